Background: an optimization exercise with open tools, aiming at small area. Do not read the settings as production practice.
RTL that was checked went through simulation tests only; none was proved equivalent to the original.
Order is by start time. A run may have started before the one above it ended, and the first run may already hold edits.
Not every run is shown, and edits may drop behaviour that the tests do not exercise.
Function not checked in runs 2 to 4 and 6 to 10: the RTL went through the layout flow alone.
No activity file was given, so power comes from the tool's default toggle rates.

===== flow/design.v =====
`timescale 1ns / 1ps
module xctrl (
	      input                    clk,
	      input                    rst,
	      output reg [10-2:0] pc,
	      input [32-1:0]     instruction,
	      output                   mem_sel,
	      output                   mem_we,
	      output reg [10-1:0] mem_addr,
	      input [32-1:0]      mem_data_from,
	      output [32-1:0]     mem_data_to
	      );
   wire [4-1 :0] 		  opcode;
   wire signed [32-1:0] 		  imm;
   wire [32-1:0] 			  operand;
   reg [32-1:0] 			  regA;
   reg [32-1:0] 			  regB;
   reg [32-1:0] 			  regC;
   reg [32:0]                        alu_result;
   reg                                    alu_carry;
   reg                                    alu_overflow;
   reg                                    alu_negative;
   wire                                   load_imm_ops = (opcode == 6 || opcode == 7);
   wire                                   load_mem_ops = (opcode == 8 || opcode == 10);
   wire                                   load_ops = load_imm_ops | load_mem_ops;
   wire                                   store_mem_ops = (opcode == 9 || opcode == 11);
   wire                                   alu_imm_ops = (opcode == 0 || opcode == 3);
   wire                                   alu_arith_ops  = (opcode == 0 || opcode == 1 || opcode == 2);
   wire                                   alu_logic_ops  = (opcode == 4 || opcode == 5);
   wire                                   alu_mem_ops  = (alu_arith_ops && opcode != 0) || alu_logic_ops;
   wire                                   alu_ops  = alu_imm_ops | alu_logic_ops | alu_arith_ops ;
   wire                                   imm_ops = load_imm_ops | alu_imm_ops;
   wire                                   branch_ops = (opcode == 12 || opcode == 14 || opcode == 13 || opcode == 15);
   assign opcode  = instruction[32-1 -: 4];
   assign imm  = (opcode == 7)?                 
                 {instruction[32/2-1:0], regA[32/2-1:0]} :
                 { { (32-28) {instruction[28-1]} }, instruction[28-1:0]};
   assign mem_sel = (store_mem_ops | load_mem_ops | alu_mem_ops) && mem_addr != (512+2**4) && mem_addr != (512+2**4+1);
   assign mem_we = store_mem_ops;
   assign mem_data_to = regA;
   always @ * begin
      if(opcode == 10 || opcode == 11)
        mem_addr = regB[10-1:0];
      else
        mem_addr = imm[10-1:0];
   end
   reg [32-1:0]                     operand_int;
   always @ * begin
      operand_int = 0;
      if(load_ops || alu_ops) begin
         if (mem_addr == ((512+2**4)))
           operand_int = regB;
         else if (mem_addr == ((512+2**4+1)))
	   operand_int = regC;
         else if (imm_ops)
           operand_int = imm;
         else if (mem_sel)
           operand_int = mem_data_from;
      end
   end
   assign operand = (opcode == 2)? -operand_int: operand_int;
   always @(posedge clk, posedge rst)
      if(rst)
        pc  <= 0;
      else begin
         pc <= pc + 1'b1;
         if (opcode == 12 && regA == 0) begin 
	    pc <= imm[10-1:0];
         end else if (opcode == 14 && regA != 0) begin
	    pc <= imm[10-1:0];
         end else if (opcode == 13 && regA == 0) begin 
	    pc <= regB[10-1:0];
         end else if (opcode == 15 && regA != 0) begin
	    pc <= regB[10-1:0];
         end
      end
   always @(posedge clk, posedge rst)
      if(rst)
        regA <= 0;
      else if (load_ops)
	regA <= operand;
      else if(alu_ops)
	regA <= alu_result;
      else if(branch_ops)
        regA <= regA-1'b1;
   always @(posedge clk, posedge rst)
     if(rst)
       regB <= 0;
     else if (mem_addr == (512+2**4) && mem_we) 
       regB <= regA;
   always @(posedge clk, posedge rst)
      if(rst)
        regC <= 0;
      else if (alu_ops)
        regC <= {alu_negative, alu_overflow, alu_carry} | 0;
   wire [32-1:0] adder_res_1 = regA[32-2:0] + operand[32-2:0];
   wire [32:0]   adder_res_2 = regA + operand;
   wire carry_n_1 = adder_res_1[32-1];
   wire carry_n = adder_res_2[32];
   wire [32-1:0] and_res = regA & operand;
   wire [32-1:0] xor_res = regA ^ operand;
   always @* begin
      alu_result = 0;
      alu_carry = 0;
      alu_negative = 0;
      alu_overflow = 0;
      if(alu_arith_ops) begin
         alu_result = adder_res_2;
         alu_carry = carry_n;
         alu_overflow = carry_n ^ carry_n_1;
         alu_negative = adder_res_2[32-1];
      end else if(opcode == 3)
        if(operand[32-1]) begin  
           alu_result = regA << 1;
           alu_carry = regA[32-1];
           alu_overflow = regA[32-1] ^ regA[32-2];
           alu_negative = regA[32-2];
        end else begin  
           alu_result = {regA[32-1], regA[32-1:1]};
           alu_carry = 0;
           alu_overflow = 0;
           alu_negative = regA[32-1];
        end
      else if(opcode == 4) begin
         alu_result = and_res;
         alu_carry = 0;
         alu_negative = and_res[32-1];
         alu_overflow = 0;
      end
      else if(opcode == 5) begin
         alu_result = xor_res;
         alu_carry = 0;
         alu_negative = xor_res[32-1];
         alu_overflow = 0;
      end   
   end
endmodule
`timescale 1ns / 1ps
module xregf (
	      input                    clk,
	      input                    sel,
	      input                    we,
	      input [4-1:0] addr,
	      input [32-1:0]      data_in,
	      output [32-1:0]     data_out
	      );
   reg [32-1:0]                   regf [2**4-1:0];
   assign data_out = sel? regf[addr] : 32'h0;
   always @ (posedge clk)
      if (sel && we)
	 regf[addr] <= data_in;
endmodule
`timescale 1ns / 1ps
module xled (
		input   	    sel,
		input 		data_in,
		output  reg	data_out,		
		input 		clk,
		input 		rst
	);
always @ (posedge clk , posedge rst)
       if(rst)
	      data_out<=0;
      else if(sel)
	      data_out<=data_in;
endmodule
`timescale 1ns / 1ps
module xaddr_decoder (
	              input [10-1:0] addr,
                      input               sel,
	              output reg          mem_sel,
                      input [31:0]        mem_data_to_rd,
	              output reg          regf_sel,
                      input [31:0]        regf_data_to_rd,
                      output reg          ext_sel,
                      input [31:0]        ext_data_to_rd,
                      output reg          trap_sel,
                      output reg          led_sel,
                      output reg [31:0]   data_to_rd
                     );
   always @ * begin
      mem_sel = 1'b0;
      regf_sel = 1'b0;
      ext_sel = 1'b0;
      trap_sel = 1'b0;
      led_sel = 1'b0;
      if ( (addr & {  {10-9{1'b1}}, {9{1'b0}}  }) == 0)
        mem_sel = sel;
      else if ( (addr & {  {10-4{1'b1}}, {4{1'b0}}  }) == 512)
        regf_sel = sel;
	  else if ( (addr & {  {10-0{1'b1}}, {0{1'b0}}  }) == 602)
        led_sel = sel;
      else
          trap_sel = sel;
   end
   always @ * begin
      data_to_rd = 32'd0;
      if(mem_sel)
        data_to_rd = mem_data_to_rd;
      else if(regf_sel)
        data_to_rd = regf_data_to_rd;
      else if(ext_sel)
        data_to_rd = ext_data_to_rd;
   end
endmodule
`timescale 1ns / 1ps
module picoversat (
             input                 clk,
             input                 rst,
             output                trap,
             output                led,
             output [10-2:0]  imem_addr,
             input [32-1:0]  imem_rdata,
             output                dmem_en,
             output                dmem_we,
             output [10-2:0]  dmem_addr,
             output [32-1:0]  dmem_wdata,
             input [32-1:0]   dmem_rdata
             );
   wire [10-2:0]             pc;
   wire                           data_sel;
   wire                           data_we;
   wire [10-1:0]             data_addr;
   wire [32-1:0]             data_to_rd;
   wire [32-1:0]             data_to_wr;
   wire                           led_sel;
   wire                           mem_sel;
   wire                           regf_sel;
   wire [32-1:0]             regf_data_to_rd;
   wire                           ext_sel;
   assign imem_addr = pc;
   assign dmem_en = mem_sel;
   assign dmem_we = data_we;
   assign dmem_addr = data_addr[10-2:0];
   assign dmem_wdata = data_to_wr;
   xled ledcontroller (
            .clk(clk),
            .sel(led_sel),
            .data_in(data_to_wr[0]),
            .data_out(led),
            .rst(rst)
            );
   xctrl controller (
                     .clk(clk),
                     .rst(rst),
                     .pc(pc),
                     .instruction(imem_rdata),
                     .mem_sel(data_sel),
                     .mem_we (data_we),
                     .mem_addr(data_addr),
                     .mem_data_from(data_to_rd),
                     .mem_data_to(data_to_wr)
                     );
   xregf regf (
               .clk(clk),
               .sel(regf_sel),
               .we(data_we),
               .addr(data_addr[4-1:0]),
               .data_in(data_to_wr),
               .data_out(regf_data_to_rd)
               );
   xaddr_decoder addr_decoder (
                               .led_sel(led_sel),
                               .sel(data_sel),
                               .addr(data_addr),
                               .mem_sel(mem_sel),
                               .mem_data_to_rd(dmem_rdata),
                               .regf_sel(regf_sel),
                               .regf_data_to_rd(regf_data_to_rd),
                               .ext_sel(ext_sel),
                               .ext_data_to_rd(32'd0),
                               .trap_sel(trap),
                               .data_to_rd(data_to_rd)
                               );
endmodule

===== flow/run.sh =====
#!/bin/bash
# synth_recipe.tcl (not shown) runs the flow's synth.tcl, then flattens the netlist and writes it again
# the make line also repeats each setting of config.mk as NAME=value (left out here)
make -C /OpenROAD-flow-scripts/flow DESIGN_CONFIG=/design/flow/config.mk WORK_HOME=/design/flow/orfs CLKGATE_MAP_FILE= SYNTH_SCRIPT=/design/flow/synth_recipe.tcl finish

===== flow/config.mk =====
export PLATFORM = sky130hd
export DESIGN_NAME = picoversat
export DESIGN_NICKNAME = picoversat
export VERILOG_FILES = /design/flow/design.v
export SDC_FILE = /design/flow/constraint.sdc
export NUM_CORES = 4
export LEC_CHECK = 0
export CAP_MARGIN = 20
export CORE_MARGIN = 2
export CORE_UTILIZATION = 40
export PLACE_DENSITY = 0.6
export SLEW_MARGIN = 20

===== flow/constraint.sdc =====
create_clock -name core_clock -period 7.5 [get_ports {clk}]
set_input_delay 1.5000 -clock core_clock [delete_from_list [all_inputs] [get_ports {clk}]]
set_output_delay 1.5000 -clock core_clock [all_outputs]
set_load 0.01 [all_outputs]

==> metrics.yaml, run 1 <==
fmax_mhz: 139
hold_ws_ns: 0.488
seqPwrFrac_pct: 40.7
slew_headroom_pct: 21.4
clock-sinks: 589
yosysTopAreaCell: "edfxtp_1"
p_int_uw: 6650
status: "finished clean"
pwr-share-clk_pct: 34.9
ys_ff_latch: 589
drc_errors: 0
seq_area_frac_synth_pct: 52.2
regToRegSetupSlack_ns: 0.84
cts_tree: "built"
cp.required_ns: 8.00
yosys_warnings: 4
dominantRegCellSynth: "edfxtp_1"
synth_fa_ha_area_share_pct: 1.42
min_from: "controller.regB[31]"
syn-cell-area_um2: 33200
wl_per_cell_um: 30.3
place_ws_ns: -0.825
slowest_delay_ns: 0.58
start_kind: "primary input"
drt_iter0_markers: 3866
synth.top_cell.area_share_pct: 46.4
hpwl_mm: 97.0
power_leakage_uw: 0.0151
cts-root-buf: "clkbuf_16"
ir_drop_mv: 0.151
ios: 120
ys_types: 96
crit_top_cell: "buf_4"
arrival_ns: 7.70
r2r_start: "controller.regB[0]"
antenna_found_initial: 3
ant_nets: 0
vias: 30111
finalHoldViolCount: 0
first_global_vias: 29551
finalCriticalPeriod_ns: 7.20
rr_endpoint: "controller.regA[25]"
period_share_pct: 96.0
fin_ws_ns: 0.299
endpoint_kind: "flop"
sw_frac_of_total_pct: 30.5
fin_util_pct: 50.8
grt_max_degree: 64
start_util_pct: 40.4
finClkSkew_ns: 0.0342
synth_mux_area_share_pct: 10.2
crit_slowest_cell: "or4b_2"
maxCapViolations: 0
fin_setup_tns_ns: 0
drive_gt1_share_pct: 25.6
synth-async-reset-ratio_pct: 13.1
rsz0062_at_grt: "no"
portBuffers: 119
drt-total-wl_mm: 139
p_total_uw: 9570
syn_nets: 3067
yosys-top-cells-area: "edfxtp_1 (46%), dfrtp_1 (5.8%), mux4_2 (4.3%)"
pwr-share-comb_pct: 24.3
p_sw_uw: 2920
fp.dieW_um: 292
syn-instance-count: 2964
viasPerCell: 6.55
hold_end: "controller.regB[31]"
synth_top_family_by_area: "compound AO/OA/AOI/OAI gates"
critPathMaxFanout: 4
h-tree-depth: 3
tightestPinTransition_ns: 1.18
syn-mean-instance-area_um2: 11.2
clkLatencyLatePin_ns: 0.63
hp-class: "flop to flop"
grt_pass1_wl_mm: 200
final_nets: 3578
cellPowerDensity_nw_per_um2: 229
place_congestion: 1.03
area_growth_pct: 25.8
drtPass1Iterations: 6
slew_violations: 0
cts.path.max_buffers: 3
die_h_um: 292
path_class: "primary input to flop"
gr-total-overflow: 0
dieArea_um2: 85200
cts_buffers: 68
synth-simple-area-share_pct: 13.0
coreArea_um2: 82100
synth-compound-area-share_pct: 17.4
cts.clk_slew.worst_paths_ns: 0.07
setup_viol: 0
worstHoldPathCells: 2
synth_xor_area_share_pct: 1.88
track_usage_pct: 31.9
synth_edf_count: 512
fp-row-count: 105
worstSetupStartpoint: "imem_rdata[9]"
ff2ff_path_depth: 27
==> worst max path at each step <==
stage	endpoint	slack (ns)	depth (start not counted)
6_report	controller.regA[25]	0.30	30
5_1_grt	controller.regA[25]	0.07	31
4_1_cts	controller.regC[1]	0.009	31
2_1_floorplan	controller.regA[30]	0.33	27
3_3_place_gp	controller.regA[30]	-0.77	29
3_5_place_dp	controller.regA[30]	-0.82	30
==> Yosys cell counts, types with 28 or more instances <==
cell       instances
or3_1             92
nor2_1           322
edfxtp_1         512
buf_2             77
xnor2_1           46
mux2i_1          139
mux4_2            63
dfrtp_1           77
o31ai_1           29
a21oi_1          198
a22oi_1           39
nand3_1           28
mux2_2            37
clkbuf_1         111
a31oi_1           32
o21ai_0          146
o22ai_1           96
nor3_1           156
o2111ai_1         29
ha_1              36
nand2_1          154
==> what timing repair did <==
action                                  CTS  global route
endpoints found under the setup margin   10            17
buffers inserted                          0            11
gates resized for setup                  10            61
gates cloned                              0             1
pin swaps                                 0            26
hold buffers                              0             0
==> cells by family (layout without fill, tap and decap cells) <==
kind of cell,Yosys count,count (layout)
compound gates,857,857
xor+xnor,71,71
fa+ha+maj,37,37
buf+inv,270,834
flops,589,589
mux,248,248
other cells,0,1
simple gates,892,892
==> area by class of cell <==
type,instances,area (um2)
Clock buffer,81,1770
Timing Repair Buffer,683,5720
Clock inverter,42,425
Fill cell,7057,40400
Multi-Input combinational cell,2105,15000
Sequential cell,589,17300
Antenna cell,1,2.50
Inverter,28,106
Tap cell,1070,1340
==> metrics by stage <==
stage	std cells	cell area [um2]
6_report	4599	41700
5_1_grt	4598	41700
4_1_cts	4586	41300
3_5_place_dp	4463	39100
3_3_place_gp	4463	39100
2_1_floorplan	2964	33200
==> critical path, delay by kind of cell <==
family          cells  cell delay, ns
mux                 1            0.09
compound gates     10            2.17
fa+ha+maj           1            0.31
simple gates       11            2.06
xor+xnor            1            0.16
buf+inv             6            1.40
==> layer usage <==
layer | up-vias | track usage, % | share of wire [%]
li1 | 12615 | - | -
met1 | 14955 | 41.1 | 38
met2 | 2095 | 50.6 | 45
met3 | 446 | 6.42 | 10
met4 | 0 | 17.2 | 5.9
met5 | - | 0 | 0
==> placed cells by master (no fill, tap or decap), drive strengths merged, types with 13 or more instances in the layout <==
master	n
a31oi	33
buf	564
nand3	31
o221ai	23
a211oi	15
o21ai	153
nand4	13
nor4	27
a22oi	39
clkinv	30
xnor2	46
mux4	63
o211ai	27
clkdlybuf4s50	115
ha	36
nor3	161
o2111ai	29
dfrtp	77
nand2b	19
or3	93
edfxtp	512
inv	31
a21oi	200
a221oi	24
nor2	322
a2bb2oi	18
clkbuf	82
mux2	43
a21o	27
o41ai	19
nand2	156
o22a	13
o31ai	30
o2bb2ai	26
xor2	25
mux2i	142
or4	13
o22ai	96
==> power by group through the flow <==
stage / logic (uW) / clock network [uW] / registers [uW]
2_1_floorplan: 973 / 0 / 4030
3_3_place_gp: 2200 / 0 / 3960
3_5_place_dp: 2230 / 0 / 3960
4_1_cts: 2240 / 3370 / 3890
5_1_grt: 2450 / 3510 / 3900
6_report: 2330 / 3340 / 3900
==> flip-flops by register name, indices dropped and copies added, names as in the netlist <==
register,cells
controller.pc,9
controller.regA,32
controller.regB,32
controller.regC,3
ledcontroller.data_out,1
regf.regf,512
==> inputs of run 2 (changes only) <==
==> flow/design.v (replaced) <==
`timescale 1ns / 1ps
module picoversat (
             input                 clk,
             input                 rst,
             output                trap,
             output                led,
             output [10-2:0]  imem_addr,
             input [32-1:0]  imem_rdata,
             output                dmem_en,
             output                dmem_we,
             output [10-2:0]  dmem_addr,
             output [32-1:0]  dmem_wdata,
             input [32-1:0]   dmem_rdata
             );
   reg [8:0]   pc;
   reg [31:0]  ra;
   reg [31:0]  rb_q;       
   reg         rb_v;       
   reg [2:0]   rc;         
   reg         led_q;
   reg [31:0]  rf [0:15];
   wire [31:0] rb = rb_q & {32{rb_v}};
   wire [31:0] instr = imem_rdata;
   wire [3:0]  op = instr[31:28];
   wire [15:0] opd;
   genvar gi;
   generate
      for (gi = 0; gi < 16; gi = gi + 1) begin : g_opd
         assign opd[gi] = (op == gi);
      end
   endgenerate
   wire op_sub    = opd[2];
   wire op_shft   = opd[3];
   wire op_and    = opd[4];
   wire op_xor    = opd[5];
   wire op_ldih   = opd[7];
   wire arith_ops = opd[0] | opd[1] | opd[2];
   wire alu_ops   = arith_ops | opd[3] | opd[4] | opd[5];
   wire load_ops  = opd[6] | opd[7] | opd[8] | opd[10];
   wire imm_ops   = opd[0] | opd[3] | opd[6] | opd[7];
   wire store_ops = opd[9] | opd[11];
   wire mem_ops   = opd[1] | opd[2] | opd[4] | opd[5] | opd[8] | opd[10];
   wire branch_ops = op[3] & op[2];
   wire use_opnd  = alu_ops | load_ops;
   wire [9:0]  addr = (opd[10] | opd[11]) ? rb[9:0] :
                      op_ldih ? ra[9:0] : instr[9:0];
   wire        is_rb  = (addr == 10'd528);
   wire        is_rc  = (addr == 10'd529);
   wire        not_bc = ~is_rb & ~is_rc;
   wire        in_ram = ~addr[9];
   wire        in_rf  = (addr[9:4] == 6'b100000);
   wire        in_led = (addr == 10'd602);
   wire        data_sel = (store_ops | mem_ops) & not_bc;
   assign dmem_en   = data_sel & in_ram;
   assign dmem_we   = store_ops;
   assign dmem_addr = addr[8:0];
   assign dmem_wdata = ra;
   assign trap = data_sel & ~in_ram & ~in_rf & ~in_led;
   wire        led_sel = data_sel & in_led;
   wire        rf_we = store_ops & not_bc & in_rf;
   wire        rb_we = store_ops & is_rb;
   wire        rf_rd = mem_ops & not_bc & in_rf;
   reg [31:0]  rf_out;
   integer     i;
   always @* begin
      rf_out = 32'd0;
      for (i = 0; i < 16; i = i + 1)
        rf_out = rf_out | (rf[i] & {32{rf_rd && addr[3:0] == i}});
   end
   wire [31:0] imm = op_ldih ? {instr[15:0], ra[15:0]} : {{4{instr[27]}}, instr[27:0]};
   wire        sel_rb  = use_opnd & is_rb;
   wire        sel_rc  = use_opnd & is_rc;
   wire        sel_imm = imm_ops & not_bc;
   wire        sel_mem = mem_ops & not_bc & in_ram;
   wire [31:0] opnd = (rb & {32{sel_rb}}) |
                      ({29'd0, rc} & {32{sel_rc}}) |
                      (imm & {32{sel_imm}}) |
                      (dmem_rdata & {32{sel_mem}}) |
                      rf_out;
   wire        inv = op_sub | branch_ops;
   wire [31:0] b = opnd ^ {32{inv}};
   wire [31:0] p = ra ^ b;
   wire [31:0] g = ra & b;
   wire [32:0] c;
   assign c[0] = op_sub;
   generate
      for (gi = 0; gi < 32; gi = gi + 1) begin : g_add
         assign c[gi+1] = g[gi] | (p[gi] & c[gi]);
      end
   endgenerate
   wire [31:0] sum = p ^ c[31:0];
   wire        nz31 = |opnd[30:0];
   wire        nz32 = nz31 | opnd[31];
   wire        cf   = c[32] & ~(op_sub & ~nz32);
   wire        c31  = c[31] & ~(op_sub & ~nz31);
   wire        shl = opnd[31];
   wire [31:0] shres = shl ? {ra[30:0], 1'b0} : {ra[31], ra[31:1]};
   reg [31:0]  ra_nx;
   always @* begin
      if (load_ops)
        ra_nx = opnd;
      else if (op_and)
        ra_nx = g;
      else if (op_xor)
        ra_nx = p;
      else if (op_shft)
        ra_nx = shres;
      else
        ra_nx = sum;
   end
   reg [2:0]   rc_nx;
   always @* begin
      if (arith_ops)
        rc_nx = {sum[31], cf ^ c31, cf};
      else if (op_shft)
        rc_nx = shl ? {ra[30], ra[31] ^ ra[30], ra[31]} : {ra[31], 2'b00};
      else if (op_and)
        rc_nx = {g[31], 2'b00};
      else
        rc_nx = {p[31], 2'b00};
   end
   wire        ra_z = (ra == 32'd0);
   wire        taken = branch_ops & (op[1] ^ ra_z);
   wire [8:0]  target = op[0] ? rb[8:0] : instr[8:0];
   always @(posedge clk, posedge rst)
     if (rst) begin
        pc <= 9'd0;
        ra <= 32'd0;
        rc <= 3'd0;
        rb_v <= 1'b0;
        led_q <= 1'b0;
     end else begin
        pc <= taken ? target : pc + 9'd1;
        ra <= ra_nx;
        if (alu_ops)
          rc <= rc_nx;
        if (rb_we)
          rb_v <= 1'b1;
        if (led_sel)
          led_q <= ra[0];
     end
   always @(posedge clk)
     if (rb_we)
       rb_q <= ra;
   generate
      for (gi = 0; gi < 16; gi = gi + 1) begin : g_rf
         always @(posedge clk)
           if (rf_we && addr[3:0] == gi)
             rf[gi] <= ra;
      end
   endgenerate
   assign imem_addr = pc;
   assign led = led_q;
endmodule
==> metrics.yaml, run 2 <==
status: "finished with violations"
so_faults: "setup timing"
hpwl_mm: 86.8
ir_drop_mv: 0.196
dpl_cell_area_um2: 32900
clkLatencyLatePin_ns: 0.62
fp.dieW_um: 264
place_congestion: 1.01
gr-total-overflow: 0
fin_ws_ns: -7.76
synthTopCellsByCount: "edfxtp_1 (544), nand2_1 (174), nor2_1 (148)"
syn_nets: 2164
largest_reg_flops: 512
cts.clk_slew.worst_paths_ns: 0.06
vias: 22112
wl_per_cell_um: 35.4
synth-async-reset-ratio_pct: 7.80
syn-instance-count: 2032
ys_ff_latch: 590
finalCriticalPeriod_ns: 15.26
ys_types: 88
cts_buffers: 67
crit_slowest_cell: "fa_2"
slew_headroom_pct: 28.6
tightestPinTransition_ns: 1.07
ios: 120
maxCapViolations: 0
ant_nets: 0
cts.path.max_buffers: 3
period_share_pct: 203
drive_gt1_share_pct: 28.5
seq_area_frac_synth_pct: 64.9
final_nets: 2734
drc_errors: 0
track_usage_pct: 35.6
die_h_um: 264
yosys-top-cells-area: "edfxtp_1 (61%), dfrtp_1 (4.3%), a22oi_1 (3.2%)"
yosysMostFrequentCell: "edfxtp_1"
start_util_pct: 40.3
start_kind: "primary input"
nFillCells: 5693
syn-mean-instance-area_um2: 13.3
dieArea_um2: 69500
grt_pass1_wl_mm: 171
coreArea_um2: 66900
crit_top_cell: "fa_2"
postLayoutCellArea_um2: 35500
arrival_ns: 15.74
rsz0062_at_grt: "yes"
grt_max_degree: 65
setup_viol: 25
slew_violations: 0
hp-class: "flop to flop"
finalHoldViolCount: 0
syn-cell-area_um2: 27000
area_growth_pct: 31.7
drt-total-wl_mm: 125
antenna_cells: 0
finClkSkew_ns: 0.0225
synth_edf_count: 544
p_total_uw: 10800
drt_iter0_markers: 3177
power_leakage_uw: 0.0130
fp-row-count: 95
layout_common_cells: "edfxtp_1 (544), buf_4 (478), nand2_1 (170)"
top_register: "rf"
cellPowerDensity_nw_per_um2: 305
hold_ws_ns: 0.511
portBuffers: 119
yosys_warnings: 2
seq_area_um2: 17500
fin_setup_tns_ns: -109.34
drtPass1Iterations: 9
slowest_delay_ns: 0.45
cts_tree: "built"
path_class: "primary input to flop"
multiInputGateArea_um2: 9210
fmax_mhz: 65.5
cts-root-buf: "clkbuf_16"
critPathMaxFanout: 11
h-tree-depth: 3
cp.required_ns: 7.98
cts_hold_buf: 0
antenna_found_initial: 7
first_global_vias: 21454
clock-sinks: 590
viasPerCell: 6.28
synth.top_cell.area_share_pct: 60.6
yosysTopAreaCell: "edfxtp_1"
reg_top3: "rf: 512 flops, ra: 32 flops, rb_q: 32 flops"
endpoint_kind: "flop"
dominantRegCellSynth: "edfxtp_1"
final_common_cell: "edfxtp_1"
[run 2: power breakdown]
group / switching, uW / internal, uW / leakage, uW
combinational: 1990 / 1260 / 0.00646
clock: 1380 / 1810 / 0.00104
sequential: 227 / 4160 / 0.00546
[run 2: logic make-up after synthesis]
kind of cell | after synthesis | share of synthesized area, %
xor gates and xnor gates | 43 | 1.40
adders and majority gates | 66 | 3.96
and+or+nand+nor | 520 | 9.13
muxes | 62 | 2.35
buffers and inverters | 198 | 3.05
DFF | 590 | 64.9
AOI/OAI and AO/OA | 553 | 15.2
[run 2: cell type report]
cell class / count / share of cell area, %
sequential: 590 / 49.3
multi-input combinational: 1244 / 26.0
timing repair buffer: 629 / 15.0
clock buffer: 84 / 5.01
tap: 873 / 3.08
clock inverter: 33 / 0.923
inverter: 70 / 0.740
[run 2: final timing paths]
path	startpoint	end	slack, ns	cells past startpoint
worst min-delay path	led_q	led_q	0.51	1
worst min register to register	led_q	led_q	0.51	1
worst max-delay path	imem_rdata[29]	ra[31]	-7.76	52
max in group asynchronous	rst	ra[13]	5.56	3
min in group asynchronous	rst	ra[9]	1.43	3
worst max register to register	ra[6]	ra[31]	-7.23	47
[run 2: what timing repair did]
item                       4_1_cts  5_1_grt
setup endpoints to repair       27       26
cloned                           2        0
setup buffers                   21        9
resized for setup               73       20
pin swaps                       24       20
[run 2: worst max-delay path: cells and delay by family]
| family | cells | cell delay, ns |
|---|---|---|
| compound gates | 6 | 1.11 |
| xor+xnor | 1 | 0.22 |
| fa+ha+maj | 29 | 10.39 |
| buf+inv | 9 | 1.32 |
| simple gates | 7 | 1.13 |
[run 2: stage by stage]
step | util (%) | worst slack [ns] | instances
finish | 53.1 | -7.76 | 3523
global route | 53.1 | -8.06 | 3523
floorplan | - | -7.70 | 2032
CTS | 52.8 | -7.72 | 3514
global placement | 49.1 | -9.05 | 3375
detailed placement | 49.1 | -8.97 | 3375
[run 2: per-layer routing]
layer	global-route usage [%]	vias up	part of all wire [%]
li1	-	9135	-
met1	47.4	11077	38
met2	55.3	1606	45
met3	7.91	292	11
met4	17.1	2	5.8
met5	0	-	0.013
==> inputs of run 3 (changes only) <==
--- a/flow/config.mk
+++ b/flow/config.mk
@@ -6,7 +6,9 @@
 export NUM_CORES = 4
 export LEC_CHECK = 0
-export CAP_MARGIN = 20
+export ABC_AREA = 1
+export CAP_MARGIN = 0
 export CORE_MARGIN = 2
-export CORE_UTILIZATION = 40
-export PLACE_DENSITY = 0.6
-export SLEW_MARGIN = 20
+export CORE_UTILIZATION = 60
+export GPL_TIMING_DRIVEN = 0
+export PLACE_DENSITY = 0.7
+export SLEW_MARGIN = 0
==> metrics.yaml, run 3 <==
status: "finished with violations"
so_faults: "capacitance limit, slew limit, setup timing"
seq_area_frac_synth_pct: 60.2
arrival_ns: 16.32
antenna_found_initial: 8
slew_violations: 24
h-tree-depth: 2
coreArea_um2: 47700
finClkSkew_ns: 0.0196
pwr-share-comb_pct: 20.2
ys_ff_latch: 590
top_register: "rf"
yosys-top-cells-area: "edfxtp_1 (56%), nand2_1 (6.3%), nand4_1 (6.1%)"
p_int_uw: 6700
cellPowerDensity_nw_per_um2: 294
final_common_cell: "edfxtp_1"
setup_viol: 26
cts.path.max_buffers: 3
syn-cell-area_um2: 29100
fin_cells: 3840
start_util_pct: 60.8
seqPwrFrac_pct: 50.8
slowest_delay_ns: 0.45
synthTopCellsByCount: "edfxtp_1 (544), nand2_1 (489), nor2_1 (463)"
min_from: "led_q"
fp.dieW_um: 224
crit_slowest_cell: "fa_2"
dp.cells: 3673
fmax_mhz: 63.4
cts_tree: "built"
cts-root-buf: "clkbuf_16"
die_h_um: 224
ant_nets: 0
period_share_pct: 210
path_class: "primary input to flop"
fin_util_pct: 73.3
clock-sinks: 590
final_nets: 3304
largest_reg_flops: 512
syn_nets: 3019
hp-class: "flop to flop"
cts_buffers: 59
rr_endpoint: "ra[31]"
postLayoutCellArea_um2: 35000
wl_per_cell_um: 31.4
finalHoldViolCount: 0
r2r_start: "ra[2]"
yosysMostFrequentCell: "edfxtp_1"
drc_errors: 0
p_sw_uw: 3570
place_congestion: 0.994
finalCriticalPeriod_ns: 15.78
layout_common_cells: "edfxtp_1 (544), nand2_1 (458), nor2_1 (437)"
ys_types: 46
rsz0062_at_grt: "yes"
synth_edf_count: 544
place_ws_ns: -10.62
fp-row-count: 80
maxCapViolations: 1
drive_gt1_share_pct: 16.4
cts_hold_buf: 0
first_global_vias: 24358
ios: 120
hpwl_mm: 82.3
crit_top_cell: "fa_2"
critPathMaxFanout: 10
grt_max_degree: 31
reg_top3: "rf: 512 flops, ra: 32 flops, rb_q: 32 flops"
dieArea_um2: 50200
cp.required_ns: 8.04
endpoint_kind: "flop"
syn-mean-instance-area_um2: 10.1
area_growth_pct: 20.4
ir_drop_mv: 0.196
track_usage_pct: 47.8
sw_frac_of_total_pct: 34.7
cts.clk_slew.worst_paths_ns: 0.07
fin_ws_ns: -8.28
synth-async-reset-ratio_pct: 7.80
drtPass1Iterations: 10
slew_headroom_pct: -2.46
hold_end: "led_q"
gr-total-overflow: 0
regToRegSetupSlack_ns: -8.26
dominantRegCellSynth: "edfxtp_1"
drt-total-wl_mm: 121
tightestPinTransition_ns: 1.54
synth.top_cell.area_share_pct: 56.2
yosys_warnings: 2
start_kind: "primary input"
power_leakage_uw: 0.0143
ff2ff_path_depth: 55
syn-instance-count: 2887
yosysTopAreaCell: "edfxtp_1"
dpl_cell_area_um2: 31900
vias: 25979
portBuffers: 118
viasPerCell: 6.77
worstHoldPathCells: 2
drt_iter0_markers: 5085
grt_pass1_wl_mm: 168
clkLatencyLatePin_ns: 0.65
pwr-share-clk_pct: 29.0
p_total_uw: 10300
==> run 3: how the worst max path moves through the flow <==
| stage | start | slack [ns] | endpoint | cells after the start |
|---|---|---|---|---|
| 2_1_floorplan | imem_rdata[29] | -7.49 | ra[31] | 59 |
| 3_3_place_gp | imem_rdata[28] | -10.51 | ra[31] | 55 |
| 4_1_cts | imem_rdata[30] | -8.11 | ra[31] | 63 |
| 5_1_grt | imem_rdata[30] | -8.42 | ra[31] | 63 |
| 3_5_place_dp | imem_rdata[28] | -10.62 | ra[31] | 55 |
| 6_report | imem_rdata[28] | -8.28 | ra[31] | 60 |
==> run 3: kinds of logic after synthesis <==
group           synth area share, %
compound gates                 3.19
xor+xnor                       1.15
fa+ha+maj                      3.67
buf+inv                        7.05
flops                          60.2
mux                           0.194
simple gates                   24.6
==> run 3: layout make-up <==
| type | count | area, um2 |
|---|---|---|
| antenna | 3 | 7.51 |
| buffer | 151 | 1070 |
| clock buffer | 79 | 1570 |
| clock inverter | 32 | 320 |
| fill | 3346 | 12800 |
| inverter | 321 | 1220 |
| multi-input combinational | 1825 | 10200 |
| sequential | 590 | 17500 |
| tap | 615 | 769 |
| timing repair buffer | 224 | 2310 |
==> run 3: layer usage <==
| metal | global-route usage [%] | vias to the layer above | routed length [um] |
|---|---|---|---|
| li1 | - | 10493 | - |
| met1 | 63.7 | 12278 | 40800 |
| met2 | 66.2 | 2658 | 49000 |
| met3 | 18.9 | 542 | 21600 |
| met4 | 27.6 | 8 | 8910 |
| met5 | 2.44 | - | 190 |
==> run 3: per-stage QoR <==
stage	setup TNS (ns)	hold WS, ns
after floorplan	-107.82	0.459
after global placement	-1254.55	0.501
after detailed placement	-193.17	0.506
after CTS	-118.79	0.530
after global routing	-125.80	0.588
final	-123.22	0.528
==> run 3: power groups by stage <==
stage | Sequential, uW | Clock (uW) | Combinational (uW)
after global routing | 5170 | 3050 | 2230
after detailed placement | 5180 | 0 | 1890
after CTS | 5120 | 2940 | 1990
final | 5220 | 2980 | 2070
after global placement | 5160 | 0 | 1850
after floorplan | 4630 | 0 | 1140
==> run 3: what timing repair did <==
action,in CTS,in global routing
endpoints found under the setup margin,32,27
pin swaps,25,17
setup buffers,46,6
resized for setup,193,32
cloned,0,1
==> run 3: worst max-delay path, delay by kind of cell <==
family	cells	cell delay, ns
AOI/OAI and AO/OA	2	0.31
xor gates and xnor gates	1	0.16
adders and majority gates	32	11.53
and+or+nand+nor	18	1.91
buffers and inverters	7	0.88
==> inputs of run 4 (changes only) <==
==> flow/design.v (replaced) <==
`timescale 1ns / 1ps
module xctrl (
              input [31:0]  ra,
              input [31:0]  opnd,
              input         inv,
              input         cin,
              input         ld,
              input         op_and,
              input         op_xor,
              input         op_shft,
              input         arith,
              output [31:0] ra_nx,
              output [2:0]  rc_nx
              );
   wire c32, c31, sum31;
   wire shl = op_shft & opnd[31];
   wire shr = op_shft & ~opnd[31];
   wire sum_sel = ~(ld | op_and | op_xor | op_shft);
   wire b0;
   wire b1;
   wire b2;
   wire b3;
   wire b4;
   wire b5;
   wire b6;
   wire b7;
   wire b8;
   wire b9;
   wire b10;
   wire b11;
   wire b12;
   wire b13;
   wire b14;
   wire b15;
   wire b16;
   wire b17;
   wire b18;
   wire b19;
   wire b20;
   wire b21;
   wire b22;
   wire b23;
   wire b24;
   wire b25;
   wire b26;
   wire b27;
   wire b28;
   wire b29;
   wire b30;
   wire b31;
   wire p0;
   wire g0;
   wire p1;
   wire g1;
   wire p2;
   wire g2;
   wire p3;
   wire g3;
   wire p4;
   wire g4;
   wire p5;
   wire g5;
   wire p6;
   wire g6;
   wire p7;
   wire g7;
   wire p8;
   wire g8;
   wire p9;
   wire g9;
   wire p10;
   wire g10;
   wire p11;
   wire g11;
   wire p12;
   wire g12;
   wire p13;
   wire g13;
   wire p14;
   wire g14;
   wire p15;
   wire g15;
   wire p16;
   wire g16;
   wire p17;
   wire g17;
   wire p18;
   wire g18;
   wire p19;
   wire g19;
   wire p20;
   wire g20;
   wire p21;
   wire g21;
   wire p22;
   wire g22;
   wire p23;
   wire g23;
   wire p24;
   wire g24;
   wire p25;
   wire g25;
   wire p26;
   wire g26;
   wire p27;
   wire g27;
   wire p28;
   wire g28;
   wire p29;
   wire g29;
   wire p30;
   wire g30;
   wire p31;
   wire g31;
   wire n64;
   wire n66;
   wire n68;
   wire n70;
   wire n72;
   wire n74;
   wire n76;
   wire n78;
   wire n80;
   wire n82;
   wire n84;
   wire n86;
   wire n88;
   wire n90;
   wire n92;
   wire n94;
   wire n96;
   wire n98;
   wire n100;
   wire n102;
   wire n104;
   wire n106;
   wire n108;
   wire n110;
   wire n112;
   wire n114;
   wire n116;
   wire n118;
   wire n120;
   wire n122;
   wire n124;
   wire n126;
   wire n128;
   wire n130;
   wire n132;
   wire n134;
   wire n136;
   wire n138;
   wire n140;
   wire n142;
   wire n144;
   wire n146;
   wire n148;
   wire n150;
   wire n152;
   wire n154;
   wire n156;
   wire n158;
   wire n160;
   wire n162;
   wire n164;
   wire n166;
   wire n168;
   wire n170;
   wire n172;
   wire n174;
   wire n176;
   wire n178;
   wire n180;
   wire n182;
   wire n184;
   wire n186;
   wire n188;
   wire n190;
   wire n192;
   wire n194;
   wire n196;
   wire n198;
   wire n200;
   wire n202;
   wire n204;
   wire n206;
   wire n208;
   wire n210;
   wire n212;
   wire n214;
   wire n216;
   wire n218;
   wire n220;
   wire n222;
   wire n224;
   wire n226;
   wire n228;
   wire n230;
   wire n232;
   wire n234;
   wire n236;
   wire n238;
   wire n240;
   wire n242;
   wire n244;
   wire n246;
   wire n248;
   wire n250;
   wire n252;
   wire n254;
   wire n256;
   wire n258;
   wire n260;
   wire n262;
   wire n264;
   wire n266;
   wire n268;
   wire n270;
   wire n272;
   wire n274;
   wire n276;
   wire n278;
   wire n280;
   wire n282;
   wire n284;
   wire n286;
   wire s0;
   wire s1;
   wire s2;
   wire s3;
   wire s4;
   wire s5;
   wire s6;
   wire s7;
   wire s8;
   wire s9;
   wire s10;
   wire s11;
   wire s12;
   wire s13;
   wire s14;
   wire s15;
   wire s16;
   wire s17;
   wire s18;
   wire s19;
   wire s20;
   wire s21;
   wire s22;
   wire s23;
   wire s24;
   wire s25;
   wire s26;
   wire s27;
   wire s28;
   wire s29;
   wire s30;
   wire s31;
   wire n320;
   wire n322;
   wire n325;
   wire n327;
   wire n330;
   wire n332;
   wire n335;
   wire n337;
   wire n340;
   wire n342;
   wire n345;
   wire n347;
   wire n350;
   wire n352;
   wire n355;
   wire n357;
   wire n360;
   wire n362;
   wire n365;
   wire n367;
   wire n370;
   wire n372;
   wire n375;
   wire n377;
   wire n380;
   wire n382;
   wire n385;
   wire n387;
   wire n390;
   wire n392;
   wire n395;
   wire n397;
   wire n400;
   wire n402;
   wire n405;
   wire n407;
   wire n410;
   wire n412;
   wire n415;
   wire n417;
   wire n420;
   wire n422;
   wire n425;
   wire n427;
   wire n430;
   wire n432;
   wire n435;
   wire n437;
   wire n440;
   wire n442;
   wire n445;
   wire n447;
   wire n450;
   wire n452;
   wire n455;
   wire n457;
   wire n460;
   wire n462;
   wire n465;
   wire n467;
   wire n470;
   wire n472;
   wire n475;
   wire n477;
   c_xor2 u0 (.a(opnd[0]), .b(inv), .y(b0));
   c_xor2 u1 (.a(opnd[1]), .b(inv), .y(b1));
   c_xor2 u2 (.a(opnd[2]), .b(inv), .y(b2));
   c_xor2 u3 (.a(opnd[3]), .b(inv), .y(b3));
   c_xor2 u4 (.a(opnd[4]), .b(inv), .y(b4));
   c_xor2 u5 (.a(opnd[5]), .b(inv), .y(b5));
   c_xor2 u6 (.a(opnd[6]), .b(inv), .y(b6));
   c_xor2 u7 (.a(opnd[7]), .b(inv), .y(b7));
   c_xor2 u8 (.a(opnd[8]), .b(inv), .y(b8));
   c_xor2 u9 (.a(opnd[9]), .b(inv), .y(b9));
   c_xor2 u10 (.a(opnd[10]), .b(inv), .y(b10));
   c_xor2 u11 (.a(opnd[11]), .b(inv), .y(b11));
   c_xor2 u12 (.a(opnd[12]), .b(inv), .y(b12));
   c_xor2 u13 (.a(opnd[13]), .b(inv), .y(b13));
   c_xor2 u14 (.a(opnd[14]), .b(inv), .y(b14));
   c_xor2 u15 (.a(opnd[15]), .b(inv), .y(b15));
   c_xor2 u16 (.a(opnd[16]), .b(inv), .y(b16));
   c_xor2 u17 (.a(opnd[17]), .b(inv), .y(b17));
   c_xor2 u18 (.a(opnd[18]), .b(inv), .y(b18));
   c_xor2 u19 (.a(opnd[19]), .b(inv), .y(b19));
   c_xor2 u20 (.a(opnd[20]), .b(inv), .y(b20));
   c_xor2 u21 (.a(opnd[21]), .b(inv), .y(b21));
   c_xor2 u22 (.a(opnd[22]), .b(inv), .y(b22));
   c_xor2 u23 (.a(opnd[23]), .b(inv), .y(b23));
   c_xor2 u24 (.a(opnd[24]), .b(inv), .y(b24));
   c_xor2 u25 (.a(opnd[25]), .b(inv), .y(b25));
   c_xor2 u26 (.a(opnd[26]), .b(inv), .y(b26));
   c_xor2 u27 (.a(opnd[27]), .b(inv), .y(b27));
   c_xor2 u28 (.a(opnd[28]), .b(inv), .y(b28));
   c_xor2 u29 (.a(opnd[29]), .b(inv), .y(b29));
   c_xor2 u30 (.a(opnd[30]), .b(inv), .y(b30));
   c_xor2 u31 (.a(opnd[31]), .b(inv), .y(b31));
   c_ha u32 (.a(ra[0]), .b(b0), .s(p0), .co(g0));
   c_ha u33 (.a(ra[1]), .b(b1), .s(p1), .co(g1));
   c_ha u34 (.a(ra[2]), .b(b2), .s(p2), .co(g2));
   c_ha u35 (.a(ra[3]), .b(b3), .s(p3), .co(g3));
   c_ha u36 (.a(ra[4]), .b(b4), .s(p4), .co(g4));
   c_ha u37 (.a(ra[5]), .b(b5), .s(p5), .co(g5));
   c_ha u38 (.a(ra[6]), .b(b6), .s(p6), .co(g6));
   c_ha u39 (.a(ra[7]), .b(b7), .s(p7), .co(g7));
   c_ha u40 (.a(ra[8]), .b(b8), .s(p8), .co(g8));
   c_ha u41 (.a(ra[9]), .b(b9), .s(p9), .co(g9));
   c_ha u42 (.a(ra[10]), .b(b10), .s(p10), .co(g10));
   c_ha u43 (.a(ra[11]), .b(b11), .s(p11), .co(g11));
   c_ha u44 (.a(ra[12]), .b(b12), .s(p12), .co(g12));
   c_ha u45 (.a(ra[13]), .b(b13), .s(p13), .co(g13));
   c_ha u46 (.a(ra[14]), .b(b14), .s(p14), .co(g14));
   c_ha u47 (.a(ra[15]), .b(b15), .s(p15), .co(g15));
   c_ha u48 (.a(ra[16]), .b(b16), .s(p16), .co(g16));
   c_ha u49 (.a(ra[17]), .b(b17), .s(p17), .co(g17));
   c_ha u50 (.a(ra[18]), .b(b18), .s(p18), .co(g18));
   c_ha u51 (.a(ra[19]), .b(b19), .s(p19), .co(g19));
   c_ha u52 (.a(ra[20]), .b(b20), .s(p20), .co(g20));
   c_ha u53 (.a(ra[21]), .b(b21), .s(p21), .co(g21));
   c_ha u54 (.a(ra[22]), .b(b22), .s(p22), .co(g22));
   c_ha u55 (.a(ra[23]), .b(b23), .s(p23), .co(g23));
   c_ha u56 (.a(ra[24]), .b(b24), .s(p24), .co(g24));
   c_ha u57 (.a(ra[25]), .b(b25), .s(p25), .co(g25));
   c_ha u58 (.a(ra[26]), .b(b26), .s(p26), .co(g26));
   c_ha u59 (.a(ra[27]), .b(b27), .s(p27), .co(g27));
   c_ha u60 (.a(ra[28]), .b(b28), .s(p28), .co(g28));
   c_ha u61 (.a(ra[29]), .b(b29), .s(p29), .co(g29));
   c_ha u62 (.a(ra[30]), .b(b30), .s(p30), .co(g30));
   c_ha u63 (.a(ra[31]), .b(b31), .s(p31), .co(g31));
   c_ao21 u65 (.a1(p1), .a2(g0), .b(g1), .y(n64));
   c_and2 u67 (.a(p1), .b(p0), .y(n66));
   c_ao21 u69 (.a1(p2), .a2(n64), .b(g2), .y(n68));
   c_and3 u71 (.a(p2), .b(p1), .c(p0), .y(n70));
   c_ao21 u73 (.a1(p3), .a2(g2), .b(g3), .y(n72));
   c_and2 u75 (.a(p3), .b(p2), .y(n74));
   c_ao21 u77 (.a1(n74), .a2(n64), .b(n72), .y(n76));
   c_and2 u79 (.a(n74), .b(n66), .y(n78));
   c_ao21 u81 (.a1(p5), .a2(g4), .b(g5), .y(n80));
   c_and2 u83 (.a(p5), .b(p4), .y(n82));
   c_ao21 u85 (.a1(p6), .a2(n80), .b(g6), .y(n84));
   c_and3 u87 (.a(p6), .b(p5), .c(p4), .y(n86));
   c_ao21 u89 (.a1(p7), .a2(g6), .b(g7), .y(n88));
   c_and2 u91 (.a(p7), .b(p6), .y(n90));
   c_ao21 u93 (.a1(n90), .a2(n80), .b(n88), .y(n92));
   c_and2 u95 (.a(n90), .b(n82), .y(n94));
   c_ao21 u97 (.a1(p9), .a2(g8), .b(g9), .y(n96));
   c_and2 u99 (.a(p9), .b(p8), .y(n98));
   c_ao21 u101 (.a1(p10), .a2(n96), .b(g10), .y(n100));
   c_and3 u103 (.a(p10), .b(p9), .c(p8), .y(n102));
   c_ao21 u105 (.a1(p11), .a2(g10), .b(g11), .y(n104));
   c_and2 u107 (.a(p11), .b(p10), .y(n106));
   c_ao21 u109 (.a1(n106), .a2(n96), .b(n104), .y(n108));
   c_and2 u111 (.a(n106), .b(n98), .y(n110));
   c_ao21 u113 (.a1(p13), .a2(g12), .b(g13), .y(n112));
   c_and2 u115 (.a(p13), .b(p12), .y(n114));
   c_ao21 u117 (.a1(p14), .a2(n112), .b(g14), .y(n116));
   c_and3 u119 (.a(p14), .b(p13), .c(p12), .y(n118));
   c_ao21 u121 (.a1(p15), .a2(g14), .b(g15), .y(n120));
   c_and2 u123 (.a(p15), .b(p14), .y(n122));
   c_ao21 u125 (.a1(n122), .a2(n112), .b(n120), .y(n124));
   c_and2 u127 (.a(n122), .b(n114), .y(n126));
   c_ao21 u129 (.a1(p17), .a2(g16), .b(g17), .y(n128));
   c_and2 u131 (.a(p17), .b(p16), .y(n130));
   c_ao21 u133 (.a1(p18), .a2(n128), .b(g18), .y(n132));
   c_and3 u135 (.a(p18), .b(p17), .c(p16), .y(n134));
   c_ao21 u137 (.a1(p19), .a2(g18), .b(g19), .y(n136));
   c_and2 u139 (.a(p19), .b(p18), .y(n138));
   c_ao21 u141 (.a1(n138), .a2(n128), .b(n136), .y(n140));
   c_and2 u143 (.a(n138), .b(n130), .y(n142));
   c_ao21 u145 (.a1(p21), .a2(g20), .b(g21), .y(n144));
   c_and2 u147 (.a(p21), .b(p20), .y(n146));
   c_ao21 u149 (.a1(p22), .a2(n144), .b(g22), .y(n148));
   c_and3 u151 (.a(p22), .b(p21), .c(p20), .y(n150));
   c_ao21 u153 (.a1(p23), .a2(g22), .b(g23), .y(n152));
   c_and2 u155 (.a(p23), .b(p22), .y(n154));
   c_ao21 u157 (.a1(n154), .a2(n144), .b(n152), .y(n156));
   c_and2 u159 (.a(n154), .b(n146), .y(n158));
   c_ao21 u161 (.a1(p25), .a2(g24), .b(g25), .y(n160));
   c_and2 u163 (.a(p25), .b(p24), .y(n162));
   c_ao21 u165 (.a1(p26), .a2(n160), .b(g26), .y(n164));
   c_and3 u167 (.a(p26), .b(p25), .c(p24), .y(n166));
   c_ao21 u169 (.a1(p27), .a2(g26), .b(g27), .y(n168));
   c_and2 u171 (.a(p27), .b(p26), .y(n170));
   c_ao21 u173 (.a1(n170), .a2(n160), .b(n168), .y(n172));
   c_and2 u175 (.a(n170), .b(n162), .y(n174));
   c_ao21 u177 (.a1(p29), .a2(g28), .b(g29), .y(n176));
   c_and2 u179 (.a(p29), .b(p28), .y(n178));
   c_ao21 u181 (.a1(p30), .a2(n176), .b(g30), .y(n180));
   c_and3 u183 (.a(p30), .b(p29), .c(p28), .y(n182));
   c_ao21 u185 (.a1(p31), .a2(g30), .b(g31), .y(n184));
   c_and2 u187 (.a(p31), .b(p30), .y(n186));
   c_ao21 u189 (.a1(n186), .a2(n176), .b(n184), .y(n188));
   c_and2 u191 (.a(n186), .b(n178), .y(n190));
   c_ao21 u193 (.a1(n94), .a2(n76), .b(n92), .y(n192));
   c_and2 u195 (.a(n94), .b(n78), .y(n194));
   c_ao21 u197 (.a1(n110), .a2(n192), .b(n108), .y(n196));
   c_and3 u199 (.a(n110), .b(n94), .c(n78), .y(n198));
   c_ao21 u201 (.a1(n126), .a2(n108), .b(n124), .y(n200));
   c_and2 u203 (.a(n126), .b(n110), .y(n202));
   c_ao21 u205 (.a1(n202), .a2(n192), .b(n200), .y(n204));
   c_and2 u207 (.a(n202), .b(n194), .y(n206));
   c_ao21 u209 (.a1(n78), .a2(cin), .b(n76), .y(n208));
   c_ao21 u211 (.a1(n194), .a2(cin), .b(n192), .y(n210));
   c_ao21 u213 (.a1(n198), .a2(cin), .b(n196), .y(n212));
   c_ao21 u215 (.a1(n206), .a2(cin), .b(n204), .y(n214));
   c_ao21 u217 (.a1(n158), .a2(n140), .b(n156), .y(n216));
   c_and2 u219 (.a(n158), .b(n142), .y(n218));
   c_ao21 u221 (.a1(n174), .a2(n216), .b(n172), .y(n220));
   c_and3 u223 (.a(n174), .b(n158), .c(n142), .y(n222));
   c_ao21 u225 (.a1(n190), .a2(n172), .b(n188), .y(n224));
   c_and2 u227 (.a(n190), .b(n174), .y(n226));
   c_ao21 u229 (.a1(n226), .a2(n216), .b(n224), .y(n228));
   c_and2 u231 (.a(n226), .b(n218), .y(n230));
   c_ao21 u233 (.a1(n142), .a2(n214), .b(n140), .y(n232));
   c_ao21 u235 (.a1(n218), .a2(n214), .b(n216), .y(n234));
   c_ao21 u237 (.a1(n222), .a2(n214), .b(n220), .y(n236));
   c_ao21 u239 (.a1(n230), .a2(n214), .b(n228), .y(n238));
   assign c32 = n238;
   c_ao21 u241 (.a1(p0), .a2(cin), .b(g0), .y(n240));
   c_ao21 u243 (.a1(n66), .a2(cin), .b(n64), .y(n242));
   c_ao21 u245 (.a1(n70), .a2(cin), .b(n68), .y(n244));
   c_ao21 u247 (.a1(p4), .a2(n208), .b(g4), .y(n246));
   c_ao21 u249 (.a1(n82), .a2(n208), .b(n80), .y(n248));
   c_ao21 u251 (.a1(n86), .a2(n208), .b(n84), .y(n250));
   c_ao21 u253 (.a1(p8), .a2(n210), .b(g8), .y(n252));
   c_ao21 u255 (.a1(n98), .a2(n210), .b(n96), .y(n254));
   c_ao21 u257 (.a1(n102), .a2(n210), .b(n100), .y(n256));
   c_ao21 u259 (.a1(p12), .a2(n212), .b(g12), .y(n258));
   c_ao21 u261 (.a1(n114), .a2(n212), .b(n112), .y(n260));
   c_ao21 u263 (.a1(n118), .a2(n212), .b(n116), .y(n262));
   c_ao21 u265 (.a1(p16), .a2(n214), .b(g16), .y(n264));
   c_ao21 u267 (.a1(n130), .a2(n214), .b(n128), .y(n266));
   c_ao21 u269 (.a1(n134), .a2(n214), .b(n132), .y(n268));
   c_ao21 u271 (.a1(p20), .a2(n232), .b(g20), .y(n270));
   c_ao21 u273 (.a1(n146), .a2(n232), .b(n144), .y(n272));
   c_ao21 u275 (.a1(n150), .a2(n232), .b(n148), .y(n274));
   c_ao21 u277 (.a1(p24), .a2(n234), .b(g24), .y(n276));
   c_ao21 u279 (.a1(n162), .a2(n234), .b(n160), .y(n278));
   c_ao21 u281 (.a1(n166), .a2(n234), .b(n164), .y(n280));
   c_ao21 u283 (.a1(p28), .a2(n236), .b(g28), .y(n282));
   c_ao21 u285 (.a1(n178), .a2(n236), .b(n176), .y(n284));
   c_ao21 u287 (.a1(n182), .a2(n236), .b(n180), .y(n286));
   assign c31 = n286;
   c_xor2 u288 (.a(p0), .b(cin), .y(s0));
   c_xor2 u289 (.a(p1), .b(n240), .y(s1));
   c_xor2 u290 (.a(p2), .b(n242), .y(s2));
   c_xor2 u291 (.a(p3), .b(n244), .y(s3));
   c_xor2 u292 (.a(p4), .b(n208), .y(s4));
   c_xor2 u293 (.a(p5), .b(n246), .y(s5));
   c_xor2 u294 (.a(p6), .b(n248), .y(s6));
   c_xor2 u295 (.a(p7), .b(n250), .y(s7));
   c_xor2 u296 (.a(p8), .b(n210), .y(s8));
   c_xor2 u297 (.a(p9), .b(n252), .y(s9));
   c_xor2 u298 (.a(p10), .b(n254), .y(s10));
   c_xor2 u299 (.a(p11), .b(n256), .y(s11));
   c_xor2 u300 (.a(p12), .b(n212), .y(s12));
   c_xor2 u301 (.a(p13), .b(n258), .y(s13));
   c_xor2 u302 (.a(p14), .b(n260), .y(s14));
   c_xor2 u303 (.a(p15), .b(n262), .y(s15));
   c_xor2 u304 (.a(p16), .b(n214), .y(s16));
   c_xor2 u305 (.a(p17), .b(n264), .y(s17));
   c_xor2 u306 (.a(p18), .b(n266), .y(s18));
   c_xor2 u307 (.a(p19), .b(n268), .y(s19));
   c_xor2 u308 (.a(p20), .b(n232), .y(s20));
   c_xor2 u309 (.a(p21), .b(n270), .y(s21));
   c_xor2 u310 (.a(p22), .b(n272), .y(s22));
   c_xor2 u311 (.a(p23), .b(n274), .y(s23));
   c_xor2 u312 (.a(p24), .b(n234), .y(s24));
   c_xor2 u313 (.a(p25), .b(n276), .y(s25));
   c_xor2 u314 (.a(p26), .b(n278), .y(s26));
   c_xor2 u315 (.a(p27), .b(n280), .y(s27));
   c_xor2 u316 (.a(p28), .b(n236), .y(s28));
   c_xor2 u317 (.a(p29), .b(n282), .y(s29));
   c_xor2 u318 (.a(p30), .b(n284), .y(s30));
   c_xor2 u319 (.a(p31), .b(n286), .y(s31));
   c_aoi222 u321 (.a1(opnd[0]), .a2(ld), .b1(g0), .b2(op_and), .c1(p0), .c2(op_xor), .y(n320));
   c_aoi222 u323 (.a1(ra[1]), .a2(shr), .b1(s0), .b2(sum_sel), .c1(ra[0]), .c2(1'b0), .y(n322));
   c_nand2 u324 (.a(n320), .b(n322), .y(ra_nx[0]));
   c_aoi222 u326 (.a1(opnd[1]), .a2(ld), .b1(g1), .b2(op_and), .c1(p1), .c2(op_xor), .y(n325));
   c_aoi222 u328 (.a1(ra[0]), .a2(shl), .b1(ra[2]), .b2(shr), .c1(s1), .c2(sum_sel), .y(n327));
   c_nand2 u329 (.a(n325), .b(n327), .y(ra_nx[1]));
   c_aoi222 u331 (.a1(opnd[2]), .a2(ld), .b1(g2), .b2(op_and), .c1(p2), .c2(op_xor), .y(n330));
   c_aoi222 u333 (.a1(ra[1]), .a2(shl), .b1(ra[3]), .b2(shr), .c1(s2), .c2(sum_sel), .y(n332));
   c_nand2 u334 (.a(n330), .b(n332), .y(ra_nx[2]));
   c_aoi222 u336 (.a1(opnd[3]), .a2(ld), .b1(g3), .b2(op_and), .c1(p3), .c2(op_xor), .y(n335));
   c_aoi222 u338 (.a1(ra[2]), .a2(shl), .b1(ra[4]), .b2(shr), .c1(s3), .c2(sum_sel), .y(n337));
   c_nand2 u339 (.a(n335), .b(n337), .y(ra_nx[3]));
   c_aoi222 u341 (.a1(opnd[4]), .a2(ld), .b1(g4), .b2(op_and), .c1(p4), .c2(op_xor), .y(n340));
   c_aoi222 u343 (.a1(ra[3]), .a2(shl), .b1(ra[5]), .b2(shr), .c1(s4), .c2(sum_sel), .y(n342));
   c_nand2 u344 (.a(n340), .b(n342), .y(ra_nx[4]));
   c_aoi222 u346 (.a1(opnd[5]), .a2(ld), .b1(g5), .b2(op_and), .c1(p5), .c2(op_xor), .y(n345));
   c_aoi222 u348 (.a1(ra[4]), .a2(shl), .b1(ra[6]), .b2(shr), .c1(s5), .c2(sum_sel), .y(n347));
   c_nand2 u349 (.a(n345), .b(n347), .y(ra_nx[5]));
   c_aoi222 u351 (.a1(opnd[6]), .a2(ld), .b1(g6), .b2(op_and), .c1(p6), .c2(op_xor), .y(n350));
   c_aoi222 u353 (.a1(ra[5]), .a2(shl), .b1(ra[7]), .b2(shr), .c1(s6), .c2(sum_sel), .y(n352));
   c_nand2 u354 (.a(n350), .b(n352), .y(ra_nx[6]));
   c_aoi222 u356 (.a1(opnd[7]), .a2(ld), .b1(g7), .b2(op_and), .c1(p7), .c2(op_xor), .y(n355));
   c_aoi222 u358 (.a1(ra[6]), .a2(shl), .b1(ra[8]), .b2(shr), .c1(s7), .c2(sum_sel), .y(n357));
   c_nand2 u359 (.a(n355), .b(n357), .y(ra_nx[7]));
   c_aoi222 u361 (.a1(opnd[8]), .a2(ld), .b1(g8), .b2(op_and), .c1(p8), .c2(op_xor), .y(n360));
   c_aoi222 u363 (.a1(ra[7]), .a2(shl), .b1(ra[9]), .b2(shr), .c1(s8), .c2(sum_sel), .y(n362));
   c_nand2 u364 (.a(n360), .b(n362), .y(ra_nx[8]));
   c_aoi222 u366 (.a1(opnd[9]), .a2(ld), .b1(g9), .b2(op_and), .c1(p9), .c2(op_xor), .y(n365));
   c_aoi222 u368 (.a1(ra[8]), .a2(shl), .b1(ra[10]), .b2(shr), .c1(s9), .c2(sum_sel), .y(n367));
   c_nand2 u369 (.a(n365), .b(n367), .y(ra_nx[9]));
   c_aoi222 u371 (.a1(opnd[10]), .a2(ld), .b1(g10), .b2(op_and), .c1(p10), .c2(op_xor), .y(n370));
   c_aoi222 u373 (.a1(ra[9]), .a2(shl), .b1(ra[11]), .b2(shr), .c1(s10), .c2(sum_sel), .y(n372));
   c_nand2 u374 (.a(n370), .b(n372), .y(ra_nx[10]));
   c_aoi222 u376 (.a1(opnd[11]), .a2(ld), .b1(g11), .b2(op_and), .c1(p11), .c2(op_xor), .y(n375));
   c_aoi222 u378 (.a1(ra[10]), .a2(shl), .b1(ra[12]), .b2(shr), .c1(s11), .c2(sum_sel), .y(n377));
   c_nand2 u379 (.a(n375), .b(n377), .y(ra_nx[11]));
   c_aoi222 u381 (.a1(opnd[12]), .a2(ld), .b1(g12), .b2(op_and), .c1(p12), .c2(op_xor), .y(n380));
   c_aoi222 u383 (.a1(ra[11]), .a2(shl), .b1(ra[13]), .b2(shr), .c1(s12), .c2(sum_sel), .y(n382));
   c_nand2 u384 (.a(n380), .b(n382), .y(ra_nx[12]));
   c_aoi222 u386 (.a1(opnd[13]), .a2(ld), .b1(g13), .b2(op_and), .c1(p13), .c2(op_xor), .y(n385));
   c_aoi222 u388 (.a1(ra[12]), .a2(shl), .b1(ra[14]), .b2(shr), .c1(s13), .c2(sum_sel), .y(n387));
   c_nand2 u389 (.a(n385), .b(n387), .y(ra_nx[13]));
   c_aoi222 u391 (.a1(opnd[14]), .a2(ld), .b1(g14), .b2(op_and), .c1(p14), .c2(op_xor), .y(n390));
   c_aoi222 u393 (.a1(ra[13]), .a2(shl), .b1(ra[15]), .b2(shr), .c1(s14), .c2(sum_sel), .y(n392));
   c_nand2 u394 (.a(n390), .b(n392), .y(ra_nx[14]));
   c_aoi222 u396 (.a1(opnd[15]), .a2(ld), .b1(g15), .b2(op_and), .c1(p15), .c2(op_xor), .y(n395));
   c_aoi222 u398 (.a1(ra[14]), .a2(shl), .b1(ra[16]), .b2(shr), .c1(s15), .c2(sum_sel), .y(n397));
   c_nand2 u399 (.a(n395), .b(n397), .y(ra_nx[15]));
   c_aoi222 u401 (.a1(opnd[16]), .a2(ld), .b1(g16), .b2(op_and), .c1(p16), .c2(op_xor), .y(n400));
   c_aoi222 u403 (.a1(ra[15]), .a2(shl), .b1(ra[17]), .b2(shr), .c1(s16), .c2(sum_sel), .y(n402));
   c_nand2 u404 (.a(n400), .b(n402), .y(ra_nx[16]));
   c_aoi222 u406 (.a1(opnd[17]), .a2(ld), .b1(g17), .b2(op_and), .c1(p17), .c2(op_xor), .y(n405));
   c_aoi222 u408 (.a1(ra[16]), .a2(shl), .b1(ra[18]), .b2(shr), .c1(s17), .c2(sum_sel), .y(n407));
   c_nand2 u409 (.a(n405), .b(n407), .y(ra_nx[17]));
   c_aoi222 u411 (.a1(opnd[18]), .a2(ld), .b1(g18), .b2(op_and), .c1(p18), .c2(op_xor), .y(n410));
   c_aoi222 u413 (.a1(ra[17]), .a2(shl), .b1(ra[19]), .b2(shr), .c1(s18), .c2(sum_sel), .y(n412));
   c_nand2 u414 (.a(n410), .b(n412), .y(ra_nx[18]));
   c_aoi222 u416 (.a1(opnd[19]), .a2(ld), .b1(g19), .b2(op_and), .c1(p19), .c2(op_xor), .y(n415));
   c_aoi222 u418 (.a1(ra[18]), .a2(shl), .b1(ra[20]), .b2(shr), .c1(s19), .c2(sum_sel), .y(n417));
   c_nand2 u419 (.a(n415), .b(n417), .y(ra_nx[19]));
   c_aoi222 u421 (.a1(opnd[20]), .a2(ld), .b1(g20), .b2(op_and), .c1(p20), .c2(op_xor), .y(n420));
   c_aoi222 u423 (.a1(ra[19]), .a2(shl), .b1(ra[21]), .b2(shr), .c1(s20), .c2(sum_sel), .y(n422));
   c_nand2 u424 (.a(n420), .b(n422), .y(ra_nx[20]));
   c_aoi222 u426 (.a1(opnd[21]), .a2(ld), .b1(g21), .b2(op_and), .c1(p21), .c2(op_xor), .y(n425));
   c_aoi222 u428 (.a1(ra[20]), .a2(shl), .b1(ra[22]), .b2(shr), .c1(s21), .c2(sum_sel), .y(n427));
   c_nand2 u429 (.a(n425), .b(n427), .y(ra_nx[21]));
   c_aoi222 u431 (.a1(opnd[22]), .a2(ld), .b1(g22), .b2(op_and), .c1(p22), .c2(op_xor), .y(n430));
   c_aoi222 u433 (.a1(ra[21]), .a2(shl), .b1(ra[23]), .b2(shr), .c1(s22), .c2(sum_sel), .y(n432));
   c_nand2 u434 (.a(n430), .b(n432), .y(ra_nx[22]));
   c_aoi222 u436 (.a1(opnd[23]), .a2(ld), .b1(g23), .b2(op_and), .c1(p23), .c2(op_xor), .y(n435));
   c_aoi222 u438 (.a1(ra[22]), .a2(shl), .b1(ra[24]), .b2(shr), .c1(s23), .c2(sum_sel), .y(n437));
   c_nand2 u439 (.a(n435), .b(n437), .y(ra_nx[23]));
   c_aoi222 u441 (.a1(opnd[24]), .a2(ld), .b1(g24), .b2(op_and), .c1(p24), .c2(op_xor), .y(n440));
   c_aoi222 u443 (.a1(ra[23]), .a2(shl), .b1(ra[25]), .b2(shr), .c1(s24), .c2(sum_sel), .y(n442));
   c_nand2 u444 (.a(n440), .b(n442), .y(ra_nx[24]));
   c_aoi222 u446 (.a1(opnd[25]), .a2(ld), .b1(g25), .b2(op_and), .c1(p25), .c2(op_xor), .y(n445));
   c_aoi222 u448 (.a1(ra[24]), .a2(shl), .b1(ra[26]), .b2(shr), .c1(s25), .c2(sum_sel), .y(n447));
   c_nand2 u449 (.a(n445), .b(n447), .y(ra_nx[25]));
   c_aoi222 u451 (.a1(opnd[26]), .a2(ld), .b1(g26), .b2(op_and), .c1(p26), .c2(op_xor), .y(n450));
   c_aoi222 u453 (.a1(ra[25]), .a2(shl), .b1(ra[27]), .b2(shr), .c1(s26), .c2(sum_sel), .y(n452));
   c_nand2 u454 (.a(n450), .b(n452), .y(ra_nx[26]));
   c_aoi222 u456 (.a1(opnd[27]), .a2(ld), .b1(g27), .b2(op_and), .c1(p27), .c2(op_xor), .y(n455));
   c_aoi222 u458 (.a1(ra[26]), .a2(shl), .b1(ra[28]), .b2(shr), .c1(s27), .c2(sum_sel), .y(n457));
   c_nand2 u459 (.a(n455), .b(n457), .y(ra_nx[27]));
   c_aoi222 u461 (.a1(opnd[28]), .a2(ld), .b1(g28), .b2(op_and), .c1(p28), .c2(op_xor), .y(n460));
   c_aoi222 u463 (.a1(ra[27]), .a2(shl), .b1(ra[29]), .b2(shr), .c1(s28), .c2(sum_sel), .y(n462));
   c_nand2 u464 (.a(n460), .b(n462), .y(ra_nx[28]));
   c_aoi222 u466 (.a1(opnd[29]), .a2(ld), .b1(g29), .b2(op_and), .c1(p29), .c2(op_xor), .y(n465));
   c_aoi222 u468 (.a1(ra[28]), .a2(shl), .b1(ra[30]), .b2(shr), .c1(s29), .c2(sum_sel), .y(n467));
   c_nand2 u469 (.a(n465), .b(n467), .y(ra_nx[29]));
   c_aoi222 u471 (.a1(opnd[30]), .a2(ld), .b1(g30), .b2(op_and), .c1(p30), .c2(op_xor), .y(n470));
   c_aoi222 u473 (.a1(ra[29]), .a2(shl), .b1(ra[31]), .b2(shr), .c1(s30), .c2(sum_sel), .y(n472));
   c_nand2 u474 (.a(n470), .b(n472), .y(ra_nx[30]));
   c_aoi222 u476 (.a1(opnd[31]), .a2(ld), .b1(g31), .b2(op_and), .c1(p31), .c2(op_xor), .y(n475));
   c_aoi222 u478 (.a1(ra[30]), .a2(shl), .b1(ra[31]), .b2(shr), .c1(s31), .c2(sum_sel), .y(n477));
   c_nand2 u479 (.a(n475), .b(n477), .y(ra_nx[31]));
   assign sum31 = s31;
   xflags flags (.ra31(ra[31]), .ra30(ra[30]), .opnd(opnd), .cin(cin),
                 .c32(c32), .c31(c31), .sum31(sum31), .p31(p31), .g31(g31),
                 .arith(arith), .shl(shl), .shr(shr), .op_and(op_and),
                 .rc_nx(rc_nx));
endmodule
module xflags (
               input        ra31,
               input        ra30,
               input [31:0] opnd,
               input        cin,
               input        c32,
               input        c31,
               input        sum31,
               input        p31,
               input        g31,
               input        arith,
               input        shl,
               input        shr,
               input        op_and,
               output [2:0] rc_nx
               );
   wire nz31 = |opnd[30:0];
   wire nz32 = nz31 | opnd[31];
   wire cf   = c32 & ~(cin & ~nz32);
   wire cv   = c31 & ~(cin & ~nz31);
   assign rc_nx = arith ? {sum31, cf ^ cv, cf} :
                  shl ? {ra30, ra31 ^ ra30, ra31} :
                  shr ? {ra31, 2'b00} :
                  op_and ? {g31, 2'b00} :
                  {p31, 2'b00};
endmodule
`timescale 1ns / 1ps
module xregf (
              input [20:0]  sel,   
              input [511:0] rf,
              input [31:0]  rb,
              input [2:0]   rc,
              input [31:0]  dmem,
              input [27:0]  instr,
              input [15:0]  ra,
              output [31:0] q
              );
   wire n0;
   wire n2;
   wire n4;
   wire n6;
   wire n8;
   wire n10;
   wire n12;
   wire n14;
   wire n16;
   wire n19;
   wire n21;
   wire n23;
   wire n25;
   wire n27;
   wire n29;
   wire n31;
   wire n33;
   wire n35;
   wire n38;
   wire n40;
   wire n42;
   wire n44;
   wire n46;
   wire n48;
   wire n50;
   wire n52;
   wire n54;
   wire n57;
   wire n59;
   wire n61;
   wire n63;
   wire n65;
   wire n67;
   wire n69;
   wire n71;
   wire n73;
   wire n76;
   wire n78;
   wire n80;
   wire n82;
   wire n84;
   wire n86;
   wire n88;
   wire n90;
   wire n92;
   wire n95;
   wire n97;
   wire n99;
   wire n101;
   wire n103;
   wire n105;
   wire n107;
   wire n109;
   wire n111;
   wire n114;
   wire n116;
   wire n118;
   wire n120;
   wire n122;
   wire n124;
   wire n126;
   wire n128;
   wire n130;
   wire n133;
   wire n135;
   wire n137;
   wire n139;
   wire n141;
   wire n143;
   wire n145;
   wire n147;
   wire n149;
   wire n152;
   wire n154;
   wire n156;
   wire n158;
   wire n160;
   wire n162;
   wire n164;
   wire n166;
   wire n168;
   wire n171;
   wire n173;
   wire n175;
   wire n177;
   wire n179;
   wire n181;
   wire n183;
   wire n185;
   wire n187;
   wire n190;
   wire n192;
   wire n194;
   wire n196;
   wire n198;
   wire n200;
   wire n202;
   wire n204;
   wire n206;
   wire n209;
   wire n211;
   wire n213;
   wire n215;
   wire n217;
   wire n219;
   wire n221;
   wire n223;
   wire n225;
   wire n228;
   wire n230;
   wire n232;
   wire n234;
   wire n236;
   wire n238;
   wire n240;
   wire n242;
   wire n244;
   wire n247;
   wire n249;
   wire n251;
   wire n253;
   wire n255;
   wire n257;
   wire n259;
   wire n261;
   wire n263;
   wire n266;
   wire n268;
   wire n270;
   wire n272;
   wire n274;
   wire n276;
   wire n278;
   wire n280;
   wire n282;
   wire n285;
   wire n287;
   wire n289;
   wire n291;
   wire n293;
   wire n295;
   wire n297;
   wire n299;
   wire n301;
   wire n304;
   wire n306;
   wire n308;
   wire n310;
   wire n312;
   wire n314;
   wire n316;
   wire n318;
   wire n320;
   wire n323;
   wire n325;
   wire n327;
   wire n329;
   wire n331;
   wire n333;
   wire n335;
   wire n337;
   wire n339;
   wire n342;
   wire n344;
   wire n346;
   wire n348;
   wire n350;
   wire n352;
   wire n354;
   wire n356;
   wire n358;
   wire n361;
   wire n363;
   wire n365;
   wire n367;
   wire n369;
   wire n371;
   wire n373;
   wire n375;
   wire n377;
   wire n380;
   wire n382;
   wire n384;
   wire n386;
   wire n388;
   wire n390;
   wire n392;
   wire n394;
   wire n396;
   wire n399;
   wire n401;
   wire n403;
   wire n405;
   wire n407;
   wire n409;
   wire n411;
   wire n413;
   wire n415;
   wire n418;
   wire n420;
   wire n422;
   wire n424;
   wire n426;
   wire n428;
   wire n430;
   wire n432;
   wire n434;
   wire n437;
   wire n439;
   wire n441;
   wire n443;
   wire n445;
   wire n447;
   wire n449;
   wire n451;
   wire n453;
   wire n456;
   wire n458;
   wire n460;
   wire n462;
   wire n464;
   wire n466;
   wire n468;
   wire n470;
   wire n472;
   wire n475;
   wire n477;
   wire n479;
   wire n481;
   wire n483;
   wire n485;
   wire n487;
   wire n489;
   wire n491;
   wire n494;
   wire n496;
   wire n498;
   wire n500;
   wire n502;
   wire n504;
   wire n506;
   wire n508;
   wire n510;
   wire n513;
   wire n515;
   wire n517;
   wire n519;
   wire n521;
   wire n523;
   wire n525;
   wire n527;
   wire n529;
   wire n532;
   wire n534;
   wire n536;
   wire n538;
   wire n540;
   wire n542;
   wire n544;
   wire n546;
   wire n548;
   wire n551;
   wire n553;
   wire n555;
   wire n557;
   wire n559;
   wire n561;
   wire n563;
   wire n565;
   wire n567;
   wire n570;
   wire n572;
   wire n574;
   wire n576;
   wire n578;
   wire n580;
   wire n582;
   wire n584;
   wire n586;
   wire n589;
   wire n591;
   wire n593;
   wire n595;
   wire n597;
   wire n599;
   wire n601;
   wire n603;
   wire n605;
   c_aoi222 u1 (.a1(rf[0]), .a2(sel[0]), .b1(rf[32]), .b2(sel[1]), .c1(rf[64]), .c2(sel[2]), .y(n0));
   c_aoi222 u3 (.a1(rf[96]), .a2(sel[3]), .b1(rf[128]), .b2(sel[4]), .c1(rf[160]), .c2(sel[5]), .y(n2));
   c_aoi222 u5 (.a1(rf[192]), .a2(sel[6]), .b1(rf[224]), .b2(sel[7]), .c1(rf[256]), .c2(sel[8]), .y(n4));
   c_aoi222 u7 (.a1(rf[288]), .a2(sel[9]), .b1(rf[320]), .b2(sel[10]), .c1(rf[352]), .c2(sel[11]), .y(n6));
   c_aoi222 u9 (.a1(rf[384]), .a2(sel[12]), .b1(rf[416]), .b2(sel[13]), .c1(rf[448]), .c2(sel[14]), .y(n8));
   c_aoi222 u11 (.a1(rf[480]), .a2(sel[15]), .b1(rb[0]), .b2(sel[16]), .c1(dmem[0]), .c2(sel[18]), .y(n10));
   c_aoi222 u13 (.a1(instr[0]), .a2(sel[19]), .b1(ra[0]), .b2(sel[20]), .c1(rc[0]), .c2(sel[17]), .y(n12));
   c_nand4 u15 (.a(n0), .b(n2), .c(n4), .d(n6), .y(n14));
   c_nand3 u17 (.a(n8), .b(n10), .c(n12), .y(n16));
   c_or2 u18 (.a(n14), .b(n16), .y(q[0]));
   c_aoi222 u20 (.a1(rf[1]), .a2(sel[0]), .b1(rf[33]), .b2(sel[1]), .c1(rf[65]), .c2(sel[2]), .y(n19));
   c_aoi222 u22 (.a1(rf[97]), .a2(sel[3]), .b1(rf[129]), .b2(sel[4]), .c1(rf[161]), .c2(sel[5]), .y(n21));
   c_aoi222 u24 (.a1(rf[193]), .a2(sel[6]), .b1(rf[225]), .b2(sel[7]), .c1(rf[257]), .c2(sel[8]), .y(n23));
   c_aoi222 u26 (.a1(rf[289]), .a2(sel[9]), .b1(rf[321]), .b2(sel[10]), .c1(rf[353]), .c2(sel[11]), .y(n25));
   c_aoi222 u28 (.a1(rf[385]), .a2(sel[12]), .b1(rf[417]), .b2(sel[13]), .c1(rf[449]), .c2(sel[14]), .y(n27));
   c_aoi222 u30 (.a1(rf[481]), .a2(sel[15]), .b1(rb[1]), .b2(sel[16]), .c1(dmem[1]), .c2(sel[18]), .y(n29));
   c_aoi222 u32 (.a1(instr[1]), .a2(sel[19]), .b1(ra[1]), .b2(sel[20]), .c1(rc[1]), .c2(sel[17]), .y(n31));
   c_nand4 u34 (.a(n19), .b(n21), .c(n23), .d(n25), .y(n33));
   c_nand3 u36 (.a(n27), .b(n29), .c(n31), .y(n35));
   c_or2 u37 (.a(n33), .b(n35), .y(q[1]));
   c_aoi222 u39 (.a1(rf[2]), .a2(sel[0]), .b1(rf[34]), .b2(sel[1]), .c1(rf[66]), .c2(sel[2]), .y(n38));
   c_aoi222 u41 (.a1(rf[98]), .a2(sel[3]), .b1(rf[130]), .b2(sel[4]), .c1(rf[162]), .c2(sel[5]), .y(n40));
   c_aoi222 u43 (.a1(rf[194]), .a2(sel[6]), .b1(rf[226]), .b2(sel[7]), .c1(rf[258]), .c2(sel[8]), .y(n42));
   c_aoi222 u45 (.a1(rf[290]), .a2(sel[9]), .b1(rf[322]), .b2(sel[10]), .c1(rf[354]), .c2(sel[11]), .y(n44));
   c_aoi222 u47 (.a1(rf[386]), .a2(sel[12]), .b1(rf[418]), .b2(sel[13]), .c1(rf[450]), .c2(sel[14]), .y(n46));
   c_aoi222 u49 (.a1(rf[482]), .a2(sel[15]), .b1(rb[2]), .b2(sel[16]), .c1(dmem[2]), .c2(sel[18]), .y(n48));
   c_aoi222 u51 (.a1(instr[2]), .a2(sel[19]), .b1(ra[2]), .b2(sel[20]), .c1(rc[2]), .c2(sel[17]), .y(n50));
   c_nand4 u53 (.a(n38), .b(n40), .c(n42), .d(n44), .y(n52));
   c_nand3 u55 (.a(n46), .b(n48), .c(n50), .y(n54));
   c_or2 u56 (.a(n52), .b(n54), .y(q[2]));
   c_aoi222 u58 (.a1(rf[3]), .a2(sel[0]), .b1(rf[35]), .b2(sel[1]), .c1(rf[67]), .c2(sel[2]), .y(n57));
   c_aoi222 u60 (.a1(rf[99]), .a2(sel[3]), .b1(rf[131]), .b2(sel[4]), .c1(rf[163]), .c2(sel[5]), .y(n59));
   c_aoi222 u62 (.a1(rf[195]), .a2(sel[6]), .b1(rf[227]), .b2(sel[7]), .c1(rf[259]), .c2(sel[8]), .y(n61));
   c_aoi222 u64 (.a1(rf[291]), .a2(sel[9]), .b1(rf[323]), .b2(sel[10]), .c1(rf[355]), .c2(sel[11]), .y(n63));
   c_aoi222 u66 (.a1(rf[387]), .a2(sel[12]), .b1(rf[419]), .b2(sel[13]), .c1(rf[451]), .c2(sel[14]), .y(n65));
   c_aoi222 u68 (.a1(rf[483]), .a2(sel[15]), .b1(rb[3]), .b2(sel[16]), .c1(dmem[3]), .c2(sel[18]), .y(n67));
   c_ao22 u70 (.a1(instr[3]), .a2(sel[19]), .b1(ra[3]), .b2(sel[20]), .y(n69));
   c_nand4 u72 (.a(n57), .b(n59), .c(n61), .d(n63), .y(n71));
   c_nand2 u74 (.a(n65), .b(n67), .y(n73));
   c_or3 u75 (.a(n71), .b(n73), .c(n69), .y(q[3]));
   c_aoi222 u77 (.a1(rf[4]), .a2(sel[0]), .b1(rf[36]), .b2(sel[1]), .c1(rf[68]), .c2(sel[2]), .y(n76));
   c_aoi222 u79 (.a1(rf[100]), .a2(sel[3]), .b1(rf[132]), .b2(sel[4]), .c1(rf[164]), .c2(sel[5]), .y(n78));
   c_aoi222 u81 (.a1(rf[196]), .a2(sel[6]), .b1(rf[228]), .b2(sel[7]), .c1(rf[260]), .c2(sel[8]), .y(n80));
   c_aoi222 u83 (.a1(rf[292]), .a2(sel[9]), .b1(rf[324]), .b2(sel[10]), .c1(rf[356]), .c2(sel[11]), .y(n82));
   c_aoi222 u85 (.a1(rf[388]), .a2(sel[12]), .b1(rf[420]), .b2(sel[13]), .c1(rf[452]), .c2(sel[14]), .y(n84));
   c_aoi222 u87 (.a1(rf[484]), .a2(sel[15]), .b1(rb[4]), .b2(sel[16]), .c1(dmem[4]), .c2(sel[18]), .y(n86));
   c_ao22 u89 (.a1(instr[4]), .a2(sel[19]), .b1(ra[4]), .b2(sel[20]), .y(n88));
   c_nand4 u91 (.a(n76), .b(n78), .c(n80), .d(n82), .y(n90));
   c_nand2 u93 (.a(n84), .b(n86), .y(n92));
   c_or3 u94 (.a(n90), .b(n92), .c(n88), .y(q[4]));
   c_aoi222 u96 (.a1(rf[5]), .a2(sel[0]), .b1(rf[37]), .b2(sel[1]), .c1(rf[69]), .c2(sel[2]), .y(n95));
   c_aoi222 u98 (.a1(rf[101]), .a2(sel[3]), .b1(rf[133]), .b2(sel[4]), .c1(rf[165]), .c2(sel[5]), .y(n97));
   c_aoi222 u100 (.a1(rf[197]), .a2(sel[6]), .b1(rf[229]), .b2(sel[7]), .c1(rf[261]), .c2(sel[8]), .y(n99));
   c_aoi222 u102 (.a1(rf[293]), .a2(sel[9]), .b1(rf[325]), .b2(sel[10]), .c1(rf[357]), .c2(sel[11]), .y(n101));
   c_aoi222 u104 (.a1(rf[389]), .a2(sel[12]), .b1(rf[421]), .b2(sel[13]), .c1(rf[453]), .c2(sel[14]), .y(n103));
   c_aoi222 u106 (.a1(rf[485]), .a2(sel[15]), .b1(rb[5]), .b2(sel[16]), .c1(dmem[5]), .c2(sel[18]), .y(n105));
   c_ao22 u108 (.a1(instr[5]), .a2(sel[19]), .b1(ra[5]), .b2(sel[20]), .y(n107));
   c_nand4 u110 (.a(n95), .b(n97), .c(n99), .d(n101), .y(n109));
   c_nand2 u112 (.a(n103), .b(n105), .y(n111));
   c_or3 u113 (.a(n109), .b(n111), .c(n107), .y(q[5]));
   c_aoi222 u115 (.a1(rf[6]), .a2(sel[0]), .b1(rf[38]), .b2(sel[1]), .c1(rf[70]), .c2(sel[2]), .y(n114));
   c_aoi222 u117 (.a1(rf[102]), .a2(sel[3]), .b1(rf[134]), .b2(sel[4]), .c1(rf[166]), .c2(sel[5]), .y(n116));
   c_aoi222 u119 (.a1(rf[198]), .a2(sel[6]), .b1(rf[230]), .b2(sel[7]), .c1(rf[262]), .c2(sel[8]), .y(n118));
   c_aoi222 u121 (.a1(rf[294]), .a2(sel[9]), .b1(rf[326]), .b2(sel[10]), .c1(rf[358]), .c2(sel[11]), .y(n120));
   c_aoi222 u123 (.a1(rf[390]), .a2(sel[12]), .b1(rf[422]), .b2(sel[13]), .c1(rf[454]), .c2(sel[14]), .y(n122));
   c_aoi222 u125 (.a1(rf[486]), .a2(sel[15]), .b1(rb[6]), .b2(sel[16]), .c1(dmem[6]), .c2(sel[18]), .y(n124));
   c_ao22 u127 (.a1(instr[6]), .a2(sel[19]), .b1(ra[6]), .b2(sel[20]), .y(n126));
   c_nand4 u129 (.a(n114), .b(n116), .c(n118), .d(n120), .y(n128));
   c_nand2 u131 (.a(n122), .b(n124), .y(n130));
   c_or3 u132 (.a(n128), .b(n130), .c(n126), .y(q[6]));
   c_aoi222 u134 (.a1(rf[7]), .a2(sel[0]), .b1(rf[39]), .b2(sel[1]), .c1(rf[71]), .c2(sel[2]), .y(n133));
   c_aoi222 u136 (.a1(rf[103]), .a2(sel[3]), .b1(rf[135]), .b2(sel[4]), .c1(rf[167]), .c2(sel[5]), .y(n135));
   c_aoi222 u138 (.a1(rf[199]), .a2(sel[6]), .b1(rf[231]), .b2(sel[7]), .c1(rf[263]), .c2(sel[8]), .y(n137));
   c_aoi222 u140 (.a1(rf[295]), .a2(sel[9]), .b1(rf[327]), .b2(sel[10]), .c1(rf[359]), .c2(sel[11]), .y(n139));
   c_aoi222 u142 (.a1(rf[391]), .a2(sel[12]), .b1(rf[423]), .b2(sel[13]), .c1(rf[455]), .c2(sel[14]), .y(n141));
   c_aoi222 u144 (.a1(rf[487]), .a2(sel[15]), .b1(rb[7]), .b2(sel[16]), .c1(dmem[7]), .c2(sel[18]), .y(n143));
   c_ao22 u146 (.a1(instr[7]), .a2(sel[19]), .b1(ra[7]), .b2(sel[20]), .y(n145));
   c_nand4 u148 (.a(n133), .b(n135), .c(n137), .d(n139), .y(n147));
   c_nand2 u150 (.a(n141), .b(n143), .y(n149));
   c_or3 u151 (.a(n147), .b(n149), .c(n145), .y(q[7]));
   c_aoi222 u153 (.a1(rf[8]), .a2(sel[0]), .b1(rf[40]), .b2(sel[1]), .c1(rf[72]), .c2(sel[2]), .y(n152));
   c_aoi222 u155 (.a1(rf[104]), .a2(sel[3]), .b1(rf[136]), .b2(sel[4]), .c1(rf[168]), .c2(sel[5]), .y(n154));
   c_aoi222 u157 (.a1(rf[200]), .a2(sel[6]), .b1(rf[232]), .b2(sel[7]), .c1(rf[264]), .c2(sel[8]), .y(n156));
   c_aoi222 u159 (.a1(rf[296]), .a2(sel[9]), .b1(rf[328]), .b2(sel[10]), .c1(rf[360]), .c2(sel[11]), .y(n158));
   c_aoi222 u161 (.a1(rf[392]), .a2(sel[12]), .b1(rf[424]), .b2(sel[13]), .c1(rf[456]), .c2(sel[14]), .y(n160));
   c_aoi222 u163 (.a1(rf[488]), .a2(sel[15]), .b1(rb[8]), .b2(sel[16]), .c1(dmem[8]), .c2(sel[18]), .y(n162));
   c_ao22 u165 (.a1(instr[8]), .a2(sel[19]), .b1(ra[8]), .b2(sel[20]), .y(n164));
   c_nand4 u167 (.a(n152), .b(n154), .c(n156), .d(n158), .y(n166));
   c_nand2 u169 (.a(n160), .b(n162), .y(n168));
   c_or3 u170 (.a(n166), .b(n168), .c(n164), .y(q[8]));
   c_aoi222 u172 (.a1(rf[9]), .a2(sel[0]), .b1(rf[41]), .b2(sel[1]), .c1(rf[73]), .c2(sel[2]), .y(n171));
   c_aoi222 u174 (.a1(rf[105]), .a2(sel[3]), .b1(rf[137]), .b2(sel[4]), .c1(rf[169]), .c2(sel[5]), .y(n173));
   c_aoi222 u176 (.a1(rf[201]), .a2(sel[6]), .b1(rf[233]), .b2(sel[7]), .c1(rf[265]), .c2(sel[8]), .y(n175));
   c_aoi222 u178 (.a1(rf[297]), .a2(sel[9]), .b1(rf[329]), .b2(sel[10]), .c1(rf[361]), .c2(sel[11]), .y(n177));
   c_aoi222 u180 (.a1(rf[393]), .a2(sel[12]), .b1(rf[425]), .b2(sel[13]), .c1(rf[457]), .c2(sel[14]), .y(n179));
   c_aoi222 u182 (.a1(rf[489]), .a2(sel[15]), .b1(rb[9]), .b2(sel[16]), .c1(dmem[9]), .c2(sel[18]), .y(n181));
   c_ao22 u184 (.a1(instr[9]), .a2(sel[19]), .b1(ra[9]), .b2(sel[20]), .y(n183));
   c_nand4 u186 (.a(n171), .b(n173), .c(n175), .d(n177), .y(n185));
   c_nand2 u188 (.a(n179), .b(n181), .y(n187));
   c_or3 u189 (.a(n185), .b(n187), .c(n183), .y(q[9]));
   c_aoi222 u191 (.a1(rf[10]), .a2(sel[0]), .b1(rf[42]), .b2(sel[1]), .c1(rf[74]), .c2(sel[2]), .y(n190));
   c_aoi222 u193 (.a1(rf[106]), .a2(sel[3]), .b1(rf[138]), .b2(sel[4]), .c1(rf[170]), .c2(sel[5]), .y(n192));
   c_aoi222 u195 (.a1(rf[202]), .a2(sel[6]), .b1(rf[234]), .b2(sel[7]), .c1(rf[266]), .c2(sel[8]), .y(n194));
   c_aoi222 u197 (.a1(rf[298]), .a2(sel[9]), .b1(rf[330]), .b2(sel[10]), .c1(rf[362]), .c2(sel[11]), .y(n196));
   c_aoi222 u199 (.a1(rf[394]), .a2(sel[12]), .b1(rf[426]), .b2(sel[13]), .c1(rf[458]), .c2(sel[14]), .y(n198));
   c_aoi222 u201 (.a1(rf[490]), .a2(sel[15]), .b1(rb[10]), .b2(sel[16]), .c1(dmem[10]), .c2(sel[18]), .y(n200));
   c_ao22 u203 (.a1(instr[10]), .a2(sel[19]), .b1(ra[10]), .b2(sel[20]), .y(n202));
   c_nand4 u205 (.a(n190), .b(n192), .c(n194), .d(n196), .y(n204));
   c_nand2 u207 (.a(n198), .b(n200), .y(n206));
   c_or3 u208 (.a(n204), .b(n206), .c(n202), .y(q[10]));
   c_aoi222 u210 (.a1(rf[11]), .a2(sel[0]), .b1(rf[43]), .b2(sel[1]), .c1(rf[75]), .c2(sel[2]), .y(n209));
   c_aoi222 u212 (.a1(rf[107]), .a2(sel[3]), .b1(rf[139]), .b2(sel[4]), .c1(rf[171]), .c2(sel[5]), .y(n211));
   c_aoi222 u214 (.a1(rf[203]), .a2(sel[6]), .b1(rf[235]), .b2(sel[7]), .c1(rf[267]), .c2(sel[8]), .y(n213));
   c_aoi222 u216 (.a1(rf[299]), .a2(sel[9]), .b1(rf[331]), .b2(sel[10]), .c1(rf[363]), .c2(sel[11]), .y(n215));
   c_aoi222 u218 (.a1(rf[395]), .a2(sel[12]), .b1(rf[427]), .b2(sel[13]), .c1(rf[459]), .c2(sel[14]), .y(n217));
   c_aoi222 u220 (.a1(rf[491]), .a2(sel[15]), .b1(rb[11]), .b2(sel[16]), .c1(dmem[11]), .c2(sel[18]), .y(n219));
   c_ao22 u222 (.a1(instr[11]), .a2(sel[19]), .b1(ra[11]), .b2(sel[20]), .y(n221));
   c_nand4 u224 (.a(n209), .b(n211), .c(n213), .d(n215), .y(n223));
   c_nand2 u226 (.a(n217), .b(n219), .y(n225));
   c_or3 u227 (.a(n223), .b(n225), .c(n221), .y(q[11]));
   c_aoi222 u229 (.a1(rf[12]), .a2(sel[0]), .b1(rf[44]), .b2(sel[1]), .c1(rf[76]), .c2(sel[2]), .y(n228));
   c_aoi222 u231 (.a1(rf[108]), .a2(sel[3]), .b1(rf[140]), .b2(sel[4]), .c1(rf[172]), .c2(sel[5]), .y(n230));
   c_aoi222 u233 (.a1(rf[204]), .a2(sel[6]), .b1(rf[236]), .b2(sel[7]), .c1(rf[268]), .c2(sel[8]), .y(n232));
   c_aoi222 u235 (.a1(rf[300]), .a2(sel[9]), .b1(rf[332]), .b2(sel[10]), .c1(rf[364]), .c2(sel[11]), .y(n234));
   c_aoi222 u237 (.a1(rf[396]), .a2(sel[12]), .b1(rf[428]), .b2(sel[13]), .c1(rf[460]), .c2(sel[14]), .y(n236));
   c_aoi222 u239 (.a1(rf[492]), .a2(sel[15]), .b1(rb[12]), .b2(sel[16]), .c1(dmem[12]), .c2(sel[18]), .y(n238));
   c_ao22 u241 (.a1(instr[12]), .a2(sel[19]), .b1(ra[12]), .b2(sel[20]), .y(n240));
   c_nand4 u243 (.a(n228), .b(n230), .c(n232), .d(n234), .y(n242));
   c_nand2 u245 (.a(n236), .b(n238), .y(n244));
   c_or3 u246 (.a(n242), .b(n244), .c(n240), .y(q[12]));
   c_aoi222 u248 (.a1(rf[13]), .a2(sel[0]), .b1(rf[45]), .b2(sel[1]), .c1(rf[77]), .c2(sel[2]), .y(n247));
   c_aoi222 u250 (.a1(rf[109]), .a2(sel[3]), .b1(rf[141]), .b2(sel[4]), .c1(rf[173]), .c2(sel[5]), .y(n249));
   c_aoi222 u252 (.a1(rf[205]), .a2(sel[6]), .b1(rf[237]), .b2(sel[7]), .c1(rf[269]), .c2(sel[8]), .y(n251));
   c_aoi222 u254 (.a1(rf[301]), .a2(sel[9]), .b1(rf[333]), .b2(sel[10]), .c1(rf[365]), .c2(sel[11]), .y(n253));
   c_aoi222 u256 (.a1(rf[397]), .a2(sel[12]), .b1(rf[429]), .b2(sel[13]), .c1(rf[461]), .c2(sel[14]), .y(n255));
   c_aoi222 u258 (.a1(rf[493]), .a2(sel[15]), .b1(rb[13]), .b2(sel[16]), .c1(dmem[13]), .c2(sel[18]), .y(n257));
   c_ao22 u260 (.a1(instr[13]), .a2(sel[19]), .b1(ra[13]), .b2(sel[20]), .y(n259));
   c_nand4 u262 (.a(n247), .b(n249), .c(n251), .d(n253), .y(n261));
   c_nand2 u264 (.a(n255), .b(n257), .y(n263));
   c_or3 u265 (.a(n261), .b(n263), .c(n259), .y(q[13]));
   c_aoi222 u267 (.a1(rf[14]), .a2(sel[0]), .b1(rf[46]), .b2(sel[1]), .c1(rf[78]), .c2(sel[2]), .y(n266));
   c_aoi222 u269 (.a1(rf[110]), .a2(sel[3]), .b1(rf[142]), .b2(sel[4]), .c1(rf[174]), .c2(sel[5]), .y(n268));
   c_aoi222 u271 (.a1(rf[206]), .a2(sel[6]), .b1(rf[238]), .b2(sel[7]), .c1(rf[270]), .c2(sel[8]), .y(n270));
   c_aoi222 u273 (.a1(rf[302]), .a2(sel[9]), .b1(rf[334]), .b2(sel[10]), .c1(rf[366]), .c2(sel[11]), .y(n272));
   c_aoi222 u275 (.a1(rf[398]), .a2(sel[12]), .b1(rf[430]), .b2(sel[13]), .c1(rf[462]), .c2(sel[14]), .y(n274));
   c_aoi222 u277 (.a1(rf[494]), .a2(sel[15]), .b1(rb[14]), .b2(sel[16]), .c1(dmem[14]), .c2(sel[18]), .y(n276));
   c_ao22 u279 (.a1(instr[14]), .a2(sel[19]), .b1(ra[14]), .b2(sel[20]), .y(n278));
   c_nand4 u281 (.a(n266), .b(n268), .c(n270), .d(n272), .y(n280));
   c_nand2 u283 (.a(n274), .b(n276), .y(n282));
   c_or3 u284 (.a(n280), .b(n282), .c(n278), .y(q[14]));
   c_aoi222 u286 (.a1(rf[15]), .a2(sel[0]), .b1(rf[47]), .b2(sel[1]), .c1(rf[79]), .c2(sel[2]), .y(n285));
   c_aoi222 u288 (.a1(rf[111]), .a2(sel[3]), .b1(rf[143]), .b2(sel[4]), .c1(rf[175]), .c2(sel[5]), .y(n287));
   c_aoi222 u290 (.a1(rf[207]), .a2(sel[6]), .b1(rf[239]), .b2(sel[7]), .c1(rf[271]), .c2(sel[8]), .y(n289));
   c_aoi222 u292 (.a1(rf[303]), .a2(sel[9]), .b1(rf[335]), .b2(sel[10]), .c1(rf[367]), .c2(sel[11]), .y(n291));
   c_aoi222 u294 (.a1(rf[399]), .a2(sel[12]), .b1(rf[431]), .b2(sel[13]), .c1(rf[463]), .c2(sel[14]), .y(n293));
   c_aoi222 u296 (.a1(rf[495]), .a2(sel[15]), .b1(rb[15]), .b2(sel[16]), .c1(dmem[15]), .c2(sel[18]), .y(n295));
   c_ao22 u298 (.a1(instr[15]), .a2(sel[19]), .b1(ra[15]), .b2(sel[20]), .y(n297));
   c_nand4 u300 (.a(n285), .b(n287), .c(n289), .d(n291), .y(n299));
   c_nand2 u302 (.a(n293), .b(n295), .y(n301));
   c_or3 u303 (.a(n299), .b(n301), .c(n297), .y(q[15]));
   c_aoi222 u305 (.a1(rf[16]), .a2(sel[0]), .b1(rf[48]), .b2(sel[1]), .c1(rf[80]), .c2(sel[2]), .y(n304));
   c_aoi222 u307 (.a1(rf[112]), .a2(sel[3]), .b1(rf[144]), .b2(sel[4]), .c1(rf[176]), .c2(sel[5]), .y(n306));
   c_aoi222 u309 (.a1(rf[208]), .a2(sel[6]), .b1(rf[240]), .b2(sel[7]), .c1(rf[272]), .c2(sel[8]), .y(n308));
   c_aoi222 u311 (.a1(rf[304]), .a2(sel[9]), .b1(rf[336]), .b2(sel[10]), .c1(rf[368]), .c2(sel[11]), .y(n310));
   c_aoi222 u313 (.a1(rf[400]), .a2(sel[12]), .b1(rf[432]), .b2(sel[13]), .c1(rf[464]), .c2(sel[14]), .y(n312));
   c_aoi222 u315 (.a1(rf[496]), .a2(sel[15]), .b1(rb[16]), .b2(sel[16]), .c1(dmem[16]), .c2(sel[18]), .y(n314));
   c_ao22 u317 (.a1(instr[16]), .a2(sel[19]), .b1(instr[0]), .b2(sel[20]), .y(n316));
   c_nand4 u319 (.a(n304), .b(n306), .c(n308), .d(n310), .y(n318));
   c_nand2 u321 (.a(n312), .b(n314), .y(n320));
   c_or3 u322 (.a(n318), .b(n320), .c(n316), .y(q[16]));
   c_aoi222 u324 (.a1(rf[17]), .a2(sel[0]), .b1(rf[49]), .b2(sel[1]), .c1(rf[81]), .c2(sel[2]), .y(n323));
   c_aoi222 u326 (.a1(rf[113]), .a2(sel[3]), .b1(rf[145]), .b2(sel[4]), .c1(rf[177]), .c2(sel[5]), .y(n325));
   c_aoi222 u328 (.a1(rf[209]), .a2(sel[6]), .b1(rf[241]), .b2(sel[7]), .c1(rf[273]), .c2(sel[8]), .y(n327));
   c_aoi222 u330 (.a1(rf[305]), .a2(sel[9]), .b1(rf[337]), .b2(sel[10]), .c1(rf[369]), .c2(sel[11]), .y(n329));
   c_aoi222 u332 (.a1(rf[401]), .a2(sel[12]), .b1(rf[433]), .b2(sel[13]), .c1(rf[465]), .c2(sel[14]), .y(n331));
   c_aoi222 u334 (.a1(rf[497]), .a2(sel[15]), .b1(rb[17]), .b2(sel[16]), .c1(dmem[17]), .c2(sel[18]), .y(n333));
   c_ao22 u336 (.a1(instr[17]), .a2(sel[19]), .b1(instr[1]), .b2(sel[20]), .y(n335));
   c_nand4 u338 (.a(n323), .b(n325), .c(n327), .d(n329), .y(n337));
   c_nand2 u340 (.a(n331), .b(n333), .y(n339));
   c_or3 u341 (.a(n337), .b(n339), .c(n335), .y(q[17]));
   c_aoi222 u343 (.a1(rf[18]), .a2(sel[0]), .b1(rf[50]), .b2(sel[1]), .c1(rf[82]), .c2(sel[2]), .y(n342));
   c_aoi222 u345 (.a1(rf[114]), .a2(sel[3]), .b1(rf[146]), .b2(sel[4]), .c1(rf[178]), .c2(sel[5]), .y(n344));
   c_aoi222 u347 (.a1(rf[210]), .a2(sel[6]), .b1(rf[242]), .b2(sel[7]), .c1(rf[274]), .c2(sel[8]), .y(n346));
   c_aoi222 u349 (.a1(rf[306]), .a2(sel[9]), .b1(rf[338]), .b2(sel[10]), .c1(rf[370]), .c2(sel[11]), .y(n348));
   c_aoi222 u351 (.a1(rf[402]), .a2(sel[12]), .b1(rf[434]), .b2(sel[13]), .c1(rf[466]), .c2(sel[14]), .y(n350));
   c_aoi222 u353 (.a1(rf[498]), .a2(sel[15]), .b1(rb[18]), .b2(sel[16]), .c1(dmem[18]), .c2(sel[18]), .y(n352));
   c_ao22 u355 (.a1(instr[18]), .a2(sel[19]), .b1(instr[2]), .b2(sel[20]), .y(n354));
   c_nand4 u357 (.a(n342), .b(n344), .c(n346), .d(n348), .y(n356));
   c_nand2 u359 (.a(n350), .b(n352), .y(n358));
   c_or3 u360 (.a(n356), .b(n358), .c(n354), .y(q[18]));
   c_aoi222 u362 (.a1(rf[19]), .a2(sel[0]), .b1(rf[51]), .b2(sel[1]), .c1(rf[83]), .c2(sel[2]), .y(n361));
   c_aoi222 u364 (.a1(rf[115]), .a2(sel[3]), .b1(rf[147]), .b2(sel[4]), .c1(rf[179]), .c2(sel[5]), .y(n363));
   c_aoi222 u366 (.a1(rf[211]), .a2(sel[6]), .b1(rf[243]), .b2(sel[7]), .c1(rf[275]), .c2(sel[8]), .y(n365));
   c_aoi222 u368 (.a1(rf[307]), .a2(sel[9]), .b1(rf[339]), .b2(sel[10]), .c1(rf[371]), .c2(sel[11]), .y(n367));
   c_aoi222 u370 (.a1(rf[403]), .a2(sel[12]), .b1(rf[435]), .b2(sel[13]), .c1(rf[467]), .c2(sel[14]), .y(n369));
   c_aoi222 u372 (.a1(rf[499]), .a2(sel[15]), .b1(rb[19]), .b2(sel[16]), .c1(dmem[19]), .c2(sel[18]), .y(n371));
   c_ao22 u374 (.a1(instr[19]), .a2(sel[19]), .b1(instr[3]), .b2(sel[20]), .y(n373));
   c_nand4 u376 (.a(n361), .b(n363), .c(n365), .d(n367), .y(n375));
   c_nand2 u378 (.a(n369), .b(n371), .y(n377));
   c_or3 u379 (.a(n375), .b(n377), .c(n373), .y(q[19]));
   c_aoi222 u381 (.a1(rf[20]), .a2(sel[0]), .b1(rf[52]), .b2(sel[1]), .c1(rf[84]), .c2(sel[2]), .y(n380));
   c_aoi222 u383 (.a1(rf[116]), .a2(sel[3]), .b1(rf[148]), .b2(sel[4]), .c1(rf[180]), .c2(sel[5]), .y(n382));
   c_aoi222 u385 (.a1(rf[212]), .a2(sel[6]), .b1(rf[244]), .b2(sel[7]), .c1(rf[276]), .c2(sel[8]), .y(n384));
   c_aoi222 u387 (.a1(rf[308]), .a2(sel[9]), .b1(rf[340]), .b2(sel[10]), .c1(rf[372]), .c2(sel[11]), .y(n386));
   c_aoi222 u389 (.a1(rf[404]), .a2(sel[12]), .b1(rf[436]), .b2(sel[13]), .c1(rf[468]), .c2(sel[14]), .y(n388));
   c_aoi222 u391 (.a1(rf[500]), .a2(sel[15]), .b1(rb[20]), .b2(sel[16]), .c1(dmem[20]), .c2(sel[18]), .y(n390));
   c_ao22 u393 (.a1(instr[20]), .a2(sel[19]), .b1(instr[4]), .b2(sel[20]), .y(n392));
   c_nand4 u395 (.a(n380), .b(n382), .c(n384), .d(n386), .y(n394));
   c_nand2 u397 (.a(n388), .b(n390), .y(n396));
   c_or3 u398 (.a(n394), .b(n396), .c(n392), .y(q[20]));
   c_aoi222 u400 (.a1(rf[21]), .a2(sel[0]), .b1(rf[53]), .b2(sel[1]), .c1(rf[85]), .c2(sel[2]), .y(n399));
   c_aoi222 u402 (.a1(rf[117]), .a2(sel[3]), .b1(rf[149]), .b2(sel[4]), .c1(rf[181]), .c2(sel[5]), .y(n401));
   c_aoi222 u404 (.a1(rf[213]), .a2(sel[6]), .b1(rf[245]), .b2(sel[7]), .c1(rf[277]), .c2(sel[8]), .y(n403));
   c_aoi222 u406 (.a1(rf[309]), .a2(sel[9]), .b1(rf[341]), .b2(sel[10]), .c1(rf[373]), .c2(sel[11]), .y(n405));
   c_aoi222 u408 (.a1(rf[405]), .a2(sel[12]), .b1(rf[437]), .b2(sel[13]), .c1(rf[469]), .c2(sel[14]), .y(n407));
   c_aoi222 u410 (.a1(rf[501]), .a2(sel[15]), .b1(rb[21]), .b2(sel[16]), .c1(dmem[21]), .c2(sel[18]), .y(n409));
   c_ao22 u412 (.a1(instr[21]), .a2(sel[19]), .b1(instr[5]), .b2(sel[20]), .y(n411));
   c_nand4 u414 (.a(n399), .b(n401), .c(n403), .d(n405), .y(n413));
   c_nand2 u416 (.a(n407), .b(n409), .y(n415));
   c_or3 u417 (.a(n413), .b(n415), .c(n411), .y(q[21]));
   c_aoi222 u419 (.a1(rf[22]), .a2(sel[0]), .b1(rf[54]), .b2(sel[1]), .c1(rf[86]), .c2(sel[2]), .y(n418));
   c_aoi222 u421 (.a1(rf[118]), .a2(sel[3]), .b1(rf[150]), .b2(sel[4]), .c1(rf[182]), .c2(sel[5]), .y(n420));
   c_aoi222 u423 (.a1(rf[214]), .a2(sel[6]), .b1(rf[246]), .b2(sel[7]), .c1(rf[278]), .c2(sel[8]), .y(n422));
   c_aoi222 u425 (.a1(rf[310]), .a2(sel[9]), .b1(rf[342]), .b2(sel[10]), .c1(rf[374]), .c2(sel[11]), .y(n424));
   c_aoi222 u427 (.a1(rf[406]), .a2(sel[12]), .b1(rf[438]), .b2(sel[13]), .c1(rf[470]), .c2(sel[14]), .y(n426));
   c_aoi222 u429 (.a1(rf[502]), .a2(sel[15]), .b1(rb[22]), .b2(sel[16]), .c1(dmem[22]), .c2(sel[18]), .y(n428));
   c_ao22 u431 (.a1(instr[22]), .a2(sel[19]), .b1(instr[6]), .b2(sel[20]), .y(n430));
   c_nand4 u433 (.a(n418), .b(n420), .c(n422), .d(n424), .y(n432));
   c_nand2 u435 (.a(n426), .b(n428), .y(n434));
   c_or3 u436 (.a(n432), .b(n434), .c(n430), .y(q[22]));
   c_aoi222 u438 (.a1(rf[23]), .a2(sel[0]), .b1(rf[55]), .b2(sel[1]), .c1(rf[87]), .c2(sel[2]), .y(n437));
   c_aoi222 u440 (.a1(rf[119]), .a2(sel[3]), .b1(rf[151]), .b2(sel[4]), .c1(rf[183]), .c2(sel[5]), .y(n439));
   c_aoi222 u442 (.a1(rf[215]), .a2(sel[6]), .b1(rf[247]), .b2(sel[7]), .c1(rf[279]), .c2(sel[8]), .y(n441));
   c_aoi222 u444 (.a1(rf[311]), .a2(sel[9]), .b1(rf[343]), .b2(sel[10]), .c1(rf[375]), .c2(sel[11]), .y(n443));
   c_aoi222 u446 (.a1(rf[407]), .a2(sel[12]), .b1(rf[439]), .b2(sel[13]), .c1(rf[471]), .c2(sel[14]), .y(n445));
   c_aoi222 u448 (.a1(rf[503]), .a2(sel[15]), .b1(rb[23]), .b2(sel[16]), .c1(dmem[23]), .c2(sel[18]), .y(n447));
   c_ao22 u450 (.a1(instr[23]), .a2(sel[19]), .b1(instr[7]), .b2(sel[20]), .y(n449));
   c_nand4 u452 (.a(n437), .b(n439), .c(n441), .d(n443), .y(n451));
   c_nand2 u454 (.a(n445), .b(n447), .y(n453));
   c_or3 u455 (.a(n451), .b(n453), .c(n449), .y(q[23]));
   c_aoi222 u457 (.a1(rf[24]), .a2(sel[0]), .b1(rf[56]), .b2(sel[1]), .c1(rf[88]), .c2(sel[2]), .y(n456));
   c_aoi222 u459 (.a1(rf[120]), .a2(sel[3]), .b1(rf[152]), .b2(sel[4]), .c1(rf[184]), .c2(sel[5]), .y(n458));
   c_aoi222 u461 (.a1(rf[216]), .a2(sel[6]), .b1(rf[248]), .b2(sel[7]), .c1(rf[280]), .c2(sel[8]), .y(n460));
   c_aoi222 u463 (.a1(rf[312]), .a2(sel[9]), .b1(rf[344]), .b2(sel[10]), .c1(rf[376]), .c2(sel[11]), .y(n462));
   c_aoi222 u465 (.a1(rf[408]), .a2(sel[12]), .b1(rf[440]), .b2(sel[13]), .c1(rf[472]), .c2(sel[14]), .y(n464));
   c_aoi222 u467 (.a1(rf[504]), .a2(sel[15]), .b1(rb[24]), .b2(sel[16]), .c1(dmem[24]), .c2(sel[18]), .y(n466));
   c_ao22 u469 (.a1(instr[24]), .a2(sel[19]), .b1(instr[8]), .b2(sel[20]), .y(n468));
   c_nand4 u471 (.a(n456), .b(n458), .c(n460), .d(n462), .y(n470));
   c_nand2 u473 (.a(n464), .b(n466), .y(n472));
   c_or3 u474 (.a(n470), .b(n472), .c(n468), .y(q[24]));
   c_aoi222 u476 (.a1(rf[25]), .a2(sel[0]), .b1(rf[57]), .b2(sel[1]), .c1(rf[89]), .c2(sel[2]), .y(n475));
   c_aoi222 u478 (.a1(rf[121]), .a2(sel[3]), .b1(rf[153]), .b2(sel[4]), .c1(rf[185]), .c2(sel[5]), .y(n477));
   c_aoi222 u480 (.a1(rf[217]), .a2(sel[6]), .b1(rf[249]), .b2(sel[7]), .c1(rf[281]), .c2(sel[8]), .y(n479));
   c_aoi222 u482 (.a1(rf[313]), .a2(sel[9]), .b1(rf[345]), .b2(sel[10]), .c1(rf[377]), .c2(sel[11]), .y(n481));
   c_aoi222 u484 (.a1(rf[409]), .a2(sel[12]), .b1(rf[441]), .b2(sel[13]), .c1(rf[473]), .c2(sel[14]), .y(n483));
   c_aoi222 u486 (.a1(rf[505]), .a2(sel[15]), .b1(rb[25]), .b2(sel[16]), .c1(dmem[25]), .c2(sel[18]), .y(n485));
   c_ao22 u488 (.a1(instr[25]), .a2(sel[19]), .b1(instr[9]), .b2(sel[20]), .y(n487));
   c_nand4 u490 (.a(n475), .b(n477), .c(n479), .d(n481), .y(n489));
   c_nand2 u492 (.a(n483), .b(n485), .y(n491));
   c_or3 u493 (.a(n489), .b(n491), .c(n487), .y(q[25]));
   c_aoi222 u495 (.a1(rf[26]), .a2(sel[0]), .b1(rf[58]), .b2(sel[1]), .c1(rf[90]), .c2(sel[2]), .y(n494));
   c_aoi222 u497 (.a1(rf[122]), .a2(sel[3]), .b1(rf[154]), .b2(sel[4]), .c1(rf[186]), .c2(sel[5]), .y(n496));
   c_aoi222 u499 (.a1(rf[218]), .a2(sel[6]), .b1(rf[250]), .b2(sel[7]), .c1(rf[282]), .c2(sel[8]), .y(n498));
   c_aoi222 u501 (.a1(rf[314]), .a2(sel[9]), .b1(rf[346]), .b2(sel[10]), .c1(rf[378]), .c2(sel[11]), .y(n500));
   c_aoi222 u503 (.a1(rf[410]), .a2(sel[12]), .b1(rf[442]), .b2(sel[13]), .c1(rf[474]), .c2(sel[14]), .y(n502));
   c_aoi222 u505 (.a1(rf[506]), .a2(sel[15]), .b1(rb[26]), .b2(sel[16]), .c1(dmem[26]), .c2(sel[18]), .y(n504));
   c_ao22 u507 (.a1(instr[26]), .a2(sel[19]), .b1(instr[10]), .b2(sel[20]), .y(n506));
   c_nand4 u509 (.a(n494), .b(n496), .c(n498), .d(n500), .y(n508));
   c_nand2 u511 (.a(n502), .b(n504), .y(n510));
   c_or3 u512 (.a(n508), .b(n510), .c(n506), .y(q[26]));
   c_aoi222 u514 (.a1(rf[27]), .a2(sel[0]), .b1(rf[59]), .b2(sel[1]), .c1(rf[91]), .c2(sel[2]), .y(n513));
   c_aoi222 u516 (.a1(rf[123]), .a2(sel[3]), .b1(rf[155]), .b2(sel[4]), .c1(rf[187]), .c2(sel[5]), .y(n515));
   c_aoi222 u518 (.a1(rf[219]), .a2(sel[6]), .b1(rf[251]), .b2(sel[7]), .c1(rf[283]), .c2(sel[8]), .y(n517));
   c_aoi222 u520 (.a1(rf[315]), .a2(sel[9]), .b1(rf[347]), .b2(sel[10]), .c1(rf[379]), .c2(sel[11]), .y(n519));
   c_aoi222 u522 (.a1(rf[411]), .a2(sel[12]), .b1(rf[443]), .b2(sel[13]), .c1(rf[475]), .c2(sel[14]), .y(n521));
   c_aoi222 u524 (.a1(rf[507]), .a2(sel[15]), .b1(rb[27]), .b2(sel[16]), .c1(dmem[27]), .c2(sel[18]), .y(n523));
   c_ao22 u526 (.a1(instr[27]), .a2(sel[19]), .b1(instr[11]), .b2(sel[20]), .y(n525));
   c_nand4 u528 (.a(n513), .b(n515), .c(n517), .d(n519), .y(n527));
   c_nand2 u530 (.a(n521), .b(n523), .y(n529));
   c_or3 u531 (.a(n527), .b(n529), .c(n525), .y(q[27]));
   c_aoi222 u533 (.a1(rf[28]), .a2(sel[0]), .b1(rf[60]), .b2(sel[1]), .c1(rf[92]), .c2(sel[2]), .y(n532));
   c_aoi222 u535 (.a1(rf[124]), .a2(sel[3]), .b1(rf[156]), .b2(sel[4]), .c1(rf[188]), .c2(sel[5]), .y(n534));
   c_aoi222 u537 (.a1(rf[220]), .a2(sel[6]), .b1(rf[252]), .b2(sel[7]), .c1(rf[284]), .c2(sel[8]), .y(n536));
   c_aoi222 u539 (.a1(rf[316]), .a2(sel[9]), .b1(rf[348]), .b2(sel[10]), .c1(rf[380]), .c2(sel[11]), .y(n538));
   c_aoi222 u541 (.a1(rf[412]), .a2(sel[12]), .b1(rf[444]), .b2(sel[13]), .c1(rf[476]), .c2(sel[14]), .y(n540));
   c_aoi222 u543 (.a1(rf[508]), .a2(sel[15]), .b1(rb[28]), .b2(sel[16]), .c1(dmem[28]), .c2(sel[18]), .y(n542));
   c_ao22 u545 (.a1(instr[27]), .a2(sel[19]), .b1(instr[12]), .b2(sel[20]), .y(n544));
   c_nand4 u547 (.a(n532), .b(n534), .c(n536), .d(n538), .y(n546));
   c_nand2 u549 (.a(n540), .b(n542), .y(n548));
   c_or3 u550 (.a(n546), .b(n548), .c(n544), .y(q[28]));
   c_aoi222 u552 (.a1(rf[29]), .a2(sel[0]), .b1(rf[61]), .b2(sel[1]), .c1(rf[93]), .c2(sel[2]), .y(n551));
   c_aoi222 u554 (.a1(rf[125]), .a2(sel[3]), .b1(rf[157]), .b2(sel[4]), .c1(rf[189]), .c2(sel[5]), .y(n553));
   c_aoi222 u556 (.a1(rf[221]), .a2(sel[6]), .b1(rf[253]), .b2(sel[7]), .c1(rf[285]), .c2(sel[8]), .y(n555));
   c_aoi222 u558 (.a1(rf[317]), .a2(sel[9]), .b1(rf[349]), .b2(sel[10]), .c1(rf[381]), .c2(sel[11]), .y(n557));
   c_aoi222 u560 (.a1(rf[413]), .a2(sel[12]), .b1(rf[445]), .b2(sel[13]), .c1(rf[477]), .c2(sel[14]), .y(n559));
   c_aoi222 u562 (.a1(rf[509]), .a2(sel[15]), .b1(rb[29]), .b2(sel[16]), .c1(dmem[29]), .c2(sel[18]), .y(n561));
   c_ao22 u564 (.a1(instr[27]), .a2(sel[19]), .b1(instr[13]), .b2(sel[20]), .y(n563));
   c_nand4 u566 (.a(n551), .b(n553), .c(n555), .d(n557), .y(n565));
   c_nand2 u568 (.a(n559), .b(n561), .y(n567));
   c_or3 u569 (.a(n565), .b(n567), .c(n563), .y(q[29]));
   c_aoi222 u571 (.a1(rf[30]), .a2(sel[0]), .b1(rf[62]), .b2(sel[1]), .c1(rf[94]), .c2(sel[2]), .y(n570));
   c_aoi222 u573 (.a1(rf[126]), .a2(sel[3]), .b1(rf[158]), .b2(sel[4]), .c1(rf[190]), .c2(sel[5]), .y(n572));
   c_aoi222 u575 (.a1(rf[222]), .a2(sel[6]), .b1(rf[254]), .b2(sel[7]), .c1(rf[286]), .c2(sel[8]), .y(n574));
   c_aoi222 u577 (.a1(rf[318]), .a2(sel[9]), .b1(rf[350]), .b2(sel[10]), .c1(rf[382]), .c2(sel[11]), .y(n576));
   c_aoi222 u579 (.a1(rf[414]), .a2(sel[12]), .b1(rf[446]), .b2(sel[13]), .c1(rf[478]), .c2(sel[14]), .y(n578));
   c_aoi222 u581 (.a1(rf[510]), .a2(sel[15]), .b1(rb[30]), .b2(sel[16]), .c1(dmem[30]), .c2(sel[18]), .y(n580));
   c_ao22 u583 (.a1(instr[27]), .a2(sel[19]), .b1(instr[14]), .b2(sel[20]), .y(n582));
   c_nand4 u585 (.a(n570), .b(n572), .c(n574), .d(n576), .y(n584));
   c_nand2 u587 (.a(n578), .b(n580), .y(n586));
   c_or3 u588 (.a(n584), .b(n586), .c(n582), .y(q[30]));
   c_aoi222 u590 (.a1(rf[31]), .a2(sel[0]), .b1(rf[63]), .b2(sel[1]), .c1(rf[95]), .c2(sel[2]), .y(n589));
   c_aoi222 u592 (.a1(rf[127]), .a2(sel[3]), .b1(rf[159]), .b2(sel[4]), .c1(rf[191]), .c2(sel[5]), .y(n591));
   c_aoi222 u594 (.a1(rf[223]), .a2(sel[6]), .b1(rf[255]), .b2(sel[7]), .c1(rf[287]), .c2(sel[8]), .y(n593));
   c_aoi222 u596 (.a1(rf[319]), .a2(sel[9]), .b1(rf[351]), .b2(sel[10]), .c1(rf[383]), .c2(sel[11]), .y(n595));
   c_aoi222 u598 (.a1(rf[415]), .a2(sel[12]), .b1(rf[447]), .b2(sel[13]), .c1(rf[479]), .c2(sel[14]), .y(n597));
   c_aoi222 u600 (.a1(rf[511]), .a2(sel[15]), .b1(rb[31]), .b2(sel[16]), .c1(dmem[31]), .c2(sel[18]), .y(n599));
   c_ao22 u602 (.a1(instr[27]), .a2(sel[19]), .b1(instr[15]), .b2(sel[20]), .y(n601));
   c_nand4 u604 (.a(n589), .b(n591), .c(n593), .d(n595), .y(n603));
   c_nand2 u606 (.a(n597), .b(n599), .y(n605));
   c_or3 u607 (.a(n603), .b(n605), .c(n601), .y(q[31]));
endmodule
`timescale 1ns / 1ps
module c_aoi222 (input a1, a2, b1, b2, c1, c2, output y);
   assign y = ~((a1 & a2) | (b1 & b2) | (c1 & c2));
endmodule
module c_ao22 (input a1, a2, b1, b2, output y);
   assign y = (a1 & a2) | (b1 & b2);
endmodule
module c_ao21 (input a1, a2, b, output y);
   assign y = (a1 & a2) | b;
endmodule
module c_nand2 (input a, b, output y);
   assign y = ~(a & b);
endmodule
module c_nand3 (input a, b, c, output y);
   assign y = ~(a & b & c);
endmodule
module c_nand4 (input a, b, c, d, output y);
   assign y = ~(a & b & c & d);
endmodule
module c_and2 (input a, b, output y);
   assign y = a & b;
endmodule
module c_and3 (input a, b, c, output y);
   assign y = a & b & c;
endmodule
module c_or2 (input a, b, output y);
   assign y = a | b;
endmodule
module c_or3 (input a, b, c, output y);
   assign y = a | b | c;
endmodule
module c_xor2 (input a, b, output y);
   assign y = a ^ b;
endmodule
module c_ha (input a, input b, output s, output co);
   assign s = a ^ b;
   assign co = a & b;
endmodule
`timescale 1ns / 1ps
module xaddr_decoder (
                      input [31:0]  instr,
                      input [9:0]   ra,
                      input [9:0]   rb,
                      output [20:0] opnd_sel,   
                      output [15:0] rf_wsel,
                      output [15:0] rf_wseln,
                      output        rb_we,
                      output        led_sel,
                      output        dmem_en,
                      output        dmem_we,
                      output        trap,
                      output [8:0]  daddr,
                      output        alu_inv,    
                      output        alu_cin,    
                      output        alu_ld,     
                      output        alu_and,
                      output        alu_xor,
                      output        alu_shft,
                      output        alu_arith,
                      output        alu_ops     
                      );
   wire [3:0]  op = instr[31:28];
   wire [15:0] opd;
   genvar      k;
   generate
      for (k = 0; k < 16; k = k + 1) begin : g_opd
         assign opd[k] = (op == k);
      end
   endgenerate
   wire arith_ops = opd[0] | opd[1] | opd[2];
   wire alu_all   = arith_ops | opd[3] | opd[4] | opd[5];
   wire load_ops  = opd[6] | opd[7] | opd[8] | opd[10];
   wire store_ops = opd[9] | opd[11];
   wire mem_ops   = opd[1] | opd[2] | opd[4] | opd[5] | opd[8] | opd[10];
   wire acc_ops   = store_ops | mem_ops;
   wire use_opnd  = alu_all | load_ops;
   wire branch_ops = op[3] & op[2];
   wire src_b = opd[10] | opd[11];
   wire src_a = opd[7];
   wire src_i = ~src_b & ~src_a;
   wire [9:0] ai = instr[9:0];
   wire i_rb = (ai == 10'd528);
   wire i_rc = (ai == 10'd529);
   wire b_rb = (rb == 10'd528);
   wire b_rc = (rb == 10'd529);
   wire a_rb = (ra == 10'd528);
   wire a_rc = (ra == 10'd529);
   wire is_rb = (src_i & i_rb) | (src_b & b_rb) | (src_a & a_rb);
   wire is_rc = (src_i & i_rc) | (src_b & b_rc) | (src_a & a_rc);
   wire in_ram = src_b ? ~rb[9] : ~ai[9];
   wire in_rf  = src_b ? (rb[9:4] == 6'b100000) : (ai[9:4] == 6'b100000);
   wire in_led = src_b ? (rb == 10'd602) : (ai == 10'd602);
   assign daddr = src_b ? rb[8:0] : ai[8:0];
   wire [15:0] rf_dec;
   generate
      for (k = 0; k < 16; k = k + 1) begin : g_dec
         assign rf_dec[k] = (daddr[3:0] == k);
      end
   endgenerate
   wire rf_rd = mem_ops & in_rf;
   wire rf_wr = store_ops & in_rf;
   assign rf_wsel = rf_dec & {16{rf_wr}};
   assign rf_wseln = ~rf_wsel;
   assign opnd_sel[15:0] = rf_dec & {16{rf_rd}};
   assign opnd_sel[16] = use_opnd & is_rb;
   assign opnd_sel[17] = use_opnd & is_rc;
   assign opnd_sel[18] = mem_ops & in_ram;
   assign opnd_sel[19] = (opd[0] | opd[3] | opd[6]) & ~i_rb & ~i_rc;
   assign opnd_sel[20] = opd[7] & ~a_rb & ~a_rc;
   assign rb_we   = store_ops & is_rb;
   assign led_sel = acc_ops & in_led;
   assign dmem_en = acc_ops & in_ram;
   assign dmem_we = store_ops;
   assign trap    = acc_ops & ~in_ram & ~in_rf & ~in_led & ~is_rb & ~is_rc;
   assign alu_inv   = opd[2] | branch_ops;
   assign alu_cin   = opd[2];
   assign alu_ld    = load_ops;
   assign alu_and   = opd[4];
   assign alu_xor   = opd[5];
   assign alu_shft  = opd[3];
   assign alu_arith = arith_ops;
   assign alu_ops   = alu_all;
endmodule
`timescale 1ns / 1ps
module picoversat (
             input                 clk,
             input                 rst,
             output                trap,
             output                led,
             output [10-2:0]  imem_addr,
             input [32-1:0]  imem_rdata,
             output                dmem_en,
             output                dmem_we,
             output [10-2:0]  dmem_addr,
             output [32-1:0]  dmem_wdata,
             input [32-1:0]   dmem_rdata
             );
   reg [8:0]   pc;
   reg [31:0]  ra;
   reg [31:0]  rb;
   reg [2:0]   rc;         
   reg         led_q;
   reg [511:0] rf;         
   wire [31:0] instr = imem_rdata;
   wire [3:0]  op = instr[31:28];
   wire [20:0] opnd_sel;
   wire [15:0] rf_wsel, rf_wseln;
   wire        rb_we, led_sel;
   wire        alu_inv, alu_cin, alu_ld, alu_and, alu_xor, alu_shft, alu_arith, alu_ops;
   xaddr_decoder dec (
                      .instr(instr),
                      .ra(ra[9:0]),
                      .rb(rb[9:0]),
                      .opnd_sel(opnd_sel),
                      .rf_wsel(rf_wsel),
                      .rf_wseln(rf_wseln),
                      .rb_we(rb_we),
                      .led_sel(led_sel),
                      .dmem_en(dmem_en),
                      .dmem_we(dmem_we),
                      .trap(trap),
                      .daddr(dmem_addr),
                      .alu_inv(alu_inv),
                      .alu_cin(alu_cin),
                      .alu_ld(alu_ld),
                      .alu_and(alu_and),
                      .alu_xor(alu_xor),
                      .alu_shft(alu_shft),
                      .alu_arith(alu_arith),
                      .alu_ops(alu_ops)
                      );
   genvar       gi, gj;
   wire [31:0] opnd;
   xregf opmux (
                .sel(opnd_sel),
                .rf(rf),
                .rb(rb),
                .rc(rc),
                .dmem(dmem_rdata),
                .instr(instr[27:0]),
                .ra(ra[15:0]),
                .q(opnd)
                );
   wire [31:0] ra_nx;
   wire [2:0]  rc_nx;
   xctrl alu (
              .ra(ra),
              .opnd(opnd),
              .inv(alu_inv),
              .cin(alu_cin),
              .ld(alu_ld),
              .op_and(alu_and),
              .op_xor(alu_xor),
              .op_shft(alu_shft),
              .arith(alu_arith),
              .ra_nx(ra_nx),
              .rc_nx(rc_nx)
              );
   wire        ra_z = ~|ra;
   wire        taken = op[3] & op[2] & (op[1] ^ ra_z);
   wire [8:0]  target = op[0] ? rb[8:0] : instr[8:0];
   wire [511:0] rf_d;
   wire [31:0]  rb_d;
   wire [2:0]   rc_d;
   wire         led_d;
   generate
      for (gj = 0; gj < 16; gj = gj + 1) begin : g_rfw
         for (gi = 0; gi < 32; gi = gi + 1) begin : g_b
            c_ao22 u (.a1(ra[gi]), .a2(rf_wsel[gj]), .b1(rf[32*gj+gi]), .b2(rf_wseln[gj]),
                      .y(rf_d[32*gj+gi]));
         end
      end
      for (gi = 0; gi < 32; gi = gi + 1) begin : g_rbw
         c_ao22 u (.a1(ra[gi]), .a2(rb_we), .b1(rb[gi]), .b2(~rb_we), .y(rb_d[gi]));
      end
      for (gi = 0; gi < 3; gi = gi + 1) begin : g_rcw
         c_ao22 u (.a1(rc_nx[gi]), .a2(alu_ops), .b1(rc[gi]), .b2(~alu_ops), .y(rc_d[gi]));
      end
   endgenerate
   c_ao22 u_ledw (.a1(ra[0]), .a2(led_sel), .b1(led_q), .b2(~led_sel), .y(led_d));
   always @(posedge clk, posedge rst)
     if (rst) begin
        pc <= 9'd0;
        ra <= 32'd0;
        rb <= 32'd0;
        rc <= 3'd0;
        led_q <= 1'b0;
     end else begin
        pc <= taken ? target : pc + 9'd1;
        ra <= ra_nx;
        rb <= rb_d;
        rc <= rc_d;
        led_q <= led_d;
     end
   always @(posedge clk)
     rf <= rf_d;
   assign imem_addr = pc;
   assign dmem_wdata = ra;
   assign led = led_q;
endmodule
==> flow/config.mk (replaced) <==
export PLATFORM = sky130hd
export DESIGN_NAME = picoversat
export DESIGN_NICKNAME = picoversat
export VERILOG_FILES = /design/flow/design.v
export SDC_FILE = /design/flow/constraint.sdc
export NUM_CORES = 4
export LEC_CHECK = 0
export CAP_MARGIN = 20
export CORE_MARGIN = 2
export CORE_UTILIZATION = 55
export CTS_CLUSTER_DIAMETER = 150
export CTS_CLUSTER_SIZE = 30
export GPL_TIMING_DRIVEN = 0
export PLACE_DENSITY = 0.65
export SETUP_SLACK_MARGIN = 0.15
export SLEW_MARGIN = 20
export SYNTH_HIERARCHICAL = 1
==> metrics.yaml, run 4 <==
nFillCells: 3384
period_share_pct: 95.1
synthTopCellsByCount: "a22o_1 (577), dfxtp_1 (512), a222oi_1 (259)"
dieArea_um2: 45200
endpoint_kind: "flop"
layout_common_cells: "a22o_1 (577), dfxtp_1 (512), a222oi_1 (259)"
yosys-top-cells-area: "dfxtp_1 (43%), a22o_1 (21%), a222oi_1 (11%)"
critPathMaxFanout: 28
clock-sinks: 589
r2r_start: "rb[9]"
fp-row-count: 76
drive_gt1_share_pct: 8.35
regToRegSetupSlack_ns: 1.43
finClkSkew_ns: 0.0243
fmax_mhz: 140
seqPwrFrac_pct: 55.9
largest_reg_flops: 512
first_global_vias: 21042
status: "finished clean"
dominantRegCellSynth: "dfxtp_1"
wl_per_cell_um: 31.4
yosysTopAreaCell: "dfxtp_1"
synth_edf_count: 0
finalHoldViolCount: 0
slew_violations: 0
coreArea_um2: 43000
cts_buffers: 23
cts.clk_slew.worst_paths_ns: 0.12
syn-instance-count: 2031
power_leakage_uw: 0.0114
cts_hold_buf: 0
hp-class: "flop to flop"
pwr-share-clk_pct: 21.4
yosys_warnings: 7
slew_headroom_pct: 24.6
ios: 120
ant_nets: 0
reg_top3: "rf: 512 flops, ra: 32 flops, rb: 32 flops"
final_nets: 2342
seq_area_frac_synth_pct: 50.9
cp.required_ns: 7.99
clkLatencyLatePin_ns: 0.60
path_class: "primary input to flop"
syn_nets: 2130
setup_viol: 0
fp.dieW_um: 213
grt_pass1_wl_mm: 133
start_util_pct: 55.7
dpl_cell_area_um2: 27300
gr-total-overflow: 0
h-tree-depth: 1
final_common_cell: "a22o_1"
grt_max_degree: 42
hold_ws_ns: 0.488
top_register: "rf"
syn-cell-area_um2: 23900
synth-async-reset-ratio_pct: 13.1
area_growth_pct: 17.3
finalCriticalPeriod_ns: 7.13
vias: 21731
track_usage_pct: 38.4
drc_errors: 0
p_sw_uw: 2610
min_from: "rf[252]"
cts_tree: "built"
viasPerCell: 7.66
cellPowerDensity_nw_per_um2: 259
place_congestion: 0.945
die_h_um: 213
start_kind: "primary input"
ys_ff_latch: 589
antenna_found_initial: 2
worstSetupStartpoint: "imem_rdata[30]"
pwr-share-comb_pct: 22.7
cts.path.max_buffers: 3
arrival_ns: 7.63
drt-total-wl_mm: 89.0
ys_types: 61
postLayoutCellArea_um2: 28100
p_int_uw: 4650
hpwl_mm: 55.6
yosysMostFrequentCell: "a22o_1"
syn-mean-instance-area_um2: 11.8
portBuffers: 119
synth.top_cell.area_share_pct: 42.8
drtPass1Iterations: 13
drt_iter0_markers: 4037
cts-root-buf: "clkbuf_16"
sw_frac_of_total_pct: 35.9
tightestPinTransition_ns: 1.13
maxCapViolations: 0
ir_drop_mv: 0.202
rsz0062_at_grt: "no"
-- run 4: area by class of cell --
class                   count  area [um2]  area share, %
diodes                      1        2.50        0.00891
plain buffers              18         105          0.374
clock buffers              32         609           2.17
clock inverters             1        16.3         0.0579
inverters                  10        40.0          0.143
multi-input cells        1414       12000           42.7
flip-flops and latches    589       12200           43.4
well taps                 585         732           2.61
repair buffers            187        2400           8.54
-- run 4: metrics by stage --
stage          utilization, %  setup TNS [ns]  total power (uW)  setup WS, ns  cells
2_1_floorplan               -               0              4840         0.675   2031
3_3_place_gp             60.2         -176.90              5610         -3.44   2735
3_5_place_dp             63.5           -9.86              5690        -0.736   2794
4_1_cts                  65.1               0              7200         0.305   2833
5_1_grt                  65.3               0              7550         0.193   2836
6_report                 65.3               0              7260         0.368   2837
-- run 4: path summary, 6_finish.rpt --
| kind | end | depth (start not counted) |
|---|---|---|
| min | rf[252] | 1 |
| max | rc[2] | 27 |
| min reg2reg | rf[252] | 1 |
| max in group asynchronous | pc[0] | 3 |
| max reg2reg | rc[2] | 24 |
| min in group asynchronous | rb[25] | 2 |
-- run 4: critical path, cell delays in order --
cell             delay, ns
clkdlybuf4s50_1       0.54
clkbuf_4              0.22
and3b_1               0.18
buf_2                 0.18
and3_1                0.15
buf_2                 0.17
o211ai_1              0.19
buf_4                 0.21
buf_4                 0.14
nor2_4                0.06
buf_12                0.18
a222oi_1              0.39
nand2_1               0.21
or3_1                 0.51
xor2_1                0.18
ha_1                  0.37
and2_1                0.18
and2_1                0.19
a21o_1                0.22
a21o_1                0.16
a21o_2                0.28
a21o_1                0.25
a21o_1                0.21
xor2_1                0.19
nand2_1               0.08
o21ai_0               0.15
a22o_1                0.30
-- run 4: per-layer routing --
layer	part of all wire, %	routed length, um	track usage [%]	vias up
met1	40	35700	53.5	10834
met3	11	9650	6.45	214
met4	4.6	4110	16.4	0
met5	0	0	0	-
li1	-	-	-	9165
met2	44	39500	59.0	1518
-- run 4: power groups by stage --
| stage | sequential [uW] | combinational, uW | clock (uW) |
|---|---|---|---|
| global route | 4090 | 1790 | 1670 |
| CTS | 4030 | 1610 | 1560 |
| finish | 4060 | 1650 | 1560 |
| floorplan | 3800 | 1040 | 0 |
| global placement | 4070 | 1540 | 0 |
| detailed placement | 4100 | 1600 | 0 |
-- run 4: timing repair --
action,CTS,global route
buffers inserted,6,3
resized for setup,4,17
pin swaps,3,2
gates cloned,0,0
setup endpoints to repair,11,11
-- run 4: kinds of logic (layout without fill, tap and decap cells) --
group,after synthesis,after routing,share of synthesized area [%]
AO/OA/AOI/OAI,952,952,35.6
flip-flops,589,589,50.9
other,1,2,0.0157
multiplexers,22,22,0.951
buffers and inverters,28,248,0.512
adder cells (fa/ha/maj),33,33,1.73
AND/OR/NAND/NOR,331,331,7.58
XOR/XNOR,75,75,2.74
-- run 4: per-module statistics from Yosys (local to each module, per instance), a selection --
module | cells inside | times used
c_and2 | 1 | 30
picoversat | 643 | 1
c_nand2 | 1 | 61
xaddr_decoder | 187 | 1
c_ao22 | 1 | 577
c_aoi222 | 1 | 259
c_nand3 | 1 | 3
==> inputs of run 5 (changes only) <==
--- a/flow/design.v
+++ b/flow/design.v
@@ -1324,5 +1324,4 @@
                       output [20:0] opnd_sel,   
                       output [15:0] rf_wsel,
-                      output [15:0] rf_wseln,
                       output        rb_we,
                       output        led_sel,
@@ -1381,5 +1380,4 @@
    wire rf_wr = store_ops & in_rf;
    assign rf_wsel = rf_dec & {16{rf_wr}};
-   assign rf_wseln = ~rf_wsel;
    assign opnd_sel[15:0] = rf_dec & {16{rf_rd}};
    assign opnd_sel[16] = use_opnd & is_rb;
@@ -1421,9 +1419,9 @@
    reg [2:0]   rc;         
    reg         led_q;
-   reg [511:0] rf;         
+   reg [31:0]  rf [0:15];
    wire [31:0] instr = imem_rdata;
    wire [3:0]  op = instr[31:28];
    wire [20:0] opnd_sel;
-   wire [15:0] rf_wsel, rf_wseln;
+   wire [15:0] rf_wsel;
    wire        rb_we, led_sel;
    wire        alu_inv, alu_cin, alu_ld, alu_and, alu_xor, alu_shft, alu_arith, alu_ops;
@@ -1434,5 +1432,4 @@
                       .opnd_sel(opnd_sel),
                       .rf_wsel(rf_wsel),
-                      .rf_wseln(rf_wseln),
                       .rb_we(rb_we),
                       .led_sel(led_sel),
@@ -1450,9 +1447,15 @@
                       .alu_ops(alu_ops)
                       );
-   genvar       gi, gj;
+   wire [511:0] rf_all;
+   genvar       gi;
+   generate
+      for (gi = 0; gi < 16; gi = gi + 1) begin : g_rfall
+         assign rf_all[32*gi +: 32] = rf[gi];
+      end
+   endgenerate
    wire [31:0] opnd;
    xregf opmux (
                 .sel(opnd_sel),
-                .rf(rf),
+                .rf(rf_all),
                 .rb(rb),
                 .rc(rc),
@@ -1480,23 +1483,4 @@
    wire        taken = op[3] & op[2] & (op[1] ^ ra_z);
    wire [8:0]  target = op[0] ? rb[8:0] : instr[8:0];
-   wire [511:0] rf_d;
-   wire [31:0]  rb_d;
-   wire [2:0]   rc_d;
-   wire         led_d;
-   generate
-      for (gj = 0; gj < 16; gj = gj + 1) begin : g_rfw
-         for (gi = 0; gi < 32; gi = gi + 1) begin : g_b
-            c_ao22 u (.a1(ra[gi]), .a2(rf_wsel[gj]), .b1(rf[32*gj+gi]), .b2(rf_wseln[gj]),
-                      .y(rf_d[32*gj+gi]));
-         end
-      end
-      for (gi = 0; gi < 32; gi = gi + 1) begin : g_rbw
-         c_ao22 u (.a1(ra[gi]), .a2(rb_we), .b1(rb[gi]), .b2(~rb_we), .y(rb_d[gi]));
-      end
-      for (gi = 0; gi < 3; gi = gi + 1) begin : g_rcw
-         c_ao22 u (.a1(rc_nx[gi]), .a2(alu_ops), .b1(rc[gi]), .b2(~alu_ops), .y(rc_d[gi]));
-      end
-   endgenerate
-   c_ao22 u_ledw (.a1(ra[0]), .a2(led_sel), .b1(led_q), .b2(~led_sel), .y(led_d));
    always @(posedge clk, posedge rst)
      if (rst) begin
@@ -1509,10 +1493,18 @@
         pc <= taken ? target : pc + 9'd1;
         ra <= ra_nx;
-        rb <= rb_d;
-        rc <= rc_d;
-        led_q <= led_d;
+        if (rb_we)
+          rb <= ra;
+        if (alu_ops)
+          rc <= rc_nx;
+        if (led_sel)
+          led_q <= ra[0];
      end
-   always @(posedge clk)
-     rf <= rf_d;
+   generate
+      for (gi = 0; gi < 16; gi = gi + 1) begin : g_rf
+         always @(posedge clk)
+           if (rf_wsel[gi])
+             rf[gi] <= ra;
+      end
+   endgenerate
    assign imem_addr = pc;
    assign dmem_wdata = ra;
--- a/flow/config.mk
+++ b/flow/config.mk
@@ -9,6 +9,6 @@
 export CORE_MARGIN = 2
 export CORE_UTILIZATION = 55
-export CTS_CLUSTER_DIAMETER = 150
-export CTS_CLUSTER_SIZE = 30
+export CTS_CLUSTER_DIAMETER = 100
+export CTS_CLUSTER_SIZE = 20
 export GPL_TIMING_DRIVEN = 0
 export PLACE_DENSITY = 0.65
==> metrics.yaml, run 5 <==
status: "finished clean"
fin_setup_tns_ns: 0
endpoint_kind: "flop"
period_share_pct: 95.6
grt_util_met3_pct: 5.09
synth_edf_count: 512
gr-total-overflow: 0
cts-root-buf: "clkbuf_16"
finClkSkew_ns: 0.0216
synth-async-reset-ratio_pct: 13.1
grt_pass1_wl_mm: 107
grt_max_degree: 64
fmax_mhz: 139
wl_per_cell_um: 31.1
gr-max-usage-layer: "met2"
yosys-top-cells-area: "edfxtp_1 (62%), a222oi_1 (11%), dfrtp_1 (7.8%)"
setup_viol: 0
antenna_found_initial: 4
coreArea_um2: 44200
synthTopCellsByCount: "edfxtp_1 (512), a222oi_1 (259), nand2_1 (94)"
drtPass1Iterations: 11
seq_area_frac_synth_pct: 70.1
arrival_ns: 7.64
multiInputGateArea_um2: 7690
finalCriticalPeriod_ns: 7.17
crit_slowest_cell: "nor2_4"
ff2ff_path_depth: 22
clock-sinks: 589
yosysTopAreaCell: "edfxtp_1"
syn-mean-instance-area_um2: 16.4
met2_usage_pct: 49.7
fp.dieW_um: 216
drt_iter0_markers: 3055
largest_reg_flops: 512
antenna_cells: 0
finalHoldViolCount: 0
slew_violations: 0
area_growth_pct: 19.2
drive_gt1_share_pct: 13.5
cellPowerDensity_nw_per_um2: 285
rsz0062_at_grt: "no"
crit_path_cell_trace: "clkdlybuf4s50_1 -> clkbuf_1 -> or2_2 -> xnor2_2 -> o21ai_4 -> nor2_4 -> a222oi_1 -> nand4_1 -> or2_1 -> xor2_1 -> ha_1 -> and2_1 -> a21o_1 -> a21o_1 -> a21o_1 -> a21o_1 -> a21o_1 -> a21o_1 -> xor2_1 -> a2bb2oi_1 -> o22ai_1 -> mux2_2"
h-tree-depth: 2
hp-class: "flop to flop"
nFillCells: 3094
yosysMostFrequentCell: "edfxtp_1"
path_class: "primary input to flop"
die_h_um: 216
syn-cell-area_um2: 24700
top_register: "rf"
cts.path.max_buffers: 3
final_nets: 1832
syn_nets: 1599
ios: 120
vias: 16695
power_leakage_uw: 0.0107
cts_tree: "built"
seq_area_um2: 17300
tightestPinTransition_ns: 1.07
hold_ws_ns: 0.500
crit_top_cell: "a21o_1"
layout_common_cells: "edfxtp_1 (512), a222oi_1 (259), clkdlybuf4s50_1 (118)"
final_common_cell: "edfxtp_1"
drc_errors: 0
cts.clk_slew.worst_paths_ns: 0.08
drt-total-wl_mm: 72.7
fp-row-count: 77
synth.top_cell.area_share_pct: 62.3
start_util_pct: 55.8
track_usage_pct: 31.1
ant_nets: 0
critPathMaxFanout: 21
cp.required_ns: 7.97
grt_util_met1_pct: 43.7
slowest_delay_ns: 0.66
ys_types: 68
dieArea_um2: 46600
slew_headroom_pct: 28.9
reg_top3: "rf: 512 flops, ra: 32 flops, rb: 32 flops"
syn-instance-count: 1500
first_global_vias: 16399
viasPerCell: 7.13
yosys_warnings: 8
place_congestion: 0.898
portBuffers: 119
maxCapViolations: 0
ir_drop_mv: 0.206
hpwl_mm: 49.0
worstHoldPathCells: 1
cts_hold_buf: 0
dominantRegCellSynth: "edfxtp_1"
clkLatencyLatePin_ns: 0.59
start_kind: "primary input"
cts_buffers: 35
ys_ff_latch: 589
[run 5: cell types whose count changed after synthesis, sizes merged, moves of 4 or more]
| cell | delta |
|---|---|
| nor2b | -4 |
| edfxtp | +512 |
| o211ai | -7 |
| nand2 | +4 |
| dfxtp | -512 |
| a32oi | +5 |
| a22o | -548 |
| or2 | -17 |
| nor4 | +5 |
| mux2 | +36 |
[run 5: per-module statistics from Yosys, one instance, submodules excluded, excerpt]
module | area (um2) | copies in the design | cells inside | flops+latches
c_xor2 | 8.76 | 64 | 1 | 0
xctrl | 28.8 | 1 | 4 | 0
c_or3 | 6.26 | 29 | 1 | 0
c_and2 | 6.26 | 30 | 1 | 0
xaddr_decoder | 1060 | 1 | 167 | 0
c_ao22 | 8.76 | 29 | 1 | 0
c_nand4 | 6.26 | 32 | 1 | 0
c_ha | 12.5 | 32 | 1 | 0
c_or2 | 6.26 | 3 | 1 | 0
picoversat | 18200 | 1 | 680 | 589
c_and3 | 6.26 | 10 | 1 | 0
c_ao21 | 7.51 | 72 | 1 | 0
c_nand2 | 3.75 | 61 | 1 | 0
c_nand3 | 5.00 | 3 | 1 | 0
xflags | 174 | 1 | 25 | 0
c_aoi222 | 10.0 | 259 | 1 | 0
[run 5: timing repair]
action | in CTS | in global routing
resized for setup | 7 | 12
pin swaps | 3 | 14
buffers inserted | 5 | 12
setup endpoints to repair | 16 | 12
gates cloned | 0 | 2
[run 5: worst paths after layout]
check	start	endpoint	slack, ns
max in group asynchronous	rst	rb[16]	5.65
worst min-delay path	rb[31]	rb[31]	0.50
worst max register to register	rb[8]	rc[1]	1.51
min in group asynchronous	rst	pc[8]	1.21
worst max-delay path	imem_rdata[28]	rc[1]	0.33
worst min register to register	rb[31]	rb[31]	0.50
[run 5: cell families (layout without fill, tap and decap cells)]
| family | count (synthesis) | count (layout) | synth area share [%] |
|---|---|---|---|
| and+or+nand+nor | 317 | 319 | 7.32 |
| buffers and inverters | 25 | 272 | 0.497 |
| AOI/OAI and AO/OA | 402 | 402 | 15.1 |
| muxes | 58 | 58 | 2.57 |
| xor gates and xnor gates | 75 | 75 | 2.69 |
| DFF | 589 | 589 | 70.1 |
| other | 1 | 1 | 0.0152 |
| adders and majority gates | 33 | 33 | 1.67 |
[run 5: final cells by class]
| cell class | instances | area share (%) |
|---|---|---|
| Clock inverter | 4 | 0.243 |
| Multi-Input combinational cell | 888 | 26.2 |
| Inverter | 7 | 0.106 |
| Timing Repair Buffer | 194 | 8.61 |
| Buffer | 18 | 0.357 |
| Tap cell | 592 | 2.52 |
| Clock buffer | 49 | 3.16 |
| Sequential cell | 589 | 58.9 |
[run 5: metrics by stage]
step                      cell area (um2)  util (%)  power, uW  cells  worst slack, ns
after global routing                29400      66.5       8730   2341            0.147
after CTS                           29200      66.1       8360   2327            0.172
after floorplan                     24700         -       5590   1500            0.905
after detailed placement            28100      63.7       6460   2269           -0.858
after global placement              26600      60.2       6370   2211            -3.64
final                               29400      66.5       8370   2341            0.329
[run 5: metal layers]
layer	up-vias	wire, um
li1	7086	-
met1	8532	29000
met2	937	34600
met3	140	6820
met4	0	2360
met5	-	0
[run 5: worst max-delay path, delay by kind of cell]
kind | cells | cell delay (ns)
and+or+nand+nor | 5 | 1.85
AOI/OAI and AO/OA | 10 | 2.02
xor gates and xnor gates | 3 | 0.86
adders and majority gates | 1 | 0.30
buffers and inverters | 2 | 0.77
muxes | 1 | 0.29
[run 5: power breakdown]
part           switching [uW]  total, uW  internal, uW  leakage [uW]
combinational             821       1650           829       0.00453
clock                    1040       1950           909      0.000480
sequential                695       4780          4080       0.00566
total                    2560       8370          5820        0.0107
==> inputs of run 6 (changes only) <==
==> flow/design.v: back to that of run 4 <==
==> flow/flow/run.sh (new file) <==
#!/bin/bash
set -euo pipefail
export BUFFER_PORTS_ARGS="-buffer_cell sky130_fd_sc_hd__buf_1"
export RECOVER_POWER=100
bash standard.sh > standard.log 2>&1
==> flow/standard.sh (new file) <==
#!/bin/bash
# synth_recipe.tcl (not shown) runs the flow's synth.tcl, then flattens the netlist and writes it again
# the make line also repeats each setting of config.mk as NAME=value (left out here)
make -C /OpenROAD-flow-scripts/flow DESIGN_CONFIG=/design/flow/config.mk WORK_HOME=/design/flow/orfs CLKGATE_MAP_FILE= SYNTH_SCRIPT=/design/flow/synth_recipe.tcl "${@:-finish}"
removed: flow/run.sh
==> metrics.yaml, run 6 <==
status: "finished with violations"
so_faults: "capacitance limit, slew limit"
worstHoldPathCells: 1
crit_top_cell: "a21o_1"
die_h_um: 213
coreArea_um2: 43000
fin_cells: 2851
drt-total-wl_mm: 89.5
synth_edf_count: 0
drtPass1Iterations: 11
area_growth_pct: 14.6
rsz0062_at_grt: "no"
grt_pass1_wl_mm: 134
dp.cells: 2794
hp-class: "flop to flop"
fin_ws_ns: 0.272
grt_util_met1_pct: 54.4
grt_util_met3_pct: 7.58
final_common_cell: "a22o_1"
cts_hold_buf: 0
path_class: "primary input to flop"
dieArea_um2: 45200
crit_slowest_cell: "or3_1"
largest_reg_flops: 512
top_register: "rf"
drc_errors: 0
cts-root-buf: "clkbuf_16"
synthTopCellsByCount: "a22o_1 (577), dfxtp_1 (512), a222oi_1 (259)"
grt_max_degree: 41
rr_endpoint: "rc[2]"
cp.required_ns: 7.97
cts.path.max_buffers: 3
p_int_uw: 4800
endpoint_kind: "flop"
gr-max-usage-layer: "met2"
cts_buffers: 35
cellPowerDensity_nw_per_um2: 273
finClkSkew_ns: 0.0187
reg_top3: "rf: 512 flops, ra: 32 flops, rb: 32 flops"
yosysTopAreaCell: "dfxtp_1"
gr-total-overflow: 0
drt_iter0_markers: 3952
pwr-share-clk_pct: 26.2
syn-cell-area_um2: 23900
seqPwrFrac_pct: 54.1
wl_per_cell_um: 31.4
start_util_pct: 55.7
h-tree-depth: 2
cts_tree: "built"
ios: 120
hpwl_mm: 55.7
sw_frac_of_total_pct: 36.0
fp-row-count: 76
viasPerCell: 7.70
power_leakage_uw: 0.0111
min_from: "rf[118]"
ir_drop_mv: 0.203
ff2ff_path_depth: 23
fp.dieW_um: 213
cts.clk_slew.worst_paths_ns: 0.09
r2r_start: "rb[8]"
antenna_found_initial: 1
setup_viol: 0
layout_common_cells: "a22o_1 (577), dfxtp_1 (512), a222oi_1 (259)"
start_kind: "primary input"
syn-instance-count: 2031
regToRegSetupSlack_ns: 1.13
clkLatencyLatePin_ns: 0.58
finalCriticalPeriod_ns: 7.23
pwr-share-comb_pct: 19.6
period_share_pct: 96.4
synth-async-reset-ratio_pct: 13.1
path_buf_inv: 6
syn_nets: 2130
ys_types: 61
met2_usage_pct: 58.4
portBuffers: 119
first_global_vias: 20814
arrival_ns: 7.70
ys_ff_latch: 589
slowest_delay_ns: 0.53
dominantRegCellSynth: "dfxtp_1"
place_ws_ns: -0.457
tightestPinTransition_ns: 3.14
vias: 21961
fmax_mhz: 138
yosys_warnings: 7
p_sw_uw: 2700
critPathMaxFanout: 19
seq_area_frac_synth_pct: 50.9
synth.top_cell.area_share_pct: 42.8
ant_nets: 0
hold_ws_ns: 0.479
yosysMostFrequentCell: "a22o_1"
slew_headroom_pct: -109
place_congestion: 0.914
slew_violations: 497
maxCapViolations: 17
hold_end: "rf[118]"
final_nets: 2352
yosys-top-cells-area: "dfxtp_1 (43%), a22o_1 (21%), a222oi_1 (11%)"
syn-mean-instance-area_um2: 11.8
track_usage_pct: 39.0
drive_gt1_share_pct: 7.02
critical_path.top_delay_family: "simple AND/OR/NAND/NOR gates"
clock-sinks: 589
finalHoldViolCount: 0
==> run 6: worst max-delay path by stage <==
stage	start	endpoint	slack, ns	cells past startpoint
final	imem_rdata[30]	rc[2]	0.27	25
after detailed placement	imem_rdata[30]	rc[2]	-0.46	25
after CTS	imem_rdata[30]	rc[2]	0.15	25
after global placement	imem_rdata[30]	ra[26]	-3.36	7
after global routing	imem_rdata[30]	rc[2]	0.1	25
after floorplan	imem_rdata[30]	rc[1]	0.68	22
==> run 6: layout make-up <==
class | instances | area, um2
multi-input cells | 1414 | 11900
fillers | 3400 | 15600
plain buffers | 18 | 77.6
inverters | 10 | 38.8
flip-flops and latches | 589 | 12200
clock buffers | 46 | 938
repair buffers | 185 | 1510
clock inverters | 3 | 41.3
well taps | 585 | 732
diodes | 1 | 2.50
==> run 6: repair_timing <==
action,CTS,global route
endpoints found under the hold margin,0,0
resized for setup,0,11
pin swaps,1,3
setup buffers,0,7
setup endpoints to repair,1,14
==> run 6: logic make-up (layout without fill, tap and decap cells) <==
logic type,after synthesis,in the layout,share of synthesized area [%]
xor gates and xnor gates,75,75,2.74
DFF,589,589,50.9
muxes,22,22,0.951
and+or+nand+nor,331,331,7.58
AOI/OAI and AO/OA,952,952,35.6
other,1,2,0.0157
buffers and inverters,28,262,0.512
adders and majority gates,33,33,1.73
==> run 6: stage by stage <==
stage                     power [uW]  cell area, um2  TNS (ns)  util [%]
after floorplan                 4840           23900         0         -
after global placement          5460           25100   -159.54      58.4
after detailed placement        5540           26600     -3.61      61.9
final                           7490           27400         0      63.8
after global routing            7790           27400         0      63.8
after CTS                       7460           27600         0      64.2
==> run 6: worst register-to-register path, delay by kind of cell, from the launching register on <==
family,cells,cell delay [ns]
adder cells (fa/ha/maj),1,0.31
flip-flops,1,0.48
buffers and inverters,3,0.71
AO/OA/AOI/OAI,7,1.63
XOR/XNOR,2,0.36
AND/OR/NAND/NOR,10,2.77
==> run 6: per-module statistics from Yosys (local to each module, per instance), a selection <==
module	cells inside	cell area [um2]	flops+latches
xctrl	4	28.8	0
c_ao21	1	7.51	0
c_or2	1	6.26	0
c_nand4	1	6.26	0
c_and3	1	6.26	0
c_nand2	1	3.75	0
==> run 6: power by group through the flow <==
stage / clock (uW) / sequential [uW] / combinational (uW)
2_1_floorplan: 0 / 3800 / 1040
3_3_place_gp: 0 / 4070 / 1390
3_5_place_dp: 0 / 4100 / 1440
4_1_cts: 1980 / 4030 / 1450
5_1_grt: 2090 / 4080 / 1620
6_report: 1970 / 4060 / 1470
==> run 6: metal layers <==
layer  vias to the layer above  wire length, um
li1                       9209                -
met1                     10959            36000
met2                      1565            38900
met3                       228            10300
met4                         0             4190
met5                         -                0
==> inputs of run 7 (changes only) <==
==> flow/run.sh (new file) <==
#!/bin/bash
# synth_recipe.tcl (not shown) runs the flow's synth.tcl, then flattens the netlist and writes it again
# the make line also repeats each setting of config.mk as NAME=value (left out here)
make -C /OpenROAD-flow-scripts/flow DESIGN_CONFIG=/design/flow/config.mk WORK_HOME=/design/flow/orfs CLKGATE_MAP_FILE= SYNTH_SCRIPT=/design/flow/synth_recipe.tcl finish
--- a/flow/config.mk
+++ b/flow/config.mk
@@ -6,5 +6,5 @@
 export NUM_CORES = 4
 export LEC_CHECK = 0
-export CAP_MARGIN = 20
+export CAP_MARGIN = 5
 export CORE_MARGIN = 2
 export CORE_UTILIZATION = 55
@@ -14,4 +14,4 @@
 export PLACE_DENSITY = 0.65
 export SETUP_SLACK_MARGIN = 0.15
-export SLEW_MARGIN = 20
+export SLEW_MARGIN = 5
 export SYNTH_HIERARCHICAL = 1
removed: flow/flow/run.sh
removed: flow/standard.sh
==> metrics.yaml, run 7 <==
slew_violations: 0
synth.top_cell.area_share_pct: 42.8
wl_met2_mm: 39.9
synth-async-reset-ratio_pct: 13.1
maxCapViolations: 0
grt_pass1_wl_mm: 133
synth_edf_count: 0
arrival_ns: 7.71
cts.clk_slew.worst_paths_ns: 0.09
portBuffers: 119
dominantRegCellSynth: "dfxtp_1"
yosys-top-cells-area: "dfxtp_1 (43%), a22o_1 (21%), a222oi_1 (11%)"
cp.required_ns: 7.98
finClkSkew_ns: 0.0194
wl_met3_mm: 10.1
largest_reg_flops: 512
coreArea_um2: 43000
yosysMostFrequentCell: "a22o_1"
synth_xor_area_share_pct: 2.74
yosys_warnings: 7
top_layer: "met4"
cts.path.max_buffers: 3
start_util_pct: 55.7
syn-cell-area_um2: 23900
hp-class: "flop to flop"
final_common_cell: "a22o_1"
ant_nets: 0
synth-compound-area-share_pct: 35.6
cts_buffers: 35
fin_ws_ns: 0.262
hpwl_mm: 54.4
fmax_mhz: 138
dieArea_um2: 45200
finalHoldViolCount: 0
clkLatencyLatePin_ns: 0.58
fin_setup_tns_ns: 0
synth_top_family_by_area: "compound AO/OA/AOI/OAI gates"
drtPass1Iterations: 9
path_class: "primary input to flop"
synth_fa_ha_area_share_pct: 1.73
drt-total-wl_mm: 89.6
antenna_found_initial: 1
finalCriticalPeriod_ns: 7.24
start_kind: "primary input"
status: "finished clean"
ys_types: 61
endpoint_kind: "flop"
h-tree-depth: 2
yosysTopAreaCell: "dfxtp_1"
die_h_um: 213
area_growth_pct: 17.7
synth-simple-area-share_pct: 7.58
dp.cells: 2782
grt_max_degree: 42
clock-sinks: 589
cts-root-buf: "clkbuf_16"
syn_nets: 2130
fp-row-count: 76
drive_gt1_share_pct: 8.24
drt_iter0_markers: 3777
hold_ws_ns: 0.481
tightestPinTransition_ns: 1.32
critPathMaxFanout: 19
place_ws_ns: -0.758
drc_errors: 0
synth_mux_area_share_pct: 0.952
ys_ff_latch: 589
layout_common_cells: "a22o_1 (577), dfxtp_1 (512), a222oi_1 (259)"
period_share_pct: 96.5
gr-total-overflow: 0
fin_util_pct: 65.5
slew_headroom_pct: 11.9
reg_top3: "rf: 512 flops, ra: 32 flops, rb: 32 flops"
wl_met1_mm: 35.8
syn-instance-count: 2031
vias: 21793
setup_viol: 0
place_congestion: 0.945
wl_per_cell_um: 31.5
viasPerCell: 7.66
track_usage_pct: 38.7
rsz0062_at_grt: "no"
synthTopCellsByCount: "a22o_1 (577), dfxtp_1 (512), a222oi_1 (259)"
seq_area_frac_synth_pct: 50.9
ios: 120
ir_drop_mv: 0.218
first_global_vias: 20990
cellPowerDensity_nw_per_um2: 271
final_nets: 2345
syn-mean-instance-area_um2: 11.8
fin_cells: 2844
top_register: "rf"
cts_tree: "built"
power_leakage_uw: 0.0114
fp.dieW_um: 213
run 7: changes by cell type in the layout (fill, tap and decap cells not counted), sizes merged:
cell and change:
clkdlybuf4s50 +119, diode +1, clkbuf -13, buf -118, clkinv +1, nor2 +4, clkinvlp -1
run 7: final cells by class:
type	count	area [um2]
diodes	2	5.00
plain buffers	18	103
clock buffers	45	913
clock inverters	3	48.8
fillers	3349	14800
inverters	10	40.0
multi-input cells	1418	12000
flip-flops and latches	589	12200
well taps	585	732
repair buffers	174	2140
run 7: cells by family (layout without fill, tap and decap cells):
logic type	count (synthesis)	after routing
buffers and inverters	28	250
adder cells (fa/ha/maj)	33	33
multiplexers	22	22
flip-flops	589	589
AO/OA/AOI/OAI	952	952
XOR/XNOR	75	75
other	1	3
AND/OR/NAND/NOR	331	335
run 7: per-module statistics from Yosys, one instance, submodules excluded, excerpt:
module | flops+latches | area (um2) | cells
c_nand2 | 0 | 3.75 | 1
c_nand3 | 0 | 5.00 | 1
c_or2 | 0 | 6.26 | 1
xflags | 0 | 174 | 25
c_nand4 | 0 | 6.26 | 1
picoversat | 589 | 12600 | 643
c_or3 | 0 | 6.26 | 1
c_and2 | 0 | 6.26 | 1
c_and3 | 0 | 6.26 | 1
c_aoi222 | 0 | 10.0 | 1
xaddr_decoder | 0 | 1090 | 187
c_ao21 | 0 | 7.51 | 1
c_ha | 0 | 12.5 | 1
c_xor2 | 0 | 8.76 | 1
c_ao22 | 0 | 8.76 | 1
run 7: timing repair:
item	in CTS	in global routing
endpoints found under the hold margin	0	0
hold buffers	0	0
setup endpoints to repair	14	13
pin swaps	3	6
gates resized for setup	4	14
cloned	0	4
buffers inserted	6	2
run 7: per-stage QoR:
step	total power (uW)	instance area, um2
6_report	7620	28200
5_1_grt	7920	28200
4_1_cts	7580	28100
3_5_place_dp	5690	27000
3_3_place_gp	5610	25900
2_1_floorplan	4840	23900
run 7: power breakdown:
group / leakage [uW] / switching, uW / internal [uW] / total (uW)
clock: 0.000464 / 1070 / 868 / 1940
combinational: 0.00582 / 812 / 821 / 1630
sequential: 0.00513 / 804 / 3250 / 4050
total: 0.0114 / 2690 / 4940 / 7620
run 7: critical path: stages:
cell	delay [ns]
clkdlybuf4s50_1	0.59
buf_2	0.30
nand3b_1	0.26
a31oi_1	0.39
clkbuf_4	0.39
nor2_4	0.17
buf_16	0.21
a222oi_1	0.45
nand4_1	0.21
or3_1	0.48
xor2_1	0.18
ha_1	0.36
and2_1	0.20
and2_1	0.17
a21o_1	0.22
a21o_1	0.17
a21o_2	0.28
a21o_1	0.24
a21o_1	0.21
xor2_1	0.19
nand2_1	0.08
o21ai_0	0.14
a22o_1	0.29
run 7: worst paths after layout:
check / startpoint / end / slack, ns / depth (start not counted)
setup / recovery: imem_rdata[31] / rc[2] / 0.26 / 23
hold / removal: rf[221] / rf[221] / 0.48 / 1
setup reg to reg: rb[8] / rc[2] / 1.47 / 24
hold reg to reg: rf[221] / rf[221] / 0.48 / 1
max in group asynchronous: rst / rb[8] / 5.55 / 3
min in group asynchronous: rst / rb[25] / 1.32 / 2
run 7: per-layer routing:
metal,up-vias,GRT usage [%]
li1,9190,-
met1,10920,53.4
met2,1459,59.2
met3,224,7.34
met4,0,17.2
met5,-,0
==> inputs of run 8 (changes only) <==
==> flow/flow/run.sh (new file) <==
#!/bin/bash
# The standard layout (standard.sh: the standard flow's own ORFS run with the standard
# synthesis), with the port buffers made of the smallest buffer cell
# (sky130_fd_sc_hd__buf_1) instead of ORFS's default choice. Every input and
# output port still gets its own buffer. ORFS writes each step's log under
# orfs/logs; standard.log holds make's own output.
set -euo pipefail
export BUFFER_PORTS_ARGS="-buffer_cell sky130_fd_sc_hd__buf_1"
bash standard.sh > standard.log 2>&1
==> flow/standard.sh (new file) <==
#!/bin/bash
# synth_recipe.tcl (not shown) runs the flow's synth.tcl, then flattens the netlist and writes it again
# the make line also repeats each setting of config.mk as NAME=value (left out here)
make -C /OpenROAD-flow-scripts/flow DESIGN_CONFIG=/design/flow/config.mk WORK_HOME=/design/flow/orfs CLKGATE_MAP_FILE= SYNTH_SCRIPT=/design/flow/synth_recipe.tcl "${@:-finish}"
--- a/flow/config.mk
+++ b/flow/config.mk
@@ -9,6 +9,6 @@
 export CORE_MARGIN = 2
 export CORE_UTILIZATION = 55
-export CTS_CLUSTER_DIAMETER = 100
-export CTS_CLUSTER_SIZE = 20
+export CTS_CLUSTER_DIAMETER = 150
+export CTS_CLUSTER_SIZE = 30
 export GPL_TIMING_DRIVEN = 0
 export PLACE_DENSITY = 0.65
removed: flow/run.sh
==> metrics.yaml, run 8 <==
status: "finished clean"
ff2ff_path_depth: 23
path_class: "primary input to flop"
period_share_pct: 96.4
setup_viol: 0
final_nets: 2329
ys_ff_latch: 589
die_h_um: 213
rsz0062_at_grt: "no"
synth_edf_count: 0
portBuffers: 119
fin_setup_tns_ns: 0
cts_tree: "built"
viasPerCell: 7.72
start_kind: "primary input"
cts.path.max_buffers: 3
synth-async-reset-ratio_pct: 13.1
drt-total-wl_mm: 89.6
place_congestion: 0.914
finClkSkew_ns: 0.0268
fin_ws_ns: 0.273
grt_max_degree: 41
critPathMaxFanout: 20
coreArea_um2: 43000
seq_area_frac_synth_pct: 50.9
grt_pass1_wl_mm: 133
crit_path_cell_trace: "buf_1 -> clkbuf_1 -> or2_2 -> xnor2_1 -> o21ai_1 -> nor2_4 -> buf_16 -> a222oi_1 -> nand4_1 -> or3_1 -> xor2_1 -> ha_1 -> a21o_1 -> a21o_1 -> a21o_1 -> a21o_1 -> a21o_1 -> a21o_1 -> a21o_1 -> xor2_1 -> nand2_1 -> o21ai_0 -> a22o_1"
endpoint_kind: "flop"
slowest_delay_ns: 0.62
syn_nets: 2130
pwr-share-clk_pct: 22.1
first_global_vias: 20690
antenna_found_initial: 1
fin_util_pct: 62.9
top_layer: "met4"
wl_met2_mm: 38.9
h-tree-depth: 1
ir_drop_mv: 0.183
fp-row-count: 76
p_total_uw: 7100
synth.top_cell.area_share_pct: 42.8
cellPowerDensity_nw_per_um2: 263
fmax_mhz: 138
cts.clk_slew.worst_paths_ns: 0.12
r2r_start: "rb[8]"
drive_gt1_share_pct: 7.42
power_leakage_uw: 0.0109
regToRegSetupSlack_ns: 0.99
nFillCells: 3467
wl_met1_mm: 36.3
top_register: "rf"
rr_endpoint: "rc[2]"
syn-mean-instance-area_um2: 11.8
pwr-share-comb_pct: 20.9
finalCriticalPeriod_ns: 7.23
syn-instance-count: 2031
vias: 21797
finalHoldViolCount: 0
ant_nets: 0
gr-total-overflow: 0
layout_common_cells: "a22o_1 (577), dfxtp_1 (512), a222oi_1 (259)"
hpwl_mm: 54.5
ios: 120
reg_top3: "rf: 512 flops, ra: 32 flops, rb: 32 flops"
slew_violations: 0
path_buf_inv: 3
start_util_pct: 55.7
yosys_warnings: 7
syn-cell-area_um2: 23900
crit_cells: 23
dominantRegCellSynth: "dfxtp_1"
yosys-top-cells-area: "dfxtp_1 (43%), a22o_1 (21%), a222oi_1 (11%)"
cts_buffers: 23
drc_errors: 0
tightestPinTransition_ns: 1.39
worstHoldPathCells: 1
crit_top_cell: "a21o_1"
clkLatencyLatePin_ns: 0.61
drtPass1Iterations: 10
hp-class: "flop to flop"
ys_types: 61
place_ws_ns: -0.493
yosysMostFrequentCell: "a22o_1"
synthTopCellsByCount: "a22o_1 (577), dfxtp_1 (512), a222oi_1 (259)"
critical_path.top_delay_family: "compound AO/OA/AOI/OAI gates"
yosysTopAreaCell: "dfxtp_1"
fp.dieW_um: 213
cp.required_ns: 8.00
p_sw_uw: 2610
wl_per_cell_um: 31.8
wl_met3_mm: 10.4
clock-sinks: 589
p_int_uw: 4500
cts-root-buf: "clkbuf_16"
hold_ws_ns: 0.484
dieArea_um2: 45200
sw_frac_of_total_pct: 36.7
drt_iter0_markers: 4036
worstSetupStartpoint: "imem_rdata[28]"
slew_headroom_pct: 7.47
track_usage_pct: 38.7
antenna_cells: 0
area_growth_pct: 13.0
final_common_cell: "a22o_1"
largest_reg_flops: 512
arrival_ns: 7.73
endpoint: "rc[2]"
maxCapViolations: 0
crit_slowest_cell: "o21ai_1"
seqPwrFrac_pct: 57.0
## run 8: worst min-delay path by stage
| stage | startpoint | endpoint | slack [ns] |
|---|---|---|---|
| CTS | rf[106] | rf[106] | 0.49 |
| global placement | rf[510] | rf[510] | 0.46 |
| global route | rf[220] | rf[220] | 0.50 |
| floorplan | rf[0] | rf[0] | 0.44 |
| finish | rf[485] | rf[485] | 0.48 |
| detailed placement | rf[399] | rf[399] | 0.45 |
## run 8: per-stage QoR
step,std cells,cell area (um2)
2_1_floorplan,2031,23900
3_3_place_gp,2735,25100
3_5_place_dp,2782,26300
4_1_cts,2814,26900
5_1_grt,2822,27000
6_report,2822,27000
## run 8: area by class of cell
cell class,count,area [um2],area share [%]
clock inverters,2,36.3,0.134
multi-input cells,1414,12000,44.2
plain buffers,18,88.8,0.329
repair buffers,174,1410,5.22
clock buffers,30,602,2.23
well taps,585,732,2.71
inverters,10,40.0,0.148
flip-flops and latches,589,12200,45.0
## run 8: worst reg2reg max path: stages (launching register included)
cell      delay, ns
dfrtp_1        0.49
nor4b_1        0.70
and3_1         0.27
buf_2          0.21
o211ai_1       0.10
buf_4          0.20
buf_12         0.13
nor2_4         0.74
a222oi_1       0.27
nand2_1        0.22
or3_1          0.23
xor2_1         0.18
ha_1           0.32
and2_1         0.19
and2_1         0.20
a21o_1         0.24
a21o_1         0.17
a21o_1         0.30
a21o_1         0.29
a21o_1         0.21
xor2_1         0.19
nand2_1        0.07
o21ai_0        0.19
a22o_1         0.31
## run 8: modules after synthesis, one instance, submodules excluded, excerpt
module         flip-flops and latches  times used
picoversat                        589           1
xaddr_decoder                       0           1
xflags                              0           1
xctrl                               0           1
c_ha                                0          32
c_xor2                              0          64
c_ao21                              0          72
c_or2                               0           3
c_and3                              0          10
c_nand4                             0          32
c_or3                               0          29
c_nand3                             0           3
c_nand2                             0          61
## run 8: power groups by stage
stage | Combinational [uW] | Sequential (uW) | Clock [uW]
after floorplan | 1040 | 3800 | 0
after global placement | 1390 | 4070 | 0
after detailed placement | 1440 | 4100 | 0
after CTS | 1450 | 4030 | 1580
after global routing | 1620 | 4090 | 1680
final | 1480 | 4050 | 1570
## run 8: metal layers
layer / GRT usage [%] / vias to the layer above
met5: 0 / -
met4: 17.2 / 0
met3: 5.85 / 224
met2: 57.9 / 1584
met1: 55.3 / 10849
li1: - / 9140
## run 8: logic make-up after synthesis
logic type / count (synthesis) / synth area share (%)
AO/OA/AOI/OAI: 952 / 35.6
flip-flops: 589 / 50.9
AND/OR/NAND/NOR: 331 / 7.58
XOR/XNOR: 75 / 2.74
adder cells (fa/ha/maj): 33 / 1.73
buffers and inverters: 28 / 0.512
multiplexers: 22 / 0.951
other: 1 / 0.0157
## run 8: repair_timing
| item | 4_1_cts | 5_1_grt |
|---|---|---|
| endpoints found under the setup margin | 2 | 13 |
| hold buffers | 0 | 0 |
| setup buffers | 0 | 8 |
| resized for setup | 0 | 10 |
| pin swaps | 1 | 3 |
==> inputs of run 9 (changes only) <==
--- a/flow/config.mk
+++ b/flow/config.mk
@@ -9,5 +9,5 @@
 export CORE_MARGIN = 2
 export CORE_UTILIZATION = 55
-export CTS_CLUSTER_DIAMETER = 150
+export CTS_CLUSTER_DIAMETER = 100
 export CTS_CLUSTER_SIZE = 30
 export GPL_TIMING_DRIVEN = 0
==> metrics.yaml, run 9 <==
fp.dieW_um: 213
ff2ff_path_depth: 22
nFillCells: 3465
syn-cell-area_um2: 23900
multiInputGateArea_um2: 12000
yosys-top-cells-area: "dfxtp_1 (43%), a22o_1 (21%), a222oi_1 (11%)"
antenna_found_initial: 2
ys_ff_latch: 589
endpoint_kind: "flop"
yosys_warnings: 7
cts_tree: "built"
syn-mean-instance-area_um2: 11.8
vias: 21783
portBuffers: 119
ir_drop_mv: 0.212
finalHoldViolCount: 0
die_h_um: 213
final_nets: 2328
maxCapViolations: 0
period_share_pct: 96.0
grt_pass1_wl_mm: 133
worstSetupStartpoint: "imem_rdata[30]"
postLayoutCellArea_um2: 27100
slew_violations: 0
dpl_cell_area_um2: 26300
cts.path.max_buffers: 3
clock-sinks: 589
grt_max_degree: 41
regToRegSetupSlack_ns: 1.05
dieArea_um2: 45200
arrival_ns: 7.71
start_util_pct: 55.7
seq_area_frac_synth_pct: 50.9
wl_per_cell_um: 31.7
syn_nets: 2130
yosysMostFrequentCell: "a22o_1"
synth.top_cell.area_share_pct: 42.8
yosysTopAreaCell: "dfxtp_1"
slew_headroom_pct: 6.90
final_common_cell: "a22o_1"
p_total_uw: 7170
drc_errors: 0
coreArea_um2: 43000
top_register: "rf"
drive_gt1_share_pct: 7.41
place_congestion: 0.914
synthTopCellsByCount: "a22o_1 (577), dfxtp_1 (512), a222oi_1 (259)"
fmax_mhz: 139
clkLatencyLatePin_ns: 0.61
track_usage_pct: 38.7
cts-root-buf: "clkbuf_16"
fp-row-count: 76
critPathMaxFanout: 20
hpwl_mm: 54.5
synth-async-reset-ratio_pct: 13.1
cp.required_ns: 8.01
setup_viol: 0
r2r_start: "rb[8]"
cts_buffers: 24
path_class: "primary input to flop"
endpoint: "rc[2]"
ios: 120
drt_iter0_markers: 3971
rr_endpoint: "rc[2]"
cts_hold_buf: 0
finClkSkew_ns: 0.0437
reg_top3: "rf: 512 flops, ra: 32 flops, rb: 32 flops"
dominantRegCellSynth: "dfxtp_1"
area_growth_pct: 13.2
tightestPinTransition_ns: 1.40
finalCriticalPeriod_ns: 7.20
h-tree-depth: 1
seq_area_um2: 12200
status: "finished clean"
viasPerCell: 7.71
synth_edf_count: 0
syn-instance-count: 2031
ant_nets: 0
power_leakage_uw: 0.0109
cellPowerDensity_nw_per_um2: 265
first_global_vias: 20710
ys_types: 61
drt-total-wl_mm: 89.6
start_kind: "primary input"
largest_reg_flops: 512
layout_common_cells: "a22o_1 (577), dfxtp_1 (512), a222oi_1 (259)"
rsz0062_at_grt: "no"
drtPass1Iterations: 9
fin_setup_tns_ns: 0
cts.clk_slew.worst_paths_ns: 0.12
hp-class: "flop to flop"
gr-total-overflow: 0
run 9: cell types whose count changed in the layout (fill, tap and decap cells not counted):
cell	change
clkinv_16	+1
buf_12	-1
clkbuf_16	+2
clkinv_8	-1
inv_16	-1
clkbuf_1	+2
buf_4	-1
inv_12	+1
diode_2	+1
run 9: cells by family (layout without fill, tap and decap cells):
| family | Yosys count | after routing | synth area share (%) |
|---|---|---|---|
| simple gates | 331 | 331 | 7.58 |
| fa+ha+maj | 33 | 33 | 1.73 |
| mux | 22 | 22 | 0.951 |
| buf+inv | 28 | 236 | 0.512 |
| compound gates | 952 | 952 | 35.6 |
| flops | 589 | 589 | 50.9 |
| xor+xnor | 75 | 75 | 2.74 |
| other cells | 1 | 2 | 0.0157 |
run 9: cell type report:
cell class,count,share of cell area (%)
repair buffers,172,5.11
flip-flops and latches,589,45.0
inverters,10,0.148
well taps,585,2.70
clock buffers,34,2.43
clock inverters,2,0.171
diodes,1,0.00924
multi-input cells,1414,44.1
plain buffers,18,0.328
run 9: modules after synthesis (local to each module, per instance), excerpt:
| module | cell area (um2) | copies in the design |
|---|---|---|
| c_and2 | 6.26 | 30 |
| c_and3 | 6.26 | 10 |
| c_ao21 | 7.51 | 72 |
| c_ao22 | 8.76 | 577 |
| c_aoi222 | 10.0 | 259 |
| c_ha | 12.5 | 32 |
| c_nand2 | 3.75 | 61 |
| c_nand3 | 5.00 | 3 |
| c_nand4 | 6.26 | 32 |
| c_or2 | 6.26 | 3 |
| c_or3 | 6.26 | 29 |
| c_xor2 | 8.76 | 64 |
| picoversat | 12600 | 1 |
| xaddr_decoder | 1090 | 1 |
| xctrl | 28.8 | 1 |
| xflags | 174 | 1 |
run 9: per-stage QoR:
stage	cells	worst slack [ns]	hold slack, ns	utilization [%]
floorplan	2031	0.675	0.442	-
global placement	2735	-3.36	0.455	58.4
detailed placement	2782	-0.493	0.454	61.2
CTS	2818	0.161	0.480	62.9
global route	2824	0.133	0.496	63.0
finish	2825	0.301	0.480	63.0
run 9: where the power goes:
part	switching [uW]	total [uW]	leakage, uW	internal, uW
logic	814	1480	0.00547	666
registers	805	4050	0.00513	3250
clock network	1000	1640	0.000337	633
run 9: worst min path at each step:
stage                       start       to  slack, ns  cells past startpoint
after floorplan             rf[0]    rf[0]       0.44                      1
after global routing      rf[260]  rf[260]       0.50                      1
after CTS                 rf[260]  rf[260]       0.48                      1
after global placement    rf[510]  rf[510]       0.46                      1
final                     rf[260]  rf[260]       0.48                      1
after detailed placement  rf[399]  rf[399]       0.45                      1
run 9: critical path, cell delays in order:
cell and delay (ns):
buf_1 0.15, buf_2 0.22, and4b_1 0.27, and4_1 0.23
o21ai_1 0.79, nor2_4 0.27, buf_16 0.27, a222oi_1 0.43
nand4_1 0.24, or3_1 0.47, xor2_1 0.18, ha_1 0.35
a21o_1 0.24, a21o_1 0.18, a21o_1 0.21, a21o_1 0.17
a21o_1 0.29, a21o_1 0.27, a21o_1 0.21, xor2_1 0.18
nand2_1 0.07, o21ai_0 0.18, a22o_1 0.31
run 9: what timing repair did:
| item | in CTS | in global routing |
|---|---|---|
| buffers inserted | 0 | 6 |
| pin swaps | 1 | 3 |
| setup endpoints to repair | 1 | 13 |
| resized for setup | 0 | 10 |
run 9: metal layers:
metal / vias up / global-route usage [%] / part of all wire (%)
met5: - / 0 / 0
met4: 0 / 17.3 / 4.8
met3: 234 / 6.38 / 11
met2: 1517 / 57.8 / 43
met1: 10874 / 55.2 / 41
li1: 9158 / - / -
==> inputs of run 10 (changes only) <==
==> flow/flow/run.sh (replaced) <==
#!/bin/bash
# The standard layout (standard.sh: the standard flow's own ORFS run with the standard
# synthesis), with the port buffers made of the smallest buffer cell
# (sky130_fd_sc_hd__buf_1) instead of ORFS's default choice, and the largest
# plain buffers (buf_12, buf_16) kept out of buffer insertion and sizing, so
# long nets are repaired with smaller buffers. Every input and output port
# still gets its own buffer. ORFS writes each step's log under orfs/logs;
# standard.log holds make's own output.
set -euo pipefail
export BUFFER_PORTS_ARGS="-buffer_cell sky130_fd_sc_hd__buf_1"
export DONT_USE_CELLS="sky130_fd_sc_hd__buf_12 sky130_fd_sc_hd__buf_16"
bash standard.sh > standard.log 2>&1
==> metrics.yaml, run 10 <==
status: "finished clean"
ys_ff_latch: 589
sw_frac_of_total_pct: 36.6
pwr-share-comb_pct: 20.6
synth-simple-area-share_pct: 7.58
wl_per_cell_um: 31.7
ys_types: 61
synth_mux_area_share_pct: 0.952
reg_top3: "rf: 512 flops, ra: 32 flops, rb: 32 flops"
largest_reg_flops: 512
p_total_uw: 7170
synth_xor_area_share_pct: 2.74
ir_drop_mv: 0.212
synth.top_cell.area_share_pct: 42.8
seqPwrFrac_pct: 56.5
finalCriticalPeriod_ns: 7.20
fp.dieW_um: 213
fp-row-count: 76
antenna_found_initial: 2
drive_gt1_share_pct: 7.41
drc_errors: 0
path_class: "primary input to flop"
rsz0062_at_grt: "no"
dp.cells: 2782
finClkSkew_ns: 0.0437
cts.clk_slew.worst_paths_ns: 0.12
cts_hold_buf: 0
seq_area_frac_synth_pct: 50.9
hpwl_mm: 54.5
drt-total-wl_mm: 89.6
start_util_pct: 55.7
clock-sinks: 589
layout_common_cells: "a22o_1 (577), dfxtp_1 (512), a222oi_1 (259)"
first_global_vias: 20710
viasPerCell: 7.71
die_h_um: 213
dieArea_um2: 45200
drt_iter0_markers: 3971
cts.path.max_buffers: 3
vias: 21783
finalHoldViolCount: 0
dpl_cell_area_um2: 26300
period_share_pct: 96.0
cts-root-buf: "clkbuf_16"
top_register: "rf"
synth_edf_count: 0
yosysTopAreaCell: "dfxtp_1"
ios: 120
grt_pass1_wl_mm: 133
slew_violations: 0
tightestPinTransition_ns: 1.40
synth_top_family_by_area: "compound AO/OA/AOI/OAI gates"
place_congestion: 0.914
portBuffers: 119
hp-class: "flop to flop"
gr-total-overflow: 0
p_int_uw: 4550
ant_nets: 0
cp.required_ns: 8.01
clkLatencyLatePin_ns: 0.61
yosysMostFrequentCell: "a22o_1"
syn_nets: 2130
coreArea_um2: 43000
syn-instance-count: 2031
fin_setup_tns_ns: 0
p_sw_uw: 2620
yosys-top-cells-area: "dfxtp_1 (43%), a22o_1 (21%), a222oi_1 (11%)"
fmax_mhz: 139
grt_max_degree: 41
synth-compound-area-share_pct: 35.6
area_growth_pct: 13.2
cts_buffers: 24
cts_tree: "built"
fin_cells: 2825
worstHoldPathCells: 1
dominantRegCellSynth: "dfxtp_1"
fin_util_pct: 63.0
h-tree-depth: 1
final_common_cell: "a22o_1"
endpoint_kind: "flop"
synth_fa_ha_area_share_pct: 1.73
syn-mean-instance-area_um2: 11.8
final_nets: 2328
track_usage_pct: 38.7
power_leakage_uw: 0.0109
syn-cell-area_um2: 23900
synth-async-reset-ratio_pct: 13.1
setup_viol: 0
postLayoutCellArea_um2: 27100
synthTopCellsByCount: "a22o_1 (577), dfxtp_1 (512), a222oi_1 (259)"
start_kind: "primary input"
drtPass1Iterations: 9
slew_headroom_pct: 6.90
cellPowerDensity_nw_per_um2: 265
pwr-share-clk_pct: 22.8
maxCapViolations: 0
ff2ff_path_depth: 22
yosys_warnings: 7
arrival_ns: 7.71
critPathMaxFanout: 20
==> run 10: cell counts after synthesis <==
No cell type changed its count.
==> run 10: path summary, 6_finish.rpt <==
path / from / to / slack [ns]
hold reg to reg: rf[260] / rf[260] / 0.48
max in group asynchronous: rst / led_q / 5.87
setup reg to reg: rb[8] / rc[2] / 1.05
setup / recovery: imem_rdata[30] / rc[2] / 0.30
min in group asynchronous: rst / rb[25] / 0.95
hold / removal: rf[260] / rf[260] / 0.48
==> run 10: cell families (layout without fill, tap and decap cells) <==
group           Yosys count  after routing
compound gates          952            952
flops                   589            589
simple gates            331            331
xor+xnor                 75             75
fa+ha+maj                33             33
buf+inv                  28            236
mux                      22             22
other cells               1              2
==> run 10: what timing repair did <==
action	CTS	global route
endpoints found under the setup margin	1	13
gates resized for setup	0	10
pin swaps	1	3
buffers inserted	0	6
==> run 10: layer usage <==
| metal | wire [um] | GRT usage [%] | up-vias |
|---|---|---|---|
| met4 | 4310 | 17.3 | 0 |
| met2 | 38700 | 57.8 | 1517 |
| met5 | 0 | 0 | - |
| met1 | 36300 | 55.2 | 10874 |
| met3 | 10200 | 6.38 | 234 |
| li1 | - | - | 9158 |
==> run 10: power groups by stage <==
stage / clock network [uW] / registers (uW) / logic (uW)
finish: 1640 / 4050 / 1480
global route: 1750 / 4090 / 1620
CTS: 1650 / 4030 / 1450
detailed placement: 0 / 4100 / 1440
global placement: 0 / 4070 / 1390
floorplan: 0 / 3800 / 1040
==> run 10: Yosys stat by module, one instance, submodules excluded, a selection <==
module	flip-flops and latches	times used
picoversat	589	1
xaddr_decoder	0	1
xflags	0	1
xctrl	0	1
c_ha	0	32
c_aoi222	0	259
c_ao22	0	577
c_ao21	0	72
c_or2	0	3
c_and3	0	10
c_and2	0	30
c_or3	0	29
c_nand4	0	32
c_nand3	0	3
c_nand2	0	61
==> run 10: critical path, stage by stage <==
cell	delay, ns
buf_1	0.15
buf_2	0.22
and4b_1	0.27
and4_1	0.23
o21ai_1	0.79
nor2_4	0.27
buf_16	0.27
a222oi_1	0.43
nand4_1	0.24
or3_1	0.47
xor2_1	0.18
ha_1	0.35
a21o_1	0.24
a21o_1	0.18
a21o_1	0.21
a21o_1	0.17
a21o_1	0.29
a21o_1	0.27
a21o_1	0.21
xor2_1	0.18
nand2_1	0.07
o21ai_0	0.18
a22o_1	0.31
==> run 10: stage by stage <==
stage	hold WS [ns]	worst slack [ns]
final	0.480	0.301
after detailed placement	0.454	-0.493
after CTS	0.480	0.161
after global routing	0.496	0.133
after floorplan	0.442	0.675
after global placement	0.455	-3.36
==> run 10: layout make-up <==
class	count	area, um2
inverters	10	40.0
plain buffers	18	88.8
diodes	1	2.50
fillers	3465	15900
multi-input cells	1414	12000
clock inverters	2	46.3
flip-flops and latches	589	12200
well taps	585	732
clock buffers	34	659
repair buffers	172	1380
==> inputs of run 11 (changes only) <==
--- a/flow/design.v
+++ b/flow/design.v
@@ -3,10 +3,12 @@
               input [31:0]  ra,
               input [31:0]  opnd,
-              input         inv,
+              input [1:0]   inv,       
               input         cin,
-              input         ld,
-              input         op_and,
-              input         op_xor,
-              input         op_shft,
+              input [1:0]   ld,
+              input [1:0]   op_and,
+              input [1:0]   op_xor,
+              input [1:0]   sum_sel,
+              input [1:0]   op_shft,
+              input         op_shftn,
               input         arith,
               output [31:0] ra_nx,
@@ -14,7 +16,9 @@
               );
    wire c32, c31, sum31;
-   wire shl = op_shft & opnd[31];
-   wire shr = op_shft & ~opnd[31];
-   wire sum_sel = ~(ld | op_and | op_xor | op_shft);
+   wire [1:0] shl, shr;
+   c_and2 u_shl0 (.a(op_shft[0]), .b(opnd[31]), .y(shl[0]));
+   c_and2 u_shl1 (.a(op_shft[1]), .b(opnd[31]), .y(shl[1]));
+   c_nor2 u_shr0 (.a(op_shftn), .b(opnd[31]), .y(shr[0]));
+   c_nor2 u_shr1 (.a(op_shftn), .b(opnd[31]), .y(shr[1]));
    wire b0;
    wire b1;
@@ -321,36 +325,36 @@
    wire n475;
    wire n477;
-   c_xor2 u0 (.a(opnd[0]), .b(inv), .y(b0));
-   c_xor2 u1 (.a(opnd[1]), .b(inv), .y(b1));
-   c_xor2 u2 (.a(opnd[2]), .b(inv), .y(b2));
-   c_xor2 u3 (.a(opnd[3]), .b(inv), .y(b3));
-   c_xor2 u4 (.a(opnd[4]), .b(inv), .y(b4));
-   c_xor2 u5 (.a(opnd[5]), .b(inv), .y(b5));
-   c_xor2 u6 (.a(opnd[6]), .b(inv), .y(b6));
-   c_xor2 u7 (.a(opnd[7]), .b(inv), .y(b7));
-   c_xor2 u8 (.a(opnd[8]), .b(inv), .y(b8));
-   c_xor2 u9 (.a(opnd[9]), .b(inv), .y(b9));
-   c_xor2 u10 (.a(opnd[10]), .b(inv), .y(b10));
-   c_xor2 u11 (.a(opnd[11]), .b(inv), .y(b11));
-   c_xor2 u12 (.a(opnd[12]), .b(inv), .y(b12));
-   c_xor2 u13 (.a(opnd[13]), .b(inv), .y(b13));
-   c_xor2 u14 (.a(opnd[14]), .b(inv), .y(b14));
-   c_xor2 u15 (.a(opnd[15]), .b(inv), .y(b15));
-   c_xor2 u16 (.a(opnd[16]), .b(inv), .y(b16));
-   c_xor2 u17 (.a(opnd[17]), .b(inv), .y(b17));
-   c_xor2 u18 (.a(opnd[18]), .b(inv), .y(b18));
-   c_xor2 u19 (.a(opnd[19]), .b(inv), .y(b19));
-   c_xor2 u20 (.a(opnd[20]), .b(inv), .y(b20));
-   c_xor2 u21 (.a(opnd[21]), .b(inv), .y(b21));
-   c_xor2 u22 (.a(opnd[22]), .b(inv), .y(b22));
-   c_xor2 u23 (.a(opnd[23]), .b(inv), .y(b23));
-   c_xor2 u24 (.a(opnd[24]), .b(inv), .y(b24));
-   c_xor2 u25 (.a(opnd[25]), .b(inv), .y(b25));
-   c_xor2 u26 (.a(opnd[26]), .b(inv), .y(b26));
-   c_xor2 u27 (.a(opnd[27]), .b(inv), .y(b27));
-   c_xor2 u28 (.a(opnd[28]), .b(inv), .y(b28));
-   c_xor2 u29 (.a(opnd[29]), .b(inv), .y(b29));
-   c_xor2 u30 (.a(opnd[30]), .b(inv), .y(b30));
-   c_xor2 u31 (.a(opnd[31]), .b(inv), .y(b31));
+   c_xor2 u0 (.a(opnd[0]), .b(inv[0]), .y(b0));
+   c_xor2 u1 (.a(opnd[1]), .b(inv[0]), .y(b1));
+   c_xor2 u2 (.a(opnd[2]), .b(inv[0]), .y(b2));
+   c_xor2 u3 (.a(opnd[3]), .b(inv[0]), .y(b3));
+   c_xor2 u4 (.a(opnd[4]), .b(inv[0]), .y(b4));
+   c_xor2 u5 (.a(opnd[5]), .b(inv[0]), .y(b5));
+   c_xor2 u6 (.a(opnd[6]), .b(inv[0]), .y(b6));
+   c_xor2 u7 (.a(opnd[7]), .b(inv[0]), .y(b7));
+   c_xor2 u8 (.a(opnd[8]), .b(inv[0]), .y(b8));
+   c_xor2 u9 (.a(opnd[9]), .b(inv[0]), .y(b9));
+   c_xor2 u10 (.a(opnd[10]), .b(inv[0]), .y(b10));
+   c_xor2 u11 (.a(opnd[11]), .b(inv[0]), .y(b11));
+   c_xor2 u12 (.a(opnd[12]), .b(inv[0]), .y(b12));
+   c_xor2 u13 (.a(opnd[13]), .b(inv[0]), .y(b13));
+   c_xor2 u14 (.a(opnd[14]), .b(inv[0]), .y(b14));
+   c_xor2 u15 (.a(opnd[15]), .b(inv[0]), .y(b15));
+   c_xor2 u16 (.a(opnd[16]), .b(inv[1]), .y(b16));
+   c_xor2 u17 (.a(opnd[17]), .b(inv[1]), .y(b17));
+   c_xor2 u18 (.a(opnd[18]), .b(inv[1]), .y(b18));
+   c_xor2 u19 (.a(opnd[19]), .b(inv[1]), .y(b19));
+   c_xor2 u20 (.a(opnd[20]), .b(inv[1]), .y(b20));
+   c_xor2 u21 (.a(opnd[21]), .b(inv[1]), .y(b21));
+   c_xor2 u22 (.a(opnd[22]), .b(inv[1]), .y(b22));
+   c_xor2 u23 (.a(opnd[23]), .b(inv[1]), .y(b23));
+   c_xor2 u24 (.a(opnd[24]), .b(inv[1]), .y(b24));
+   c_xor2 u25 (.a(opnd[25]), .b(inv[1]), .y(b25));
+   c_xor2 u26 (.a(opnd[26]), .b(inv[1]), .y(b26));
+   c_xor2 u27 (.a(opnd[27]), .b(inv[1]), .y(b27));
+   c_xor2 u28 (.a(opnd[28]), .b(inv[1]), .y(b28));
+   c_xor2 u29 (.a(opnd[29]), .b(inv[1]), .y(b29));
+   c_xor2 u30 (.a(opnd[30]), .b(inv[1]), .y(b30));
+   c_xor2 u31 (.a(opnd[31]), .b(inv[1]), .y(b31));
    c_ha u32 (.a(ra[0]), .b(b0), .s(p0), .co(g0));
    c_ha u33 (.a(ra[1]), .b(b1), .s(p1), .co(g1));
@@ -531,104 +535,104 @@
    c_xor2 u318 (.a(p30), .b(n284), .y(s30));
    c_xor2 u319 (.a(p31), .b(n286), .y(s31));
-   c_aoi222 u321 (.a1(opnd[0]), .a2(ld), .b1(g0), .b2(op_and), .c1(p0), .c2(op_xor), .y(n320));
-   c_aoi222 u323 (.a1(ra[1]), .a2(shr), .b1(s0), .b2(sum_sel), .c1(ra[0]), .c2(1'b0), .y(n322));
+   c_aoi222 u321 (.a1(opnd[0]), .a2(ld[0]), .b1(g0), .b2(op_and[0]), .c1(p0), .c2(op_xor[0]), .y(n320));
+   c_aoi222 u323 (.a1(ra[1]), .a2(shr[0]), .b1(s0), .b2(sum_sel[0]), .c1(ra[0]), .c2(1'b0), .y(n322));
    c_nand2 u324 (.a(n320), .b(n322), .y(ra_nx[0]));
-   c_aoi222 u326 (.a1(opnd[1]), .a2(ld), .b1(g1), .b2(op_and), .c1(p1), .c2(op_xor), .y(n325));
-   c_aoi222 u328 (.a1(ra[0]), .a2(shl), .b1(ra[2]), .b2(shr), .c1(s1), .c2(sum_sel), .y(n327));
+   c_aoi222 u326 (.a1(opnd[1]), .a2(ld[0]), .b1(g1), .b2(op_and[0]), .c1(p1), .c2(op_xor[0]), .y(n325));
+   c_aoi222 u328 (.a1(ra[0]), .a2(shl[0]), .b1(ra[2]), .b2(shr[0]), .c1(s1), .c2(sum_sel[0]), .y(n327));
    c_nand2 u329 (.a(n325), .b(n327), .y(ra_nx[1]));
-   c_aoi222 u331 (.a1(opnd[2]), .a2(ld), .b1(g2), .b2(op_and), .c1(p2), .c2(op_xor), .y(n330));
-   c_aoi222 u333 (.a1(ra[1]), .a2(shl), .b1(ra[3]), .b2(shr), .c1(s2), .c2(sum_sel), .y(n332));
+   c_aoi222 u331 (.a1(opnd[2]), .a2(ld[0]), .b1(g2), .b2(op_and[0]), .c1(p2), .c2(op_xor[0]), .y(n330));
+   c_aoi222 u333 (.a1(ra[1]), .a2(shl[0]), .b1(ra[3]), .b2(shr[0]), .c1(s2), .c2(sum_sel[0]), .y(n332));
    c_nand2 u334 (.a(n330), .b(n332), .y(ra_nx[2]));
-   c_aoi222 u336 (.a1(opnd[3]), .a2(ld), .b1(g3), .b2(op_and), .c1(p3), .c2(op_xor), .y(n335));
-   c_aoi222 u338 (.a1(ra[2]), .a2(shl), .b1(ra[4]), .b2(shr), .c1(s3), .c2(sum_sel), .y(n337));
+   c_aoi222 u336 (.a1(opnd[3]), .a2(ld[0]), .b1(g3), .b2(op_and[0]), .c1(p3), .c2(op_xor[0]), .y(n335));
+   c_aoi222 u338 (.a1(ra[2]), .a2(shl[0]), .b1(ra[4]), .b2(shr[0]), .c1(s3), .c2(sum_sel[0]), .y(n337));
    c_nand2 u339 (.a(n335), .b(n337), .y(ra_nx[3]));
-   c_aoi222 u341 (.a1(opnd[4]), .a2(ld), .b1(g4), .b2(op_and), .c1(p4), .c2(op_xor), .y(n340));
-   c_aoi222 u343 (.a1(ra[3]), .a2(shl), .b1(ra[5]), .b2(shr), .c1(s4), .c2(sum_sel), .y(n342));
+   c_aoi222 u341 (.a1(opnd[4]), .a2(ld[0]), .b1(g4), .b2(op_and[0]), .c1(p4), .c2(op_xor[0]), .y(n340));
+   c_aoi222 u343 (.a1(ra[3]), .a2(shl[0]), .b1(ra[5]), .b2(shr[0]), .c1(s4), .c2(sum_sel[0]), .y(n342));
    c_nand2 u344 (.a(n340), .b(n342), .y(ra_nx[4]));
-   c_aoi222 u346 (.a1(opnd[5]), .a2(ld), .b1(g5), .b2(op_and), .c1(p5), .c2(op_xor), .y(n345));
-   c_aoi222 u348 (.a1(ra[4]), .a2(shl), .b1(ra[6]), .b2(shr), .c1(s5), .c2(sum_sel), .y(n347));
+   c_aoi222 u346 (.a1(opnd[5]), .a2(ld[0]), .b1(g5), .b2(op_and[0]), .c1(p5), .c2(op_xor[0]), .y(n345));
+   c_aoi222 u348 (.a1(ra[4]), .a2(shl[0]), .b1(ra[6]), .b2(shr[0]), .c1(s5), .c2(sum_sel[0]), .y(n347));
    c_nand2 u349 (.a(n345), .b(n347), .y(ra_nx[5]));
-   c_aoi222 u351 (.a1(opnd[6]), .a2(ld), .b1(g6), .b2(op_and), .c1(p6), .c2(op_xor), .y(n350));
-   c_aoi222 u353 (.a1(ra[5]), .a2(shl), .b1(ra[7]), .b2(shr), .c1(s6), .c2(sum_sel), .y(n352));
+   c_aoi222 u351 (.a1(opnd[6]), .a2(ld[0]), .b1(g6), .b2(op_and[0]), .c1(p6), .c2(op_xor[0]), .y(n350));
+   c_aoi222 u353 (.a1(ra[5]), .a2(shl[0]), .b1(ra[7]), .b2(shr[0]), .c1(s6), .c2(sum_sel[0]), .y(n352));
    c_nand2 u354 (.a(n350), .b(n352), .y(ra_nx[6]));
-   c_aoi222 u356 (.a1(opnd[7]), .a2(ld), .b1(g7), .b2(op_and), .c1(p7), .c2(op_xor), .y(n355));
-   c_aoi222 u358 (.a1(ra[6]), .a2(shl), .b1(ra[8]), .b2(shr), .c1(s7), .c2(sum_sel), .y(n357));
+   c_aoi222 u356 (.a1(opnd[7]), .a2(ld[0]), .b1(g7), .b2(op_and[0]), .c1(p7), .c2(op_xor[0]), .y(n355));
+   c_aoi222 u358 (.a1(ra[6]), .a2(shl[0]), .b1(ra[8]), .b2(shr[0]), .c1(s7), .c2(sum_sel[0]), .y(n357));
    c_nand2 u359 (.a(n355), .b(n357), .y(ra_nx[7]));
-   c_aoi222 u361 (.a1(opnd[8]), .a2(ld), .b1(g8), .b2(op_and), .c1(p8), .c2(op_xor), .y(n360));
-   c_aoi222 u363 (.a1(ra[7]), .a2(shl), .b1(ra[9]), .b2(shr), .c1(s8), .c2(sum_sel), .y(n362));
+   c_aoi222 u361 (.a1(opnd[8]), .a2(ld[0]), .b1(g8), .b2(op_and[0]), .c1(p8), .c2(op_xor[0]), .y(n360));
+   c_aoi222 u363 (.a1(ra[7]), .a2(shl[0]), .b1(ra[9]), .b2(shr[0]), .c1(s8), .c2(sum_sel[0]), .y(n362));
    c_nand2 u364 (.a(n360), .b(n362), .y(ra_nx[8]));
-   c_aoi222 u366 (.a1(opnd[9]), .a2(ld), .b1(g9), .b2(op_and), .c1(p9), .c2(op_xor), .y(n365));
-   c_aoi222 u368 (.a1(ra[8]), .a2(shl), .b1(ra[10]), .b2(shr), .c1(s9), .c2(sum_sel), .y(n367));
+   c_aoi222 u366 (.a1(opnd[9]), .a2(ld[0]), .b1(g9), .b2(op_and[0]), .c1(p9), .c2(op_xor[0]), .y(n365));
+   c_aoi222 u368 (.a1(ra[8]), .a2(shl[0]), .b1(ra[10]), .b2(shr[0]), .c1(s9), .c2(sum_sel[0]), .y(n367));
    c_nand2 u369 (.a(n365), .b(n367), .y(ra_nx[9]));
-   c_aoi222 u371 (.a1(opnd[10]), .a2(ld), .b1(g10), .b2(op_and), .c1(p10), .c2(op_xor), .y(n370));
-   c_aoi222 u373 (.a1(ra[9]), .a2(shl), .b1(ra[11]), .b2(shr), .c1(s10), .c2(sum_sel), .y(n372));
+   c_aoi222 u371 (.a1(opnd[10]), .a2(ld[0]), .b1(g10), .b2(op_and[0]), .c1(p10), .c2(op_xor[0]), .y(n370));
+   c_aoi222 u373 (.a1(ra[9]), .a2(shl[0]), .b1(ra[11]), .b2(shr[0]), .c1(s10), .c2(sum_sel[0]), .y(n372));
    c_nand2 u374 (.a(n370), .b(n372), .y(ra_nx[10]));
-   c_aoi222 u376 (.a1(opnd[11]), .a2(ld), .b1(g11), .b2(op_and), .c1(p11), .c2(op_xor), .y(n375));
-   c_aoi222 u378 (.a1(ra[10]), .a2(shl), .b1(ra[12]), .b2(shr), .c1(s11), .c2(sum_sel), .y(n377));
+   c_aoi222 u376 (.a1(opnd[11]), .a2(ld[0]), .b1(g11), .b2(op_and[0]), .c1(p11), .c2(op_xor[0]), .y(n375));
+   c_aoi222 u378 (.a1(ra[10]), .a2(shl[0]), .b1(ra[12]), .b2(shr[0]), .c1(s11), .c2(sum_sel[0]), .y(n377));
    c_nand2 u379 (.a(n375), .b(n377), .y(ra_nx[11]));
-   c_aoi222 u381 (.a1(opnd[12]), .a2(ld), .b1(g12), .b2(op_and), .c1(p12), .c2(op_xor), .y(n380));
-   c_aoi222 u383 (.a1(ra[11]), .a2(shl), .b1(ra[13]), .b2(shr), .c1(s12), .c2(sum_sel), .y(n382));
+   c_aoi222 u381 (.a1(opnd[12]), .a2(ld[0]), .b1(g12), .b2(op_and[0]), .c1(p12), .c2(op_xor[0]), .y(n380));
+   c_aoi222 u383 (.a1(ra[11]), .a2(shl[0]), .b1(ra[13]), .b2(shr[0]), .c1(s12), .c2(sum_sel[0]), .y(n382));
    c_nand2 u384 (.a(n380), .b(n382), .y(ra_nx[12]));
-   c_aoi222 u386 (.a1(opnd[13]), .a2(ld), .b1(g13), .b2(op_and), .c1(p13), .c2(op_xor), .y(n385));
-   c_aoi222 u388 (.a1(ra[12]), .a2(shl), .b1(ra[14]), .b2(shr), .c1(s13), .c2(sum_sel), .y(n387));
+   c_aoi222 u386 (.a1(opnd[13]), .a2(ld[0]), .b1(g13), .b2(op_and[0]), .c1(p13), .c2(op_xor[0]), .y(n385));
+   c_aoi222 u388 (.a1(ra[12]), .a2(shl[0]), .b1(ra[14]), .b2(shr[0]), .c1(s13), .c2(sum_sel[0]), .y(n387));
    c_nand2 u389 (.a(n385), .b(n387), .y(ra_nx[13]));
-   c_aoi222 u391 (.a1(opnd[14]), .a2(ld), .b1(g14), .b2(op_and), .c1(p14), .c2(op_xor), .y(n390));
-   c_aoi222 u393 (.a1(ra[13]), .a2(shl), .b1(ra[15]), .b2(shr), .c1(s14), .c2(sum_sel), .y(n392));
+   c_aoi222 u391 (.a1(opnd[14]), .a2(ld[0]), .b1(g14), .b2(op_and[0]), .c1(p14), .c2(op_xor[0]), .y(n390));
+   c_aoi222 u393 (.a1(ra[13]), .a2(shl[0]), .b1(ra[15]), .b2(shr[0]), .c1(s14), .c2(sum_sel[0]), .y(n392));
    c_nand2 u394 (.a(n390), .b(n392), .y(ra_nx[14]));
-   c_aoi222 u396 (.a1(opnd[15]), .a2(ld), .b1(g15), .b2(op_and), .c1(p15), .c2(op_xor), .y(n395));
-   c_aoi222 u398 (.a1(ra[14]), .a2(shl), .b1(ra[16]), .b2(shr), .c1(s15), .c2(sum_sel), .y(n397));
+   c_aoi222 u396 (.a1(opnd[15]), .a2(ld[0]), .b1(g15), .b2(op_and[0]), .c1(p15), .c2(op_xor[0]), .y(n395));
+   c_aoi222 u398 (.a1(ra[14]), .a2(shl[0]), .b1(ra[16]), .b2(shr[0]), .c1(s15), .c2(sum_sel[0]), .y(n397));
    c_nand2 u399 (.a(n395), .b(n397), .y(ra_nx[15]));
-   c_aoi222 u401 (.a1(opnd[16]), .a2(ld), .b1(g16), .b2(op_and), .c1(p16), .c2(op_xor), .y(n400));
-   c_aoi222 u403 (.a1(ra[15]), .a2(shl), .b1(ra[17]), .b2(shr), .c1(s16), .c2(sum_sel), .y(n402));
+   c_aoi222 u401 (.a1(opnd[16]), .a2(ld[1]), .b1(g16), .b2(op_and[1]), .c1(p16), .c2(op_xor[1]), .y(n400));
+   c_aoi222 u403 (.a1(ra[15]), .a2(shl[1]), .b1(ra[17]), .b2(shr[1]), .c1(s16), .c2(sum_sel[1]), .y(n402));
    c_nand2 u404 (.a(n400), .b(n402), .y(ra_nx[16]));
-   c_aoi222 u406 (.a1(opnd[17]), .a2(ld), .b1(g17), .b2(op_and), .c1(p17), .c2(op_xor), .y(n405));
-   c_aoi222 u408 (.a1(ra[16]), .a2(shl), .b1(ra[18]), .b2(shr), .c1(s17), .c2(sum_sel), .y(n407));
+   c_aoi222 u406 (.a1(opnd[17]), .a2(ld[1]), .b1(g17), .b2(op_and[1]), .c1(p17), .c2(op_xor[1]), .y(n405));
+   c_aoi222 u408 (.a1(ra[16]), .a2(shl[1]), .b1(ra[18]), .b2(shr[1]), .c1(s17), .c2(sum_sel[1]), .y(n407));
    c_nand2 u409 (.a(n405), .b(n407), .y(ra_nx[17]));
-   c_aoi222 u411 (.a1(opnd[18]), .a2(ld), .b1(g18), .b2(op_and), .c1(p18), .c2(op_xor), .y(n410));
-   c_aoi222 u413 (.a1(ra[17]), .a2(shl), .b1(ra[19]), .b2(shr), .c1(s18), .c2(sum_sel), .y(n412));
+   c_aoi222 u411 (.a1(opnd[18]), .a2(ld[1]), .b1(g18), .b2(op_and[1]), .c1(p18), .c2(op_xor[1]), .y(n410));
+   c_aoi222 u413 (.a1(ra[17]), .a2(shl[1]), .b1(ra[19]), .b2(shr[1]), .c1(s18), .c2(sum_sel[1]), .y(n412));
    c_nand2 u414 (.a(n410), .b(n412), .y(ra_nx[18]));
-   c_aoi222 u416 (.a1(opnd[19]), .a2(ld), .b1(g19), .b2(op_and), .c1(p19), .c2(op_xor), .y(n415));
-   c_aoi222 u418 (.a1(ra[18]), .a2(shl), .b1(ra[20]), .b2(shr), .c1(s19), .c2(sum_sel), .y(n417));
+   c_aoi222 u416 (.a1(opnd[19]), .a2(ld[1]), .b1(g19), .b2(op_and[1]), .c1(p19), .c2(op_xor[1]), .y(n415));
+   c_aoi222 u418 (.a1(ra[18]), .a2(shl[1]), .b1(ra[20]), .b2(shr[1]), .c1(s19), .c2(sum_sel[1]), .y(n417));
    c_nand2 u419 (.a(n415), .b(n417), .y(ra_nx[19]));
-   c_aoi222 u421 (.a1(opnd[20]), .a2(ld), .b1(g20), .b2(op_and), .c1(p20), .c2(op_xor), .y(n420));
-   c_aoi222 u423 (.a1(ra[19]), .a2(shl), .b1(ra[21]), .b2(shr), .c1(s20), .c2(sum_sel), .y(n422));
+   c_aoi222 u421 (.a1(opnd[20]), .a2(ld[1]), .b1(g20), .b2(op_and[1]), .c1(p20), .c2(op_xor[1]), .y(n420));
+   c_aoi222 u423 (.a1(ra[19]), .a2(shl[1]), .b1(ra[21]), .b2(shr[1]), .c1(s20), .c2(sum_sel[1]), .y(n422));
    c_nand2 u424 (.a(n420), .b(n422), .y(ra_nx[20]));
-   c_aoi222 u426 (.a1(opnd[21]), .a2(ld), .b1(g21), .b2(op_and), .c1(p21), .c2(op_xor), .y(n425));
-   c_aoi222 u428 (.a1(ra[20]), .a2(shl), .b1(ra[22]), .b2(shr), .c1(s21), .c2(sum_sel), .y(n427));
+   c_aoi222 u426 (.a1(opnd[21]), .a2(ld[1]), .b1(g21), .b2(op_and[1]), .c1(p21), .c2(op_xor[1]), .y(n425));
+   c_aoi222 u428 (.a1(ra[20]), .a2(shl[1]), .b1(ra[22]), .b2(shr[1]), .c1(s21), .c2(sum_sel[1]), .y(n427));
    c_nand2 u429 (.a(n425), .b(n427), .y(ra_nx[21]));
-   c_aoi222 u431 (.a1(opnd[22]), .a2(ld), .b1(g22), .b2(op_and), .c1(p22), .c2(op_xor), .y(n430));
-   c_aoi222 u433 (.a1(ra[21]), .a2(shl), .b1(ra[23]), .b2(shr), .c1(s22), .c2(sum_sel), .y(n432));
+   c_aoi222 u431 (.a1(opnd[22]), .a2(ld[1]), .b1(g22), .b2(op_and[1]), .c1(p22), .c2(op_xor[1]), .y(n430));
+   c_aoi222 u433 (.a1(ra[21]), .a2(shl[1]), .b1(ra[23]), .b2(shr[1]), .c1(s22), .c2(sum_sel[1]), .y(n432));
    c_nand2 u434 (.a(n430), .b(n432), .y(ra_nx[22]));
-   c_aoi222 u436 (.a1(opnd[23]), .a2(ld), .b1(g23), .b2(op_and), .c1(p23), .c2(op_xor), .y(n435));
-   c_aoi222 u438 (.a1(ra[22]), .a2(shl), .b1(ra[24]), .b2(shr), .c1(s23), .c2(sum_sel), .y(n437));
+   c_aoi222 u436 (.a1(opnd[23]), .a2(ld[1]), .b1(g23), .b2(op_and[1]), .c1(p23), .c2(op_xor[1]), .y(n435));
+   c_aoi222 u438 (.a1(ra[22]), .a2(shl[1]), .b1(ra[24]), .b2(shr[1]), .c1(s23), .c2(sum_sel[1]), .y(n437));
    c_nand2 u439 (.a(n435), .b(n437), .y(ra_nx[23]));
-   c_aoi222 u441 (.a1(opnd[24]), .a2(ld), .b1(g24), .b2(op_and), .c1(p24), .c2(op_xor), .y(n440));
-   c_aoi222 u443 (.a1(ra[23]), .a2(shl), .b1(ra[25]), .b2(shr), .c1(s24), .c2(sum_sel), .y(n442));
+   c_aoi222 u441 (.a1(opnd[24]), .a2(ld[1]), .b1(g24), .b2(op_and[1]), .c1(p24), .c2(op_xor[1]), .y(n440));
+   c_aoi222 u443 (.a1(ra[23]), .a2(shl[1]), .b1(ra[25]), .b2(shr[1]), .c1(s24), .c2(sum_sel[1]), .y(n442));
    c_nand2 u444 (.a(n440), .b(n442), .y(ra_nx[24]));
-   c_aoi222 u446 (.a1(opnd[25]), .a2(ld), .b1(g25), .b2(op_and), .c1(p25), .c2(op_xor), .y(n445));
-   c_aoi222 u448 (.a1(ra[24]), .a2(shl), .b1(ra[26]), .b2(shr), .c1(s25), .c2(sum_sel), .y(n447));
+   c_aoi222 u446 (.a1(opnd[25]), .a2(ld[1]), .b1(g25), .b2(op_and[1]), .c1(p25), .c2(op_xor[1]), .y(n445));
+   c_aoi222 u448 (.a1(ra[24]), .a2(shl[1]), .b1(ra[26]), .b2(shr[1]), .c1(s25), .c2(sum_sel[1]), .y(n447));
    c_nand2 u449 (.a(n445), .b(n447), .y(ra_nx[25]));
-   c_aoi222 u451 (.a1(opnd[26]), .a2(ld), .b1(g26), .b2(op_and), .c1(p26), .c2(op_xor), .y(n450));
-   c_aoi222 u453 (.a1(ra[25]), .a2(shl), .b1(ra[27]), .b2(shr), .c1(s26), .c2(sum_sel), .y(n452));
+   c_aoi222 u451 (.a1(opnd[26]), .a2(ld[1]), .b1(g26), .b2(op_and[1]), .c1(p26), .c2(op_xor[1]), .y(n450));
+   c_aoi222 u453 (.a1(ra[25]), .a2(shl[1]), .b1(ra[27]), .b2(shr[1]), .c1(s26), .c2(sum_sel[1]), .y(n452));
    c_nand2 u454 (.a(n450), .b(n452), .y(ra_nx[26]));
-   c_aoi222 u456 (.a1(opnd[27]), .a2(ld), .b1(g27), .b2(op_and), .c1(p27), .c2(op_xor), .y(n455));
-   c_aoi222 u458 (.a1(ra[26]), .a2(shl), .b1(ra[28]), .b2(shr), .c1(s27), .c2(sum_sel), .y(n457));
+   c_aoi222 u456 (.a1(opnd[27]), .a2(ld[1]), .b1(g27), .b2(op_and[1]), .c1(p27), .c2(op_xor[1]), .y(n455));
+   c_aoi222 u458 (.a1(ra[26]), .a2(shl[1]), .b1(ra[28]), .b2(shr[1]), .c1(s27), .c2(sum_sel[1]), .y(n457));
    c_nand2 u459 (.a(n455), .b(n457), .y(ra_nx[27]));
-   c_aoi222 u461 (.a1(opnd[28]), .a2(ld), .b1(g28), .b2(op_and), .c1(p28), .c2(op_xor), .y(n460));
-   c_aoi222 u463 (.a1(ra[27]), .a2(shl), .b1(ra[29]), .b2(shr), .c1(s28), .c2(sum_sel), .y(n462));
+   c_aoi222 u461 (.a1(opnd[28]), .a2(ld[1]), .b1(g28), .b2(op_and[1]), .c1(p28), .c2(op_xor[1]), .y(n460));
+   c_aoi222 u463 (.a1(ra[27]), .a2(shl[1]), .b1(ra[29]), .b2(shr[1]), .c1(s28), .c2(sum_sel[1]), .y(n462));
    c_nand2 u464 (.a(n460), .b(n462), .y(ra_nx[28]));
-   c_aoi222 u466 (.a1(opnd[29]), .a2(ld), .b1(g29), .b2(op_and), .c1(p29), .c2(op_xor), .y(n465));
-   c_aoi222 u468 (.a1(ra[28]), .a2(shl), .b1(ra[30]), .b2(shr), .c1(s29), .c2(sum_sel), .y(n467));
+   c_aoi222 u466 (.a1(opnd[29]), .a2(ld[1]), .b1(g29), .b2(op_and[1]), .c1(p29), .c2(op_xor[1]), .y(n465));
+   c_aoi222 u468 (.a1(ra[28]), .a2(shl[1]), .b1(ra[30]), .b2(shr[1]), .c1(s29), .c2(sum_sel[1]), .y(n467));
    c_nand2 u469 (.a(n465), .b(n467), .y(ra_nx[29]));
-   c_aoi222 u471 (.a1(opnd[30]), .a2(ld), .b1(g30), .b2(op_and), .c1(p30), .c2(op_xor), .y(n470));
-   c_aoi222 u473 (.a1(ra[29]), .a2(shl), .b1(ra[31]), .b2(shr), .c1(s30), .c2(sum_sel), .y(n472));
+   c_aoi222 u471 (.a1(opnd[30]), .a2(ld[1]), .b1(g30), .b2(op_and[1]), .c1(p30), .c2(op_xor[1]), .y(n470));
+   c_aoi222 u473 (.a1(ra[29]), .a2(shl[1]), .b1(ra[31]), .b2(shr[1]), .c1(s30), .c2(sum_sel[1]), .y(n472));
    c_nand2 u474 (.a(n470), .b(n472), .y(ra_nx[30]));
-   c_aoi222 u476 (.a1(opnd[31]), .a2(ld), .b1(g31), .b2(op_and), .c1(p31), .c2(op_xor), .y(n475));
-   c_aoi222 u478 (.a1(ra[30]), .a2(shl), .b1(ra[31]), .b2(shr), .c1(s31), .c2(sum_sel), .y(n477));
+   c_aoi222 u476 (.a1(opnd[31]), .a2(ld[1]), .b1(g31), .b2(op_and[1]), .c1(p31), .c2(op_xor[1]), .y(n475));
+   c_aoi222 u478 (.a1(ra[30]), .a2(shl[1]), .b1(ra[31]), .b2(shr[1]), .c1(s31), .c2(sum_sel[1]), .y(n477));
    c_nand2 u479 (.a(n475), .b(n477), .y(ra_nx[31]));
    assign sum31 = s31;
    xflags flags (.ra31(ra[31]), .ra30(ra[30]), .opnd(opnd), .cin(cin),
                  .c32(c32), .c31(c31), .sum31(sum31), .p31(p31), .g31(g31),
-                 .arith(arith), .shl(shl), .shr(shr), .op_and(op_and),
+                 .arith(arith), .shl(shl[1]), .shr(shr[1]), .op_and(op_and[1]),
                  .rc_nx(rc_nx));
 endmodule
@@ -661,5 +665,5 @@
 `timescale 1ns / 1ps
 module xregf (
-              input [20:0]  sel,   
+              input [41:0]  sel,   
               input [511:0] rf,
               input [31:0]  rb,
@@ -1118,161 +1122,161 @@
    c_nand2 u302 (.a(n293), .b(n295), .y(n301));
    c_or3 u303 (.a(n299), .b(n301), .c(n297), .y(q[15]));
-   c_aoi222 u305 (.a1(rf[16]), .a2(sel[0]), .b1(rf[48]), .b2(sel[1]), .c1(rf[80]), .c2(sel[2]), .y(n304));
-   c_aoi222 u307 (.a1(rf[112]), .a2(sel[3]), .b1(rf[144]), .b2(sel[4]), .c1(rf[176]), .c2(sel[5]), .y(n306));
-   c_aoi222 u309 (.a1(rf[208]), .a2(sel[6]), .b1(rf[240]), .b2(sel[7]), .c1(rf[272]), .c2(sel[8]), .y(n308));
-   c_aoi222 u311 (.a1(rf[304]), .a2(sel[9]), .b1(rf[336]), .b2(sel[10]), .c1(rf[368]), .c2(sel[11]), .y(n310));
-   c_aoi222 u313 (.a1(rf[400]), .a2(sel[12]), .b1(rf[432]), .b2(sel[13]), .c1(rf[464]), .c2(sel[14]), .y(n312));
-   c_aoi222 u315 (.a1(rf[496]), .a2(sel[15]), .b1(rb[16]), .b2(sel[16]), .c1(dmem[16]), .c2(sel[18]), .y(n314));
-   c_ao22 u317 (.a1(instr[16]), .a2(sel[19]), .b1(instr[0]), .b2(sel[20]), .y(n316));
+   c_aoi222 u305 (.a1(rf[16]), .a2(sel[21]), .b1(rf[48]), .b2(sel[22]), .c1(rf[80]), .c2(sel[23]), .y(n304));
+   c_aoi222 u307 (.a1(rf[112]), .a2(sel[24]), .b1(rf[144]), .b2(sel[25]), .c1(rf[176]), .c2(sel[26]), .y(n306));
+   c_aoi222 u309 (.a1(rf[208]), .a2(sel[27]), .b1(rf[240]), .b2(sel[28]), .c1(rf[272]), .c2(sel[29]), .y(n308));
+   c_aoi222 u311 (.a1(rf[304]), .a2(sel[30]), .b1(rf[336]), .b2(sel[31]), .c1(rf[368]), .c2(sel[32]), .y(n310));
+   c_aoi222 u313 (.a1(rf[400]), .a2(sel[33]), .b1(rf[432]), .b2(sel[34]), .c1(rf[464]), .c2(sel[35]), .y(n312));
+   c_aoi222 u315 (.a1(rf[496]), .a2(sel[36]), .b1(rb[16]), .b2(sel[37]), .c1(dmem[16]), .c2(sel[39]), .y(n314));
+   c_ao22 u317 (.a1(instr[16]), .a2(sel[40]), .b1(instr[0]), .b2(sel[41]), .y(n316));
    c_nand4 u319 (.a(n304), .b(n306), .c(n308), .d(n310), .y(n318));
    c_nand2 u321 (.a(n312), .b(n314), .y(n320));
    c_or3 u322 (.a(n318), .b(n320), .c(n316), .y(q[16]));
-   c_aoi222 u324 (.a1(rf[17]), .a2(sel[0]), .b1(rf[49]), .b2(sel[1]), .c1(rf[81]), .c2(sel[2]), .y(n323));
-   c_aoi222 u326 (.a1(rf[113]), .a2(sel[3]), .b1(rf[145]), .b2(sel[4]), .c1(rf[177]), .c2(sel[5]), .y(n325));
-   c_aoi222 u328 (.a1(rf[209]), .a2(sel[6]), .b1(rf[241]), .b2(sel[7]), .c1(rf[273]), .c2(sel[8]), .y(n327));
-   c_aoi222 u330 (.a1(rf[305]), .a2(sel[9]), .b1(rf[337]), .b2(sel[10]), .c1(rf[369]), .c2(sel[11]), .y(n329));
-   c_aoi222 u332 (.a1(rf[401]), .a2(sel[12]), .b1(rf[433]), .b2(sel[13]), .c1(rf[465]), .c2(sel[14]), .y(n331));
-   c_aoi222 u334 (.a1(rf[497]), .a2(sel[15]), .b1(rb[17]), .b2(sel[16]), .c1(dmem[17]), .c2(sel[18]), .y(n333));
-   c_ao22 u336 (.a1(instr[17]), .a2(sel[19]), .b1(instr[1]), .b2(sel[20]), .y(n335));
+   c_aoi222 u324 (.a1(rf[17]), .a2(sel[21]), .b1(rf[49]), .b2(sel[22]), .c1(rf[81]), .c2(sel[23]), .y(n323));
+   c_aoi222 u326 (.a1(rf[113]), .a2(sel[24]), .b1(rf[145]), .b2(sel[25]), .c1(rf[177]), .c2(sel[26]), .y(n325));
+   c_aoi222 u328 (.a1(rf[209]), .a2(sel[27]), .b1(rf[241]), .b2(sel[28]), .c1(rf[273]), .c2(sel[29]), .y(n327));
+   c_aoi222 u330 (.a1(rf[305]), .a2(sel[30]), .b1(rf[337]), .b2(sel[31]), .c1(rf[369]), .c2(sel[32]), .y(n329));
+   c_aoi222 u332 (.a1(rf[401]), .a2(sel[33]), .b1(rf[433]), .b2(sel[34]), .c1(rf[465]), .c2(sel[35]), .y(n331));
+   c_aoi222 u334 (.a1(rf[497]), .a2(sel[36]), .b1(rb[17]), .b2(sel[37]), .c1(dmem[17]), .c2(sel[39]), .y(n333));
+   c_ao22 u336 (.a1(instr[17]), .a2(sel[40]), .b1(instr[1]), .b2(sel[41]), .y(n335));
    c_nand4 u338 (.a(n323), .b(n325), .c(n327), .d(n329), .y(n337));
    c_nand2 u340 (.a(n331), .b(n333), .y(n339));
    c_or3 u341 (.a(n337), .b(n339), .c(n335), .y(q[17]));
-   c_aoi222 u343 (.a1(rf[18]), .a2(sel[0]), .b1(rf[50]), .b2(sel[1]), .c1(rf[82]), .c2(sel[2]), .y(n342));
-   c_aoi222 u345 (.a1(rf[114]), .a2(sel[3]), .b1(rf[146]), .b2(sel[4]), .c1(rf[178]), .c2(sel[5]), .y(n344));
-   c_aoi222 u347 (.a1(rf[210]), .a2(sel[6]), .b1(rf[242]), .b2(sel[7]), .c1(rf[274]), .c2(sel[8]), .y(n346));
-   c_aoi222 u349 (.a1(rf[306]), .a2(sel[9]), .b1(rf[338]), .b2(sel[10]), .c1(rf[370]), .c2(sel[11]), .y(n348));
-   c_aoi222 u351 (.a1(rf[402]), .a2(sel[12]), .b1(rf[434]), .b2(sel[13]), .c1(rf[466]), .c2(sel[14]), .y(n350));
-   c_aoi222 u353 (.a1(rf[498]), .a2(sel[15]), .b1(rb[18]), .b2(sel[16]), .c1(dmem[18]), .c2(sel[18]), .y(n352));
-   c_ao22 u355 (.a1(instr[18]), .a2(sel[19]), .b1(instr[2]), .b2(sel[20]), .y(n354));
+   c_aoi222 u343 (.a1(rf[18]), .a2(sel[21]), .b1(rf[50]), .b2(sel[22]), .c1(rf[82]), .c2(sel[23]), .y(n342));
+   c_aoi222 u345 (.a1(rf[114]), .a2(sel[24]), .b1(rf[146]), .b2(sel[25]), .c1(rf[178]), .c2(sel[26]), .y(n344));
+   c_aoi222 u347 (.a1(rf[210]), .a2(sel[27]), .b1(rf[242]), .b2(sel[28]), .c1(rf[274]), .c2(sel[29]), .y(n346));
+   c_aoi222 u349 (.a1(rf[306]), .a2(sel[30]), .b1(rf[338]), .b2(sel[31]), .c1(rf[370]), .c2(sel[32]), .y(n348));
+   c_aoi222 u351 (.a1(rf[402]), .a2(sel[33]), .b1(rf[434]), .b2(sel[34]), .c1(rf[466]), .c2(sel[35]), .y(n350));
+   c_aoi222 u353 (.a1(rf[498]), .a2(sel[36]), .b1(rb[18]), .b2(sel[37]), .c1(dmem[18]), .c2(sel[39]), .y(n352));
+   c_ao22 u355 (.a1(instr[18]), .a2(sel[40]), .b1(instr[2]), .b2(sel[41]), .y(n354));
    c_nand4 u357 (.a(n342), .b(n344), .c(n346), .d(n348), .y(n356));
    c_nand2 u359 (.a(n350), .b(n352), .y(n358));
    c_or3 u360 (.a(n356), .b(n358), .c(n354), .y(q[18]));
-   c_aoi222 u362 (.a1(rf[19]), .a2(sel[0]), .b1(rf[51]), .b2(sel[1]), .c1(rf[83]), .c2(sel[2]), .y(n361));
-   c_aoi222 u364 (.a1(rf[115]), .a2(sel[3]), .b1(rf[147]), .b2(sel[4]), .c1(rf[179]), .c2(sel[5]), .y(n363));
-   c_aoi222 u366 (.a1(rf[211]), .a2(sel[6]), .b1(rf[243]), .b2(sel[7]), .c1(rf[275]), .c2(sel[8]), .y(n365));
-   c_aoi222 u368 (.a1(rf[307]), .a2(sel[9]), .b1(rf[339]), .b2(sel[10]), .c1(rf[371]), .c2(sel[11]), .y(n367));
-   c_aoi222 u370 (.a1(rf[403]), .a2(sel[12]), .b1(rf[435]), .b2(sel[13]), .c1(rf[467]), .c2(sel[14]), .y(n369));
-   c_aoi222 u372 (.a1(rf[499]), .a2(sel[15]), .b1(rb[19]), .b2(sel[16]), .c1(dmem[19]), .c2(sel[18]), .y(n371));
-   c_ao22 u374 (.a1(instr[19]), .a2(sel[19]), .b1(instr[3]), .b2(sel[20]), .y(n373));
+   c_aoi222 u362 (.a1(rf[19]), .a2(sel[21]), .b1(rf[51]), .b2(sel[22]), .c1(rf[83]), .c2(sel[23]), .y(n361));
+   c_aoi222 u364 (.a1(rf[115]), .a2(sel[24]), .b1(rf[147]), .b2(sel[25]), .c1(rf[179]), .c2(sel[26]), .y(n363));
+   c_aoi222 u366 (.a1(rf[211]), .a2(sel[27]), .b1(rf[243]), .b2(sel[28]), .c1(rf[275]), .c2(sel[29]), .y(n365));
+   c_aoi222 u368 (.a1(rf[307]), .a2(sel[30]), .b1(rf[339]), .b2(sel[31]), .c1(rf[371]), .c2(sel[32]), .y(n367));
+   c_aoi222 u370 (.a1(rf[403]), .a2(sel[33]), .b1(rf[435]), .b2(sel[34]), .c1(rf[467]), .c2(sel[35]), .y(n369));
+   c_aoi222 u372 (.a1(rf[499]), .a2(sel[36]), .b1(rb[19]), .b2(sel[37]), .c1(dmem[19]), .c2(sel[39]), .y(n371));
+   c_ao22 u374 (.a1(instr[19]), .a2(sel[40]), .b1(instr[3]), .b2(sel[41]), .y(n373));
    c_nand4 u376 (.a(n361), .b(n363), .c(n365), .d(n367), .y(n375));
    c_nand2 u378 (.a(n369), .b(n371), .y(n377));
    c_or3 u379 (.a(n375), .b(n377), .c(n373), .y(q[19]));
-   c_aoi222 u381 (.a1(rf[20]), .a2(sel[0]), .b1(rf[52]), .b2(sel[1]), .c1(rf[84]), .c2(sel[2]), .y(n380));
-   c_aoi222 u383 (.a1(rf[116]), .a2(sel[3]), .b1(rf[148]), .b2(sel[4]), .c1(rf[180]), .c2(sel[5]), .y(n382));
-   c_aoi222 u385 (.a1(rf[212]), .a2(sel[6]), .b1(rf[244]), .b2(sel[7]), .c1(rf[276]), .c2(sel[8]), .y(n384));
-   c_aoi222 u387 (.a1(rf[308]), .a2(sel[9]), .b1(rf[340]), .b2(sel[10]), .c1(rf[372]), .c2(sel[11]), .y(n386));
-   c_aoi222 u389 (.a1(rf[404]), .a2(sel[12]), .b1(rf[436]), .b2(sel[13]), .c1(rf[468]), .c2(sel[14]), .y(n388));
-   c_aoi222 u391 (.a1(rf[500]), .a2(sel[15]), .b1(rb[20]), .b2(sel[16]), .c1(dmem[20]), .c2(sel[18]), .y(n390));
-   c_ao22 u393 (.a1(instr[20]), .a2(sel[19]), .b1(instr[4]), .b2(sel[20]), .y(n392));
+   c_aoi222 u381 (.a1(rf[20]), .a2(sel[21]), .b1(rf[52]), .b2(sel[22]), .c1(rf[84]), .c2(sel[23]), .y(n380));
+   c_aoi222 u383 (.a1(rf[116]), .a2(sel[24]), .b1(rf[148]), .b2(sel[25]), .c1(rf[180]), .c2(sel[26]), .y(n382));
+   c_aoi222 u385 (.a1(rf[212]), .a2(sel[27]), .b1(rf[244]), .b2(sel[28]), .c1(rf[276]), .c2(sel[29]), .y(n384));
+   c_aoi222 u387 (.a1(rf[308]), .a2(sel[30]), .b1(rf[340]), .b2(sel[31]), .c1(rf[372]), .c2(sel[32]), .y(n386));
+   c_aoi222 u389 (.a1(rf[404]), .a2(sel[33]), .b1(rf[436]), .b2(sel[34]), .c1(rf[468]), .c2(sel[35]), .y(n388));
+   c_aoi222 u391 (.a1(rf[500]), .a2(sel[36]), .b1(rb[20]), .b2(sel[37]), .c1(dmem[20]), .c2(sel[39]), .y(n390));
+   c_ao22 u393 (.a1(instr[20]), .a2(sel[40]), .b1(instr[4]), .b2(sel[41]), .y(n392));
    c_nand4 u395 (.a(n380), .b(n382), .c(n384), .d(n386), .y(n394));
    c_nand2 u397 (.a(n388), .b(n390), .y(n396));
    c_or3 u398 (.a(n394), .b(n396), .c(n392), .y(q[20]));
-   c_aoi222 u400 (.a1(rf[21]), .a2(sel[0]), .b1(rf[53]), .b2(sel[1]), .c1(rf[85]), .c2(sel[2]), .y(n399));
-   c_aoi222 u402 (.a1(rf[117]), .a2(sel[3]), .b1(rf[149]), .b2(sel[4]), .c1(rf[181]), .c2(sel[5]), .y(n401));
-   c_aoi222 u404 (.a1(rf[213]), .a2(sel[6]), .b1(rf[245]), .b2(sel[7]), .c1(rf[277]), .c2(sel[8]), .y(n403));
-   c_aoi222 u406 (.a1(rf[309]), .a2(sel[9]), .b1(rf[341]), .b2(sel[10]), .c1(rf[373]), .c2(sel[11]), .y(n405));
-   c_aoi222 u408 (.a1(rf[405]), .a2(sel[12]), .b1(rf[437]), .b2(sel[13]), .c1(rf[469]), .c2(sel[14]), .y(n407));
-   c_aoi222 u410 (.a1(rf[501]), .a2(sel[15]), .b1(rb[21]), .b2(sel[16]), .c1(dmem[21]), .c2(sel[18]), .y(n409));
-   c_ao22 u412 (.a1(instr[21]), .a2(sel[19]), .b1(instr[5]), .b2(sel[20]), .y(n411));
+   c_aoi222 u400 (.a1(rf[21]), .a2(sel[21]), .b1(rf[53]), .b2(sel[22]), .c1(rf[85]), .c2(sel[23]), .y(n399));
+   c_aoi222 u402 (.a1(rf[117]), .a2(sel[24]), .b1(rf[149]), .b2(sel[25]), .c1(rf[181]), .c2(sel[26]), .y(n401));
+   c_aoi222 u404 (.a1(rf[213]), .a2(sel[27]), .b1(rf[245]), .b2(sel[28]), .c1(rf[277]), .c2(sel[29]), .y(n403));
+   c_aoi222 u406 (.a1(rf[309]), .a2(sel[30]), .b1(rf[341]), .b2(sel[31]), .c1(rf[373]), .c2(sel[32]), .y(n405));
+   c_aoi222 u408 (.a1(rf[405]), .a2(sel[33]), .b1(rf[437]), .b2(sel[34]), .c1(rf[469]), .c2(sel[35]), .y(n407));
+   c_aoi222 u410 (.a1(rf[501]), .a2(sel[36]), .b1(rb[21]), .b2(sel[37]), .c1(dmem[21]), .c2(sel[39]), .y(n409));
+   c_ao22 u412 (.a1(instr[21]), .a2(sel[40]), .b1(instr[5]), .b2(sel[41]), .y(n411));
    c_nand4 u414 (.a(n399), .b(n401), .c(n403), .d(n405), .y(n413));
    c_nand2 u416 (.a(n407), .b(n409), .y(n415));
    c_or3 u417 (.a(n413), .b(n415), .c(n411), .y(q[21]));
-   c_aoi222 u419 (.a1(rf[22]), .a2(sel[0]), .b1(rf[54]), .b2(sel[1]), .c1(rf[86]), .c2(sel[2]), .y(n418));
-   c_aoi222 u421 (.a1(rf[118]), .a2(sel[3]), .b1(rf[150]), .b2(sel[4]), .c1(rf[182]), .c2(sel[5]), .y(n420));
-   c_aoi222 u423 (.a1(rf[214]), .a2(sel[6]), .b1(rf[246]), .b2(sel[7]), .c1(rf[278]), .c2(sel[8]), .y(n422));
-   c_aoi222 u425 (.a1(rf[310]), .a2(sel[9]), .b1(rf[342]), .b2(sel[10]), .c1(rf[374]), .c2(sel[11]), .y(n424));
-   c_aoi222 u427 (.a1(rf[406]), .a2(sel[12]), .b1(rf[438]), .b2(sel[13]), .c1(rf[470]), .c2(sel[14]), .y(n426));
-   c_aoi222 u429 (.a1(rf[502]), .a2(sel[15]), .b1(rb[22]), .b2(sel[16]), .c1(dmem[22]), .c2(sel[18]), .y(n428));
-   c_ao22 u431 (.a1(instr[22]), .a2(sel[19]), .b1(instr[6]), .b2(sel[20]), .y(n430));
+   c_aoi222 u419 (.a1(rf[22]), .a2(sel[21]), .b1(rf[54]), .b2(sel[22]), .c1(rf[86]), .c2(sel[23]), .y(n418));
+   c_aoi222 u421 (.a1(rf[118]), .a2(sel[24]), .b1(rf[150]), .b2(sel[25]), .c1(rf[182]), .c2(sel[26]), .y(n420));
+   c_aoi222 u423 (.a1(rf[214]), .a2(sel[27]), .b1(rf[246]), .b2(sel[28]), .c1(rf[278]), .c2(sel[29]), .y(n422));
+   c_aoi222 u425 (.a1(rf[310]), .a2(sel[30]), .b1(rf[342]), .b2(sel[31]), .c1(rf[374]), .c2(sel[32]), .y(n424));
+   c_aoi222 u427 (.a1(rf[406]), .a2(sel[33]), .b1(rf[438]), .b2(sel[34]), .c1(rf[470]), .c2(sel[35]), .y(n426));
+   c_aoi222 u429 (.a1(rf[502]), .a2(sel[36]), .b1(rb[22]), .b2(sel[37]), .c1(dmem[22]), .c2(sel[39]), .y(n428));
+   c_ao22 u431 (.a1(instr[22]), .a2(sel[40]), .b1(instr[6]), .b2(sel[41]), .y(n430));
    c_nand4 u433 (.a(n418), .b(n420), .c(n422), .d(n424), .y(n432));
    c_nand2 u435 (.a(n426), .b(n428), .y(n434));
    c_or3 u436 (.a(n432), .b(n434), .c(n430), .y(q[22]));
-   c_aoi222 u438 (.a1(rf[23]), .a2(sel[0]), .b1(rf[55]), .b2(sel[1]), .c1(rf[87]), .c2(sel[2]), .y(n437));
-   c_aoi222 u440 (.a1(rf[119]), .a2(sel[3]), .b1(rf[151]), .b2(sel[4]), .c1(rf[183]), .c2(sel[5]), .y(n439));
-   c_aoi222 u442 (.a1(rf[215]), .a2(sel[6]), .b1(rf[247]), .b2(sel[7]), .c1(rf[279]), .c2(sel[8]), .y(n441));
-   c_aoi222 u444 (.a1(rf[311]), .a2(sel[9]), .b1(rf[343]), .b2(sel[10]), .c1(rf[375]), .c2(sel[11]), .y(n443));
-   c_aoi222 u446 (.a1(rf[407]), .a2(sel[12]), .b1(rf[439]), .b2(sel[13]), .c1(rf[471]), .c2(sel[14]), .y(n445));
-   c_aoi222 u448 (.a1(rf[503]), .a2(sel[15]), .b1(rb[23]), .b2(sel[16]), .c1(dmem[23]), .c2(sel[18]), .y(n447));
-   c_ao22 u450 (.a1(instr[23]), .a2(sel[19]), .b1(instr[7]), .b2(sel[20]), .y(n449));
+   c_aoi222 u438 (.a1(rf[23]), .a2(sel[21]), .b1(rf[55]), .b2(sel[22]), .c1(rf[87]), .c2(sel[23]), .y(n437));
+   c_aoi222 u440 (.a1(rf[119]), .a2(sel[24]), .b1(rf[151]), .b2(sel[25]), .c1(rf[183]), .c2(sel[26]), .y(n439));
+   c_aoi222 u442 (.a1(rf[215]), .a2(sel[27]), .b1(rf[247]), .b2(sel[28]), .c1(rf[279]), .c2(sel[29]), .y(n441));
+   c_aoi222 u444 (.a1(rf[311]), .a2(sel[30]), .b1(rf[343]), .b2(sel[31]), .c1(rf[375]), .c2(sel[32]), .y(n443));
+   c_aoi222 u446 (.a1(rf[407]), .a2(sel[33]), .b1(rf[439]), .b2(sel[34]), .c1(rf[471]), .c2(sel[35]), .y(n445));
+   c_aoi222 u448 (.a1(rf[503]), .a2(sel[36]), .b1(rb[23]), .b2(sel[37]), .c1(dmem[23]), .c2(sel[39]), .y(n447));
+   c_ao22 u450 (.a1(instr[23]), .a2(sel[40]), .b1(instr[7]), .b2(sel[41]), .y(n449));
    c_nand4 u452 (.a(n437), .b(n439), .c(n441), .d(n443), .y(n451));
    c_nand2 u454 (.a(n445), .b(n447), .y(n453));
    c_or3 u455 (.a(n451), .b(n453), .c(n449), .y(q[23]));
-   c_aoi222 u457 (.a1(rf[24]), .a2(sel[0]), .b1(rf[56]), .b2(sel[1]), .c1(rf[88]), .c2(sel[2]), .y(n456));
-   c_aoi222 u459 (.a1(rf[120]), .a2(sel[3]), .b1(rf[152]), .b2(sel[4]), .c1(rf[184]), .c2(sel[5]), .y(n458));
-   c_aoi222 u461 (.a1(rf[216]), .a2(sel[6]), .b1(rf[248]), .b2(sel[7]), .c1(rf[280]), .c2(sel[8]), .y(n460));
-   c_aoi222 u463 (.a1(rf[312]), .a2(sel[9]), .b1(rf[344]), .b2(sel[10]), .c1(rf[376]), .c2(sel[11]), .y(n462));
-   c_aoi222 u465 (.a1(rf[408]), .a2(sel[12]), .b1(rf[440]), .b2(sel[13]), .c1(rf[472]), .c2(sel[14]), .y(n464));
-   c_aoi222 u467 (.a1(rf[504]), .a2(sel[15]), .b1(rb[24]), .b2(sel[16]), .c1(dmem[24]), .c2(sel[18]), .y(n466));
-   c_ao22 u469 (.a1(instr[24]), .a2(sel[19]), .b1(instr[8]), .b2(sel[20]), .y(n468));
+   c_aoi222 u457 (.a1(rf[24]), .a2(sel[21]), .b1(rf[56]), .b2(sel[22]), .c1(rf[88]), .c2(sel[23]), .y(n456));
+   c_aoi222 u459 (.a1(rf[120]), .a2(sel[24]), .b1(rf[152]), .b2(sel[25]), .c1(rf[184]), .c2(sel[26]), .y(n458));
+   c_aoi222 u461 (.a1(rf[216]), .a2(sel[27]), .b1(rf[248]), .b2(sel[28]), .c1(rf[280]), .c2(sel[29]), .y(n460));
+   c_aoi222 u463 (.a1(rf[312]), .a2(sel[30]), .b1(rf[344]), .b2(sel[31]), .c1(rf[376]), .c2(sel[32]), .y(n462));
+   c_aoi222 u465 (.a1(rf[408]), .a2(sel[33]), .b1(rf[440]), .b2(sel[34]), .c1(rf[472]), .c2(sel[35]), .y(n464));
+   c_aoi222 u467 (.a1(rf[504]), .a2(sel[36]), .b1(rb[24]), .b2(sel[37]), .c1(dmem[24]), .c2(sel[39]), .y(n466));
+   c_ao22 u469 (.a1(instr[24]), .a2(sel[40]), .b1(instr[8]), .b2(sel[41]), .y(n468));
    c_nand4 u471 (.a(n456), .b(n458), .c(n460), .d(n462), .y(n470));
    c_nand2 u473 (.a(n464), .b(n466), .y(n472));
    c_or3 u474 (.a(n470), .b(n472), .c(n468), .y(q[24]));
-   c_aoi222 u476 (.a1(rf[25]), .a2(sel[0]), .b1(rf[57]), .b2(sel[1]), .c1(rf[89]), .c2(sel[2]), .y(n475));
-   c_aoi222 u478 (.a1(rf[121]), .a2(sel[3]), .b1(rf[153]), .b2(sel[4]), .c1(rf[185]), .c2(sel[5]), .y(n477));
-   c_aoi222 u480 (.a1(rf[217]), .a2(sel[6]), .b1(rf[249]), .b2(sel[7]), .c1(rf[281]), .c2(sel[8]), .y(n479));
-   c_aoi222 u482 (.a1(rf[313]), .a2(sel[9]), .b1(rf[345]), .b2(sel[10]), .c1(rf[377]), .c2(sel[11]), .y(n481));
-   c_aoi222 u484 (.a1(rf[409]), .a2(sel[12]), .b1(rf[441]), .b2(sel[13]), .c1(rf[473]), .c2(sel[14]), .y(n483));
-   c_aoi222 u486 (.a1(rf[505]), .a2(sel[15]), .b1(rb[25]), .b2(sel[16]), .c1(dmem[25]), .c2(sel[18]), .y(n485));
-   c_ao22 u488 (.a1(instr[25]), .a2(sel[19]), .b1(instr[9]), .b2(sel[20]), .y(n487));
+   c_aoi222 u476 (.a1(rf[25]), .a2(sel[21]), .b1(rf[57]), .b2(sel[22]), .c1(rf[89]), .c2(sel[23]), .y(n475));
+   c_aoi222 u478 (.a1(rf[121]), .a2(sel[24]), .b1(rf[153]), .b2(sel[25]), .c1(rf[185]), .c2(sel[26]), .y(n477));
+   c_aoi222 u480 (.a1(rf[217]), .a2(sel[27]), .b1(rf[249]), .b2(sel[28]), .c1(rf[281]), .c2(sel[29]), .y(n479));
+   c_aoi222 u482 (.a1(rf[313]), .a2(sel[30]), .b1(rf[345]), .b2(sel[31]), .c1(rf[377]), .c2(sel[32]), .y(n481));
+   c_aoi222 u484 (.a1(rf[409]), .a2(sel[33]), .b1(rf[441]), .b2(sel[34]), .c1(rf[473]), .c2(sel[35]), .y(n483));
+   c_aoi222 u486 (.a1(rf[505]), .a2(sel[36]), .b1(rb[25]), .b2(sel[37]), .c1(dmem[25]), .c2(sel[39]), .y(n485));
+   c_ao22 u488 (.a1(instr[25]), .a2(sel[40]), .b1(instr[9]), .b2(sel[41]), .y(n487));
    c_nand4 u490 (.a(n475), .b(n477), .c(n479), .d(n481), .y(n489));
    c_nand2 u492 (.a(n483), .b(n485), .y(n491));
    c_or3 u493 (.a(n489), .b(n491), .c(n487), .y(q[25]));
-   c_aoi222 u495 (.a1(rf[26]), .a2(sel[0]), .b1(rf[58]), .b2(sel[1]), .c1(rf[90]), .c2(sel[2]), .y(n494));
-   c_aoi222 u497 (.a1(rf[122]), .a2(sel[3]), .b1(rf[154]), .b2(sel[4]), .c1(rf[186]), .c2(sel[5]), .y(n496));
-   c_aoi222 u499 (.a1(rf[218]), .a2(sel[6]), .b1(rf[250]), .b2(sel[7]), .c1(rf[282]), .c2(sel[8]), .y(n498));
-   c_aoi222 u501 (.a1(rf[314]), .a2(sel[9]), .b1(rf[346]), .b2(sel[10]), .c1(rf[378]), .c2(sel[11]), .y(n500));
-   c_aoi222 u503 (.a1(rf[410]), .a2(sel[12]), .b1(rf[442]), .b2(sel[13]), .c1(rf[474]), .c2(sel[14]), .y(n502));
-   c_aoi222 u505 (.a1(rf[506]), .a2(sel[15]), .b1(rb[26]), .b2(sel[16]), .c1(dmem[26]), .c2(sel[18]), .y(n504));
-   c_ao22 u507 (.a1(instr[26]), .a2(sel[19]), .b1(instr[10]), .b2(sel[20]), .y(n506));
+   c_aoi222 u495 (.a1(rf[26]), .a2(sel[21]), .b1(rf[58]), .b2(sel[22]), .c1(rf[90]), .c2(sel[23]), .y(n494));
+   c_aoi222 u497 (.a1(rf[122]), .a2(sel[24]), .b1(rf[154]), .b2(sel[25]), .c1(rf[186]), .c2(sel[26]), .y(n496));
+   c_aoi222 u499 (.a1(rf[218]), .a2(sel[27]), .b1(rf[250]), .b2(sel[28]), .c1(rf[282]), .c2(sel[29]), .y(n498));
+   c_aoi222 u501 (.a1(rf[314]), .a2(sel[30]), .b1(rf[346]), .b2(sel[31]), .c1(rf[378]), .c2(sel[32]), .y(n500));
+   c_aoi222 u503 (.a1(rf[410]), .a2(sel[33]), .b1(rf[442]), .b2(sel[34]), .c1(rf[474]), .c2(sel[35]), .y(n502));
+   c_aoi222 u505 (.a1(rf[506]), .a2(sel[36]), .b1(rb[26]), .b2(sel[37]), .c1(dmem[26]), .c2(sel[39]), .y(n504));
+   c_ao22 u507 (.a1(instr[26]), .a2(sel[40]), .b1(instr[10]), .b2(sel[41]), .y(n506));
    c_nand4 u509 (.a(n494), .b(n496), .c(n498), .d(n500), .y(n508));
    c_nand2 u511 (.a(n502), .b(n504), .y(n510));
    c_or3 u512 (.a(n508), .b(n510), .c(n506), .y(q[26]));
-   c_aoi222 u514 (.a1(rf[27]), .a2(sel[0]), .b1(rf[59]), .b2(sel[1]), .c1(rf[91]), .c2(sel[2]), .y(n513));
-   c_aoi222 u516 (.a1(rf[123]), .a2(sel[3]), .b1(rf[155]), .b2(sel[4]), .c1(rf[187]), .c2(sel[5]), .y(n515));
-   c_aoi222 u518 (.a1(rf[219]), .a2(sel[6]), .b1(rf[251]), .b2(sel[7]), .c1(rf[283]), .c2(sel[8]), .y(n517));
-   c_aoi222 u520 (.a1(rf[315]), .a2(sel[9]), .b1(rf[347]), .b2(sel[10]), .c1(rf[379]), .c2(sel[11]), .y(n519));
-   c_aoi222 u522 (.a1(rf[411]), .a2(sel[12]), .b1(rf[443]), .b2(sel[13]), .c1(rf[475]), .c2(sel[14]), .y(n521));
-   c_aoi222 u524 (.a1(rf[507]), .a2(sel[15]), .b1(rb[27]), .b2(sel[16]), .c1(dmem[27]), .c2(sel[18]), .y(n523));
-   c_ao22 u526 (.a1(instr[27]), .a2(sel[19]), .b1(instr[11]), .b2(sel[20]), .y(n525));
+   c_aoi222 u514 (.a1(rf[27]), .a2(sel[21]), .b1(rf[59]), .b2(sel[22]), .c1(rf[91]), .c2(sel[23]), .y(n513));
+   c_aoi222 u516 (.a1(rf[123]), .a2(sel[24]), .b1(rf[155]), .b2(sel[25]), .c1(rf[187]), .c2(sel[26]), .y(n515));
+   c_aoi222 u518 (.a1(rf[219]), .a2(sel[27]), .b1(rf[251]), .b2(sel[28]), .c1(rf[283]), .c2(sel[29]), .y(n517));
+   c_aoi222 u520 (.a1(rf[315]), .a2(sel[30]), .b1(rf[347]), .b2(sel[31]), .c1(rf[379]), .c2(sel[32]), .y(n519));
+   c_aoi222 u522 (.a1(rf[411]), .a2(sel[33]), .b1(rf[443]), .b2(sel[34]), .c1(rf[475]), .c2(sel[35]), .y(n521));
+   c_aoi222 u524 (.a1(rf[507]), .a2(sel[36]), .b1(rb[27]), .b2(sel[37]), .c1(dmem[27]), .c2(sel[39]), .y(n523));
+   c_ao22 u526 (.a1(instr[27]), .a2(sel[40]), .b1(instr[11]), .b2(sel[41]), .y(n525));
    c_nand4 u528 (.a(n513), .b(n515), .c(n517), .d(n519), .y(n527));
    c_nand2 u530 (.a(n521), .b(n523), .y(n529));
    c_or3 u531 (.a(n527), .b(n529), .c(n525), .y(q[27]));
-   c_aoi222 u533 (.a1(rf[28]), .a2(sel[0]), .b1(rf[60]), .b2(sel[1]), .c1(rf[92]), .c2(sel[2]), .y(n532));
-   c_aoi222 u535 (.a1(rf[124]), .a2(sel[3]), .b1(rf[156]), .b2(sel[4]), .c1(rf[188]), .c2(sel[5]), .y(n534));
-   c_aoi222 u537 (.a1(rf[220]), .a2(sel[6]), .b1(rf[252]), .b2(sel[7]), .c1(rf[284]), .c2(sel[8]), .y(n536));
-   c_aoi222 u539 (.a1(rf[316]), .a2(sel[9]), .b1(rf[348]), .b2(sel[10]), .c1(rf[380]), .c2(sel[11]), .y(n538));
-   c_aoi222 u541 (.a1(rf[412]), .a2(sel[12]), .b1(rf[444]), .b2(sel[13]), .c1(rf[476]), .c2(sel[14]), .y(n540));
-   c_aoi222 u543 (.a1(rf[508]), .a2(sel[15]), .b1(rb[28]), .b2(sel[16]), .c1(dmem[28]), .c2(sel[18]), .y(n542));
-   c_ao22 u545 (.a1(instr[27]), .a2(sel[19]), .b1(instr[12]), .b2(sel[20]), .y(n544));
+   c_aoi222 u533 (.a1(rf[28]), .a2(sel[21]), .b1(rf[60]), .b2(sel[22]), .c1(rf[92]), .c2(sel[23]), .y(n532));
+   c_aoi222 u535 (.a1(rf[124]), .a2(sel[24]), .b1(rf[156]), .b2(sel[25]), .c1(rf[188]), .c2(sel[26]), .y(n534));
+   c_aoi222 u537 (.a1(rf[220]), .a2(sel[27]), .b1(rf[252]), .b2(sel[28]), .c1(rf[284]), .c2(sel[29]), .y(n536));
+   c_aoi222 u539 (.a1(rf[316]), .a2(sel[30]), .b1(rf[348]), .b2(sel[31]), .c1(rf[380]), .c2(sel[32]), .y(n538));
+   c_aoi222 u541 (.a1(rf[412]), .a2(sel[33]), .b1(rf[444]), .b2(sel[34]), .c1(rf[476]), .c2(sel[35]), .y(n540));
+   c_aoi222 u543 (.a1(rf[508]), .a2(sel[36]), .b1(rb[28]), .b2(sel[37]), .c1(dmem[28]), .c2(sel[39]), .y(n542));
+   c_ao22 u545 (.a1(instr[27]), .a2(sel[40]), .b1(instr[12]), .b2(sel[41]), .y(n544));
    c_nand4 u547 (.a(n532), .b(n534), .c(n536), .d(n538), .y(n546));
    c_nand2 u549 (.a(n540), .b(n542), .y(n548));
    c_or3 u550 (.a(n546), .b(n548), .c(n544), .y(q[28]));
-   c_aoi222 u552 (.a1(rf[29]), .a2(sel[0]), .b1(rf[61]), .b2(sel[1]), .c1(rf[93]), .c2(sel[2]), .y(n551));
-   c_aoi222 u554 (.a1(rf[125]), .a2(sel[3]), .b1(rf[157]), .b2(sel[4]), .c1(rf[189]), .c2(sel[5]), .y(n553));
-   c_aoi222 u556 (.a1(rf[221]), .a2(sel[6]), .b1(rf[253]), .b2(sel[7]), .c1(rf[285]), .c2(sel[8]), .y(n555));
-   c_aoi222 u558 (.a1(rf[317]), .a2(sel[9]), .b1(rf[349]), .b2(sel[10]), .c1(rf[381]), .c2(sel[11]), .y(n557));
-   c_aoi222 u560 (.a1(rf[413]), .a2(sel[12]), .b1(rf[445]), .b2(sel[13]), .c1(rf[477]), .c2(sel[14]), .y(n559));
-   c_aoi222 u562 (.a1(rf[509]), .a2(sel[15]), .b1(rb[29]), .b2(sel[16]), .c1(dmem[29]), .c2(sel[18]), .y(n561));
-   c_ao22 u564 (.a1(instr[27]), .a2(sel[19]), .b1(instr[13]), .b2(sel[20]), .y(n563));
+   c_aoi222 u552 (.a1(rf[29]), .a2(sel[21]), .b1(rf[61]), .b2(sel[22]), .c1(rf[93]), .c2(sel[23]), .y(n551));
+   c_aoi222 u554 (.a1(rf[125]), .a2(sel[24]), .b1(rf[157]), .b2(sel[25]), .c1(rf[189]), .c2(sel[26]), .y(n553));
+   c_aoi222 u556 (.a1(rf[221]), .a2(sel[27]), .b1(rf[253]), .b2(sel[28]), .c1(rf[285]), .c2(sel[29]), .y(n555));
+   c_aoi222 u558 (.a1(rf[317]), .a2(sel[30]), .b1(rf[349]), .b2(sel[31]), .c1(rf[381]), .c2(sel[32]), .y(n557));
+   c_aoi222 u560 (.a1(rf[413]), .a2(sel[33]), .b1(rf[445]), .b2(sel[34]), .c1(rf[477]), .c2(sel[35]), .y(n559));
+   c_aoi222 u562 (.a1(rf[509]), .a2(sel[36]), .b1(rb[29]), .b2(sel[37]), .c1(dmem[29]), .c2(sel[39]), .y(n561));
+   c_ao22 u564 (.a1(instr[27]), .a2(sel[40]), .b1(instr[13]), .b2(sel[41]), .y(n563));
    c_nand4 u566 (.a(n551), .b(n553), .c(n555), .d(n557), .y(n565));
    c_nand2 u568 (.a(n559), .b(n561), .y(n567));
    c_or3 u569 (.a(n565), .b(n567), .c(n563), .y(q[29]));
-   c_aoi222 u571 (.a1(rf[30]), .a2(sel[0]), .b1(rf[62]), .b2(sel[1]), .c1(rf[94]), .c2(sel[2]), .y(n570));
-   c_aoi222 u573 (.a1(rf[126]), .a2(sel[3]), .b1(rf[158]), .b2(sel[4]), .c1(rf[190]), .c2(sel[5]), .y(n572));
-   c_aoi222 u575 (.a1(rf[222]), .a2(sel[6]), .b1(rf[254]), .b2(sel[7]), .c1(rf[286]), .c2(sel[8]), .y(n574));
-   c_aoi222 u577 (.a1(rf[318]), .a2(sel[9]), .b1(rf[350]), .b2(sel[10]), .c1(rf[382]), .c2(sel[11]), .y(n576));
-   c_aoi222 u579 (.a1(rf[414]), .a2(sel[12]), .b1(rf[446]), .b2(sel[13]), .c1(rf[478]), .c2(sel[14]), .y(n578));
-   c_aoi222 u581 (.a1(rf[510]), .a2(sel[15]), .b1(rb[30]), .b2(sel[16]), .c1(dmem[30]), .c2(sel[18]), .y(n580));
-   c_ao22 u583 (.a1(instr[27]), .a2(sel[19]), .b1(instr[14]), .b2(sel[20]), .y(n582));
+   c_aoi222 u571 (.a1(rf[30]), .a2(sel[21]), .b1(rf[62]), .b2(sel[22]), .c1(rf[94]), .c2(sel[23]), .y(n570));
+   c_aoi222 u573 (.a1(rf[126]), .a2(sel[24]), .b1(rf[158]), .b2(sel[25]), .c1(rf[190]), .c2(sel[26]), .y(n572));
+   c_aoi222 u575 (.a1(rf[222]), .a2(sel[27]), .b1(rf[254]), .b2(sel[28]), .c1(rf[286]), .c2(sel[29]), .y(n574));
+   c_aoi222 u577 (.a1(rf[318]), .a2(sel[30]), .b1(rf[350]), .b2(sel[31]), .c1(rf[382]), .c2(sel[32]), .y(n576));
+   c_aoi222 u579 (.a1(rf[414]), .a2(sel[33]), .b1(rf[446]), .b2(sel[34]), .c1(rf[478]), .c2(sel[35]), .y(n578));
+   c_aoi222 u581 (.a1(rf[510]), .a2(sel[36]), .b1(rb[30]), .b2(sel[37]), .c1(dmem[30]), .c2(sel[39]), .y(n580));
+   c_ao22 u583 (.a1(instr[27]), .a2(sel[40]), .b1(instr[14]), .b2(sel[41]), .y(n582));
    c_nand4 u585 (.a(n570), .b(n572), .c(n574), .d(n576), .y(n584));
    c_nand2 u587 (.a(n578), .b(n580), .y(n586));
    c_or3 u588 (.a(n584), .b(n586), .c(n582), .y(q[30]));
-   c_aoi222 u590 (.a1(rf[31]), .a2(sel[0]), .b1(rf[63]), .b2(sel[1]), .c1(rf[95]), .c2(sel[2]), .y(n589));
-   c_aoi222 u592 (.a1(rf[127]), .a2(sel[3]), .b1(rf[159]), .b2(sel[4]), .c1(rf[191]), .c2(sel[5]), .y(n591));
-   c_aoi222 u594 (.a1(rf[223]), .a2(sel[6]), .b1(rf[255]), .b2(sel[7]), .c1(rf[287]), .c2(sel[8]), .y(n593));
-   c_aoi222 u596 (.a1(rf[319]), .a2(sel[9]), .b1(rf[351]), .b2(sel[10]), .c1(rf[383]), .c2(sel[11]), .y(n595));
-   c_aoi222 u598 (.a1(rf[415]), .a2(sel[12]), .b1(rf[447]), .b2(sel[13]), .c1(rf[479]), .c2(sel[14]), .y(n597));
-   c_aoi222 u600 (.a1(rf[511]), .a2(sel[15]), .b1(rb[31]), .b2(sel[16]), .c1(dmem[31]), .c2(sel[18]), .y(n599));
-   c_ao22 u602 (.a1(instr[27]), .a2(sel[19]), .b1(instr[15]), .b2(sel[20]), .y(n601));
+   c_aoi222 u590 (.a1(rf[31]), .a2(sel[21]), .b1(rf[63]), .b2(sel[22]), .c1(rf[95]), .c2(sel[23]), .y(n589));
+   c_aoi222 u592 (.a1(rf[127]), .a2(sel[24]), .b1(rf[159]), .b2(sel[25]), .c1(rf[191]), .c2(sel[26]), .y(n591));
+   c_aoi222 u594 (.a1(rf[223]), .a2(sel[27]), .b1(rf[255]), .b2(sel[28]), .c1(rf[287]), .c2(sel[29]), .y(n593));
+   c_aoi222 u596 (.a1(rf[319]), .a2(sel[30]), .b1(rf[351]), .b2(sel[31]), .c1(rf[383]), .c2(sel[32]), .y(n595));
+   c_aoi222 u598 (.a1(rf[415]), .a2(sel[33]), .b1(rf[447]), .b2(sel[34]), .c1(rf[479]), .c2(sel[35]), .y(n597));
+   c_aoi222 u600 (.a1(rf[511]), .a2(sel[36]), .b1(rb[31]), .b2(sel[37]), .c1(dmem[31]), .c2(sel[39]), .y(n599));
+   c_ao22 u602 (.a1(instr[27]), .a2(sel[40]), .b1(instr[15]), .b2(sel[41]), .y(n601));
    c_nand4 u604 (.a(n589), .b(n591), .c(n593), .d(n595), .y(n603));
    c_nand2 u606 (.a(n597), .b(n599), .y(n605));
@@ -1307,4 +1311,7 @@
    assign y = a | b;
 endmodule
+module c_nor2 (input a, b, output y);
+   assign y = ~(a | b);
+endmodule
 module c_or3 (input a, b, c, output y);
    assign y = a | b | c;
@@ -1322,7 +1329,7 @@
                       input [9:0]   ra,
                       input [9:0]   rb,
-                      output [20:0] opnd_sel,   
-                      output [15:0] rf_wsel,
-                      output [15:0] rf_wseln,
+                      output [41:0] opnd_sel,   
+                      output [31:0] rf_wsel,    
+                      output [31:0] rf_wseln,
                       output        rb_we,
                       output        led_sel,
@@ -1331,10 +1338,12 @@
                       output        trap,
                       output [8:0]  daddr,
-                      output        alu_inv,    
+                      output [1:0]  alu_inv,    
                       output        alu_cin,    
-                      output        alu_ld,     
-                      output        alu_and,
-                      output        alu_xor,
-                      output        alu_shft,
+                      output [1:0]  alu_ld,     
+                      output [1:0]  alu_and,
+                      output [1:0]  alu_xor,
+                      output [1:0]  alu_sum,    
+                      output [1:0]  alu_shft,
+                      output        alu_shftn,
                       output        alu_arith,
                       output        alu_ops     
@@ -1342,5 +1351,5 @@
    wire [3:0]  op = instr[31:28];
    wire [15:0] opd;
-   genvar      k;
+   genvar      k, c;
    generate
       for (k = 0; k < 16; k = k + 1) begin : g_opd
@@ -1380,12 +1389,35 @@
    wire rf_rd = mem_ops & in_rf;
    wire rf_wr = store_ops & in_rf;
-   assign rf_wsel = rf_dec & {16{rf_wr}};
-   assign rf_wseln = ~rf_wsel;
-   assign opnd_sel[15:0] = rf_dec & {16{rf_rd}};
-   assign opnd_sel[16] = use_opnd & is_rb;
-   assign opnd_sel[17] = use_opnd & is_rc;
-   assign opnd_sel[18] = mem_ops & in_ram;
-   assign opnd_sel[19] = (opd[0] | opd[3] | opd[6]) & ~i_rb & ~i_rc;
-   assign opnd_sel[20] = opd[7] & ~a_rb & ~a_rc;
+   wire [20:0] sa, sb;
+   assign sa[15:0] = rf_dec;
+   assign sb[15:0] = {16{rf_rd}};
+   assign sa[16] = use_opnd;                      assign sb[16] = is_rb;
+   assign sa[17] = use_opnd;                      assign sb[17] = is_rc;
+   assign sa[18] = mem_ops;                       assign sb[18] = in_ram;
+   assign sa[19] = opd[0] | opd[3] | opd[6];      assign sb[19] = ~i_rb & ~i_rc;
+   assign sa[20] = opd[7];                        assign sb[20] = ~a_rb & ~a_rc;
+   wire ld_a  = opd[6] | opd[7];
+   wire ld_b  = opd[8] | opd[10];
+   wire lo3   = ~op[3] & op[2];                    
+   wire sum_a = load_ops;
+   wire sum_b = opd[3] | opd[4] | opd[5];
+   generate
+      for (c = 0; c < 2; c = c + 1) begin : g_copy
+         for (k = 0; k < 21; k = k + 1) begin : g_sel
+            c_and2 u_sel (.a(sa[k]), .b(sb[k]), .y(opnd_sel[21*c+k]));
+         end
+         for (k = 0; k < 16; k = k + 1) begin : g_w
+            c_and2 u_w (.a(rf_dec[k]), .b(rf_wr), .y(rf_wsel[16*c+k]));
+            c_nand2 u_wn (.a(rf_dec[k]), .b(rf_wr), .y(rf_wseln[16*c+k]));
+         end
+         c_or2 u_inv (.a(opd[2]), .b(branch_ops), .y(alu_inv[c]));
+         c_or2 u_ld (.a(ld_a), .b(ld_b), .y(alu_ld[c]));
+         c_and2 u_and (.a(lo3), .b(~op[1] & ~op[0]), .y(alu_and[c]));
+         c_and2 u_xor (.a(lo3), .b(~op[1] & op[0]), .y(alu_xor[c]));
+         c_nor2 u_sum (.a(sum_a), .b(sum_b), .y(alu_sum[c]));
+         c_and2 u_shft (.a(~op[3] & ~op[2]), .b(op[1] & op[0]), .y(alu_shft[c]));
+      end
+   endgenerate
+   assign alu_shftn = ~opd[3];
    assign rb_we   = store_ops & is_rb;
    assign led_sel = acc_ops & in_led;
@@ -1393,10 +1425,5 @@
    assign dmem_we = store_ops;
    assign trap    = acc_ops & ~in_ram & ~in_rf & ~in_led & ~is_rb & ~is_rc;
-   assign alu_inv   = opd[2] | branch_ops;
    assign alu_cin   = opd[2];
-   assign alu_ld    = load_ops;
-   assign alu_and   = opd[4];
-   assign alu_xor   = opd[5];
-   assign alu_shft  = opd[3];
    assign alu_arith = arith_ops;
    assign alu_ops   = alu_all;
@@ -1424,8 +1451,9 @@
    wire [31:0] instr = imem_rdata;
    wire [3:0]  op = instr[31:28];
-   wire [20:0] opnd_sel;
-   wire [15:0] rf_wsel, rf_wseln;
+   wire [41:0] opnd_sel;
+   wire [31:0] rf_wsel, rf_wseln;
    wire        rb_we, led_sel;
-   wire        alu_inv, alu_cin, alu_ld, alu_and, alu_xor, alu_shft, alu_arith, alu_ops;
+   wire [1:0]  alu_inv, alu_ld, alu_and, alu_xor, alu_sum, alu_shft;
+   wire        alu_cin, alu_shftn, alu_arith, alu_ops;
    xaddr_decoder dec (
                       .instr(instr),
@@ -1446,5 +1474,7 @@
                       .alu_and(alu_and),
                       .alu_xor(alu_xor),
+                      .alu_sum(alu_sum),
                       .alu_shft(alu_shft),
+                      .alu_shftn(alu_shftn),
                       .alu_arith(alu_arith),
                       .alu_ops(alu_ops)
@@ -1472,5 +1502,7 @@
               .op_and(alu_and),
               .op_xor(alu_xor),
+              .sum_sel(alu_sum),
               .op_shft(alu_shft),
+              .op_shftn(alu_shftn),
               .arith(alu_arith),
               .ra_nx(ra_nx),
@@ -1487,5 +1519,5 @@
       for (gj = 0; gj < 16; gj = gj + 1) begin : g_rfw
          for (gi = 0; gi < 32; gi = gi + 1) begin : g_b
-            c_ao22 u (.a1(ra[gi]), .a2(rf_wsel[gj]), .b1(rf[32*gj+gi]), .b2(rf_wseln[gj]),
+            c_ao22 u (.a1(ra[gi]), .a2(rf_wsel[16*(gi/16)+gj]), .b1(rf[32*gj+gi]), .b2(rf_wseln[16*(gi/16)+gj]),
                       .y(rf_d[32*gj+gi]));
          end
==> flow/flow/run.sh (replaced) <==
#!/bin/bash
# The standard layout (standard.sh: the standard flow's own ORFS run with the standard
# synthesis), with the port buffers made of the smallest buffer cell
# (sky130_fd_sc_hd__buf_1) instead of ORFS's default choice. Every input and
# output port still gets its own buffer. ORFS writes each step's log under
# orfs/logs; standard.log holds make's own output.
set -euo pipefail
export BUFFER_PORTS_ARGS="-buffer_cell sky130_fd_sc_hd__buf_1"
bash standard.sh > standard.log 2>&1
--- a/flow/config.mk
+++ b/flow/config.mk
@@ -10,5 +10,5 @@
 export CORE_UTILIZATION = 55
 export CTS_CLUSTER_DIAMETER = 100
-export CTS_CLUSTER_SIZE = 30
+export CTS_CLUSTER_SIZE = 20
 export GPL_TIMING_DRIVEN = 0
 export PLACE_DENSITY = 0.65
==> metrics.yaml, run 11 <==
status: "finished clean"
finalCriticalPeriod_ns: 7.12
final_nets: 2335
clock-sinks: 589
vias: 21341
hold_end: "rf[231]"
ir_drop_mv: 0.304
cellPowerDensity_nw_per_um2: 285
fin_setup_tns_ns: 0
start_kind: "primary input"
dieArea_um2: 45700
drt_iter0_markers: 3602
cts.clk_slew.worst_paths_ns: 0.11
grt_util_met1_pct: 52.5
drive_gt1_share_pct: 3.60
critPathMaxFanout: 16
path_class: "primary input to flop"
hp-class: "flop to flop"
gr-max-usage-layer: "met2"
syn_nets: 2174
start_util_pct: 55.9
min_from: "rf[231]"
maxCapViolations: 0
drc_errors: 0
syn-instance-count: 2075
wl_per_cell_um: 30.3
place_congestion: 0.948
slew_headroom_pct: 10.5
finalHoldViolCount: 0
rsz0062_at_grt: "no"
fin_util_pct: 61.2
cts_tree: "built"
largest_reg_flops: 512
setup_viol: 0
antenna_found_initial: 3
ff2ff_path_depth: 21
r2r_start: "ra[9]"
cts-root-buf: "clkbuf_16"
multiInputGateArea_um2: 12000
slew_violations: 0
fp-row-count: 76
drt-total-wl_mm: 85.9
clkLatencyLatePin_ns: 0.60
viasPerCell: 7.53
worstSetupStartpoint: "imem_rdata[30]"
arrival_ns: 7.61
reg_top3: "rf: 512 flops, ra: 32 flops, rb: 32 flops"
track_usage_pct: 36.6
grt_pass1_wl_mm: 126
seq_area_um2: 12200
nFillCells: 3595
finClkSkew_ns: 0.0392
die_h_um: 214
syn-mean-instance-area_um2: 11.7
tightestPinTransition_ns: 1.34
syn-cell-area_um2: 24200
fp.dieW_um: 214
regToRegSetupSlack_ns: 1.24
ant_nets: 0
area_growth_pct: 9.46
final_common_cell: "a22o_1"
endpoint_kind: "flop"
yosys_warnings: 7
coreArea_um2: 43300
top_register: "rf"
portBuffers: 119
hpwl_mm: 53.4
ios: 120
cp.required_ns: 8.00
power_leakage_uw: 0.0108
worstHoldPathCells: 1
met2_usage_pct: 56.3
grt_max_degree: 43
fmax_mhz: 141
cts.path.max_buffers: 3
gr-total-overflow: 0
cts_buffers: 35
grt_util_met3_pct: 4.99
drtPass1Iterations: 12
period_share_pct: 94.9
layout_common_cells: "a22o_1 (577), dfxtp_1 (512), a222oi_1 (259)"
h-tree-depth: 2
first_global_vias: 19492
rr_endpoint: "rc[1]"
run 11: how the worst max path moves through the flow:
stage	endpoint	slack (ns)
5_1_grt	rc[1]	0.19
2_1_floorplan	rc[1]	1.44
3_5_place_dp	rc[1]	-0.35
6_report	rc[1]	0.38
4_1_cts	rc[1]	0.28
3_3_place_gp	rc[1]	-1.10
run 11: where the power goes:
group,total (uW),switching (uW),internal (uW)
clock network,1960,1070,886
logic,1420,776,649
registers,4170,925,3250
run 11: critical path: stages:
cell and delay [ns]:
buf_1 0.25, nand3b_4 0.23, buf_2 0.27, nor3_1 0.13, o21bai_4 0.31, nor2_4 0.18, and2_1 0.44, a222oi_1 0.75
nand4_1 0.33, or3_1 0.49, xor2_1 0.17, ha_1 0.38, and2_1 0.17, and2_1 0.16, and2_1 0.16, a21o_1 0.18
a21o_1 0.31, a21o_1 0.29, a21o_1 0.21, xor2_1 0.14, a2bb2oi_1 0.15, o22ai_1 0.13, a22o_1 0.25
run 11: what timing repair did:
| item | CTS | global route |
|---|---|---|
| hold buffers | 0 | 0 |
| endpoints found under the setup margin | 0 | 12 |
| gates resized for setup | 0 | 9 |
| buffers inserted | 0 | 0 |
run 11: final cells by class:
type	count	area share [%]
Inverter	11	0.165
Tap cell	585	2.76
Sequential cell	589	46.0
Buffer	8	0.179
Clock inverter	3	0.156
Multi-Input combinational cell	1468	45.3
Antenna cell	2	0.0189
Clock buffer	45	3.53
Timing Repair Buffer	123	1.92
run 11: stage by stage:
stage          worst slack [ns]  cell area [um2]  hold slack [ns]  std cells  total power (uW)
2_1_floorplan              1.44            24200            0.442       2075              4820
3_3_place_gp              -1.10            25400            0.455       2779              5550
3_5_place_dp             -0.350            25500            0.454       2782              5600
4_1_cts                   0.281            26400            0.479       2830              7510
5_1_grt                   0.187            26500            0.489       2833              7840
6_report                  0.384            26500            0.478       2834              7550
run 11: routing by layer:
layer / vias up / wire [um]
met2: 1272 / 39200
met3: 179 / 7560
met5: - / 0
met1: 10724 / 35900
li1: 9166 / -
met4: 0 / 3230
==> inputs of run 12 (changes only) <==
--- a/flow/config.mk
+++ b/flow/config.mk
@@ -9,6 +9,6 @@
 export CORE_MARGIN = 2
 export CORE_UTILIZATION = 55
-export CTS_CLUSTER_DIAMETER = 100
-export CTS_CLUSTER_SIZE = 20
+export CTS_CLUSTER_DIAMETER = 80
+export CTS_CLUSTER_SIZE = 25
 export GPL_TIMING_DRIVEN = 0
 export PLACE_DENSITY = 0.65
==> metrics.yaml, run 12 <==
status: "finished clean"
cts.path.max_buffers: 3
hpwl_mm: 53.4
hold_end: "rf[331]"
vias: 21353
top_register: "rf"
cts_setup_buffers: 0
track_usage_pct: 36.5
fmax_mhz: 139
critical_path.top_delay_family: "compound AO/OA/AOI/OAI gates"
syn_nets: 2174
finClkSkew_ns: 0.0331
slew_headroom_pct: 7.04
fin_util_pct: 61.4
layout_common_cells: "a22o_1 (577), dfxtp_1 (512), a222oi_1 (259)"
sw_frac_of_total_pct: 37.1
p_total_uw: 7620
power_leakage_uw: 0.0109
area_growth_pct: 9.69
slew_violations: 0
fp-row-count: 76
endpoint_kind: "flop"
hold_ws_ns: 0.481
arrival_ns: 7.64
grt_pass1_wl_mm: 126
crit_cells: 22
path_class: "primary input to flop"
critPathMaxFanout: 16
cts_hold_buf: 0
fin_setup_tns_ns: 0
final_nets: 2333
start_kind: "primary input"
ios: 120
cp.required_ns: 7.95
yosys_warnings: 7
finalHoldViolCount: 0
syn-mean-instance-area_um2: 11.7
seq_area_um2: 12200
grt_util_met1_pct: 52.3
final_common_cell: "a22o_1"
clkLatencyLatePin_ns: 0.59
cts_tree: "built"
place_congestion: 0.948
multiInputGateArea_um2: 12000
crit_path_cell_trace: "buf_1 -> clkbuf_1 -> nor2_1 -> xnor2_2 -> nor2_4 -> and2_1 -> a222oi_1 -> nand4_1 -> or3_1 -> xor2_1 -> ha_1 -> and2_1 -> and2_1 -> and2_1 -> a21o_1 -> a21o_1 -> a21o_1 -> a21o_1 -> xor2_1 -> a2bb2oi_1 -> o22ai_1 -> a22o_1"
min_from: "rf[331]"
syn-instance-count: 2075
tightestPinTransition_ns: 1.39
maxCapViolations: 0
p_sw_uw: 2830
syn-cell-area_um2: 24200
drtPass1Iterations: 13
slowest_delay_ns: 0.72
drt-total-wl_mm: 85.7
finalCriticalPeriod_ns: 7.18
ant_nets: 0
pwr-share-clk_pct: 26.6
crit_slowest_cell: "a222oi_1"
grt_max_degree: 43
pwr-share-comb_pct: 18.7
ff2ff_path_depth: 21
antenna_found_initial: 2
setup_viol: 0
cellPowerDensity_nw_per_um2: 287
post_cts_resized: 0
rsz0062_at_grt: "no"
viasPerCell: 7.53
hp-class: "flop to flop"
ir_drop_mv: 0.303
seqPwrFrac_pct: 54.7
largest_reg_flops: 512
reg_top3: "rf: 512 flops, ra: 32 flops, rb: 32 flops"
grt_util_met3_pct: 5.24
dieArea_um2: 45700
p_int_uw: 4800
place_ws_ns: -0.350
die_h_um: 214
regToRegSetupSlack_ns: 1.18
cts-root-buf: "clkbuf_16"
gr-total-overflow: 0
first_global_vias: 19525
drive_gt1_share_pct: 3.87
wl_per_cell_um: 30.2
drt_iter0_markers: 3832
period_share_pct: 95.8
cts_buffers: 34
h-tree-depth: 2
clock-sinks: 589
gr-max-usage-layer: "met2"
drc_errors: 0
fp.dieW_um: 214
r2r_start: "rb[8]"
worstHoldPathCells: 1
cts.clk_slew.worst_paths_ns: 0.09
portBuffers: 119
coreArea_um2: 43300
fin_ws_ns: 0.319
path_buf_inv: 2
nFillCells: 3600
rr_endpoint: "rc[1]"
start_util_pct: 55.9
met2_usage_pct: 56.2
==> run 12: cell types whose count changed in the layout (fill, tap and decap cells not counted), sizes merged <==
cell	before	now
buf	127	126
clkbuf	49	43
clkinv	3	2
inv	11	19
==> run 12: power groups by stage <==
stage | Clock, uW | Combinational [uW] | Sequential [uW]
2_1_floorplan | 0 | 1010 | 3800
3_3_place_gp | 0 | 1360 | 4190
5_1_grt | 2150 | 1570 | 4190
4_1_cts | 2050 | 1400 | 4140
6_report | 2030 | 1430 | 4170
3_5_place_dp | 0 | 1380 | 4210
==> run 12: metal layers <==
layer,vias to the layer above,routed length (um)
li1,9145,-
met1,10747,35700
met2,1295,39100
met3,166,7930
met4,0,3050
met5,-,0
==> run 12: area by class of cell <==
| class | instances | share of cell area [%] |
|---|---|---|
| Clock buffer | 39 | 3.39 |
| Inverter | 11 | 0.165 |
| Antenna cell | 2 | 0.0189 |
| Tap cell | 585 | 2.76 |
| Multi-Input combinational cell | 1468 | 45.2 |
| Sequential cell | 589 | 45.9 |
| Clock inverter | 10 | 0.519 |
| Buffer | 8 | 0.174 |
| Timing Repair Buffer | 122 | 1.89 |
==> run 12: worst max-delay path by stage <==
| stage | start | to |
|---|---|---|
| 6_report | imem_rdata[31] | rc[1] |
| 4_1_cts | imem_rdata[31] | rc[1] |
| 3_5_place_dp | imem_rdata[31] | rc[1] |
| 2_1_floorplan | imem_rdata[30] | rc[1] |
| 5_1_grt | imem_rdata[31] | rc[1] |
| 3_3_place_gp | imem_rdata[30] | rc[1] |
==> run 12: stage by stage <==
step	instance area, um2	cells
4_1_cts	26500	2831
3_5_place_dp	25500	2782
3_3_place_gp	25400	2779
5_1_grt	26500	2833
6_report	26500	2834
2_1_floorplan	24200	2075
==> inputs of run 13 (changes only) <==
--- a/flow/config.mk
+++ b/flow/config.mk
@@ -6,12 +6,12 @@
 export NUM_CORES = 4
 export LEC_CHECK = 0
-export CAP_MARGIN = 5
+export CAP_MARGIN = 10
 export CORE_MARGIN = 2
-export CORE_UTILIZATION = 55
+export CORE_UTILIZATION = 65
 export CTS_CLUSTER_DIAMETER = 80
 export CTS_CLUSTER_SIZE = 25
 export GPL_TIMING_DRIVEN = 0
-export PLACE_DENSITY = 0.65
+export PLACE_DENSITY = 0.75
 export SETUP_SLACK_MARGIN = 0.15
-export SLEW_MARGIN = 5
+export SLEW_MARGIN = 10
 export SYNTH_HIERARCHICAL = 1
==> metrics.yaml, run 13 <==
start_kind: "primary input"
wl_per_cell_um: 30.6
cts_hold_buf: 0
area_growth_pct: 8.68
layout_common_cells: "a22o_1 (577), dfxtp_1 (512), a222oi_1 (259)"
setup_viol: 0
hpwl_mm: 51.9
slew_headroom_pct: 11.7
cts_tree: "built"
clkLatencyLatePin_ns: 0.64
coreArea_um2: 36600
rr_endpoint: "rc[1]"
ant_nets: 0
drt_iter0_markers: 3390
status: "finished clean"
ios: 120
dp.cells: 2665
p_total_uw: 7500
maxCapViolations: 0
die_h_um: 197
cts-root-buf: "clkbuf_16"
start_util_pct: 66.1
h-tree-depth: 1
arrival_ns: 7.71
slew_violations: 0
endpoint_kind: "flop"
multiInputGateArea_um2: 12000
gr-total-overflow: 0
ir_drop_mv: 0.408
ff2ff_path_depth: 21
path_class: "primary input to flop"
drc_errors: 0
period_share_pct: 95.8
portBuffers: 119
syn_nets: 2174
hp-class: "flop to flop"
rsz0062_at_grt: "no"
finalHoldViolCount: 0
r2r_start: "rb[7]"
largest_reg_flops: 512
drt-total-wl_mm: 83.0
antenna_found_initial: 2
reg_top3: "rf: 512 flops, ra: 32 flops, rb: 32 flops"
cts.path.max_buffers: 3
cts.clk_slew.worst_paths_ns: 0.09
syn-mean-instance-area_um2: 11.7
fin_cells: 2714
place_congestion: 0.987
hold_end: "rf[426]"
nFillCells: 2680
fp-row-count: 70
dieArea_um2: 38800
finClkSkew_ns: 0.0286
top_register: "rf"
final_common_cell: "a22o_1"
viasPerCell: 8.04
worstHoldPathCells: 1
grt_pass1_wl_mm: 125
regToRegSetupSlack_ns: 0.92
min_from: "rf[426]"
fp.dieW_um: 197
track_usage_pct: 41.5
hold_ws_ns: 0.485
cts_buffers: 30
final_nets: 2328
clock-sinks: 589
yosys_warnings: 7
power_leakage_uw: 0.0108
finalCriticalPeriod_ns: 7.19
drive_gt1_share_pct: 3.65
seq_area_um2: 12200
syn-instance-count: 2075
vias: 21811
fin_ws_ns: 0.312
syn-cell-area_um2: 24200
tightestPinTransition_ns: 1.32
fmax_mhz: 139
place_ws_ns: -0.286
critPathMaxFanout: 16
first_global_vias: 20306
grt_max_degree: 45
drtPass1Iterations: 14
cellPowerDensity_nw_per_um2: 285
cp.required_ns: 8.02
fin_setup_tns_ns: 0
run 13: worst max-delay path by stage:
| stage | depth (start not counted) | from | endpoint | slack [ns] |
|---|---|---|---|---|
| 6_report | 23 | imem_rdata[30] | rc[1] | 0.31 |
| 5_1_grt | 23 | imem_rdata[30] | rc[1] | 0.15 |
| 4_1_cts | 23 | imem_rdata[30] | rc[1] | 0.34 |
| 3_5_place_dp | 23 | imem_rdata[30] | rc[1] | -0.29 |
| 3_3_place_gp | 23 | imem_rdata[30] | rc[1] | -1.01 |
| 2_1_floorplan | 22 | imem_rdata[30] | rc[1] | 1.44 |
run 13: critical path, stage by stage:
cell and delay (ns):
buf_1 0.26, nand3b_4 0.24, buf_6 0.17, mux2_4 0.33, nand2_1 0.24, nor2_1 0.20
and2_1 0.43, a222oi_1 0.75, nand4_1 0.35, or3_1 0.50, xor2_1 0.17, ha_1 0.38
and2_1 0.18, and2_1 0.16, and2_1 0.16, and2_1 0.15, a21o_1 0.33, a21o_1 0.28
a21o_1 0.21, xor2_1 0.14, a2bb2oi_1 0.17, o22ai_1 0.11, a22o_1 0.25
run 13: where the power goes:
| part | internal [uW] | switching, uW | total (uW) |
|---|---|---|---|
| logic | 648 | 784 | 1430 |
| registers | 3250 | 908 | 4160 |
| clock network | 849 | 1070 | 1920 |
| total | 4740 | 2760 | 7500 |
run 13: per-stage QoR:
step	util, %	area (um2)
finish	71.8	26300
global route	71.8	26300
CTS	71.7	26300
detailed placement	69.1	25300
global placement	68.9	25200
floorplan	-	24200
run 13: layer usage:
layer,part of all wire (%),up-vias,global-route usage (%)
met5,0,-,0
met4,6.5,0,21.7
met3,11,282,7.10
met2,44,1619,62.6
met1,38,10758,57.4
li1,-,9152,-
run 13: repair_timing:
item,CTS,global route
endpoints found under the hold margin,0,0
endpoints found under the setup margin,0,12
resized for setup,0,6
buffers inserted,0,0
run 13: area by class of cell:
type	instances	area share, %
Inverter	11	0.167
Multi-Input combinational cell	1467	45.6
Timing Repair Buffer	122	1.88
Buffer	8	0.176
Clock buffer	37	3.03
Antenna cell	2	0.0190
Sequential cell	589	46.3
Tap cell	468	2.23
Clock inverter	10	0.628
==> inputs of run 14 (changes only) <==
--- a/flow/design.v
+++ b/flow/design.v
@@ -197,36 +197,4 @@
    wire n220;
    wire n222;
-   wire n224;
-   wire n226;
-   wire n228;
-   wire n230;
-   wire n232;
-   wire n234;
-   wire n236;
-   wire n238;
-   wire n240;
-   wire n242;
-   wire n244;
-   wire n246;
-   wire n248;
-   wire n250;
-   wire n252;
-   wire n254;
-   wire n256;
-   wire n258;
-   wire n260;
-   wire n262;
-   wire n264;
-   wire n266;
-   wire n268;
-   wire n270;
-   wire n272;
-   wire n274;
-   wire n276;
-   wire n278;
-   wire n280;
-   wire n282;
-   wire n284;
-   wire n286;
    wire s0;
    wire s1;
@@ -261,68 +229,68 @@
    wire s30;
    wire s31;
-   wire n320;
-   wire n322;
-   wire n325;
-   wire n327;
-   wire n330;
-   wire n332;
-   wire n335;
-   wire n337;
-   wire n340;
-   wire n342;
-   wire n345;
-   wire n347;
-   wire n350;
-   wire n352;
-   wire n355;
-   wire n357;
-   wire n360;
-   wire n362;
-   wire n365;
-   wire n367;
-   wire n370;
-   wire n372;
-   wire n375;
-   wire n377;
-   wire n380;
-   wire n382;
-   wire n385;
-   wire n387;
-   wire n390;
-   wire n392;
-   wire n395;
-   wire n397;
-   wire n400;
-   wire n402;
-   wire n405;
-   wire n407;
-   wire n410;
-   wire n412;
-   wire n415;
-   wire n417;
-   wire n420;
-   wire n422;
-   wire n425;
-   wire n427;
-   wire n430;
-   wire n432;
-   wire n435;
-   wire n437;
-   wire n440;
-   wire n442;
-   wire n445;
-   wire n447;
-   wire n450;
-   wire n452;
-   wire n455;
-   wire n457;
-   wire n460;
-   wire n462;
-   wire n465;
-   wire n467;
-   wire n470;
-   wire n472;
-   wire n475;
-   wire n477;
+   wire n256;
+   wire n258;
+   wire n261;
+   wire n263;
+   wire n266;
+   wire n268;
+   wire n271;
+   wire n273;
+   wire n276;
+   wire n278;
+   wire n281;
+   wire n283;
+   wire n286;
+   wire n288;
+   wire n291;
+   wire n293;
+   wire n296;
+   wire n298;
+   wire n301;
+   wire n303;
+   wire n306;
+   wire n308;
+   wire n311;
+   wire n313;
+   wire n316;
+   wire n318;
+   wire n321;
+   wire n323;
+   wire n326;
+   wire n328;
+   wire n331;
+   wire n333;
+   wire n336;
+   wire n338;
+   wire n341;
+   wire n343;
+   wire n346;
+   wire n348;
+   wire n351;
+   wire n353;
+   wire n356;
+   wire n358;
+   wire n361;
+   wire n363;
+   wire n366;
+   wire n368;
+   wire n371;
+   wire n373;
+   wire n376;
+   wire n378;
+   wire n381;
+   wire n383;
+   wire n386;
+   wire n388;
+   wire n391;
+   wire n393;
+   wire n396;
+   wire n398;
+   wire n401;
+   wire n403;
+   wire n406;
+   wire n408;
+   wire n411;
+   wire n413;
    c_xor2 u0 (.a(opnd[0]), .b(inv[0]), .y(b0));
    c_xor2 u1 (.a(opnd[1]), .b(inv[0]), .y(b1));
@@ -390,245 +358,213 @@
    c_ha u63 (.a(ra[31]), .b(b31), .s(p31), .co(g31));
    c_ao21 u65 (.a1(p1), .a2(g0), .b(g1), .y(n64));
-   c_and2 u67 (.a(p1), .b(p0), .y(n66));
-   c_ao21 u69 (.a1(p2), .a2(n64), .b(g2), .y(n68));
-   c_and3 u71 (.a(p2), .b(p1), .c(p0), .y(n70));
-   c_ao21 u73 (.a1(p3), .a2(g2), .b(g3), .y(n72));
-   c_and2 u75 (.a(p3), .b(p2), .y(n74));
-   c_ao21 u77 (.a1(n74), .a2(n64), .b(n72), .y(n76));
-   c_and2 u79 (.a(n74), .b(n66), .y(n78));
-   c_ao21 u81 (.a1(p5), .a2(g4), .b(g5), .y(n80));
-   c_and2 u83 (.a(p5), .b(p4), .y(n82));
-   c_ao21 u85 (.a1(p6), .a2(n80), .b(g6), .y(n84));
-   c_and3 u87 (.a(p6), .b(p5), .c(p4), .y(n86));
-   c_ao21 u89 (.a1(p7), .a2(g6), .b(g7), .y(n88));
-   c_and2 u91 (.a(p7), .b(p6), .y(n90));
-   c_ao21 u93 (.a1(n90), .a2(n80), .b(n88), .y(n92));
-   c_and2 u95 (.a(n90), .b(n82), .y(n94));
-   c_ao21 u97 (.a1(p9), .a2(g8), .b(g9), .y(n96));
-   c_and2 u99 (.a(p9), .b(p8), .y(n98));
-   c_ao21 u101 (.a1(p10), .a2(n96), .b(g10), .y(n100));
-   c_and3 u103 (.a(p10), .b(p9), .c(p8), .y(n102));
-   c_ao21 u105 (.a1(p11), .a2(g10), .b(g11), .y(n104));
-   c_and2 u107 (.a(p11), .b(p10), .y(n106));
-   c_ao21 u109 (.a1(n106), .a2(n96), .b(n104), .y(n108));
-   c_and2 u111 (.a(n106), .b(n98), .y(n110));
-   c_ao21 u113 (.a1(p13), .a2(g12), .b(g13), .y(n112));
-   c_and2 u115 (.a(p13), .b(p12), .y(n114));
-   c_ao21 u117 (.a1(p14), .a2(n112), .b(g14), .y(n116));
-   c_and3 u119 (.a(p14), .b(p13), .c(p12), .y(n118));
-   c_ao21 u121 (.a1(p15), .a2(g14), .b(g15), .y(n120));
-   c_and2 u123 (.a(p15), .b(p14), .y(n122));
-   c_ao21 u125 (.a1(n122), .a2(n112), .b(n120), .y(n124));
-   c_and2 u127 (.a(n122), .b(n114), .y(n126));
-   c_ao21 u129 (.a1(p17), .a2(g16), .b(g17), .y(n128));
-   c_and2 u131 (.a(p17), .b(p16), .y(n130));
-   c_ao21 u133 (.a1(p18), .a2(n128), .b(g18), .y(n132));
-   c_and3 u135 (.a(p18), .b(p17), .c(p16), .y(n134));
-   c_ao21 u137 (.a1(p19), .a2(g18), .b(g19), .y(n136));
-   c_and2 u139 (.a(p19), .b(p18), .y(n138));
+   c_ao21 u67 (.a1(p2), .a2(n64), .b(g2), .y(n66));
+   c_ao21 u69 (.a1(p3), .a2(n66), .b(g3), .y(n68));
+   c_and4 u71 (.a(p0), .b(p1), .c(p2), .d(p3), .y(n70));
+   c_ao21 u73 (.a1(p5), .a2(g4), .b(g5), .y(n72));
+   c_ao21 u75 (.a1(p6), .a2(n72), .b(g6), .y(n74));
+   c_ao21 u77 (.a1(p7), .a2(n74), .b(g7), .y(n76));
+   c_and4 u79 (.a(p4), .b(p5), .c(p6), .d(p7), .y(n78));
+   c_ao21 u81 (.a1(p9), .a2(g8), .b(g9), .y(n80));
+   c_ao21 u83 (.a1(p10), .a2(n80), .b(g10), .y(n82));
+   c_ao21 u85 (.a1(p11), .a2(n82), .b(g11), .y(n84));
+   c_and4 u87 (.a(p8), .b(p9), .c(p10), .d(p11), .y(n86));
+   c_ao21 u89 (.a1(p13), .a2(g12), .b(g13), .y(n88));
+   c_ao21 u91 (.a1(p14), .a2(n88), .b(g14), .y(n90));
+   c_ao21 u93 (.a1(p15), .a2(n90), .b(g15), .y(n92));
+   c_and4 u95 (.a(p12), .b(p13), .c(p14), .d(p15), .y(n94));
+   c_ao21 u97 (.a1(p17), .a2(g16), .b(g17), .y(n96));
+   c_ao21 u99 (.a1(p18), .a2(n96), .b(g18), .y(n98));
+   c_ao21 u101 (.a1(p19), .a2(n98), .b(g19), .y(n100));
+   c_and4 u103 (.a(p16), .b(p17), .c(p18), .d(p19), .y(n102));
+   c_ao21 u105 (.a1(p21), .a2(g20), .b(g21), .y(n104));
+   c_ao21 u107 (.a1(p22), .a2(n104), .b(g22), .y(n106));
+   c_ao21 u109 (.a1(p23), .a2(n106), .b(g23), .y(n108));
+   c_and4 u111 (.a(p20), .b(p21), .c(p22), .d(p23), .y(n110));
+   c_ao21 u113 (.a1(p25), .a2(g24), .b(g25), .y(n112));
+   c_ao21 u115 (.a1(p26), .a2(n112), .b(g26), .y(n114));
+   c_ao21 u117 (.a1(p27), .a2(n114), .b(g27), .y(n116));
+   c_and4 u119 (.a(p24), .b(p25), .c(p26), .d(p27), .y(n118));
+   c_ao21 u121 (.a1(p29), .a2(g28), .b(g29), .y(n120));
+   c_ao21 u123 (.a1(p30), .a2(n120), .b(g30), .y(n122));
+   c_ao21 u125 (.a1(p31), .a2(n122), .b(g31), .y(n124));
+   c_and4 u127 (.a(p28), .b(p29), .c(p30), .d(p31), .y(n126));
+   c_ao21 u129 (.a1(n78), .a2(n68), .b(n76), .y(n128));
+   c_and2 u131 (.a(n78), .b(n70), .y(n130));
+   c_ao21 u133 (.a1(n86), .a2(n128), .b(n84), .y(n132));
+   c_and3 u135 (.a(n86), .b(n78), .c(n70), .y(n134));
+   c_ao21 u137 (.a1(n94), .a2(n84), .b(n92), .y(n136));
+   c_and2 u139 (.a(n94), .b(n86), .y(n138));
    c_ao21 u141 (.a1(n138), .a2(n128), .b(n136), .y(n140));
    c_and2 u143 (.a(n138), .b(n130), .y(n142));
-   c_ao21 u145 (.a1(p21), .a2(g20), .b(g21), .y(n144));
-   c_and2 u147 (.a(p21), .b(p20), .y(n146));
-   c_ao21 u149 (.a1(p22), .a2(n144), .b(g22), .y(n148));
-   c_and3 u151 (.a(p22), .b(p21), .c(p20), .y(n150));
-   c_ao21 u153 (.a1(p23), .a2(g22), .b(g23), .y(n152));
-   c_and2 u155 (.a(p23), .b(p22), .y(n154));
-   c_ao21 u157 (.a1(n154), .a2(n144), .b(n152), .y(n156));
-   c_and2 u159 (.a(n154), .b(n146), .y(n158));
-   c_ao21 u161 (.a1(p25), .a2(g24), .b(g25), .y(n160));
-   c_and2 u163 (.a(p25), .b(p24), .y(n162));
-   c_ao21 u165 (.a1(p26), .a2(n160), .b(g26), .y(n164));
-   c_and3 u167 (.a(p26), .b(p25), .c(p24), .y(n166));
-   c_ao21 u169 (.a1(p27), .a2(g26), .b(g27), .y(n168));
-   c_and2 u171 (.a(p27), .b(p26), .y(n170));
-   c_ao21 u173 (.a1(n170), .a2(n160), .b(n168), .y(n172));
-   c_and2 u175 (.a(n170), .b(n162), .y(n174));
-   c_ao21 u177 (.a1(p29), .a2(g28), .b(g29), .y(n176));
-   c_and2 u179 (.a(p29), .b(p28), .y(n178));
-   c_ao21 u181 (.a1(p30), .a2(n176), .b(g30), .y(n180));
-   c_and3 u183 (.a(p30), .b(p29), .c(p28), .y(n182));
-   c_ao21 u185 (.a1(p31), .a2(g30), .b(g31), .y(n184));
-   c_and2 u187 (.a(p31), .b(p30), .y(n186));
-   c_ao21 u189 (.a1(n186), .a2(n176), .b(n184), .y(n188));
-   c_and2 u191 (.a(n186), .b(n178), .y(n190));
-   c_ao21 u193 (.a1(n94), .a2(n76), .b(n92), .y(n192));
-   c_and2 u195 (.a(n94), .b(n78), .y(n194));
-   c_ao21 u197 (.a1(n110), .a2(n192), .b(n108), .y(n196));
-   c_and3 u199 (.a(n110), .b(n94), .c(n78), .y(n198));
-   c_ao21 u201 (.a1(n126), .a2(n108), .b(n124), .y(n200));
-   c_and2 u203 (.a(n126), .b(n110), .y(n202));
-   c_ao21 u205 (.a1(n202), .a2(n192), .b(n200), .y(n204));
-   c_and2 u207 (.a(n202), .b(n194), .y(n206));
-   c_ao21 u209 (.a1(n78), .a2(cin), .b(n76), .y(n208));
-   c_ao21 u211 (.a1(n194), .a2(cin), .b(n192), .y(n210));
-   c_ao21 u213 (.a1(n198), .a2(cin), .b(n196), .y(n212));
-   c_ao21 u215 (.a1(n206), .a2(cin), .b(n204), .y(n214));
-   c_ao21 u217 (.a1(n158), .a2(n140), .b(n156), .y(n216));
-   c_and2 u219 (.a(n158), .b(n142), .y(n218));
-   c_ao21 u221 (.a1(n174), .a2(n216), .b(n172), .y(n220));
-   c_and3 u223 (.a(n174), .b(n158), .c(n142), .y(n222));
-   c_ao21 u225 (.a1(n190), .a2(n172), .b(n188), .y(n224));
-   c_and2 u227 (.a(n190), .b(n174), .y(n226));
-   c_ao21 u229 (.a1(n226), .a2(n216), .b(n224), .y(n228));
-   c_and2 u231 (.a(n226), .b(n218), .y(n230));
-   c_ao21 u233 (.a1(n142), .a2(n214), .b(n140), .y(n232));
-   c_ao21 u235 (.a1(n218), .a2(n214), .b(n216), .y(n234));
-   c_ao21 u237 (.a1(n222), .a2(n214), .b(n220), .y(n236));
-   c_ao21 u239 (.a1(n230), .a2(n214), .b(n228), .y(n238));
-   assign c32 = n238;
-   c_ao21 u241 (.a1(p0), .a2(cin), .b(g0), .y(n240));
-   c_ao21 u243 (.a1(n66), .a2(cin), .b(n64), .y(n242));
-   c_ao21 u245 (.a1(n70), .a2(cin), .b(n68), .y(n244));
-   c_ao21 u247 (.a1(p4), .a2(n208), .b(g4), .y(n246));
-   c_ao21 u249 (.a1(n82), .a2(n208), .b(n80), .y(n248));
-   c_ao21 u251 (.a1(n86), .a2(n208), .b(n84), .y(n250));
-   c_ao21 u253 (.a1(p8), .a2(n210), .b(g8), .y(n252));
-   c_ao21 u255 (.a1(n98), .a2(n210), .b(n96), .y(n254));
-   c_ao21 u257 (.a1(n102), .a2(n210), .b(n100), .y(n256));
-   c_ao21 u259 (.a1(p12), .a2(n212), .b(g12), .y(n258));
-   c_ao21 u261 (.a1(n114), .a2(n212), .b(n112), .y(n260));
-   c_ao21 u263 (.a1(n118), .a2(n212), .b(n116), .y(n262));
-   c_ao21 u265 (.a1(p16), .a2(n214), .b(g16), .y(n264));
-   c_ao21 u267 (.a1(n130), .a2(n214), .b(n128), .y(n266));
-   c_ao21 u269 (.a1(n134), .a2(n214), .b(n132), .y(n268));
-   c_ao21 u271 (.a1(p20), .a2(n232), .b(g20), .y(n270));
-   c_ao21 u273 (.a1(n146), .a2(n232), .b(n144), .y(n272));
-   c_ao21 u275 (.a1(n150), .a2(n232), .b(n148), .y(n274));
-   c_ao21 u277 (.a1(p24), .a2(n234), .b(g24), .y(n276));
-   c_ao21 u279 (.a1(n162), .a2(n234), .b(n160), .y(n278));
-   c_ao21 u281 (.a1(n166), .a2(n234), .b(n164), .y(n280));
-   c_ao21 u283 (.a1(p28), .a2(n236), .b(g28), .y(n282));
-   c_ao21 u285 (.a1(n178), .a2(n236), .b(n176), .y(n284));
-   c_ao21 u287 (.a1(n182), .a2(n236), .b(n180), .y(n286));
-   assign c31 = n286;
-   c_xor2 u288 (.a(p0), .b(cin), .y(s0));
-   c_xor2 u289 (.a(p1), .b(n240), .y(s1));
-   c_xor2 u290 (.a(p2), .b(n242), .y(s2));
-   c_xor2 u291 (.a(p3), .b(n244), .y(s3));
-   c_xor2 u292 (.a(p4), .b(n208), .y(s4));
-   c_xor2 u293 (.a(p5), .b(n246), .y(s5));
-   c_xor2 u294 (.a(p6), .b(n248), .y(s6));
-   c_xor2 u295 (.a(p7), .b(n250), .y(s7));
-   c_xor2 u296 (.a(p8), .b(n210), .y(s8));
-   c_xor2 u297 (.a(p9), .b(n252), .y(s9));
-   c_xor2 u298 (.a(p10), .b(n254), .y(s10));
-   c_xor2 u299 (.a(p11), .b(n256), .y(s11));
-   c_xor2 u300 (.a(p12), .b(n212), .y(s12));
-   c_xor2 u301 (.a(p13), .b(n258), .y(s13));
-   c_xor2 u302 (.a(p14), .b(n260), .y(s14));
-   c_xor2 u303 (.a(p15), .b(n262), .y(s15));
-   c_xor2 u304 (.a(p16), .b(n214), .y(s16));
-   c_xor2 u305 (.a(p17), .b(n264), .y(s17));
-   c_xor2 u306 (.a(p18), .b(n266), .y(s18));
-   c_xor2 u307 (.a(p19), .b(n268), .y(s19));
-   c_xor2 u308 (.a(p20), .b(n232), .y(s20));
-   c_xor2 u309 (.a(p21), .b(n270), .y(s21));
-   c_xor2 u310 (.a(p22), .b(n272), .y(s22));
-   c_xor2 u311 (.a(p23), .b(n274), .y(s23));
-   c_xor2 u312 (.a(p24), .b(n234), .y(s24));
-   c_xor2 u313 (.a(p25), .b(n276), .y(s25));
-   c_xor2 u314 (.a(p26), .b(n278), .y(s26));
-   c_xor2 u315 (.a(p27), .b(n280), .y(s27));
-   c_xor2 u316 (.a(p28), .b(n236), .y(s28));
-   c_xor2 u317 (.a(p29), .b(n282), .y(s29));
-   c_xor2 u318 (.a(p30), .b(n284), .y(s30));
-   c_xor2 u319 (.a(p31), .b(n286), .y(s31));
-   c_aoi222 u321 (.a1(opnd[0]), .a2(ld[0]), .b1(g0), .b2(op_and[0]), .c1(p0), .c2(op_xor[0]), .y(n320));
-   c_aoi222 u323 (.a1(ra[1]), .a2(shr[0]), .b1(s0), .b2(sum_sel[0]), .c1(ra[0]), .c2(1'b0), .y(n322));
-   c_nand2 u324 (.a(n320), .b(n322), .y(ra_nx[0]));
-   c_aoi222 u326 (.a1(opnd[1]), .a2(ld[0]), .b1(g1), .b2(op_and[0]), .c1(p1), .c2(op_xor[0]), .y(n325));
-   c_aoi222 u328 (.a1(ra[0]), .a2(shl[0]), .b1(ra[2]), .b2(shr[0]), .c1(s1), .c2(sum_sel[0]), .y(n327));
-   c_nand2 u329 (.a(n325), .b(n327), .y(ra_nx[1]));
-   c_aoi222 u331 (.a1(opnd[2]), .a2(ld[0]), .b1(g2), .b2(op_and[0]), .c1(p2), .c2(op_xor[0]), .y(n330));
-   c_aoi222 u333 (.a1(ra[1]), .a2(shl[0]), .b1(ra[3]), .b2(shr[0]), .c1(s2), .c2(sum_sel[0]), .y(n332));
-   c_nand2 u334 (.a(n330), .b(n332), .y(ra_nx[2]));
-   c_aoi222 u336 (.a1(opnd[3]), .a2(ld[0]), .b1(g3), .b2(op_and[0]), .c1(p3), .c2(op_xor[0]), .y(n335));
-   c_aoi222 u338 (.a1(ra[2]), .a2(shl[0]), .b1(ra[4]), .b2(shr[0]), .c1(s3), .c2(sum_sel[0]), .y(n337));
-   c_nand2 u339 (.a(n335), .b(n337), .y(ra_nx[3]));
-   c_aoi222 u341 (.a1(opnd[4]), .a2(ld[0]), .b1(g4), .b2(op_and[0]), .c1(p4), .c2(op_xor[0]), .y(n340));
-   c_aoi222 u343 (.a1(ra[3]), .a2(shl[0]), .b1(ra[5]), .b2(shr[0]), .c1(s4), .c2(sum_sel[0]), .y(n342));
-   c_nand2 u344 (.a(n340), .b(n342), .y(ra_nx[4]));
-   c_aoi222 u346 (.a1(opnd[5]), .a2(ld[0]), .b1(g5), .b2(op_and[0]), .c1(p5), .c2(op_xor[0]), .y(n345));
-   c_aoi222 u348 (.a1(ra[4]), .a2(shl[0]), .b1(ra[6]), .b2(shr[0]), .c1(s5), .c2(sum_sel[0]), .y(n347));
-   c_nand2 u349 (.a(n345), .b(n347), .y(ra_nx[5]));
-   c_aoi222 u351 (.a1(opnd[6]), .a2(ld[0]), .b1(g6), .b2(op_and[0]), .c1(p6), .c2(op_xor[0]), .y(n350));
-   c_aoi222 u353 (.a1(ra[5]), .a2(shl[0]), .b1(ra[7]), .b2(shr[0]), .c1(s6), .c2(sum_sel[0]), .y(n352));
-   c_nand2 u354 (.a(n350), .b(n352), .y(ra_nx[6]));
-   c_aoi222 u356 (.a1(opnd[7]), .a2(ld[0]), .b1(g7), .b2(op_and[0]), .c1(p7), .c2(op_xor[0]), .y(n355));
-   c_aoi222 u358 (.a1(ra[6]), .a2(shl[0]), .b1(ra[8]), .b2(shr[0]), .c1(s7), .c2(sum_sel[0]), .y(n357));
-   c_nand2 u359 (.a(n355), .b(n357), .y(ra_nx[7]));
-   c_aoi222 u361 (.a1(opnd[8]), .a2(ld[0]), .b1(g8), .b2(op_and[0]), .c1(p8), .c2(op_xor[0]), .y(n360));
-   c_aoi222 u363 (.a1(ra[7]), .a2(shl[0]), .b1(ra[9]), .b2(shr[0]), .c1(s8), .c2(sum_sel[0]), .y(n362));
-   c_nand2 u364 (.a(n360), .b(n362), .y(ra_nx[8]));
-   c_aoi222 u366 (.a1(opnd[9]), .a2(ld[0]), .b1(g9), .b2(op_and[0]), .c1(p9), .c2(op_xor[0]), .y(n365));
-   c_aoi222 u368 (.a1(ra[8]), .a2(shl[0]), .b1(ra[10]), .b2(shr[0]), .c1(s9), .c2(sum_sel[0]), .y(n367));
-   c_nand2 u369 (.a(n365), .b(n367), .y(ra_nx[9]));
-   c_aoi222 u371 (.a1(opnd[10]), .a2(ld[0]), .b1(g10), .b2(op_and[0]), .c1(p10), .c2(op_xor[0]), .y(n370));
-   c_aoi222 u373 (.a1(ra[9]), .a2(shl[0]), .b1(ra[11]), .b2(shr[0]), .c1(s10), .c2(sum_sel[0]), .y(n372));
-   c_nand2 u374 (.a(n370), .b(n372), .y(ra_nx[10]));
-   c_aoi222 u376 (.a1(opnd[11]), .a2(ld[0]), .b1(g11), .b2(op_and[0]), .c1(p11), .c2(op_xor[0]), .y(n375));
-   c_aoi222 u378 (.a1(ra[10]), .a2(shl[0]), .b1(ra[12]), .b2(shr[0]), .c1(s11), .c2(sum_sel[0]), .y(n377));
-   c_nand2 u379 (.a(n375), .b(n377), .y(ra_nx[11]));
-   c_aoi222 u381 (.a1(opnd[12]), .a2(ld[0]), .b1(g12), .b2(op_and[0]), .c1(p12), .c2(op_xor[0]), .y(n380));
-   c_aoi222 u383 (.a1(ra[11]), .a2(shl[0]), .b1(ra[13]), .b2(shr[0]), .c1(s12), .c2(sum_sel[0]), .y(n382));
-   c_nand2 u384 (.a(n380), .b(n382), .y(ra_nx[12]));
-   c_aoi222 u386 (.a1(opnd[13]), .a2(ld[0]), .b1(g13), .b2(op_and[0]), .c1(p13), .c2(op_xor[0]), .y(n385));
-   c_aoi222 u388 (.a1(ra[12]), .a2(shl[0]), .b1(ra[14]), .b2(shr[0]), .c1(s13), .c2(sum_sel[0]), .y(n387));
-   c_nand2 u389 (.a(n385), .b(n387), .y(ra_nx[13]));
-   c_aoi222 u391 (.a1(opnd[14]), .a2(ld[0]), .b1(g14), .b2(op_and[0]), .c1(p14), .c2(op_xor[0]), .y(n390));
-   c_aoi222 u393 (.a1(ra[13]), .a2(shl[0]), .b1(ra[15]), .b2(shr[0]), .c1(s14), .c2(sum_sel[0]), .y(n392));
-   c_nand2 u394 (.a(n390), .b(n392), .y(ra_nx[14]));
-   c_aoi222 u396 (.a1(opnd[15]), .a2(ld[0]), .b1(g15), .b2(op_and[0]), .c1(p15), .c2(op_xor[0]), .y(n395));
-   c_aoi222 u398 (.a1(ra[14]), .a2(shl[0]), .b1(ra[16]), .b2(shr[0]), .c1(s15), .c2(sum_sel[0]), .y(n397));
-   c_nand2 u399 (.a(n395), .b(n397), .y(ra_nx[15]));
-   c_aoi222 u401 (.a1(opnd[16]), .a2(ld[1]), .b1(g16), .b2(op_and[1]), .c1(p16), .c2(op_xor[1]), .y(n400));
-   c_aoi222 u403 (.a1(ra[15]), .a2(shl[1]), .b1(ra[17]), .b2(shr[1]), .c1(s16), .c2(sum_sel[1]), .y(n402));
-   c_nand2 u404 (.a(n400), .b(n402), .y(ra_nx[16]));
-   c_aoi222 u406 (.a1(opnd[17]), .a2(ld[1]), .b1(g17), .b2(op_and[1]), .c1(p17), .c2(op_xor[1]), .y(n405));
-   c_aoi222 u408 (.a1(ra[16]), .a2(shl[1]), .b1(ra[18]), .b2(shr[1]), .c1(s17), .c2(sum_sel[1]), .y(n407));
-   c_nand2 u409 (.a(n405), .b(n407), .y(ra_nx[17]));
-   c_aoi222 u411 (.a1(opnd[18]), .a2(ld[1]), .b1(g18), .b2(op_and[1]), .c1(p18), .c2(op_xor[1]), .y(n410));
-   c_aoi222 u413 (.a1(ra[17]), .a2(shl[1]), .b1(ra[19]), .b2(shr[1]), .c1(s18), .c2(sum_sel[1]), .y(n412));
-   c_nand2 u414 (.a(n410), .b(n412), .y(ra_nx[18]));
-   c_aoi222 u416 (.a1(opnd[19]), .a2(ld[1]), .b1(g19), .b2(op_and[1]), .c1(p19), .c2(op_xor[1]), .y(n415));
-   c_aoi222 u418 (.a1(ra[18]), .a2(shl[1]), .b1(ra[20]), .b2(shr[1]), .c1(s19), .c2(sum_sel[1]), .y(n417));
-   c_nand2 u419 (.a(n415), .b(n417), .y(ra_nx[19]));
-   c_aoi222 u421 (.a1(opnd[20]), .a2(ld[1]), .b1(g20), .b2(op_and[1]), .c1(p20), .c2(op_xor[1]), .y(n420));
-   c_aoi222 u423 (.a1(ra[19]), .a2(shl[1]), .b1(ra[21]), .b2(shr[1]), .c1(s20), .c2(sum_sel[1]), .y(n422));
-   c_nand2 u424 (.a(n420), .b(n422), .y(ra_nx[20]));
-   c_aoi222 u426 (.a1(opnd[21]), .a2(ld[1]), .b1(g21), .b2(op_and[1]), .c1(p21), .c2(op_xor[1]), .y(n425));
-   c_aoi222 u428 (.a1(ra[20]), .a2(shl[1]), .b1(ra[22]), .b2(shr[1]), .c1(s21), .c2(sum_sel[1]), .y(n427));
-   c_nand2 u429 (.a(n425), .b(n427), .y(ra_nx[21]));
-   c_aoi222 u431 (.a1(opnd[22]), .a2(ld[1]), .b1(g22), .b2(op_and[1]), .c1(p22), .c2(op_xor[1]), .y(n430));
-   c_aoi222 u433 (.a1(ra[21]), .a2(shl[1]), .b1(ra[23]), .b2(shr[1]), .c1(s22), .c2(sum_sel[1]), .y(n432));
-   c_nand2 u434 (.a(n430), .b(n432), .y(ra_nx[22]));
-   c_aoi222 u436 (.a1(opnd[23]), .a2(ld[1]), .b1(g23), .b2(op_and[1]), .c1(p23), .c2(op_xor[1]), .y(n435));
-   c_aoi222 u438 (.a1(ra[22]), .a2(shl[1]), .b1(ra[24]), .b2(shr[1]), .c1(s23), .c2(sum_sel[1]), .y(n437));
-   c_nand2 u439 (.a(n435), .b(n437), .y(ra_nx[23]));
-   c_aoi222 u441 (.a1(opnd[24]), .a2(ld[1]), .b1(g24), .b2(op_and[1]), .c1(p24), .c2(op_xor[1]), .y(n440));
-   c_aoi222 u443 (.a1(ra[23]), .a2(shl[1]), .b1(ra[25]), .b2(shr[1]), .c1(s24), .c2(sum_sel[1]), .y(n442));
-   c_nand2 u444 (.a(n440), .b(n442), .y(ra_nx[24]));
-   c_aoi222 u446 (.a1(opnd[25]), .a2(ld[1]), .b1(g25), .b2(op_and[1]), .c1(p25), .c2(op_xor[1]), .y(n445));
-   c_aoi222 u448 (.a1(ra[24]), .a2(shl[1]), .b1(ra[26]), .b2(shr[1]), .c1(s25), .c2(sum_sel[1]), .y(n447));
-   c_nand2 u449 (.a(n445), .b(n447), .y(ra_nx[25]));
-   c_aoi222 u451 (.a1(opnd[26]), .a2(ld[1]), .b1(g26), .b2(op_and[1]), .c1(p26), .c2(op_xor[1]), .y(n450));
-   c_aoi222 u453 (.a1(ra[25]), .a2(shl[1]), .b1(ra[27]), .b2(shr[1]), .c1(s26), .c2(sum_sel[1]), .y(n452));
-   c_nand2 u454 (.a(n450), .b(n452), .y(ra_nx[26]));
-   c_aoi222 u456 (.a1(opnd[27]), .a2(ld[1]), .b1(g27), .b2(op_and[1]), .c1(p27), .c2(op_xor[1]), .y(n455));
-   c_aoi222 u458 (.a1(ra[26]), .a2(shl[1]), .b1(ra[28]), .b2(shr[1]), .c1(s27), .c2(sum_sel[1]), .y(n457));
-   c_nand2 u459 (.a(n455), .b(n457), .y(ra_nx[27]));
-   c_aoi222 u461 (.a1(opnd[28]), .a2(ld[1]), .b1(g28), .b2(op_and[1]), .c1(p28), .c2(op_xor[1]), .y(n460));
-   c_aoi222 u463 (.a1(ra[27]), .a2(shl[1]), .b1(ra[29]), .b2(shr[1]), .c1(s28), .c2(sum_sel[1]), .y(n462));
-   c_nand2 u464 (.a(n460), .b(n462), .y(ra_nx[28]));
-   c_aoi222 u466 (.a1(opnd[29]), .a2(ld[1]), .b1(g29), .b2(op_and[1]), .c1(p29), .c2(op_xor[1]), .y(n465));
-   c_aoi222 u468 (.a1(ra[28]), .a2(shl[1]), .b1(ra[30]), .b2(shr[1]), .c1(s29), .c2(sum_sel[1]), .y(n467));
-   c_nand2 u469 (.a(n465), .b(n467), .y(ra_nx[29]));
-   c_aoi222 u471 (.a1(opnd[30]), .a2(ld[1]), .b1(g30), .b2(op_and[1]), .c1(p30), .c2(op_xor[1]), .y(n470));
-   c_aoi222 u473 (.a1(ra[29]), .a2(shl[1]), .b1(ra[31]), .b2(shr[1]), .c1(s30), .c2(sum_sel[1]), .y(n472));
-   c_nand2 u474 (.a(n470), .b(n472), .y(ra_nx[30]));
-   c_aoi222 u476 (.a1(opnd[31]), .a2(ld[1]), .b1(g31), .b2(op_and[1]), .c1(p31), .c2(op_xor[1]), .y(n475));
-   c_aoi222 u478 (.a1(ra[30]), .a2(shl[1]), .b1(ra[31]), .b2(shr[1]), .c1(s31), .c2(sum_sel[1]), .y(n477));
-   c_nand2 u479 (.a(n475), .b(n477), .y(ra_nx[31]));
+   c_ao21 u145 (.a1(n70), .a2(cin), .b(n68), .y(n144));
+   c_ao21 u147 (.a1(n130), .a2(cin), .b(n128), .y(n146));
+   c_ao21 u149 (.a1(n134), .a2(cin), .b(n132), .y(n148));
+   c_ao21 u151 (.a1(n142), .a2(cin), .b(n140), .y(n150));
+   c_ao21 u153 (.a1(n110), .a2(n100), .b(n108), .y(n152));
+   c_and2 u155 (.a(n110), .b(n102), .y(n154));
+   c_ao21 u157 (.a1(n118), .a2(n152), .b(n116), .y(n156));
+   c_and3 u159 (.a(n118), .b(n110), .c(n102), .y(n158));
+   c_ao21 u161 (.a1(n126), .a2(n116), .b(n124), .y(n160));
+   c_and2 u163 (.a(n126), .b(n118), .y(n162));
+   c_ao21 u165 (.a1(n162), .a2(n152), .b(n160), .y(n164));
+   c_and2 u167 (.a(n162), .b(n154), .y(n166));
+   c_ao21 u169 (.a1(n102), .a2(n150), .b(n100), .y(n168));
+   c_ao21 u171 (.a1(n154), .a2(n150), .b(n152), .y(n170));
+   c_ao21 u173 (.a1(n158), .a2(n150), .b(n156), .y(n172));
+   c_ao21 u175 (.a1(n166), .a2(n150), .b(n164), .y(n174));
+   assign c32 = n174;
+   c_ao21 u177 (.a1(p0), .a2(cin), .b(g0), .y(n176));
+   c_ao21 u179 (.a1(p1), .a2(n176), .b(g1), .y(n178));
+   c_ao21 u181 (.a1(p2), .a2(n178), .b(g2), .y(n180));
+   c_ao21 u183 (.a1(p4), .a2(n144), .b(g4), .y(n182));
+   c_ao21 u185 (.a1(p5), .a2(n182), .b(g5), .y(n184));
+   c_ao21 u187 (.a1(p6), .a2(n184), .b(g6), .y(n186));
+   c_ao21 u189 (.a1(p8), .a2(n146), .b(g8), .y(n188));
+   c_ao21 u191 (.a1(p9), .a2(n188), .b(g9), .y(n190));
+   c_ao21 u193 (.a1(p10), .a2(n190), .b(g10), .y(n192));
+   c_ao21 u195 (.a1(p12), .a2(n148), .b(g12), .y(n194));
+   c_ao21 u197 (.a1(p13), .a2(n194), .b(g13), .y(n196));
+   c_ao21 u199 (.a1(p14), .a2(n196), .b(g14), .y(n198));
+   c_ao21 u201 (.a1(p16), .a2(n150), .b(g16), .y(n200));
+   c_ao21 u203 (.a1(p17), .a2(n200), .b(g17), .y(n202));
+   c_ao21 u205 (.a1(p18), .a2(n202), .b(g18), .y(n204));
+   c_ao21 u207 (.a1(p20), .a2(n168), .b(g20), .y(n206));
+   c_ao21 u209 (.a1(p21), .a2(n206), .b(g21), .y(n208));
+   c_ao21 u211 (.a1(p22), .a2(n208), .b(g22), .y(n210));
+   c_ao21 u213 (.a1(p24), .a2(n170), .b(g24), .y(n212));
+   c_ao21 u215 (.a1(p25), .a2(n212), .b(g25), .y(n214));
+   c_ao21 u217 (.a1(p26), .a2(n214), .b(g26), .y(n216));
+   c_ao21 u219 (.a1(p28), .a2(n172), .b(g28), .y(n218));
+   c_ao21 u221 (.a1(p29), .a2(n218), .b(g29), .y(n220));
+   c_ao21 u223 (.a1(p30), .a2(n220), .b(g30), .y(n222));
+   assign c31 = n222;
+   c_xor2 u224 (.a(p0), .b(cin), .y(s0));
+   c_xor2 u225 (.a(p1), .b(n176), .y(s1));
+   c_xor2 u226 (.a(p2), .b(n178), .y(s2));
+   c_xor2 u227 (.a(p3), .b(n180), .y(s3));
+   c_xor2 u228 (.a(p4), .b(n144), .y(s4));
+   c_xor2 u229 (.a(p5), .b(n182), .y(s5));
+   c_xor2 u230 (.a(p6), .b(n184), .y(s6));
+   c_xor2 u231 (.a(p7), .b(n186), .y(s7));
+   c_xor2 u232 (.a(p8), .b(n146), .y(s8));
+   c_xor2 u233 (.a(p9), .b(n188), .y(s9));
+   c_xor2 u234 (.a(p10), .b(n190), .y(s10));
+   c_xor2 u235 (.a(p11), .b(n192), .y(s11));
+   c_xor2 u236 (.a(p12), .b(n148), .y(s12));
+   c_xor2 u237 (.a(p13), .b(n194), .y(s13));
+   c_xor2 u238 (.a(p14), .b(n196), .y(s14));
+   c_xor2 u239 (.a(p15), .b(n198), .y(s15));
+   c_xor2 u240 (.a(p16), .b(n150), .y(s16));
+   c_xor2 u241 (.a(p17), .b(n200), .y(s17));
+   c_xor2 u242 (.a(p18), .b(n202), .y(s18));
+   c_xor2 u243 (.a(p19), .b(n204), .y(s19));
+   c_xor2 u244 (.a(p20), .b(n168), .y(s20));
+   c_xor2 u245 (.a(p21), .b(n206), .y(s21));
+   c_xor2 u246 (.a(p22), .b(n208), .y(s22));
+   c_xor2 u247 (.a(p23), .b(n210), .y(s23));
+   c_xor2 u248 (.a(p24), .b(n170), .y(s24));
+   c_xor2 u249 (.a(p25), .b(n212), .y(s25));
+   c_xor2 u250 (.a(p26), .b(n214), .y(s26));
+   c_xor2 u251 (.a(p27), .b(n216), .y(s27));
+   c_xor2 u252 (.a(p28), .b(n172), .y(s28));
+   c_xor2 u253 (.a(p29), .b(n218), .y(s29));
+   c_xor2 u254 (.a(p30), .b(n220), .y(s30));
+   c_xor2 u255 (.a(p31), .b(n222), .y(s31));
+   c_aoi222 u257 (.a1(opnd[0]), .a2(ld[0]), .b1(g0), .b2(op_and[0]), .c1(p0), .c2(op_xor[0]), .y(n256));
+   c_aoi222 u259 (.a1(ra[1]), .a2(shr[0]), .b1(s0), .b2(sum_sel[0]), .c1(ra[0]), .c2(1'b0), .y(n258));
+   c_nand2 u260 (.a(n256), .b(n258), .y(ra_nx[0]));
+   c_aoi222 u262 (.a1(opnd[1]), .a2(ld[0]), .b1(g1), .b2(op_and[0]), .c1(p1), .c2(op_xor[0]), .y(n261));
+   c_aoi222 u264 (.a1(ra[0]), .a2(shl[0]), .b1(ra[2]), .b2(shr[0]), .c1(s1), .c2(sum_sel[0]), .y(n263));
+   c_nand2 u265 (.a(n261), .b(n263), .y(ra_nx[1]));
+   c_aoi222 u267 (.a1(opnd[2]), .a2(ld[0]), .b1(g2), .b2(op_and[0]), .c1(p2), .c2(op_xor[0]), .y(n266));
+   c_aoi222 u269 (.a1(ra[1]), .a2(shl[0]), .b1(ra[3]), .b2(shr[0]), .c1(s2), .c2(sum_sel[0]), .y(n268));
+   c_nand2 u270 (.a(n266), .b(n268), .y(ra_nx[2]));
+   c_aoi222 u272 (.a1(opnd[3]), .a2(ld[0]), .b1(g3), .b2(op_and[0]), .c1(p3), .c2(op_xor[0]), .y(n271));
+   c_aoi222 u274 (.a1(ra[2]), .a2(shl[0]), .b1(ra[4]), .b2(shr[0]), .c1(s3), .c2(sum_sel[0]), .y(n273));
+   c_nand2 u275 (.a(n271), .b(n273), .y(ra_nx[3]));
+   c_aoi222 u277 (.a1(opnd[4]), .a2(ld[0]), .b1(g4), .b2(op_and[0]), .c1(p4), .c2(op_xor[0]), .y(n276));
+   c_aoi222 u279 (.a1(ra[3]), .a2(shl[0]), .b1(ra[5]), .b2(shr[0]), .c1(s4), .c2(sum_sel[0]), .y(n278));
+   c_nand2 u280 (.a(n276), .b(n278), .y(ra_nx[4]));
+   c_aoi222 u282 (.a1(opnd[5]), .a2(ld[0]), .b1(g5), .b2(op_and[0]), .c1(p5), .c2(op_xor[0]), .y(n281));
+   c_aoi222 u284 (.a1(ra[4]), .a2(shl[0]), .b1(ra[6]), .b2(shr[0]), .c1(s5), .c2(sum_sel[0]), .y(n283));
+   c_nand2 u285 (.a(n281), .b(n283), .y(ra_nx[5]));
+   c_aoi222 u287 (.a1(opnd[6]), .a2(ld[0]), .b1(g6), .b2(op_and[0]), .c1(p6), .c2(op_xor[0]), .y(n286));
+   c_aoi222 u289 (.a1(ra[5]), .a2(shl[0]), .b1(ra[7]), .b2(shr[0]), .c1(s6), .c2(sum_sel[0]), .y(n288));
+   c_nand2 u290 (.a(n286), .b(n288), .y(ra_nx[6]));
+   c_aoi222 u292 (.a1(opnd[7]), .a2(ld[0]), .b1(g7), .b2(op_and[0]), .c1(p7), .c2(op_xor[0]), .y(n291));
+   c_aoi222 u294 (.a1(ra[6]), .a2(shl[0]), .b1(ra[8]), .b2(shr[0]), .c1(s7), .c2(sum_sel[0]), .y(n293));
+   c_nand2 u295 (.a(n291), .b(n293), .y(ra_nx[7]));
+   c_aoi222 u297 (.a1(opnd[8]), .a2(ld[0]), .b1(g8), .b2(op_and[0]), .c1(p8), .c2(op_xor[0]), .y(n296));
+   c_aoi222 u299 (.a1(ra[7]), .a2(shl[0]), .b1(ra[9]), .b2(shr[0]), .c1(s8), .c2(sum_sel[0]), .y(n298));
+   c_nand2 u300 (.a(n296), .b(n298), .y(ra_nx[8]));
+   c_aoi222 u302 (.a1(opnd[9]), .a2(ld[0]), .b1(g9), .b2(op_and[0]), .c1(p9), .c2(op_xor[0]), .y(n301));
+   c_aoi222 u304 (.a1(ra[8]), .a2(shl[0]), .b1(ra[10]), .b2(shr[0]), .c1(s9), .c2(sum_sel[0]), .y(n303));
+   c_nand2 u305 (.a(n301), .b(n303), .y(ra_nx[9]));
+   c_aoi222 u307 (.a1(opnd[10]), .a2(ld[0]), .b1(g10), .b2(op_and[0]), .c1(p10), .c2(op_xor[0]), .y(n306));
+   c_aoi222 u309 (.a1(ra[9]), .a2(shl[0]), .b1(ra[11]), .b2(shr[0]), .c1(s10), .c2(sum_sel[0]), .y(n308));
+   c_nand2 u310 (.a(n306), .b(n308), .y(ra_nx[10]));
+   c_aoi222 u312 (.a1(opnd[11]), .a2(ld[0]), .b1(g11), .b2(op_and[0]), .c1(p11), .c2(op_xor[0]), .y(n311));
+   c_aoi222 u314 (.a1(ra[10]), .a2(shl[0]), .b1(ra[12]), .b2(shr[0]), .c1(s11), .c2(sum_sel[0]), .y(n313));
+   c_nand2 u315 (.a(n311), .b(n313), .y(ra_nx[11]));
+   c_aoi222 u317 (.a1(opnd[12]), .a2(ld[0]), .b1(g12), .b2(op_and[0]), .c1(p12), .c2(op_xor[0]), .y(n316));
+   c_aoi222 u319 (.a1(ra[11]), .a2(shl[0]), .b1(ra[13]), .b2(shr[0]), .c1(s12), .c2(sum_sel[0]), .y(n318));
+   c_nand2 u320 (.a(n316), .b(n318), .y(ra_nx[12]));
+   c_aoi222 u322 (.a1(opnd[13]), .a2(ld[0]), .b1(g13), .b2(op_and[0]), .c1(p13), .c2(op_xor[0]), .y(n321));
+   c_aoi222 u324 (.a1(ra[12]), .a2(shl[0]), .b1(ra[14]), .b2(shr[0]), .c1(s13), .c2(sum_sel[0]), .y(n323));
+   c_nand2 u325 (.a(n321), .b(n323), .y(ra_nx[13]));
+   c_aoi222 u327 (.a1(opnd[14]), .a2(ld[0]), .b1(g14), .b2(op_and[0]), .c1(p14), .c2(op_xor[0]), .y(n326));
+   c_aoi222 u329 (.a1(ra[13]), .a2(shl[0]), .b1(ra[15]), .b2(shr[0]), .c1(s14), .c2(sum_sel[0]), .y(n328));
+   c_nand2 u330 (.a(n326), .b(n328), .y(ra_nx[14]));
+   c_aoi222 u332 (.a1(opnd[15]), .a2(ld[0]), .b1(g15), .b2(op_and[0]), .c1(p15), .c2(op_xor[0]), .y(n331));
+   c_aoi222 u334 (.a1(ra[14]), .a2(shl[0]), .b1(ra[16]), .b2(shr[0]), .c1(s15), .c2(sum_sel[0]), .y(n333));
+   c_nand2 u335 (.a(n331), .b(n333), .y(ra_nx[15]));
+   c_aoi222 u337 (.a1(opnd[16]), .a2(ld[1]), .b1(g16), .b2(op_and[1]), .c1(p16), .c2(op_xor[1]), .y(n336));
+   c_aoi222 u339 (.a1(ra[15]), .a2(shl[1]), .b1(ra[17]), .b2(shr[1]), .c1(s16), .c2(sum_sel[1]), .y(n338));
+   c_nand2 u340 (.a(n336), .b(n338), .y(ra_nx[16]));
+   c_aoi222 u342 (.a1(opnd[17]), .a2(ld[1]), .b1(g17), .b2(op_and[1]), .c1(p17), .c2(op_xor[1]), .y(n341));
+   c_aoi222 u344 (.a1(ra[16]), .a2(shl[1]), .b1(ra[18]), .b2(shr[1]), .c1(s17), .c2(sum_sel[1]), .y(n343));
+   c_nand2 u345 (.a(n341), .b(n343), .y(ra_nx[17]));
+   c_aoi222 u347 (.a1(opnd[18]), .a2(ld[1]), .b1(g18), .b2(op_and[1]), .c1(p18), .c2(op_xor[1]), .y(n346));
+   c_aoi222 u349 (.a1(ra[17]), .a2(shl[1]), .b1(ra[19]), .b2(shr[1]), .c1(s18), .c2(sum_sel[1]), .y(n348));
+   c_nand2 u350 (.a(n346), .b(n348), .y(ra_nx[18]));
+   c_aoi222 u352 (.a1(opnd[19]), .a2(ld[1]), .b1(g19), .b2(op_and[1]), .c1(p19), .c2(op_xor[1]), .y(n351));
+   c_aoi222 u354 (.a1(ra[18]), .a2(shl[1]), .b1(ra[20]), .b2(shr[1]), .c1(s19), .c2(sum_sel[1]), .y(n353));
+   c_nand2 u355 (.a(n351), .b(n353), .y(ra_nx[19]));
+   c_aoi222 u357 (.a1(opnd[20]), .a2(ld[1]), .b1(g20), .b2(op_and[1]), .c1(p20), .c2(op_xor[1]), .y(n356));
+   c_aoi222 u359 (.a1(ra[19]), .a2(shl[1]), .b1(ra[21]), .b2(shr[1]), .c1(s20), .c2(sum_sel[1]), .y(n358));
+   c_nand2 u360 (.a(n356), .b(n358), .y(ra_nx[20]));
+   c_aoi222 u362 (.a1(opnd[21]), .a2(ld[1]), .b1(g21), .b2(op_and[1]), .c1(p21), .c2(op_xor[1]), .y(n361));
+   c_aoi222 u364 (.a1(ra[20]), .a2(shl[1]), .b1(ra[22]), .b2(shr[1]), .c1(s21), .c2(sum_sel[1]), .y(n363));
+   c_nand2 u365 (.a(n361), .b(n363), .y(ra_nx[21]));
+   c_aoi222 u367 (.a1(opnd[22]), .a2(ld[1]), .b1(g22), .b2(op_and[1]), .c1(p22), .c2(op_xor[1]), .y(n366));
+   c_aoi222 u369 (.a1(ra[21]), .a2(shl[1]), .b1(ra[23]), .b2(shr[1]), .c1(s22), .c2(sum_sel[1]), .y(n368));
+   c_nand2 u370 (.a(n366), .b(n368), .y(ra_nx[22]));
+   c_aoi222 u372 (.a1(opnd[23]), .a2(ld[1]), .b1(g23), .b2(op_and[1]), .c1(p23), .c2(op_xor[1]), .y(n371));
+   c_aoi222 u374 (.a1(ra[22]), .a2(shl[1]), .b1(ra[24]), .b2(shr[1]), .c1(s23), .c2(sum_sel[1]), .y(n373));
+   c_nand2 u375 (.a(n371), .b(n373), .y(ra_nx[23]));
+   c_aoi222 u377 (.a1(opnd[24]), .a2(ld[1]), .b1(g24), .b2(op_and[1]), .c1(p24), .c2(op_xor[1]), .y(n376));
+   c_aoi222 u379 (.a1(ra[23]), .a2(shl[1]), .b1(ra[25]), .b2(shr[1]), .c1(s24), .c2(sum_sel[1]), .y(n378));
+   c_nand2 u380 (.a(n376), .b(n378), .y(ra_nx[24]));
+   c_aoi222 u382 (.a1(opnd[25]), .a2(ld[1]), .b1(g25), .b2(op_and[1]), .c1(p25), .c2(op_xor[1]), .y(n381));
+   c_aoi222 u384 (.a1(ra[24]), .a2(shl[1]), .b1(ra[26]), .b2(shr[1]), .c1(s25), .c2(sum_sel[1]), .y(n383));
+   c_nand2 u385 (.a(n381), .b(n383), .y(ra_nx[25]));
+   c_aoi222 u387 (.a1(opnd[26]), .a2(ld[1]), .b1(g26), .b2(op_and[1]), .c1(p26), .c2(op_xor[1]), .y(n386));
+   c_aoi222 u389 (.a1(ra[25]), .a2(shl[1]), .b1(ra[27]), .b2(shr[1]), .c1(s26), .c2(sum_sel[1]), .y(n388));
+   c_nand2 u390 (.a(n386), .b(n388), .y(ra_nx[26]));
+   c_aoi222 u392 (.a1(opnd[27]), .a2(ld[1]), .b1(g27), .b2(op_and[1]), .c1(p27), .c2(op_xor[1]), .y(n391));
+   c_aoi222 u394 (.a1(ra[26]), .a2(shl[1]), .b1(ra[28]), .b2(shr[1]), .c1(s27), .c2(sum_sel[1]), .y(n393));
+   c_nand2 u395 (.a(n391), .b(n393), .y(ra_nx[27]));
+   c_aoi222 u397 (.a1(opnd[28]), .a2(ld[1]), .b1(g28), .b2(op_and[1]), .c1(p28), .c2(op_xor[1]), .y(n396));
+   c_aoi222 u399 (.a1(ra[27]), .a2(shl[1]), .b1(ra[29]), .b2(shr[1]), .c1(s28), .c2(sum_sel[1]), .y(n398));
+   c_nand2 u400 (.a(n396), .b(n398), .y(ra_nx[28]));
+   c_aoi222 u402 (.a1(opnd[29]), .a2(ld[1]), .b1(g29), .b2(op_and[1]), .c1(p29), .c2(op_xor[1]), .y(n401));
+   c_aoi222 u404 (.a1(ra[28]), .a2(shl[1]), .b1(ra[30]), .b2(shr[1]), .c1(s29), .c2(sum_sel[1]), .y(n403));
+   c_nand2 u405 (.a(n401), .b(n403), .y(ra_nx[29]));
+   c_aoi222 u407 (.a1(opnd[30]), .a2(ld[1]), .b1(g30), .b2(op_and[1]), .c1(p30), .c2(op_xor[1]), .y(n406));
+   c_aoi222 u409 (.a1(ra[29]), .a2(shl[1]), .b1(ra[31]), .b2(shr[1]), .c1(s30), .c2(sum_sel[1]), .y(n408));
+   c_nand2 u410 (.a(n406), .b(n408), .y(ra_nx[30]));
+   c_aoi222 u412 (.a1(opnd[31]), .a2(ld[1]), .b1(g31), .b2(op_and[1]), .c1(p31), .c2(op_xor[1]), .y(n411));
+   c_aoi222 u414 (.a1(ra[30]), .a2(shl[1]), .b1(ra[31]), .b2(shr[1]), .c1(s31), .c2(sum_sel[1]), .y(n413));
+   c_nand2 u415 (.a(n411), .b(n413), .y(ra_nx[31]));
    assign sum31 = s31;
    xflags flags (.ra31(ra[31]), .ra30(ra[30]), .opnd(opnd), .cin(cin),
@@ -1308,4 +1244,7 @@
    assign y = a & b & c;
 endmodule
+module c_and4 (input a, b, c, d, output y);
+   assign y = a & b & c & d;
+endmodule
 module c_or2 (input a, b, output y);
    assign y = a | b;
==> flow/config.mk (replaced) <==
export PLATFORM = sky130hd
export DESIGN_NAME = picoversat
export DESIGN_NICKNAME = picoversat
export VERILOG_FILES = /design/flow/design.v
export SDC_FILE = /design/flow/constraint.sdc
export NUM_CORES = 4
export LEC_CHECK = 0
export CAP_MARGIN = 5
export CORE_MARGIN = 2
export CORE_UTILIZATION = 55
export CTS_CLUSTER_DIAMETER = 100
export CTS_CLUSTER_SIZE = 20
export GPL_TIMING_DRIVEN = 0
export PLACE_DENSITY = 0.65
export SETUP_SLACK_MARGIN = 0.15
export SLEW_MARGIN = 5
export SYNTH_HIERARCHICAL = 1
==> metrics.yaml, run 14 <==
wl_per_cell_um: 30.5
rr_endpoint: "rc[1]"
maxCapViolations: 0
ff2ff_path_depth: 24
critPathMaxFanout: 16
finalHoldViolCount: 0
cp.required_ns: 7.99
layout_common_cells: "a22o_1 (577), dfxtp_1 (512), a222oi_1 (259)"
fp-row-count: 76
nFillCells: 3596
final_common_cell: "a22o_1"
finClkSkew_ns: 0.0368
status: "finished clean"
area_growth_pct: 9.78
regToRegSetupSlack_ns: 0.77
slew_violations: 0
worstHoldPathCells: 1
drt-total-wl_mm: 85.6
slowest_delay_ns: 0.66
reg_top3: "rf: 512 flops, ra: 32 flops, rb: 32 flops"
drt_iter0_markers: 3517
ant_nets: 0
finalCriticalPeriod_ns: 7.29
power_leakage_uw: 0.0107
min_from: "rf[97]"
fin_setup_tns_ns: 0
cts.clk_slew.worst_paths_ns: 0.11
clock-sinks: 589
coreArea_um2: 43100
fp.dieW_um: 213
arrival_ns: 7.78
hold_end: "rf[97]"
antenna_found_initial: 4
grt_max_degree: 50
rsz0062_at_grt: "no"
r2r_start: "ra[9]"
gr-total-overflow: 0
vias: 21312
endpoint_kind: "flop"
hpwl_mm: 52.9
viasPerCell: 7.60
drc_errors: 0
top_register: "rf"
tightestPinTransition_ns: 1.39
first_global_vias: 19520
dieArea_um2: 45300
crit_top_cell: "a21o_1"
p_total_uw: 7460
ios: 120
ir_drop_mv: 0.317
cts_tree: "built"
syn-instance-count: 2043
place_congestion: 0.937
cts.path.max_buffers: 3
slew_headroom_pct: 7.16
drtPass1Iterations: 13
syn-cell-area_um2: 24000
cellPowerDensity_nw_per_um2: 283
hp-class: "flop to flop"
largest_reg_flops: 512
period_share_pct: 97.2
final_nets: 2305
die_h_um: 213
fmax_mhz: 137
drive_gt1_share_pct: 4.87
start_kind: "primary input"
clkLatencyLatePin_ns: 0.59
portBuffers: 119
crit_slowest_cell: "a222oi_1"
syn_nets: 2142
setup_viol: 0
cts-root-buf: "clkbuf_16"
h-tree-depth: 2
cts_buffers: 35
grt_pass1_wl_mm: 126
syn-mean-instance-area_um2: 11.8
yosys_warnings: 7
start_util_pct: 55.7
track_usage_pct: 36.6
cts_hold_buf: 0
path_class: "primary input to flop"
## run 14: layer usage
metal / wire, um / global-route usage, %
met5: 0 / 0
met4: 4040 / 16.4
met3: 7880 / 4.96
met2: 38500 / 56.0
met1: 35200 / 51.6
## run 14: final cells by class
type / count / area, um2 / share of cell area (%)
antenna: 4 / 10.0 / 0.0380
buffer: 8 / 47.5 / 0.180
clock buffer: 46 / 960 / 3.64
clock inverter: 1 / 16.3 / 0.0617
inverter: 11 / 43.8 / 0.166
multi-input combinational: 1436 / 11800 / 44.9
sequential: 589 / 12200 / 46.2
tap: 585 / 732 / 2.78
timing repair buffer: 125 / 528 / 2.00
## run 14: worst max path at each step
stage	start	end
final	imem_rdata[30]	rc[1]
after global routing	imem_rdata[30]	rc[1]
after CTS	imem_rdata[30]	rc[1]
after detailed placement	imem_rdata[30]	rc[1]
after global placement	imem_rdata[30]	rc[1]
after floorplan	imem_rdata[30]	rc[1]
## run 14: what timing repair did
action	4_1_cts	5_1_grt
pin swaps	5	4
gates cloned	1	0
gates resized for setup	10	27
endpoints found under the hold margin	0	0
setup endpoints to repair	8	8
buffers inserted	2	0
## run 14: critical path: cells and delay by family
family	cells	cell delay [ns]
xor+xnor	2	0.31
mux	1	0.22
compound gates	14	3.07
simple gates	6	1.94
fa+ha+maj	1	0.38
buf+inv	2	0.32
## run 14: where the power goes
| part | internal, uW | leakage (uW) | switching [uW] |
|---|---|---|---|
| Clock | 902 | 0.000474 | 1060 |
| Combinational | 601 | 0.00511 | 716 |
| Sequential | 3240 | 0.00513 | 937 |
## run 14: metrics by stage
stage	util [%]	area, um2	setup slack, ns	hold WS [ns]	instances
floorplan	-	24000	1.04	0.442	2043
global placement	58.5	25200	-1.57	0.455	2747
detailed placement	58.7	25300	-0.748	0.455	2750
CTS	61.0	26300	0.169	0.480	2800
global route	61.2	26400	0.147	0.486	2805
finish	61.2	26400	0.211	0.479	2805
==> inputs of run 15 (changes only) <==
==> flow/config.mk (replaced) <==
export PLATFORM = sky130hd
export DESIGN_NAME = picoversat
export DESIGN_NICKNAME = picoversat
export VERILOG_FILES = /design/flow/design.v
export SDC_FILE = /design/flow/constraint.sdc
export NUM_CORES = 4
export LEC_CHECK = 0
export CAP_MARGIN = 10
export CORE_MARGIN = 2
export CORE_UTILIZATION = 65
export CTS_CLUSTER_DIAMETER = 60
export CTS_CLUSTER_SIZE = 30
export GPL_TIMING_DRIVEN = 0
export PLACE_DENSITY = 0.75
export SETUP_SLACK_MARGIN = 0.15
export SLEW_MARGIN = 10
export SYNTH_HIERARCHICAL = 1
==> metrics.yaml, run 15 <==
cts_buffers: 38
h-tree-depth: 2
cts.path.max_buffers: 3
drt_iter0_markers: 3361
critPathMaxFanout: 16
slowest_delay_ns: 0.62
ff2ff_path_depth: 24
clock-sinks: 589
crit_top_cell: "a21o_1"
path_class: "primary input to flop"
syn-mean-instance-area_um2: 11.8
dpl_cell_area_um2: 25100
power_leakage_uw: 0.0109
drtPass1Iterations: 14
start_kind: "primary input"
clkLatencyLatePin_ns: 0.61
rr_endpoint: "rc[1]"
fp-row-count: 70
hpwl_mm: 51.1
r2r_start: "ra[9]"
met2_usage_pct: 64.0
gr-max-usage-layer: "met2"
finalCriticalPeriod_ns: 7.26
pwr-share-comb_pct: 16.9
finalHoldViolCount: 0
critical_path.top_delay_family: "compound AO/OA/AOI/OAI gates"
area_growth_pct: 11.1
drc_errors: 0
pwr-share-clk_pct: 30.4
nFillCells: 2631
ios: 120
place_congestion: 0.949
die_h_um: 196
setup_viol: 0
cts-root-buf: "clkbuf_16"
syn-cell-area_um2: 24000
slew_headroom_pct: 12.3
top_register: "rf"
hold_end: "rf[400]"
grt_pass1_wl_mm: 124
grt_util_met3_pct: 7.94
cts_tree: "built"
fmax_mhz: 138
vias: 21641
viasPerCell: 7.97
final_common_cell: "a22o_1"
yosys_warnings: 7
fin_setup_tns_ns: 0
postLayoutCellArea_um2: 26700
crit_slowest_cell: "a222oi_1"
slew_violations: 0
finClkSkew_ns: 0.0326
seqPwrFrac_pct: 52.7
status: "finished clean"
period_share_pct: 96.9
cellPowerDensity_nw_per_um2: 296
final_nets: 2311
ant_nets: 0
path_buf_inv: 2
fp.dieW_um: 196
regToRegSetupSlack_ns: 0.69
ir_drop_mv: 0.356
cts.clk_slew.worst_paths_ns: 0.09
start_util_pct: 65.7
drive_gt1_share_pct: 5.84
first_global_vias: 19964
worstSetupStartpoint: "imem_rdata[30]"
hp-class: "flop to flop"
tightestPinTransition_ns: 1.32
dieArea_um2: 38500
grt_max_degree: 47
worstHoldPathCells: 1
drt-total-wl_mm: 82.7
largest_reg_flops: 512
track_usage_pct: 41.7
p_sw_uw: 2910
p_int_uw: 4980
endpoint_kind: "flop"
layout_common_cells: "a22o_1 (577), dfxtp_1 (512), a222oi_1 (259)"
rsz0062_at_grt: "no"
portBuffers: 119
cp.required_ns: 7.97
syn_nets: 2142
min_from: "rf[400]"
gr-total-overflow: 0
reg_top3: "rf: 512 flops, ra: 32 flops, rb: 32 flops"
maxCapViolations: 0
hold_ws_ns: 0.481
arrival_ns: 7.74
sw_frac_of_total_pct: 36.9
wl_per_cell_um: 30.5
coreArea_um2: 36500
antenna_found_initial: 3
grt_util_met1_pct: 57.3
syn-instance-count: 2043
==> run 15: what timing repair did <==
| action | CTS | global route |
|---|---|---|
| buffers inserted | 0 | 6 |
| setup endpoints to repair | 5 | 9 |
| hold buffers | 0 | 0 |
| gates cloned | 0 | 1 |
| resized for setup | 7 | 22 |
| pin swaps | 2 | 8 |
==> run 15: power groups by stage <==
stage,Clock [uW],Sequential (uW),Combinational [uW]
after floorplan,0,3800,936
after global placement,0,4160,1260
after detailed placement,0,4190,1290
after CTS,2400,4120,1300
after global routing,2520,4170,1450
final,2400,4160,1330
==> run 15: how the worst max path moves through the flow <==
stage / slack (ns) / cells past startpoint / endpoint
detailed placement: -0.67 / 26 / rc[1]
global placement: -1.34 / 26 / rc[1]
floorplan: 1.04 / 25 / rc[1]
global route: 0.21 / 26 / rc[1]
CTS: 0.18 / 26 / rc[1]
finish: 0.24 / 26 / rc[1]
==> run 15: layout make-up <==
class,instances,area [um2],area share (%)
tap,468,586,2.20
inverter,11,43.8,0.164
clock buffer,45,1080,4.06
sequential,589,12200,45.7
multi-input combinational,1436,11800,44.4
timing repair buffer,128,551,2.06
clock inverter,25,327,1.22
buffer,8,48.8,0.183
antenna,5,12.5,0.0469
==> run 15: layer usage <==
layer  wire length (um)  share of wire [%]
met2              36900                 45
met1              31800                 38
met3               9240                 11
met5                  0                  0
met4               4760                5.8
==> run 15: per-stage QoR <==
step / cells / setup WS, ns / power [uW] / util (%)
floorplan: 2043 / 1.04 / 4740 / -
CTS: 2703 / 0.182 / 7820 / 72.7
global route: 2713 / 0.214 / 8140 / 73.0
global placement: 2630 / -1.34 / 5420 / 68.6
finish: 2715 / 0.235 / 7890 / 73.0
detailed placement: 2633 / -0.669 / 5480 / 68.8
==> inputs of run 16 (changes only) <==
--- a/flow/config.mk
+++ b/flow/config.mk
@@ -9,6 +9,6 @@
 export CORE_MARGIN = 2
 export CORE_UTILIZATION = 65
-export CTS_CLUSTER_DIAMETER = 60
-export CTS_CLUSTER_SIZE = 30
+export CTS_CLUSTER_DIAMETER = 80
+export CTS_CLUSTER_SIZE = 25
 export GPL_TIMING_DRIVEN = 0
 export PLACE_DENSITY = 0.75
==> metrics.yaml, run 16 <==
status: "finished clean"
hpwl_mm: 51.1
portBuffers: 119
cts.path.max_buffers: 3
final_common_cell: "a22o_1"
seqPwrFrac_pct: 56.5
ant_nets: 0
critical_path.top_delay_family: "compound AO/OA/AOI/OAI gates"
r2r_start: "ra[9]"
cts.clk_slew.worst_paths_ns: 0.10
p_total_uw: 7360
cts_hold_buf: 0
drive_gt1_share_pct: 4.55
cts_tree: "built"
vias: 21520
grt_max_degree: 47
syn_nets: 2142
reg_top3: "rf: 512 flops, ra: 32 flops, rb: 32 flops"
slowest_delay_ns: 0.60
layout_common_cells: "a22o_1 (577), dfxtp_1 (512), a222oi_1 (259)"
pwr-share-comb_pct: 18.1
finalCriticalPeriod_ns: 7.27
pwr-share-clk_pct: 25.4
first_global_vias: 19924
yosys_warnings: 7
path_class: "primary input to flop"
track_usage_pct: 41.1
largest_reg_flops: 512
slew_violations: 0
fp.dieW_um: 196
p_sw_uw: 2700
path_buf_inv: 2
setup_viol: 0
clkLatencyLatePin_ns: 0.62
crit_slowest_cell: "a222oi_1"
slew_headroom_pct: 14.5
syn-mean-instance-area_um2: 11.8
wl_per_cell_um: 30.5
critPathMaxFanout: 16
clock-sinks: 589
min_from: "rf[197]"
dp.cells: 2633
fmax_mhz: 137
viasPerCell: 8.00
drc_errors: 0
hold_ws_ns: 0.481
start_util_pct: 65.7
die_h_um: 196
maxCapViolations: 0
ir_drop_mv: 0.343
drtPass1Iterations: 12
fp-row-count: 70
nFillCells: 2692
h-tree-depth: 1
syn-instance-count: 2043
finalHoldViolCount: 0
ios: 120
grt_pass1_wl_mm: 123
coreArea_um2: 36500
start_kind: "primary input"
dieArea_um2: 38500
gr-total-overflow: 0
finClkSkew_ns: 0.0369
endpoint_kind: "flop"
hp-class: "flop to flop"
drt_iter0_markers: 3357
top_register: "rf"
sw_frac_of_total_pct: 36.7
place_congestion: 0.949
p_int_uw: 4660
final_nets: 2303
drt-total-wl_mm: 82.1
arrival_ns: 7.78
power_leakage_uw: 0.0107
antenna_found_initial: 3
fin_cells: 2690
tightestPinTransition_ns: 1.28
syn-cell-area_um2: 24000
rsz0062_at_grt: "no"
worstSetupStartpoint: "imem_rdata[31]"
cts_buffers: 30
cellPowerDensity_nw_per_um2: 281
crit_top_cell: "a21o_1"
period_share_pct: 97.0
area_growth_pct: 9.09
fin_util_pct: 71.7
cts-root-buf: "clkbuf_16"
cp.required_ns: 8.01
run 16: cell count changes in the layout (fill, tap and decap cells not counted), moves of 2 or more:
cell       change
inv_12         -5
buf_1          +2
inv_16         -3
inv_6          -5
and2_4         +2
clkbuf_1       +4
clkbuf_16     -10
clkbuf_2       -2
run 16: timing repair:
item,4_1_cts,5_1_grt
setup endpoints to repair,5,7
setup buffers,0,6
cloned,0,1
pin swaps,2,9
gates resized for setup,7,22
run 16: worst paths after layout:
| kind | endpoint | slack [ns] | depth (start not counted) |
|---|---|---|---|
| min in group asynchronous | pc[3] | 0.90 | 2 |
| worst max register to register | rc[1] | 0.74 | 24 |
| max in group asynchronous | ra[9] | 5.97 | 3 |
| worst min register to register | rf[197] | 0.48 | 1 |
| worst min-delay path | rf[197] | 0.48 | 1 |
| worst max-delay path | rc[1] | 0.23 | 26 |
run 16: worst reg2reg max path: stages, from the launching register on:
cell       delay (ns)
dfrtp_1          1.20
nor4b_2          0.37
nand3b_1         0.14
or3_4            0.44
o221ai_2         0.24
and2_1           0.61
a222oi_1         0.15
nand2_1          0.16
or3_1            0.23
xor2_1           0.17
ha_1             0.31
a21o_1           0.20
a21o_1           0.15
a21o_1           0.15
a21o_1           0.18
a21o_1           0.17
a21o_1           0.29
a21o_1           0.24
a21o_1           0.19
a21o_1           0.18
a21o_1           0.19
xor2_1           0.15
a2bb2oi_1        0.17
o22ai_1          0.11
a22o_1           0.24
run 16: per-stage QoR:
step	cell area (um2)	setup WS, ns	TNS [ns]
after detailed placement	25100	-0.669	-5.78
after CTS	26100	0.209	0
after global routing	26200	0.163	0
after global placement	25000	-1.34	-23.55
after floorplan	24000	1.04	0
final	26200	0.226	0
run 16: layout make-up:
| type | count | area (um2) | share of cell area, % |
|---|---|---|---|
| plain buffers | 8 | 48.8 | 0.186 |
| diodes | 4 | 10.0 | 0.0382 |
| flip-flops and latches | 589 | 12200 | 46.5 |
| inverters | 11 | 43.8 | 0.167 |
| well taps | 468 | 586 | 2.24 |
| multi-input cells | 1436 | 11800 | 45.2 |
| repair buffers | 128 | 548 | 2.09 |
| clock buffers | 38 | 833 | 3.18 |
| clock inverters | 8 | 101 | 0.387 |
run 16: power by group through the flow:
| stage | sequential [uW] | combinational, uW | clock (uW) |
|---|---|---|---|
| 2_1_floorplan | 3800 | 936 | 0 |
| 3_3_place_gp | 4160 | 1260 | 0 |
| 3_5_place_dp | 4190 | 1290 | 0 |
| 4_1_cts | 4120 | 1300 | 1870 |
| 5_1_grt | 4170 | 1450 | 1970 |
| 6_report | 4160 | 1330 | 1870 |
run 16: per-layer routing:
| layer | part of all wire (%) | wire, um | GRT usage (%) | up-vias |
|---|---|---|---|---|
| met4 | 6.1 | 4980 | 20.2 | 0 |
| met1 | 39 | 31800 | 57.3 | 10597 |
| met2 | 45 | 36600 | 63.0 | 1552 |
| met5 | 0 | 0 | 0 | - |
| met3 | 11 | 8780 | 6.10 | 297 |
| li1 | - | - | - | 9074 |
==> inputs of run 17 (changes only) <==
==> flow/config.mk (replaced) <==
export PLATFORM = sky130hd
export DESIGN_NAME = picoversat
export DESIGN_NICKNAME = picoversat
export VERILOG_FILES = /design/flow/design.v
export SDC_FILE = /design/flow/constraint.sdc
export NUM_CORES = 4
export LEC_CHECK = 0
export CAP_MARGIN = 5
export CORE_MARGIN = 2
export CORE_UTILIZATION = 55
export CTS_BUF_LIST = sky130_fd_sc_hd__clkbuf_8
export CTS_CLUSTER_DIAMETER = 80
export CTS_CLUSTER_SIZE = 16
export GPL_TIMING_DRIVEN = 0
export PLACE_DENSITY = 0.65
export SETUP_SLACK_MARGIN = 0.15
export SLEW_MARGIN = 5
export SYNTH_HIERARCHICAL = 1
==> metrics.yaml, run 17 <==
status: "finished clean"
cts_hold_buf: 0
endpoint_kind: "flop"
slew_headroom_pct: 6.79
start_kind: "primary input"
cts-root-buf: "clkbuf_8"
syn_nets: 2142
hold_ws_ns: 0.483
die_h_um: 213
rsz0062_at_grt: "no"
final_nets: 2312
clock-sinks: 589
critPathMaxFanout: 16
drt_iter0_markers: 3598
drt-total-wl_mm: 85.6
r2r_start: "ra[9]"
hp-class: "flop to flop"
nFillCells: 3653
wl_met3_mm: 8.27
fin_util_pct: 60.5
setup_viol: 0
clkLatencyLatePin_ns: 0.67
gr-total-overflow: 0
finalHoldViolCount: 0
hold_end: "rf[411]"
h-tree-depth: 2
p_int_uw: 4400
first_global_vias: 19507
min_from: "rf[411]"
wl_per_cell_um: 30.4
sw_frac_of_total_pct: 38.0
portBuffers: 119
drive_gt1_share_pct: 4.71
finalCriticalPeriod_ns: 7.25
wl_met2_mm: 38.6
fin_ws_ns: 0.251
slew_violations: 0
path_class: "primary input to flop"
dieArea_um2: 45300
ant_nets: 0
fp.dieW_um: 213
yosys_warnings: 7
power_leakage_uw: 0.0106
worstHoldPathCells: 1
tightestPinTransition_ns: 1.39
hpwl_mm: 52.9
syn-instance-count: 2043
syn-cell-area_um2: 24000
reg_top3: "rf: 512 flops, ra: 32 flops, rb: 32 flops"
vias: 21308
largest_reg_flops: 512
coreArea_um2: 43100
p_total_uw: 7100
p_sw_uw: 2700
cp.required_ns: 8.06
cts_tree: "built"
maxCapViolations: 0
cts_buffers: 43
pwr-share-clk_pct: 22.5
ios: 120
rr_endpoint: "rc[1]"
seq_area_um2: 12200
final_common_cell: "a22o_1"
antenna_found_initial: 4
period_share_pct: 96.7
top_layer: "met4"
place_ws_ns: -0.748
viasPerCell: 7.57
cts.path.max_buffers: 3
place_congestion: 0.937
dpl_cell_area_um2: 25300
seqPwrFrac_pct: 59.0
drtPass1Iterations: 17
drc_errors: 0
grt_max_degree: 50
area_growth_pct: 8.53
track_usage_pct: 36.5
multiInputGateArea_um2: 11800
start_util_pct: 55.7
syn-mean-instance-area_um2: 11.8
ff2ff_path_depth: 24
layout_common_cells: "a22o_1 (577), dfxtp_1 (512), a222oi_1 (259)"
finClkSkew_ns: 0.0267
top_register: "rf"
postLayoutCellArea_um2: 26100
grt_pass1_wl_mm: 126
regToRegSetupSlack_ns: 0.77
cts.clk_slew.worst_paths_ns: 0.11
fp-row-count: 76
arrival_ns: 7.81
ir_drop_mv: 0.333
pwr-share-comb_pct: 18.5
wl_met1_mm: 34.9
cellPowerDensity_nw_per_um2: 272
fmax_mhz: 138
==> run 17: worst max-delay path, stage by stage <==
cell       delay, ns
clkbuf_2        0.17
nand3b_4        0.19
buf_6           0.16
mux2_4          0.33
nand2_1         0.24
nor2_1          0.21
and2_1          0.44
a222oi_1        0.63
nand4_1         0.27
or3_1           0.52
xor2_1          0.19
ha_1            0.38
a21o_1          0.19
a21o_1          0.14
a21o_1          0.18
a21o_1          0.15
a21o_1          0.15
a21o_1          0.28
a21o_1          0.24
a21o_1          0.19
a21o_1          0.19
a21o_1          0.19
xor2_1          0.14
a2bb2oi_1       0.16
o22ai_1         0.10
a22o_1          0.25
==> run 17: area by class of cell <==
cell class | instances | share of cell area [%]
Buffer | 8 | 0.192
Antenna cell | 4 | 0.0384
Clock buffer | 45 | 2.38
Tap cell | 585 | 2.81
Timing Repair Buffer | 124 | 2.00
Multi-Input combinational cell | 1436 | 45.4
Clock inverter | 14 | 0.269
Inverter | 11 | 0.168
Sequential cell | 589 | 46.7
==> run 17: power groups by stage <==
stage / logic [uW] / clock network, uW / registers [uW]
floorplan: 936 / 0 / 3800
global placement: 1260 / 0 / 4210
detailed placement: 1280 / 0 / 4230
CTS: 1290 / 1620 / 4150
global route: 1450 / 1720 / 4190
finish: 1310 / 1600 / 4190
==> run 17: how the worst max path moves through the flow <==
| stage | startpoint | endpoint | slack, ns | depth (start not counted) |
|---|---|---|---|---|
| floorplan | imem_rdata[30] | rc[1] | 1.04 | 25 |
| global route | imem_rdata[30] | rc[1] | 0.18 | 26 |
| detailed placement | imem_rdata[30] | rc[1] | -0.75 | 26 |
| global placement | imem_rdata[30] | rc[1] | -1.57 | 26 |
| CTS | imem_rdata[30] | rc[1] | 0.19 | 26 |
| finish | imem_rdata[30] | rc[1] | 0.25 | 26 |
==> run 17: per-layer routing <==
metal | track usage (%) | vias up
li1 | - | 9079
met1 | 51.6 | 10681
met2 | 55.8 | 1358
met3 | 5.35 | 190
met4 | 15.8 | 0
met5 | 0 | -
==> run 17: metrics by stage <==
stage / instances / TNS, ns
final: 2816 / 0
after global routing: 2816 / 0
after CTS: 2809 / 0
after detailed placement: 2750 / -7.01
after global placement: 2747 / -62.35
after floorplan: 2043 / 0
==> run 17: timing repair <==
item,in CTS,in global routing
gates cloned,0,1
gates resized for setup,8,18
pin swaps,2,4
setup buffers,0,1
endpoints found under the setup margin,5,8
==> inputs of run 18 (changes only) <==
--- a/flow/config.mk
+++ b/flow/config.mk
@@ -10,6 +10,6 @@
 export CORE_UTILIZATION = 55
 export CTS_BUF_LIST = sky130_fd_sc_hd__clkbuf_8
-export CTS_CLUSTER_DIAMETER = 80
-export CTS_CLUSTER_SIZE = 16
+export CTS_CLUSTER_DIAMETER = 70
+export CTS_CLUSTER_SIZE = 14
 export GPL_TIMING_DRIVEN = 0
 export PLACE_DENSITY = 0.65
==> metrics.yaml, run 18 <==
gr-total-overflow: 0
cts-root-buf: "clkbuf_8"
syn_nets: 2142
fmax_mhz: 137
dp.cells: 2750
arrival_ns: 7.83
grt_pass1_wl_mm: 126
largest_reg_flops: 512
final_nets: 2318
coreArea_um2: 43100
finClkSkew_ns: 0.0269
cts_buffers: 49
fin_util_pct: 60.7
critical_path.top_delay_family: "compound AO/OA/AOI/OAI gates"
hp-class: "flop to flop"
rsz0062_at_grt: "no"
endpoint_kind: "flop"
first_global_vias: 19657
crit_slowest_cell: "and2_1"
postLayoutCellArea_um2: 26200
power_leakage_uw: 0.0107
start_kind: "primary input"
antenna_found_initial: 4
drc_errors: 0
drive_gt1_share_pct: 5.19
period_share_pct: 97.1
ant_nets: 0
path_buf_inv: 3
drtPass1Iterations: 14
reg_top3: "rf: 512 flops, ra: 32 flops, rb: 32 flops"
drt_iter0_markers: 3624
dieArea_um2: 45300
drt-total-wl_mm: 85.7
critPathMaxFanout: 16
hold_ws_ns: 0.481
cp.required_ns: 8.05
syn-instance-count: 2043
ir_drop_mv: 0.361
hpwl_mm: 52.9
cts_hold_buf: 0
path_class: "primary input to flop"
ios: 120
maxCapViolations: 0
fp.dieW_um: 213
cts.clk_slew.worst_paths_ns: 0.08
nFillCells: 3643
fp-row-count: 76
fin_setup_tns_ns: 0
vias: 21349
h-tree-depth: 2
cellPowerDensity_nw_per_um2: 275
syn-cell-area_um2: 24000
slowest_delay_ns: 0.70
cts_tree: "built"
cts.path.max_buffers: 3
crit_top_cell: "a21o_1"
wl_per_cell_um: 30.3
grt_max_degree: 50
start_util_pct: 55.7
tightestPinTransition_ns: 1.31
ff2ff_path_depth: 24
setup_viol: 0
status: "finished clean"
dpl_cell_area_um2: 25300
yosys_warnings: 7
crit_cells: 26
worstHoldPathCells: 1
viasPerCell: 7.56
slew_violations: 0
slew_headroom_pct: 12.6
clock-sinks: 589
die_h_um: 213
finalHoldViolCount: 0
area_growth_pct: 8.92
track_usage_pct: 36.6
layout_common_cells: "a22o_1 (577), dfxtp_1 (512), a222oi_1 (259)"
place_congestion: 0.937
clkLatencyLatePin_ns: 0.68
top_register: "rf"
portBuffers: 119
fin_cells: 2824
finalCriticalPeriod_ns: 7.28
final_common_cell: "a22o_1"
syn-mean-instance-area_um2: 11.8
[run 18: repair_timing]
action / CTS / global route
resized for setup: 7 / 23
buffers inserted: 0 / 1
pin swaps: 2 / 6
gates cloned: 0 / 1
endpoints found under the setup margin: 5 / 9
[run 18: routing by layer]
layer	vias to the layer above	global-route usage, %	part of all wire (%)
met5	-	0	0
met4	0	15.6	4.6
met3	215	5.29	9.2
met2	1341	56.3	45
met1	10696	51.5	41
li1	9097	-	-
[run 18: final cells by class]
type                    count  area (um2)  share of cell area, %
clock inverters            16        81.3                  0.311
multi-input cells        1436       11800                   45.3
plain buffers               8        50.0                  0.191
repair buffers            124         520                   1.99
clock buffers              51         702                   2.68
diodes                      4        10.0                 0.0383
flip-flops and latches    589       12200                   46.6
inverters                  11        43.8                  0.167
well taps                 585         732                   2.80
[run 18: where the power goes]
group	internal (uW)	total [uW]	switching, uW
Sequential	3240	4190	940
Clock	624	1680	1060
Combinational	601	1320	715
Total	4470	7190	2720
[run 18: worst paths after layout]
kind,from,endpoint,slack [ns]
max,imem_rdata[30],rc[1],0.22
min,rf[411],rf[411],0.48
max reg2reg,ra[9],rc[1],0.75
min reg2reg,rf[411],rf[411],0.48
max in group asynchronous,rst,ra[6],6.03
min in group asynchronous,rst,pc[8],0.82
[run 18: per-stage QoR]
stage	total power (uW)	setup slack (ns)
detailed placement	5510	-0.748
global route	7450	0.143
floorplan	4740	1.04
global placement	5470	-1.57
CTS	7150	0.151
finish	7190	0.216

-- static timing again, ports no longer ideal --
The results above use ideal ports. As a check the final layouts listed here were re-extracted and re-timed, cells and wires unchanged.
Step 1 assumes that a clkbuf_16 drives the clock port and a buf_2 every other input.
Step 2, shift: input delay + t, output delay - t, t = (earliest + latest rising clock arrival at the registers) / 2. This alone moves slack from input paths to output paths.
Slacks: ideal / step 1 / step 2; pairs: ideal / step 1.
| run | shift t [ns] | setup slack, ns | worst register clock-pin slew, ns | worst slew at a driven data input, ns |
|---|---|---|---|---|
| run 1 | 0.684 | 0.299 / 0.344 / -0.340 | 0.07 / 0.07 | 0.07 |
| run 2 | 0.668 | -7.759 / -7.748 / -8.416 | 0.06 / 0.06 | 0.09 |
| run 3 | 0.702 | -8.283 / -8.277 / -8.980 | 0.07 / 0.07 | 0.08 |
| run 4 | 0.645 | 0.368 / 0.402 / -0.243 | 0.12 / 0.12 | 0.05 |
| run 5 | 0.639 | 0.329 / 0.370 / -0.269 | 0.09 / 0.09 | 0.07 |
| run 6 | 0.637 | 0.272 / 0.292 / -0.345 | 0.09 / 0.09 | 0.07 |
| run 7 | 0.631 | 0.262 / 0.298 / -0.332 | 0.09 / 0.09 | 0.06 |
| run 8 | 0.657 | 0.273 / 0.309 / -0.348 | 0.12 / 0.12 | 0.07 |
| run 9 | 0.647 | 0.301 / 0.335 / -0.313 | 0.12 / 0.12 | 0.07 |
| run 10 | 0.647 | 0.301 / 0.335 / -0.313 | 0.12 / 0.12 | 0.07 |
| run 11 | 0.635 | 0.384 / 0.420 / -0.215 | 0.11 / 0.11 | 0.09 |
| run 12 | 0.633 | 0.319 / 0.348 / -0.286 | 0.10 / 0.10 | 0.10 |
| run 13 | 0.680 | 0.312 / 0.348 / -0.332 | 0.10 / 0.10 | 0.08 |
| run 14 | 0.635 | 0.211 / 0.248 / -0.387 | 0.11 / 0.11 | 0.08 |
| run 15 | 0.647 | 0.235 / 0.271 / -0.376 | 0.11 / 0.11 | 0.08 |
| run 16 | 0.665 | 0.226 / 0.253 / -0.412 | 0.11 / 0.11 | 0.08 |
| run 17 | 0.712 | 0.251 / 0.277 / -0.435 | 0.12 / 0.12 | 0.09 |
| run 18 | 0.714 | 0.216 / 0.244 / -0.471 | 0.10 / 0.10 | 0.08 |
For run 3, which loses most, drivers alone change the setup slack by +0.006 ns; drivers and shift together by -0.697 ns.
